This design comes from an exercise in tuning for small area on the open sky130 flow, not from production work.
RTL that was checked went through simulation tests only; none was proved equivalent to the original.
Runs are listed by start time; runs that overlapped did not see each other's results, and the first one shown may already differ from the original design.
Not every run is shown, and edits may drop behaviour that the tests do not exercise.
Function not checked in run 6: the RTL went through the layout flow alone.
Power and IR drop assume default switching activity.

$ cat flow/run.sh
#!/bin/bash
# synth_recipe.tcl (not shown) runs the flow's synth.tcl, then flattens the netlist and writes it again
# the make line also repeats each setting of config.mk as NAME=value (left out here)
make -C /OpenROAD-flow-scripts/flow DESIGN_CONFIG=/design/flow/config.mk WORK_HOME=/design/flow/orfs CLKGATE_MAP_FILE= SYNTH_SCRIPT=/design/flow/synth_recipe.tcl finish
$ cat flow/config.mk
export PLATFORM = sky130hd
export DESIGN_NAME = multiply
export DESIGN_NICKNAME = multiply
export VERILOG_FILES = /design/flow/design.v
export SDC_FILE = /design/flow/constraint.sdc
export NUM_CORES = 4
export LEC_CHECK = 0
export CAP_MARGIN = 20
export CORE_MARGIN = 2
export CORE_UTILIZATION = 40
export PLACE_DENSITY = 0.6
export SLEW_MARGIN = 20
$ cat flow/design.v
module multiply #(
    parameter
    SIGN_WIDTH = 1,
    EXPONENT_WIDTH = 8,
    MANTISSA_WIDTH = 18
)
(   
    input            clk,
    input [ 26 :0]   input_a,
    input [ 26 :0]   input_b,
    output [ 26 :0]  output_q,
    output           underflow
);
reg [35 : 0 ] reg_multiply;      
reg [8 : 0 ]  reg_summ1;         
reg [8 : 0 ]  reg_summ2;         
reg           reg_sign;          
reg [17 : 0 ] reg_mantissa1;  
reg [17 : 0 ] reg_mantissa2;     
reg [8 : 0 ]  reg_summ3;         
always@(posedge clk) begin
    if (input_a[17:0] == 0 || input_b[17:0] == 0) begin   
        reg_multiply <= 0;
        reg_summ1 <= 0 ;
        reg_summ2 <= 0 ;
        reg_sign <= 0;
        end
    else begin
        reg_multiply <= input_a[17:0] * input_b[17:0];           
        reg_summ1 <= input_a[25:18] + input_b[25:18] - 8'h7F ;   
        reg_summ2 <= input_a[25:18] + input_b[25:18] - 8'h80 ;
        reg_sign <= input_a[26] ^ input_b[26];                   
        end
end
always@* begin
    reg_mantissa1 <= reg_multiply >> 18 ; 
    reg_mantissa2 <= reg_multiply >> 17 ;            
    reg_summ3 <= input_a[25:18] + input_b[25:18];    
end
assign underflow =  reg_summ3 < 8'h7F     
                        ? 1'b1 : 1'b0 ;
assign output_q  = reg_multiply[35]  ? 
                        { reg_sign , reg_summ1[7:0] , reg_mantissa1[17:0] } 
                        :
                        { reg_sign , reg_summ2[7:0] , reg_mantissa2[17:0] }
                    ;
endmodule
$ cat flow/constraint.sdc
create_clock -name core_clock -period 8.5 [get_ports {clk}]
set_input_delay 1.7000 -clock core_clock [delete_from_list [all_inputs] [get_ports {clk}]]
set_output_delay 1.7000 -clock core_clock [all_outputs]
set_load 0.01 [all_outputs]
==> out/metrics.csv, run 1 <==
stage,metric,value,unit
detailed_routing,wire length per cell,15.9,µm
cts,H-tree levels,2,
sta,fin crit period,7.95,ns
sta,Peak Freq,126,MHz
layout,layout cell share with drive strength beyond 1,6.40,%
sta,unrepaired setup endpoints after global routing,no,
logic_synthesis,Synth Cell Area,12200,µm²
detailed_routing,remaining antenna violation count,0,
floorplanning,Rows,64,
floorplanning,DIE AREA,32000,µm²
cts,hold_buf cts,0,
job,MaxCap Viol Count,0,
logic_synthesis,register area share after synthesis,5.89,%
logic_synthesis,Synth Instances,1406,
min_path,worst min path class,primary input to flop,
cts,Root Driver,clkbuf_16,
critical_path,Critical Path End,reg_multiply[34]$_SDFF_PP0_,
detailed_routing,Starting DRT DRC Count,377,
global_routing,initial antenna violation count,0,
sta,Final Max Slew Viols,0,
critical_path,Critical Path AT,8.11,ns
layout,n_diodes,0,
detailed_routing,vias after detailed routing,9375,
floorplanning,Ports,83,
logic_synthesis,Yosys reg bits,36,
global_routing,GRT Util Overall,19.8,%
cts,Post-CTS Resized,0,
global_routing,vias in the first global route,10231,
detailed_routing,WL final,29500,µm
cts,# clock sinks,36,
global_routing,total gr overflow,0,
critical_path,kind of end point of the critical path,flop,
placed_design,GPL Wtd Cong,0.840,
sta,Final Hold Fails,0,
floorplanning,Initial Util,40.3,%
detailed_routing,Via-to-Cell Ratio,5.07,
logic_synthesis,Netlist cell types,58,
floorplanning,die width,179,µm
detailed_routing,DRC,0,
sta,Setup TNS,0,ns
placed_design,Port Buffers,82,
layout,nets,1879,
layout,Area growth syn-to-layout,11.8,%
critical_path,crit-path max FO,14,
detailed_routing,drt first pass iters,6,
global_routing,first-pass GRT wire length,49800,µm
critical_path,"Req. time, crit path",8.66,ns
layout,fin cells,1850,
logic_synthesis,Post-synth EDFFs,0,
placed_design,Final HPWL DP,25400,µm
sta,period utilization,93.5,%
logic_synthesis,syn avg cell area,8.70,µm²
placed_design,Post-Place Cells,1842,
logic_synthesis,YS warnings,1,
critical_path,Worst Setup SP,input_a[14],
sta,final setup fails,0,
logic_synthesis,async set-or-reset flop fraction in the synthesized netlist,0,%
logic_synthesis,Mapped Nets,1832,
logic_synthesis,ys flop type,dfxtp_1,
floorplanning,die height,179,µm
cts,"Reg clk slew, reported paths",0.05,ns
global_routing,largest net degree at the start of global routing,38,
status,outcome,"complete, no violations",
cts,CTS Buf Count,5,
cts,CTS tree,done,
sta,Worst Max-Slew Pin Slew,0.751,ns
sta,Max-slew headroom,49.8,%
cts,Post-CTS Setup Bufs,0,
critical_path,Setup CP Type,primary input to flop,
cts,clock tree buffer depth,2,
floorplanning,core area,30300,µm²
critical_path,Startpoint Class,primary input,
## worst max-delay path: stages
cell and delay [ns]:
clkdlybuf4s50_1 0.79, buf_4 0.36, and2_1 0.17, fa_1 0.50
inv_1 0.05, fa_1 0.47, fa_1 0.53, inv_1 0.06
fa_1 0.49, fa_1 0.50, inv_1 0.05, fa_1 0.47
inv_1 0.04, ha_1 0.41, nand4_1 0.20, nor3_1 0.21
o21ai_0 0.14, nand3_1 0.21, o21ai_0 0.18, a21oi_1 0.21
mux2_2 0.34
## placed cells by master (no fill, tap or decap), types with 4 or more instances in the layout
| cell | count |
|---|---|
| or2_2 | 5 |
| a21o_1 | 7 |
| clkbuf_16 | 5 |
| buf_4 | 41 |
| nor2_1 | 41 |
| a21oi_1 | 37 |
| and3_1 | 8 |
| a211oi_1 | 4 |
| inv_1 | 290 |
| xnor2_1 | 13 |
| dfxtp_1 | 35 |
| ha_1 | 116 |
| nand4_1 | 7 |
| mux2_2 | 26 |
| nor3_1 | 15 |
| nor4_1 | 9 |
| xor2_1 | 11 |
| o21ai_0 | 28 |
| o2111ai_1 | 4 |
| nand2_1 | 201 |
| o21bai_1 | 5 |
| and2_1 | 141 |
| nand3_1 | 18 |
| fa_1 | 255 |
| clkdlybuf4s50_1 | 82 |
| nor3b_1 | 4 |
## sequential cells by signal, indices dropped and copies added, names as in the netlist
| register | flops |
|---|---|
| reg_multiply | 19 |
| reg_sign | 1 |
| reg_summ1 | 8 |
| reg_summ2 | 8 |
## final cells by class
cell class / count / area (µm²)
tap: 396 / 495
clock buffer: 7 / 153
sequential: 36 / 722
multi-input combinational: 997 / 10100
timing repair buffer: 123 / 1130
inverter: 290 / 1090
fill: 3012 / 16700
clock inverter: 1 / 30.0
## through the flow
step	area, µm²	setup WS [ns]	hold slack, ns	util [%]
2_1_floorplan	12200	1.30	1.84	-
3_3_place_gp	13500	0.408	2.33	44.4
3_5_place_dp	13500	0.364	2.34	44.4
4_1_cts	13700	0.643	2.05	45.0
5_1_grt	13700	0.374	2.10	45.0
6_report	13700	0.555	2.05	45.0
## worst min path at each step
stage,start,endpoint,cells after the start,slack (ns)
4_1_cts,input_a[26],reg_sign$_SDFF_PP0_,3,2.05
5_1_grt,input_a[26],reg_sign$_SDFF_PP0_,3,2.10
6_report,input_a[26],reg_sign$_SDFF_PP0_,3,2.05
3_3_place_gp,input_a[26],reg_sign$_SDFF_PP0_,3,2.33
3_5_place_dp,input_a[26],reg_sign$_SDFF_PP0_,3,2.34
2_1_floorplan,input_a[26],reg_sign$_SDFF_PP0_,2,1.84
## kinds of logic (layout without fill, tap and decap cells)
group                      count (synthesis)  in the layout  share of synthesized area [%]
and+or+nand+nor                          464            464                           18.7
buffers and inverters                    373            421                           11.9
adders and majority gates                371            371                           53.6
AOI/OAI and AO/OA                        112            112                           5.83
DFF                                       36             36                           5.89
muxes                                     26             26                           2.39
xor gates and xnor gates                  24             24                           1.72
## metal layers
metal,vias to the layer above,wire length [µm],track usage (%)
met1,4776,12100,24.6
met3,59,937,1.23
li1,4338,-,-
met2,202,15300,36.5
met4,0,1030,6.61
met5,-,0,0
## cells in the mapped netlist (all sizes together), types with 13 or more instances
cell type,instances,area (µm²)
a21oi,39,203
and2,143,898
buf,14,96.3
clkbuf,69,270
dfxtp,36,721
fa,255,5100
ha,116,1450
inv,290,1090
mux2,26,293
nand2,202,761
nand3,18,90.1
nor2,41,154
nor3,15,75.1
o21ai,29,145
xnor2,13,114
Power of run 1 is not shown: default switching activity piles up to over one toggle a cycle in this logic, so the estimate is an artifact.
==> run 2: changes to the inputs <==
==> flow/design.v (replaced) <==
module fa (input a, input b, input c, output s, output co);
  assign s = a ^ b ^ c;
  assign co = (a & b) | (a & c) | (b & c);
endmodule
module ha (input a, input b, output s, output co);
  assign s = a ^ b;
  assign co = a & b;
endmodule
module multiply (
    input             clk,
    input      [26:0] input_a,
    input      [26:0] input_b,
    output reg [26:0] output_q,
    output            underflow
);
wire [17:0] ma = input_a[17:0];
wire [17:0] mb = input_b[17:0];
wire [7:0]  ea = input_a[25:18];
wire [7:0]  eb = input_b[25:18];
wire [8:0]  esum = ea + eb;
assign underflow = esum < 9'd127;
wire one0, two0, neg0, bpn_0_0, bpn_0_1, bpn_0_2, bpn_0_3, bpn_0_4, bpn_0_5, bpn_0_6, bpn_0_7, bpn_0_8;
wire bpn_0_9, bpn_0_10, bpn_0_11, bpn_0_12, bpn_0_13, bpn_0_14, bpn_0_15, bpn_0_16, bpn_0_17, bpn_0_18, one1, two1;
wire neg1, bpn_1_0, bpn_1_1, bpn_1_2, bpn_1_3, bpn_1_4, bpn_1_5, bpn_1_6, bpn_1_7, bpn_1_8, bpn_1_9, bpn_1_10;
wire bpn_1_11, bpn_1_12, bpn_1_13, bpn_1_14, bpn_1_15, bpn_1_16, bpn_1_17, bpn_1_18, one2, two2, neg2, bpn_2_0;
wire bpn_2_1, bpn_2_2, bpn_2_3, bpn_2_4, bpn_2_5, bpn_2_6, bpn_2_7, bpn_2_8, bpn_2_9, bpn_2_10, bpn_2_11, bpn_2_12;
wire bpn_2_13, bpn_2_14, bpn_2_15, bpn_2_16, bpn_2_17, bpn_2_18, one3, two3, neg3, bpn_3_0, bpn_3_1, bpn_3_2;
wire bpn_3_3, bpn_3_4, bpn_3_5, bpn_3_6, bpn_3_7, bpn_3_8, bpn_3_9, bpn_3_10, bpn_3_11, bpn_3_12, bpn_3_13, bpn_3_14;
wire bpn_3_15, bpn_3_16, bpn_3_17, bpn_3_18, one4, two4, neg4, bpn_4_0, bpn_4_1, bpn_4_2, bpn_4_3, bpn_4_4;
wire bpn_4_5, bpn_4_6, bpn_4_7, bpn_4_8, bpn_4_9, bpn_4_10, bpn_4_11, bpn_4_12, bpn_4_13, bpn_4_14, bpn_4_15, bpn_4_16;
wire bpn_4_17, bpn_4_18, one5, two5, neg5, bpn_5_0, bpn_5_1, bpn_5_2, bpn_5_3, bpn_5_4, bpn_5_5, bpn_5_6;
wire bpn_5_7, bpn_5_8, bpn_5_9, bpn_5_10, bpn_5_11, bpn_5_12, bpn_5_13, bpn_5_14, bpn_5_15, bpn_5_16, bpn_5_17, bpn_5_18;
wire one6, two6, neg6, bpn_6_0, bpn_6_1, bpn_6_2, bpn_6_3, bpn_6_4, bpn_6_5, bpn_6_6, bpn_6_7, bpn_6_8;
wire bpn_6_9, bpn_6_10, bpn_6_11, bpn_6_12, bpn_6_13, bpn_6_14, bpn_6_15, bpn_6_16, bpn_6_17, bpn_6_18, one7, two7;
wire neg7, bpn_7_0, bpn_7_1, bpn_7_2, bpn_7_3, bpn_7_4, bpn_7_5, bpn_7_6, bpn_7_7, bpn_7_8, bpn_7_9, bpn_7_10;
wire bpn_7_11, bpn_7_12, bpn_7_13, bpn_7_14, bpn_7_15, bpn_7_16, bpn_7_17, bpn_7_18, one8, two8, neg8, bpn_8_0;
wire bpn_8_1, bpn_8_2, bpn_8_3, bpn_8_4, bpn_8_5, bpn_8_6, bpn_8_7, bpn_8_8, bpn_8_9, bpn_8_10, bpn_8_11, bpn_8_12;
wire bpn_8_13, bpn_8_14, bpn_8_15, bpn_8_16, bpn_8_17, bpn_8_18, ppn_l_0, ppn_l_1, ppn_l_2, ppn_l_3, ppn_l_4, ppn_l_5;
wire ppn_l_6, ppn_l_7, ppn_l_8, ppn_l_9, ppn_l_10, ppn_l_11, ppn_l_12, ppn_l_13, ppn_l_14, ppn_l_15, ppn_l_16, ppn_l_17;
wire is0, ic0, is1, ic1, fs0, fc0, fs1, fc1, fs2, fc2, fs3, fc3;
wire is2, ic2, is3, ic3, fs4, fc4, is4, ic4, fs5, fc5, is5, ic5;
wire fs6, fc6, fs7, fc7, is6, ic6, fs8, fc8, fs9, fc9, is7, ic7;
wire fs10, fc10, fs11, fc11, fs12, fc12, fs13, fc13, fs14, fc14, fs15, fc15;
wire fs16, fc16, fs17, fc17, fs18, fc18, fs19, fc19, fs20, fc20, fs21, fc21;
wire fs22, fc22, fs23, fc23, fs24, fc24, fs25, fc25, fs26, fc26, fs27, fc27;
wire fs28, fc28, fs29, fc29, fs30, fc30, fs31, fc31, fs32, fc32, fs33, fc33;
wire hs0, hc0, fs34, fc34, is8, ic8, fs35, fc35, fs36, fc36, hs1, hc1;
wire is9, ic9, fs37, fc37, is10, ic10, is11, ic11, fs38, fc38, is12, ic12;
wire fs39, fc39, is13, ic13, fs40, fc40, fs41, fc41, fs42, fc42, fs43, fc43;
wire fs44, fc44, fs45, fc45, fs46, fc46, fs47, fc47, fs48, fc48, fs49, fc49;
wire fs50, fc50, fs51, fc51, fs52, fc52, fs53, fc53, fs54, fc54, fs55, fc55;
wire fs56, fc56, fs57, fc57, fs58, fc58, fs59, fc59, fs60, fc60, fs61, fc61;
wire fs62, fc62, fs63, fc63, fs64, fc64, fs65, fc65, fs66, fc66, fs67, fc67;
wire fs68, fc68, fs69, fc69, fs70, fc70, fs71, fc71, fs72, fc72, fs73, fc73;
wire fs74, fc74, fs75, fc75, fs76, fc76, fs77, fc77, fs78, fc78, fs79, fc79;
wire hs2, hc2, is14, ic14, fs80, fc80, is15, ic15, is16, ic16, fs81, fc81;
wire fs82, fc82, fs83, fc83, fs84, fc84, fs85, fc85, fs86, fc86, fs87, fc87;
wire fs88, fc88, fs89, fc89, fs90, fc90, fs91, fc91, fs92, fc92, fs93, fc93;
wire fs94, fc94, fs95, fc95, fs96, fc96, fs97, fc97, fs98, fc98, fs99, fc99;
wire fs100, fc100, fs101, fc101, fs102, fc102, fs103, fc103, fs104, fc104, fs105, fc105;
wire fs106, fc106, fs107, fc107, fs108, fc108, is17, ic17, is18, ic18, fs109, fc109;
wire fs110, fc110, fs111, fc111, fs112, fc112, fs113, fc113, fs114, fc114, fs115, fc115;
wire fs116, fc116, fs117, fc117, fs118, fc118, fs119, fc119, fs120, fc120, fs121, fc121;
wire fs122, fc122, fs123, fc123, fs124, fc124, fs125, fc125, fs126, fc126, fs127, fc127;
wire fs128, fc128, fs129, fc129, fs130, fc130, fs131, fc131, fs132, fc132, fs133, fc133;
wire fs134, fc134, fs135, fc135, fs136, fc136, fs137, fc137, fs138, fc138, fs139, fc139;
wire fs140, fc140;
assign one0 = mb[0] ^ 1'b0;
assign two0 = (mb[1] & ~mb[0] & ~1'b0) | (~mb[1] & mb[0] & 1'b0);
assign neg0 = mb[1];
assign bpn_0_0 = ~(((one0 & ma[0])) ^ neg0);
assign bpn_0_1 = ~(((one0 & ma[1]) | (two0 & ma[0])) ^ neg0);
assign bpn_0_2 = ~(((one0 & ma[2]) | (two0 & ma[1])) ^ neg0);
assign bpn_0_3 = ~(((one0 & ma[3]) | (two0 & ma[2])) ^ neg0);
assign bpn_0_4 = ~(((one0 & ma[4]) | (two0 & ma[3])) ^ neg0);
assign bpn_0_5 = ~(((one0 & ma[5]) | (two0 & ma[4])) ^ neg0);
assign bpn_0_6 = ~(((one0 & ma[6]) | (two0 & ma[5])) ^ neg0);
assign bpn_0_7 = ~(((one0 & ma[7]) | (two0 & ma[6])) ^ neg0);
assign bpn_0_8 = ~(((one0 & ma[8]) | (two0 & ma[7])) ^ neg0);
assign bpn_0_9 = ~(((one0 & ma[9]) | (two0 & ma[8])) ^ neg0);
assign bpn_0_10 = ~(((one0 & ma[10]) | (two0 & ma[9])) ^ neg0);
assign bpn_0_11 = ~(((one0 & ma[11]) | (two0 & ma[10])) ^ neg0);
assign bpn_0_12 = ~(((one0 & ma[12]) | (two0 & ma[11])) ^ neg0);
assign bpn_0_13 = ~(((one0 & ma[13]) | (two0 & ma[12])) ^ neg0);
assign bpn_0_14 = ~(((one0 & ma[14]) | (two0 & ma[13])) ^ neg0);
assign bpn_0_15 = ~(((one0 & ma[15]) | (two0 & ma[14])) ^ neg0);
assign bpn_0_16 = ~(((one0 & ma[16]) | (two0 & ma[15])) ^ neg0);
assign bpn_0_17 = ~(((one0 & ma[17]) | (two0 & ma[16])) ^ neg0);
assign bpn_0_18 = ~(((two0 & ma[17])) ^ neg0);
assign one1 = mb[2] ^ mb[1];
assign two1 = (mb[3] & ~mb[2] & ~mb[1]) | (~mb[3] & mb[2] & mb[1]);
assign neg1 = mb[3];
assign bpn_1_0 = ~(((one1 & ma[0])) ^ neg1);
assign bpn_1_1 = ~(((one1 & ma[1]) | (two1 & ma[0])) ^ neg1);
assign bpn_1_2 = ~(((one1 & ma[2]) | (two1 & ma[1])) ^ neg1);
assign bpn_1_3 = ~(((one1 & ma[3]) | (two1 & ma[2])) ^ neg1);
assign bpn_1_4 = ~(((one1 & ma[4]) | (two1 & ma[3])) ^ neg1);
assign bpn_1_5 = ~(((one1 & ma[5]) | (two1 & ma[4])) ^ neg1);
assign bpn_1_6 = ~(((one1 & ma[6]) | (two1 & ma[5])) ^ neg1);
assign bpn_1_7 = ~(((one1 & ma[7]) | (two1 & ma[6])) ^ neg1);
assign bpn_1_8 = ~(((one1 & ma[8]) | (two1 & ma[7])) ^ neg1);
assign bpn_1_9 = ~(((one1 & ma[9]) | (two1 & ma[8])) ^ neg1);
assign bpn_1_10 = ~(((one1 & ma[10]) | (two1 & ma[9])) ^ neg1);
assign bpn_1_11 = ~(((one1 & ma[11]) | (two1 & ma[10])) ^ neg1);
assign bpn_1_12 = ~(((one1 & ma[12]) | (two1 & ma[11])) ^ neg1);
assign bpn_1_13 = ~(((one1 & ma[13]) | (two1 & ma[12])) ^ neg1);
assign bpn_1_14 = ~(((one1 & ma[14]) | (two1 & ma[13])) ^ neg1);
assign bpn_1_15 = ~(((one1 & ma[15]) | (two1 & ma[14])) ^ neg1);
assign bpn_1_16 = ~(((one1 & ma[16]) | (two1 & ma[15])) ^ neg1);
assign bpn_1_17 = ~(((one1 & ma[17]) | (two1 & ma[16])) ^ neg1);
assign bpn_1_18 = ~(((two1 & ma[17])) ^ neg1);
assign one2 = mb[4] ^ mb[3];
assign two2 = (mb[5] & ~mb[4] & ~mb[3]) | (~mb[5] & mb[4] & mb[3]);
assign neg2 = mb[5];
assign bpn_2_0 = ~(((one2 & ma[0])) ^ neg2);
assign bpn_2_1 = ~(((one2 & ma[1]) | (two2 & ma[0])) ^ neg2);
assign bpn_2_2 = ~(((one2 & ma[2]) | (two2 & ma[1])) ^ neg2);
assign bpn_2_3 = ~(((one2 & ma[3]) | (two2 & ma[2])) ^ neg2);
assign bpn_2_4 = ~(((one2 & ma[4]) | (two2 & ma[3])) ^ neg2);
assign bpn_2_5 = ~(((one2 & ma[5]) | (two2 & ma[4])) ^ neg2);
assign bpn_2_6 = ~(((one2 & ma[6]) | (two2 & ma[5])) ^ neg2);
assign bpn_2_7 = ~(((one2 & ma[7]) | (two2 & ma[6])) ^ neg2);
assign bpn_2_8 = ~(((one2 & ma[8]) | (two2 & ma[7])) ^ neg2);
assign bpn_2_9 = ~(((one2 & ma[9]) | (two2 & ma[8])) ^ neg2);
assign bpn_2_10 = ~(((one2 & ma[10]) | (two2 & ma[9])) ^ neg2);
assign bpn_2_11 = ~(((one2 & ma[11]) | (two2 & ma[10])) ^ neg2);
assign bpn_2_12 = ~(((one2 & ma[12]) | (two2 & ma[11])) ^ neg2);
assign bpn_2_13 = ~(((one2 & ma[13]) | (two2 & ma[12])) ^ neg2);
assign bpn_2_14 = ~(((one2 & ma[14]) | (two2 & ma[13])) ^ neg2);
assign bpn_2_15 = ~(((one2 & ma[15]) | (two2 & ma[14])) ^ neg2);
assign bpn_2_16 = ~(((one2 & ma[16]) | (two2 & ma[15])) ^ neg2);
assign bpn_2_17 = ~(((one2 & ma[17]) | (two2 & ma[16])) ^ neg2);
assign bpn_2_18 = ~(((two2 & ma[17])) ^ neg2);
assign one3 = mb[6] ^ mb[5];
assign two3 = (mb[7] & ~mb[6] & ~mb[5]) | (~mb[7] & mb[6] & mb[5]);
assign neg3 = mb[7];
assign bpn_3_0 = ~(((one3 & ma[0])) ^ neg3);
assign bpn_3_1 = ~(((one3 & ma[1]) | (two3 & ma[0])) ^ neg3);
assign bpn_3_2 = ~(((one3 & ma[2]) | (two3 & ma[1])) ^ neg3);
assign bpn_3_3 = ~(((one3 & ma[3]) | (two3 & ma[2])) ^ neg3);
assign bpn_3_4 = ~(((one3 & ma[4]) | (two3 & ma[3])) ^ neg3);
assign bpn_3_5 = ~(((one3 & ma[5]) | (two3 & ma[4])) ^ neg3);
assign bpn_3_6 = ~(((one3 & ma[6]) | (two3 & ma[5])) ^ neg3);
assign bpn_3_7 = ~(((one3 & ma[7]) | (two3 & ma[6])) ^ neg3);
assign bpn_3_8 = ~(((one3 & ma[8]) | (two3 & ma[7])) ^ neg3);
assign bpn_3_9 = ~(((one3 & ma[9]) | (two3 & ma[8])) ^ neg3);
assign bpn_3_10 = ~(((one3 & ma[10]) | (two3 & ma[9])) ^ neg3);
assign bpn_3_11 = ~(((one3 & ma[11]) | (two3 & ma[10])) ^ neg3);
assign bpn_3_12 = ~(((one3 & ma[12]) | (two3 & ma[11])) ^ neg3);
assign bpn_3_13 = ~(((one3 & ma[13]) | (two3 & ma[12])) ^ neg3);
assign bpn_3_14 = ~(((one3 & ma[14]) | (two3 & ma[13])) ^ neg3);
assign bpn_3_15 = ~(((one3 & ma[15]) | (two3 & ma[14])) ^ neg3);
assign bpn_3_16 = ~(((one3 & ma[16]) | (two3 & ma[15])) ^ neg3);
assign bpn_3_17 = ~(((one3 & ma[17]) | (two3 & ma[16])) ^ neg3);
assign bpn_3_18 = ~(((two3 & ma[17])) ^ neg3);
assign one4 = mb[8] ^ mb[7];
assign two4 = (mb[9] & ~mb[8] & ~mb[7]) | (~mb[9] & mb[8] & mb[7]);
assign neg4 = mb[9];
assign bpn_4_0 = ~(((one4 & ma[0])) ^ neg4);
assign bpn_4_1 = ~(((one4 & ma[1]) | (two4 & ma[0])) ^ neg4);
assign bpn_4_2 = ~(((one4 & ma[2]) | (two4 & ma[1])) ^ neg4);
assign bpn_4_3 = ~(((one4 & ma[3]) | (two4 & ma[2])) ^ neg4);
assign bpn_4_4 = ~(((one4 & ma[4]) | (two4 & ma[3])) ^ neg4);
assign bpn_4_5 = ~(((one4 & ma[5]) | (two4 & ma[4])) ^ neg4);
assign bpn_4_6 = ~(((one4 & ma[6]) | (two4 & ma[5])) ^ neg4);
assign bpn_4_7 = ~(((one4 & ma[7]) | (two4 & ma[6])) ^ neg4);
assign bpn_4_8 = ~(((one4 & ma[8]) | (two4 & ma[7])) ^ neg4);
assign bpn_4_9 = ~(((one4 & ma[9]) | (two4 & ma[8])) ^ neg4);
assign bpn_4_10 = ~(((one4 & ma[10]) | (two4 & ma[9])) ^ neg4);
assign bpn_4_11 = ~(((one4 & ma[11]) | (two4 & ma[10])) ^ neg4);
assign bpn_4_12 = ~(((one4 & ma[12]) | (two4 & ma[11])) ^ neg4);
assign bpn_4_13 = ~(((one4 & ma[13]) | (two4 & ma[12])) ^ neg4);
assign bpn_4_14 = ~(((one4 & ma[14]) | (two4 & ma[13])) ^ neg4);
assign bpn_4_15 = ~(((one4 & ma[15]) | (two4 & ma[14])) ^ neg4);
assign bpn_4_16 = ~(((one4 & ma[16]) | (two4 & ma[15])) ^ neg4);
assign bpn_4_17 = ~(((one4 & ma[17]) | (two4 & ma[16])) ^ neg4);
assign bpn_4_18 = ~(((two4 & ma[17])) ^ neg4);
assign one5 = mb[10] ^ mb[9];
assign two5 = (mb[11] & ~mb[10] & ~mb[9]) | (~mb[11] & mb[10] & mb[9]);
assign neg5 = mb[11];
assign bpn_5_0 = ~(((one5 & ma[0])) ^ neg5);
assign bpn_5_1 = ~(((one5 & ma[1]) | (two5 & ma[0])) ^ neg5);
assign bpn_5_2 = ~(((one5 & ma[2]) | (two5 & ma[1])) ^ neg5);
assign bpn_5_3 = ~(((one5 & ma[3]) | (two5 & ma[2])) ^ neg5);
assign bpn_5_4 = ~(((one5 & ma[4]) | (two5 & ma[3])) ^ neg5);
assign bpn_5_5 = ~(((one5 & ma[5]) | (two5 & ma[4])) ^ neg5);
assign bpn_5_6 = ~(((one5 & ma[6]) | (two5 & ma[5])) ^ neg5);
assign bpn_5_7 = ~(((one5 & ma[7]) | (two5 & ma[6])) ^ neg5);
assign bpn_5_8 = ~(((one5 & ma[8]) | (two5 & ma[7])) ^ neg5);
assign bpn_5_9 = ~(((one5 & ma[9]) | (two5 & ma[8])) ^ neg5);
assign bpn_5_10 = ~(((one5 & ma[10]) | (two5 & ma[9])) ^ neg5);
assign bpn_5_11 = ~(((one5 & ma[11]) | (two5 & ma[10])) ^ neg5);
assign bpn_5_12 = ~(((one5 & ma[12]) | (two5 & ma[11])) ^ neg5);
assign bpn_5_13 = ~(((one5 & ma[13]) | (two5 & ma[12])) ^ neg5);
assign bpn_5_14 = ~(((one5 & ma[14]) | (two5 & ma[13])) ^ neg5);
assign bpn_5_15 = ~(((one5 & ma[15]) | (two5 & ma[14])) ^ neg5);
assign bpn_5_16 = ~(((one5 & ma[16]) | (two5 & ma[15])) ^ neg5);
assign bpn_5_17 = ~(((one5 & ma[17]) | (two5 & ma[16])) ^ neg5);
assign bpn_5_18 = ~(((two5 & ma[17])) ^ neg5);
assign one6 = mb[12] ^ mb[11];
assign two6 = (mb[13] & ~mb[12] & ~mb[11]) | (~mb[13] & mb[12] & mb[11]);
assign neg6 = mb[13];
assign bpn_6_0 = ~(((one6 & ma[0])) ^ neg6);
assign bpn_6_1 = ~(((one6 & ma[1]) | (two6 & ma[0])) ^ neg6);
assign bpn_6_2 = ~(((one6 & ma[2]) | (two6 & ma[1])) ^ neg6);
assign bpn_6_3 = ~(((one6 & ma[3]) | (two6 & ma[2])) ^ neg6);
assign bpn_6_4 = ~(((one6 & ma[4]) | (two6 & ma[3])) ^ neg6);
assign bpn_6_5 = ~(((one6 & ma[5]) | (two6 & ma[4])) ^ neg6);
assign bpn_6_6 = ~(((one6 & ma[6]) | (two6 & ma[5])) ^ neg6);
assign bpn_6_7 = ~(((one6 & ma[7]) | (two6 & ma[6])) ^ neg6);
assign bpn_6_8 = ~(((one6 & ma[8]) | (two6 & ma[7])) ^ neg6);
assign bpn_6_9 = ~(((one6 & ma[9]) | (two6 & ma[8])) ^ neg6);
assign bpn_6_10 = ~(((one6 & ma[10]) | (two6 & ma[9])) ^ neg6);
assign bpn_6_11 = ~(((one6 & ma[11]) | (two6 & ma[10])) ^ neg6);
assign bpn_6_12 = ~(((one6 & ma[12]) | (two6 & ma[11])) ^ neg6);
assign bpn_6_13 = ~(((one6 & ma[13]) | (two6 & ma[12])) ^ neg6);
assign bpn_6_14 = ~(((one6 & ma[14]) | (two6 & ma[13])) ^ neg6);
assign bpn_6_15 = ~(((one6 & ma[15]) | (two6 & ma[14])) ^ neg6);
assign bpn_6_16 = ~(((one6 & ma[16]) | (two6 & ma[15])) ^ neg6);
assign bpn_6_17 = ~(((one6 & ma[17]) | (two6 & ma[16])) ^ neg6);
assign bpn_6_18 = ~(((two6 & ma[17])) ^ neg6);
assign one7 = mb[14] ^ mb[13];
assign two7 = (mb[15] & ~mb[14] & ~mb[13]) | (~mb[15] & mb[14] & mb[13]);
assign neg7 = mb[15];
assign bpn_7_0 = ~(((one7 & ma[0])) ^ neg7);
assign bpn_7_1 = ~(((one7 & ma[1]) | (two7 & ma[0])) ^ neg7);
assign bpn_7_2 = ~(((one7 & ma[2]) | (two7 & ma[1])) ^ neg7);
assign bpn_7_3 = ~(((one7 & ma[3]) | (two7 & ma[2])) ^ neg7);
assign bpn_7_4 = ~(((one7 & ma[4]) | (two7 & ma[3])) ^ neg7);
assign bpn_7_5 = ~(((one7 & ma[5]) | (two7 & ma[4])) ^ neg7);
assign bpn_7_6 = ~(((one7 & ma[6]) | (two7 & ma[5])) ^ neg7);
assign bpn_7_7 = ~(((one7 & ma[7]) | (two7 & ma[6])) ^ neg7);
assign bpn_7_8 = ~(((one7 & ma[8]) | (two7 & ma[7])) ^ neg7);
assign bpn_7_9 = ~(((one7 & ma[9]) | (two7 & ma[8])) ^ neg7);
assign bpn_7_10 = ~(((one7 & ma[10]) | (two7 & ma[9])) ^ neg7);
assign bpn_7_11 = ~(((one7 & ma[11]) | (two7 & ma[10])) ^ neg7);
assign bpn_7_12 = ~(((one7 & ma[12]) | (two7 & ma[11])) ^ neg7);
assign bpn_7_13 = ~(((one7 & ma[13]) | (two7 & ma[12])) ^ neg7);
assign bpn_7_14 = ~(((one7 & ma[14]) | (two7 & ma[13])) ^ neg7);
assign bpn_7_15 = ~(((one7 & ma[15]) | (two7 & ma[14])) ^ neg7);
assign bpn_7_16 = ~(((one7 & ma[16]) | (two7 & ma[15])) ^ neg7);
assign bpn_7_17 = ~(((one7 & ma[17]) | (two7 & ma[16])) ^ neg7);
assign bpn_7_18 = ~(((two7 & ma[17])) ^ neg7);
assign one8 = mb[16] ^ mb[15];
assign two8 = (mb[17] & ~mb[16] & ~mb[15]) | (~mb[17] & mb[16] & mb[15]);
assign neg8 = mb[17];
assign bpn_8_0 = ~(((one8 & ma[0])) ^ neg8);
assign bpn_8_1 = ~(((one8 & ma[1]) | (two8 & ma[0])) ^ neg8);
assign bpn_8_2 = ~(((one8 & ma[2]) | (two8 & ma[1])) ^ neg8);
assign bpn_8_3 = ~(((one8 & ma[3]) | (two8 & ma[2])) ^ neg8);
assign bpn_8_4 = ~(((one8 & ma[4]) | (two8 & ma[3])) ^ neg8);
assign bpn_8_5 = ~(((one8 & ma[5]) | (two8 & ma[4])) ^ neg8);
assign bpn_8_6 = ~(((one8 & ma[6]) | (two8 & ma[5])) ^ neg8);
assign bpn_8_7 = ~(((one8 & ma[7]) | (two8 & ma[6])) ^ neg8);
assign bpn_8_8 = ~(((one8 & ma[8]) | (two8 & ma[7])) ^ neg8);
assign bpn_8_9 = ~(((one8 & ma[9]) | (two8 & ma[8])) ^ neg8);
assign bpn_8_10 = ~(((one8 & ma[10]) | (two8 & ma[9])) ^ neg8);
assign bpn_8_11 = ~(((one8 & ma[11]) | (two8 & ma[10])) ^ neg8);
assign bpn_8_12 = ~(((one8 & ma[12]) | (two8 & ma[11])) ^ neg8);
assign bpn_8_13 = ~(((one8 & ma[13]) | (two8 & ma[12])) ^ neg8);
assign bpn_8_14 = ~(((one8 & ma[14]) | (two8 & ma[13])) ^ neg8);
assign bpn_8_15 = ~(((one8 & ma[15]) | (two8 & ma[14])) ^ neg8);
assign bpn_8_16 = ~(((one8 & ma[16]) | (two8 & ma[15])) ^ neg8);
assign bpn_8_17 = ~(((one8 & ma[17]) | (two8 & ma[16])) ^ neg8);
assign bpn_8_18 = ~(((two8 & ma[17])) ^ neg8);
assign ppn_l_0 = ~(ma[0] & mb[17]);
assign ppn_l_1 = ~(ma[1] & mb[17]);
assign ppn_l_2 = ~(ma[2] & mb[17]);
assign ppn_l_3 = ~(ma[3] & mb[17]);
assign ppn_l_4 = ~(ma[4] & mb[17]);
assign ppn_l_5 = ~(ma[5] & mb[17]);
assign ppn_l_6 = ~(ma[6] & mb[17]);
assign ppn_l_7 = ~(ma[7] & mb[17]);
assign ppn_l_8 = ~(ma[8] & mb[17]);
assign ppn_l_9 = ~(ma[9] & mb[17]);
assign ppn_l_10 = ~(ma[10] & mb[17]);
assign ppn_l_11 = ~(ma[11] & mb[17]);
assign ppn_l_12 = ~(ma[12] & mb[17]);
assign ppn_l_13 = ~(ma[13] & mb[17]);
assign ppn_l_14 = ~(ma[14] & mb[17]);
assign ppn_l_15 = ~(ma[15] & mb[17]);
assign ppn_l_16 = ~(ma[16] & mb[17]);
assign ppn_l_17 = ~(ma[17] & mb[17]);
assign is0 = ~(bpn_0_16 ^ bpn_1_14);
assign ic0 = bpn_0_16 | bpn_1_14;
assign is1 = ~(bpn_0_17 ^ bpn_1_15);
assign ic1 = bpn_0_17 | bpn_1_15;
fa u_fa0 (.a(bpn_0_18), .b(bpn_1_16), .c(bpn_2_14), .s(fs0), .co(fc0));
fa u_fa1 (.a(~neg0), .b(bpn_1_17), .c(bpn_2_15), .s(fs1), .co(fc1));
fa u_fa2 (.a(~neg0), .b(bpn_1_18), .c(bpn_2_16), .s(fs2), .co(fc2));
fa u_fa3 (.a(neg0), .b(neg1), .c(bpn_2_17), .s(fs3), .co(fc3));
assign is2 = ~(bpn_0_10 ^ bpn_1_8);
assign ic2 = bpn_0_10 | bpn_1_8;
assign is3 = ~(bpn_0_11 ^ bpn_1_9);
assign ic3 = bpn_0_11 | bpn_1_9;
fa u_fa4 (.a(bpn_0_12), .b(bpn_1_10), .c(bpn_2_8), .s(fs4), .co(fc4));
assign is4 = ~(bpn_3_6 ^ bpn_4_4);
assign ic4 = bpn_3_6 | bpn_4_4;
fa u_fa5 (.a(bpn_0_13), .b(bpn_1_11), .c(bpn_2_9), .s(fs5), .co(fc5));
assign is5 = ~(bpn_3_7 ^ bpn_4_5);
assign ic5 = bpn_3_7 | bpn_4_5;
fa u_fa6 (.a(bpn_0_14), .b(bpn_1_12), .c(bpn_2_10), .s(fs6), .co(fc6));
fa u_fa7 (.a(bpn_3_8), .b(bpn_4_6), .c(bpn_5_4), .s(fs7), .co(fc7));
assign is6 = ~(bpn_6_2 ^ bpn_7_0);
assign ic6 = bpn_6_2 | bpn_7_0;
fa u_fa8 (.a(bpn_0_15), .b(bpn_1_13), .c(bpn_2_11), .s(fs8), .co(fc8));
fa u_fa9 (.a(bpn_3_9), .b(bpn_4_7), .c(bpn_5_5), .s(fs9), .co(fc9));
assign is7 = ~(bpn_6_3 ^ bpn_7_1);
assign ic7 = bpn_6_3 | bpn_7_1;
fa u_fa10 (.a(is0), .b(bpn_2_12), .c(bpn_3_10), .s(fs10), .co(fc10));
fa u_fa11 (.a(bpn_4_8), .b(bpn_5_6), .c(bpn_6_4), .s(fs11), .co(fc11));
fa u_fa12 (.a(bpn_7_2), .b(bpn_8_0), .c(~neg8), .s(fs12), .co(fc12));
fa u_fa13 (.a(ic0), .b(is1), .c(bpn_2_13), .s(fs13), .co(fc13));
fa u_fa14 (.a(bpn_3_11), .b(bpn_4_9), .c(bpn_5_7), .s(fs14), .co(fc14));
fa u_fa15 (.a(bpn_6_5), .b(bpn_7_3), .c(bpn_8_1), .s(fs15), .co(fc15));
fa u_fa16 (.a(ic1), .b(fs0), .c(bpn_3_12), .s(fs16), .co(fc16));
fa u_fa17 (.a(bpn_4_10), .b(bpn_5_8), .c(bpn_6_6), .s(fs17), .co(fc17));
fa u_fa18 (.a(bpn_7_4), .b(bpn_8_2), .c(ppn_l_0), .s(fs18), .co(fc18));
fa u_fa19 (.a(fc0), .b(fs1), .c(bpn_3_13), .s(fs19), .co(fc19));
fa u_fa20 (.a(bpn_4_11), .b(bpn_5_9), .c(bpn_6_7), .s(fs20), .co(fc20));
fa u_fa21 (.a(bpn_7_5), .b(bpn_8_3), .c(ppn_l_1), .s(fs21), .co(fc21));
fa u_fa22 (.a(fc1), .b(fs2), .c(bpn_3_14), .s(fs22), .co(fc22));
fa u_fa23 (.a(bpn_4_12), .b(bpn_5_10), .c(bpn_6_8), .s(fs23), .co(fc23));
fa u_fa24 (.a(bpn_7_6), .b(bpn_8_4), .c(ppn_l_2), .s(fs24), .co(fc24));
fa u_fa25 (.a(fc2), .b(fs3), .c(bpn_3_15), .s(fs25), .co(fc25));
fa u_fa26 (.a(bpn_4_13), .b(bpn_5_11), .c(bpn_6_9), .s(fs26), .co(fc26));
fa u_fa27 (.a(bpn_7_7), .b(bpn_8_5), .c(ppn_l_3), .s(fs27), .co(fc27));
fa u_fa28 (.a(fc3), .b(~bpn_2_18), .c(bpn_3_16), .s(fs28), .co(fc28));
fa u_fa29 (.a(bpn_4_14), .b(bpn_5_12), .c(bpn_6_10), .s(fs29), .co(fc29));
fa u_fa30 (.a(bpn_7_8), .b(bpn_8_6), .c(ppn_l_4), .s(fs30), .co(fc30));
fa u_fa31 (.a(bpn_2_18), .b(neg2), .c(bpn_3_17), .s(fs31), .co(fc31));
fa u_fa32 (.a(bpn_4_15), .b(bpn_5_13), .c(bpn_6_11), .s(fs32), .co(fc32));
fa u_fa33 (.a(bpn_7_9), .b(bpn_8_7), .c(ppn_l_5), .s(fs33), .co(fc33));
ha u_ha0 (.a(bpn_3_18), .b(bpn_4_16), .s(hs0), .co(hc0));
fa u_fa34 (.a(bpn_5_14), .b(bpn_6_12), .c(bpn_7_10), .s(fs34), .co(fc34));
assign is8 = ~(bpn_8_8 ^ ppn_l_6);
assign ic8 = bpn_8_8 | ppn_l_6;
fa u_fa35 (.a(neg3), .b(bpn_4_17), .c(bpn_5_15), .s(fs35), .co(fc35));
fa u_fa36 (.a(bpn_6_13), .b(bpn_7_11), .c(bpn_8_9), .s(fs36), .co(fc36));
ha u_ha1 (.a(bpn_4_18), .b(bpn_5_16), .s(hs1), .co(hc1));
assign is9 = ~(bpn_6_14 ^ bpn_7_12);
assign ic9 = bpn_6_14 | bpn_7_12;
fa u_fa37 (.a(neg4), .b(bpn_5_17), .c(bpn_6_15), .s(fs37), .co(fc37));
assign is10 = ~(bpn_0_6 ^ bpn_1_4);
assign ic10 = bpn_0_6 | bpn_1_4;
assign is11 = ~(bpn_0_7 ^ bpn_1_5);
assign ic11 = bpn_0_7 | bpn_1_5;
fa u_fa38 (.a(bpn_0_8), .b(bpn_1_6), .c(bpn_2_4), .s(fs38), .co(fc38));
assign is12 = ~(bpn_3_2 ^ bpn_4_0);
assign ic12 = bpn_3_2 | bpn_4_0;
fa u_fa39 (.a(bpn_0_9), .b(bpn_1_7), .c(bpn_2_5), .s(fs39), .co(fc39));
assign is13 = ~(bpn_3_3 ^ bpn_4_1);
assign ic13 = bpn_3_3 | bpn_4_1;
fa u_fa40 (.a(is2), .b(bpn_2_6), .c(bpn_3_4), .s(fs40), .co(fc40));
fa u_fa41 (.a(bpn_4_2), .b(bpn_5_0), .c(~neg5), .s(fs41), .co(fc41));
fa u_fa42 (.a(ic2), .b(is3), .c(bpn_2_7), .s(fs42), .co(fc42));
fa u_fa43 (.a(bpn_3_5), .b(bpn_4_3), .c(bpn_5_1), .s(fs43), .co(fc43));
fa u_fa44 (.a(ic3), .b(fs4), .c(is4), .s(fs44), .co(fc44));
fa u_fa45 (.a(bpn_5_2), .b(bpn_6_0), .c(~neg6), .s(fs45), .co(fc45));
fa u_fa46 (.a(fc4), .b(ic4), .c(fs5), .s(fs46), .co(fc46));
fa u_fa47 (.a(is5), .b(bpn_5_3), .c(bpn_6_1), .s(fs47), .co(fc47));
fa u_fa48 (.a(fc5), .b(ic5), .c(fs6), .s(fs48), .co(fc48));
fa u_fa49 (.a(fs7), .b(is6), .c(~neg7), .s(fs49), .co(fc49));
fa u_fa50 (.a(fc6), .b(fc7), .c(ic6), .s(fs50), .co(fc50));
fa u_fa51 (.a(fs8), .b(fs9), .c(is7), .s(fs51), .co(fc51));
fa u_fa52 (.a(fc8), .b(fc9), .c(ic7), .s(fs52), .co(fc52));
fa u_fa53 (.a(fs10), .b(fs11), .c(fs12), .s(fs53), .co(fc53));
fa u_fa54 (.a(fc10), .b(fc11), .c(fc12), .s(fs54), .co(fc54));
fa u_fa55 (.a(fs13), .b(fs14), .c(fs15), .s(fs55), .co(fc55));
fa u_fa56 (.a(fc13), .b(fc14), .c(fc15), .s(fs56), .co(fc56));
fa u_fa57 (.a(fs16), .b(fs17), .c(fs18), .s(fs57), .co(fc57));
fa u_fa58 (.a(fc16), .b(fc17), .c(fc18), .s(fs58), .co(fc58));
fa u_fa59 (.a(fs19), .b(fs20), .c(fs21), .s(fs59), .co(fc59));
fa u_fa60 (.a(fc19), .b(fc20), .c(fc21), .s(fs60), .co(fc60));
fa u_fa61 (.a(fs22), .b(fs23), .c(fs24), .s(fs61), .co(fc61));
fa u_fa62 (.a(fc22), .b(fc23), .c(fc24), .s(fs62), .co(fc62));
fa u_fa63 (.a(fs25), .b(fs26), .c(fs27), .s(fs63), .co(fc63));
fa u_fa64 (.a(fc25), .b(fc26), .c(fc27), .s(fs64), .co(fc64));
fa u_fa65 (.a(fs28), .b(fs29), .c(fs30), .s(fs65), .co(fc65));
fa u_fa66 (.a(fc28), .b(fc29), .c(fc30), .s(fs66), .co(fc66));
fa u_fa67 (.a(fs31), .b(fs32), .c(fs33), .s(fs67), .co(fc67));
fa u_fa68 (.a(fc31), .b(fc32), .c(fc33), .s(fs68), .co(fc68));
fa u_fa69 (.a(hs0), .b(fs34), .c(is8), .s(fs69), .co(fc69));
fa u_fa70 (.a(hc0), .b(fc34), .c(ic8), .s(fs70), .co(fc70));
fa u_fa71 (.a(fs35), .b(fs36), .c(ppn_l_7), .s(fs71), .co(fc71));
fa u_fa72 (.a(fc35), .b(fc36), .c(hs1), .s(fs72), .co(fc72));
fa u_fa73 (.a(is9), .b(bpn_8_10), .c(ppn_l_8), .s(fs73), .co(fc73));
fa u_fa74 (.a(hc1), .b(ic9), .c(fs37), .s(fs74), .co(fc74));
fa u_fa75 (.a(bpn_7_13), .b(bpn_8_11), .c(ppn_l_9), .s(fs75), .co(fc75));
fa u_fa76 (.a(fc37), .b(~bpn_5_18), .c(bpn_6_16), .s(fs76), .co(fc76));
fa u_fa77 (.a(bpn_7_14), .b(bpn_8_12), .c(ppn_l_10), .s(fs77), .co(fc77));
fa u_fa78 (.a(bpn_5_18), .b(neg5), .c(bpn_6_17), .s(fs78), .co(fc78));
fa u_fa79 (.a(bpn_7_15), .b(bpn_8_13), .c(ppn_l_11), .s(fs79), .co(fc79));
ha u_ha2 (.a(bpn_6_18), .b(bpn_7_16), .s(hs2), .co(hc2));
assign is14 = ~(bpn_8_14 ^ ppn_l_12);
assign ic14 = bpn_8_14 | ppn_l_12;
fa u_fa80 (.a(neg6), .b(bpn_7_17), .c(bpn_8_15), .s(fs80), .co(fc80));
assign is15 = ~(bpn_0_4 ^ bpn_1_2);
assign ic15 = bpn_0_4 | bpn_1_2;
assign is16 = ~(bpn_0_5 ^ bpn_1_3);
assign ic16 = bpn_0_5 | bpn_1_3;
fa u_fa81 (.a(is10), .b(bpn_2_2), .c(bpn_3_0), .s(fs81), .co(fc81));
fa u_fa82 (.a(ic10), .b(is11), .c(bpn_2_3), .s(fs82), .co(fc82));
fa u_fa83 (.a(ic11), .b(fs38), .c(is12), .s(fs83), .co(fc83));
fa u_fa84 (.a(fc38), .b(ic12), .c(fs39), .s(fs84), .co(fc84));
fa u_fa85 (.a(fc39), .b(ic13), .c(fs40), .s(fs85), .co(fc85));
fa u_fa86 (.a(fc40), .b(fc41), .c(fs42), .s(fs86), .co(fc86));
fa u_fa87 (.a(fc42), .b(fc43), .c(fs44), .s(fs87), .co(fc87));
fa u_fa88 (.a(fc44), .b(fc45), .c(fs46), .s(fs88), .co(fc88));
fa u_fa89 (.a(fc46), .b(fc47), .c(fs48), .s(fs89), .co(fc89));
fa u_fa90 (.a(fc48), .b(fc49), .c(fs50), .s(fs90), .co(fc90));
fa u_fa91 (.a(fc50), .b(fc51), .c(fs52), .s(fs91), .co(fc91));
fa u_fa92 (.a(fc52), .b(fc53), .c(fs54), .s(fs92), .co(fc92));
fa u_fa93 (.a(fc54), .b(fc55), .c(fs56), .s(fs93), .co(fc93));
fa u_fa94 (.a(fc56), .b(fc57), .c(fs58), .s(fs94), .co(fc94));
fa u_fa95 (.a(fc58), .b(fc59), .c(fs60), .s(fs95), .co(fc95));
fa u_fa96 (.a(fc60), .b(fc61), .c(fs62), .s(fs96), .co(fc96));
fa u_fa97 (.a(fc62), .b(fc63), .c(fs64), .s(fs97), .co(fc97));
fa u_fa98 (.a(fc64), .b(fc65), .c(fs66), .s(fs98), .co(fc98));
fa u_fa99 (.a(fc66), .b(fc67), .c(fs68), .s(fs99), .co(fc99));
fa u_fa100 (.a(fc68), .b(fc69), .c(fs70), .s(fs100), .co(fc100));
fa u_fa101 (.a(fc70), .b(fc71), .c(fs72), .s(fs101), .co(fc101));
fa u_fa102 (.a(fc72), .b(fc73), .c(fs74), .s(fs102), .co(fc102));
fa u_fa103 (.a(fc74), .b(fc75), .c(fs76), .s(fs103), .co(fc103));
fa u_fa104 (.a(fc76), .b(fc77), .c(fs78), .s(fs104), .co(fc104));
fa u_fa105 (.a(fc78), .b(fc79), .c(hs2), .s(fs105), .co(fc105));
fa u_fa106 (.a(hc2), .b(ic14), .c(fs80), .s(fs106), .co(fc106));
fa u_fa107 (.a(fc80), .b(~bpn_7_18), .c(bpn_8_16), .s(fs107), .co(fc107));
fa u_fa108 (.a(bpn_7_18), .b(neg7), .c(bpn_8_17), .s(fs108), .co(fc108));
assign is17 = ~(bpn_0_2 ^ bpn_1_0);
assign ic17 = bpn_0_2 | bpn_1_0;
assign is18 = ~(bpn_0_3 ^ bpn_1_1);
assign ic18 = bpn_0_3 | bpn_1_1;
fa u_fa109 (.a(is15), .b(bpn_2_0), .c(~neg2), .s(fs109), .co(fc109));
fa u_fa110 (.a(ic15), .b(is16), .c(bpn_2_1), .s(fs110), .co(fc110));
fa u_fa111 (.a(ic16), .b(fs81), .c(~neg3), .s(fs111), .co(fc111));
fa u_fa112 (.a(fc81), .b(fs82), .c(bpn_3_1), .s(fs112), .co(fc112));
fa u_fa113 (.a(fc82), .b(fs83), .c(~neg4), .s(fs113), .co(fc113));
fa u_fa114 (.a(fc83), .b(fs84), .c(is13), .s(fs114), .co(fc114));
fa u_fa115 (.a(fc84), .b(fs85), .c(fs41), .s(fs115), .co(fc115));
fa u_fa116 (.a(fc85), .b(fs86), .c(fs43), .s(fs116), .co(fc116));
fa u_fa117 (.a(fc86), .b(fs87), .c(fs45), .s(fs117), .co(fc117));
fa u_fa118 (.a(fc87), .b(fs88), .c(fs47), .s(fs118), .co(fc118));
fa u_fa119 (.a(fc88), .b(fs89), .c(fs49), .s(fs119), .co(fc119));
fa u_fa120 (.a(fc89), .b(fs90), .c(fs51), .s(fs120), .co(fc120));
fa u_fa121 (.a(fc90), .b(fs91), .c(fs53), .s(fs121), .co(fc121));
fa u_fa122 (.a(fc91), .b(fs92), .c(fs55), .s(fs122), .co(fc122));
fa u_fa123 (.a(fc92), .b(fs93), .c(fs57), .s(fs123), .co(fc123));
fa u_fa124 (.a(fc93), .b(fs94), .c(fs59), .s(fs124), .co(fc124));
fa u_fa125 (.a(fc94), .b(fs95), .c(fs61), .s(fs125), .co(fc125));
fa u_fa126 (.a(fc95), .b(fs96), .c(fs63), .s(fs126), .co(fc126));
fa u_fa127 (.a(fc96), .b(fs97), .c(fs65), .s(fs127), .co(fc127));
fa u_fa128 (.a(fc97), .b(fs98), .c(fs67), .s(fs128), .co(fc128));
fa u_fa129 (.a(fc98), .b(fs99), .c(fs69), .s(fs129), .co(fc129));
fa u_fa130 (.a(fc99), .b(fs100), .c(fs71), .s(fs130), .co(fc130));
fa u_fa131 (.a(fc100), .b(fs101), .c(fs73), .s(fs131), .co(fc131));
fa u_fa132 (.a(fc101), .b(fs102), .c(fs75), .s(fs132), .co(fc132));
fa u_fa133 (.a(fc102), .b(fs103), .c(fs77), .s(fs133), .co(fc133));
fa u_fa134 (.a(fc103), .b(fs104), .c(fs79), .s(fs134), .co(fc134));
fa u_fa135 (.a(fc104), .b(fs105), .c(is14), .s(fs135), .co(fc135));
fa u_fa136 (.a(fc105), .b(fs106), .c(ppn_l_13), .s(fs136), .co(fc136));
fa u_fa137 (.a(fc106), .b(fs107), .c(ppn_l_14), .s(fs137), .co(fc137));
fa u_fa138 (.a(fc107), .b(fs108), .c(ppn_l_15), .s(fs138), .co(fc138));
fa u_fa139 (.a(fc108), .b(~bpn_8_18), .c(ppn_l_16), .s(fs139), .co(fc139));
fa u_fa140 (.a(bpn_8_18), .b(neg8), .c(ppn_l_17), .s(fs140), .co(fc140));
wire [35:0] ran = {fc139, fc138, fc137, fc136, fc135, fc134, fc133, fc132, fc131, fc130, fc129, fc128, fc127, fc126, fc125, fc124, fc123, fc122, fc121, fc120, fc119, fc118, fc117, fc116, fc115, fc114, fc113, fc112, fc111, fc110, fc109, ic18, ic17, is17, bpn_0_1, bpn_0_0};
wire [35:0] rbn = {fs140, fs139, fs138, fs137, fs136, fs135, fs134, fs133, fs132, fs131, fs130, fs129, fs128, fs127, fs126, fs125, fs124, fs123, fs122, fs121, fs120, fs119, fs118, fs117, fs116, fs115, fs114, fs113, fs112, fs111, fs110, fs109, is18, ~neg1, 1'b1, ~neg0};
wire [35:0] pn = ran + rbn + 36'd1;
wire p35 = ~pn[35];
wire nz = (|ma) & (|mb);
wire [7:0] einc = esum[7:0] + 8'd1;
wire [7:0] e = p35 ? einc : esum[7:0];
wire [17:0] m = ~(p35 ? pn[35:18] : pn[34:17]);
always @(posedge clk)
    output_q <= {(input_a[26] ^ input_b[26]) & nz, {~e[7], e[6:0]} & {8{nz}}, m};
endmodule
--- a/flow/config.mk
+++ b/flow/config.mk
@@ -5,8 +5,11 @@
 export SDC_FILE = /design/flow/constraint.sdc
 export NUM_CORES = 4
 export LEC_CHECK = 0
+export ABC_AREA = 1
 export CAP_MARGIN = 20
 export CORE_MARGIN = 2
 export CORE_UTILIZATION = 40
 export PLACE_DENSITY = 0.6
 export SLEW_MARGIN = 20
+export SYNTH_HIERARCHICAL = 1
+export SYNTH_MINIMUM_KEEP_SIZE = 0
==> out/metrics.csv, run 2 <==
stage,metric,value,unit
status,outcome,"complete, no violations",
sta,Setup TNS,0,ns
floorplanning,die width,162,µm
detailed_routing,wire length per cell,18.9,µm
critical_path,Worst Setup SP,input_b[7],
layout,max reg flops,27,
sta,Peak Freq,130,MHz
critical_path,Critical Path End,output_q[1]$_DFF_P_,
layout,"commonest non-fill, non-tap cells in the layout","nand2_1, xor2_1, o22ai_1",
cts,CTS Buf Count,3,
logic_synthesis,post-synth top area cell,fa_1,
sta,final setup fails,0,
placed_design,Final HPWL DP,26000,µm
sta,hold_ws,2.09,ns
sta,Final Hold Fails,0,
critical_path,Critical Path AT,7.79,ns
floorplanning,die height,162,µm
detailed_routing,WL final,31900,µm
logic_synthesis,Yosys reg bits,27,
logic_synthesis,Synth Area in Compound Gates,15.0,%
cts,Root Driver,clkbuf_16,
floorplanning,Ports,83,
logic_synthesis,syn avg cell area,7.61,µm²
layout,"most common cell after layout, fill and taps aside",nand2_1,
critical_path,"Req. time, crit path",8.62,ns
floorplanning,Rows,57,
floorplanning,Initial Util,41.0,%
logic_synthesis,main combinational cell family by area after synthesis,adder cells,
cts,clock tree buffer depth,2,
logic_synthesis,Post-synth EDFFs,0,
global_routing,first-pass GRT wire length,51400,µm
cts,hold_buf cts,0,
floorplanning,DIE AREA,26400,µm²
global_routing,initial antenna violation count,0,
detailed_routing,Starting DRT DRC Count,740,
logic_synthesis,ys flop type,dfxtp_1,
logic_synthesis,top-count cell post-synth,nand2_1,
critical_path,kind of end point of the critical path,flop,
layout,Top reg by flops,output_q,
detailed_routing,drt first pass iters,7,
cts,H-tree levels,1,
logic_synthesis,Netlist cell types,41,
sta,Worst Max-Slew Pin Slew,0.823,ns
logic_synthesis,async set-or-reset flop fraction in the synthesized netlist,0,%
placed_design,GPL Wtd Cong,0.929,
global_routing,total gr overflow,0,
floorplanning,core area,24500,µm²
critical_path,Startpoint Class,primary input,
detailed_routing,remaining antenna violation count,0,
layout,Area growth syn-to-layout,11.9,%
logic_synthesis,Mapped Nets,1580,
sta,unrepaired setup endpoints after global routing,no,
cts,# clock sinks,27,
placed_design,pre-CTS setup slack,0.665,ns
min_path,worst min path class,primary input to flop,
critical_path,Setup CP Type,primary input to flop,
cts,Post-CTS Setup Bufs,0,
detailed_routing,Via-to-Cell Ratio,5.55,
logic_synthesis,Synth Cell Area,10000,µm²
logic_synthesis,top-area cell type share of the netlist area,28.3,%
sta,Max-slew headroom,44.6,%
global_routing,vias in the first global route,9475,
global_routing,largest net degree at the start of global routing,28,
detailed_routing,vias after detailed routing,9388,
cts,"Reg clk slew, reported paths",0.06,ns
layout,layout cell share with drive strength beyond 1,4.75,%
cts,CTS tree,done,
layout,leading registers by flop count,output_q: 27 flops,
logic_synthesis,Synth Area in Adders,36.3,%
logic_synthesis,YS warnings,7,
sta,period utilization,90.3,%
sta,worst setup margin,0.825,ns
sta,fin crit period,7.68,ns
logic_synthesis,Post-synth top cells,"nand2_1, xor2_1, o22ai_1",
logic_synthesis,"top cells by area, synth","fa_1, xor2_1, nand2_1",
logic_synthesis,simple-gate share of the synthesized area,18.9,%
logic_synthesis,post-synthesis xor/xnor area fraction,15.9,%
job,MaxCap Viol Count,0,
critical_path,crit-path max FO,23,
placed_design,Port Buffers,82,
logic_synthesis,mux contribution to synthesized area,0,%
sta,Final Max Slew Viols,0,
cts,Post-CTS Resized,0,
logic_synthesis,register area share after synthesis,5.38,%
layout,n_diodes,0,
layout,nets,1630,
logic_synthesis,Synth Instances,1319,
global_routing,GRT Util Overall,24.7,%
detailed_routing,DRC,0,
==> run 2: changes by cell type after synthesis, sizes merged, moves of 15 or more <==
| cell | change |
|---|---|
| inv | -169 |
| xor2 | +160 |
| buf | +15 |
| mux2 | -26 |
| fa | -113 |
| ha | -52 |
| nor2 | +52 |
| clkinv | +26 |
| and2 | -142 |
| nand2 | +72 |
| clkbuf | -36 |
| nand3 | +19 |
| a21oi | +15 |
| o22ai | +150 |
==> run 2: worst max-delay path, cell delays in order <==
cell	delay (ns)
clkdlybuf4s50_1	0.73
nor2_1	0.19
nor2_1	0.18
clkinv_1	0.51
o22ai_1	0.40
xor2_1	0.22
fa_1	0.47
fa_1	0.45
fa_1	0.56
fa_1	0.43
ha_1	0.40
a21oi_1	0.23
nand2_1	0.14
a21oi_1	0.17
nand3_2	0.20
nand2_2	0.14
nand2_2	0.07
nand2_1	0.08
nand2_2	0.23
nand2_1	0.15
o21ai_0	0.11
==> run 2: stage by stage <==
step / area, µm² / utilization (%) / instances
final: 11200 / 45.9 / 1692
after global routing: 11200 / 45.9 / 1692
after CTS: 11200 / 45.9 / 1692
after detailed placement: 11200 / 45.6 / 1688
after global placement: 11200 / 45.6 / 1688
after floorplan: 10000 / - / 1319
==> run 2: final cells by class <==
cell class	instances	area (µm²)
Clock inverter	1	5.00
Multi-Input combinational cell	1083	8640
Tap cell	324	405
Inverter	147	553
Timing Repair Buffer	107	1010
Fill cell	2464	13200
Clock buffer	3	75.1
Sequential cell	27	541
==> run 2: cells by family after synthesis <==
logic type / count (synthesis)
fa+ha+maj: 206
flops: 27
simple gates: 446
xor+xnor: 182
buf+inv: 209
compound gates: 249
==> run 2: how the worst min path moves through the flow <==
stage,endpoint,startpoint,slack [ns],depth (start not counted)
3_5_place_dp,output_q[26]$_DFF_P_,input_a[26],2.35,3
2_1_floorplan,output_q[26]$_DFF_P_,input_a[26],1.85,2
5_1_grt,output_q[26]$_DFF_P_,input_a[26],2.14,3
6_report,output_q[26]$_DFF_P_,input_a[26],2.09,3
4_1_cts,output_q[26]$_DFF_P_,input_a[26],2.09,3
3_3_place_gp,output_q[26]$_DFF_P_,input_a[26],2.35,3
==> run 2: layer usage <==
metal | global-route usage, % | vias to the layer above | wire length (µm)
met2 | 39.7 | 398 | 14600
met1 | 34.4 | 4474 | 13700
li1 | - | 4437 | -
met5 | 0 | - | 0
met4 | 8.41 | 0 | 1210
met3 | 3.18 | 79 | 2400
==> run 2: per-module statistics from Yosys, one instance, submodules excluded <==
module	copies in the design	cell area [µm²]	flip-flops and latches	cells inside
fa	141	20.0	0	1
ha	3	12.5	0	1
multiply	1	7180	27	1175
Power of run 2 is left out for the same reason.
==> run 3: changes to the inputs <==
--- a/flow/design.v
+++ b/flow/design.v
@@ -465,7 +465,138 @@
 fa u_fa140 (.a(bpn_8_18), .b(neg8), .c(ppn_l_17), .s(fs140), .co(fc140));
 wire [35:0] ran = {fc139, fc138, fc137, fc136, fc135, fc134, fc133, fc132, fc131, fc130, fc129, fc128, fc127, fc126, fc125, fc124, fc123, fc122, fc121, fc120, fc119, fc118, fc117, fc116, fc115, fc114, fc113, fc112, fc111, fc110, fc109, ic18, ic17, is17, bpn_0_1, bpn_0_0};
 wire [35:0] rbn = {fs140, fs139, fs138, fs137, fs136, fs135, fs134, fs133, fs132, fs131, fs130, fs129, fs128, fs127, fs126, fs125, fs124, fs123, fs122, fs121, fs120, fs119, fs118, fs117, fs116, fs115, fs114, fs113, fs112, fs111, fs110, fs109, is18, ~neg1, 1'b1, ~neg0};
-wire [35:0] pn = ran + rbn + 36'd1;
+wire [35:0] pn, g, p;
+assign p = ran ^ rbn;
+assign g = {ran[35:1] & rbn[35:1], ran[0] | rbn[0]};
+wire G0 = g[1] | (p[1] & g[0]);
+wire G1 = g[3] | (p[3] & g[2]);
+wire P1 = p[3] & p[2];
+wire G2 = g[5] | (p[5] & g[4]);
+wire P2 = p[5] & p[4];
+wire G3 = g[7] | (p[7] & g[6]);
+wire P3 = p[7] & p[6];
+wire G4 = g[9] | (p[9] & g[8]);
+wire P4 = p[9] & p[8];
+wire G5 = g[11] | (p[11] & g[10]);
+wire P5 = p[11] & p[10];
+wire G6 = g[13] | (p[13] & g[12]);
+wire P6 = p[13] & p[12];
+wire G7 = g[15] | (p[15] & g[14]);
+wire P7 = p[15] & p[14];
+wire G8 = g[17] | (p[17] & g[16]);
+wire P8 = p[17] & p[16];
+wire G9 = g[19] | (p[19] & g[18]);
+wire P9 = p[19] & p[18];
+wire G10 = g[21] | (p[21] & g[20]);
+wire P10 = p[21] & p[20];
+wire G11 = g[23] | (p[23] & g[22]);
+wire P11 = p[23] & p[22];
+wire G12 = g[25] | (p[25] & g[24]);
+wire P12 = p[25] & p[24];
+wire G13 = g[27] | (p[27] & g[26]);
+wire P13 = p[27] & p[26];
+wire G14 = g[29] | (p[29] & g[28]);
+wire P14 = p[29] & p[28];
+wire G15 = g[31] | (p[31] & g[30]);
+wire P15 = p[31] & p[30];
+wire G16 = g[33] | (p[33] & g[32]);
+wire P16 = p[33] & p[32];
+wire G17 = g[35] | (p[35] & g[34]);
+wire P17 = p[35] & p[34];
+wire G18 = G1 | (P1 & G0);
+wire G19 = G3 | (P3 & G2);
+wire P19 = P3 & P2;
+wire G20 = G5 | (P5 & G4);
+wire P20 = P5 & P4;
+wire G21 = G7 | (P7 & G6);
+wire P21 = P7 & P6;
+wire G22 = G9 | (P9 & G8);
+wire P22 = P9 & P8;
+wire G23 = G11 | (P11 & G10);
+wire P23 = P11 & P10;
+wire G24 = G13 | (P13 & G12);
+wire P24 = P13 & P12;
+wire G25 = G15 | (P15 & G14);
+wire P25 = P15 & P14;
+wire G26 = G17 | (P17 & G16);
+wire P26 = P17 & P16;
+wire G27 = G19 | (P19 & G18);
+wire G28 = G21 | (P21 & G20);
+wire P28 = P21 & P20;
+wire G29 = G23 | (P23 & G22);
+wire P29 = P23 & P22;
+wire G30 = G25 | (P25 & G24);
+wire P30 = P25 & P24;
+wire G31 = G28 | (P28 & G27);
+wire G32 = G30 | (P30 & G29);
+wire P32 = P30 & P29;
+wire G33 = G32 | (P32 & G31);
+wire G34 = G29 | (P29 & G31);
+wire G35 = G20 | (P20 & G27);
+wire G36 = G22 | (P22 & G31);
+wire G37 = G24 | (P24 & G34);
+wire G38 = G26 | (P26 & G33);
+wire G39 = G2 | (P2 & G18);
+wire G40 = G4 | (P4 & G27);
+wire G41 = G6 | (P6 & G35);
+wire G42 = G8 | (P8 & G31);
+wire G43 = G10 | (P10 & G36);
+wire G44 = G12 | (P12 & G34);
+wire G45 = G14 | (P14 & G37);
+wire G46 = G16 | (P16 & G33);
+wire G47 = g[2] | (p[2] & G0);
+wire G48 = g[4] | (p[4] & G18);
+wire G49 = g[6] | (p[6] & G39);
+wire G50 = g[8] | (p[8] & G27);
+wire G51 = g[10] | (p[10] & G40);
+wire G52 = g[12] | (p[12] & G35);
+wire G53 = g[14] | (p[14] & G41);
+wire G54 = g[16] | (p[16] & G31);
+wire G55 = g[18] | (p[18] & G42);
+wire G56 = g[20] | (p[20] & G36);
+wire G57 = g[22] | (p[22] & G43);
+wire G58 = g[24] | (p[24] & G34);
+wire G59 = g[26] | (p[26] & G44);
+wire G60 = g[28] | (p[28] & G37);
+wire G61 = g[30] | (p[30] & G45);
+wire G62 = g[32] | (p[32] & G33);
+wire G63 = g[34] | (p[34] & G46);
+assign pn[0] = ~p[0];
+assign pn[1] = p[1] ^ g[0];
+assign pn[2] = p[2] ^ G0;
+assign pn[3] = p[3] ^ G47;
+assign pn[4] = p[4] ^ G18;
+assign pn[5] = p[5] ^ G48;
+assign pn[6] = p[6] ^ G39;
+assign pn[7] = p[7] ^ G49;
+assign pn[8] = p[8] ^ G27;
+assign pn[9] = p[9] ^ G50;
+assign pn[10] = p[10] ^ G40;
+assign pn[11] = p[11] ^ G51;
+assign pn[12] = p[12] ^ G35;
+assign pn[13] = p[13] ^ G52;
+assign pn[14] = p[14] ^ G41;
+assign pn[15] = p[15] ^ G53;
+assign pn[16] = p[16] ^ G31;
+assign pn[17] = p[17] ^ G54;
+assign pn[18] = p[18] ^ G42;
+assign pn[19] = p[19] ^ G55;
+assign pn[20] = p[20] ^ G36;
+assign pn[21] = p[21] ^ G56;
+assign pn[22] = p[22] ^ G43;
+assign pn[23] = p[23] ^ G57;
+assign pn[24] = p[24] ^ G34;
+assign pn[25] = p[25] ^ G58;
+assign pn[26] = p[26] ^ G44;
+assign pn[27] = p[27] ^ G59;
+assign pn[28] = p[28] ^ G37;
+assign pn[29] = p[29] ^ G60;
+assign pn[30] = p[30] ^ G45;
+assign pn[31] = p[31] ^ G61;
+assign pn[32] = p[32] ^ G33;
+assign pn[33] = p[33] ^ G62;
+assign pn[34] = p[34] ^ G46;
+assign pn[35] = p[35] ^ G63;
 wire p35 = ~pn[35];
 wire nz = (|ma) & (|mb);
 wire [7:0] einc = esum[7:0] + 8'd1;
==> out/metrics.csv, run 3 <==
stage,metric,value,unit
logic_synthesis,syn avg cell area,9.03,µm²
layout,Final Instance Area,10600,µm²
critical_path,most frequent CP cell,fa_1,
cts,CTS Buf Count,3,
logic_synthesis,YS warnings,7,
logic_synthesis,"top cells by area, synth","fa_1, xor2_1, ha_1",
cts,Root Driver,clkbuf_16,
global_routing,initial antenna violation count,0,
placed_design,GPL Wtd Cong,0.926,
logic_synthesis,post-synth top area cell,fa_1,
sta,Final Hold Fails,0,
detailed_routing,vias after detailed routing,7732,
critical_path,Worst Setup SP,input_b[3],
status,outcome,"complete, no violations",
detailed_routing,Starting DRT DRC Count,667,
placed_design,Final HPWL DP,22000,µm
layout,fin cells,1399,
detailed_routing,drt first pass iters,5,
layout,multi-input logic area,7890,µm²
logic_synthesis,top-count cell post-synth,xor2_1,
layout,layout cell share with drive strength beyond 1,13.2,%
layout,nets,1384,
layout,fill count,2226,
layout,leading registers by flop count,output_q: 27 flops,
sta,unrepaired setup endpoints after global routing,no,
logic_synthesis,register area share after synthesis,5.82,%
cts,clock tree buffer depth,2,
sta,worst setup margin,0.520,ns
cts,# clock sinks,27,
global_routing,total gr overflow,0,
critical_path,Setup CP Type,primary input to flop,
critical_path,kind of end point of the critical path,flop,
critical_path,Slowest cell on crit path,clkdlybuf4s50_1,
critical_path,"Req. time, crit path",8.67,ns
floorplanning,core area,22700,µm²
sta,Worst Max-Slew Pin Slew,0.587,ns
sta,Peak Freq,125,MHz
detailed_routing,WL final,27100,µm
critical_path,crit-path max FO,17,
layout,max reg flops,27,
job,MaxCap Viol Count,0,
detailed_routing,DRC,0,
cts,"Reg clk slew, reported paths",0.07,ns
sta,fin crit period,7.98,ns
global_routing,GRT Util Overall,22.7,%
cts,CTS tree,done,
placed_design,Post-Place Cells,1395,
logic_synthesis,Yosys reg bits,27,
global_routing,first-pass GRT wire length,43100,µm
critical_path,max incr delay on CP,0.57,ns
detailed_routing,wire length per cell,19.4,µm
logic_synthesis,Post-synth top cells,"xor2_1, fa_1, o22ai_1",
logic_synthesis,Post-synth EDFFs,0,
logic_synthesis,ys flop type,dfxtp_1,
global_routing,vias in the first global route,7943,
floorplanning,Initial Util,40.9,%
min_path,Hold Path Stages,3,
placed_design,Area after DPL,10500,µm²
layout,"most common cell after layout, fill and taps aside",xor2_1,
placed_design,pre-CTS setup slack,0.216,ns
min_path,WHS Endpoint,output_q[26]$_DFF_P_,
layout,Area growth syn-to-layout,14.5,%
sta,Setup TNS,0,ns
logic_synthesis,top-area cell type share of the netlist area,32.5,%
critical_path,Startpoint Class,primary input,
layout,Top reg by flops,output_q,
layout,"commonest non-fill, non-tap cells in the layout","xor2_1, fa_1, o22ai_1",
logic_synthesis,Mapped Nets,1298,
min_path,worst min path class,primary input to flop,
min_path,Worst Hold Launch,input_a[26],
critical_path,Critical Path AT,8.15,ns
cts,H-tree levels,1,
logic_synthesis,Synth Cell Area,9290,µm²
layout,area taken by flip-flops and latches,541,µm²
cts,Post-CTS Setup Bufs,0,
sta,Final Max Slew Viols,0,
floorplanning,Ports,83,
floorplanning,die height,156,µm
sta,final setup fails,0,
floorplanning,die width,156,µm
logic_synthesis,async set-or-reset flop fraction in the synthesized netlist,0,%
detailed_routing,Via-to-Cell Ratio,5.53,
logic_synthesis,Netlist cell types,45,
floorplanning,Rows,55,
detailed_routing,remaining antenna violation count,0,
floorplanning,DIE AREA,24500,µm²
layout,n_diodes,0,
logic_synthesis,Synth Instances,1029,
sta,Max-slew headroom,60.6,%
global_routing,largest net degree at the start of global routing,23,
placed_design,Port Buffers,82,
sta,period utilization,93.9,%
## run 3: logic make-up after synthesis
logic type	after synthesis	synth area share [%]
buffers and inverters	190	9.31
adder cells (fa/ha/maj)	214	41.0
AO/OA/AOI/OAI	224	17.3
AND/OR/NAND/NOR	193	9.40
XOR/XNOR	181	17.1
flip-flops	27	5.82
## run 3: worst max-delay path by stage
| stage | end | slack [ns] | depth (start not counted) |
|---|---|---|---|
| after detailed placement | output_q[24]$_DFF_P_ | 0.22 | 32 |
| after floorplan | output_q[25]$_DFF_P_ | 1.45 | 29 |
| after global placement | output_q[24]$_DFF_P_ | 0.37 | 32 |
| after global routing | output_q[24]$_DFF_P_ | 0.07 | 32 |
| after CTS | output_q[24]$_DFF_P_ | 0.48 | 32 |
| final | output_q[24]$_DFF_P_ | 0.52 | 32 |
## run 3: per-module statistics from Yosys (local to each module, per instance)
module    cells inside  times used
multiply           885           1
ha                   1           3
fa                   1         141
## run 3: layout make-up
cell class | count | area share, %
multi-input cells | 812 | 74.2
repair buffers | 143 | 12.1
flip-flops and latches | 27 | 5.08
inverters | 128 | 4.59
well taps | 285 | 3.35
clock buffers | 3 | 0.706
clock inverters | 1 | 0.0471
## run 3: layer usage
| layer | up-vias | routed length [µm] | part of all wire, % | global-route usage, % |
|---|---|---|---|---|
| met5 | - | 0 | 0 | 0 |
| met4 | 0 | 814 | 3.0 | 6.03 |
| met3 | 54 | 2130 | 7.9 | 3.96 |
| met2 | 310 | 12400 | 46 | 36.6 |
| met1 | 3784 | 11800 | 43 | 31.5 |
| li1 | 3584 | - | - | - |
## run 3: stage by stage
step,hold slack [ns],utilization [%]
3_5_place_dp,2.37,46.4
4_1_cts,2.09,46.8
6_report,2.09,46.8
5_1_grt,2.13,46.8
2_1_floorplan,1.85,-
3_3_place_gp,2.36,46.4
## run 3: timing repair
item	4_1_cts	5_1_grt
gates resized for setup	0	2
hold buffers	0	0
setup endpoints to repair	0	1
## run 3: critical path, delay by kind of cell
kind / cells / cell delay (ns)
xor gates and xnor gates: 1 / 0.21
adders and majority gates: 7 / 3.16
AOI/OAI and AO/OA: 4 / 0.55
and+or+nand+nor: 13 / 1.28
buffers and inverters: 7 / 1.22
Power of run 3 is not shown: the default activity estimate is doubtful for this run.
==> run 4: changes to the inputs <==
==> flow/flow/run.sh (new file) <==
#!/bin/bash
# Layout flow: the standard flow, except that
#  - synthesis maps the logic with our own ABC script (flow/abc.script),
#    otherwise it is the standard flow's synthesis script unchanged;
#  - ports are buffered with the smallest buffer;
#  - non-critical gates are downsized after global routing (RECOVER_POWER).
set -euo pipefail
W=$(pwd)
{
  head -n 1 synth_recipe.tcl
  cat <<'EOT'
proc abc {args} {
  set i [lsearch -exact $args -script]
  if {$i >= 0} { lset args [expr {$i + 1}] $::env(MY_ABC_SCRIPT) }
  yosys abc {*}$args
}
EOT
  tail -n +2 synth_recipe.tcl
} > my_synth.tcl
export MY_ABC_SCRIPT=$W/flow/abc.script
EXTRA=()
[[ -f flow/extra.txt ]] && mapfile -t EXTRA < flow/extra.txt
bash standard.sh SYNTH_SCRIPT=$W/my_synth.tcl "${EXTRA[@]}" finish > make_finish.log 2>&1
==> flow/flow/abc.script (new file) <==
strash
dch
map
topo
stime -c
==> flow/flow/extra.txt (new file) <==
BUFFER_PORTS_ARGS=-buffer_cell sky130_fd_sc_hd__buf_1
RECOVER_POWER=100
==> flow/standard.sh (new file) <==
#!/bin/bash
# synth_recipe.tcl (not shown) runs the flow's synth.tcl, then flattens the netlist and writes it again
# the make line also repeats each setting of config.mk as NAME=value (left out here)
make -C /OpenROAD-flow-scripts/flow DESIGN_CONFIG=/design/flow/config.mk WORK_HOME=/design/flow/orfs CLKGATE_MAP_FILE= SYNTH_SCRIPT=/design/flow/synth_recipe.tcl "${@:-finish}"
--- a/flow/config.mk
+++ b/flow/config.mk
@@ -5,7 +5,6 @@
 export SDC_FILE = /design/flow/constraint.sdc
 export NUM_CORES = 4
 export LEC_CHECK = 0
-export ABC_AREA = 1
 export CAP_MARGIN = 20
 export CORE_MARGIN = 2
 export CORE_UTILIZATION = 40
removed: flow/run.sh
==> out/metrics.csv, run 4 <==
stage,metric,value,unit
status,outcome,"complete, no violations",
layout,"commonest non-fill, non-tap cells in the layout","xor2_1, o22ai_1, fa_1",
detailed_routing,WL final,26900,µm
global_routing,GRT Util Overall,24.8,%
logic_synthesis,Synth Area in Adders,44.9,%
detailed_routing,wire length per cell,19.9,µm
cts,clock tree buffer depth,2,
placed_design,Post-Place Cells,1344,
logic_synthesis,"top cells by area, synth","fa_1, xor2_1, o22ai_1",
logic_synthesis,top-count cell post-synth,xor2_1,
floorplanning,DIE AREA,22400,µm²
global_routing,largest net degree at the start of global routing,23,
placed_design,Port Buffers,82,
logic_synthesis,Synth Cell Area,8480,µm²
detailed_routing,Via-to-Cell Ratio,5.78,
critical_path,CP cell instances,buf_1 -> nor2_1 -> clkinv_1 -> nand2_1 -> o22ai_1 -> xor2_1 -> fa_1 -> fa_1 -> fa_1 -> fa_1 -> fa_1 -> ha_1 -> a21o_2 -> a31oi_1 -> o21ai_0 -> nand3_1 -> nand3_1 -> a31oi_1 -> fa_1 -> xnor2_1 -> buf_4 -> nor2_1 -> a41oi_1,
sta,fin crit period,8.03,ns
layout,Top reg by flops,output_q,
sta,final setup fails,0,
sta,period utilization,94.5,%
layout,fin cells,1348,
cts,Post-CTS Resized,0,
layout,max reg flops,27,
logic_synthesis,register area share after synthesis,6.37,%
critical_path,Slowest cell on crit path,fa_1,
critical_path,most frequent CP cell,fa_1,
floorplanning,die height,150,µm
logic_synthesis,Post-synth top cells,"xor2_1, o22ai_1, fa_1",
logic_synthesis,Synth Instances,933,
cts,"Reg clk slew, reported paths",0.07,ns
min_path,worst min path class,primary input to flop,
cts,# clock sinks,27,
cts,Post-CTS Setup Bufs,0,
layout,leading registers by flop count,output_q: 27 flops,
cts,CTS Buf Count,3,
placed_design,GPL Wtd Cong,0.928,
global_routing,vias in the first global route,7956,
layout,layout cell share with drive strength beyond 1,6.71,%
cts,hold_buf cts,0,
logic_synthesis,Netlist cell types,29,
logic_synthesis,syn avg cell area,9.09,µm²
floorplanning,Ports,83,
critical_path,max incr delay on CP,0.58,ns
critical_path,Startpoint Class,primary input,
critical_path,Critical Path AT,8.21,ns
sta,Max-slew headroom,52.0,%
logic_synthesis,mux contribution to synthesized area,0,%
critical_path,Setup CP Type,primary input to flop,
sta,Peak Freq,125,MHz
layout,Area growth syn-to-layout,13.4,%
floorplanning,die width,150,µm
logic_synthesis,Post-synth EDFFs,0,
logic_synthesis,Yosys reg bits,27,
layout,Finished Core Util,46.1,%
logic_synthesis,YS warnings,7,
critical_path,kind of end point of the critical path,flop,
sta,Setup TNS,0,ns
placed_design,Final HPWL DP,21100,µm
layout,"most common cell after layout, fill and taps aside",xor2_1,
logic_synthesis,async set-or-reset flop fraction in the synthesized netlist,0,%
logic_synthesis,Synth Area in Compound Gates,17.2,%
detailed_routing,vias after detailed routing,7798,
detailed_routing,DRC,0,
logic_synthesis,post-synth top area cell,fa_1,
sta,unrepaired setup endpoints after global routing,no,
critical_path,"Req. time, crit path",8.68,ns
global_routing,total gr overflow,0,
floorplanning,Rows,53,
logic_synthesis,main combinational cell family by area after synthesis,adder cells,
cts,H-tree levels,1,
logic_synthesis,top-area cell type share of the netlist area,35.6,%
logic_synthesis,ys flop type,dfxtp_1,
cts,CTS tree,done,
global_routing,first-pass GRT wire length,42800,µm
floorplanning,Initial Util,40.6,%
logic_synthesis,post-synthesis xor/xnor area fraction,18.3,%
placed_design,Area after DPL,9550,µm²
sta,Final Max Slew Viols,0,
sta,Final Hold Fails,0,
critical_path,crit-path max FO,20,
global_routing,initial antenna violation count,0,
sta,Worst Max-Slew Pin Slew,0.718,ns
detailed_routing,drt first pass iters,5,
layout,n_diodes,0,
job,MaxCap Viol Count,0,
layout,nets,1343,
layout,fill count,2100,
floorplanning,core area,20900,µm²
logic_synthesis,Mapped Nets,1202,
cts,Root Driver,clkbuf_16,
detailed_routing,remaining antenna violation count,0,
logic_synthesis,simple-gate share of the synthesized area,8.47,%
detailed_routing,Starting DRT DRC Count,603,
layout,Final Instance Area,9620,µm²
[run 4: kinds of logic (layout without fill, tap and decap cells)]
kind of cell               count (synthesis)  after routing
DFF                                       27             27
xor gates and xnor gates                 177            177
AOI/OAI and AO/OA                        240            240
buffers and inverters                    108            248
adders and majority gates                214            214
and+or+nand+nor                          167            167
[run 4: worst paths after layout]
| kind | startpoint | endpoint | depth (start not counted) |
|---|---|---|---|
| worst max-delay path | input_b[1] | output_q[0]$_DFF_P_ | 23 |
| worst min-delay path | input_a[26] | output_q[26]$_DFF_P_ | 3 |
[run 4: metal layers]
layer	share of wire, %	GRT usage, %	vias up
met5	0	0	-
met4	4.6	9.52	0
met3	8.7	4.09	90
met2	45	39.7	446
met1	41	33.6	3729
li1	-	-	3533
[run 4: worst max-delay path, delay by kind of cell]
| family | cells | cell delay (ns) |
|---|---|---|
| adder cells (fa/ha/maj) | 7 | 3.26 |
| AND/OR/NAND/NOR | 5 | 1.13 |
| AO/OA/AOI/OAI | 6 | 0.97 |
| XOR/XNOR | 2 | 0.62 |
| buffers and inverters | 3 | 0.52 |
[run 4: per-stage QoR]
step	setup slack (ns)	hold slack [ns]
detailed placement	0.297	1.99
floorplan	0.357	1.85
CTS	0.551	1.72
finish	0.471	1.71
global route	0.160	1.75
global placement	0.433	1.97
[run 4: area by class of cell]
type | count | area, µm² | area share [%]
inverters | 108 | 405 | 4.21
multi-input cells | 798 | 7540 | 78.3
well taps | 275 | 344 | 3.58
clock inverters | 1 | 5.00 | 0.0520
flip-flops and latches | 27 | 541 | 5.62
repair buffers | 136 | 713 | 7.41
clock buffers | 3 | 75.1 | 0.780
[run 4: per-module statistics from Yosys, one instance, submodules excluded]
module / cells / copies in the design / cell area, µm² / flip-flops and latches
ha: 1 / 3 / 12.5 / 0
fa: 1 / 141 / 20.0 / 0
multiply: 789 / 1 / 5620 / 27
Power of run 4 is not shown: the default activity estimate is doubtful for this run.
==> run 5: changes to the inputs <==
==> flow/flow/abc.script (replaced) <==
strash
dch
amap
topo
stime -c
==> out/metrics.csv, run 5 <==
stage,metric,value,unit
status,outcome,"complete, no violations",
critical_path,crit-path max FO,7,
layout,"most common cell after layout, fill and taps aside",nor2_1,
layout,fill count,2030,
detailed_routing,Via-to-Cell Ratio,5.57,
layout,"commonest non-fill, non-tap cells in the layout","nor2_1, o22ai_1, a21oi_1",
critical_path,max incr delay on CP,0.58,ns
layout,Area growth syn-to-layout,24.0,%
critical_path,most frequent CP cell,clkinv_1,
critical_path,Startpoint Class,primary input,
global_routing,total gr overflow,0,
layout,layout cell share with drive strength beyond 1,15.1,%
layout,multi-input logic area,7610,µm²
global_routing,largest net degree at the start of global routing,39,
cts,hold_buf cts,0,
layout,Top reg by flops,output_q,
sta,Final Hold Fails,0,
logic_synthesis,Post-synth top cells,"nor2_1, o22ai_1, a21oi_1",
logic_synthesis,top-area cell type share of the netlist area,36.5,%
critical_path,Slowest cell on crit path,fa_1,
cts,CTS Buf Count,3,
global_routing,vias in the first global route,8277,
layout,area taken by flip-flops and latches,541,µm²
cts,CTS tree,done,
floorplanning,Rows,52,
floorplanning,Ports,83,
sta,period utilization,96.3,%
cts,Root Driver,clkbuf_16,
critical_path,Critical Path End,output_q[24]$_DFF_P_,
logic_synthesis,Post-synth EDFFs,0,
logic_synthesis,YS warnings,7,
detailed_routing,vias after detailed routing,8556,
placed_design,GPL Wtd Cong,0.952,
logic_synthesis,Synth Cell Area,8290,µm²
logic_synthesis,ys flop type,dfxtp_1,
logic_synthesis,Mapped Nets,1320,
logic_synthesis,syn avg cell area,7.88,µm²
logic_synthesis,Synth Instances,1051,
floorplanning,core area,20300,µm²
detailed_routing,remaining antenna violation count,0,
layout,Finished Core Util,50.6,%
critical_path,Setup CP Type,primary input to flop,
logic_synthesis,Netlist cell types,31,
cts,# clock sinks,27,
sta,Max-slew headroom,62.7,%
logic_synthesis,post-synth top area cell,fa_1,
sta,Worst Max-Slew Pin Slew,0.560,ns
logic_synthesis,"top cells by area, synth","fa_1, o22ai_1, ha_1",
detailed_routing,drt first pass iters,5,
floorplanning,die height,148,µm
logic_synthesis,register area share after synthesis,6.52,%
floorplanning,Initial Util,40.8,%
sta,final setup fails,0,
placed_design,Port Buffers,82,
sta,Final Max Slew Viols,0,
cts,H-tree levels,1,
detailed_routing,Starting DRT DRC Count,588,
layout,nets,1535,
logic_synthesis,async set-or-reset flop fraction in the synthesized netlist,0,%
cts,clock tree buffer depth,2,
detailed_routing,WL final,27700,µm
critical_path,Critical Path AT,8.34,ns
detailed_routing,DRC,0,
global_routing,GRT Util Overall,25.6,%
critical_path,kind of end point of the critical path,flop,
critical_path,Worst Setup SP,input_b[3],
cts,"Reg clk slew, reported paths",0.06,ns
detailed_routing,wire length per cell,18.0,µm
floorplanning,DIE AREA,21900,µm²
layout,max reg flops,27,
min_path,worst min path class,primary input to flop,
logic_synthesis,top-count cell post-synth,nor2_1,
global_routing,first-pass GRT wire length,43900,µm
global_routing,initial antenna violation count,0,
job,MaxCap Viol Count,0,
layout,leading registers by flop count,output_q: 27 flops,
sta,Peak Freq,122,MHz
sta,fin crit period,8.19,ns
logic_synthesis,Yosys reg bits,27,
floorplanning,die width,148,µm
layout,n_diodes,0,
critical_path,"Req. time, crit path",8.65,ns
placed_design,Final HPWL DP,22700,µm
-- run 5: cell count changes after synthesis, moves of 8 or more --
cell / before / now
xor2_1: 169 / 0
nand3_1: 13 / 2
o22ai_1: 153 / 171
nor2_1: 43 / 183
a21oi_1: 34 / 154
o21ai_0: 32 / 57
xnor2_1: 8 / 0
-- run 5: final cells by class --
type                       count  share of cell area [%]
tap                          270                    3.29
multi-input combinational    917                    74.0
inverter                     107                    4.16
sequential                    27                    5.26
timing repair buffer         210                    12.5
clock inverter                 1                  0.0487
clock buffer                   3                   0.730
-- run 5: cell families after synthesis --
logic type,after synthesis,share of synthesized area (%)
compound gates,413,28.7
buf+inv,107,4.85
flops,27,6.52
fa+ha+maj,214,46.0
simple gates,290,13.9
-- run 5: per-stage QoR --
step | instance area (µm²) | hold slack, ns | cells | TNS (ns) | setup slack [ns]
after floorplan | 8430 | 1.80 | 1051 | 0 | 0.0383
after global placement | 10000 | 1.91 | 1529 | -0.184 | -0.106
after detailed placement | 10000 | 1.92 | 1529 | -1.07 | -0.347
after CTS | 10100 | 1.64 | 1533 | 0 | 0.0297
after global routing | 10300 | 1.65 | 1535 | -0.110 | -0.0588
final | 10300 | 1.65 | 1535 | 0 | 0.315
-- run 5: routing by layer --
layer	track usage, %	share of wire (%)	vias up
met3	4.60	7.8	44
met2	41.0	47	335
met5	0	0	-
li1	-	-	4241
met1	35.6	42	3936
met4	7.48	3.0	0
-- run 5: what timing repair did --
item	4_1_cts	5_1_grt
pin swaps	0	13
buffers inserted	0	2
endpoints found under the setup margin	2	5
gates resized for setup	1	36
-- run 5: worst min-delay path by stage --
stage / startpoint / end / cells past startpoint
2_1_floorplan: input_b[26] / output_q[26]$_DFF_P_ / 1
3_3_place_gp: input_b[26] / output_q[26]$_DFF_P_ / 2
3_5_place_dp: input_a[26] / output_q[26]$_DFF_P_ / 2
4_1_cts: input_b[26] / output_q[26]$_DFF_P_ / 2
5_1_grt: input_b[26] / output_q[26]$_DFF_P_ / 2
6_report: input_b[26] / output_q[26]$_DFF_P_ / 2
-- run 5: Yosys stat by module (local to each module, per instance) --
module / copies in the design / cell area, µm² / cells / flops+latches
fa: 141 / 20.0 / 1 / 0
ha: 3 / 12.5 / 1 / 0
multiply: 1 / 5430 / 907 / 27
-- run 5: worst max-delay path: cells and delay by family --
kind	cells	cell delay, ns
AOI/OAI and AO/OA	9	1.86
adders and majority gates	7	2.95
buffers and inverters	11	1.20
and+or+nand+nor	4	0.64
Power of run 5 is not shown: the default activity estimate is doubtful for this run.
==> run 6: changes to the inputs <==
==> flow/design.v (replaced) <==
module fa (input a, input b, input c, output s, output co);
  assign s = a ^ b ^ c;
  assign co = (a & b) | (a & c) | (b & c);
endmodule
module multiply (
    input             clk,
    input      [26:0] input_a,
    input      [26:0] input_b,
    output reg [26:0] output_q,
    output            underflow
);
wire [17:0] ma = input_a[17:0];
wire [17:0] mb = input_b[17:0];
wire [7:0]  ea = input_a[25:18];
wire [7:0]  eb = input_b[25:18];
wire [8:0]  esum = ea + eb;
assign underflow = esum < 9'd127;
wire s1_0, s2_0, s3_0, ppn_0_0, ppn_0_1, ppn_0_2, ppn_0_3, ppn_0_4, ppn_0_5, ppn_0_6, ppn_0_7, ppn_0_8;
wire ppn_0_9, ppn_0_10, ppn_0_11, ppn_0_12, ppn_0_13, ppn_0_14, ppn_0_15, ppn_0_16, ppn_0_17, ppn_0_18, ppn_0_19, s1_1;
wire s2_1, s3_1, ppn_1_0, ppn_1_1, ppn_1_2, ppn_1_3, ppn_1_4, ppn_1_5, ppn_1_6, ppn_1_7, ppn_1_8, ppn_1_9;
wire ppn_1_10, ppn_1_11, ppn_1_12, ppn_1_13, ppn_1_14, ppn_1_15, ppn_1_16, ppn_1_17, ppn_1_18, ppn_1_19, s1_2, s2_2;
wire s3_2, ppn_2_0, ppn_2_1, ppn_2_2, ppn_2_3, ppn_2_4, ppn_2_5, ppn_2_6, ppn_2_7, ppn_2_8, ppn_2_9, ppn_2_10;
wire ppn_2_11, ppn_2_12, ppn_2_13, ppn_2_14, ppn_2_15, ppn_2_16, ppn_2_17, ppn_2_18, ppn_2_19, s1_3, s2_3, s3_3;
wire ppn_3_0, ppn_3_1, ppn_3_2, ppn_3_3, ppn_3_4, ppn_3_5, ppn_3_6, ppn_3_7, ppn_3_8, ppn_3_9, ppn_3_10, ppn_3_11;
wire ppn_3_12, ppn_3_13, ppn_3_14, ppn_3_15, ppn_3_16, ppn_3_17, ppn_3_18, ppn_3_19, s1_4, s2_4, s3_4, ppn_4_0;
wire ppn_4_1, ppn_4_2, ppn_4_3, ppn_4_4, ppn_4_5, ppn_4_6, ppn_4_7, ppn_4_8, ppn_4_9, ppn_4_10, ppn_4_11, ppn_4_12;
wire ppn_4_13, ppn_4_14, ppn_4_15, ppn_4_16, ppn_4_17, ppn_4_18, ppn_4_19, s1_5, s2_5, s3_5, ppn_5_0, ppn_5_1;
wire ppn_5_2, ppn_5_3, ppn_5_4, ppn_5_5, ppn_5_6, ppn_5_7, ppn_5_8, ppn_5_9, ppn_5_10, ppn_5_11, ppn_5_12, ppn_5_13;
wire ppn_5_14, ppn_5_15, ppn_5_16, ppn_5_17, ppn_5_18, ppn_5_19, s1_6, s2_6, s3_6, ppn_6_0, ppn_6_1, ppn_6_2;
wire ppn_6_3, ppn_6_4, ppn_6_5, ppn_6_6, ppn_6_7, ppn_6_8, ppn_6_9, ppn_6_10, ppn_6_11, ppn_6_12, ppn_6_13, ppn_6_14;
wire ppn_6_15, ppn_6_16, ppn_6_17, ppn_6_18, ppn_6_19, s1_7, s2_7, s3_7, ppn_7_0, ppn_7_1, ppn_7_2, ppn_7_3;
wire ppn_7_4, ppn_7_5, ppn_7_6, ppn_7_7, ppn_7_8, ppn_7_9, ppn_7_10, ppn_7_11, ppn_7_12, ppn_7_13, ppn_7_14, ppn_7_15;
wire ppn_7_16, ppn_7_17, ppn_7_18, ppn_7_19, s1_8, s2_8, s3_8, ppn_8_0, ppn_8_1, ppn_8_2, ppn_8_3, ppn_8_4;
wire ppn_8_5, ppn_8_6, ppn_8_7, ppn_8_8, ppn_8_9, ppn_8_10, ppn_8_11, ppn_8_12, ppn_8_13, ppn_8_14, ppn_8_15, ppn_8_16;
wire ppn_8_17, ppn_8_18, ppn_8_19, is0, ic0, fs0, fc0, fs1, fc1, is1, ic1, fs2;
wire fc2, fs3, fc3, fs4, fc4, fs5, fc5, is2, ic2, fs6, fc6, fs7;
wire fc7, fs8, fc8, fs9, fc9, fs10, fc10, fs11, fc11, fs12, fc12, fs13;
wire fc13, fs14, fc14, fs15, fc15, fs16, fc16, is3, ic3, fs17, fc17, fs18;
wire fc18, is4, ic4, fs19, fc19, fs20, fc20, fs21, fc21, is5, ic5, fs22;
wire fc22, is6, ic6, is7, ic7, fs23, fc23, fs24, fc24, is8, ic8, fs25;
wire fc25, fs26, fc26, fs27, fc27, fs28, fc28, fs29, fc29, fs30, fc30, fs31;
wire fc31, fs32, fc32, fs33, fc33, fs34, fc34, fs35, fc35, fs36, fc36, fs37;
wire fc37, fs38, fc38, fs39, fc39, fs40, fc40, fs41, fc41, fs42, fc42, fs43;
wire fc43, fs44, fc44, fs45, fc45, fs46, fc46, fs47, fc47, fs48, fc48, fs49;
wire fc49, fs50, fc50, fs51, fc51, fs52, fc52, fs53, fc53, fs54, fc54, fs55;
wire fc55, fs56, fc56, fs57, fc57, is9, ic9, fs58, fc58, is10, ic10, is11;
wire ic11, fs59, fc59, fs60, fc60, fs61, fc61, fs62, fc62, fs63, fc63, fs64;
wire fc64, fs65, fc65, fs66, fc66, fs67, fc67, fs68, fc68, fs69, fc69, fs70;
wire fc70, fs71, fc71, fs72, fc72, fs73, fc73, fs74, fc74, fs75, fc75, fs76;
wire fc76, fs77, fc77, fs78, fc78, fs79, fc79, fs80, fc80, fs81, fc81, fs82;
wire fc82, is12, ic12, is13, ic13, fs83, fc83, fs84, fc84, fs85, fc85, fs86;
wire fc86, fs87, fc87, fs88, fc88, fs89, fc89, fs90, fc90, fs91, fc91, fs92;
wire fc92, fs93, fc93, fs94, fc94, fs95, fc95, fs96, fc96, fs97, fc97, fs98;
wire fc98, fs99, fc99, fs100, fc100, fs101, fc101, fs102, fc102, fs103, fc103, fs104;
wire fc104, fs105, fc105, fs106, fc106, fs107, fc107, fs108, fc108, fs109, fc109, fs110;
wire fc110, is14, ic14;
wire [19:0] t;
wire [17:0] tg, tp;
assign t[0] = ma[0];
assign tg[1] = ma[1] & ma[0];
assign tp[1] = ma[1] ^ ma[0];
assign tg[2] = ma[2] & ma[1];
assign tp[2] = ma[2] ^ ma[1];
assign tg[3] = ma[3] & ma[2];
assign tp[3] = ma[3] ^ ma[2];
assign tg[4] = ma[4] & ma[3];
assign tp[4] = ma[4] ^ ma[3];
assign tg[5] = ma[5] & ma[4];
assign tp[5] = ma[5] ^ ma[4];
assign tg[6] = ma[6] & ma[5];
assign tp[6] = ma[6] ^ ma[5];
assign tg[7] = ma[7] & ma[6];
assign tp[7] = ma[7] ^ ma[6];
assign tg[8] = ma[8] & ma[7];
assign tp[8] = ma[8] ^ ma[7];
assign tg[9] = ma[9] & ma[8];
assign tp[9] = ma[9] ^ ma[8];
assign tg[10] = ma[10] & ma[9];
assign tp[10] = ma[10] ^ ma[9];
assign tg[11] = ma[11] & ma[10];
assign tp[11] = ma[11] ^ ma[10];
assign tg[12] = ma[12] & ma[11];
assign tp[12] = ma[12] ^ ma[11];
assign tg[13] = ma[13] & ma[12];
assign tp[13] = ma[13] ^ ma[12];
assign tg[14] = ma[14] & ma[13];
assign tp[14] = ma[14] ^ ma[13];
assign tg[15] = ma[15] & ma[14];
assign tp[15] = ma[15] ^ ma[14];
assign tg[16] = ma[16] & ma[15];
assign tp[16] = ma[16] ^ ma[15];
assign tg[17] = ma[17] & ma[16];
assign tp[17] = ma[17] ^ ma[16];
assign tg[0] = 1'b0;
assign tp[0] = 1'b0;
wire tG0 = tg[1] | (tp[1] & tg[0]);
wire tG1 = tg[3] | (tp[3] & tg[2]);
wire tP1 = tp[3] & tp[2];
wire tG2 = tg[5] | (tp[5] & tg[4]);
wire tP2 = tp[5] & tp[4];
wire tG3 = tg[7] | (tp[7] & tg[6]);
wire tP3 = tp[7] & tp[6];
wire tG4 = tg[9] | (tp[9] & tg[8]);
wire tP4 = tp[9] & tp[8];
wire tG5 = tg[11] | (tp[11] & tg[10]);
wire tP5 = tp[11] & tp[10];
wire tG6 = tg[13] | (tp[13] & tg[12]);
wire tP6 = tp[13] & tp[12];
wire tG7 = tg[15] | (tp[15] & tg[14]);
wire tP7 = tp[15] & tp[14];
wire tG8 = tg[17] | (tp[17] & tg[16]);
wire tP8 = tp[17] & tp[16];
wire tG9 = tG1 | (tP1 & tG0);
wire tG10 = tG3 | (tP3 & tG2);
wire tP10 = tP3 & tP2;
wire tG11 = tG5 | (tP5 & tG4);
wire tP11 = tP5 & tP4;
wire tG12 = tG7 | (tP7 & tG6);
wire tP12 = tP7 & tP6;
wire tG13 = tG10 | (tP10 & tG9);
wire tG14 = tG12 | (tP12 & tG11);
wire tP14 = tP12 & tP11;
wire tG15 = tG14 | (tP14 & tG13);
wire tG16 = tG11 | (tP11 & tG13);
wire tG17 = tG2 | (tP2 & tG9);
wire tG18 = tG4 | (tP4 & tG13);
wire tG19 = tG6 | (tP6 & tG16);
wire tG20 = tG8 | (tP8 & tG15);
wire tG21 = tg[2] | (tp[2] & tG0);
wire tG22 = tg[4] | (tp[4] & tG9);
wire tG23 = tg[6] | (tp[6] & tG17);
wire tG24 = tg[8] | (tp[8] & tG13);
wire tG25 = tg[10] | (tp[10] & tG18);
wire tG26 = tg[12] | (tp[12] & tG16);
wire tG27 = tg[14] | (tp[14] & tG19);
wire tG28 = tg[16] | (tp[16] & tG15);
assign t[1] = tp[1];
assign t[2] = tp[2] ^ tG0;
assign t[3] = tp[3] ^ tG21;
assign t[4] = tp[4] ^ tG9;
assign t[5] = tp[5] ^ tG22;
assign t[6] = tp[6] ^ tG17;
assign t[7] = tp[7] ^ tG23;
assign t[8] = tp[8] ^ tG13;
assign t[9] = tp[9] ^ tG24;
assign t[10] = tp[10] ^ tG18;
assign t[11] = tp[11] ^ tG25;
assign t[12] = tp[12] ^ tG16;
assign t[13] = tp[13] ^ tG26;
assign t[14] = tp[14] ^ tG19;
assign t[15] = tp[15] ^ tG27;
assign t[16] = tp[16] ^ tG15;
assign t[17] = tp[17] ^ tG28;
assign t[18] = ma[17] ^ tG20;
assign t[19] = ma[17] & tG20;
assign s1_0 = mb[0] & ~mb[1];
assign s2_0 = mb[1] & ~mb[0];
assign s3_0 = mb[1] & mb[0];
assign ppn_0_0 = ~((s1_0 & ma[0]) | (s3_0 & t[0]));
assign ppn_0_1 = ~((s1_0 & ma[1]) | (s2_0 & ma[0]) | (s3_0 & t[1]));
assign ppn_0_2 = ~((s1_0 & ma[2]) | (s2_0 & ma[1]) | (s3_0 & t[2]));
assign ppn_0_3 = ~((s1_0 & ma[3]) | (s2_0 & ma[2]) | (s3_0 & t[3]));
assign ppn_0_4 = ~((s1_0 & ma[4]) | (s2_0 & ma[3]) | (s3_0 & t[4]));
assign ppn_0_5 = ~((s1_0 & ma[5]) | (s2_0 & ma[4]) | (s3_0 & t[5]));
assign ppn_0_6 = ~((s1_0 & ma[6]) | (s2_0 & ma[5]) | (s3_0 & t[6]));
assign ppn_0_7 = ~((s1_0 & ma[7]) | (s2_0 & ma[6]) | (s3_0 & t[7]));
assign ppn_0_8 = ~((s1_0 & ma[8]) | (s2_0 & ma[7]) | (s3_0 & t[8]));
assign ppn_0_9 = ~((s1_0 & ma[9]) | (s2_0 & ma[8]) | (s3_0 & t[9]));
assign ppn_0_10 = ~((s1_0 & ma[10]) | (s2_0 & ma[9]) | (s3_0 & t[10]));
assign ppn_0_11 = ~((s1_0 & ma[11]) | (s2_0 & ma[10]) | (s3_0 & t[11]));
assign ppn_0_12 = ~((s1_0 & ma[12]) | (s2_0 & ma[11]) | (s3_0 & t[12]));
assign ppn_0_13 = ~((s1_0 & ma[13]) | (s2_0 & ma[12]) | (s3_0 & t[13]));
assign ppn_0_14 = ~((s1_0 & ma[14]) | (s2_0 & ma[13]) | (s3_0 & t[14]));
assign ppn_0_15 = ~((s1_0 & ma[15]) | (s2_0 & ma[14]) | (s3_0 & t[15]));
assign ppn_0_16 = ~((s1_0 & ma[16]) | (s2_0 & ma[15]) | (s3_0 & t[16]));
assign ppn_0_17 = ~((s1_0 & ma[17]) | (s2_0 & ma[16]) | (s3_0 & t[17]));
assign ppn_0_18 = ~((s2_0 & ma[17]) | (s3_0 & t[18]));
assign ppn_0_19 = ~((s3_0 & t[19]));
assign s1_1 = mb[2] & ~mb[3];
assign s2_1 = mb[3] & ~mb[2];
assign s3_1 = mb[3] & mb[2];
assign ppn_1_0 = ~((s1_1 & ma[0]) | (s3_1 & t[0]));
assign ppn_1_1 = ~((s1_1 & ma[1]) | (s2_1 & ma[0]) | (s3_1 & t[1]));
assign ppn_1_2 = ~((s1_1 & ma[2]) | (s2_1 & ma[1]) | (s3_1 & t[2]));
assign ppn_1_3 = ~((s1_1 & ma[3]) | (s2_1 & ma[2]) | (s3_1 & t[3]));
assign ppn_1_4 = ~((s1_1 & ma[4]) | (s2_1 & ma[3]) | (s3_1 & t[4]));
assign ppn_1_5 = ~((s1_1 & ma[5]) | (s2_1 & ma[4]) | (s3_1 & t[5]));
assign ppn_1_6 = ~((s1_1 & ma[6]) | (s2_1 & ma[5]) | (s3_1 & t[6]));
assign ppn_1_7 = ~((s1_1 & ma[7]) | (s2_1 & ma[6]) | (s3_1 & t[7]));
assign ppn_1_8 = ~((s1_1 & ma[8]) | (s2_1 & ma[7]) | (s3_1 & t[8]));
assign ppn_1_9 = ~((s1_1 & ma[9]) | (s2_1 & ma[8]) | (s3_1 & t[9]));
assign ppn_1_10 = ~((s1_1 & ma[10]) | (s2_1 & ma[9]) | (s3_1 & t[10]));
assign ppn_1_11 = ~((s1_1 & ma[11]) | (s2_1 & ma[10]) | (s3_1 & t[11]));
assign ppn_1_12 = ~((s1_1 & ma[12]) | (s2_1 & ma[11]) | (s3_1 & t[12]));
assign ppn_1_13 = ~((s1_1 & ma[13]) | (s2_1 & ma[12]) | (s3_1 & t[13]));
assign ppn_1_14 = ~((s1_1 & ma[14]) | (s2_1 & ma[13]) | (s3_1 & t[14]));
assign ppn_1_15 = ~((s1_1 & ma[15]) | (s2_1 & ma[14]) | (s3_1 & t[15]));
assign ppn_1_16 = ~((s1_1 & ma[16]) | (s2_1 & ma[15]) | (s3_1 & t[16]));
assign ppn_1_17 = ~((s1_1 & ma[17]) | (s2_1 & ma[16]) | (s3_1 & t[17]));
assign ppn_1_18 = ~((s2_1 & ma[17]) | (s3_1 & t[18]));
assign ppn_1_19 = ~((s3_1 & t[19]));
assign s1_2 = mb[4] & ~mb[5];
assign s2_2 = mb[5] & ~mb[4];
assign s3_2 = mb[5] & mb[4];
assign ppn_2_0 = ~((s1_2 & ma[0]) | (s3_2 & t[0]));
assign ppn_2_1 = ~((s1_2 & ma[1]) | (s2_2 & ma[0]) | (s3_2 & t[1]));
assign ppn_2_2 = ~((s1_2 & ma[2]) | (s2_2 & ma[1]) | (s3_2 & t[2]));
assign ppn_2_3 = ~((s1_2 & ma[3]) | (s2_2 & ma[2]) | (s3_2 & t[3]));
assign ppn_2_4 = ~((s1_2 & ma[4]) | (s2_2 & ma[3]) | (s3_2 & t[4]));
assign ppn_2_5 = ~((s1_2 & ma[5]) | (s2_2 & ma[4]) | (s3_2 & t[5]));
assign ppn_2_6 = ~((s1_2 & ma[6]) | (s2_2 & ma[5]) | (s3_2 & t[6]));
assign ppn_2_7 = ~((s1_2 & ma[7]) | (s2_2 & ma[6]) | (s3_2 & t[7]));
assign ppn_2_8 = ~((s1_2 & ma[8]) | (s2_2 & ma[7]) | (s3_2 & t[8]));
assign ppn_2_9 = ~((s1_2 & ma[9]) | (s2_2 & ma[8]) | (s3_2 & t[9]));
assign ppn_2_10 = ~((s1_2 & ma[10]) | (s2_2 & ma[9]) | (s3_2 & t[10]));
assign ppn_2_11 = ~((s1_2 & ma[11]) | (s2_2 & ma[10]) | (s3_2 & t[11]));
assign ppn_2_12 = ~((s1_2 & ma[12]) | (s2_2 & ma[11]) | (s3_2 & t[12]));
assign ppn_2_13 = ~((s1_2 & ma[13]) | (s2_2 & ma[12]) | (s3_2 & t[13]));
assign ppn_2_14 = ~((s1_2 & ma[14]) | (s2_2 & ma[13]) | (s3_2 & t[14]));
assign ppn_2_15 = ~((s1_2 & ma[15]) | (s2_2 & ma[14]) | (s3_2 & t[15]));
assign ppn_2_16 = ~((s1_2 & ma[16]) | (s2_2 & ma[15]) | (s3_2 & t[16]));
assign ppn_2_17 = ~((s1_2 & ma[17]) | (s2_2 & ma[16]) | (s3_2 & t[17]));
assign ppn_2_18 = ~((s2_2 & ma[17]) | (s3_2 & t[18]));
assign ppn_2_19 = ~((s3_2 & t[19]));
assign s1_3 = mb[6] & ~mb[7];
assign s2_3 = mb[7] & ~mb[6];
assign s3_3 = mb[7] & mb[6];
assign ppn_3_0 = ~((s1_3 & ma[0]) | (s3_3 & t[0]));
assign ppn_3_1 = ~((s1_3 & ma[1]) | (s2_3 & ma[0]) | (s3_3 & t[1]));
assign ppn_3_2 = ~((s1_3 & ma[2]) | (s2_3 & ma[1]) | (s3_3 & t[2]));
assign ppn_3_3 = ~((s1_3 & ma[3]) | (s2_3 & ma[2]) | (s3_3 & t[3]));
assign ppn_3_4 = ~((s1_3 & ma[4]) | (s2_3 & ma[3]) | (s3_3 & t[4]));
assign ppn_3_5 = ~((s1_3 & ma[5]) | (s2_3 & ma[4]) | (s3_3 & t[5]));
assign ppn_3_6 = ~((s1_3 & ma[6]) | (s2_3 & ma[5]) | (s3_3 & t[6]));
assign ppn_3_7 = ~((s1_3 & ma[7]) | (s2_3 & ma[6]) | (s3_3 & t[7]));
assign ppn_3_8 = ~((s1_3 & ma[8]) | (s2_3 & ma[7]) | (s3_3 & t[8]));
assign ppn_3_9 = ~((s1_3 & ma[9]) | (s2_3 & ma[8]) | (s3_3 & t[9]));
assign ppn_3_10 = ~((s1_3 & ma[10]) | (s2_3 & ma[9]) | (s3_3 & t[10]));
assign ppn_3_11 = ~((s1_3 & ma[11]) | (s2_3 & ma[10]) | (s3_3 & t[11]));
assign ppn_3_12 = ~((s1_3 & ma[12]) | (s2_3 & ma[11]) | (s3_3 & t[12]));
assign ppn_3_13 = ~((s1_3 & ma[13]) | (s2_3 & ma[12]) | (s3_3 & t[13]));
assign ppn_3_14 = ~((s1_3 & ma[14]) | (s2_3 & ma[13]) | (s3_3 & t[14]));
assign ppn_3_15 = ~((s1_3 & ma[15]) | (s2_3 & ma[14]) | (s3_3 & t[15]));
assign ppn_3_16 = ~((s1_3 & ma[16]) | (s2_3 & ma[15]) | (s3_3 & t[16]));
assign ppn_3_17 = ~((s1_3 & ma[17]) | (s2_3 & ma[16]) | (s3_3 & t[17]));
assign ppn_3_18 = ~((s2_3 & ma[17]) | (s3_3 & t[18]));
assign ppn_3_19 = ~((s3_3 & t[19]));
assign s1_4 = mb[8] & ~mb[9];
assign s2_4 = mb[9] & ~mb[8];
assign s3_4 = mb[9] & mb[8];
assign ppn_4_0 = ~((s1_4 & ma[0]) | (s3_4 & t[0]));
assign ppn_4_1 = ~((s1_4 & ma[1]) | (s2_4 & ma[0]) | (s3_4 & t[1]));
assign ppn_4_2 = ~((s1_4 & ma[2]) | (s2_4 & ma[1]) | (s3_4 & t[2]));
assign ppn_4_3 = ~((s1_4 & ma[3]) | (s2_4 & ma[2]) | (s3_4 & t[3]));
assign ppn_4_4 = ~((s1_4 & ma[4]) | (s2_4 & ma[3]) | (s3_4 & t[4]));
assign ppn_4_5 = ~((s1_4 & ma[5]) | (s2_4 & ma[4]) | (s3_4 & t[5]));
assign ppn_4_6 = ~((s1_4 & ma[6]) | (s2_4 & ma[5]) | (s3_4 & t[6]));
assign ppn_4_7 = ~((s1_4 & ma[7]) | (s2_4 & ma[6]) | (s3_4 & t[7]));
assign ppn_4_8 = ~((s1_4 & ma[8]) | (s2_4 & ma[7]) | (s3_4 & t[8]));
assign ppn_4_9 = ~((s1_4 & ma[9]) | (s2_4 & ma[8]) | (s3_4 & t[9]));
assign ppn_4_10 = ~((s1_4 & ma[10]) | (s2_4 & ma[9]) | (s3_4 & t[10]));
assign ppn_4_11 = ~((s1_4 & ma[11]) | (s2_4 & ma[10]) | (s3_4 & t[11]));
assign ppn_4_12 = ~((s1_4 & ma[12]) | (s2_4 & ma[11]) | (s3_4 & t[12]));
assign ppn_4_13 = ~((s1_4 & ma[13]) | (s2_4 & ma[12]) | (s3_4 & t[13]));
assign ppn_4_14 = ~((s1_4 & ma[14]) | (s2_4 & ma[13]) | (s3_4 & t[14]));
assign ppn_4_15 = ~((s1_4 & ma[15]) | (s2_4 & ma[14]) | (s3_4 & t[15]));
assign ppn_4_16 = ~((s1_4 & ma[16]) | (s2_4 & ma[15]) | (s3_4 & t[16]));
assign ppn_4_17 = ~((s1_4 & ma[17]) | (s2_4 & ma[16]) | (s3_4 & t[17]));
assign ppn_4_18 = ~((s2_4 & ma[17]) | (s3_4 & t[18]));
assign ppn_4_19 = ~((s3_4 & t[19]));
assign s1_5 = mb[10] & ~mb[11];
assign s2_5 = mb[11] & ~mb[10];
assign s3_5 = mb[11] & mb[10];
assign ppn_5_0 = ~((s1_5 & ma[0]) | (s3_5 & t[0]));
assign ppn_5_1 = ~((s1_5 & ma[1]) | (s2_5 & ma[0]) | (s3_5 & t[1]));
assign ppn_5_2 = ~((s1_5 & ma[2]) | (s2_5 & ma[1]) | (s3_5 & t[2]));
assign ppn_5_3 = ~((s1_5 & ma[3]) | (s2_5 & ma[2]) | (s3_5 & t[3]));
assign ppn_5_4 = ~((s1_5 & ma[4]) | (s2_5 & ma[3]) | (s3_5 & t[4]));
assign ppn_5_5 = ~((s1_5 & ma[5]) | (s2_5 & ma[4]) | (s3_5 & t[5]));
assign ppn_5_6 = ~((s1_5 & ma[6]) | (s2_5 & ma[5]) | (s3_5 & t[6]));
assign ppn_5_7 = ~((s1_5 & ma[7]) | (s2_5 & ma[6]) | (s3_5 & t[7]));
assign ppn_5_8 = ~((s1_5 & ma[8]) | (s2_5 & ma[7]) | (s3_5 & t[8]));
assign ppn_5_9 = ~((s1_5 & ma[9]) | (s2_5 & ma[8]) | (s3_5 & t[9]));
assign ppn_5_10 = ~((s1_5 & ma[10]) | (s2_5 & ma[9]) | (s3_5 & t[10]));
assign ppn_5_11 = ~((s1_5 & ma[11]) | (s2_5 & ma[10]) | (s3_5 & t[11]));
assign ppn_5_12 = ~((s1_5 & ma[12]) | (s2_5 & ma[11]) | (s3_5 & t[12]));
assign ppn_5_13 = ~((s1_5 & ma[13]) | (s2_5 & ma[12]) | (s3_5 & t[13]));
assign ppn_5_14 = ~((s1_5 & ma[14]) | (s2_5 & ma[13]) | (s3_5 & t[14]));
assign ppn_5_15 = ~((s1_5 & ma[15]) | (s2_5 & ma[14]) | (s3_5 & t[15]));
assign ppn_5_16 = ~((s1_5 & ma[16]) | (s2_5 & ma[15]) | (s3_5 & t[16]));
assign ppn_5_17 = ~((s1_5 & ma[17]) | (s2_5 & ma[16]) | (s3_5 & t[17]));
assign ppn_5_18 = ~((s2_5 & ma[17]) | (s3_5 & t[18]));
assign ppn_5_19 = ~((s3_5 & t[19]));
assign s1_6 = mb[12] & ~mb[13];
assign s2_6 = mb[13] & ~mb[12];
assign s3_6 = mb[13] & mb[12];
assign ppn_6_0 = ~((s1_6 & ma[0]) | (s3_6 & t[0]));
assign ppn_6_1 = ~((s1_6 & ma[1]) | (s2_6 & ma[0]) | (s3_6 & t[1]));
assign ppn_6_2 = ~((s1_6 & ma[2]) | (s2_6 & ma[1]) | (s3_6 & t[2]));
assign ppn_6_3 = ~((s1_6 & ma[3]) | (s2_6 & ma[2]) | (s3_6 & t[3]));
assign ppn_6_4 = ~((s1_6 & ma[4]) | (s2_6 & ma[3]) | (s3_6 & t[4]));
assign ppn_6_5 = ~((s1_6 & ma[5]) | (s2_6 & ma[4]) | (s3_6 & t[5]));
assign ppn_6_6 = ~((s1_6 & ma[6]) | (s2_6 & ma[5]) | (s3_6 & t[6]));
assign ppn_6_7 = ~((s1_6 & ma[7]) | (s2_6 & ma[6]) | (s3_6 & t[7]));
assign ppn_6_8 = ~((s1_6 & ma[8]) | (s2_6 & ma[7]) | (s3_6 & t[8]));
assign ppn_6_9 = ~((s1_6 & ma[9]) | (s2_6 & ma[8]) | (s3_6 & t[9]));
assign ppn_6_10 = ~((s1_6 & ma[10]) | (s2_6 & ma[9]) | (s3_6 & t[10]));
assign ppn_6_11 = ~((s1_6 & ma[11]) | (s2_6 & ma[10]) | (s3_6 & t[11]));
assign ppn_6_12 = ~((s1_6 & ma[12]) | (s2_6 & ma[11]) | (s3_6 & t[12]));
assign ppn_6_13 = ~((s1_6 & ma[13]) | (s2_6 & ma[12]) | (s3_6 & t[13]));
assign ppn_6_14 = ~((s1_6 & ma[14]) | (s2_6 & ma[13]) | (s3_6 & t[14]));
assign ppn_6_15 = ~((s1_6 & ma[15]) | (s2_6 & ma[14]) | (s3_6 & t[15]));
assign ppn_6_16 = ~((s1_6 & ma[16]) | (s2_6 & ma[15]) | (s3_6 & t[16]));
assign ppn_6_17 = ~((s1_6 & ma[17]) | (s2_6 & ma[16]) | (s3_6 & t[17]));
assign ppn_6_18 = ~((s2_6 & ma[17]) | (s3_6 & t[18]));
assign ppn_6_19 = ~((s3_6 & t[19]));
assign s1_7 = mb[14] & ~mb[15];
assign s2_7 = mb[15] & ~mb[14];
assign s3_7 = mb[15] & mb[14];
assign ppn_7_0 = ~((s1_7 & ma[0]) | (s3_7 & t[0]));
assign ppn_7_1 = ~((s1_7 & ma[1]) | (s2_7 & ma[0]) | (s3_7 & t[1]));
assign ppn_7_2 = ~((s1_7 & ma[2]) | (s2_7 & ma[1]) | (s3_7 & t[2]));
assign ppn_7_3 = ~((s1_7 & ma[3]) | (s2_7 & ma[2]) | (s3_7 & t[3]));
assign ppn_7_4 = ~((s1_7 & ma[4]) | (s2_7 & ma[3]) | (s3_7 & t[4]));
assign ppn_7_5 = ~((s1_7 & ma[5]) | (s2_7 & ma[4]) | (s3_7 & t[5]));
assign ppn_7_6 = ~((s1_7 & ma[6]) | (s2_7 & ma[5]) | (s3_7 & t[6]));
assign ppn_7_7 = ~((s1_7 & ma[7]) | (s2_7 & ma[6]) | (s3_7 & t[7]));
assign ppn_7_8 = ~((s1_7 & ma[8]) | (s2_7 & ma[7]) | (s3_7 & t[8]));
assign ppn_7_9 = ~((s1_7 & ma[9]) | (s2_7 & ma[8]) | (s3_7 & t[9]));
assign ppn_7_10 = ~((s1_7 & ma[10]) | (s2_7 & ma[9]) | (s3_7 & t[10]));
assign ppn_7_11 = ~((s1_7 & ma[11]) | (s2_7 & ma[10]) | (s3_7 & t[11]));
assign ppn_7_12 = ~((s1_7 & ma[12]) | (s2_7 & ma[11]) | (s3_7 & t[12]));
assign ppn_7_13 = ~((s1_7 & ma[13]) | (s2_7 & ma[12]) | (s3_7 & t[13]));
assign ppn_7_14 = ~((s1_7 & ma[14]) | (s2_7 & ma[13]) | (s3_7 & t[14]));
assign ppn_7_15 = ~((s1_7 & ma[15]) | (s2_7 & ma[14]) | (s3_7 & t[15]));
assign ppn_7_16 = ~((s1_7 & ma[16]) | (s2_7 & ma[15]) | (s3_7 & t[16]));
assign ppn_7_17 = ~((s1_7 & ma[17]) | (s2_7 & ma[16]) | (s3_7 & t[17]));
assign ppn_7_18 = ~((s2_7 & ma[17]) | (s3_7 & t[18]));
assign ppn_7_19 = ~((s3_7 & t[19]));
assign s1_8 = mb[16] & ~mb[17];
assign s2_8 = mb[17] & ~mb[16];
assign s3_8 = mb[17] & mb[16];
assign ppn_8_0 = ~((s1_8 & ma[0]) | (s3_8 & t[0]));
assign ppn_8_1 = ~((s1_8 & ma[1]) | (s2_8 & ma[0]) | (s3_8 & t[1]));
assign ppn_8_2 = ~((s1_8 & ma[2]) | (s2_8 & ma[1]) | (s3_8 & t[2]));
assign ppn_8_3 = ~((s1_8 & ma[3]) | (s2_8 & ma[2]) | (s3_8 & t[3]));
assign ppn_8_4 = ~((s1_8 & ma[4]) | (s2_8 & ma[3]) | (s3_8 & t[4]));
assign ppn_8_5 = ~((s1_8 & ma[5]) | (s2_8 & ma[4]) | (s3_8 & t[5]));
assign ppn_8_6 = ~((s1_8 & ma[6]) | (s2_8 & ma[5]) | (s3_8 & t[6]));
assign ppn_8_7 = ~((s1_8 & ma[7]) | (s2_8 & ma[6]) | (s3_8 & t[7]));
assign ppn_8_8 = ~((s1_8 & ma[8]) | (s2_8 & ma[7]) | (s3_8 & t[8]));
assign ppn_8_9 = ~((s1_8 & ma[9]) | (s2_8 & ma[8]) | (s3_8 & t[9]));
assign ppn_8_10 = ~((s1_8 & ma[10]) | (s2_8 & ma[9]) | (s3_8 & t[10]));
assign ppn_8_11 = ~((s1_8 & ma[11]) | (s2_8 & ma[10]) | (s3_8 & t[11]));
assign ppn_8_12 = ~((s1_8 & ma[12]) | (s2_8 & ma[11]) | (s3_8 & t[12]));
assign ppn_8_13 = ~((s1_8 & ma[13]) | (s2_8 & ma[12]) | (s3_8 & t[13]));
assign ppn_8_14 = ~((s1_8 & ma[14]) | (s2_8 & ma[13]) | (s3_8 & t[14]));
assign ppn_8_15 = ~((s1_8 & ma[15]) | (s2_8 & ma[14]) | (s3_8 & t[15]));
assign ppn_8_16 = ~((s1_8 & ma[16]) | (s2_8 & ma[15]) | (s3_8 & t[16]));
assign ppn_8_17 = ~((s1_8 & ma[17]) | (s2_8 & ma[16]) | (s3_8 & t[17]));
assign ppn_8_18 = ~((s2_8 & ma[17]) | (s3_8 & t[18]));
assign ppn_8_19 = ~((s3_8 & t[19]));
assign is0 = ~(ppn_0_12 ^ ppn_1_10);
assign ic0 = ppn_0_12 | ppn_1_10;
fa u_fa0 (.a(ppn_0_13), .b(ppn_1_11), .c(ppn_2_9), .s(fs0), .co(fc0));
fa u_fa1 (.a(ppn_0_14), .b(ppn_1_12), .c(ppn_2_10), .s(fs1), .co(fc1));
assign is1 = ~(ppn_3_8 ^ ppn_4_6);
assign ic1 = ppn_3_8 | ppn_4_6;
fa u_fa2 (.a(ppn_0_15), .b(ppn_1_13), .c(ppn_2_11), .s(fs2), .co(fc2));
fa u_fa3 (.a(ppn_3_9), .b(ppn_4_7), .c(ppn_5_5), .s(fs3), .co(fc3));
fa u_fa4 (.a(ppn_0_16), .b(ppn_1_14), .c(ppn_2_12), .s(fs4), .co(fc4));
fa u_fa5 (.a(ppn_3_10), .b(ppn_4_8), .c(ppn_5_6), .s(fs5), .co(fc5));
assign is2 = ~(ppn_6_4 ^ ppn_7_2);
assign ic2 = ppn_6_4 | ppn_7_2;
fa u_fa6 (.a(ppn_0_17), .b(ppn_1_15), .c(ppn_2_13), .s(fs6), .co(fc6));
fa u_fa7 (.a(ppn_3_11), .b(ppn_4_9), .c(ppn_5_7), .s(fs7), .co(fc7));
fa u_fa8 (.a(ppn_6_5), .b(ppn_7_3), .c(ppn_8_1), .s(fs8), .co(fc8));
fa u_fa9 (.a(ppn_0_18), .b(ppn_1_16), .c(ppn_2_14), .s(fs9), .co(fc9));
fa u_fa10 (.a(ppn_3_12), .b(ppn_4_10), .c(ppn_5_8), .s(fs10), .co(fc10));
fa u_fa11 (.a(ppn_6_6), .b(ppn_7_4), .c(ppn_8_2), .s(fs11), .co(fc11));
fa u_fa12 (.a(ppn_0_19), .b(ppn_1_17), .c(ppn_2_15), .s(fs12), .co(fc12));
fa u_fa13 (.a(ppn_3_13), .b(ppn_4_11), .c(ppn_5_9), .s(fs13), .co(fc13));
fa u_fa14 (.a(ppn_6_7), .b(ppn_7_5), .c(ppn_8_3), .s(fs14), .co(fc14));
fa u_fa15 (.a(ppn_1_18), .b(ppn_2_16), .c(ppn_3_14), .s(fs15), .co(fc15));
fa u_fa16 (.a(ppn_4_12), .b(ppn_5_10), .c(ppn_6_8), .s(fs16), .co(fc16));
assign is3 = ~(ppn_7_6 ^ ppn_8_4);
assign ic3 = ppn_7_6 | ppn_8_4;
fa u_fa17 (.a(ppn_1_19), .b(ppn_2_17), .c(ppn_3_15), .s(fs17), .co(fc17));
fa u_fa18 (.a(ppn_4_13), .b(ppn_5_11), .c(ppn_6_9), .s(fs18), .co(fc18));
assign is4 = ~(ppn_7_7 ^ ppn_8_5);
assign ic4 = ppn_7_7 | ppn_8_5;
fa u_fa19 (.a(ppn_2_18), .b(ppn_3_16), .c(ppn_4_14), .s(fs19), .co(fc19));
fa u_fa20 (.a(ppn_5_12), .b(ppn_6_10), .c(ppn_7_8), .s(fs20), .co(fc20));
fa u_fa21 (.a(ppn_2_19), .b(ppn_3_17), .c(ppn_4_15), .s(fs21), .co(fc21));
assign is5 = ~(ppn_5_13 ^ ppn_6_11);
assign ic5 = ppn_5_13 | ppn_6_11;
fa u_fa22 (.a(ppn_3_18), .b(ppn_4_16), .c(ppn_5_14), .s(fs22), .co(fc22));
assign is6 = ~(ppn_3_19 ^ ppn_4_17);
assign ic6 = ppn_3_19 | ppn_4_17;
assign is7 = ~(ppn_0_8 ^ ppn_1_6);
assign ic7 = ppn_0_8 | ppn_1_6;
fa u_fa23 (.a(ppn_0_9), .b(ppn_1_7), .c(ppn_2_5), .s(fs23), .co(fc23));
fa u_fa24 (.a(ppn_0_10), .b(ppn_1_8), .c(ppn_2_6), .s(fs24), .co(fc24));
assign is8 = ~(ppn_3_4 ^ ppn_4_2);
assign ic8 = ppn_3_4 | ppn_4_2;
fa u_fa25 (.a(ppn_0_11), .b(ppn_1_9), .c(ppn_2_7), .s(fs25), .co(fc25));
fa u_fa26 (.a(ppn_3_5), .b(ppn_4_3), .c(ppn_5_1), .s(fs26), .co(fc26));
fa u_fa27 (.a(is0), .b(ppn_2_8), .c(ppn_3_6), .s(fs27), .co(fc27));
fa u_fa28 (.a(ppn_4_4), .b(ppn_5_2), .c(ppn_6_0), .s(fs28), .co(fc28));
fa u_fa29 (.a(ic0), .b(fs0), .c(ppn_3_7), .s(fs29), .co(fc29));
fa u_fa30 (.a(ppn_4_5), .b(ppn_5_3), .c(ppn_6_1), .s(fs30), .co(fc30));
fa u_fa31 (.a(fc0), .b(fs1), .c(is1), .s(fs31), .co(fc31));
fa u_fa32 (.a(ppn_5_4), .b(ppn_6_2), .c(ppn_7_0), .s(fs32), .co(fc32));
fa u_fa33 (.a(fc1), .b(ic1), .c(fs2), .s(fs33), .co(fc33));
fa u_fa34 (.a(fs3), .b(ppn_6_3), .c(ppn_7_1), .s(fs34), .co(fc34));
fa u_fa35 (.a(fc2), .b(fc3), .c(fs4), .s(fs35), .co(fc35));
fa u_fa36 (.a(fs5), .b(is2), .c(ppn_8_0), .s(fs36), .co(fc36));
fa u_fa37 (.a(fc4), .b(fc5), .c(ic2), .s(fs37), .co(fc37));
fa u_fa38 (.a(fs6), .b(fs7), .c(fs8), .s(fs38), .co(fc38));
fa u_fa39 (.a(fc6), .b(fc7), .c(fc8), .s(fs39), .co(fc39));
fa u_fa40 (.a(fs9), .b(fs10), .c(fs11), .s(fs40), .co(fc40));
fa u_fa41 (.a(fc9), .b(fc10), .c(fc11), .s(fs41), .co(fc41));
fa u_fa42 (.a(fs12), .b(fs13), .c(fs14), .s(fs42), .co(fc42));
fa u_fa43 (.a(fc12), .b(fc13), .c(fc14), .s(fs43), .co(fc43));
fa u_fa44 (.a(fs15), .b(fs16), .c(is3), .s(fs44), .co(fc44));
fa u_fa45 (.a(fc15), .b(fc16), .c(ic3), .s(fs45), .co(fc45));
fa u_fa46 (.a(fs17), .b(fs18), .c(is4), .s(fs46), .co(fc46));
fa u_fa47 (.a(fc17), .b(fc18), .c(ic4), .s(fs47), .co(fc47));
fa u_fa48 (.a(fs19), .b(fs20), .c(ppn_8_6), .s(fs48), .co(fc48));
fa u_fa49 (.a(fc19), .b(fc20), .c(fs21), .s(fs49), .co(fc49));
fa u_fa50 (.a(is5), .b(ppn_7_9), .c(ppn_8_7), .s(fs50), .co(fc50));
fa u_fa51 (.a(fc21), .b(ic5), .c(fs22), .s(fs51), .co(fc51));
fa u_fa52 (.a(ppn_6_12), .b(ppn_7_10), .c(ppn_8_8), .s(fs52), .co(fc52));
fa u_fa53 (.a(fc22), .b(is6), .c(ppn_5_15), .s(fs53), .co(fc53));
fa u_fa54 (.a(ppn_6_13), .b(ppn_7_11), .c(ppn_8_9), .s(fs54), .co(fc54));
fa u_fa55 (.a(ic6), .b(ppn_4_18), .c(ppn_5_16), .s(fs55), .co(fc55));
fa u_fa56 (.a(ppn_6_14), .b(ppn_7_12), .c(ppn_8_10), .s(fs56), .co(fc56));
fa u_fa57 (.a(ppn_4_19), .b(ppn_5_17), .c(ppn_6_15), .s(fs57), .co(fc57));
assign is9 = ~(ppn_7_13 ^ ppn_8_11);
assign ic9 = ppn_7_13 | ppn_8_11;
fa u_fa58 (.a(ppn_5_18), .b(ppn_6_16), .c(ppn_7_14), .s(fs58), .co(fc58));
assign is10 = ~(ppn_5_19 ^ ppn_6_17);
assign ic10 = ppn_5_19 | ppn_6_17;
assign is11 = ~(ppn_0_6 ^ ppn_1_4);
assign ic11 = ppn_0_6 | ppn_1_4;
fa u_fa59 (.a(ppn_0_7), .b(ppn_1_5), .c(ppn_2_3), .s(fs59), .co(fc59));
fa u_fa60 (.a(is7), .b(ppn_2_4), .c(ppn_3_2), .s(fs60), .co(fc60));
fa u_fa61 (.a(ic7), .b(fs23), .c(ppn_3_3), .s(fs61), .co(fc61));
fa u_fa62 (.a(fc23), .b(fs24), .c(is8), .s(fs62), .co(fc62));
fa u_fa63 (.a(fc24), .b(ic8), .c(fs25), .s(fs63), .co(fc63));
fa u_fa64 (.a(fc25), .b(fc26), .c(fs27), .s(fs64), .co(fc64));
fa u_fa65 (.a(fc27), .b(fc28), .c(fs29), .s(fs65), .co(fc65));
fa u_fa66 (.a(fc29), .b(fc30), .c(fs31), .s(fs66), .co(fc66));
fa u_fa67 (.a(fc31), .b(fc32), .c(fs33), .s(fs67), .co(fc67));
fa u_fa68 (.a(fc33), .b(fc34), .c(fs35), .s(fs68), .co(fc68));
fa u_fa69 (.a(fc35), .b(fc36), .c(fs37), .s(fs69), .co(fc69));
fa u_fa70 (.a(fc37), .b(fc38), .c(fs39), .s(fs70), .co(fc70));
fa u_fa71 (.a(fc39), .b(fc40), .c(fs41), .s(fs71), .co(fc71));
fa u_fa72 (.a(fc41), .b(fc42), .c(fs43), .s(fs72), .co(fc72));
fa u_fa73 (.a(fc43), .b(fc44), .c(fs45), .s(fs73), .co(fc73));
fa u_fa74 (.a(fc45), .b(fc46), .c(fs47), .s(fs74), .co(fc74));
fa u_fa75 (.a(fc47), .b(fc48), .c(fs49), .s(fs75), .co(fc75));
fa u_fa76 (.a(fc49), .b(fc50), .c(fs51), .s(fs76), .co(fc76));
fa u_fa77 (.a(fc51), .b(fc52), .c(fs53), .s(fs77), .co(fc77));
fa u_fa78 (.a(fc53), .b(fc54), .c(fs55), .s(fs78), .co(fc78));
fa u_fa79 (.a(fc55), .b(fc56), .c(fs57), .s(fs79), .co(fc79));
fa u_fa80 (.a(fc57), .b(ic9), .c(fs58), .s(fs80), .co(fc80));
fa u_fa81 (.a(fc58), .b(is10), .c(ppn_7_15), .s(fs81), .co(fc81));
fa u_fa82 (.a(ic10), .b(ppn_6_18), .c(ppn_7_16), .s(fs82), .co(fc82));
assign is12 = ~(ppn_6_19 ^ ppn_7_17);
assign ic12 = ppn_6_19 | ppn_7_17;
assign is13 = ~(ppn_0_4 ^ ppn_1_2);
assign ic13 = ppn_0_4 | ppn_1_2;
fa u_fa83 (.a(ppn_0_5), .b(ppn_1_3), .c(ppn_2_1), .s(fs83), .co(fc83));
fa u_fa84 (.a(is11), .b(ppn_2_2), .c(ppn_3_0), .s(fs84), .co(fc84));
fa u_fa85 (.a(ic11), .b(fs59), .c(ppn_3_1), .s(fs85), .co(fc85));
fa u_fa86 (.a(fc59), .b(fs60), .c(ppn_4_0), .s(fs86), .co(fc86));
fa u_fa87 (.a(fc60), .b(fs61), .c(ppn_4_1), .s(fs87), .co(fc87));
fa u_fa88 (.a(fc61), .b(fs62), .c(ppn_5_0), .s(fs88), .co(fc88));
fa u_fa89 (.a(fc62), .b(fs63), .c(fs26), .s(fs89), .co(fc89));
fa u_fa90 (.a(fc63), .b(fs64), .c(fs28), .s(fs90), .co(fc90));
fa u_fa91 (.a(fc64), .b(fs65), .c(fs30), .s(fs91), .co(fc91));
fa u_fa92 (.a(fc65), .b(fs66), .c(fs32), .s(fs92), .co(fc92));
fa u_fa93 (.a(fc66), .b(fs67), .c(fs34), .s(fs93), .co(fc93));
fa u_fa94 (.a(fc67), .b(fs68), .c(fs36), .s(fs94), .co(fc94));
fa u_fa95 (.a(fc68), .b(fs69), .c(fs38), .s(fs95), .co(fc95));
fa u_fa96 (.a(fc69), .b(fs70), .c(fs40), .s(fs96), .co(fc96));
fa u_fa97 (.a(fc70), .b(fs71), .c(fs42), .s(fs97), .co(fc97));
fa u_fa98 (.a(fc71), .b(fs72), .c(fs44), .s(fs98), .co(fc98));
fa u_fa99 (.a(fc72), .b(fs73), .c(fs46), .s(fs99), .co(fc99));
fa u_fa100 (.a(fc73), .b(fs74), .c(fs48), .s(fs100), .co(fc100));
fa u_fa101 (.a(fc74), .b(fs75), .c(fs50), .s(fs101), .co(fc101));
fa u_fa102 (.a(fc75), .b(fs76), .c(fs52), .s(fs102), .co(fc102));
fa u_fa103 (.a(fc76), .b(fs77), .c(fs54), .s(fs103), .co(fc103));
fa u_fa104 (.a(fc77), .b(fs78), .c(fs56), .s(fs104), .co(fc104));
fa u_fa105 (.a(fc78), .b(fs79), .c(is9), .s(fs105), .co(fc105));
fa u_fa106 (.a(fc79), .b(fs80), .c(ppn_8_12), .s(fs106), .co(fc106));
fa u_fa107 (.a(fc80), .b(fs81), .c(ppn_8_13), .s(fs107), .co(fc107));
fa u_fa108 (.a(fc81), .b(fs82), .c(ppn_8_14), .s(fs108), .co(fc108));
fa u_fa109 (.a(fc82), .b(is12), .c(ppn_8_15), .s(fs109), .co(fc109));
fa u_fa110 (.a(ic12), .b(ppn_7_18), .c(ppn_8_16), .s(fs110), .co(fc110));
assign is14 = ~(ppn_7_19 ^ ppn_8_17);
assign ic14 = ppn_7_19 | ppn_8_17;
wire [35:0] ran = {ppn_8_19, ic14, fc110, fc109, fc108, fc107, fc106, fc105, fc104, fc103, fc102, fc101, fc100, fc99, fc98, fc97, fc96, fc95, fc94, fc93, fc92, fc91, fc90, fc89, fc88, fc87, fc86, fc85, fc84, fc83, ic13, is13, ppn_0_3, ppn_0_2, ppn_0_1, ppn_0_0};
wire [35:0] rbn = {1'b1, ppn_8_18, is14, fs110, fs109, fs108, fs107, fs106, fs105, fs104, fs103, fs102, fs101, fs100, fs99, fs98, fs97, fs96, fs95, fs94, fs93, fs92, fs91, fs90, fs89, fs88, fs87, fs86, fs85, fs84, fs83, ppn_2_0, ppn_1_1, ppn_1_0, 1'b1, 1'b1};
wire [35:0] pr, g, p;
assign p = ran ^ rbn;
assign g = ~(ran | rbn);
wire cG0 = g[1] | (p[1] & g[0]);
wire cG1 = g[3] | (p[3] & g[2]);
wire cP1 = p[3] & p[2];
wire cG2 = g[5] | (p[5] & g[4]);
wire cP2 = p[5] & p[4];
wire cG3 = g[7] | (p[7] & g[6]);
wire cP3 = p[7] & p[6];
wire cG4 = g[9] | (p[9] & g[8]);
wire cP4 = p[9] & p[8];
wire cG5 = g[11] | (p[11] & g[10]);
wire cP5 = p[11] & p[10];
wire cG6 = g[13] | (p[13] & g[12]);
wire cP6 = p[13] & p[12];
wire cG7 = g[15] | (p[15] & g[14]);
wire cP7 = p[15] & p[14];
wire cG8 = g[17] | (p[17] & g[16]);
wire cP8 = p[17] & p[16];
wire cG9 = g[19] | (p[19] & g[18]);
wire cP9 = p[19] & p[18];
wire cG10 = g[21] | (p[21] & g[20]);
wire cP10 = p[21] & p[20];
wire cG11 = g[23] | (p[23] & g[22]);
wire cP11 = p[23] & p[22];
wire cG12 = g[25] | (p[25] & g[24]);
wire cP12 = p[25] & p[24];
wire cG13 = g[27] | (p[27] & g[26]);
wire cP13 = p[27] & p[26];
wire cG14 = g[29] | (p[29] & g[28]);
wire cP14 = p[29] & p[28];
wire cG15 = g[31] | (p[31] & g[30]);
wire cP15 = p[31] & p[30];
wire cG16 = g[33] | (p[33] & g[32]);
wire cP16 = p[33] & p[32];
wire cG17 = g[35] | (p[35] & g[34]);
wire cP17 = p[35] & p[34];
wire cG18 = cG1 | (cP1 & cG0);
wire cG19 = cG3 | (cP3 & cG2);
wire cP19 = cP3 & cP2;
wire cG20 = cG5 | (cP5 & cG4);
wire cP20 = cP5 & cP4;
wire cG21 = cG7 | (cP7 & cG6);
wire cP21 = cP7 & cP6;
wire cG22 = cG9 | (cP9 & cG8);
wire cP22 = cP9 & cP8;
wire cG23 = cG11 | (cP11 & cG10);
wire cP23 = cP11 & cP10;
wire cG24 = cG13 | (cP13 & cG12);
wire cP24 = cP13 & cP12;
wire cG25 = cG15 | (cP15 & cG14);
wire cP25 = cP15 & cP14;
wire cG26 = cG17 | (cP17 & cG16);
wire cP26 = cP17 & cP16;
wire cG27 = cG19 | (cP19 & cG18);
wire cG28 = cG21 | (cP21 & cG20);
wire cP28 = cP21 & cP20;
wire cG29 = cG23 | (cP23 & cG22);
wire cP29 = cP23 & cP22;
wire cG30 = cG25 | (cP25 & cG24);
wire cP30 = cP25 & cP24;
wire cG31 = cG28 | (cP28 & cG27);
wire cG32 = cG30 | (cP30 & cG29);
wire cP32 = cP30 & cP29;
wire cG33 = cG32 | (cP32 & cG31);
wire cG34 = cG29 | (cP29 & cG31);
wire cG35 = cG20 | (cP20 & cG27);
wire cG36 = cG22 | (cP22 & cG31);
wire cG37 = cG24 | (cP24 & cG34);
wire cG38 = cG26 | (cP26 & cG33);
wire cG39 = cG2 | (cP2 & cG18);
wire cG40 = cG4 | (cP4 & cG27);
wire cG41 = cG6 | (cP6 & cG35);
wire cG42 = cG8 | (cP8 & cG31);
wire cG43 = cG10 | (cP10 & cG36);
wire cG44 = cG12 | (cP12 & cG34);
wire cG45 = cG14 | (cP14 & cG37);
wire cG46 = cG16 | (cP16 & cG33);
wire cG47 = g[2] | (p[2] & cG0);
wire cG48 = g[4] | (p[4] & cG18);
wire cG49 = g[6] | (p[6] & cG39);
wire cG50 = g[8] | (p[8] & cG27);
wire cG51 = g[10] | (p[10] & cG40);
wire cG52 = g[12] | (p[12] & cG35);
wire cG53 = g[14] | (p[14] & cG41);
wire cG54 = g[16] | (p[16] & cG31);
wire cG55 = g[18] | (p[18] & cG42);
wire cG56 = g[20] | (p[20] & cG36);
wire cG57 = g[22] | (p[22] & cG43);
wire cG58 = g[24] | (p[24] & cG34);
wire cG59 = g[26] | (p[26] & cG44);
wire cG60 = g[28] | (p[28] & cG37);
wire cG61 = g[30] | (p[30] & cG45);
wire cG62 = g[32] | (p[32] & cG33);
wire cG63 = g[34] | (p[34] & cG46);
assign pr[0] = p[0];
assign pr[1] = p[1] ^ g[0];
assign pr[2] = p[2] ^ cG0;
assign pr[3] = p[3] ^ cG47;
assign pr[4] = p[4] ^ cG18;
assign pr[5] = p[5] ^ cG48;
assign pr[6] = p[6] ^ cG39;
assign pr[7] = p[7] ^ cG49;
assign pr[8] = p[8] ^ cG27;
assign pr[9] = p[9] ^ cG50;
assign pr[10] = p[10] ^ cG40;
assign pr[11] = p[11] ^ cG51;
assign pr[12] = p[12] ^ cG35;
assign pr[13] = p[13] ^ cG52;
assign pr[14] = p[14] ^ cG41;
assign pr[15] = p[15] ^ cG53;
assign pr[16] = p[16] ^ cG31;
assign pr[17] = p[17] ^ cG54;
assign pr[18] = p[18] ^ cG42;
assign pr[19] = p[19] ^ cG55;
assign pr[20] = p[20] ^ cG36;
assign pr[21] = p[21] ^ cG56;
assign pr[22] = p[22] ^ cG43;
assign pr[23] = p[23] ^ cG57;
assign pr[24] = p[24] ^ cG34;
assign pr[25] = p[25] ^ cG58;
assign pr[26] = p[26] ^ cG44;
assign pr[27] = p[27] ^ cG59;
assign pr[28] = p[28] ^ cG37;
assign pr[29] = p[29] ^ cG60;
assign pr[30] = p[30] ^ cG45;
assign pr[31] = p[31] ^ cG61;
assign pr[32] = p[32] ^ cG33;
assign pr[33] = p[33] ^ cG62;
assign pr[34] = p[34] ^ cG46;
assign pr[35] = p[35] ^ cG63;
wire p35 = pr[35];
wire nz = (|ma) & (|mb);
wire [7:0] einc = esum[7:0] + 8'd1;
wire [7:0] e = p35 ? einc : esum[7:0];
wire [17:0] m = p35 ? pr[35:18] : pr[34:17];
always @(posedge clk)
    output_q <= {(input_a[26] ^ input_b[26]) & nz, {~e[7], e[6:0]} & {8{nz}}, m};
endmodule
==> flow/flow/run.sh (replaced) <==
#!/bin/bash
# Layout flow: the standard flow (standard.sh), except that
#  - synthesis maps the logic with our own ABC script (flow/abc.script) and
#    extracts half adders only inside the design's ha modules (full adders
#    everywhere); otherwise it is the standard flow's synthesis script unchanged;
#  - extra make variables from flow/extra.txt (port buffer cell, power
#    recovery).
# Tool logs are under orfs/logs; make's output goes to make_finish.log.
set -euo pipefail
W=$(pwd)
{
  head -n 1 synth_recipe.tcl
  cat <<'EOT'
proc abc {args} {
  set i [lsearch -exact $args -script]
  if {$i >= 0} { lset args [expr {$i + 1}] $::env(MY_ABC_SCRIPT) }
  yosys abc {*}$args
}
proc extract_fa {args} {
  yosys extract_fa -fa {*}$args
  yosys extract_fa -ha {*}$args ha
}
EOT
  tail -n +2 synth_recipe.tcl
} > my_synth.tcl
export MY_ABC_SCRIPT=$W/flow/abc.script
EXTRA=()
[[ -f flow/extra.txt ]] && mapfile -t EXTRA < flow/extra.txt
bash standard.sh SYNTH_SCRIPT=$W/my_synth.tcl "${EXTRA[@]}" finish > make_finish.log 2>&1
==> flow/flow/abc.script (replaced) <==
strash
dch
map
topo
stime -c
==> out/metrics.csv, run 6 <==
stage,metric,value,unit
status,outcome,"complete, no violations",
logic_synthesis,"top cells by area, synth","fa_1, o22ai_1, a21oi_1",
cts,clock tree buffer depth,2,
logic_synthesis,syn avg cell area,7.34,µm²
logic_synthesis,register area share after synthesis,7.01,%
placed_design,GPL Wtd Cong,1.15,
global_routing,total gr overflow,0,
detailed_routing,drt first pass iters,6,
cts,"Reg clk slew, reported paths",0.07,ns
cts,hold_buf cts,0,
logic_synthesis,top-area cell type share of the netlist area,33.5,%
logic_synthesis,main combinational cell family by area after synthesis,adder cells,
logic_synthesis,Synth Area in Compound Gates,30.9,%
cts,CTS Buf Count,3,
logic_synthesis,post-synth top area cell,fa_1,
global_routing,GRT Util Overall,35.3,%
placed_design,Final HPWL DP,27900,µm
layout,Final Instance Area,9660,µm²
detailed_routing,met3 WL,4070,µm
cts,H-tree levels,1,
sta,Setup TNS,0,ns
layout,"commonest non-fill, non-tap cells in the layout","nand2_1, buf_4, a21oi_1",
layout,n_diodes,0,
logic_synthesis,YS warnings,8,
logic_synthesis,async set-or-reset flop fraction in the synthesized netlist,0,%
layout,leading registers by flop count,output_q: 27 flops,
floorplanning,die height,143,µm
logic_synthesis,Yosys reg bits,27,
layout,max reg flops,27,
sta,Final Hold Fails,0,
detailed_routing,Via-to-Cell Ratio,6.13,
critical_path,Slowest cell on crit path,fa_2,
critical_path,crit-path leading delay family,adder cells,
power,total power,0.00351,W
detailed_routing,remaining antenna violation count,0,
detailed_routing,wl on met1,14700,µm
detailed_routing,wire length per cell,23.1,µm
critical_path,crit-path max FO,5,
sta,period utilization,94.4,%
placed_design,Port Buffers,82,
global_routing,largest net degree at the start of global routing,21,
critical_path,"Buf+Inv Stages, Crit Path",10,
logic_synthesis,ys flop type,dfxtp_1,
global_routing,vias in the first global route,9233,
critical_path,Setup CP Type,primary input to flop,
layout,layout cell share with drive strength beyond 1,15.4,%
sta,Peak Freq,125,MHz
min_path,worst min path class,primary input to flop,
logic_synthesis,top-count cell post-synth,nand2_1,
layout,Top reg by flops,output_q,
logic_synthesis,Post-synth EDFFs,0,
detailed_routing,DRC,0,
detailed_routing,WL met2,15000,µm
cts,CTS tree,done,
layout,nets,1476,
detailed_routing,vias after detailed routing,9510,
detailed_routing,highest routed layer,met4,
logic_synthesis,mux contribution to synthesized area,0,%
logic_synthesis,post-synthesis xor/xnor area fraction,4.43,%
logic_synthesis,Mapped Nets,1234,
critical_path,Startpoint Class,primary input,
sta,Final Max Slew Viols,0,
placed_design,Post-Place Cells,1544,
detailed_routing,Starting DRT DRC Count,1257,
critical_path,max incr delay on CP,0.63,ns
critical_path,kind of end point of the critical path,flop,
logic_synthesis,Synth Cell Area,7710,µm²
cts,# clock sinks,27,
placed_design,Area after DPL,9480,µm²
sta,worst setup margin,0.479,ns
power,leakage,3.47,nW
layout,fin cells,1551,
critical_path,Critical Path AT,8.16,ns
logic_synthesis,simple-gate share of the synthesized area,18.0,%
global_routing,first-pass GRT wire length,53600,µm
power,PwrDens,364,nW/µm²
detailed_routing,WL final,35800,µm
global_routing,initial antenna violation count,0,
logic_synthesis,Synth Area in Adders,33.5,%
sta,final setup fails,0,
logic_synthesis,Post-synth top cells,"nand2_1, a21oi_1, fa_1",
floorplanning,Rows,50,
layout,Area growth syn-to-layout,25.4,%
logic_synthesis,Synth Instances,1050,
sta,Max-slew headroom,30.0,%
floorplanning,Initial Util,40.9,%
floorplanning,DIE AREA,20400,µm²
sta,Worst Max-Slew Pin Slew,1.05,ns
cts,Root Driver,clkbuf_16,
floorplanning,Ports,83,
floorplanning,core area,18800,µm²
sta,fin crit period,8.02,ns
power,maximum vdd ir drop,251,µV
logic_synthesis,Netlist cell types,34,
placed_design,pre-CTS setup slack,-0.285,ns
job,MaxCap Viol Count,0,
floorplanning,die width,143,µm
critical_path,"Req. time, crit path",8.64,ns
-- run 6: cells by family after synthesis --
logic type      count (synthesis)
compound gates                404
simple gates                  324
fa+ha+maj                     129
buf+inv                       127
xor+xnor                       39
flops                          27
-- run 6: area by class of cell --
class                           instances  area [µm²]
Fill cell                            1915        9170
Sequential cell                        27         541
Multi-Input combinational cell        897        6780
Clock buffer                            3        75.1
Inverter                              127         477
Clock inverter                          1        5.00
Tap cell                              260         325
Timing Repair Buffer                  236        1460
-- run 6: metal layers --
layer | track usage, % | vias up
met3 | 8.45 | 153
met1 | 48.0 | 4465
met4 | 16.1 | 0
met5 | 0 | -
met2 | 53.1 | 650
li1 | - | 4242
-- run 6: worst paths after layout --
check,startpoint,to,slack [ns],depth (start not counted)
min,input_a[26],output_q[26]$_DFF_P_,1.70,3
max,input_a[3],output_q[11]$_DFF_P_,0.48,35
-- run 6: power by group --
group | leakage [nW] | switching (W) | total (W) | internal, W
Clock | 0.0409 | 0.0000450 | 0.000109 | 0.0000636
Combinational | 3.20 | 0.00173 | 0.00318 | 0.00144
Sequential | 0.228 | 0.0000142 | 0.000227 | 0.000212
Total | 3.47 | 0.00179 | 0.00351 | 0.00172
-- run 6: tightest hold or removal path, delay by kind of cell --
family        cells  cell delay [ns]
simple gates      1             0.09
buf+inv           1             0.08
xor+xnor          1             0.06
-- run 6: stage by stage --
stage	util, %	hold WS, ns
after global placement	50.4	1.97
after floorplan	-	1.85
after detailed placement	50.4	1.98
after CTS	50.8	1.70
final	51.3	1.70
after global routing	51.3	1.72
-- run 6: timing repair --
item / CTS / global route
setup endpoints to repair: 0 / 26
setup buffers: 0 / 2
endpoints found under the hold margin: 0 / 0
gates resized for setup: 0 / 34
-- run 6: modules after synthesis (local to each module, per instance) --
module	area [µm²]	flip-flops and latches
multiply	5480	27
fa	20.0	0
==> run 7: too many edits to list; what changed since run 6 <==
flow/design.v: 645 -> 642 lines; modules unchanged: 1
  hai: new, 4 lines
  sel3: new, 3 lines
  multiply: edited, 641 -> 631 lines, shown in part
==> module hai as of run 7 <==
module hai (input an, input bn, output sn, output con);
  assign sn = ~(an ^ bn);
  assign con = an | bn;
endmodule
==> module sel3 as of run 7 <==
module sel3 (input s1, input s2, input s3, input a, input b, input c, output y);
  assign y = ~((s1 & a) | (s2 & b) | (s3 & c));
endmodule
==> module multiply, changes in run 7, first 32 of 483 lines <==
@@ -2,7 +2,7 @@
     input             clk,
     input      [26:0] input_a,
     input      [26:0] input_b,
-    output reg [26:0] output_q,
+    output     [26:0] output_q,
     output            underflow
 );
 wire [17:0] ma = input_a[17:0];
@@ -153,221 +153,218 @@
 assign s2_0 = mb[1] & ~mb[0];
 assign s3_0 = mb[1] & mb[0];
 assign ppn_0_0 = ~((s1_0 & ma[0]) | (s3_0 & t[0]));
-assign ppn_0_1 = ~((s1_0 & ma[1]) | (s2_0 & ma[0]) | (s3_0 & t[1]));
-assign ppn_0_2 = ~((s1_0 & ma[2]) | (s2_0 & ma[1]) | (s3_0 & t[2]));
-assign ppn_0_3 = ~((s1_0 & ma[3]) | (s2_0 & ma[2]) | (s3_0 & t[3]));
-assign ppn_0_4 = ~((s1_0 & ma[4]) | (s2_0 & ma[3]) | (s3_0 & t[4]));
-assign ppn_0_5 = ~((s1_0 & ma[5]) | (s2_0 & ma[4]) | (s3_0 & t[5]));
-assign ppn_0_6 = ~((s1_0 & ma[6]) | (s2_0 & ma[5]) | (s3_0 & t[6]));
-assign ppn_0_7 = ~((s1_0 & ma[7]) | (s2_0 & ma[6]) | (s3_0 & t[7]));
-assign ppn_0_8 = ~((s1_0 & ma[8]) | (s2_0 & ma[7]) | (s3_0 & t[8]));
-assign ppn_0_9 = ~((s1_0 & ma[9]) | (s2_0 & ma[8]) | (s3_0 & t[9]));
-assign ppn_0_10 = ~((s1_0 & ma[10]) | (s2_0 & ma[9]) | (s3_0 & t[10]));
-assign ppn_0_11 = ~((s1_0 & ma[11]) | (s2_0 & ma[10]) | (s3_0 & t[11]));
-assign ppn_0_12 = ~((s1_0 & ma[12]) | (s2_0 & ma[11]) | (s3_0 & t[12]));
-assign ppn_0_13 = ~((s1_0 & ma[13]) | (s2_0 & ma[12]) | (s3_0 & t[13]));
-assign ppn_0_14 = ~((s1_0 & ma[14]) | (s2_0 & ma[13]) | (s3_0 & t[14]));
-assign ppn_0_15 = ~((s1_0 & ma[15]) | (s2_0 & ma[14]) | (s3_0 & t[15]));
-assign ppn_0_16 = ~((s1_0 & ma[16]) | (s2_0 & ma[15]) | (s3_0 & t[16]));
-assign ppn_0_17 = ~((s1_0 & ma[17]) | (s2_0 & ma[16]) | (s3_0 & t[17]));
+sel3 u_sel0_1 (.s1(s1_0), .s2(s2_0), .s3(s3_0), .a(ma[1]), .b(ma[0]), .c(t[1]), .y(ppn_0_1));
+sel3 u_sel0_2 (.s1(s1_0), .s2(s2_0), .s3(s3_0), .a(ma[2]), .b(ma[1]), .c(t[2]), .y(ppn_0_2));
==> flow/flow/run.sh (replaced) <==
#!/bin/bash
# Layout flow: the standard flow (standard.sh), except that
#  - synthesis maps the small leaf modules (sel3, hai) with an area-oriented
#    ABC script (flow/abc_leaf.script) and the rest with flow/abc.script, and
#    extracts half adders only inside the design's ha modules (full adders
#    everywhere); otherwise it is the standard flow's synthesis script unchanged;
#  - extra make variables from flow/extra.txt (port buffer cell, power
#    recovery).
# Tool logs are under orfs/logs; make's output goes to make_finish.log.
set -euo pipefail
W=$(pwd)
{
  head -n 1 synth_recipe.tcl
  cat <<'EOT'
proc abc {args} {
  set i [lsearch -exact $args -script]
  set a1 $args; set a2 $args
  lset a1 [expr {$i + 1}] $::env(MY_ABC_SCRIPT_LEAF)
  lset a2 [expr {$i + 1}] $::env(MY_ABC_SCRIPT)
  yosys abc {*}$a1 sel3 hai
  yosys abc {*}$a2 multiply
}
proc extract_fa {args} {
  yosys extract_fa -fa {*}$args
  yosys extract_fa -ha {*}$args ha
}
EOT
  tail -n +2 synth_recipe.tcl
} > my_synth.tcl
export MY_ABC_SCRIPT=$W/flow/abc.script
export MY_ABC_SCRIPT_LEAF=$W/flow/abc_leaf.script
EXTRA=()
[[ -f flow/extra.txt ]] && mapfile -t EXTRA < flow/extra.txt
bash standard.sh SYNTH_SCRIPT=$W/my_synth.tcl "${EXTRA[@]}" finish > make_finish.log 2>&1
==> flow/flow/abc.script (replaced) <==
strash
dch
map -D 5000
topo
stime -c
==> flow/flow/abc_leaf.script (new file) <==
strash
dch
amap
topo
stime -c
--- a/flow/config.mk
+++ b/flow/config.mk
@@ -6,9 +6,11 @@
 export NUM_CORES = 4
 export LEC_CHECK = 0
 export CAP_MARGIN = 20
+export CELL_PAD_IN_SITES_DETAIL_PLACEMENT = 1
 export CORE_MARGIN = 2
 export CORE_UTILIZATION = 40
-export PLACE_DENSITY = 0.6
+export GPL_TIMING_DRIVEN = 0
+export PLACE_DENSITY = 0.5
 export SLEW_MARGIN = 20
 export SYNTH_HIERARCHICAL = 1
 export SYNTH_MINIMUM_KEEP_SIZE = 0
==> out/metrics.csv, run 7 <==
stage,metric,value,unit
global_routing,initial antenna violation count,0,
cts,H-tree levels,1,
critical_path,Critical Path AT,8.39,ns
sta,Worst Max-Slew Pin Slew,1.16,ns
sta,period utilization,96.9,%
logic_synthesis,register area share after synthesis,7.87,%
sta,Peak Freq,121,MHz
logic_synthesis,Yosys reg bits,28,
layout,nets,1128,
logic_synthesis,post-synth top area cell,fa_1,
critical_path,Setup CP Type,primary input to flop,
detailed_routing,Starting DRT DRC Count,1405,
critical_path,max incr delay on CP,0.56,ns
min_path,Worst Hold Launch,input_a[26],
floorplanning,die width,137,µm
power,leakage,2.72,nW
placed_design,Final HPWL DP,20400,µm
detailed_routing,remaining antenna violation count,0,
layout,Top reg by flops,q_prod,
floorplanning,Rows,48,
global_routing,first-pass GRT wire length,45100,µm
detailed_routing,DRC,0,
floorplanning,Ports,83,
status,outcome,"complete, no violations",
placed_design,Post-Place Cells,1152,
min_path,Hold Path Stages,3,
layout,multi-input logic area,6400,µm²
floorplanning,die height,137,µm
layout,"commonest non-fill, non-tap cells in the layout","a222oi_1, nand2_1, fa_1",
logic_synthesis,Post-synth EDFFs,0,
layout,fill count,2110,
sta,hold_ws,1.73,ns
layout,max reg flops,19,
logic_synthesis,Post-synth top cells,"a222oi_1, nand2_1, fa_1",
layout,leading registers by flop count,"q_prod: 19 flops, q_exp: 8 flops, q_sign: 1 flops",
global_routing,vias in the first global route,8378,
global_routing,GRT Util Overall,30.9,%
floorplanning,core area,17400,µm²
layout,Area growth syn-to-layout,17.4,%
detailed_routing,drt first pass iters,17,
layout,layout cell share with drive strength beyond 1,12.7,%
cts,# clock sinks,28,
critical_path,Startpoint Class,primary input,
logic_synthesis,Mapped Nets,1027,
critical_path,kind of end point of the critical path,flop,
logic_synthesis,async set-or-reset flop fraction in the synthesized netlist,0,%
min_path,WHS Endpoint,q_sign$_DFF_P_,
layout,n_diodes,0,
cts,hold_buf cts,0,
logic_synthesis,Synth Cell Area,7130,µm²
global_routing,total gr overflow,0,
detailed_routing,vias after detailed routing,8016,
layout,Final Instance Area,8360,µm²
layout,fin cells,1167,
job,MaxCap Viol Count,0,
detailed_routing,wire length per cell,24.7,µm
critical_path,Slowest cell on crit path,fa_1,
placed_design,GPL Wtd Cong,0.886,
min_path,worst min path class,primary input to flop,
placed_design,Port Buffers,82,
logic_synthesis,YS warnings,8,
logic_synthesis,Synth Instances,843,
floorplanning,DIE AREA,18900,µm²
global_routing,largest net degree at the start of global routing,24,
cts,CTS Buf Count,3,
critical_path,crit-path max FO,20,
layout,"most common cell after layout, fill and taps aside",a222oi_1,
cts,CTS tree,done,
sta,fin crit period,8.24,ns
sta,Max-slew headroom,22.6,%
placed_design,Area after DPL,7820,µm²
logic_synthesis,syn avg cell area,8.45,µm²
layout,area taken by flip-flops and latches,561,µm²
critical_path,"Req. time, crit path",8.65,ns
logic_synthesis,top-area cell type share of the netlist area,36.2,%
sta,final setup fails,0,
sta,Final Hold Fails,0,
logic_synthesis,top-count cell post-synth,a222oi_1,
logic_synthesis,Netlist cell types,29,
power,maximum vdd ir drop,219,µV
power,PwrDens,338,nW/µm²
detailed_routing,WL final,28800,µm
sta,Final Max Slew Viols,0,
detailed_routing,Via-to-Cell Ratio,6.87,
cts,clock tree buffer depth,2,
logic_synthesis,"top cells by area, synth","fa_1, a222oi_1, dfxtp_1",
logic_synthesis,ys flop type,dfxtp_1,
cts,"Reg clk slew, reported paths",0.07,ns
floorplanning,Initial Util,41.1,%
power,total power,0.00283,W
cts,Root Driver,clkbuf_16,
## run 7: changes by cell type in the layout (fill, tap and decap cells not counted), sizes merged, moves of 20 or more
cell,before,now
a21oi,141,26
buf,232,94
nand3,33,13
o21ai,66,33
a222oi,0,152
o22ai,125,4
## run 7: critical path, delay by kind of cell
kind                     cells  cell delay [ns]
AO/OA/AOI/OAI                9             1.38
XOR/XNOR                     2             0.36
adder cells (fa/ha/maj)      6             2.93
buffers and inverters        8             0.71
AND/OR/NAND/NOR             13             1.29
## run 7: final cells by class
cell class	instances	area share, %
Buffer	1	0.0898
Clock buffer	3	0.898
Inverter	127	6.19
Multi-Input combinational cell	687	76.5
Sequential cell	28	6.70
Tap cell	225	3.37
Timing Repair Buffer	96	6.28
## run 7: how the worst max path moves through the flow
stage / start / to / cells after the start
floorplan: input_a[1] / q_prod[17]$_DFF_P_ / 35
global placement: input_a[0] / q_prod[17]$_DFF_P_ / 36
detailed placement: input_a[1] / q_prod[17]$_DFF_P_ / 36
CTS: input_a[1] / q_prod[17]$_DFF_P_ / 36
global route: input_a[1] / q_prod[18]$_DFF_P_ / 38
finish: input_a[1] / q_prod[18]$_DFF_P_ / 38
## run 7: routing by layer
metal / wire length, µm / track usage (%) / vias up / share of wire [%]
met3: 3140 / 8.35 / 98 / 11
met2: 14100 / 51.2 / 523 / 49
met1: 10200 / 37.2 / 3988 / 36
met5: 0 / 0.833 / - / 0
li1: - / - / 3407 / -
met4: 1370 / 14.8 / 0 / 4.8
## run 7: power by group
group	total (W)	leakage, nW	internal [W]	switching (W)
clock network	0.000106	0.0370	0.0000625	0.0000437
registers	0.000249	0.236	0.000221	0.0000281
logic	0.00247	2.45	0.000996	0.00147
## run 7: what timing repair did
action / CTS / global route
pin swaps: 6 / 31
setup buffers: 2 / 9
setup endpoints to repair: 19 / 17
resized for setup: 71 / 80
## run 7: through the flow
step	util, %	setup WS [ns]	setup TNS [ns]
4_1_cts	46.7	0.00157	0
5_1_grt	48.2	-0.0613	-0.131
3_5_place_dp	45.0	-2.08	-30.98
3_3_place_gp	44.5	-1.93	-28.51
6_report	48.2	0.260	0
2_1_floorplan	-	0.694	0
## run 7: per-module statistics from Yosys (local to each module, per instance)
module / cells inside / cell area, µm² / times used / flops+latches
hai: 4 / 16.3 / 15 / 0
fa: 1 / 20.0 / 111 / 0
multiply: 520 / 3140 / 1 / 28
sel3: 1 / 10.0 / 152 / 0
## run 7: cell families (layout without fill, tap and decap cells)
family | after synthesis | count (layout) | share of synthesized area, %
xor gates and xnor gates | 35 | 35 | 4.30
buffers and inverters | 128 | 227 | 6.79
and+or+nand+nor | 278 | 278 | 15.8
adders and majority gates | 129 | 129 | 36.2
AOI/OAI and AO/OA | 245 | 245 | 29.0
DFF | 28 | 28 | 7.87
==> run 8: changes to the inputs <==
--- a/flow/design.v
+++ b/flow/design.v
@@ -164,207 +164,207 @@
 assign s2_0 = mb[1] & ~mb[0];
 assign s3_0 = mb[1] & mb[0];
 assign ppn_0_0 = ~((s1_0 & ma[0]) | (s3_0 & t[0]));
-sel3 u_sel0_1 (.s1(s1_0), .s2(s2_0), .s3(s3_0), .a(ma[1]), .b(ma[0]), .c(t[1]), .y(ppn_0_1));
-sel3 u_sel0_2 (.s1(s1_0), .s2(s2_0), .s3(s3_0), .a(ma[2]), .b(ma[1]), .c(t[2]), .y(ppn_0_2));
-sel3 u_sel0_3 (.s1(s1_0), .s2(s2_0), .s3(s3_0), .a(ma[3]), .b(ma[2]), .c(t[3]), .y(ppn_0_3));
-sel3 u_sel0_4 (.s1(s1_0), .s2(s2_0), .s3(s3_0), .a(ma[4]), .b(ma[3]), .c(t[4]), .y(ppn_0_4));
-sel3 u_sel0_5 (.s1(s1_0), .s2(s2_0), .s3(s3_0), .a(ma[5]), .b(ma[4]), .c(t[5]), .y(ppn_0_5));
-sel3 u_sel0_6 (.s1(s1_0), .s2(s2_0), .s3(s3_0), .a(ma[6]), .b(ma[5]), .c(t[6]), .y(ppn_0_6));
-sel3 u_sel0_7 (.s1(s1_0), .s2(s2_0), .s3(s3_0), .a(ma[7]), .b(ma[6]), .c(t[7]), .y(ppn_0_7));
-sel3 u_sel0_8 (.s1(s1_0), .s2(s2_0), .s3(s3_0), .a(ma[8]), .b(ma[7]), .c(t[8]), .y(ppn_0_8));
-sel3 u_sel0_9 (.s1(s1_0), .s2(s2_0), .s3(s3_0), .a(ma[9]), .b(ma[8]), .c(t[9]), .y(ppn_0_9));
-sel3 u_sel0_10 (.s1(s1_0), .s2(s2_0), .s3(s3_0), .a(ma[10]), .b(ma[9]), .c(t[10]), .y(ppn_0_10));
-sel3 u_sel0_11 (.s1(s1_0), .s2(s2_0), .s3(s3_0), .a(ma[11]), .b(ma[10]), .c(t[11]), .y(ppn_0_11));
-sel3 u_sel0_12 (.s1(s1_0), .s2(s2_0), .s3(s3_0), .a(ma[12]), .b(ma[11]), .c(t[12]), .y(ppn_0_12));
-sel3 u_sel0_13 (.s1(s1_0), .s2(s2_0), .s3(s3_0), .a(ma[13]), .b(ma[12]), .c(t[13]), .y(ppn_0_13));
-sel3 u_sel0_14 (.s1(s1_0), .s2(s2_0), .s3(s3_0), .a(ma[14]), .b(ma[13]), .c(t[14]), .y(ppn_0_14));
-sel3 u_sel0_15 (.s1(s1_0), .s2(s2_0), .s3(s3_0), .a(ma[15]), .b(ma[14]), .c(t[15]), .y(ppn_0_15));
-sel3 u_sel0_16 (.s1(s1_0), .s2(s2_0), .s3(s3_0), .a(ma[16]), .b(ma[15]), .c(t[16]), .y(ppn_0_16));
-sel3 u_sel0_17 (.s1(s1_0), .s2(s2_0), .s3(s3_0), .a(ma[17]), .b(ma[16]), .c(t[17]), .y(ppn_0_17));
+assign ppn_0_1 = ~((s1_0 & ma[1]) | (s2_0 & ma[0]) | (s3_0 & t[1]));
+assign ppn_0_2 = ~((s1_0 & ma[2]) | (s2_0 & ma[1]) | (s3_0 & t[2]));
+assign ppn_0_3 = ~((s1_0 & ma[3]) | (s2_0 & ma[2]) | (s3_0 & t[3]));
+assign ppn_0_4 = ~((s1_0 & ma[4]) | (s2_0 & ma[3]) | (s3_0 & t[4]));
+assign ppn_0_5 = ~((s1_0 & ma[5]) | (s2_0 & ma[4]) | (s3_0 & t[5]));
+assign ppn_0_6 = ~((s1_0 & ma[6]) | (s2_0 & ma[5]) | (s3_0 & t[6]));
+assign ppn_0_7 = ~((s1_0 & ma[7]) | (s2_0 & ma[6]) | (s3_0 & t[7]));
+assign ppn_0_8 = ~((s1_0 & ma[8]) | (s2_0 & ma[7]) | (s3_0 & t[8]));
+assign ppn_0_9 = ~((s1_0 & ma[9]) | (s2_0 & ma[8]) | (s3_0 & t[9]));
+assign ppn_0_10 = ~((s1_0 & ma[10]) | (s2_0 & ma[9]) | (s3_0 & t[10]));
+assign ppn_0_11 = ~((s1_0 & ma[11]) | (s2_0 & ma[10]) | (s3_0 & t[11]));
+assign ppn_0_12 = ~((s1_0 & ma[12]) | (s2_0 & ma[11]) | (s3_0 & t[12]));
+assign ppn_0_13 = ~((s1_0 & ma[13]) | (s2_0 & ma[12]) | (s3_0 & t[13]));
+assign ppn_0_14 = ~((s1_0 & ma[14]) | (s2_0 & ma[13]) | (s3_0 & t[14]));
+assign ppn_0_15 = ~((s1_0 & ma[15]) | (s2_0 & ma[14]) | (s3_0 & t[15]));
+assign ppn_0_16 = ~((s1_0 & ma[16]) | (s2_0 & ma[15]) | (s3_0 & t[16]));
+assign ppn_0_17 = ~((s1_0 & ma[17]) | (s2_0 & ma[16]) | (s3_0 & t[17]));
 assign ppn_0_18 = ~((s2_0 & ma[17]) | (s3_0 & t[18]));
 assign ppn_0_19 = ~((s3_0 & t[19]));
 assign s1_1 = mb[2] & ~mb[3];
 assign s2_1 = mb[3] & ~mb[2];
 assign s3_1 = mb[3] & mb[2];
 assign ppn_1_0 = ~((s1_1 & ma[0]) | (s3_1 & t[0]));
-sel3 u_sel1_1 (.s1(s1_1), .s2(s2_1), .s3(s3_1), .a(ma[1]), .b(ma[0]), .c(t[1]), .y(ppn_1_1));
-sel3 u_sel1_2 (.s1(s1_1), .s2(s2_1), .s3(s3_1), .a(ma[2]), .b(ma[1]), .c(t[2]), .y(ppn_1_2));
-sel3 u_sel1_3 (.s1(s1_1), .s2(s2_1), .s3(s3_1), .a(ma[3]), .b(ma[2]), .c(t[3]), .y(ppn_1_3));
-sel3 u_sel1_4 (.s1(s1_1), .s2(s2_1), .s3(s3_1), .a(ma[4]), .b(ma[3]), .c(t[4]), .y(ppn_1_4));
-sel3 u_sel1_5 (.s1(s1_1), .s2(s2_1), .s3(s3_1), .a(ma[5]), .b(ma[4]), .c(t[5]), .y(ppn_1_5));
-sel3 u_sel1_6 (.s1(s1_1), .s2(s2_1), .s3(s3_1), .a(ma[6]), .b(ma[5]), .c(t[6]), .y(ppn_1_6));
-sel3 u_sel1_7 (.s1(s1_1), .s2(s2_1), .s3(s3_1), .a(ma[7]), .b(ma[6]), .c(t[7]), .y(ppn_1_7));
-sel3 u_sel1_8 (.s1(s1_1), .s2(s2_1), .s3(s3_1), .a(ma[8]), .b(ma[7]), .c(t[8]), .y(ppn_1_8));
-sel3 u_sel1_9 (.s1(s1_1), .s2(s2_1), .s3(s3_1), .a(ma[9]), .b(ma[8]), .c(t[9]), .y(ppn_1_9));
-sel3 u_sel1_10 (.s1(s1_1), .s2(s2_1), .s3(s3_1), .a(ma[10]), .b(ma[9]), .c(t[10]), .y(ppn_1_10));
-sel3 u_sel1_11 (.s1(s1_1), .s2(s2_1), .s3(s3_1), .a(ma[11]), .b(ma[10]), .c(t[11]), .y(ppn_1_11));
-sel3 u_sel1_12 (.s1(s1_1), .s2(s2_1), .s3(s3_1), .a(ma[12]), .b(ma[11]), .c(t[12]), .y(ppn_1_12));
-sel3 u_sel1_13 (.s1(s1_1), .s2(s2_1), .s3(s3_1), .a(ma[13]), .b(ma[12]), .c(t[13]), .y(ppn_1_13));
-sel3 u_sel1_14 (.s1(s1_1), .s2(s2_1), .s3(s3_1), .a(ma[14]), .b(ma[13]), .c(t[14]), .y(ppn_1_14));
-sel3 u_sel1_15 (.s1(s1_1), .s2(s2_1), .s3(s3_1), .a(ma[15]), .b(ma[14]), .c(t[15]), .y(ppn_1_15));
-sel3 u_sel1_16 (.s1(s1_1), .s2(s2_1), .s3(s3_1), .a(ma[16]), .b(ma[15]), .c(t[16]), .y(ppn_1_16));
-sel3 u_sel1_17 (.s1(s1_1), .s2(s2_1), .s3(s3_1), .a(ma[17]), .b(ma[16]), .c(t[17]), .y(ppn_1_17));
+assign ppn_1_1 = ~((s1_1 & ma[1]) | (s2_1 & ma[0]) | (s3_1 & t[1]));
+assign ppn_1_2 = ~((s1_1 & ma[2]) | (s2_1 & ma[1]) | (s3_1 & t[2]));
+assign ppn_1_3 = ~((s1_1 & ma[3]) | (s2_1 & ma[2]) | (s3_1 & t[3]));
+assign ppn_1_4 = ~((s1_1 & ma[4]) | (s2_1 & ma[3]) | (s3_1 & t[4]));
+assign ppn_1_5 = ~((s1_1 & ma[5]) | (s2_1 & ma[4]) | (s3_1 & t[5]));
+assign ppn_1_6 = ~((s1_1 & ma[6]) | (s2_1 & ma[5]) | (s3_1 & t[6]));
+assign ppn_1_7 = ~((s1_1 & ma[7]) | (s2_1 & ma[6]) | (s3_1 & t[7]));
+assign ppn_1_8 = ~((s1_1 & ma[8]) | (s2_1 & ma[7]) | (s3_1 & t[8]));
+assign ppn_1_9 = ~((s1_1 & ma[9]) | (s2_1 & ma[8]) | (s3_1 & t[9]));
+assign ppn_1_10 = ~((s1_1 & ma[10]) | (s2_1 & ma[9]) | (s3_1 & t[10]));
+assign ppn_1_11 = ~((s1_1 & ma[11]) | (s2_1 & ma[10]) | (s3_1 & t[11]));
+assign ppn_1_12 = ~((s1_1 & ma[12]) | (s2_1 & ma[11]) | (s3_1 & t[12]));
+assign ppn_1_13 = ~((s1_1 & ma[13]) | (s2_1 & ma[12]) | (s3_1 & t[13]));
+assign ppn_1_14 = ~((s1_1 & ma[14]) | (s2_1 & ma[13]) | (s3_1 & t[14]));
+assign ppn_1_15 = ~((s1_1 & ma[15]) | (s2_1 & ma[14]) | (s3_1 & t[15]));
+assign ppn_1_16 = ~((s1_1 & ma[16]) | (s2_1 & ma[15]) | (s3_1 & t[16]));
+assign ppn_1_17 = ~((s1_1 & ma[17]) | (s2_1 & ma[16]) | (s3_1 & t[17]));
 assign ppn_1_18 = ~((s2_1 & ma[17]) | (s3_1 & t[18]));
 assign ppn_1_19 = ~((s3_1 & t[19]));
 assign s1_2 = mb[4] & ~mb[5];
 assign s2_2 = mb[5] & ~mb[4];
 assign s3_2 = mb[5] & mb[4];
 assign ppn_2_0 = ~((s1_2 & ma[0]) | (s3_2 & t[0]));
-sel3 u_sel2_1 (.s1(s1_2), .s2(s2_2), .s3(s3_2), .a(ma[1]), .b(ma[0]), .c(t[1]), .y(ppn_2_1));
-sel3 u_sel2_2 (.s1(s1_2), .s2(s2_2), .s3(s3_2), .a(ma[2]), .b(ma[1]), .c(t[2]), .y(ppn_2_2));
-sel3 u_sel2_3 (.s1(s1_2), .s2(s2_2), .s3(s3_2), .a(ma[3]), .b(ma[2]), .c(t[3]), .y(ppn_2_3));
-sel3 u_sel2_4 (.s1(s1_2), .s2(s2_2), .s3(s3_2), .a(ma[4]), .b(ma[3]), .c(t[4]), .y(ppn_2_4));
-sel3 u_sel2_5 (.s1(s1_2), .s2(s2_2), .s3(s3_2), .a(ma[5]), .b(ma[4]), .c(t[5]), .y(ppn_2_5));
-sel3 u_sel2_6 (.s1(s1_2), .s2(s2_2), .s3(s3_2), .a(ma[6]), .b(ma[5]), .c(t[6]), .y(ppn_2_6));
-sel3 u_sel2_7 (.s1(s1_2), .s2(s2_2), .s3(s3_2), .a(ma[7]), .b(ma[6]), .c(t[7]), .y(ppn_2_7));
-sel3 u_sel2_8 (.s1(s1_2), .s2(s2_2), .s3(s3_2), .a(ma[8]), .b(ma[7]), .c(t[8]), .y(ppn_2_8));
-sel3 u_sel2_9 (.s1(s1_2), .s2(s2_2), .s3(s3_2), .a(ma[9]), .b(ma[8]), .c(t[9]), .y(ppn_2_9));
-sel3 u_sel2_10 (.s1(s1_2), .s2(s2_2), .s3(s3_2), .a(ma[10]), .b(ma[9]), .c(t[10]), .y(ppn_2_10));
-sel3 u_sel2_11 (.s1(s1_2), .s2(s2_2), .s3(s3_2), .a(ma[11]), .b(ma[10]), .c(t[11]), .y(ppn_2_11));
-sel3 u_sel2_12 (.s1(s1_2), .s2(s2_2), .s3(s3_2), .a(ma[12]), .b(ma[11]), .c(t[12]), .y(ppn_2_12));
-sel3 u_sel2_13 (.s1(s1_2), .s2(s2_2), .s3(s3_2), .a(ma[13]), .b(ma[12]), .c(t[13]), .y(ppn_2_13));
-sel3 u_sel2_14 (.s1(s1_2), .s2(s2_2), .s3(s3_2), .a(ma[14]), .b(ma[13]), .c(t[14]), .y(ppn_2_14));
-sel3 u_sel2_15 (.s1(s1_2), .s2(s2_2), .s3(s3_2), .a(ma[15]), .b(ma[14]), .c(t[15]), .y(ppn_2_15));
-sel3 u_sel2_16 (.s1(s1_2), .s2(s2_2), .s3(s3_2), .a(ma[16]), .b(ma[15]), .c(t[16]), .y(ppn_2_16));
-sel3 u_sel2_17 (.s1(s1_2), .s2(s2_2), .s3(s3_2), .a(ma[17]), .b(ma[16]), .c(t[17]), .y(ppn_2_17));
+assign ppn_2_1 = ~((s1_2 & ma[1]) | (s2_2 & ma[0]) | (s3_2 & t[1]));
+assign ppn_2_2 = ~((s1_2 & ma[2]) | (s2_2 & ma[1]) | (s3_2 & t[2]));
+assign ppn_2_3 = ~((s1_2 & ma[3]) | (s2_2 & ma[2]) | (s3_2 & t[3]));
+assign ppn_2_4 = ~((s1_2 & ma[4]) | (s2_2 & ma[3]) | (s3_2 & t[4]));
+assign ppn_2_5 = ~((s1_2 & ma[5]) | (s2_2 & ma[4]) | (s3_2 & t[5]));
+assign ppn_2_6 = ~((s1_2 & ma[6]) | (s2_2 & ma[5]) | (s3_2 & t[6]));
+assign ppn_2_7 = ~((s1_2 & ma[7]) | (s2_2 & ma[6]) | (s3_2 & t[7]));
+assign ppn_2_8 = ~((s1_2 & ma[8]) | (s2_2 & ma[7]) | (s3_2 & t[8]));
+assign ppn_2_9 = ~((s1_2 & ma[9]) | (s2_2 & ma[8]) | (s3_2 & t[9]));
+assign ppn_2_10 = ~((s1_2 & ma[10]) | (s2_2 & ma[9]) | (s3_2 & t[10]));
+assign ppn_2_11 = ~((s1_2 & ma[11]) | (s2_2 & ma[10]) | (s3_2 & t[11]));
+assign ppn_2_12 = ~((s1_2 & ma[12]) | (s2_2 & ma[11]) | (s3_2 & t[12]));
+assign ppn_2_13 = ~((s1_2 & ma[13]) | (s2_2 & ma[12]) | (s3_2 & t[13]));
+assign ppn_2_14 = ~((s1_2 & ma[14]) | (s2_2 & ma[13]) | (s3_2 & t[14]));
+assign ppn_2_15 = ~((s1_2 & ma[15]) | (s2_2 & ma[14]) | (s3_2 & t[15]));
+assign ppn_2_16 = ~((s1_2 & ma[16]) | (s2_2 & ma[15]) | (s3_2 & t[16]));
+assign ppn_2_17 = ~((s1_2 & ma[17]) | (s2_2 & ma[16]) | (s3_2 & t[17]));
 assign ppn_2_18 = ~((s2_2 & ma[17]) | (s3_2 & t[18]));
 assign ppn_2_19 = ~((s3_2 & t[19]));
 assign s1_3 = mb[6] & ~mb[7];
 assign s2_3 = mb[7] & ~mb[6];
 assign s3_3 = mb[7] & mb[6];
 assign ppn_3_0 = ~((s1_3 & ma[0]) | (s3_3 & t[0]));
-sel3 u_sel3_1 (.s1(s1_3), .s2(s2_3), .s3(s3_3), .a(ma[1]), .b(ma[0]), .c(t[1]), .y(ppn_3_1));
-sel3 u_sel3_2 (.s1(s1_3), .s2(s2_3), .s3(s3_3), .a(ma[2]), .b(ma[1]), .c(t[2]), .y(ppn_3_2));
-sel3 u_sel3_3 (.s1(s1_3), .s2(s2_3), .s3(s3_3), .a(ma[3]), .b(ma[2]), .c(t[3]), .y(ppn_3_3));
-sel3 u_sel3_4 (.s1(s1_3), .s2(s2_3), .s3(s3_3), .a(ma[4]), .b(ma[3]), .c(t[4]), .y(ppn_3_4));
-sel3 u_sel3_5 (.s1(s1_3), .s2(s2_3), .s3(s3_3), .a(ma[5]), .b(ma[4]), .c(t[5]), .y(ppn_3_5));
-sel3 u_sel3_6 (.s1(s1_3), .s2(s2_3), .s3(s3_3), .a(ma[6]), .b(ma[5]), .c(t[6]), .y(ppn_3_6));
-sel3 u_sel3_7 (.s1(s1_3), .s2(s2_3), .s3(s3_3), .a(ma[7]), .b(ma[6]), .c(t[7]), .y(ppn_3_7));
-sel3 u_sel3_8 (.s1(s1_3), .s2(s2_3), .s3(s3_3), .a(ma[8]), .b(ma[7]), .c(t[8]), .y(ppn_3_8));
-sel3 u_sel3_9 (.s1(s1_3), .s2(s2_3), .s3(s3_3), .a(ma[9]), .b(ma[8]), .c(t[9]), .y(ppn_3_9));
-sel3 u_sel3_10 (.s1(s1_3), .s2(s2_3), .s3(s3_3), .a(ma[10]), .b(ma[9]), .c(t[10]), .y(ppn_3_10));
-sel3 u_sel3_11 (.s1(s1_3), .s2(s2_3), .s3(s3_3), .a(ma[11]), .b(ma[10]), .c(t[11]), .y(ppn_3_11));
-sel3 u_sel3_12 (.s1(s1_3), .s2(s2_3), .s3(s3_3), .a(ma[12]), .b(ma[11]), .c(t[12]), .y(ppn_3_12));
-sel3 u_sel3_13 (.s1(s1_3), .s2(s2_3), .s3(s3_3), .a(ma[13]), .b(ma[12]), .c(t[13]), .y(ppn_3_13));
-sel3 u_sel3_14 (.s1(s1_3), .s2(s2_3), .s3(s3_3), .a(ma[14]), .b(ma[13]), .c(t[14]), .y(ppn_3_14));
-sel3 u_sel3_15 (.s1(s1_3), .s2(s2_3), .s3(s3_3), .a(ma[15]), .b(ma[14]), .c(t[15]), .y(ppn_3_15));
-sel3 u_sel3_16 (.s1(s1_3), .s2(s2_3), .s3(s3_3), .a(ma[16]), .b(ma[15]), .c(t[16]), .y(ppn_3_16));
-sel3 u_sel3_17 (.s1(s1_3), .s2(s2_3), .s3(s3_3), .a(ma[17]), .b(ma[16]), .c(t[17]), .y(ppn_3_17));
+assign ppn_3_1 = ~((s1_3 & ma[1]) | (s2_3 & ma[0]) | (s3_3 & t[1]));
+assign ppn_3_2 = ~((s1_3 & ma[2]) | (s2_3 & ma[1]) | (s3_3 & t[2]));
+assign ppn_3_3 = ~((s1_3 & ma[3]) | (s2_3 & ma[2]) | (s3_3 & t[3]));
+assign ppn_3_4 = ~((s1_3 & ma[4]) | (s2_3 & ma[3]) | (s3_3 & t[4]));
+assign ppn_3_5 = ~((s1_3 & ma[5]) | (s2_3 & ma[4]) | (s3_3 & t[5]));
+assign ppn_3_6 = ~((s1_3 & ma[6]) | (s2_3 & ma[5]) | (s3_3 & t[6]));
+assign ppn_3_7 = ~((s1_3 & ma[7]) | (s2_3 & ma[6]) | (s3_3 & t[7]));
+assign ppn_3_8 = ~((s1_3 & ma[8]) | (s2_3 & ma[7]) | (s3_3 & t[8]));
+assign ppn_3_9 = ~((s1_3 & ma[9]) | (s2_3 & ma[8]) | (s3_3 & t[9]));
+assign ppn_3_10 = ~((s1_3 & ma[10]) | (s2_3 & ma[9]) | (s3_3 & t[10]));
+assign ppn_3_11 = ~((s1_3 & ma[11]) | (s2_3 & ma[10]) | (s3_3 & t[11]));
+assign ppn_3_12 = ~((s1_3 & ma[12]) | (s2_3 & ma[11]) | (s3_3 & t[12]));
+assign ppn_3_13 = ~((s1_3 & ma[13]) | (s2_3 & ma[12]) | (s3_3 & t[13]));
+assign ppn_3_14 = ~((s1_3 & ma[14]) | (s2_3 & ma[13]) | (s3_3 & t[14]));
+assign ppn_3_15 = ~((s1_3 & ma[15]) | (s2_3 & ma[14]) | (s3_3 & t[15]));
+assign ppn_3_16 = ~((s1_3 & ma[16]) | (s2_3 & ma[15]) | (s3_3 & t[16]));
+assign ppn_3_17 = ~((s1_3 & ma[17]) | (s2_3 & ma[16]) | (s3_3 & t[17]));
 assign ppn_3_18 = ~((s2_3 & ma[17]) | (s3_3 & t[18]));
 assign ppn_3_19 = ~((s3_3 & t[19]));
 assign s1_4 = mb[8] & ~mb[9];
 assign s2_4 = mb[9] & ~mb[8];
 assign s3_4 = mb[9] & mb[8];
 assign ppn_4_0 = ~((s1_4 & ma[0]) | (s3_4 & t[0]));
-sel3 u_sel4_1 (.s1(s1_4), .s2(s2_4), .s3(s3_4), .a(ma[1]), .b(ma[0]), .c(t[1]), .y(ppn_4_1));
-sel3 u_sel4_2 (.s1(s1_4), .s2(s2_4), .s3(s3_4), .a(ma[2]), .b(ma[1]), .c(t[2]), .y(ppn_4_2));
-sel3 u_sel4_3 (.s1(s1_4), .s2(s2_4), .s3(s3_4), .a(ma[3]), .b(ma[2]), .c(t[3]), .y(ppn_4_3));
-sel3 u_sel4_4 (.s1(s1_4), .s2(s2_4), .s3(s3_4), .a(ma[4]), .b(ma[3]), .c(t[4]), .y(ppn_4_4));
-sel3 u_sel4_5 (.s1(s1_4), .s2(s2_4), .s3(s3_4), .a(ma[5]), .b(ma[4]), .c(t[5]), .y(ppn_4_5));
-sel3 u_sel4_6 (.s1(s1_4), .s2(s2_4), .s3(s3_4), .a(ma[6]), .b(ma[5]), .c(t[6]), .y(ppn_4_6));
-sel3 u_sel4_7 (.s1(s1_4), .s2(s2_4), .s3(s3_4), .a(ma[7]), .b(ma[6]), .c(t[7]), .y(ppn_4_7));
-sel3 u_sel4_8 (.s1(s1_4), .s2(s2_4), .s3(s3_4), .a(ma[8]), .b(ma[7]), .c(t[8]), .y(ppn_4_8));
-sel3 u_sel4_9 (.s1(s1_4), .s2(s2_4), .s3(s3_4), .a(ma[9]), .b(ma[8]), .c(t[9]), .y(ppn_4_9));
-sel3 u_sel4_10 (.s1(s1_4), .s2(s2_4), .s3(s3_4), .a(ma[10]), .b(ma[9]), .c(t[10]), .y(ppn_4_10));
-sel3 u_sel4_11 (.s1(s1_4), .s2(s2_4), .s3(s3_4), .a(ma[11]), .b(ma[10]), .c(t[11]), .y(ppn_4_11));
-sel3 u_sel4_12 (.s1(s1_4), .s2(s2_4), .s3(s3_4), .a(ma[12]), .b(ma[11]), .c(t[12]), .y(ppn_4_12));
-sel3 u_sel4_13 (.s1(s1_4), .s2(s2_4), .s3(s3_4), .a(ma[13]), .b(ma[12]), .c(t[13]), .y(ppn_4_13));
-sel3 u_sel4_14 (.s1(s1_4), .s2(s2_4), .s3(s3_4), .a(ma[14]), .b(ma[13]), .c(t[14]), .y(ppn_4_14));
-sel3 u_sel4_15 (.s1(s1_4), .s2(s2_4), .s3(s3_4), .a(ma[15]), .b(ma[14]), .c(t[15]), .y(ppn_4_15));
-sel3 u_sel4_16 (.s1(s1_4), .s2(s2_4), .s3(s3_4), .a(ma[16]), .b(ma[15]), .c(t[16]), .y(ppn_4_16));
-sel3 u_sel4_17 (.s1(s1_4), .s2(s2_4), .s3(s3_4), .a(ma[17]), .b(ma[16]), .c(t[17]), .y(ppn_4_17));
+assign ppn_4_1 = ~((s1_4 & ma[1]) | (s2_4 & ma[0]) | (s3_4 & t[1]));
+assign ppn_4_2 = ~((s1_4 & ma[2]) | (s2_4 & ma[1]) | (s3_4 & t[2]));
+assign ppn_4_3 = ~((s1_4 & ma[3]) | (s2_4 & ma[2]) | (s3_4 & t[3]));
+assign ppn_4_4 = ~((s1_4 & ma[4]) | (s2_4 & ma[3]) | (s3_4 & t[4]));
+assign ppn_4_5 = ~((s1_4 & ma[5]) | (s2_4 & ma[4]) | (s3_4 & t[5]));
+assign ppn_4_6 = ~((s1_4 & ma[6]) | (s2_4 & ma[5]) | (s3_4 & t[6]));
+assign ppn_4_7 = ~((s1_4 & ma[7]) | (s2_4 & ma[6]) | (s3_4 & t[7]));
+assign ppn_4_8 = ~((s1_4 & ma[8]) | (s2_4 & ma[7]) | (s3_4 & t[8]));
+assign ppn_4_9 = ~((s1_4 & ma[9]) | (s2_4 & ma[8]) | (s3_4 & t[9]));
+assign ppn_4_10 = ~((s1_4 & ma[10]) | (s2_4 & ma[9]) | (s3_4 & t[10]));
+assign ppn_4_11 = ~((s1_4 & ma[11]) | (s2_4 & ma[10]) | (s3_4 & t[11]));
+assign ppn_4_12 = ~((s1_4 & ma[12]) | (s2_4 & ma[11]) | (s3_4 & t[12]));
+assign ppn_4_13 = ~((s1_4 & ma[13]) | (s2_4 & ma[12]) | (s3_4 & t[13]));
+assign ppn_4_14 = ~((s1_4 & ma[14]) | (s2_4 & ma[13]) | (s3_4 & t[14]));
+assign ppn_4_15 = ~((s1_4 & ma[15]) | (s2_4 & ma[14]) | (s3_4 & t[15]));
+assign ppn_4_16 = ~((s1_4 & ma[16]) | (s2_4 & ma[15]) | (s3_4 & t[16]));
+assign ppn_4_17 = ~((s1_4 & ma[17]) | (s2_4 & ma[16]) | (s3_4 & t[17]));
 assign ppn_4_18 = ~((s2_4 & ma[17]) | (s3_4 & t[18]));
 assign ppn_4_19 = ~((s3_4 & t[19]));
 assign s1_5 = mb[10] & ~mb[11];
 assign s2_5 = mb[11] & ~mb[10];
 assign s3_5 = mb[11] & mb[10];
 assign ppn_5_0 = ~((s1_5 & ma[0]) | (s3_5 & t[0]));
-sel3 u_sel5_1 (.s1(s1_5), .s2(s2_5), .s3(s3_5), .a(ma[1]), .b(ma[0]), .c(t[1]), .y(ppn_5_1));
-sel3 u_sel5_2 (.s1(s1_5), .s2(s2_5), .s3(s3_5), .a(ma[2]), .b(ma[1]), .c(t[2]), .y(ppn_5_2));
-sel3 u_sel5_3 (.s1(s1_5), .s2(s2_5), .s3(s3_5), .a(ma[3]), .b(ma[2]), .c(t[3]), .y(ppn_5_3));
-sel3 u_sel5_4 (.s1(s1_5), .s2(s2_5), .s3(s3_5), .a(ma[4]), .b(ma[3]), .c(t[4]), .y(ppn_5_4));
-sel3 u_sel5_5 (.s1(s1_5), .s2(s2_5), .s3(s3_5), .a(ma[5]), .b(ma[4]), .c(t[5]), .y(ppn_5_5));
-sel3 u_sel5_6 (.s1(s1_5), .s2(s2_5), .s3(s3_5), .a(ma[6]), .b(ma[5]), .c(t[6]), .y(ppn_5_6));
-sel3 u_sel5_7 (.s1(s1_5), .s2(s2_5), .s3(s3_5), .a(ma[7]), .b(ma[6]), .c(t[7]), .y(ppn_5_7));
-sel3 u_sel5_8 (.s1(s1_5), .s2(s2_5), .s3(s3_5), .a(ma[8]), .b(ma[7]), .c(t[8]), .y(ppn_5_8));
-sel3 u_sel5_9 (.s1(s1_5), .s2(s2_5), .s3(s3_5), .a(ma[9]), .b(ma[8]), .c(t[9]), .y(ppn_5_9));
-sel3 u_sel5_10 (.s1(s1_5), .s2(s2_5), .s3(s3_5), .a(ma[10]), .b(ma[9]), .c(t[10]), .y(ppn_5_10));
-sel3 u_sel5_11 (.s1(s1_5), .s2(s2_5), .s3(s3_5), .a(ma[11]), .b(ma[10]), .c(t[11]), .y(ppn_5_11));
-sel3 u_sel5_12 (.s1(s1_5), .s2(s2_5), .s3(s3_5), .a(ma[12]), .b(ma[11]), .c(t[12]), .y(ppn_5_12));
-sel3 u_sel5_13 (.s1(s1_5), .s2(s2_5), .s3(s3_5), .a(ma[13]), .b(ma[12]), .c(t[13]), .y(ppn_5_13));
-sel3 u_sel5_14 (.s1(s1_5), .s2(s2_5), .s3(s3_5), .a(ma[14]), .b(ma[13]), .c(t[14]), .y(ppn_5_14));
-sel3 u_sel5_15 (.s1(s1_5), .s2(s2_5), .s3(s3_5), .a(ma[15]), .b(ma[14]), .c(t[15]), .y(ppn_5_15));
-sel3 u_sel5_16 (.s1(s1_5), .s2(s2_5), .s3(s3_5), .a(ma[16]), .b(ma[15]), .c(t[16]), .y(ppn_5_16));
-sel3 u_sel5_17 (.s1(s1_5), .s2(s2_5), .s3(s3_5), .a(ma[17]), .b(ma[16]), .c(t[17]), .y(ppn_5_17));
+assign ppn_5_1 = ~((s1_5 & ma[1]) | (s2_5 & ma[0]) | (s3_5 & t[1]));
+assign ppn_5_2 = ~((s1_5 & ma[2]) | (s2_5 & ma[1]) | (s3_5 & t[2]));
+assign ppn_5_3 = ~((s1_5 & ma[3]) | (s2_5 & ma[2]) | (s3_5 & t[3]));
+assign ppn_5_4 = ~((s1_5 & ma[4]) | (s2_5 & ma[3]) | (s3_5 & t[4]));
+assign ppn_5_5 = ~((s1_5 & ma[5]) | (s2_5 & ma[4]) | (s3_5 & t[5]));
+assign ppn_5_6 = ~((s1_5 & ma[6]) | (s2_5 & ma[5]) | (s3_5 & t[6]));
+assign ppn_5_7 = ~((s1_5 & ma[7]) | (s2_5 & ma[6]) | (s3_5 & t[7]));
+assign ppn_5_8 = ~((s1_5 & ma[8]) | (s2_5 & ma[7]) | (s3_5 & t[8]));
+assign ppn_5_9 = ~((s1_5 & ma[9]) | (s2_5 & ma[8]) | (s3_5 & t[9]));
+assign ppn_5_10 = ~((s1_5 & ma[10]) | (s2_5 & ma[9]) | (s3_5 & t[10]));
+assign ppn_5_11 = ~((s1_5 & ma[11]) | (s2_5 & ma[10]) | (s3_5 & t[11]));
+assign ppn_5_12 = ~((s1_5 & ma[12]) | (s2_5 & ma[11]) | (s3_5 & t[12]));
+assign ppn_5_13 = ~((s1_5 & ma[13]) | (s2_5 & ma[12]) | (s3_5 & t[13]));
+assign ppn_5_14 = ~((s1_5 & ma[14]) | (s2_5 & ma[13]) | (s3_5 & t[14]));
+assign ppn_5_15 = ~((s1_5 & ma[15]) | (s2_5 & ma[14]) | (s3_5 & t[15]));
+assign ppn_5_16 = ~((s1_5 & ma[16]) | (s2_5 & ma[15]) | (s3_5 & t[16]));
+assign ppn_5_17 = ~((s1_5 & ma[17]) | (s2_5 & ma[16]) | (s3_5 & t[17]));
 assign ppn_5_18 = ~((s2_5 & ma[17]) | (s3_5 & t[18]));
 assign ppn_5_19 = ~((s3_5 & t[19]));
 assign s1_6 = mb[12] & ~mb[13];
 assign s2_6 = mb[13] & ~mb[12];
 assign s3_6 = mb[13] & mb[12];
 assign ppn_6_0 = ~((s1_6 & ma[0]) | (s3_6 & t[0]));
-sel3 u_sel6_1 (.s1(s1_6), .s2(s2_6), .s3(s3_6), .a(ma[1]), .b(ma[0]), .c(t[1]), .y(ppn_6_1));
-sel3 u_sel6_2 (.s1(s1_6), .s2(s2_6), .s3(s3_6), .a(ma[2]), .b(ma[1]), .c(t[2]), .y(ppn_6_2));
-sel3 u_sel6_3 (.s1(s1_6), .s2(s2_6), .s3(s3_6), .a(ma[3]), .b(ma[2]), .c(t[3]), .y(ppn_6_3));
-sel3 u_sel6_4 (.s1(s1_6), .s2(s2_6), .s3(s3_6), .a(ma[4]), .b(ma[3]), .c(t[4]), .y(ppn_6_4));
-sel3 u_sel6_5 (.s1(s1_6), .s2(s2_6), .s3(s3_6), .a(ma[5]), .b(ma[4]), .c(t[5]), .y(ppn_6_5));
-sel3 u_sel6_6 (.s1(s1_6), .s2(s2_6), .s3(s3_6), .a(ma[6]), .b(ma[5]), .c(t[6]), .y(ppn_6_6));
-sel3 u_sel6_7 (.s1(s1_6), .s2(s2_6), .s3(s3_6), .a(ma[7]), .b(ma[6]), .c(t[7]), .y(ppn_6_7));
-sel3 u_sel6_8 (.s1(s1_6), .s2(s2_6), .s3(s3_6), .a(ma[8]), .b(ma[7]), .c(t[8]), .y(ppn_6_8));
-sel3 u_sel6_9 (.s1(s1_6), .s2(s2_6), .s3(s3_6), .a(ma[9]), .b(ma[8]), .c(t[9]), .y(ppn_6_9));
-sel3 u_sel6_10 (.s1(s1_6), .s2(s2_6), .s3(s3_6), .a(ma[10]), .b(ma[9]), .c(t[10]), .y(ppn_6_10));
-sel3 u_sel6_11 (.s1(s1_6), .s2(s2_6), .s3(s3_6), .a(ma[11]), .b(ma[10]), .c(t[11]), .y(ppn_6_11));
-sel3 u_sel6_12 (.s1(s1_6), .s2(s2_6), .s3(s3_6), .a(ma[12]), .b(ma[11]), .c(t[12]), .y(ppn_6_12));
-sel3 u_sel6_13 (.s1(s1_6), .s2(s2_6), .s3(s3_6), .a(ma[13]), .b(ma[12]), .c(t[13]), .y(ppn_6_13));
-sel3 u_sel6_14 (.s1(s1_6), .s2(s2_6), .s3(s3_6), .a(ma[14]), .b(ma[13]), .c(t[14]), .y(ppn_6_14));
-sel3 u_sel6_15 (.s1(s1_6), .s2(s2_6), .s3(s3_6), .a(ma[15]), .b(ma[14]), .c(t[15]), .y(ppn_6_15));
-sel3 u_sel6_16 (.s1(s1_6), .s2(s2_6), .s3(s3_6), .a(ma[16]), .b(ma[15]), .c(t[16]), .y(ppn_6_16));
-sel3 u_sel6_17 (.s1(s1_6), .s2(s2_6), .s3(s3_6), .a(ma[17]), .b(ma[16]), .c(t[17]), .y(ppn_6_17));
+assign ppn_6_1 = ~((s1_6 & ma[1]) | (s2_6 & ma[0]) | (s3_6 & t[1]));
+assign ppn_6_2 = ~((s1_6 & ma[2]) | (s2_6 & ma[1]) | (s3_6 & t[2]));
+assign ppn_6_3 = ~((s1_6 & ma[3]) | (s2_6 & ma[2]) | (s3_6 & t[3]));
+assign ppn_6_4 = ~((s1_6 & ma[4]) | (s2_6 & ma[3]) | (s3_6 & t[4]));
+assign ppn_6_5 = ~((s1_6 & ma[5]) | (s2_6 & ma[4]) | (s3_6 & t[5]));
+assign ppn_6_6 = ~((s1_6 & ma[6]) | (s2_6 & ma[5]) | (s3_6 & t[6]));
+assign ppn_6_7 = ~((s1_6 & ma[7]) | (s2_6 & ma[6]) | (s3_6 & t[7]));
+assign ppn_6_8 = ~((s1_6 & ma[8]) | (s2_6 & ma[7]) | (s3_6 & t[8]));
+assign ppn_6_9 = ~((s1_6 & ma[9]) | (s2_6 & ma[8]) | (s3_6 & t[9]));
+assign ppn_6_10 = ~((s1_6 & ma[10]) | (s2_6 & ma[9]) | (s3_6 & t[10]));
+assign ppn_6_11 = ~((s1_6 & ma[11]) | (s2_6 & ma[10]) | (s3_6 & t[11]));
+assign ppn_6_12 = ~((s1_6 & ma[12]) | (s2_6 & ma[11]) | (s3_6 & t[12]));
+assign ppn_6_13 = ~((s1_6 & ma[13]) | (s2_6 & ma[12]) | (s3_6 & t[13]));
+assign ppn_6_14 = ~((s1_6 & ma[14]) | (s2_6 & ma[13]) | (s3_6 & t[14]));
+assign ppn_6_15 = ~((s1_6 & ma[15]) | (s2_6 & ma[14]) | (s3_6 & t[15]));
+assign ppn_6_16 = ~((s1_6 & ma[16]) | (s2_6 & ma[15]) | (s3_6 & t[16]));
+assign ppn_6_17 = ~((s1_6 & ma[17]) | (s2_6 & ma[16]) | (s3_6 & t[17]));
 assign ppn_6_18 = ~((s2_6 & ma[17]) | (s3_6 & t[18]));
 assign ppn_6_19 = ~((s3_6 & t[19]));
 assign s1_7 = mb[14] & ~mb[15];
 assign s2_7 = mb[15] & ~mb[14];
 assign s3_7 = mb[15] & mb[14];
 assign ppn_7_0 = ~((s1_7 & ma[0]) | (s3_7 & t[0]));
-sel3 u_sel7_1 (.s1(s1_7), .s2(s2_7), .s3(s3_7), .a(ma[1]), .b(ma[0]), .c(t[1]), .y(ppn_7_1));
-sel3 u_sel7_2 (.s1(s1_7), .s2(s2_7), .s3(s3_7), .a(ma[2]), .b(ma[1]), .c(t[2]), .y(ppn_7_2));
-sel3 u_sel7_3 (.s1(s1_7), .s2(s2_7), .s3(s3_7), .a(ma[3]), .b(ma[2]), .c(t[3]), .y(ppn_7_3));
-sel3 u_sel7_4 (.s1(s1_7), .s2(s2_7), .s3(s3_7), .a(ma[4]), .b(ma[3]), .c(t[4]), .y(ppn_7_4));
-sel3 u_sel7_5 (.s1(s1_7), .s2(s2_7), .s3(s3_7), .a(ma[5]), .b(ma[4]), .c(t[5]), .y(ppn_7_5));
-sel3 u_sel7_6 (.s1(s1_7), .s2(s2_7), .s3(s3_7), .a(ma[6]), .b(ma[5]), .c(t[6]), .y(ppn_7_6));
-sel3 u_sel7_7 (.s1(s1_7), .s2(s2_7), .s3(s3_7), .a(ma[7]), .b(ma[6]), .c(t[7]), .y(ppn_7_7));
-sel3 u_sel7_8 (.s1(s1_7), .s2(s2_7), .s3(s3_7), .a(ma[8]), .b(ma[7]), .c(t[8]), .y(ppn_7_8));
-sel3 u_sel7_9 (.s1(s1_7), .s2(s2_7), .s3(s3_7), .a(ma[9]), .b(ma[8]), .c(t[9]), .y(ppn_7_9));
-sel3 u_sel7_10 (.s1(s1_7), .s2(s2_7), .s3(s3_7), .a(ma[10]), .b(ma[9]), .c(t[10]), .y(ppn_7_10));
-sel3 u_sel7_11 (.s1(s1_7), .s2(s2_7), .s3(s3_7), .a(ma[11]), .b(ma[10]), .c(t[11]), .y(ppn_7_11));
-sel3 u_sel7_12 (.s1(s1_7), .s2(s2_7), .s3(s3_7), .a(ma[12]), .b(ma[11]), .c(t[12]), .y(ppn_7_12));
-sel3 u_sel7_13 (.s1(s1_7), .s2(s2_7), .s3(s3_7), .a(ma[13]), .b(ma[12]), .c(t[13]), .y(ppn_7_13));
-sel3 u_sel7_14 (.s1(s1_7), .s2(s2_7), .s3(s3_7), .a(ma[14]), .b(ma[13]), .c(t[14]), .y(ppn_7_14));
-sel3 u_sel7_15 (.s1(s1_7), .s2(s2_7), .s3(s3_7), .a(ma[15]), .b(ma[14]), .c(t[15]), .y(ppn_7_15));
-sel3 u_sel7_16 (.s1(s1_7), .s2(s2_7), .s3(s3_7), .a(ma[16]), .b(ma[15]), .c(t[16]), .y(ppn_7_16));
-sel3 u_sel7_17 (.s1(s1_7), .s2(s2_7), .s3(s3_7), .a(ma[17]), .b(ma[16]), .c(t[17]), .y(ppn_7_17));
+assign ppn_7_1 = ~((s1_7 & ma[1]) | (s2_7 & ma[0]) | (s3_7 & t[1]));
+assign ppn_7_2 = ~((s1_7 & ma[2]) | (s2_7 & ma[1]) | (s3_7 & t[2]));
+assign ppn_7_3 = ~((s1_7 & ma[3]) | (s2_7 & ma[2]) | (s3_7 & t[3]));
+assign ppn_7_4 = ~((s1_7 & ma[4]) | (s2_7 & ma[3]) | (s3_7 & t[4]));
+assign ppn_7_5 = ~((s1_7 & ma[5]) | (s2_7 & ma[4]) | (s3_7 & t[5]));
+assign ppn_7_6 = ~((s1_7 & ma[6]) | (s2_7 & ma[5]) | (s3_7 & t[6]));
+assign ppn_7_7 = ~((s1_7 & ma[7]) | (s2_7 & ma[6]) | (s3_7 & t[7]));
+assign ppn_7_8 = ~((s1_7 & ma[8]) | (s2_7 & ma[7]) | (s3_7 & t[8]));
+assign ppn_7_9 = ~((s1_7 & ma[9]) | (s2_7 & ma[8]) | (s3_7 & t[9]));
+assign ppn_7_10 = ~((s1_7 & ma[10]) | (s2_7 & ma[9]) | (s3_7 & t[10]));
+assign ppn_7_11 = ~((s1_7 & ma[11]) | (s2_7 & ma[10]) | (s3_7 & t[11]));
+assign ppn_7_12 = ~((s1_7 & ma[12]) | (s2_7 & ma[11]) | (s3_7 & t[12]));
+assign ppn_7_13 = ~((s1_7 & ma[13]) | (s2_7 & ma[12]) | (s3_7 & t[13]));
+assign ppn_7_14 = ~((s1_7 & ma[14]) | (s2_7 & ma[13]) | (s3_7 & t[14]));
+assign ppn_7_15 = ~((s1_7 & ma[15]) | (s2_7 & ma[14]) | (s3_7 & t[15]));
+assign ppn_7_16 = ~((s1_7 & ma[16]) | (s2_7 & ma[15]) | (s3_7 & t[16]));
+assign ppn_7_17 = ~((s1_7 & ma[17]) | (s2_7 & ma[16]) | (s3_7 & t[17]));
 assign ppn_7_18 = ~((s2_7 & ma[17]) | (s3_7 & t[18]));
 assign ppn_7_19 = ~((s3_7 & t[19]));
 assign s1_8 = mb[16] & ~mb[17];
 assign s2_8 = mb[17] & ~mb[16];
 assign s3_8 = mb[17] & mb[16];
 assign ppn_8_0 = ~((s1_8 & ma[0]) | (s3_8 & t[0]));
-sel3 u_sel8_1 (.s1(s1_8), .s2(s2_8), .s3(s3_8), .a(ma[1]), .b(ma[0]), .c(t[1]), .y(ppn_8_1));
-sel3 u_sel8_2 (.s1(s1_8), .s2(s2_8), .s3(s3_8), .a(ma[2]), .b(ma[1]), .c(t[2]), .y(ppn_8_2));
-sel3 u_sel8_3 (.s1(s1_8), .s2(s2_8), .s3(s3_8), .a(ma[3]), .b(ma[2]), .c(t[3]), .y(ppn_8_3));
-sel3 u_sel8_4 (.s1(s1_8), .s2(s2_8), .s3(s3_8), .a(ma[4]), .b(ma[3]), .c(t[4]), .y(ppn_8_4));
-sel3 u_sel8_5 (.s1(s1_8), .s2(s2_8), .s3(s3_8), .a(ma[5]), .b(ma[4]), .c(t[5]), .y(ppn_8_5));
-sel3 u_sel8_6 (.s1(s1_8), .s2(s2_8), .s3(s3_8), .a(ma[6]), .b(ma[5]), .c(t[6]), .y(ppn_8_6));
-sel3 u_sel8_7 (.s1(s1_8), .s2(s2_8), .s3(s3_8), .a(ma[7]), .b(ma[6]), .c(t[7]), .y(ppn_8_7));
-sel3 u_sel8_8 (.s1(s1_8), .s2(s2_8), .s3(s3_8), .a(ma[8]), .b(ma[7]), .c(t[8]), .y(ppn_8_8));
-sel3 u_sel8_9 (.s1(s1_8), .s2(s2_8), .s3(s3_8), .a(ma[9]), .b(ma[8]), .c(t[9]), .y(ppn_8_9));
-sel3 u_sel8_10 (.s1(s1_8), .s2(s2_8), .s3(s3_8), .a(ma[10]), .b(ma[9]), .c(t[10]), .y(ppn_8_10));
-sel3 u_sel8_11 (.s1(s1_8), .s2(s2_8), .s3(s3_8), .a(ma[11]), .b(ma[10]), .c(t[11]), .y(ppn_8_11));
-sel3 u_sel8_12 (.s1(s1_8), .s2(s2_8), .s3(s3_8), .a(ma[12]), .b(ma[11]), .c(t[12]), .y(ppn_8_12));
-sel3 u_sel8_13 (.s1(s1_8), .s2(s2_8), .s3(s3_8), .a(ma[13]), .b(ma[12]), .c(t[13]), .y(ppn_8_13));
-sel3 u_sel8_14 (.s1(s1_8), .s2(s2_8), .s3(s3_8), .a(ma[14]), .b(ma[13]), .c(t[14]), .y(ppn_8_14));
-sel3 u_sel8_15 (.s1(s1_8), .s2(s2_8), .s3(s3_8), .a(ma[15]), .b(ma[14]), .c(t[15]), .y(ppn_8_15));
-sel3 u_sel8_16 (.s1(s1_8), .s2(s2_8), .s3(s3_8), .a(ma[16]), .b(ma[15]), .c(t[16]), .y(ppn_8_16));
-sel3 u_sel8_17 (.s1(s1_8), .s2(s2_8), .s3(s3_8), .a(ma[17]), .b(ma[16]), .c(t[17]), .y(ppn_8_17));
+assign ppn_8_1 = ~((s1_8 & ma[1]) | (s2_8 & ma[0]) | (s3_8 & t[1]));
+assign ppn_8_2 = ~((s1_8 & ma[2]) | (s2_8 & ma[1]) | (s3_8 & t[2]));
+assign ppn_8_3 = ~((s1_8 & ma[3]) | (s2_8 & ma[2]) | (s3_8 & t[3]));
+assign ppn_8_4 = ~((s1_8 & ma[4]) | (s2_8 & ma[3]) | (s3_8 & t[4]));
+assign ppn_8_5 = ~((s1_8 & ma[5]) | (s2_8 & ma[4]) | (s3_8 & t[5]));
+assign ppn_8_6 = ~((s1_8 & ma[6]) | (s2_8 & ma[5]) | (s3_8 & t[6]));
+assign ppn_8_7 = ~((s1_8 & ma[7]) | (s2_8 & ma[6]) | (s3_8 & t[7]));
+assign ppn_8_8 = ~((s1_8 & ma[8]) | (s2_8 & ma[7]) | (s3_8 & t[8]));
+assign ppn_8_9 = ~((s1_8 & ma[9]) | (s2_8 & ma[8]) | (s3_8 & t[9]));
+assign ppn_8_10 = ~((s1_8 & ma[10]) | (s2_8 & ma[9]) | (s3_8 & t[10]));
+assign ppn_8_11 = ~((s1_8 & ma[11]) | (s2_8 & ma[10]) | (s3_8 & t[11]));
+assign ppn_8_12 = ~((s1_8 & ma[12]) | (s2_8 & ma[11]) | (s3_8 & t[12]));
+assign ppn_8_13 = ~((s1_8 & ma[13]) | (s2_8 & ma[12]) | (s3_8 & t[13]));
+assign ppn_8_14 = ~((s1_8 & ma[14]) | (s2_8 & ma[13]) | (s3_8 & t[14]));
+assign ppn_8_15 = ~((s1_8 & ma[15]) | (s2_8 & ma[14]) | (s3_8 & t[15]));
+assign ppn_8_16 = ~((s1_8 & ma[16]) | (s2_8 & ma[15]) | (s3_8 & t[16]));
+assign ppn_8_17 = ~((s1_8 & ma[17]) | (s2_8 & ma[16]) | (s3_8 & t[17]));
 assign ppn_8_18 = ~((s2_8 & ma[17]) | (s3_8 & t[18]));
 assign ppn_8_19 = ~((s3_8 & t[19]));
 hai u_hai0 (.an(ppn_0_12), .bn(ppn_1_10), .sn(is0), .con(ic0));
--- a/flow/config.mk
+++ b/flow/config.mk
@@ -6,11 +6,10 @@
 export NUM_CORES = 4
 export LEC_CHECK = 0
 export CAP_MARGIN = 20
-export CELL_PAD_IN_SITES_DETAIL_PLACEMENT = 1
 export CORE_MARGIN = 2
 export CORE_UTILIZATION = 40
 export GPL_TIMING_DRIVEN = 0
-export PLACE_DENSITY = 0.5
+export PLACE_DENSITY = 0.6
 export SLEW_MARGIN = 20
 export SYNTH_HIERARCHICAL = 1
 export SYNTH_MINIMUM_KEEP_SIZE = 0
==> out/metrics.csv, run 8 <==
stage,metric,value,unit
status,outcome,"complete, no violations",
detailed_routing,vias after detailed routing,8212,
logic_synthesis,register area share after synthesis,7.54,%
sta,Peak Freq,122,MHz
logic_synthesis,Synth Cell Area,7430,µm²
job,MaxCap Viol Count,0,
layout,Top reg by flops,q_prod,
sta,period utilization,96.5,%
floorplanning,DIE AREA,19700,µm²
critical_path,Slowest cell on crit path,fa_2,
placed_design,Final HPWL DP,21800,µm
layout,Final Instance Area,8490,µm²
layout,"most common cell after layout, fill and taps aside",a21oi_1,
sta,Max-slew headroom,10.9,%
global_routing,initial antenna violation count,0,
placed_design,Area after DPL,8040,µm²
sta,hold_ws,1.70,ns
sta,Worst Max-Slew Pin Slew,1.33,ns
detailed_routing,WL final,28200,µm
layout,max reg flops,19,
logic_synthesis,top-count cell post-synth,a21oi_1,
logic_synthesis,Mapped Nets,1213,
logic_synthesis,top-area cell type share of the netlist area,34.7,%
layout,Finished Core Util,46.9,%
global_routing,GRT Util Overall,28.8,%
logic_synthesis,"top cells by area, synth","fa_1, o22ai_1, a21oi_1",
detailed_routing,DRC,0,
power,Clock power frac,4.4,%
critical_path,"Req. time, crit path",8.65,ns
critical_path,kind of end point of the critical path,flop,
global_routing,largest net degree at the start of global routing,23,
global_routing,first-pass GRT wire length,44300,µm
logic_synthesis,Netlist cell types,26,
cts,"Reg clk slew, reported paths",0.07,ns
sta,worst setup margin,0.295,ns
placed_design,GPL Wtd Cong,1.00,
logic_synthesis,post-synth top area cell,fa_1,
cts,H-tree levels,1,
floorplanning,Ports,83,
global_routing,total gr overflow,0,
cts,# clock sinks,28,
global_routing,vias in the first global route,8013,
cts,CTS Buf Count,3,
critical_path,most frequent CP cell,fa_1,
detailed_routing,wire length per cell,20.8,µm
layout,Area growth syn-to-layout,14.2,%
layout,layout cell share with drive strength beyond 1,6.74,%
floorplanning,die height,140,µm
critical_path,Setup CP Type,primary input to flop,
layout,leading registers by flop count,"q_prod: 19 flops, q_exp: 8 flops, q_sign: 1 flops",
cts,CTS tree,done,
logic_synthesis,Synth Instances,1029,
logic_synthesis,Post-synth top cells,"a21oi_1, clkinv_1, nand2_1",
cts,clock tree buffer depth,2,
logic_synthesis,Yosys reg bits,28,
power,Int Pwr,0.00122,W
detailed_routing,Starting DRT DRC Count,905,
logic_synthesis,syn avg cell area,7.22,µm²
layout,n_diodes,0,
floorplanning,Initial Util,41.1,%
critical_path,Critical Path AT,8.35,ns
min_path,worst min path class,primary input to flop,
floorplanning,core area,18100,µm²
logic_synthesis,async set-or-reset flop fraction in the synthesized netlist,0,%
power,Psw,0.00141,W
power,maximum vdd ir drop,267,µV
logic_synthesis,YS warnings,9,
sta,final setup fails,0,
layout,"commonest non-fill, non-tap cells in the layout","a21oi_1, nand2_1, o22ai_1",
power,switching power share of the total,53.7,%
critical_path,max incr delay on CP,0.64,ns
critical_path,Startpoint Class,primary input,
floorplanning,die width,140,µm
critical_path,crit-path max FO,18,
placed_design,pre-CTS setup slack,-2.10,ns
power,Seq pwr share,9.4,%
logic_synthesis,Post-synth EDFFs,0,
layout,fill count,1913,
power,leakage,2.83,nW
sta,Final Max Slew Viols,0,
floorplanning,Rows,49,
placed_design,Port Buffers,82,
power,Logic pwr share,86.2,%
logic_synthesis,ys flop type,dfxtp_1,
detailed_routing,remaining antenna violation count,0,
detailed_routing,Via-to-Cell Ratio,6.06,
layout,nets,1312,
sta,fin crit period,8.21,ns
power,PwrDens,311,nW/µm²
detailed_routing,drt first pass iters,5,
sta,Final Hold Fails,0,
cts,Root Driver,clkbuf_16,
-- run 8: changes by cell type in the layout (fill, tap and decap cells not counted), moves of 28 or more --
cell / change
a222oi_1: -152
o22ai_1: +141
a21oi_1: +135
nor2_1: +42
clkinv_1: +31
nor2_2: -28
-- run 8: layer usage --
layer  vias up  track usage, %  part of all wire (%)
met4         0            10.7                   4.6
met3        90            6.63                    11
met2       507            44.6                    44
met5         -               0                     0
li1       3794               -                     -
met1      3821            39.3                    41
-- run 8: path summary, 6_finish.rpt --
| check | from | endpoint | slack, ns | depth (start not counted) |
|---|---|---|---|---|
| worst min-delay path | input_a[26] | q_sign$_DFF_P_ | 1.70 | 3 |
| worst max-delay path | input_a[8] | q_prod[18]$_DFF_P_ | 0.29 | 31 |
-- run 8: timing repair --
action | in CTS | in global routing
hold buffers | 0 | 0
pin swaps | 6 | 5
setup buffers | 6 | 6
endpoints found under the setup margin | 19 | 12
resized for setup | 59 | 28
-- run 8: area by class of cell --
type / instances / area, µm² / area share (%)
plain buffers: 1 / 7.51 / 0.0885
well taps: 229 / 287 / 3.38
repair buffers: 94 / 454 / 5.35
clock buffers: 4 / 88.8 / 1.05
multi-input cells: 844 / 6460 / 76.1
flip-flops and latches: 28 / 561 / 6.60
inverters: 156 / 632 / 7.45
-- run 8: through the flow --
step	instances	total power, W	TNS (ns)
floorplan	1029	0.00191	0
global placement	1340	0.00240	-30.16
detailed placement	1340	0.00244	-30.44
CTS	1350	0.00261	0
global route	1356	0.00300	-0.00396
finish	1356	0.00264	0
-- run 8: critical path, delay by kind of cell --
kind / cells / cell delay (ns)
simple gates: 11 / 1.33
compound gates: 8 / 1.17
buf+inv: 5 / 0.98
xor+xnor: 1 / 0.14
fa+ha+maj: 6 / 3.03
-- run 8: power by group through the flow --
stage | clock, W | combinational [W] | sequential [W]
after floorplan | 0 | 0.00167 | 0.000244
after global placement | 0 | 0.00215 | 0.000251
after detailed placement | 0 | 0.00219 | 0.000251
after CTS | 0.000119 | 0.00224 | 0.000249
after global routing | 0.000124 | 0.00262 | 0.000256
final | 0.000115 | 0.00227 | 0.000248
-- run 8: per-module statistics from Yosys (local to each module, per instance) --
module	cells	area, µm²	copies in the design	flops+latches
multiply	858	4970	1	28
fa	1	20.0	111	0
hai	4	16.3	15	0
-- run 8: logic make-up after synthesis --
| kind of cell | share of synthesized area (%) |
|---|---|
| AO/OA/AOI/OAI | 28.5 |
| XOR/XNOR | 4.71 |
| adder cells (fa/ha/maj) | 34.7 |
| buffers and inverters | 7.98 |
| flip-flops | 7.54 |
| AND/OR/NAND/NOR | 16.5 |
==> run 9: changes to the inputs <==
--- a/flow/config.mk
+++ b/flow/config.mk
@@ -7,9 +7,9 @@
 export LEC_CHECK = 0
 export CAP_MARGIN = 20
 export CORE_MARGIN = 2
-export CORE_UTILIZATION = 40
+export CORE_UTILIZATION = 60
 export GPL_TIMING_DRIVEN = 0
-export PLACE_DENSITY = 0.6
+export PLACE_DENSITY = 0.72
 export SLEW_MARGIN = 20
 export SYNTH_HIERARCHICAL = 1
 export SYNTH_MINIMUM_KEEP_SIZE = 0
==> out/metrics.csv, run 9 <==
stage,metric,value,unit
status,outcome,"complete, no violations",
floorplanning,Ports,83,
layout,"most common cell after layout, fill and taps aside",a21oi_1,
sta,unrepaired setup endpoints after global routing,no,
global_routing,largest net degree at the start of global routing,23,
sta,Setup TNS,0,ns
floorplanning,Rows,40,
critical_path,Slowest cell on crit path,fa_2,
power,PwrDens,313,nW/µm²
detailed_routing,remaining antenna violation count,0,
logic_synthesis,Synth Cell Area,7430,µm²
logic_synthesis,Synth Instances,1029,
detailed_routing,wire length per cell,21.1,µm
global_routing,total gr overflow,0,
detailed_routing,Starting DRT DRC Count,1544,
logic_synthesis,Post-synth EDFFs,0,
critical_path,crit-path max FO,17,
detailed_routing,DRC,0,
logic_synthesis,Yosys reg bits,28,
logic_synthesis,top-area cell type share of the netlist area,34.7,%
logic_synthesis,"top cells by area, synth","fa_1, o22ai_1, a21oi_1",
critical_path,"Buf+Inv Stages, Crit Path",5,
layout,Finished Core Util,69.5,%
sta,Worst Max-Slew Pin Slew,1.23,ns
cts,Root Driver,clkbuf_16,
cts,# clock sinks,28,
floorplanning,die height,115,µm
sta,fin crit period,8.21,ns
logic_synthesis,Synth Area in Compound Gates,28.5,%
cts,"Reg clk slew, reported paths",0.06,ns
critical_path,most frequent CP cell,fa_1,
layout,"commonest non-fill, non-tap cells in the layout","a21oi_1, nand2_1, o22ai_1",
cts,clock tree buffer depth,2,
logic_synthesis,register area share after synthesis,7.54,%
logic_synthesis,Synth Area in Adders,34.7,%
sta,period utilization,96.5,%
placed_design,Port Buffers,82,
cts,CTS tree,done,
logic_synthesis,Netlist cell types,26,
cts,CTS Buf Count,3,
global_routing,vias in the first global route,8229,
critical_path,kind of end point of the critical path,flop,
layout,n_diodes,0,
detailed_routing,WL final,27300,µm
logic_synthesis,ys flop type,dfxtp_1,
logic_synthesis,async set-or-reset flop fraction in the synthesized netlist,0,%
sta,Final Hold Fails,0,
logic_synthesis,post-synthesis xor/xnor area fraction,4.71,%
layout,multi-input logic area,6440,µm²
logic_synthesis,syn avg cell area,7.22,µm²
sta,Peak Freq,122,MHz
critical_path,Critical Path AT,8.36,ns
layout,layout cell share with drive strength beyond 1,6.23,%
detailed_routing,vias after detailed routing,8752,
sta,hold_ws,1.74,ns
logic_synthesis,post-synth top area cell,fa_1,
detailed_routing,drt first pass iters,8,
logic_synthesis,Post-synth top cells,"a21oi_1, clkinv_1, nand2_1",
layout,max reg flops,19,
min_path,worst min path class,primary input to flop,
layout,fill count,1087,
placed_design,GPL Wtd Cong,1.10,
logic_synthesis,Mapped Nets,1213,
floorplanning,Initial Util,61.6,%
layout,area taken by flip-flops and latches,561,µm²
detailed_routing,Via-to-Cell Ratio,6.78,
logic_synthesis,main combinational cell family by area after synthesis,adder cells,
critical_path,crit-path leading delay family,adder cells,
floorplanning,DIE AREA,13300,µm²
cts,H-tree levels,1,
global_routing,GRT Util Overall,41.5,%
global_routing,first-pass GRT wire length,42300,µm
layout,nets,1308,
logic_synthesis,YS warnings,9,
power,maximum vdd ir drop,354,µV
layout,leading registers by flop count,"q_prod: 19 flops, q_exp: 8 flops, q_sign: 1 flops",
floorplanning,core area,12100,µm²
critical_path,max incr delay on CP,0.56,ns
critical_path,Startpoint Class,primary input,
global_routing,initial antenna violation count,1,
sta,Final Max Slew Viols,0,
layout,Top reg by flops,q_prod,
logic_synthesis,simple-gate share of the synthesized area,16.5,%
critical_path,"Req. time, crit path",8.65,ns
floorplanning,die width,115,µm
sta,Max-slew headroom,17.9,%
placed_design,Final HPWL DP,19900,µm
layout,Area growth syn-to-layout,12.7,%
job,MaxCap Viol Count,0,
logic_synthesis,mux contribution to synthesized area,0,%
power,leakage,2.81,nW
logic_synthesis,top-count cell post-synth,a21oi_1,
sta,final setup fails,0,
critical_path,Setup CP Type,primary input to flop,
-- run 9: cell counts after synthesis --
Identical to the previous run, type by type.
-- run 9: per-stage QoR --
stage	cells	setup WS (ns)	area, µm²	total power (W)
floorplan	1029	0.357	7430	0.00191
global placement	1279	-2.04	7950	0.00237
detailed placement	1279	-2.06	7960	0.00242
CTS	1288	0.0144	8250	0.00257
global route	1291	0.0318	8380	0.00295
finish	1291	0.294	8380	0.00262
-- run 9: final cells by class --
class	instances	share of cell area (%)
multi-input cells	844	76.9
inverters	156	7.57
flip-flops and latches	28	6.69
repair buffers	90	5.17
well taps	168	2.51
clock buffers	4	1.06
plain buffers	1	0.0896
-- run 9: worst paths after layout --
check / start / endpoint / slack (ns) / depth (start not counted)
min: input_a[26] / q_sign$_DFF_P_ / 1.74 / 3
max: input_a[12] / q_prod[18]$_DFF_P_ / 0.29 / 30
-- run 9: per-module statistics from Yosys (local to each module, per instance) --
module	cells inside	cell area (µm²)	times used	flip-flops and latches
fa	1	20.0	111	0
hai	4	16.3	15	0
multiply	858	4970	1	28
-- run 9: report_power, final --
group	switching (W)	total [W]	leakage (nW)	internal (W)
Combinational	0.00135	0.00226	2.53	0.000916
Sequential	0.0000268	0.000247	0.236	0.000220
Clock	0.0000428	0.000115	0.0442	0.0000721
Total	0.00142	0.00262	2.81	0.00121
-- run 9: what timing repair did --
action | in CTS | in global routing
resized for setup | 54 | 36
setup buffers | 5 | 2
endpoints found under the setup margin | 19 | 10
pin swaps | 5 | 3
hold buffers | 0 | 0
-- run 9: kinds of logic after synthesis --
kind of cell / Yosys count
xor+xnor: 40
fa+ha+maj: 129
flops: 28
compound gates: 371
buf+inv: 157
simple gates: 304
-- run 9: routing by layer --
layer	global-route usage [%]	up-vias	routed length, µm	part of all wire (%)
met5	0	-	13	0.048
met4	22.4	2	2180	8.0
met3	17.0	227	4140	15
met2	61.2	787	11300	41
met1	51.9	3953	9640	35
li1	-	3783	-	-
==> run 10: changes to the inputs <==
--- a/flow/design.v
+++ b/flow/design.v
@@ -164,207 +164,207 @@
 assign s2_0 = mb[1] & ~mb[0];
 assign s3_0 = mb[1] & mb[0];
 assign ppn_0_0 = ~((s1_0 & ma[0]) | (s3_0 & t[0]));
-assign ppn_0_1 = ~((s1_0 & ma[1]) | (s2_0 & ma[0]) | (s3_0 & t[1]));
-assign ppn_0_2 = ~((s1_0 & ma[2]) | (s2_0 & ma[1]) | (s3_0 & t[2]));
-assign ppn_0_3 = ~((s1_0 & ma[3]) | (s2_0 & ma[2]) | (s3_0 & t[3]));
-assign ppn_0_4 = ~((s1_0 & ma[4]) | (s2_0 & ma[3]) | (s3_0 & t[4]));
-assign ppn_0_5 = ~((s1_0 & ma[5]) | (s2_0 & ma[4]) | (s3_0 & t[5]));
-assign ppn_0_6 = ~((s1_0 & ma[6]) | (s2_0 & ma[5]) | (s3_0 & t[6]));
-assign ppn_0_7 = ~((s1_0 & ma[7]) | (s2_0 & ma[6]) | (s3_0 & t[7]));
-assign ppn_0_8 = ~((s1_0 & ma[8]) | (s2_0 & ma[7]) | (s3_0 & t[8]));
-assign ppn_0_9 = ~((s1_0 & ma[9]) | (s2_0 & ma[8]) | (s3_0 & t[9]));
-assign ppn_0_10 = ~((s1_0 & ma[10]) | (s2_0 & ma[9]) | (s3_0 & t[10]));
-assign ppn_0_11 = ~((s1_0 & ma[11]) | (s2_0 & ma[10]) | (s3_0 & t[11]));
-assign ppn_0_12 = ~((s1_0 & ma[12]) | (s2_0 & ma[11]) | (s3_0 & t[12]));
-assign ppn_0_13 = ~((s1_0 & ma[13]) | (s2_0 & ma[12]) | (s3_0 & t[13]));
-assign ppn_0_14 = ~((s1_0 & ma[14]) | (s2_0 & ma[13]) | (s3_0 & t[14]));
-assign ppn_0_15 = ~((s1_0 & ma[15]) | (s2_0 & ma[14]) | (s3_0 & t[15]));
-assign ppn_0_16 = ~((s1_0 & ma[16]) | (s2_0 & ma[15]) | (s3_0 & t[16]));
-assign ppn_0_17 = ~((s1_0 & ma[17]) | (s2_0 & ma[16]) | (s3_0 & t[17]));
+sel3 u_sel0_1 (.s1(s1_0), .s2(s2_0), .s3(s3_0), .a(ma[1]), .b(ma[0]), .c(t[1]), .y(ppn_0_1));
+sel3 u_sel0_2 (.s1(s1_0), .s2(s2_0), .s3(s3_0), .a(ma[2]), .b(ma[1]), .c(t[2]), .y(ppn_0_2));
+sel3 u_sel0_3 (.s1(s1_0), .s2(s2_0), .s3(s3_0), .a(ma[3]), .b(ma[2]), .c(t[3]), .y(ppn_0_3));
+sel3 u_sel0_4 (.s1(s1_0), .s2(s2_0), .s3(s3_0), .a(ma[4]), .b(ma[3]), .c(t[4]), .y(ppn_0_4));
+sel3 u_sel0_5 (.s1(s1_0), .s2(s2_0), .s3(s3_0), .a(ma[5]), .b(ma[4]), .c(t[5]), .y(ppn_0_5));
+sel3 u_sel0_6 (.s1(s1_0), .s2(s2_0), .s3(s3_0), .a(ma[6]), .b(ma[5]), .c(t[6]), .y(ppn_0_6));
+sel3 u_sel0_7 (.s1(s1_0), .s2(s2_0), .s3(s3_0), .a(ma[7]), .b(ma[6]), .c(t[7]), .y(ppn_0_7));
+sel3 u_sel0_8 (.s1(s1_0), .s2(s2_0), .s3(s3_0), .a(ma[8]), .b(ma[7]), .c(t[8]), .y(ppn_0_8));
+sel3 u_sel0_9 (.s1(s1_0), .s2(s2_0), .s3(s3_0), .a(ma[9]), .b(ma[8]), .c(t[9]), .y(ppn_0_9));
+sel3 u_sel0_10 (.s1(s1_0), .s2(s2_0), .s3(s3_0), .a(ma[10]), .b(ma[9]), .c(t[10]), .y(ppn_0_10));
+sel3 u_sel0_11 (.s1(s1_0), .s2(s2_0), .s3(s3_0), .a(ma[11]), .b(ma[10]), .c(t[11]), .y(ppn_0_11));
+sel3 u_sel0_12 (.s1(s1_0), .s2(s2_0), .s3(s3_0), .a(ma[12]), .b(ma[11]), .c(t[12]), .y(ppn_0_12));
+sel3 u_sel0_13 (.s1(s1_0), .s2(s2_0), .s3(s3_0), .a(ma[13]), .b(ma[12]), .c(t[13]), .y(ppn_0_13));
+sel3 u_sel0_14 (.s1(s1_0), .s2(s2_0), .s3(s3_0), .a(ma[14]), .b(ma[13]), .c(t[14]), .y(ppn_0_14));
+sel3 u_sel0_15 (.s1(s1_0), .s2(s2_0), .s3(s3_0), .a(ma[15]), .b(ma[14]), .c(t[15]), .y(ppn_0_15));
+sel3 u_sel0_16 (.s1(s1_0), .s2(s2_0), .s3(s3_0), .a(ma[16]), .b(ma[15]), .c(t[16]), .y(ppn_0_16));
+sel3 u_sel0_17 (.s1(s1_0), .s2(s2_0), .s3(s3_0), .a(ma[17]), .b(ma[16]), .c(t[17]), .y(ppn_0_17));
 assign ppn_0_18 = ~((s2_0 & ma[17]) | (s3_0 & t[18]));
 assign ppn_0_19 = ~((s3_0 & t[19]));
 assign s1_1 = mb[2] & ~mb[3];
 assign s2_1 = mb[3] & ~mb[2];
 assign s3_1 = mb[3] & mb[2];
 assign ppn_1_0 = ~((s1_1 & ma[0]) | (s3_1 & t[0]));
-assign ppn_1_1 = ~((s1_1 & ma[1]) | (s2_1 & ma[0]) | (s3_1 & t[1]));
-assign ppn_1_2 = ~((s1_1 & ma[2]) | (s2_1 & ma[1]) | (s3_1 & t[2]));
-assign ppn_1_3 = ~((s1_1 & ma[3]) | (s2_1 & ma[2]) | (s3_1 & t[3]));
-assign ppn_1_4 = ~((s1_1 & ma[4]) | (s2_1 & ma[3]) | (s3_1 & t[4]));
-assign ppn_1_5 = ~((s1_1 & ma[5]) | (s2_1 & ma[4]) | (s3_1 & t[5]));
-assign ppn_1_6 = ~((s1_1 & ma[6]) | (s2_1 & ma[5]) | (s3_1 & t[6]));
-assign ppn_1_7 = ~((s1_1 & ma[7]) | (s2_1 & ma[6]) | (s3_1 & t[7]));
-assign ppn_1_8 = ~((s1_1 & ma[8]) | (s2_1 & ma[7]) | (s3_1 & t[8]));
-assign ppn_1_9 = ~((s1_1 & ma[9]) | (s2_1 & ma[8]) | (s3_1 & t[9]));
-assign ppn_1_10 = ~((s1_1 & ma[10]) | (s2_1 & ma[9]) | (s3_1 & t[10]));
-assign ppn_1_11 = ~((s1_1 & ma[11]) | (s2_1 & ma[10]) | (s3_1 & t[11]));
-assign ppn_1_12 = ~((s1_1 & ma[12]) | (s2_1 & ma[11]) | (s3_1 & t[12]));
-assign ppn_1_13 = ~((s1_1 & ma[13]) | (s2_1 & ma[12]) | (s3_1 & t[13]));
-assign ppn_1_14 = ~((s1_1 & ma[14]) | (s2_1 & ma[13]) | (s3_1 & t[14]));
-assign ppn_1_15 = ~((s1_1 & ma[15]) | (s2_1 & ma[14]) | (s3_1 & t[15]));
-assign ppn_1_16 = ~((s1_1 & ma[16]) | (s2_1 & ma[15]) | (s3_1 & t[16]));
-assign ppn_1_17 = ~((s1_1 & ma[17]) | (s2_1 & ma[16]) | (s3_1 & t[17]));
+sel3 u_sel1_1 (.s1(s1_1), .s2(s2_1), .s3(s3_1), .a(ma[1]), .b(ma[0]), .c(t[1]), .y(ppn_1_1));
+sel3 u_sel1_2 (.s1(s1_1), .s2(s2_1), .s3(s3_1), .a(ma[2]), .b(ma[1]), .c(t[2]), .y(ppn_1_2));
+sel3 u_sel1_3 (.s1(s1_1), .s2(s2_1), .s3(s3_1), .a(ma[3]), .b(ma[2]), .c(t[3]), .y(ppn_1_3));
+sel3 u_sel1_4 (.s1(s1_1), .s2(s2_1), .s3(s3_1), .a(ma[4]), .b(ma[3]), .c(t[4]), .y(ppn_1_4));
+sel3 u_sel1_5 (.s1(s1_1), .s2(s2_1), .s3(s3_1), .a(ma[5]), .b(ma[4]), .c(t[5]), .y(ppn_1_5));
+sel3 u_sel1_6 (.s1(s1_1), .s2(s2_1), .s3(s3_1), .a(ma[6]), .b(ma[5]), .c(t[6]), .y(ppn_1_6));
+sel3 u_sel1_7 (.s1(s1_1), .s2(s2_1), .s3(s3_1), .a(ma[7]), .b(ma[6]), .c(t[7]), .y(ppn_1_7));
+sel3 u_sel1_8 (.s1(s1_1), .s2(s2_1), .s3(s3_1), .a(ma[8]), .b(ma[7]), .c(t[8]), .y(ppn_1_8));
+sel3 u_sel1_9 (.s1(s1_1), .s2(s2_1), .s3(s3_1), .a(ma[9]), .b(ma[8]), .c(t[9]), .y(ppn_1_9));
+sel3 u_sel1_10 (.s1(s1_1), .s2(s2_1), .s3(s3_1), .a(ma[10]), .b(ma[9]), .c(t[10]), .y(ppn_1_10));
+sel3 u_sel1_11 (.s1(s1_1), .s2(s2_1), .s3(s3_1), .a(ma[11]), .b(ma[10]), .c(t[11]), .y(ppn_1_11));
+sel3 u_sel1_12 (.s1(s1_1), .s2(s2_1), .s3(s3_1), .a(ma[12]), .b(ma[11]), .c(t[12]), .y(ppn_1_12));
+sel3 u_sel1_13 (.s1(s1_1), .s2(s2_1), .s3(s3_1), .a(ma[13]), .b(ma[12]), .c(t[13]), .y(ppn_1_13));
+sel3 u_sel1_14 (.s1(s1_1), .s2(s2_1), .s3(s3_1), .a(ma[14]), .b(ma[13]), .c(t[14]), .y(ppn_1_14));
+sel3 u_sel1_15 (.s1(s1_1), .s2(s2_1), .s3(s3_1), .a(ma[15]), .b(ma[14]), .c(t[15]), .y(ppn_1_15));
+sel3 u_sel1_16 (.s1(s1_1), .s2(s2_1), .s3(s3_1), .a(ma[16]), .b(ma[15]), .c(t[16]), .y(ppn_1_16));
+sel3 u_sel1_17 (.s1(s1_1), .s2(s2_1), .s3(s3_1), .a(ma[17]), .b(ma[16]), .c(t[17]), .y(ppn_1_17));
 assign ppn_1_18 = ~((s2_1 & ma[17]) | (s3_1 & t[18]));
 assign ppn_1_19 = ~((s3_1 & t[19]));
 assign s1_2 = mb[4] & ~mb[5];
 assign s2_2 = mb[5] & ~mb[4];
 assign s3_2 = mb[5] & mb[4];
 assign ppn_2_0 = ~((s1_2 & ma[0]) | (s3_2 & t[0]));
-assign ppn_2_1 = ~((s1_2 & ma[1]) | (s2_2 & ma[0]) | (s3_2 & t[1]));
-assign ppn_2_2 = ~((s1_2 & ma[2]) | (s2_2 & ma[1]) | (s3_2 & t[2]));
-assign ppn_2_3 = ~((s1_2 & ma[3]) | (s2_2 & ma[2]) | (s3_2 & t[3]));
-assign ppn_2_4 = ~((s1_2 & ma[4]) | (s2_2 & ma[3]) | (s3_2 & t[4]));
-assign ppn_2_5 = ~((s1_2 & ma[5]) | (s2_2 & ma[4]) | (s3_2 & t[5]));
-assign ppn_2_6 = ~((s1_2 & ma[6]) | (s2_2 & ma[5]) | (s3_2 & t[6]));
-assign ppn_2_7 = ~((s1_2 & ma[7]) | (s2_2 & ma[6]) | (s3_2 & t[7]));
-assign ppn_2_8 = ~((s1_2 & ma[8]) | (s2_2 & ma[7]) | (s3_2 & t[8]));
-assign ppn_2_9 = ~((s1_2 & ma[9]) | (s2_2 & ma[8]) | (s3_2 & t[9]));
-assign ppn_2_10 = ~((s1_2 & ma[10]) | (s2_2 & ma[9]) | (s3_2 & t[10]));
-assign ppn_2_11 = ~((s1_2 & ma[11]) | (s2_2 & ma[10]) | (s3_2 & t[11]));
-assign ppn_2_12 = ~((s1_2 & ma[12]) | (s2_2 & ma[11]) | (s3_2 & t[12]));
-assign ppn_2_13 = ~((s1_2 & ma[13]) | (s2_2 & ma[12]) | (s3_2 & t[13]));
-assign ppn_2_14 = ~((s1_2 & ma[14]) | (s2_2 & ma[13]) | (s3_2 & t[14]));
-assign ppn_2_15 = ~((s1_2 & ma[15]) | (s2_2 & ma[14]) | (s3_2 & t[15]));
-assign ppn_2_16 = ~((s1_2 & ma[16]) | (s2_2 & ma[15]) | (s3_2 & t[16]));
-assign ppn_2_17 = ~((s1_2 & ma[17]) | (s2_2 & ma[16]) | (s3_2 & t[17]));
+sel3 u_sel2_1 (.s1(s1_2), .s2(s2_2), .s3(s3_2), .a(ma[1]), .b(ma[0]), .c(t[1]), .y(ppn_2_1));
+sel3 u_sel2_2 (.s1(s1_2), .s2(s2_2), .s3(s3_2), .a(ma[2]), .b(ma[1]), .c(t[2]), .y(ppn_2_2));
+sel3 u_sel2_3 (.s1(s1_2), .s2(s2_2), .s3(s3_2), .a(ma[3]), .b(ma[2]), .c(t[3]), .y(ppn_2_3));
+sel3 u_sel2_4 (.s1(s1_2), .s2(s2_2), .s3(s3_2), .a(ma[4]), .b(ma[3]), .c(t[4]), .y(ppn_2_4));
+sel3 u_sel2_5 (.s1(s1_2), .s2(s2_2), .s3(s3_2), .a(ma[5]), .b(ma[4]), .c(t[5]), .y(ppn_2_5));
+sel3 u_sel2_6 (.s1(s1_2), .s2(s2_2), .s3(s3_2), .a(ma[6]), .b(ma[5]), .c(t[6]), .y(ppn_2_6));
+sel3 u_sel2_7 (.s1(s1_2), .s2(s2_2), .s3(s3_2), .a(ma[7]), .b(ma[6]), .c(t[7]), .y(ppn_2_7));
+sel3 u_sel2_8 (.s1(s1_2), .s2(s2_2), .s3(s3_2), .a(ma[8]), .b(ma[7]), .c(t[8]), .y(ppn_2_8));
+sel3 u_sel2_9 (.s1(s1_2), .s2(s2_2), .s3(s3_2), .a(ma[9]), .b(ma[8]), .c(t[9]), .y(ppn_2_9));
+sel3 u_sel2_10 (.s1(s1_2), .s2(s2_2), .s3(s3_2), .a(ma[10]), .b(ma[9]), .c(t[10]), .y(ppn_2_10));
+sel3 u_sel2_11 (.s1(s1_2), .s2(s2_2), .s3(s3_2), .a(ma[11]), .b(ma[10]), .c(t[11]), .y(ppn_2_11));
+sel3 u_sel2_12 (.s1(s1_2), .s2(s2_2), .s3(s3_2), .a(ma[12]), .b(ma[11]), .c(t[12]), .y(ppn_2_12));
+sel3 u_sel2_13 (.s1(s1_2), .s2(s2_2), .s3(s3_2), .a(ma[13]), .b(ma[12]), .c(t[13]), .y(ppn_2_13));
+sel3 u_sel2_14 (.s1(s1_2), .s2(s2_2), .s3(s3_2), .a(ma[14]), .b(ma[13]), .c(t[14]), .y(ppn_2_14));
+sel3 u_sel2_15 (.s1(s1_2), .s2(s2_2), .s3(s3_2), .a(ma[15]), .b(ma[14]), .c(t[15]), .y(ppn_2_15));
+sel3 u_sel2_16 (.s1(s1_2), .s2(s2_2), .s3(s3_2), .a(ma[16]), .b(ma[15]), .c(t[16]), .y(ppn_2_16));
+sel3 u_sel2_17 (.s1(s1_2), .s2(s2_2), .s3(s3_2), .a(ma[17]), .b(ma[16]), .c(t[17]), .y(ppn_2_17));
 assign ppn_2_18 = ~((s2_2 & ma[17]) | (s3_2 & t[18]));
 assign ppn_2_19 = ~((s3_2 & t[19]));
 assign s1_3 = mb[6] & ~mb[7];
 assign s2_3 = mb[7] & ~mb[6];
 assign s3_3 = mb[7] & mb[6];
 assign ppn_3_0 = ~((s1_3 & ma[0]) | (s3_3 & t[0]));
-assign ppn_3_1 = ~((s1_3 & ma[1]) | (s2_3 & ma[0]) | (s3_3 & t[1]));
-assign ppn_3_2 = ~((s1_3 & ma[2]) | (s2_3 & ma[1]) | (s3_3 & t[2]));
-assign ppn_3_3 = ~((s1_3 & ma[3]) | (s2_3 & ma[2]) | (s3_3 & t[3]));
-assign ppn_3_4 = ~((s1_3 & ma[4]) | (s2_3 & ma[3]) | (s3_3 & t[4]));
-assign ppn_3_5 = ~((s1_3 & ma[5]) | (s2_3 & ma[4]) | (s3_3 & t[5]));
-assign ppn_3_6 = ~((s1_3 & ma[6]) | (s2_3 & ma[5]) | (s3_3 & t[6]));
-assign ppn_3_7 = ~((s1_3 & ma[7]) | (s2_3 & ma[6]) | (s3_3 & t[7]));
-assign ppn_3_8 = ~((s1_3 & ma[8]) | (s2_3 & ma[7]) | (s3_3 & t[8]));
-assign ppn_3_9 = ~((s1_3 & ma[9]) | (s2_3 & ma[8]) | (s3_3 & t[9]));
-assign ppn_3_10 = ~((s1_3 & ma[10]) | (s2_3 & ma[9]) | (s3_3 & t[10]));
-assign ppn_3_11 = ~((s1_3 & ma[11]) | (s2_3 & ma[10]) | (s3_3 & t[11]));
-assign ppn_3_12 = ~((s1_3 & ma[12]) | (s2_3 & ma[11]) | (s3_3 & t[12]));
-assign ppn_3_13 = ~((s1_3 & ma[13]) | (s2_3 & ma[12]) | (s3_3 & t[13]));
-assign ppn_3_14 = ~((s1_3 & ma[14]) | (s2_3 & ma[13]) | (s3_3 & t[14]));
-assign ppn_3_15 = ~((s1_3 & ma[15]) | (s2_3 & ma[14]) | (s3_3 & t[15]));
-assign ppn_3_16 = ~((s1_3 & ma[16]) | (s2_3 & ma[15]) | (s3_3 & t[16]));
-assign ppn_3_17 = ~((s1_3 & ma[17]) | (s2_3 & ma[16]) | (s3_3 & t[17]));
+sel3 u_sel3_1 (.s1(s1_3), .s2(s2_3), .s3(s3_3), .a(ma[1]), .b(ma[0]), .c(t[1]), .y(ppn_3_1));
+sel3 u_sel3_2 (.s1(s1_3), .s2(s2_3), .s3(s3_3), .a(ma[2]), .b(ma[1]), .c(t[2]), .y(ppn_3_2));
+sel3 u_sel3_3 (.s1(s1_3), .s2(s2_3), .s3(s3_3), .a(ma[3]), .b(ma[2]), .c(t[3]), .y(ppn_3_3));
+sel3 u_sel3_4 (.s1(s1_3), .s2(s2_3), .s3(s3_3), .a(ma[4]), .b(ma[3]), .c(t[4]), .y(ppn_3_4));
+sel3 u_sel3_5 (.s1(s1_3), .s2(s2_3), .s3(s3_3), .a(ma[5]), .b(ma[4]), .c(t[5]), .y(ppn_3_5));
+sel3 u_sel3_6 (.s1(s1_3), .s2(s2_3), .s3(s3_3), .a(ma[6]), .b(ma[5]), .c(t[6]), .y(ppn_3_6));
+sel3 u_sel3_7 (.s1(s1_3), .s2(s2_3), .s3(s3_3), .a(ma[7]), .b(ma[6]), .c(t[7]), .y(ppn_3_7));
+sel3 u_sel3_8 (.s1(s1_3), .s2(s2_3), .s3(s3_3), .a(ma[8]), .b(ma[7]), .c(t[8]), .y(ppn_3_8));
+sel3 u_sel3_9 (.s1(s1_3), .s2(s2_3), .s3(s3_3), .a(ma[9]), .b(ma[8]), .c(t[9]), .y(ppn_3_9));
+sel3 u_sel3_10 (.s1(s1_3), .s2(s2_3), .s3(s3_3), .a(ma[10]), .b(ma[9]), .c(t[10]), .y(ppn_3_10));
+sel3 u_sel3_11 (.s1(s1_3), .s2(s2_3), .s3(s3_3), .a(ma[11]), .b(ma[10]), .c(t[11]), .y(ppn_3_11));
+sel3 u_sel3_12 (.s1(s1_3), .s2(s2_3), .s3(s3_3), .a(ma[12]), .b(ma[11]), .c(t[12]), .y(ppn_3_12));
+sel3 u_sel3_13 (.s1(s1_3), .s2(s2_3), .s3(s3_3), .a(ma[13]), .b(ma[12]), .c(t[13]), .y(ppn_3_13));
+sel3 u_sel3_14 (.s1(s1_3), .s2(s2_3), .s3(s3_3), .a(ma[14]), .b(ma[13]), .c(t[14]), .y(ppn_3_14));
+sel3 u_sel3_15 (.s1(s1_3), .s2(s2_3), .s3(s3_3), .a(ma[15]), .b(ma[14]), .c(t[15]), .y(ppn_3_15));
+sel3 u_sel3_16 (.s1(s1_3), .s2(s2_3), .s3(s3_3), .a(ma[16]), .b(ma[15]), .c(t[16]), .y(ppn_3_16));
+sel3 u_sel3_17 (.s1(s1_3), .s2(s2_3), .s3(s3_3), .a(ma[17]), .b(ma[16]), .c(t[17]), .y(ppn_3_17));
 assign ppn_3_18 = ~((s2_3 & ma[17]) | (s3_3 & t[18]));
 assign ppn_3_19 = ~((s3_3 & t[19]));
 assign s1_4 = mb[8] & ~mb[9];
 assign s2_4 = mb[9] & ~mb[8];
 assign s3_4 = mb[9] & mb[8];
 assign ppn_4_0 = ~((s1_4 & ma[0]) | (s3_4 & t[0]));
-assign ppn_4_1 = ~((s1_4 & ma[1]) | (s2_4 & ma[0]) | (s3_4 & t[1]));
-assign ppn_4_2 = ~((s1_4 & ma[2]) | (s2_4 & ma[1]) | (s3_4 & t[2]));
-assign ppn_4_3 = ~((s1_4 & ma[3]) | (s2_4 & ma[2]) | (s3_4 & t[3]));
-assign ppn_4_4 = ~((s1_4 & ma[4]) | (s2_4 & ma[3]) | (s3_4 & t[4]));
-assign ppn_4_5 = ~((s1_4 & ma[5]) | (s2_4 & ma[4]) | (s3_4 & t[5]));
-assign ppn_4_6 = ~((s1_4 & ma[6]) | (s2_4 & ma[5]) | (s3_4 & t[6]));
-assign ppn_4_7 = ~((s1_4 & ma[7]) | (s2_4 & ma[6]) | (s3_4 & t[7]));
-assign ppn_4_8 = ~((s1_4 & ma[8]) | (s2_4 & ma[7]) | (s3_4 & t[8]));
-assign ppn_4_9 = ~((s1_4 & ma[9]) | (s2_4 & ma[8]) | (s3_4 & t[9]));
-assign ppn_4_10 = ~((s1_4 & ma[10]) | (s2_4 & ma[9]) | (s3_4 & t[10]));
-assign ppn_4_11 = ~((s1_4 & ma[11]) | (s2_4 & ma[10]) | (s3_4 & t[11]));
-assign ppn_4_12 = ~((s1_4 & ma[12]) | (s2_4 & ma[11]) | (s3_4 & t[12]));
-assign ppn_4_13 = ~((s1_4 & ma[13]) | (s2_4 & ma[12]) | (s3_4 & t[13]));
-assign ppn_4_14 = ~((s1_4 & ma[14]) | (s2_4 & ma[13]) | (s3_4 & t[14]));
-assign ppn_4_15 = ~((s1_4 & ma[15]) | (s2_4 & ma[14]) | (s3_4 & t[15]));
-assign ppn_4_16 = ~((s1_4 & ma[16]) | (s2_4 & ma[15]) | (s3_4 & t[16]));
-assign ppn_4_17 = ~((s1_4 & ma[17]) | (s2_4 & ma[16]) | (s3_4 & t[17]));
+sel3 u_sel4_1 (.s1(s1_4), .s2(s2_4), .s3(s3_4), .a(ma[1]), .b(ma[0]), .c(t[1]), .y(ppn_4_1));
+sel3 u_sel4_2 (.s1(s1_4), .s2(s2_4), .s3(s3_4), .a(ma[2]), .b(ma[1]), .c(t[2]), .y(ppn_4_2));
+sel3 u_sel4_3 (.s1(s1_4), .s2(s2_4), .s3(s3_4), .a(ma[3]), .b(ma[2]), .c(t[3]), .y(ppn_4_3));
+sel3 u_sel4_4 (.s1(s1_4), .s2(s2_4), .s3(s3_4), .a(ma[4]), .b(ma[3]), .c(t[4]), .y(ppn_4_4));
+sel3 u_sel4_5 (.s1(s1_4), .s2(s2_4), .s3(s3_4), .a(ma[5]), .b(ma[4]), .c(t[5]), .y(ppn_4_5));
+sel3 u_sel4_6 (.s1(s1_4), .s2(s2_4), .s3(s3_4), .a(ma[6]), .b(ma[5]), .c(t[6]), .y(ppn_4_6));
+sel3 u_sel4_7 (.s1(s1_4), .s2(s2_4), .s3(s3_4), .a(ma[7]), .b(ma[6]), .c(t[7]), .y(ppn_4_7));
+sel3 u_sel4_8 (.s1(s1_4), .s2(s2_4), .s3(s3_4), .a(ma[8]), .b(ma[7]), .c(t[8]), .y(ppn_4_8));
+sel3 u_sel4_9 (.s1(s1_4), .s2(s2_4), .s3(s3_4), .a(ma[9]), .b(ma[8]), .c(t[9]), .y(ppn_4_9));
+sel3 u_sel4_10 (.s1(s1_4), .s2(s2_4), .s3(s3_4), .a(ma[10]), .b(ma[9]), .c(t[10]), .y(ppn_4_10));
+sel3 u_sel4_11 (.s1(s1_4), .s2(s2_4), .s3(s3_4), .a(ma[11]), .b(ma[10]), .c(t[11]), .y(ppn_4_11));
+sel3 u_sel4_12 (.s1(s1_4), .s2(s2_4), .s3(s3_4), .a(ma[12]), .b(ma[11]), .c(t[12]), .y(ppn_4_12));
+sel3 u_sel4_13 (.s1(s1_4), .s2(s2_4), .s3(s3_4), .a(ma[13]), .b(ma[12]), .c(t[13]), .y(ppn_4_13));
+sel3 u_sel4_14 (.s1(s1_4), .s2(s2_4), .s3(s3_4), .a(ma[14]), .b(ma[13]), .c(t[14]), .y(ppn_4_14));
+sel3 u_sel4_15 (.s1(s1_4), .s2(s2_4), .s3(s3_4), .a(ma[15]), .b(ma[14]), .c(t[15]), .y(ppn_4_15));
+sel3 u_sel4_16 (.s1(s1_4), .s2(s2_4), .s3(s3_4), .a(ma[16]), .b(ma[15]), .c(t[16]), .y(ppn_4_16));
+sel3 u_sel4_17 (.s1(s1_4), .s2(s2_4), .s3(s3_4), .a(ma[17]), .b(ma[16]), .c(t[17]), .y(ppn_4_17));
 assign ppn_4_18 = ~((s2_4 & ma[17]) | (s3_4 & t[18]));
 assign ppn_4_19 = ~((s3_4 & t[19]));
 assign s1_5 = mb[10] & ~mb[11];
 assign s2_5 = mb[11] & ~mb[10];
 assign s3_5 = mb[11] & mb[10];
 assign ppn_5_0 = ~((s1_5 & ma[0]) | (s3_5 & t[0]));
-assign ppn_5_1 = ~((s1_5 & ma[1]) | (s2_5 & ma[0]) | (s3_5 & t[1]));
-assign ppn_5_2 = ~((s1_5 & ma[2]) | (s2_5 & ma[1]) | (s3_5 & t[2]));
-assign ppn_5_3 = ~((s1_5 & ma[3]) | (s2_5 & ma[2]) | (s3_5 & t[3]));
-assign ppn_5_4 = ~((s1_5 & ma[4]) | (s2_5 & ma[3]) | (s3_5 & t[4]));
-assign ppn_5_5 = ~((s1_5 & ma[5]) | (s2_5 & ma[4]) | (s3_5 & t[5]));
-assign ppn_5_6 = ~((s1_5 & ma[6]) | (s2_5 & ma[5]) | (s3_5 & t[6]));
-assign ppn_5_7 = ~((s1_5 & ma[7]) | (s2_5 & ma[6]) | (s3_5 & t[7]));
-assign ppn_5_8 = ~((s1_5 & ma[8]) | (s2_5 & ma[7]) | (s3_5 & t[8]));
-assign ppn_5_9 = ~((s1_5 & ma[9]) | (s2_5 & ma[8]) | (s3_5 & t[9]));
-assign ppn_5_10 = ~((s1_5 & ma[10]) | (s2_5 & ma[9]) | (s3_5 & t[10]));
-assign ppn_5_11 = ~((s1_5 & ma[11]) | (s2_5 & ma[10]) | (s3_5 & t[11]));
-assign ppn_5_12 = ~((s1_5 & ma[12]) | (s2_5 & ma[11]) | (s3_5 & t[12]));
-assign ppn_5_13 = ~((s1_5 & ma[13]) | (s2_5 & ma[12]) | (s3_5 & t[13]));
-assign ppn_5_14 = ~((s1_5 & ma[14]) | (s2_5 & ma[13]) | (s3_5 & t[14]));
-assign ppn_5_15 = ~((s1_5 & ma[15]) | (s2_5 & ma[14]) | (s3_5 & t[15]));
-assign ppn_5_16 = ~((s1_5 & ma[16]) | (s2_5 & ma[15]) | (s3_5 & t[16]));
-assign ppn_5_17 = ~((s1_5 & ma[17]) | (s2_5 & ma[16]) | (s3_5 & t[17]));
+sel3 u_sel5_1 (.s1(s1_5), .s2(s2_5), .s3(s3_5), .a(ma[1]), .b(ma[0]), .c(t[1]), .y(ppn_5_1));
+sel3 u_sel5_2 (.s1(s1_5), .s2(s2_5), .s3(s3_5), .a(ma[2]), .b(ma[1]), .c(t[2]), .y(ppn_5_2));
+sel3 u_sel5_3 (.s1(s1_5), .s2(s2_5), .s3(s3_5), .a(ma[3]), .b(ma[2]), .c(t[3]), .y(ppn_5_3));
+sel3 u_sel5_4 (.s1(s1_5), .s2(s2_5), .s3(s3_5), .a(ma[4]), .b(ma[3]), .c(t[4]), .y(ppn_5_4));
+sel3 u_sel5_5 (.s1(s1_5), .s2(s2_5), .s3(s3_5), .a(ma[5]), .b(ma[4]), .c(t[5]), .y(ppn_5_5));
+sel3 u_sel5_6 (.s1(s1_5), .s2(s2_5), .s3(s3_5), .a(ma[6]), .b(ma[5]), .c(t[6]), .y(ppn_5_6));
+sel3 u_sel5_7 (.s1(s1_5), .s2(s2_5), .s3(s3_5), .a(ma[7]), .b(ma[6]), .c(t[7]), .y(ppn_5_7));
+sel3 u_sel5_8 (.s1(s1_5), .s2(s2_5), .s3(s3_5), .a(ma[8]), .b(ma[7]), .c(t[8]), .y(ppn_5_8));
+sel3 u_sel5_9 (.s1(s1_5), .s2(s2_5), .s3(s3_5), .a(ma[9]), .b(ma[8]), .c(t[9]), .y(ppn_5_9));
+sel3 u_sel5_10 (.s1(s1_5), .s2(s2_5), .s3(s3_5), .a(ma[10]), .b(ma[9]), .c(t[10]), .y(ppn_5_10));
+sel3 u_sel5_11 (.s1(s1_5), .s2(s2_5), .s3(s3_5), .a(ma[11]), .b(ma[10]), .c(t[11]), .y(ppn_5_11));
+sel3 u_sel5_12 (.s1(s1_5), .s2(s2_5), .s3(s3_5), .a(ma[12]), .b(ma[11]), .c(t[12]), .y(ppn_5_12));
+sel3 u_sel5_13 (.s1(s1_5), .s2(s2_5), .s3(s3_5), .a(ma[13]), .b(ma[12]), .c(t[13]), .y(ppn_5_13));
+sel3 u_sel5_14 (.s1(s1_5), .s2(s2_5), .s3(s3_5), .a(ma[14]), .b(ma[13]), .c(t[14]), .y(ppn_5_14));
+sel3 u_sel5_15 (.s1(s1_5), .s2(s2_5), .s3(s3_5), .a(ma[15]), .b(ma[14]), .c(t[15]), .y(ppn_5_15));
+sel3 u_sel5_16 (.s1(s1_5), .s2(s2_5), .s3(s3_5), .a(ma[16]), .b(ma[15]), .c(t[16]), .y(ppn_5_16));
+sel3 u_sel5_17 (.s1(s1_5), .s2(s2_5), .s3(s3_5), .a(ma[17]), .b(ma[16]), .c(t[17]), .y(ppn_5_17));
 assign ppn_5_18 = ~((s2_5 & ma[17]) | (s3_5 & t[18]));
 assign ppn_5_19 = ~((s3_5 & t[19]));
 assign s1_6 = mb[12] & ~mb[13];
 assign s2_6 = mb[13] & ~mb[12];
 assign s3_6 = mb[13] & mb[12];
 assign ppn_6_0 = ~((s1_6 & ma[0]) | (s3_6 & t[0]));
-assign ppn_6_1 = ~((s1_6 & ma[1]) | (s2_6 & ma[0]) | (s3_6 & t[1]));
-assign ppn_6_2 = ~((s1_6 & ma[2]) | (s2_6 & ma[1]) | (s3_6 & t[2]));
-assign ppn_6_3 = ~((s1_6 & ma[3]) | (s2_6 & ma[2]) | (s3_6 & t[3]));
-assign ppn_6_4 = ~((s1_6 & ma[4]) | (s2_6 & ma[3]) | (s3_6 & t[4]));
-assign ppn_6_5 = ~((s1_6 & ma[5]) | (s2_6 & ma[4]) | (s3_6 & t[5]));
-assign ppn_6_6 = ~((s1_6 & ma[6]) | (s2_6 & ma[5]) | (s3_6 & t[6]));
-assign ppn_6_7 = ~((s1_6 & ma[7]) | (s2_6 & ma[6]) | (s3_6 & t[7]));
-assign ppn_6_8 = ~((s1_6 & ma[8]) | (s2_6 & ma[7]) | (s3_6 & t[8]));
-assign ppn_6_9 = ~((s1_6 & ma[9]) | (s2_6 & ma[8]) | (s3_6 & t[9]));
-assign ppn_6_10 = ~((s1_6 & ma[10]) | (s2_6 & ma[9]) | (s3_6 & t[10]));
-assign ppn_6_11 = ~((s1_6 & ma[11]) | (s2_6 & ma[10]) | (s3_6 & t[11]));
-assign ppn_6_12 = ~((s1_6 & ma[12]) | (s2_6 & ma[11]) | (s3_6 & t[12]));
-assign ppn_6_13 = ~((s1_6 & ma[13]) | (s2_6 & ma[12]) | (s3_6 & t[13]));
-assign ppn_6_14 = ~((s1_6 & ma[14]) | (s2_6 & ma[13]) | (s3_6 & t[14]));
-assign ppn_6_15 = ~((s1_6 & ma[15]) | (s2_6 & ma[14]) | (s3_6 & t[15]));
-assign ppn_6_16 = ~((s1_6 & ma[16]) | (s2_6 & ma[15]) | (s3_6 & t[16]));
-assign ppn_6_17 = ~((s1_6 & ma[17]) | (s2_6 & ma[16]) | (s3_6 & t[17]));
+sel3 u_sel6_1 (.s1(s1_6), .s2(s2_6), .s3(s3_6), .a(ma[1]), .b(ma[0]), .c(t[1]), .y(ppn_6_1));
+sel3 u_sel6_2 (.s1(s1_6), .s2(s2_6), .s3(s3_6), .a(ma[2]), .b(ma[1]), .c(t[2]), .y(ppn_6_2));
+sel3 u_sel6_3 (.s1(s1_6), .s2(s2_6), .s3(s3_6), .a(ma[3]), .b(ma[2]), .c(t[3]), .y(ppn_6_3));
+sel3 u_sel6_4 (.s1(s1_6), .s2(s2_6), .s3(s3_6), .a(ma[4]), .b(ma[3]), .c(t[4]), .y(ppn_6_4));
+sel3 u_sel6_5 (.s1(s1_6), .s2(s2_6), .s3(s3_6), .a(ma[5]), .b(ma[4]), .c(t[5]), .y(ppn_6_5));
+sel3 u_sel6_6 (.s1(s1_6), .s2(s2_6), .s3(s3_6), .a(ma[6]), .b(ma[5]), .c(t[6]), .y(ppn_6_6));
+sel3 u_sel6_7 (.s1(s1_6), .s2(s2_6), .s3(s3_6), .a(ma[7]), .b(ma[6]), .c(t[7]), .y(ppn_6_7));
+sel3 u_sel6_8 (.s1(s1_6), .s2(s2_6), .s3(s3_6), .a(ma[8]), .b(ma[7]), .c(t[8]), .y(ppn_6_8));
+sel3 u_sel6_9 (.s1(s1_6), .s2(s2_6), .s3(s3_6), .a(ma[9]), .b(ma[8]), .c(t[9]), .y(ppn_6_9));
+sel3 u_sel6_10 (.s1(s1_6), .s2(s2_6), .s3(s3_6), .a(ma[10]), .b(ma[9]), .c(t[10]), .y(ppn_6_10));
+sel3 u_sel6_11 (.s1(s1_6), .s2(s2_6), .s3(s3_6), .a(ma[11]), .b(ma[10]), .c(t[11]), .y(ppn_6_11));
+sel3 u_sel6_12 (.s1(s1_6), .s2(s2_6), .s3(s3_6), .a(ma[12]), .b(ma[11]), .c(t[12]), .y(ppn_6_12));
+sel3 u_sel6_13 (.s1(s1_6), .s2(s2_6), .s3(s3_6), .a(ma[13]), .b(ma[12]), .c(t[13]), .y(ppn_6_13));
+sel3 u_sel6_14 (.s1(s1_6), .s2(s2_6), .s3(s3_6), .a(ma[14]), .b(ma[13]), .c(t[14]), .y(ppn_6_14));
+sel3 u_sel6_15 (.s1(s1_6), .s2(s2_6), .s3(s3_6), .a(ma[15]), .b(ma[14]), .c(t[15]), .y(ppn_6_15));
+sel3 u_sel6_16 (.s1(s1_6), .s2(s2_6), .s3(s3_6), .a(ma[16]), .b(ma[15]), .c(t[16]), .y(ppn_6_16));
+sel3 u_sel6_17 (.s1(s1_6), .s2(s2_6), .s3(s3_6), .a(ma[17]), .b(ma[16]), .c(t[17]), .y(ppn_6_17));
 assign ppn_6_18 = ~((s2_6 & ma[17]) | (s3_6 & t[18]));
 assign ppn_6_19 = ~((s3_6 & t[19]));
 assign s1_7 = mb[14] & ~mb[15];
 assign s2_7 = mb[15] & ~mb[14];
 assign s3_7 = mb[15] & mb[14];
 assign ppn_7_0 = ~((s1_7 & ma[0]) | (s3_7 & t[0]));
-assign ppn_7_1 = ~((s1_7 & ma[1]) | (s2_7 & ma[0]) | (s3_7 & t[1]));
-assign ppn_7_2 = ~((s1_7 & ma[2]) | (s2_7 & ma[1]) | (s3_7 & t[2]));
-assign ppn_7_3 = ~((s1_7 & ma[3]) | (s2_7 & ma[2]) | (s3_7 & t[3]));
-assign ppn_7_4 = ~((s1_7 & ma[4]) | (s2_7 & ma[3]) | (s3_7 & t[4]));
-assign ppn_7_5 = ~((s1_7 & ma[5]) | (s2_7 & ma[4]) | (s3_7 & t[5]));
-assign ppn_7_6 = ~((s1_7 & ma[6]) | (s2_7 & ma[5]) | (s3_7 & t[6]));
-assign ppn_7_7 = ~((s1_7 & ma[7]) | (s2_7 & ma[6]) | (s3_7 & t[7]));
-assign ppn_7_8 = ~((s1_7 & ma[8]) | (s2_7 & ma[7]) | (s3_7 & t[8]));
-assign ppn_7_9 = ~((s1_7 & ma[9]) | (s2_7 & ma[8]) | (s3_7 & t[9]));
-assign ppn_7_10 = ~((s1_7 & ma[10]) | (s2_7 & ma[9]) | (s3_7 & t[10]));
-assign ppn_7_11 = ~((s1_7 & ma[11]) | (s2_7 & ma[10]) | (s3_7 & t[11]));
-assign ppn_7_12 = ~((s1_7 & ma[12]) | (s2_7 & ma[11]) | (s3_7 & t[12]));
-assign ppn_7_13 = ~((s1_7 & ma[13]) | (s2_7 & ma[12]) | (s3_7 & t[13]));
-assign ppn_7_14 = ~((s1_7 & ma[14]) | (s2_7 & ma[13]) | (s3_7 & t[14]));
-assign ppn_7_15 = ~((s1_7 & ma[15]) | (s2_7 & ma[14]) | (s3_7 & t[15]));
-assign ppn_7_16 = ~((s1_7 & ma[16]) | (s2_7 & ma[15]) | (s3_7 & t[16]));
-assign ppn_7_17 = ~((s1_7 & ma[17]) | (s2_7 & ma[16]) | (s3_7 & t[17]));
+sel3 u_sel7_1 (.s1(s1_7), .s2(s2_7), .s3(s3_7), .a(ma[1]), .b(ma[0]), .c(t[1]), .y(ppn_7_1));
+sel3 u_sel7_2 (.s1(s1_7), .s2(s2_7), .s3(s3_7), .a(ma[2]), .b(ma[1]), .c(t[2]), .y(ppn_7_2));
+sel3 u_sel7_3 (.s1(s1_7), .s2(s2_7), .s3(s3_7), .a(ma[3]), .b(ma[2]), .c(t[3]), .y(ppn_7_3));
+sel3 u_sel7_4 (.s1(s1_7), .s2(s2_7), .s3(s3_7), .a(ma[4]), .b(ma[3]), .c(t[4]), .y(ppn_7_4));
+sel3 u_sel7_5 (.s1(s1_7), .s2(s2_7), .s3(s3_7), .a(ma[5]), .b(ma[4]), .c(t[5]), .y(ppn_7_5));
+sel3 u_sel7_6 (.s1(s1_7), .s2(s2_7), .s3(s3_7), .a(ma[6]), .b(ma[5]), .c(t[6]), .y(ppn_7_6));
+sel3 u_sel7_7 (.s1(s1_7), .s2(s2_7), .s3(s3_7), .a(ma[7]), .b(ma[6]), .c(t[7]), .y(ppn_7_7));
+sel3 u_sel7_8 (.s1(s1_7), .s2(s2_7), .s3(s3_7), .a(ma[8]), .b(ma[7]), .c(t[8]), .y(ppn_7_8));
+sel3 u_sel7_9 (.s1(s1_7), .s2(s2_7), .s3(s3_7), .a(ma[9]), .b(ma[8]), .c(t[9]), .y(ppn_7_9));
+sel3 u_sel7_10 (.s1(s1_7), .s2(s2_7), .s3(s3_7), .a(ma[10]), .b(ma[9]), .c(t[10]), .y(ppn_7_10));
+sel3 u_sel7_11 (.s1(s1_7), .s2(s2_7), .s3(s3_7), .a(ma[11]), .b(ma[10]), .c(t[11]), .y(ppn_7_11));
+sel3 u_sel7_12 (.s1(s1_7), .s2(s2_7), .s3(s3_7), .a(ma[12]), .b(ma[11]), .c(t[12]), .y(ppn_7_12));
+sel3 u_sel7_13 (.s1(s1_7), .s2(s2_7), .s3(s3_7), .a(ma[13]), .b(ma[12]), .c(t[13]), .y(ppn_7_13));
+sel3 u_sel7_14 (.s1(s1_7), .s2(s2_7), .s3(s3_7), .a(ma[14]), .b(ma[13]), .c(t[14]), .y(ppn_7_14));
+sel3 u_sel7_15 (.s1(s1_7), .s2(s2_7), .s3(s3_7), .a(ma[15]), .b(ma[14]), .c(t[15]), .y(ppn_7_15));
+sel3 u_sel7_16 (.s1(s1_7), .s2(s2_7), .s3(s3_7), .a(ma[16]), .b(ma[15]), .c(t[16]), .y(ppn_7_16));
+sel3 u_sel7_17 (.s1(s1_7), .s2(s2_7), .s3(s3_7), .a(ma[17]), .b(ma[16]), .c(t[17]), .y(ppn_7_17));
 assign ppn_7_18 = ~((s2_7 & ma[17]) | (s3_7 & t[18]));
 assign ppn_7_19 = ~((s3_7 & t[19]));
 assign s1_8 = mb[16] & ~mb[17];
 assign s2_8 = mb[17] & ~mb[16];
 assign s3_8 = mb[17] & mb[16];
 assign ppn_8_0 = ~((s1_8 & ma[0]) | (s3_8 & t[0]));
-assign ppn_8_1 = ~((s1_8 & ma[1]) | (s2_8 & ma[0]) | (s3_8 & t[1]));
-assign ppn_8_2 = ~((s1_8 & ma[2]) | (s2_8 & ma[1]) | (s3_8 & t[2]));
-assign ppn_8_3 = ~((s1_8 & ma[3]) | (s2_8 & ma[2]) | (s3_8 & t[3]));
-assign ppn_8_4 = ~((s1_8 & ma[4]) | (s2_8 & ma[3]) | (s3_8 & t[4]));
-assign ppn_8_5 = ~((s1_8 & ma[5]) | (s2_8 & ma[4]) | (s3_8 & t[5]));
-assign ppn_8_6 = ~((s1_8 & ma[6]) | (s2_8 & ma[5]) | (s3_8 & t[6]));
-assign ppn_8_7 = ~((s1_8 & ma[7]) | (s2_8 & ma[6]) | (s3_8 & t[7]));
-assign ppn_8_8 = ~((s1_8 & ma[8]) | (s2_8 & ma[7]) | (s3_8 & t[8]));
-assign ppn_8_9 = ~((s1_8 & ma[9]) | (s2_8 & ma[8]) | (s3_8 & t[9]));
-assign ppn_8_10 = ~((s1_8 & ma[10]) | (s2_8 & ma[9]) | (s3_8 & t[10]));
-assign ppn_8_11 = ~((s1_8 & ma[11]) | (s2_8 & ma[10]) | (s3_8 & t[11]));
-assign ppn_8_12 = ~((s1_8 & ma[12]) | (s2_8 & ma[11]) | (s3_8 & t[12]));
-assign ppn_8_13 = ~((s1_8 & ma[13]) | (s2_8 & ma[12]) | (s3_8 & t[13]));
-assign ppn_8_14 = ~((s1_8 & ma[14]) | (s2_8 & ma[13]) | (s3_8 & t[14]));
-assign ppn_8_15 = ~((s1_8 & ma[15]) | (s2_8 & ma[14]) | (s3_8 & t[15]));
-assign ppn_8_16 = ~((s1_8 & ma[16]) | (s2_8 & ma[15]) | (s3_8 & t[16]));
-assign ppn_8_17 = ~((s1_8 & ma[17]) | (s2_8 & ma[16]) | (s3_8 & t[17]));
+sel3 u_sel8_1 (.s1(s1_8), .s2(s2_8), .s3(s3_8), .a(ma[1]), .b(ma[0]), .c(t[1]), .y(ppn_8_1));
+sel3 u_sel8_2 (.s1(s1_8), .s2(s2_8), .s3(s3_8), .a(ma[2]), .b(ma[1]), .c(t[2]), .y(ppn_8_2));
+sel3 u_sel8_3 (.s1(s1_8), .s2(s2_8), .s3(s3_8), .a(ma[3]), .b(ma[2]), .c(t[3]), .y(ppn_8_3));
+sel3 u_sel8_4 (.s1(s1_8), .s2(s2_8), .s3(s3_8), .a(ma[4]), .b(ma[3]), .c(t[4]), .y(ppn_8_4));
+sel3 u_sel8_5 (.s1(s1_8), .s2(s2_8), .s3(s3_8), .a(ma[5]), .b(ma[4]), .c(t[5]), .y(ppn_8_5));
+sel3 u_sel8_6 (.s1(s1_8), .s2(s2_8), .s3(s3_8), .a(ma[6]), .b(ma[5]), .c(t[6]), .y(ppn_8_6));
+sel3 u_sel8_7 (.s1(s1_8), .s2(s2_8), .s3(s3_8), .a(ma[7]), .b(ma[6]), .c(t[7]), .y(ppn_8_7));
+sel3 u_sel8_8 (.s1(s1_8), .s2(s2_8), .s3(s3_8), .a(ma[8]), .b(ma[7]), .c(t[8]), .y(ppn_8_8));
+sel3 u_sel8_9 (.s1(s1_8), .s2(s2_8), .s3(s3_8), .a(ma[9]), .b(ma[8]), .c(t[9]), .y(ppn_8_9));
+sel3 u_sel8_10 (.s1(s1_8), .s2(s2_8), .s3(s3_8), .a(ma[10]), .b(ma[9]), .c(t[10]), .y(ppn_8_10));
+sel3 u_sel8_11 (.s1(s1_8), .s2(s2_8), .s3(s3_8), .a(ma[11]), .b(ma[10]), .c(t[11]), .y(ppn_8_11));
+sel3 u_sel8_12 (.s1(s1_8), .s2(s2_8), .s3(s3_8), .a(ma[12]), .b(ma[11]), .c(t[12]), .y(ppn_8_12));
+sel3 u_sel8_13 (.s1(s1_8), .s2(s2_8), .s3(s3_8), .a(ma[13]), .b(ma[12]), .c(t[13]), .y(ppn_8_13));
+sel3 u_sel8_14 (.s1(s1_8), .s2(s2_8), .s3(s3_8), .a(ma[14]), .b(ma[13]), .c(t[14]), .y(ppn_8_14));
+sel3 u_sel8_15 (.s1(s1_8), .s2(s2_8), .s3(s3_8), .a(ma[15]), .b(ma[14]), .c(t[15]), .y(ppn_8_15));
+sel3 u_sel8_16 (.s1(s1_8), .s2(s2_8), .s3(s3_8), .a(ma[16]), .b(ma[15]), .c(t[16]), .y(ppn_8_16));
+sel3 u_sel8_17 (.s1(s1_8), .s2(s2_8), .s3(s3_8), .a(ma[17]), .b(ma[16]), .c(t[17]), .y(ppn_8_17));
 assign ppn_8_18 = ~((s2_8 & ma[17]) | (s3_8 & t[18]));
 assign ppn_8_19 = ~((s3_8 & t[19]));
 hai u_hai0 (.an(ppn_0_12), .bn(ppn_1_10), .sn(is0), .con(ic0));
@@ -533,100 +533,148 @@
 wire cP16 = p[33] & p[32];
 wire cG17 = g[35] | (p[35] & g[34]);
 wire cP17 = p[35] & p[34];
-wire cG18 = cG1 | (cP1 & cG0);
-wire cG19 = cG3 | (cP3 & cG2);
-wire cP19 = cP3 & cP2;
-wire cG20 = cG5 | (cP5 & cG4);
-wire cP20 = cP5 & cP4;
-wire cG21 = cG7 | (cP7 & cG6);
-wire cP21 = cP7 & cP6;
-wire cG22 = cG9 | (cP9 & cG8);
-wire cP22 = cP9 & cP8;
-wire cG23 = cG11 | (cP11 & cG10);
-wire cP23 = cP11 & cP10;
-wire cG24 = cG13 | (cP13 & cG12);
-wire cP24 = cP13 & cP12;
-wire cG25 = cG15 | (cP15 & cG14);
-wire cP25 = cP15 & cP14;
-wire cG26 = cG17 | (cP17 & cG16);
-wire cP26 = cP17 & cP16;
-wire cG27 = cG19 | (cP19 & cG18);
-wire cG28 = cG21 | (cP21 & cG20);
-wire cP28 = cP21 & cP20;
-wire cG29 = cG23 | (cP23 & cG22);
-wire cP29 = cP23 & cP22;
-wire cG30 = cG25 | (cP25 & cG24);
-wire cP30 = cP25 & cP24;
-wire cG31 = cG28 | (cP28 & cG27);
-wire cG32 = cG30 | (cP30 & cG29);
-wire cP32 = cP30 & cP29;
-wire cG33 = cG32 | (cP32 & cG31);
-wire cG34 = cG29 | (cP29 & cG31);
-wire cG35 = cG20 | (cP20 & cG27);
-wire cG36 = cG22 | (cP22 & cG31);
-wire cG37 = cG24 | (cP24 & cG34);
-wire cG38 = cG26 | (cP26 & cG33);
-wire cG39 = cG2 | (cP2 & cG18);
-wire cG40 = cG4 | (cP4 & cG27);
-wire cG41 = cG6 | (cP6 & cG35);
-wire cG42 = cG8 | (cP8 & cG31);
-wire cG43 = cG10 | (cP10 & cG36);
-wire cG44 = cG12 | (cP12 & cG34);
-wire cG45 = cG14 | (cP14 & cG37);
-wire cG46 = cG16 | (cP16 & cG33);
-wire cG47 = g[2] | (p[2] & cG0);
-wire cG48 = g[4] | (p[4] & cG18);
-wire cG49 = g[6] | (p[6] & cG39);
-wire cG50 = g[8] | (p[8] & cG27);
-wire cG51 = g[10] | (p[10] & cG40);
-wire cG52 = g[12] | (p[12] & cG35);
-wire cG53 = g[14] | (p[14] & cG41);
-wire cG54 = g[16] | (p[16] & cG31);
-wire cG55 = g[18] | (p[18] & cG42);
-wire cG56 = g[20] | (p[20] & cG36);
-wire cG57 = g[22] | (p[22] & cG43);
-wire cG58 = g[24] | (p[24] & cG34);
-wire cG59 = g[26] | (p[26] & cG44);
-wire cG60 = g[28] | (p[28] & cG37);
-wire cG61 = g[30] | (p[30] & cG45);
-wire cG62 = g[32] | (p[32] & cG33);
-wire cG63 = g[34] | (p[34] & cG46);
+wire cG18 = g[2] | (p[2] & cG0);
+wire cG19 = cG1 | (cP1 & cG0);
+wire cG20 = g[6] | (p[6] & cG2);
+wire cP20 = p[6] & cP2;
+wire cG21 = cG3 | (cP3 & cG2);
+wire cP21 = cP3 & cP2;
+wire cG22 = g[10] | (p[10] & cG4);
+wire cP22 = p[10] & cP4;
+wire cG23 = cG5 | (cP5 & cG4);
+wire cP23 = cP5 & cP4;
+wire cG24 = g[14] | (p[14] & cG6);
+wire cP24 = p[14] & cP6;
+wire cG25 = cG7 | (cP7 & cG6);
+wire cP25 = cP7 & cP6;
+wire cG26 = g[18] | (p[18] & cG8);
+wire cP26 = p[18] & cP8;
+wire cG27 = cG9 | (cP9 & cG8);
+wire cP27 = cP9 & cP8;
+wire cG28 = g[22] | (p[22] & cG10);
+wire cP28 = p[22] & cP10;
+wire cG29 = cG11 | (cP11 & cG10);
+wire cP29 = cP11 & cP10;
+wire cG30 = g[26] | (p[26] & cG12);
+wire cP30 = p[26] & cP12;
+wire cG31 = cG13 | (cP13 & cG12);
+wire cP31 = cP13 & cP12;
+wire cG32 = g[30] | (p[30] & cG14);
+wire cP32 = p[30] & cP14;
+wire cG33 = cG15 | (cP15 & cG14);
+wire cP33 = cP15 & cP14;
+wire cG34 = g[34] | (p[34] & cG16);
+wire cP34 = p[34] & cP16;
+wire cG35 = cG17 | (cP17 & cG16);
+wire cP35 = cP17 & cP16;
+wire cG36 = g[4] | (p[4] & cG19);
+wire cG37 = cG2 | (cP2 & cG19);
+wire cG38 = cG20 | (cP20 & cG19);
+wire cG39 = cG21 | (cP21 & cG19);
+wire cG40 = g[12] | (p[12] & cG23);
+wire cP40 = p[12] & cP23;
+wire cG41 = cG6 | (cP6 & cG23);
+wire cP41 = cP6 & cP23;
+wire cG42 = cG24 | (cP24 & cG23);
+wire cP42 = cP24 & cP23;
+wire cG43 = cG25 | (cP25 & cG23);
+wire cP43 = cP25 & cP23;
+wire cG44 = g[20] | (p[20] & cG27);
+wire cP44 = p[20] & cP27;
+wire cG45 = cG10 | (cP10 & cG27);
+wire cP45 = cP10 & cP27;
+wire cG46 = cG28 | (cP28 & cG27);
+wire cP46 = cP28 & cP27;
+wire cG47 = cG29 | (cP29 & cG27);
+wire cP47 = cP29 & cP27;
+wire cG48 = g[28] | (p[28] & cG31);
+wire cP48 = p[28] & cP31;
+wire cG49 = cG14 | (cP14 & cG31);
+wire cP49 = cP14 & cP31;
+wire cG50 = cG32 | (cP32 & cG31);
+wire cP50 = cP32 & cP31;
+wire cG51 = cG33 | (cP33 & cG31);
+wire cP51 = cP33 & cP31;
+wire cG52 = g[8] | (p[8] & cG39);
+wire cG53 = cG4 | (cP4 & cG39);
+wire cG54 = cG22 | (cP22 & cG39);
+wire cG55 = cG23 | (cP23 & cG39);
+wire cG56 = cG40 | (cP40 & cG39);
+wire cG57 = cG41 | (cP41 & cG39);
+wire cG58 = cG42 | (cP42 & cG39);
+wire cG59 = cG43 | (cP43 & cG39);
+wire cG60 = g[24] | (p[24] & cG47);
+wire cP60 = p[24] & cP47;
+wire cG61 = cG12 | (cP12 & cG47);
+wire cP61 = cP12 & cP47;
+wire cG62 = cG30 | (cP30 & cG47);
+wire cP62 = cP30 & cP47;
+wire cG63 = cG31 | (cP31 & cG47);
+wire cP63 = cP31 & cP47;
+wire cG64 = cG48 | (cP48 & cG47);
+wire cP64 = cP48 & cP47;
+wire cG65 = cG49 | (cP49 & cG47);
+wire cP65 = cP49 & cP47;
+wire cG66 = cG50 | (cP50 & cG47);
+wire cP66 = cP50 & cP47;
+wire cG67 = cG51 | (cP51 & cG47);
+wire cP67 = cP51 & cP47;
+wire cG68 = g[16] | (p[16] & cG59);
+wire cG69 = cG8 | (cP8 & cG59);
+wire cG70 = cG26 | (cP26 & cG59);
+wire cG71 = cG27 | (cP27 & cG59);
+wire cG72 = cG44 | (cP44 & cG59);
+wire cG73 = cG45 | (cP45 & cG59);
+wire cG74 = cG46 | (cP46 & cG59);
+wire cG75 = cG47 | (cP47 & cG59);
+wire cG76 = cG60 | (cP60 & cG59);
+wire cG77 = cG61 | (cP61 & cG59);
+wire cG78 = cG62 | (cP62 & cG59);
+wire cG79 = cG63 | (cP63 & cG59);
+wire cG80 = cG64 | (cP64 & cG59);
+wire cG81 = cG65 | (cP65 & cG59);
+wire cG82 = cG66 | (cP66 & cG59);
+wire cG83 = cG67 | (cP67 & cG59);
+wire cG84 = g[32] | (p[32] & cG83);
+wire cG85 = cG16 | (cP16 & cG83);
+wire cG86 = cG34 | (cP34 & cG83);
+wire cG87 = cG35 | (cP35 & cG83);
 assign pr[0] = p[0];
 assign pr[1] = p[1] ^ g[0];
 assign pr[2] = p[2] ^ cG0;
-assign pr[3] = p[3] ^ cG47;
-assign pr[4] = p[4] ^ cG18;
-assign pr[5] = p[5] ^ cG48;
-assign pr[6] = p[6] ^ cG39;
-assign pr[7] = p[7] ^ cG49;
-assign pr[8] = p[8] ^ cG27;
-assign pr[9] = p[9] ^ cG50;
-assign pr[10] = p[10] ^ cG40;
-assign pr[11] = p[11] ^ cG51;
-assign pr[12] = p[12] ^ cG35;
-assign pr[13] = p[13] ^ cG52;
-assign pr[14] = p[14] ^ cG41;
-assign pr[15] = p[15] ^ cG53;
-assign pr[16] = p[16] ^ cG31;
-assign pr[17] = p[17] ^ cG54;
-assign pr[18] = p[18] ^ cG42;
-assign pr[19] = p[19] ^ cG55;
-assign pr[20] = p[20] ^ cG36;
-assign pr[21] = p[21] ^ cG56;
-assign pr[22] = p[22] ^ cG43;
-assign pr[23] = p[23] ^ cG57;
-assign pr[24] = p[24] ^ cG34;
-assign pr[25] = p[25] ^ cG58;
-assign pr[26] = p[26] ^ cG44;
-assign pr[27] = p[27] ^ cG59;
-assign pr[28] = p[28] ^ cG37;
-assign pr[29] = p[29] ^ cG60;
-assign pr[30] = p[30] ^ cG45;
-assign pr[31] = p[31] ^ cG61;
-assign pr[32] = p[32] ^ cG33;
-assign pr[33] = p[33] ^ cG62;
-assign pr[34] = p[34] ^ cG46;
-assign pr[35] = p[35] ^ cG63;
+assign pr[3] = p[3] ^ cG18;
+assign pr[4] = p[4] ^ cG19;
+assign pr[5] = p[5] ^ cG36;
+assign pr[6] = p[6] ^ cG37;
+assign pr[7] = p[7] ^ cG38;
+assign pr[8] = p[8] ^ cG39;
+assign pr[9] = p[9] ^ cG52;
+assign pr[10] = p[10] ^ cG53;
+assign pr[11] = p[11] ^ cG54;
+assign pr[12] = p[12] ^ cG55;
+assign pr[13] = p[13] ^ cG56;
+assign pr[14] = p[14] ^ cG57;
+assign pr[15] = p[15] ^ cG58;
+assign pr[16] = p[16] ^ cG59;
+assign pr[17] = p[17] ^ cG68;
+assign pr[18] = p[18] ^ cG69;
+assign pr[19] = p[19] ^ cG70;
+assign pr[20] = p[20] ^ cG71;
+assign pr[21] = p[21] ^ cG72;
+assign pr[22] = p[22] ^ cG73;
+assign pr[23] = p[23] ^ cG74;
+assign pr[24] = p[24] ^ cG75;
+assign pr[25] = p[25] ^ cG76;
+assign pr[26] = p[26] ^ cG77;
+assign pr[27] = p[27] ^ cG78;
+assign pr[28] = p[28] ^ cG79;
+assign pr[29] = p[29] ^ cG80;
+assign pr[30] = p[30] ^ cG81;
+assign pr[31] = p[31] ^ cG82;
+assign pr[32] = p[32] ^ cG83;
+assign pr[33] = p[33] ^ cG84;
+assign pr[34] = p[34] ^ cG85;
+assign pr[35] = p[35] ^ cG86;
 wire nz = (|ma) & (|mb);
 reg        q_sign;
 reg [7:0]  q_exp;
--- a/flow/config.mk
+++ b/flow/config.mk
@@ -7,9 +7,9 @@
 export LEC_CHECK = 0
 export CAP_MARGIN = 20
 export CORE_MARGIN = 2
-export CORE_UTILIZATION = 60
+export CORE_UTILIZATION = 40
 export GPL_TIMING_DRIVEN = 0
-export PLACE_DENSITY = 0.72
+export PLACE_DENSITY = 0.6
 export SLEW_MARGIN = 20
 export SYNTH_HIERARCHICAL = 1
 export SYNTH_MINIMUM_KEEP_SIZE = 0
==> out/metrics.csv, run 10 <==
stage,metric,value,unit
status,outcome,"complete, no violations",
sta,Worst Max-Slew Pin Slew,1.22,ns
critical_path,CP Depth,29,
detailed_routing,vias after detailed routing,7750,
layout,multi-input logic area,6310,µm²
sta,period utilization,95.5,%
critical_path,kind of end point of the critical path,flop,
layout,"commonest non-fill, non-tap cells in the layout","a222oi_1, nand2_1, fa_1",
floorplanning,Initial Util,41.2,%
logic_synthesis,Synth Cell Area,7140,µm²
power,leakage,2.70,nW
logic_synthesis,top-area cell type share of the netlist area,33.9,%
logic_synthesis,"top cells by area, synth","fa_1, a222oi_1, dfxtp_1",
global_routing,GRT Util Overall,26.4,%
power,total power,0.00262,W
job,MaxCap Viol Count,0,
detailed_routing,drt first pass iters,28,
detailed_routing,remaining antenna violation count,0,
power,Seq pwr share,9.4,%
logic_synthesis,YS warnings,8,
floorplanning,die height,138,µm
critical_path,max incr delay on CP,0.54,ns
min_path,Hold Path Stages,3,
detailed_routing,wire length per cell,20.5,µm
global_routing,met3 GRT Util,6.03,%
layout,"most common cell after layout, fill and taps aside",a222oi_1,
critical_path,most frequent CP cell,fa_1,
placed_design,Port Buffers,82,
cts,clock tree buffer depth,2,
critical_path,Critical Path AT,8.31,ns
critical_path,crit-path leading delay family,adder cells,
global_routing,total gr overflow,0,
cts,H-tree levels,1,
layout,n_diodes,0,
detailed_routing,WL final,24300,µm
power,Clock power frac,5.3,%
logic_synthesis,top-count cell post-synth,a222oi_1,
min_path,worst min path class,primary input to flop,
logic_synthesis,Mapped Nets,1041,
detailed_routing,DRC,0,
global_routing,first-pass GRT wire length,39200,µm
logic_synthesis,async set-or-reset flop fraction in the synthesized netlist,0,%
power,Psw,0.00141,W
critical_path,Startpoint Class,primary input,
min_path,WHS Endpoint,q_sign$_DFF_P_,
sta,Peak Freq,123,MHz
layout,nets,1136,
power,maximum vdd ir drop,270,µV
floorplanning,Ports,83,
sta,Final Hold Fails,0,
placed_design,Area after DPL,7820,µm²
logic_synthesis,Synth Instances,865,
detailed_routing,Starting DRT DRC Count,1684,
global_routing,met1 usage,36.9,%
global_routing,gr busiest metal,met2,
layout,Final Instance Area,8110,µm²
critical_path,Slowest cell on crit path,a222oi_1,
logic_synthesis,syn avg cell area,8.26,µm²
cts,CTS tree,done,
layout,fill count,1739,
power,Logic pwr share,85.2,%
logic_synthesis,Yosys reg bits,28,
cts,# clock sinks,28,
sta,Setup TNS,0,ns
cts,CTS Buf Count,3,
layout,Area growth syn-to-layout,13.6,%
power,Int Pwr,0.00120,W
sta,Final Max Slew Viols,0,
power,PwrDens,323,nW/µm²
placed_design,GPL Wtd Cong,0.910,
floorplanning,DIE AREA,18900,µm²
critical_path,Setup CP Type,primary input to flop,
logic_synthesis,Post-synth top cells,"a222oi_1, nand2_1, nor2_1",
global_routing,initial antenna violation count,0,
layout,layout cell share with drive strength beyond 1,8.13,%
layout,Top reg by flops,q_prod,
critical_path,"Buf+Inv Stages, Crit Path",5,
sta,Max-slew headroom,18.6,%
sta,hold_ws,1.71,ns
layout,area taken by flip-flops and latches,561,µm²
sta,unrepaired setup endpoints after global routing,no,
layout,leading registers by flop count,"q_prod: 19 flops, q_exp: 8 flops, q_sign: 1 flops",
floorplanning,Rows,48,
floorplanning,core area,17400,µm²
power,switching power share of the total,54.0,%
logic_synthesis,Netlist cell types,30,
placed_design,Final HPWL DP,17700,µm
global_routing,largest net degree at the start of global routing,24,
sta,fin crit period,8.12,ns
logic_synthesis,ys flop type,dfxtp_1,
logic_synthesis,post-synth top area cell,fa_1,
cts,"Reg clk slew, reported paths",0.07,ns
global_routing,GRT met2 Usage,41.0,%
sta,final setup fails,0,
floorplanning,die width,138,µm
critical_path,crit-path max FO,22,
logic_synthesis,Post-synth EDFFs,0,
critical_path,"Req. time, crit path",8.70,ns
logic_synthesis,register area share after synthesis,7.85,%
min_path,Worst Hold Launch,input_a[26],
cts,Root Driver,clkbuf_16,
layout,max reg flops,19,
detailed_routing,Via-to-Cell Ratio,6.55,
global_routing,vias in the first global route,7277,
==> run 10: per-layer routing <==
metal	wire length (µm)	up-vias
met5	0	-
met4	761	0
met3	3120	78
met2	10800	560
met1	9620	3645
li1	-	3467
==> run 10: through the flow <==
step	std cells	util [%]	worst slack [ns]
floorplan	865	-	0.932
global placement	1172	44.6	-1.27
detailed placement	1176	45.0	-1.30
CTS	1182	46.7	0.0158
global route	1184	46.7	0.00852
finish	1184	46.7	0.383
==> run 10: layout make-up <==
type,instances,share of cell area [%]
flip-flops and latches,28,6.91
multi-input cells,721,77.7
plain buffers,1,0.0925
clock buffers,3,0.925
inverters,115,5.37
repair buffers,90,5.12
clock inverters,1,0.370
well taps,225,3.47
==> run 10: kinds of logic after synthesis <==
kind of cell	share of synthesized area, %
fa+ha+maj	34.1
buf+inv	6.15
compound gates	28.3
simple gates	17.7
flops	7.85
xor+xnor	5.89
==> run 10: how the worst max path moves through the flow <==
| stage | start | endpoint | slack (ns) |
|---|---|---|---|
| after global placement | input_a[7] | q_prod[18]$_DFF_P_ | -1.27 |
| after floorplan | input_a[1] | q_prod[18]$_DFF_P_ | 0.93 |
| after CTS | input_a[3] | q_prod[18]$_DFF_P_ | 0.02 |
| after global routing | input_a[3] | q_prod[18]$_DFF_P_ | 0.009 |
| after detailed placement | input_a[5] | q_prod[18]$_DFF_P_ | -1.30 |
| final | input_a[3] | q_prod[18]$_DFF_P_ | 0.38 |
==> run 10: Yosys stat by module, one instance, submodules excluded <==
module | copies in the design | cell area (µm²)
fa | 111 | 20.0
hai | 15 | 16.3
multiply | 1 | 3160
sel3 | 152 | 10.0
==> run 10: what timing repair did <==
action | CTS | global route
hold buffers | 0 | 0
setup endpoints to repair | 17 | 10
hold endpoints to repair | 0 | 0
pin swaps | 0 | 0
buffers inserted | 2 | 2
resized for setup | 36 | 44
==> run 10: power by group through the flow <==
stage	logic, W	registers, W	clock network [W]
after floorplan	0.00171	0.000244	0
after global placement	0.00217	0.000250	0
after detailed placement	0.00220	0.000250	0
after CTS	0.00224	0.000247	0.000143
after global routing	0.00256	0.000254	0.000151
final	0.00223	0.000247	0.000140
==> run 11: changes to the inputs <==
==> flow/design.v: back to that of run 7 <==
==> flow/flow/abc.script (replaced) <==
strash
dch
map -D 1300
topo
stime -c
==> out/metrics.csv, run 11 <==
stage,metric,value,unit
status,outcome,"complete, no violations",
logic_synthesis,Mapped Nets,1020,
sta,hold_ws,1.70,ns
layout,"most common cell after layout, fill and taps aside",a222oi_1,
detailed_routing,DRC,0,
logic_synthesis,Synth Area in Adders,36.0,%
cts,hold_buf cts,0,
cts,CTS tree,done,
global_routing,largest net degree at the start of global routing,24,
global_routing,total gr overflow,0,
layout,Top reg by flops,q_prod,
logic_synthesis,mux contribution to synthesized area,0,%
critical_path,Critical Path AT,8.28,ns
logic_synthesis,Synth Cell Area,7170,µm²
sta,Max-slew headroom,21.8,%
logic_synthesis,post-synth top area cell,fa_1,
logic_synthesis,register area share after synthesis,7.82,%
cts,H-tree levels,1,
sta,final setup fails,0,
floorplanning,Ports,83,
detailed_routing,highest routed layer,met4,
job,MaxCap Viol Count,0,
placed_design,Post-Place Cells,1146,
logic_synthesis,YS warnings,8,
cts,"Reg clk slew, reported paths",0.07,ns
cts,# clock sinks,28,
power,PwrDens,313,nW/µm²
detailed_routing,wire length per cell,21.1,µm
layout,nets,1111,
layout,layout cell share with drive strength beyond 1,8.42,%
critical_path,Startpoint Class,primary input,
layout,fin cells,1151,
floorplanning,Rows,48,
logic_synthesis,Netlist cell types,37,
layout,max reg flops,19,
logic_synthesis,async set-or-reset flop fraction in the synthesized netlist,0,%
placed_design,Final HPWL DP,17900,µm
detailed_routing,drt first pass iters,21,
sta,Peak Freq,124,MHz
logic_synthesis,simple-gate share of the synthesized area,16.2,%
placed_design,GPL Wtd Cong,0.933,
layout,Area growth syn-to-layout,13.2,%
power,maximum vdd ir drop,210,µV
logic_synthesis,Synth Instances,836,
logic_synthesis,post-synthesis xor/xnor area fraction,4.52,%
placed_design,Port Buffers,82,
layout,"commonest non-fill, non-tap cells in the layout","a222oi_1, nand2_1, fa_1",
detailed_routing,WL final,24300,µm
critical_path,Worst Setup SP,input_a[11],
cts,CTS Buf Count,3,
logic_synthesis,ys flop type,dfxtp_1,
critical_path,Setup CP Type,primary input to flop,
global_routing,first-pass GRT wire length,39000,µm
sta,Final Hold Fails,0,
logic_synthesis,top-area cell type share of the netlist area,36.0,%
cts,Root Driver,clkbuf_16,
logic_synthesis,Yosys reg bits,28,
power,leakage,2.65,nW
sta,Setup TNS,0,ns
logic_synthesis,"top cells by area, synth","fa_1, a222oi_1, dfxtp_1",
detailed_routing,vias after detailed routing,7628,
global_routing,vias in the first global route,7275,
layout,n_diodes,0,
detailed_routing,wl on met1,9240,µm
floorplanning,die height,138,µm
detailed_routing,Starting DRT DRC Count,1535,
detailed_routing,met3 WL,2930,µm
logic_synthesis,Post-synth EDFFs,0,
layout,leading registers by flop count,"q_prod: 19 flops, q_exp: 8 flops, q_sign: 1 flops",
sta,Final Max Slew Viols,0,
cts,clock tree buffer depth,2,
detailed_routing,remaining antenna violation count,0,
sta,Worst Max-Slew Pin Slew,1.17,ns
floorplanning,die width,138,µm
floorplanning,core area,17400,µm²
sta,fin crit period,8.07,ns
logic_synthesis,Post-synth top cells,"a222oi_1, nand2_1, fa_1",
sta,unrepaired setup endpoints after global routing,no,
floorplanning,DIE AREA,19000,µm²
critical_path,kind of end point of the critical path,flop,
logic_synthesis,Synth Area in Compound Gates,29.3,%
critical_path,crit-path max FO,23,
critical_path,"Req. time, crit path",8.71,ns
detailed_routing,WL met2,11100,µm
global_routing,GRT Util Overall,26.1,%
sta,period utilization,95.0,%
logic_synthesis,top-count cell post-synth,a222oi_1,
min_path,worst min path class,primary input to flop,
floorplanning,Initial Util,41.2,%
global_routing,initial antenna violation count,0,
critical_path,Critical Path End,q_prod[18]$_DFF_P_,
logic_synthesis,main combinational cell family by area after synthesis,adder cells,
logic_synthesis,syn avg cell area,8.58,µm²
detailed_routing,Via-to-Cell Ratio,6.63,
==> run 11: per-stage QoR <==
step	setup slack (ns)	util (%)	power [W]	area, µm²
2_1_floorplan	1.07	-	0.00190	7170
3_3_place_gp	-1.41	44.5	0.00235	7760
5_1_grt	0.00803	46.6	0.00289	8120
6_report	0.427	46.6	0.00254	8120
4_1_cts	0.0288	46.1	0.00253	8040
3_5_place_dp	-1.41	45.0	0.00238	7840
==> run 11: logic make-up after synthesis <==
group / Yosys count
xor+xnor: 37
simple gates: 282
flops: 28
fa+ha+maj: 129
buf+inv: 115
compound gates: 245
==> run 11: worst min-delay path by stage <==
stage                      from        endpoint  slack, ns  cells past startpoint
floorplan           input_a[26]  q_sign$_DFF_P_       1.85                      2
global placement    input_a[26]  q_sign$_DFF_P_       1.97                      3
detailed placement  input_a[26]  q_sign$_DFF_P_       1.98                      3
CTS                 input_a[26]  q_sign$_DFF_P_       1.70                      3
global route        input_a[26]  q_sign$_DFF_P_       1.75                      3
finish              input_a[26]  q_sign$_DFF_P_       1.70                      3
==> run 11: Yosys stat by module (local to each module, per instance) <==
module    times used  cells  flip-flops and latches
fa               111      1                       0
multiply           1    513                      28
sel3             152      1                       0
hai               15      4                       0
==> run 11: layout make-up <==
type                       instances  area [µm²]
fill                            1779        9300
tap                              225         282
multi-input combinational        693        6330
buffer                             1        7.51
inverter                         114         433
timing repair buffer              86         414
sequential                        28         561
clock buffer                       4        88.8
==> run 11: power breakdown <==
part	switching (W)	leakage, nW	total (W)	internal (W)
Clock	0.0000455	0.0442	0.000118	0.0000722
Sequential	0.0000260	0.236	0.000247	0.000221
Combinational	0.00128	2.37	0.00217	0.000899
Total	0.00135	2.65	0.00254	0.00119
==> run 11: critical path: stages <==
cell and delay [ns]:
clkdlybuf4s15_2 0.56, clkinv_1 0.28, a21oi_1 0.27, nor4_1 0.08, nand2_1 0.07, nand2_1 0.10
fa_1 0.67, a222oi_1 0.51, fa_1 0.51, fa_1 0.41, fa_1 0.57, fa_1 0.43
or2_2 0.32, nand2_1 0.11, o21ai_0 0.12, a21oi_1 0.21, nor2_1 0.07, nor2_1 0.18
o31ai_4 0.13, nand3_1 0.10, a21o_2 0.12, o211ai_1 0.09, fa_1 0.40, nand3b_1 0.17
nand2_1 0.11
==> run 11: per-layer routing <==
metal	GRT usage, %	up-vias
met4	10.1	0
met1	35.2	3576
met2	41.1	563
met5	0	-
met3	5.70	88
li1	-	3401
==> run 11: what timing repair did <==
item	in CTS	in global routing
buffers inserted	0	1
pin swaps	0	2
gates resized for setup	48	27
endpoints found under the setup margin	19	14

[afterwards: timing with drivers on the ports]
Ports are ideal in the flow. The routed layouts listed here were re-timed in OpenROAD. Step 1 sets driving cells, clkbuf_16 on the clock port and buf_2 on the other inputs (assumed; they add their load-dependent delay and slew). Step 2 also shifts input and output timing later by t, the mid clock arrival at the registers, as if the neighbouring blocks saw the same clock. Slacks: ideal ports / drivers / drivers and shift; pairs: ideal ports / drivers.
run | t (ns) | setup WS [ns] | worst setup path at the end | worst slew at a driven data input, ns
run 1 | 0.308 | 0.555 / 0.567 / 0.259 | input to register | 0.05
run 2 | 0.284 | 0.825 / 0.834 / 0.549 | input to register | 0.05
run 3 | 0.298 | 0.520 / 0.530 / 0.231 | input to register | 0.05
run 4 | 0.297 | 0.471 / 0.484 / 0.187 | input to register | 0.06
run 5 | 0.286 | 0.315 / 0.312 / 0.026 | input to register | 0.05
run 6 | 0.298 | 0.479 / 0.494 / 0.196 | input to register | 0.06
run 7 | 0.292 | 0.260 / 0.232 / -0.060 | input to register | 0.07
run 8 | 0.292 | 0.295 / 0.300 / 0.008 | input to register | 0.04
run 9 | 0.294 | 0.294 / 0.305 / 0.011 | input to register | 0.05
run 10 | 0.301 | 0.383 / 0.386 / 0.085 | input to register | 0.04
run 11 | 0.297 | 0.427 / 0.426 / 0.129 | input to register | 0.04
Met with ideal ports but missed after step 2: setup timing in run 7. The setup slack of run 7, which loses most, moves by -0.028 ns with the drivers and by -0.320 ns with both steps.
